Context: an optimization exercise on an open-source flow, tuned for small area and a short achievable clock period. The choices shown serve that exercise and are no tape-out recipe.
Where RTL was checked, it was by simulation tests only, not by an equivalence proof against the original.
Runs are listed by start time; runs that overlapped did not see each other's results, and the first one shown may already differ from the original design.
Not every run is shown, and edits may drop behaviour that the tests do not exercise.
No functional check of the RTL was part of runs 2, 3 and 16.

--- flow/config.mk ---
export PLATFORM = sky130hd
export DESIGN_NAME = trash_compactor_part1
export DESIGN_NICKNAME = trash_compactor_part1
export VERILOG_FILES = /design/flow/design.v
export SDC_FILE = /design/flow/constraint.sdc
export NUM_CORES = 4
export LEC_CHECK = 0
export CAP_MARGIN = 20
export CORE_MARGIN = 2
export CORE_UTILIZATION = 40
export PLACE_DENSITY = 0.6
export SLEW_MARGIN = 20
--- flow/constraint.sdc ---
create_clock -name core_clock -period 10.0 [get_ports {clk}]
set_input_delay 2.0000 -clock core_clock [delete_from_list [all_inputs] [get_ports {clk}]]
set_output_delay 2.0000 -clock core_clock [all_outputs]
set_load 0.01 [all_outputs]
--- flow/design.v ---
module trash_compactor_part1 (
    input clk,
    input rst,
    input [31:0] data_in,  
    input op,
    input valid_in,
    output ready,
    output reg finished,
    output reg [63:0] result  
);
    localparam DATA_WIDTH = 16;
    localparam RESULT_WIDTH = 64;
    localparam NUM_ELEMENTS = 1000;
    localparam CHUNK1 = 1'b0;
    localparam CHUNK2 = 1'b1;
    reg word_cnt;
    reg [63:0] buffer;
    reg input_ready;
    reg buffer_op;
    reg stage1_valid;
    reg [DATA_WIDTH-1:0] stage1_line1;
    reg [DATA_WIDTH-1:0] stage1_line2;
    reg [DATA_WIDTH-1:0] stage1_line3;
    reg [DATA_WIDTH-1:0] stage1_line4;
    reg stage1_op;
    reg stage2_valid;
    reg [RESULT_WIDTH/2-1:0] stage2_result1;
    reg [RESULT_WIDTH/2-1:0] stage2_result2;
    reg stage2_op;
    reg stage3_valid;
    reg [RESULT_WIDTH-1:0] stage3_result;
    reg [DATA_WIDTH-1:0] stage3_low1;
    reg [DATA_WIDTH-1:0] stage3_low2;
    reg [DATA_WIDTH-1:0] stage3_high1;
    reg [DATA_WIDTH-1:0] stage3_high2;
    reg stage3_op;
    reg stage4_valid;
    reg [RESULT_WIDTH-1:0] stage4_result;
    reg [RESULT_WIDTH/2-1:0] stage4_hh;
    reg [RESULT_WIDTH/2-1:0] stage4_hl;
    reg [RESULT_WIDTH/2-1:0] stage4_lh;
    reg [RESULT_WIDTH/2-1:0] stage4_ll;
    reg stage4_op;
    reg stage5_valid;
    reg [RESULT_WIDTH-1:0] stage5_result;
    reg [RESULT_WIDTH-1:0] stage5_hh;
    reg [RESULT_WIDTH-1:0] stage5_hl;
    reg [RESULT_WIDTH-1:0] stage5_lh;
    reg [RESULT_WIDTH-1:0] stage5_ll;
    reg stage5_op;
    reg stage6_valid;
    reg [RESULT_WIDTH-1:0] stage6_result;
    reg [RESULT_WIDTH-1:0] sum_accumulator;
    reg [31:0] count_valid;
    assign ready = 1'b1;
    function [15:0] bcd_to_binary;
        input [15:0] bcd;
        reg [3:0] d3, d2, d1, d0;
        begin
            d3 = bcd[15:12];
            d2 = bcd[11:8];
            d1 = bcd[7:4];
            d0 = bcd[3:0];
            if(d2 == 0 && d1 == 0 && d0 == 0) begin
                bcd_to_binary = d3;
            end else if(d1 == 0 && d0 == 0) begin
                bcd_to_binary = d3 * 10 + d2;
            end else if(d0 == 0) begin
                bcd_to_binary = d3 * 100 + d2 * 10 + d1;
            end else begin
                bcd_to_binary = d3 * 1000 + d2 * 100 + d1 * 10 + d0;
            end
        end
    endfunction
    always @(posedge clk) begin
        if (rst) begin
            word_cnt <= CHUNK1;
            input_ready <= 0;
            buffer <= 64'b0;
            buffer_op <= 0;
        end else begin
            input_ready <= 0;
            if (valid_in) begin
                if (word_cnt == CHUNK1) begin
                    buffer[31:0] <= data_in;
                    buffer_op <= op;
                    word_cnt <= CHUNK2;
                end else begin
                    buffer[63:32] <= data_in;
                    word_cnt <= CHUNK1;
                    input_ready <= 1;
                end
            end
        end
    end
    always @(posedge clk) begin
        if (rst) begin
            stage1_valid <= 0;
        end else begin
            stage1_valid <= input_ready;
            if (input_ready) begin
                stage1_line1 <= bcd_to_binary(buffer[15:0]);
                stage1_line2 <= bcd_to_binary(buffer[31:16]);
                stage1_line3 <= bcd_to_binary(buffer[47:32]);
                stage1_line4 <= bcd_to_binary(buffer[63:48]);
                stage1_op <= buffer_op;
            end
        end
    end
    always @(posedge clk) begin
        if (rst) begin
            stage2_valid <= 0;
            stage2_result1 <= 0;
            stage2_result2 <= 0;
        end else begin
            stage2_valid <= stage1_valid;
            if (stage1_valid) begin
                if (stage1_op == 1'b0) begin
                    stage2_result1 <= stage1_line1 * stage1_line2;
                    stage2_result2 <= stage1_line3 * stage1_line4;
                end else begin
                    stage2_result1 <= stage1_line1 + stage1_line2;
                    stage2_result2 <= stage1_line3 + stage1_line4;
                end
                stage2_op <= stage1_op;
            end
        end
    end
    always @(posedge clk) begin
        if (rst) begin
            stage3_valid <= 0;
            stage3_result <= 0;
            stage3_low1 <= 0;
            stage3_low2 <= 0;
            stage3_high1 <= 0;
            stage3_high2 <= 0;
        end else begin
            stage3_valid <= stage2_valid;
            if (stage2_valid) begin
                if (stage2_op == 1'b0) begin
                    stage3_low1 <= stage2_result1[15:0];
                    stage3_high1 <= stage2_result1[31:16];
                    stage3_low2 <= stage2_result2[15:0];
                    stage3_high2 <= stage2_result2[31:16];
                end else begin
                    stage3_result <= stage2_result1 + stage2_result2;
                end
                stage3_op <= stage2_op;
            end
        end
    end
    always @(posedge clk) begin
        if (rst) begin
            stage4_valid <= 0;
            stage4_result <= 0;
            stage4_hh <= 0;
            stage4_hl <= 0;
            stage4_lh <= 0;
            stage4_ll <= 0;
        end else begin
            stage4_valid <= stage3_valid;
            if (stage3_valid) begin
                if (stage3_op == 1'b0) begin
                    stage4_ll <= stage3_low1 * stage3_low2;
                    stage4_hh <= stage3_high1 * stage3_high2;
                    stage4_hl <= stage3_high1 * stage3_low2;
                    stage4_lh <= stage3_low1 * stage3_high2;
                end else begin
                    stage4_result <= stage3_result;
                end
                stage4_op <= stage3_op;
            end
        end
    end
    always @(posedge clk) begin
        if (rst) begin
            stage5_valid <= 0;
            stage5_hh <= 0;
            stage5_hl <= 0;
            stage5_lh <= 0;
            stage5_ll <= 0;
            stage5_result <= 0;
        end else begin
            stage5_valid <= stage4_valid;
            if (stage4_valid) begin
                if (stage4_op == 1'b0) begin
                    stage5_hh <= stage4_hh << 32;
                    stage5_hl <= stage4_hl << 16;
                    stage5_lh <= stage4_lh << 16;
                    stage5_ll <= stage4_ll;
                end else begin
                    stage5_result <= stage4_result;
                end
                stage5_op <= stage4_op;
            end
        end
    end
    always @(posedge clk) begin
        if (rst) begin
            stage6_valid <= 0;
            stage6_result <= 0;
        end else begin
            stage6_valid <= stage5_valid;
            if (stage5_valid) begin
                if (stage5_op == 1'b0) begin
                    stage6_result <= stage5_hh + stage5_hl + stage5_lh + stage5_ll;
                end else begin
                    stage6_result <= stage5_result;
                end
            end
        end
    end
    always @(posedge clk) begin
        if (rst) begin
            sum_accumulator <= 0;
            count_valid <= 0;
            finished <= 0;
            result <= 0;
        end else if (stage6_valid) begin
            sum_accumulator <= sum_accumulator + stage6_result;
            count_valid <= count_valid + 1;
            if (count_valid == NUM_ELEMENTS - 1) begin
                finished <= 1;
                result <= sum_accumulator + stage6_result;
            end
        end
    end
endmodule
--- flow/run.sh ---
#!/bin/bash
# synth_recipe.tcl (not shown) runs the flow's synth.tcl, then flattens the netlist and writes it again
# the make line also repeats each setting of config.mk as NAME=value (left out here)
make -C /OpenROAD-flow-scripts/flow DESIGN_CONFIG=/design/flow/config.mk WORK_HOME=/design/flow/orfs CLKGATE_MAP_FILE= SYNTH_SCRIPT=/design/flow/synth_recipe.tcl finish
==> flow_metrics.tcl, run 1 <==
set metrics [dict create \
    design_area_um2 104900 \
    grt_first_pass_wirelength_mm 439.7 \
    clk_pin_slew_worst_paths_ps 70 \
    finalHoldViolations 0 \
    final_common_cell "nand2_1" \
    gp_congestion 0.9016 \
    grt_pass1_vias 78960 \
    cts_setup_buffers 0 \
    antenna_cells 0 \
    placed_area_um2 101500 \
    die_h_um 497.7 \
    slew_headroom_pct 29.58 \
    holdBufCountCts 0 \
    reg2reg_to "stage4_hh[30]$_SDFFE_PP0P_" \
    setup_viol 0 \
    n_fill_cell 23990 \
    rrSetupSlack_ps 2840 \
    worst_r2r_path_depth 22 \
    critical_path.cell_chain "buf_4, nand2_1, fa_1, fa_1, fa_1, fa_1, inv_1, fa_1, inv_1, fa_1, inv_1, ha_1, and4_1, a221oi_2, o21ai_1, a22oi_1, a21oi_1, o41ai_1, o31ai_1, xor2_1, nand2_1, a21oi_1" \
    viasPerCell 5.246 \
    antenna_left 0 \
    antenna_found_initial 2 \
    ys_warn_count 1 \
    nNetsFinal 13540 \
    grt.total_usage_pct 22.04 \
    cp.required_ps 10620 \
    critPathSlowestCell "dfxtp_1" \
    fmax_mhz 139.7 \
    cts_buffers 99 \
    min_path_type "flip-flop to flip-flop" \
    cp.arrival_ps 7770 \
    cts_num_sinks 846 \
    hpwlAfterDp_mm 211.1 \
    clk_latency_ps 770 \
    drv_slew 0 \
    slowest_delay_ps 830 \
    syn_area_per_cell_um2 8.586 \
    layout-area-overhead-vs-synth_pct 7.534 \
    crit_end "stage4_hh[30]$_SDFFE_PP0P_" \
    io_buffers 100 \
    clockBufferDepth 3 \
    cts_tree "done" \
    htree_levels 3 \
    cap_violations 0 \
    synth_flop_cell "dfxtp_1" \
    synth_nets 13770 \
    path_class "flip-flop to flip-flop" \
    outcome "timing/DRC/antenna clean" \
    rsz0062_at_grt "false" \
    critPathMaxFanout 19 \
    dieArea_um2 247700 \
    chipWidth_um 497.7 \
    fin_hold_ws_ps 440.1 \
    netlist_area_um2 97510 \
    ys_seq_area_share_pct 18.04 \
    core-area_um2 242800 \
    finalCritPeriodShare_pct 71.57 \
    cp_common_cell "fa_1" \
    async_flop_share_pct 0 \
    end_kind "flip-flop" \
    drt-pass1-iter-count 8 \
    worst_pin_slew_ps 1056 \
    vias 75640 \
    multiInputGateArea_um2 71940 \
    drc 0 \
    clock_skew_ps 35.78 \
    regToRegStartpoint "stage3_high2[3]$_SDFFE_PP0P_" \
    rows 181 \
    grt_max_degree 222 \
    wirelength_mm 272.4 \
    grt_overflow 0 \
    startpoint_type "flip-flop" \
    wl_per_cell_um 18.89 \
    start_util_pct 40.16 \
    synth-edff-count 65 \
    most-common-layout-cells "nand2_1 (1918), inv_1 (1621), fa_1 (1243), ha_1 (1130), a21oi_1 (890)" \
    syn_inst 11360 \
    min_period_ps 7157 \
    regArea_um2 17590 \
    crit_path_start "stage3_high2[3]$_SDFFE_PP0P_" \
    yosys_register_bits 846 \
    finalSetupTns_ps 0 \
    root_buffer "clkbuf_16" \
    ys_types 98 \
    drive_gt1_share_pct 3.174 \
    cts-resized-gates 0 \
    top_level_ports 102 \
    drt_iter0_markers 4427 \
]
worst max-delay path: cells and delay by family, from the launching register on:
family | cells | cell delay, ps
XOR/XNOR | 1 | 170
AO/OA/AOI/OAI | 7 | 1600
buffers and inverters | 4 | 580
adder cells (fa/ha/maj) | 7 | 3330
flip-flops | 1 | 830
AND/OR/NAND/NOR | 3 | 470
worst min path at each step:
stage / end / depth (start not counted) / start
floorplan: stage1_op$_DFFE_PP_ / 0 / buffer_op$_SDFFE_PP0P_
global placement: stage1_op$_DFFE_PP_ / 0 / buffer_op$_SDFFE_PP0P_
detailed placement: stage1_op$_DFFE_PP_ / 0 / buffer_op$_SDFFE_PP0P_
CTS: stage5_hl[23]$_SDFFE_PP0P_ / 2 / stage4_hl[7]$_SDFFE_PP0P_
global route: stage5_ll[10]$_SDFFE_PP0P_ / 2 / stage4_ll[10]$_SDFFE_PP0P_
finish: stage4_result[28]$_SDFFE_PP0P_ / 2 / stage3_result[28]$_SDFFE_PP0P_
per-layer routing:
metal / global-route usage, % / vias up / part of all wire [%]
met4: 6.162 / 0 / 2.9
met2: 37.13 / 1829 / 47
met5: 0 / - / 0
met1: 29.22 / 37500 / 45
li1: - / 35910 / -
met3: 3.413 / 403 / 5.5
synthesized netlist by cell type, types with 13 or more instances:
cell,instances,area share [%]
nand2_1,1918,7.4
inv_1,1621,6.2
fa_1,1243,26
ha_1,1130,15
a21oi_1,891,4.6
dfxtp_1,781,16
and2_1,710,4.6
clkbuf_1,494,1.9
nor2_1,418,1.6
xnor2_1,283,2.5
o21ai_0,245,1.3
a21o_1,195,1.5
xor2_1,166,1.5
mux2i_1,96,0.99
a211oi_1,82,0.63
o21bai_1,77,0.59
a22o_1,75,0.67
nor2b_1,73,0.47
nor3_1,73,0.37
edfxtp_1,65,2.0
nand3_1,64,0.33
nand2b_1,61,0.39
a31oi_1,53,0.34
nand4_1,51,0.33
o21a_1,44,0.34
buf_1,35,0.13
o211ai_1,34,0.26
o21ai_1,34,0.17
or3_1,31,0.20
and3_1,27,0.17
o22ai_1,21,0.13
nor4_1,20,0.13
o31ai_1,18,0.14
a22oi_1,15,0.12
or2_2,14,0.090
and4_1,13,0.12
cells by family after synthesis:
| kind of cell | after synthesis | share of synthesized area [%] |
|---|---|---|
| other | 1 | 0.003846 |
| AO/OA/AOI/OAI | 1911 | 12.04 |
| buffers and inverters | 2155 | 8.302 |
| flip-flops | 846 | 18.04 |
| multiplexers | 96 | 0.9855 |
| AND/OR/NAND/NOR | 3524 | 16.56 |
| adder cells (fa/ha/maj) | 2373 | 40.02 |
| XOR/XNOR | 450 | 4.050 |
final cells by class:
class                           instances  share of cell area (%)
Inverter                             1623                   5.810
Sequential cell                       846                   16.78
Timing Repair Buffer                  209                   1.774
Clock buffer                          132                   2.617
Tap cell                             3202                   3.821
Multi-Input combinational cell       8355                   68.61
Clock inverter                         50                  0.5847
state kept, by name (all words and copies together), names as in the netlist, 33 cells and up:
signal           flops
stage3_result       33
buffer              64
stage4_result       33
stage5_result       33
result              64
sum_accumulator     64
stage6_result       64
through the flow:
step                      worst slack, ps  util, %  std cells
after floorplan                      3714        -      11360
after global placement               2990    41.79      14230
after detailed placement             2884    41.80      14230
after CTS                            2850    43.18      14420
after global routing                 2409    43.19      14420
final                                2843    43.19      14420
Power of run 1 is not shown: the default activity estimate is doubtful for this run.
==> run 2: too many edits to list; what changed since run 1 <==
flow/design.v: 228 -> 1711 lines; modules unchanged: 0
  trash_compactor_part1: edited, 228 -> 1711 lines, shown in part
==> module trash_compactor_part1 as of run 2, first 63 of 1711 lines <==
module trash_compactor_part1 (
    input clk,
    input rst,
    input [31:0] data_in,
    input op,
    input valid_in,
    output ready,
    output reg finished,
    output reg [63:0] result
);
    localparam NUM_ELEMENTS = 1000;
    localparam FIN = 1016;
    assign ready = 1'b1;
    function [13:0] bcd2bin;
        input [15:0] x;
        reg [15:0] s;
        reg [6:0] hi, lo;
        begin
            if (x[11:0] == 12'd0)     s = {12'd0, x[15:12]};
            else if (x[7:0] == 8'd0)  s = {8'd0, x[15:8]};
            else if (x[3:0] == 4'd0)  s = {4'd0, x[15:4]};
            else                      s = x;
            hi = s[15:12] * 4'd10 + s[11:8];
            lo = s[7:4] * 4'd10 + s[3:0];
            bcd2bin = hi * 7'd100 + lo;
        end
    endfunction
    reg [31:0] d0;
    reg vin, opin, rst_q;
    always @(posedge clk) begin
        d0 <= data_in;
        opin <= op;
        vin <= valid_in & ~rst;
        rst_q <= rst;
    end
    reg wsel, opst;
    reg [9:0] cnt;
    wire stop = (cnt >= NUM_ELEMENTS);
    wire take = vin & ~stop;
    reg v1, f1, op1;
    reg [13:0] a1, b1;
    always @(posedge clk) begin
        a1 <= bcd2bin(d0[15:0]);
        b1 <= bcd2bin(d0[31:16]);
        v1 <= take & ~rst;
        f1 <= ~wsel;
        op1 <= wsel ? opst : opin;
        if (take & ~wsel) opst <= opin;
        if (rst_q) begin
            wsel <= 1'b0;
            cnt <= 10'd0;
        end else begin
            if (take) wsel <= ~wsel;
            if (stop ? (cnt != FIN) : (take & wsel)) cnt <= cnt + 10'd1;
        end
        finished <= ~rst & ~rst_q & (finished | (cnt == FIN));
    end
    wire [13:0] bm = op1 ? 14'd1 : b1;
    wire [13:0] em = op1 ? b1 : 14'd0;
    reg [26:0] r2_0;
    reg [26:0] r2_1;
    reg v2, f2, op2;
    always @(posedge clk) begin
==> run 2 against run 1 <==
Effect of this change: highest routed layer unchanged; sequential cell count shrank 490; design area is 65% lower; critical path type unchanged; critical endpoint is now r4_0[13]$_DFF_P_; largest cell class unchanged; count of clock-buffer cells in the layout shrank 72; cell count is 69% lower; die area is 65% lower; sequential share of layout area up 3.3 points; worst hold slack worse by 120 ps.
==> flow_metrics.tcl, run 2 <==
set metrics [dict create \
    grt_first_pass_wirelength_mm 126.9 \
    critPathSlowestCell "nor2_2" \
    dp.cells 4396 \
    core-area_um2 82240 \
    synth_common_cells "inv_1 (600), fa_1 (545), nor2b_1 (371)" \
    grt.total_usage_pct 18.98 \
    nNetsFinal 4156 \
    viasPerCell 4.827 \
    cts_num_sinks 356 \
    slowest_delay_ps 740 \
    outcome "timing/DRC/antenna clean" \
    synth.area.top_cells "fa_1 (33%), dfxtp_1 (20%), ha_1 (7.6%)" \
    die_h_um 292.4 \
    syn_inst 3327 \
    cp_common_cell "fa_1" \
    async_flop_share_pct 0 \
    rsz0062_at_grt "false" \
    grt_pass1_vias 23030 \
    io_buffers 100 \
    antenna_found_initial 4 \
    critPathMaxFanout 21 \
    finalHoldViolations 0 \
    root_buffer "clkbuf_16" \
    path_class "flip-flop to flip-flop" \
    holdBufCountCts 0 \
    largestRegisters "result: 64 flops, r4_0: 40 flops, r4_1: 40 flops" \
    top_level_ports 102 \
    drt-met1-wl_mm 34.43 \
    chipWidth_um 292.4 \
    cts_setup_buffers 0 \
    drv_slew 0 \
    crit_buf_inv 3 \
    cts_buffers 46 \
    netlist_area_um2 33270 \
    cp.required_ps 10480 \
    wl_met2_mm 37.59 \
    critical_path.cell_chain "nand2b_1, nor2_2, a22oi_2, buf_4, nor2b_1, fa_1, inv_1, fa_1, fa_1, fa_1, fa_1, inv_1, fa_1" \
    post-route-util_pct 44.80 \
    ys_types 76 \
    worst_pin_slew_ps 1043 \
    gp_congestion 0.8399 \
    drive_gt1_share_pct 5.951 \
    cp.arrival_ps 5680 \
    ys_seq_area_share_pct 22.26 \
    drt-pass1-iter-count 6 \
    ys_warn_count 1 \
    htree_levels 2 \
    layout-area-overhead-vs-synth_pct 10.74 \
    vias 21630 \
    finalSetupTns_ps 0 \
    cts_tree "done" \
    dieArea_um2 85490 \
    clockBufferDepth 3 \
    most-common-layout-cells "inv_1 (600), fa_1 (545), nor2b_1 (371), dfxtp_1 (326), and2_1 (270)" \
    clk_latency_ps 610 \
    stdcell_count 4481 \
    rows 105 \
    antenna_cells 0 \
    slew_headroom_pct 30.44 \
    hpwlAfterDp_mm 60.98 \
    regMostFlops "result" \
    startpoint_type "flip-flop" \
    yosys_register_bits 356 \
    end_kind "flip-flop" \
    wl_met3_mm 3.595 \
    min_period_ps 5206 \
    fmax_mhz 192.1 \
    antenna_left 0 \
    setup_viol 0 \
    largest_register_ffs 64 \
    drt_iter0_markers 922 \
    cp_top_family "adder cells" \
    cap_violations 0 \
    clock_skew_ps 34.83 \
    synth_nets 4109 \
    wirelength_mm 78.40 \
    finalCritPeriodShare_pct 52.06 \
    highest_layer "met4" \
    synth_top_area_cell "fa_1" \
    drc 0 \
    grt_overflow 0 \
    wl_per_cell_um 17.50 \
    min_path_type "flip-flop to flip-flop" \
    cts-resized-gates 0 \
    netlist.area_leader.share_pct 32.80 \
    synth-edff-count 28 \
    start_util_pct 40.45 \
    grt_max_degree 57 \
    syn_area_per_cell_um2 9.999 \
    synth_most_common_cell "inv_1" \
    final_common_cell "inv_1" \
    synth_flop_cell "dfxtp_1" \
    clk_pin_slew_worst_paths_ps 60 \
]
[run 2: cell count changes after synthesis, sizes merged, moves of 377 or more]
cell / previous run / this run
a21oi: 895 / 81
and2: 710 / 270
clkbuf: 494 / 117
dfxtp: 781 / 328
fa: 1243 / 545
ha: 1130 / 201
inv: 1621 / 600
nand2: 1918 / 94
[run 2: cell type report]
cell class | instances | area, µm²
Fill cell | 7908 | 45400
Timing Repair Buffer | 135 | 1264
Clock inverter | 25 | 229.0
Sequential cell | 356 | 7412
Multi-Input combinational cell | 2235 | 23040
Clock buffer | 60 | 1306
Tap cell | 1070 | 1339
Inverter | 600 | 2252
[run 2: metal layers]
layer  up-vias  global-route usage, %
li1      10280                      -
met1     10690                  24.49
met2       507                  32.59
met3       155                  2.701
met4         0                  6.679
met5         -                      0
[run 2: stage by stage]
stage / hold WS (ps) / setup slack, ps / cell area [µm²]
after CTS: 316.9 / 4768 / 36840
after global placement: 313.9 / 4938 / 35310
after detailed placement: 312.1 / 4766 / 35310
after global routing: 333.9 / 4424 / 36840
final: 324.2 / 4794 / 36840
after floorplan: 309.6 / 5234 / 33270
[run 2: cells by family after synthesis]
group           after synthesis  synth area share [%]
simple gates               1010                 17.42
flops                       356                 22.26
buf+inv                     736                 8.477
fa+ha+maj                   746                 40.36
xor+xnor                    128                 3.411
compound gates              291                 6.051
other cells                   1               0.01127
mux                          59                 2.005
[run 2: worst paths after layout]
kind | endpoint | slack [ps] | cells past startpoint | from
max reg2reg | r4_0[13]$_DFF_P_ | 4790 | 13 | f3$_DFF_P_
max | r4_0[13]$_DFF_P_ | 4790 | 13 | f3$_DFF_P_
min | yh[5]$_DFF_P_ | 320 | 0 | r3[19]$_DFF_P_
min reg2reg | yh[5]$_DFF_P_ | 320 | 0 | r3[19]$_DFF_P_
Power of run 2 is not shown: the default activity estimate is doubtful for this run.
==> run 3: too many edits to list; what changed since run 2 <==
flow/design.v: 1711 -> 1670 lines; modules unchanged: 0
  trash_compactor_part1: edited, 1711 -> 1670 lines, shown in part
==> module trash_compactor_part1, changes in run 3, first 59 of 1382 lines <==
@@ -12,13 +12,17 @@
     localparam FIN = 1016;
     assign ready = 1'b1;
-    function [13:0] bcd2bin;
+    function [15:0] bcd_shift;
         input [15:0] x;
-        reg [15:0] s;
+        begin
+            if (x[11:0] == 12'd0)     bcd_shift = {12'd0, x[15:12]};
+            else if (x[7:0] == 8'd0)  bcd_shift = {8'd0, x[15:8]};
+            else if (x[3:0] == 4'd0)  bcd_shift = {4'd0, x[15:4]};
+            else                      bcd_shift = x;
+        end
+    endfunction
+    function [13:0] bcd2bin;
+        input [15:0] s;
         reg [6:0] hi, lo;
         begin
-            if (x[11:0] == 12'd0)     s = {12'd0, x[15:12]};
-            else if (x[7:0] == 8'd0)  s = {8'd0, x[15:8]};
-            else if (x[3:0] == 4'd0)  s = {4'd0, x[15:4]};
-            else                      s = x;
             hi = s[15:12] * 4'd10 + s[11:8];
             lo = s[7:4] * 4'd10 + s[3:0];
@@ -29,5 +33,5 @@
     reg vin, opin, rst_q;
     always @(posedge clk) begin
-        d0 <= data_in;
+        d0 <= {bcd_shift(data_in[31:16]), bcd_shift(data_in[15:0])};
         opin <= op;
         vin <= valid_in & ~rst;
@@ -66,8 +70,9 @@
         op2 <= op1;
     end
+    wire [26:0] cpa = r2_0 + r2_1;
     reg [26:0] r3;
     reg v3, f3, op3;
     always @(posedge clk) begin
-        r3 <= r2_0 + r2_1;
+        r3 <= cpa;
         v3 <= v2 & ~rst;
         f3 <= f2;
@@ -75,18 +80,24 @@
     end
     reg [26:0] xh;
-    reg [12:0] yh;
+    reg [13:0] yp;
     reg hi, oph;
     wire lo = v3 & ~f3;
+    wire lo_next = v2 & ~f2;
     always @(posedge clk) begin
-        if (v3 & f3) xh <= r3;
-        yh <= r3[26:14];
+        if ((v3 & f3) | (lo & op3)) xh <= r3;
         hi <= lo & ~rst;
         oph <= op3;
+        if (rst)
+            yp <= 14'd0;
+        else if (lo_next)
==> run 3 against run 2 <==
Effect of this change: cell count shrank 1.7%; sequential share of layout area grew 0.40 points; critical path depth shrank 3; die area shrank 2.5%; synthesized cell count shrank 2.0%; first-iteration DRC count grew 1.4%; utilization grew 0.12 points; register-to-register slack gained 360 ps; non-clock buffer count shrank 7; design area shrank 1.9%; critical endpoint is now r2_0[13]$_DFF_P_; largest cell class unchanged; highest routed layer is now met5.
==> flow_metrics.tcl, run 3 <==
set metrics [dict create \
    outcome "timing/DRC/antenna clean" \
    clock_skew_ps 22.34 \
    dieArea_um2 83350 \
    cts_setup_buffers 0 \
    start_util_pct 40.32 \
    viasPerCell 4.824 \
    antenna_left 0 \
    min_period_ps 4842 \
    vias 21260 \
    regToRegStartpoint "op1$_DFF_P_" \
    syn_area_per_cell_um2 9.943 \
    grt_max_degree 73 \
    antenna_cells 0 \
    most-common-layout-cells "inv_1 (586), and2_1 (545), fa_1 (529), dfxtp_1 (326), ha_1 (192)" \
    async_flop_share_pct 0 \
    crit_path_start "op1$_DFF_P_" \
    largestRegisters "result: 64 flops, r4_0: 40 flops, r4_1: 39 flops" \
    final_common_cell "inv_1" \
    cp.required_ps 10480 \
    drt_iter0_markers 935 \
    die_h_um 288.7 \
    synth_common_cells "inv_1 (586), and2_1 (545), fa_1 (529)" \
    grt_overflow 0 \
    clk_pin_slew_worst_paths_ps 60 \
    cp.arrival_ps 5320 \
    finalSetupTns_ps 0 \
    end_kind "flip-flop" \
    cap_violations 0 \
    finalHoldViolations 0 \
    ys_seq_area_share_pct 22.84 \
    fmax_mhz 206.5 \
    synth_nets 4018 \
    setup_viol 0 \
    critPathMaxFanout 30 \
    cts_buffers 45 \
    drv_slew 0 \
    grt_first_pass_wirelength_mm 126.3 \
    worst_pin_slew_ps 1123 \
    cts-resized-gates 0 \
    cts_tree "done" \
    clockBufferDepth 3 \
    chipWidth_um 288.7 \
    clk_latency_ps 600 \
    grt_pass1_vias 22960 \
    startpoint_type "flip-flop" \
    htree_levels 2 \
    ys_warn_count 1 \
    yosys_register_bits 356 \
    holdBufCountCts 0 \
    ys_types 70 \
    largest_register_ffs 64 \
    slew_headroom_pct 25.01 \
    core-area_um2 80420 \
    drt-pass1-iter-count 5 \
    cts_num_sinks 356 \
    io_buffers 100 \
    root_buffer "clkbuf_16" \
    layout-area-overhead-vs-synth_pct 11.41 \
    synth.area.top_cells "fa_1 (33%), dfxtp_1 (20%), and2_1 (11%)" \
    drive_gt1_share_pct 5.497 \
    netlist.area_leader.share_pct 32.66 \
    synth_top_area_cell "fa_1" \
    top_level_ports 102 \
    wirelength_mm 77.83 \
    min_path_type "flip-flop to flip-flop" \
    finalCritPeriodShare_pct 48.42 \
    n_fill_cell 7832 \
    drc 0 \
    synth_most_common_cell "inv_1" \
    min-delay-start "d0[0]$_DFF_P_" \
    antenna_found_initial 3 \
    path_class "flip-flop to flip-flop" \
    rows 104 \
    synth_flop_cell "dfxtp_1" \
    rsz0062_at_grt "false" \
    regMostFlops "result" \
    hpwlAfterDp_mm 59.11 \
    syn_inst 3261 \
    wl_per_cell_um 17.66 \
    gp_congestion 0.8562 \
    grt.total_usage_pct 19.60 \
    netlist_area_um2 32420 \
    nNetsFinal 4067 \
    synth-edff-count 28 \
]
[run 3: cell count changes after synthesis, sizes merged, moves of 11 or more]
| cell | previous run | this run |
|---|---|---|
| nor2b | 371 | 77 |
| and2 | 270 | 545 |
| nand2 | 94 | 128 |
| and3 | 34 | 7 |
| xor2 | 63 | 45 |
| fa | 545 | 529 |
| a22o | 6 | 20 |
| inv | 600 | 586 |
| a22oi | 11 | 0 |
| nand2b | 27 | 16 |
[run 3: cell families (layout without fill, tap and decap cells)]
kind of cell / count (synthesis) / in the layout / synth area share [%]
AO/OA/AOI/OAI: 302 / 302 / 6.113
buffers and inverters: 712 / 798 / 8.370
flip-flops: 356 / 356 / 22.84
other: 1 / 1 / 0.01157
AND/OR/NAND/NOR: 988 / 988 / 17.19
XOR/XNOR: 117 / 117 / 3.203
adder cells (fa/ha/maj): 721 / 721 / 40.07
multiplexers: 64 / 64 / 2.196
[run 3: final cells by class]
type	count	area, µm²	area share (%)
Clock inverter	30	441.7	1.223
Multi-Input combinational cell	2193	22300	61.74
Inverter	586	2200	6.089
Clock buffer	54	1231	3.408
Tap cell	1060	1326	3.671
Sequential cell	356	7412	20.52
Timing Repair Buffer	128	1211	3.353
[run 3: critical path, cell delays in order, from the launching register on]
cell and delay [ps]:
dfxtp_1 570, nor2_1 850, nor2b_1 160, fa_1 580, inv_1 60, fa_1 520, fa_1 450, fa_1 500
fa_1 540, inv_1 50, fa_1 440
[run 3: per-stage QoR]
step                      worst slack [ps]  instances  hold slack (ps)  area, µm²  utilization (%)
after CTS                             5145       4407            326.3      36120            44.92
final                                 5158       4407            326.0      36120            44.92
after detailed placement              5146       4323            312.1      34450            42.84
after global routing                  4771       4407            332.3      36120            44.92
after global placement                5247       4323            313.4      34450            42.84
after floorplan                       5876       3261            309.6      32420                -
[run 3: final timing paths]
path	to	slack [ps]	depth (start not counted)
worst min register to register	a1[0]$_DFF_P_	330	0
worst max-delay path	r2_0[13]$_DFF_P_	5160	10
worst max register to register	r2_0[13]$_DFF_P_	5160	10
worst min-delay path	a1[0]$_DFF_P_	330	0
[run 3: layer usage]
| layer | track usage, % | routed length (µm) |
|---|---|---|
| met5 | 0 | 52 |
| met4 | 5.180 | 1906 |
| met3 | 2.654 | 3333 |
| met2 | 34.10 | 37980 |
| met1 | 25.66 | 34550 |
Power of run 3 is not shown: the default activity estimate is doubtful for this run.
--- run 4: outline of the changes from run 3 ---
flow/design.v: 1670 -> 1271 lines; modules unchanged: 0
  trash_compactor_part1: edited, 1670 -> 1271 lines, shown in part
==> module trash_compactor_part1, changes in run 4, first 23 of 2800 lines <==
@@ -21,11 +21,50 @@
         end
     endfunction
-    function [13:0] bcd2bin;
-        input [15:0] s;
-        reg [6:0] hi, lo;
+    function [13:0] mul1000;
+        input [3:0] d;
         begin
-            hi = s[15:12] * 4'd10 + s[11:8];
-            lo = s[7:4] * 4'd10 + s[3:0];
-            bcd2bin = hi * 7'd100 + lo;
+            mul1000[0] = 1'b0;
+            mul1000[1] = 1'b0;
+            mul1000[2] = 1'b0;
+            mul1000[3] = (d == 4'd1) | (d == 4'd3) | (d == 4'd5) | (d == 4'd7) | (d == 4'd9) | (d == 4'd11) | (d == 4'd13) | (d == 4'd15);
+            mul1000[4] = (d == 4'd2) | (d == 4'd3) | (d == 4'd6) | (d == 4'd7) | (d == 4'd10) | (d == 4'd11) | (d == 4'd14) | (d == 4'd15);
+            mul1000[5] = (d == 4'd1) | (d == 4'd3) | (d == 4'd4) | (d == 4'd6) | (d == 4'd9) | (d == 4'd11) | (d == 4'd12) | (d == 4'd14);
+            mul1000[6] = (d == 4'd1) | (d == 4'd2) | (d == 4'd6) | (d == 4'd7) | (d == 4'd8) | (d == 4'd11) | (d == 4'd12) | (d == 4'd13);
+            mul1000[7] = (d == 4'd1) | (d == 4'd2) | (d == 4'd3) | (d == 4'd4) | (d == 4'd5) | (d == 4'd11) | (d == 4'd12) | (d == 4'd13) | (d == 4'd14) | (d == 4'd15);
+            mul1000[8] = (d == 4'd1) | (d == 4'd2) | (d == 4'd3) | (d == 4'd4) | (d == 4'd5) | (d == 4'd6) | (d == 4'd7) | (d == 4'd8) | (d == 4'd9) | (d == 4'd10);
+            mul1000[9] = (d == 4'd1) | (d == 4'd2) | (d == 4'd3) | (d == 4'd4) | (d == 4'd5) | (d == 4'd6) | (d == 4'd7) | (d == 4'd8) | (d == 4'd9) | (d == 4'd10) | (d == 4'd11) | (d == 4'd12) | (d == 4'd13) | (d == 4'd14) | (d == 4'd15);
+            mul1000[10] = (d == 4'd2) | (d == 4'd4) | (d == 4'd6) | (d == 4'd8) | (d == 4'd10) | (d == 4'd12) | (d == 4'd14);
==> run 4 against run 3 <==
Effect of this change: cell count grew 0.91%; synthesized cell count up 5.6%; maximum frequency up 4.0%; area after synthesis down 1.6%; clock skew up 4.9 ps; worst hold slack got worse by 2.1 ps; non-clock buffer count increased by 14; highest routed layer is now met4.
==> flow_metrics.tcl, run 4 <==
set metrics [dict create \
    synth_xor_area_share_pct 8.596 \
    io_buffers 100 \
    slew_headroom_pct 24.74 \
    synth_mux_area_share_pct 2.935 \
    synth_most_common_cell "inv_1" \
    grt_overflow 0 \
    cts-resized-gates 0 \
    grt.total_usage_pct 20.40 \
    drt-pass1-iter-count 7 \
    min_period_ps 4656 \
    antenna_found_initial 2 \
    grt_pass1_vias 23420 \
    rsz0062_at_grt "false" \
    synth_flop_cell "dfxtp_1" \
    antenna_cells 0 \
    syn_inst 3445 \
    synth_common_cells "inv_1 (373), dfxtp_1 (349), fa_1 (340)" \
    drive_gt1_share_pct 7.036 \
    synth_top_area_cell "dfxtp_1" \
    grt_first_pass_wirelength_mm 133.0 \
    clock_skew_ps 27.28 \
    rows 103 \
    cts_num_sinks 377 \
    antenna_left 0 \
    chipWidth_um 286.4 \
    drt_iter0_markers 1896 \
    layout-area-overhead-vs-synth_pct 9.702 \
    largestRegisters "result: 64 flops, r4_0: 42 flops, r4_1: 41 flops" \
    cp.arrival_ps 5110 \
    most-common-layout-cells "inv_1 (373), dfxtp_1 (342), fa_1 (340), a22oi_1 (242), nor2_1 (229)" \
    synth.area.top_cells "dfxtp_1 (22%), fa_1 (21%), ha_1 (6.7%)" \
    finalHoldViolations 0 \
    cts_buffers 45 \
    clk_latency_ps 600 \
    n_fill_cell 7635 \
    outcome "timing/DRC/antenna clean" \
    drv_slew 0 \
    dieArea_um2 82000 \
    setup_viol 0 \
    die_h_um 286.4 \
    min_path_type "flip-flop to flip-flop" \
    cts_setup_buffers 0 \
    yosys_register_bits 377 \
    drc 0 \
    synth_compound_area_share_pct 16.76 \
    htree_levels 2 \
    worst_pin_slew_ps 1127 \
    core-area_um2 79000 \
    netlist_area_um2 31890 \
    top_level_ports 102 \
    fin_hold_ws_ps 323.9 \
    pre_cts_ws_ps 5372 \
    largest_register_ffs 64 \
    ys_seq_area_share_pct 24.54 \
    holdBufCountCts 0 \
    final_common_cell "inv_1" \
    synth_nets 3992 \
    clockBufferDepth 3 \
    fin_ws_ps 5344 \
    synth_fa_ha_area_share_pct 28.84 \
    syn_area_per_cell_um2 9.257 \
    fmax_mhz 214.8 \
    finalCritPeriodShare_pct 46.56 \
    ys_types 82 \
    viasPerCell 5.306 \
    path_class "flip-flop to flip-flop" \
    async_flop_share_pct 0 \
    wirelength_mm 83.79 \
    regMostFlops "result" \
    hpwlAfterDp_mm 62.62 \
    netlist.area_leader.share_pct 21.91 \
    synth-edff-count 28 \
    end_kind "flip-flop" \
    vias 23600 \
    critPathMaxFanout 26 \
    synth_top_family_by_area "adder cells" \
    start_util_pct 40.37 \
    synthSimpleGateAreaFrac_pct 10.53 \
    nNetsFinal 3908 \
    cp.required_ps 10450 \
    gp_congestion 0.9072 \
    ys_warn_count 1 \
    startpoint_type "flip-flop" \
    cap_violations 0 \
    grt_max_degree 77 \
    clk_pin_slew_worst_paths_ps 60 \
    root_buffer "clkbuf_16" \
    wl_per_cell_um 18.84 \
    finalSetupTns_ps 0 \
    cts_tree "done" \
]
-- run 4: area by class of cell --
cell class                      instances  area [µm²]  share of cell area (%)
Multi-Input combinational cell       2419       21580                   61.69
Inverter                              376        1411                   4.034
Sequential cell                       377        7841                   22.41
Timing Repair Buffer                  142        1316                   3.762
Clock inverter                         26       256.5                  0.7331
Tap cell                             1050        1314                   3.755
Clock buffer                           57        1264                   3.612
-- run 4: path summary, 6_finish.rpt --
kind,start,endpoint,slack [ps],depth (start not counted)
max,b1[1]$_DFF_P_,r2_0[13]$_DFF_P_,5340,9
min,f1$_DFF_P_,f2$_DFF_P_,320,0
max reg2reg,b1[1]$_DFF_P_,r2_0[13]$_DFF_P_,5340,9
min reg2reg,f1$_DFF_P_,f2$_DFF_P_,320,0
-- run 4: metal layers --
metal	vias to the layer above	global-route usage [%]	wire, µm	share of wire, %
met5	-	0	0	0
met4	0	9.202	4129	4.9
met3	181	2.687	4547	5.4
met2	766	33.81	39240	47
met1	11370	26.57	35870	43
li1	11280	-	-	-
-- run 4: per-stage QoR --
stage                     cell area [µm²]  std cells  utilization [%]
after floorplan                     31890       3445                -
after global placement              33460       4364            42.36
after detailed placement            33460       4364            42.36
after CTS                           34980       4447            44.28
after global routing                34990       4447            44.29
final                               34990       4447            44.29
-- run 4: kinds of logic (layout without fill, tap and decap cells) --
kind of cell             Yosys count  count (layout)
flip-flops                       377             377
other                              1               1
AO/OA/AOI/OAI                    811             811
XOR/XNOR                         313             313
multiplexers                      86              86
adder cells (fa/ha/maj)          536             536
AND/OR/NAND/NOR                  672             672
buffers and inverters            649             601
-- run 4: worst max-delay path, cell delays in order, from the launching register on --
cell,delay [ps]
dfxtp_1,790
clkinv_1,780
a21o_1,520
a22o_1,320
fa_1,530
inv_1,50
fa_1,500
fa_1,540
inv_1,50
fa_1,430
Power of run 4 is not shown: the default activity estimate is doubtful for this run.
==> run 5, diff against run 4 <==
==> flow/flow/run.sh (new file) <==
#!/bin/bash
# Layout: the standard flow with the standard synthesis; the later steps
# repair setup timing towards a slack of 5.8 ns (a shorter achieved period).
set -euo pipefail
bash standard.sh synth > synth.log 2>&1
bash standard.sh SETUP_SLACK_MARGIN=5.8 finish > layout.log 2>&1
==> flow/standard.sh (new file) <==
#!/bin/bash
# synth_recipe.tcl (not shown) runs the flow's synth.tcl, then flattens the netlist and writes it again
# the make line also repeats each setting of config.mk as NAME=value (left out here)
make -C /OpenROAD-flow-scripts/flow DESIGN_CONFIG=/design/flow/config.mk WORK_HOME=/design/flow/orfs CLKGATE_MAP_FILE= SYNTH_SCRIPT=/design/flow/synth_recipe.tcl "${@:-finish}"
removed: flow/run.sh
==> run 5 against run 4 <==
Effect of this change: design area is 0.19% higher; setup slack better by 610 ps; critical path depth is 3 higher; non-clock buffer count grew 1; count of clock-buffer cells in the layout did not move; clock skew is 2.6 ps higher; utilization rose by 0.082 points; synthesized cell count is the same; critical path type unchanged; largest cell class unchanged.
==> flow_metrics.tcl, run 5 <==
set metrics [dict create \
    die_h_um 286.4 \
    start_util_pct 40.37 \
    finalSetupTns_ps 0 \
    async_flop_share_pct 0 \
    grt_first_pass_wirelength_mm 133.0 \
    antenna_found_initial 2 \
    path_class "flip-flop to flip-flop" \
    io_buffers 100 \
    vias 23600 \
    clk_latency_ps 600 \
    netlist_area_um2 31890 \
    crit_path_start "b1[7]$_DFF_P_" \
    cp.required_ps 10470 \
    top_level_ports 102 \
    drv_slew 0 \
    worst_pin_slew_ps 1141 \
    drc 0 \
    viasPerCell 5.305 \
    nNetsFinal 3909 \
    wl_per_cell_um 18.86 \
    htree_levels 2 \
    synth_flop_cell "dfxtp_1" \
    cts_tree "done" \
    regArea_um2 7844 \
    clockBufferDepth 3 \
    drt_iter0_markers 1898 \
    drive_gt1_share_pct 7.416 \
    dieArea_um2 82000 \
    clk_pin_slew_worst_paths_ps 60 \
    synth_nets 3992 \
    antenna_left 0 \
    syn_area_per_cell_um2 9.257 \
    syn_inst 3445 \
    finalHoldViolations 0 \
    slew_headroom_pct 23.82 \
    regMostFlops "result" \
    ys_seq_area_share_pct 24.54 \
    end_kind "flip-flop" \
    ys_types 82 \
    cap_violations 0 \
    drt-pass1-iter-count 6 \
    chipWidth_um 286.4 \
    most-common-layout-cells "inv_1 (373), fa_1 (340), dfxtp_1 (340), a22oi_1 (242), nor2_1 (224)" \
    netlist.area_leader.share_pct 21.91 \
    largest_register_ffs 64 \
    grt.total_usage_pct 20.40 \
    ys_warn_count 1 \
    hpwlAfterDp_mm 62.62 \
    rsz0062_at_grt "true" \
    synth_top_area_cell "dfxtp_1" \
    critPathMaxFanout 25 \
    cp.arrival_ps 4520 \
    outcome "timing/DRC/antenna clean" \
    largestRegisters "result: 64 flops, r4_0: 42 flops, r4_1: 41 flops" \
    synth-edff-count 28 \
    min-delay-start "f1$_DFF_P_" \
    rows 103 \
    wirelength_mm 83.89 \
    cts_num_sinks 377 \
    grt_pass1_vias 23420 \
    yosys_register_bits 377 \
    n_fill_cell 7620 \
    fmax_mhz 247.0 \
    final_common_cell "inv_1" \
    grt_max_degree 77 \
    layout-area-overhead-vs-synth_pct 9.906 \
    grt_overflow 0 \
    startpoint_type "flip-flop" \
    min_path_type "flip-flop to flip-flop" \
    finalCritPeriodShare_pct 40.49 \
    core-area_um2 79000 \
    clock_skew_ps 29.85 \
    gp_congestion 0.9072 \
    cts_buffers 45 \
    synth_most_common_cell "inv_1" \
    antenna_cells 0 \
    synth.area.top_cells "dfxtp_1 (22%), fa_1 (21%), ha_1 (6.7%)" \
    multiInputGateArea_um2 21610 \
    regToRegStartpoint "b1[7]$_DFF_P_" \
    min_period_ps 4049 \
    root_buffer "clkbuf_16" \
    setup_viol 0 \
    synth_common_cells "inv_1 (373), dfxtp_1 (349), fa_1 (340)" \
]
## run 5: changes by cell type in the layout (fill, tap and decap cells not counted), moves of 2 or more
cell	before	now
dfxtp_1	342	340
nor2b_1	65	61
nor2_2	0	5
nor2_1	229	224
buf_4	42	40
nor2b_2	0	4
dfxtp_2	5	7
## run 5: worst max-delay path, cell delays in order, from the launching register on
cell	delay (ps)
dfxtp_1	320
buf_4	270
xor2_1	200
nor2b_2	520
a222oi_1	170
or2_2	320
fa_1	500
inv_1	50
fa_1	490
inv_1	50
fa_1	520
inv_1	50
fa_1	450
## run 5: per-stage QoR
stage | util, % | instances | hold slack (ps) | instance area, µm² | worst slack [ps]
floorplan | - | 3445 | 309.6 | 31890 | 6236
CTS | 44.30 | 4447 | 326.5 | 35000 | 5800
global route | 44.37 | 4448 | 335.4 | 35050 | 5744
finish | 44.37 | 4448 | 323.9 | 35050 | 5951
detailed placement | 42.36 | 4364 | 313.2 | 33460 | 5372
global placement | 42.36 | 4364 | 312.0 | 33460 | 5467
## run 5: what timing repair did
action | CTS | global route
buffers inserted | 0 | 1
setup endpoints to repair | 18 | 19
hold buffers | 0 | 0
gates resized for setup | 6 | 10
## run 5: final cells by class
class | count | area share, %
Clock inverter | 26 | 0.7318
Timing Repair Buffer | 143 | 3.866
Multi-Input combinational cell | 2419 | 61.64
Inverter | 376 | 4.030
Tap cell | 1050 | 3.748
Sequential cell | 377 | 22.38
Clock buffer | 57 | 3.605
## run 5: cells by family (layout without fill, tap and decap cells)
| logic type | after synthesis | count (layout) | share of synthesized area (%) |
|---|---|---|---|
| compound gates | 811 | 811 | 16.76 |
| simple gates | 672 | 672 | 10.53 |
| buf+inv | 649 | 602 | 7.780 |
| fa+ha+maj | 536 | 536 | 28.84 |
| flops | 377 | 377 | 24.54 |
| xor+xnor | 313 | 313 | 8.596 |
| mux | 86 | 86 | 2.935 |
| other cells | 1 | 1 | 0.01176 |
## run 5: final timing paths
check	endpoint	slack [ps]	depth (start not counted)
worst max-delay path	r2_0[15]$_DFF_P_	5950	12
worst min-delay path	f2$_DFF_P_	320	0
worst max register to register	r2_0[15]$_DFF_P_	5950	12
worst min register to register	f2$_DFF_P_	320	0
## run 5: layer usage
layer / wire (µm) / track usage [%] / vias to the layer above
met5: 0 / 0 / -
met4: 3948 / 9.202 / 0
met3: 4628 / 2.687 / 170
met2: 39500 / 33.81 / 743
met1: 35810 / 26.57 / 11400
li1: - / - / 11290
Power of run 5 is not shown: the default activity estimate is doubtful for this run.
==> run 6, diff against run 5 <==
==> flow/flow/run.sh (replaced) <==
#!/bin/bash
# Layout: the standard flow with the standard synthesis; the later steps
# repair setup timing towards a slack of 6.3 ns (a shorter achieved period).
set -euo pipefail
bash standard.sh synth > synth.log 2>&1
bash standard.sh SETUP_SLACK_MARGIN=6.3 finish > layout.log 2>&1
==> run 6 against run 5 <==
Effect of this change: non-clock buffer count is 48 higher; routed wire length up 4.6%; utilization is 1.2 points higher; synthesized cell count unchanged; sequential cell count unchanged; clock skew shrank 8.9 ps; critical path type unchanged; largest cell class unchanged.
==> flow_metrics.tcl, run 6 <==
set metrics [dict create \
    outcome "timing/DRC/antenna clean" \
    cp_common_cell "fa_1" \
    synth_common_cells "inv_1 (373), dfxtp_1 (349), fa_1 (340)" \
    clk_pin_slew_worst_paths_ps 60 \
    min_period_ps 3659 \
    path_class "flip-flop to flip-flop" \
    wl_per_cell_um 19.50 \
    cp.arrival_ps 4120 \
    rows 103 \
    syn_area_per_cell_um2 9.257 \
    cap_violations 0 \
    netlist.area_leader.share_pct 21.91 \
    synth-edff-count 28 \
    worst_r2r_path_depth 12 \
    top_level_ports 102 \
    vias 24170 \
    n_fill_cell 7538 \
    synth.area.top_cells "dfxtp_1 (22%), fa_1 (21%), ha_1 (6.7%)" \
    slowest_delay_ps 550 \
    whs_endpoint "f2$_DFF_P_" \
    layout-area-overhead-vs-synth_pct 12.83 \
    yosys_register_bits 377 \
    regMostFlops "result" \
    grt_pass1_vias 23680 \
    drv_slew 0 \
    antenna_left 0 \
    nNetsFinal 3960 \
    reg2reg_to "r2_0[15]$_DFF_P_" \
    grt_max_degree 63 \
    grt_first_pass_wirelength_mm 136.2 \
    io_buffers 100 \
    syn_inst 3445 \
    min_path_cells 0 \
    netlist_area_um2 31890 \
    rrSetupSlack_ps 6340 \
    final_common_cell "inv_1" \
    gp_congestion 0.9075 \
    ys_types 82 \
    synth_top_area_cell "dfxtp_1" \
    synth_most_common_cell "inv_1" \
    largest_register_ffs 64 \
    regToRegStartpoint "b1[5]$_DFF_P_" \
    rsz0062_at_grt "true" \
    clockBufferDepth 3 \
    drive_gt1_share_pct 9.890 \
    cp.required_ps 10460 \
    most-common-layout-cells "inv_1 (368), fa_1 (340), dfxtp_1 (325), a22oi_1 (242), nor2_1 (217)" \
    startpoint_type "flip-flop" \
    min_path_type "flip-flop to flip-flop" \
    crit_cells 12 \
    drc 0 \
    hpwlAfterDp_mm 62.37 \
    finalHoldViolations 0 \
    slew_headroom_pct 33.52 \
    critPathMaxFanout 19 \
    grt.total_usage_pct 21.05 \
    ys_warn_count 1 \
    synth_flop_cell "dfxtp_1" \
    synth_nets 3992 \
    ys_seq_area_share_pct 24.54 \
    die_h_um 286.4 \
    drt-pass1-iter-count 6 \
    antenna_found_initial 0 \
    end_kind "flip-flop" \
    viasPerCell 5.372 \
    cp_top_family "adder cells" \
    critPathSlowestCell "fa_1" \
    core-area_um2 79000 \
    root_buffer "clkbuf_16" \
    finalSetupTns_ps 0 \
    setup_viol 0 \
    holdBufCountCts 0 \
    cts_tree "done" \
    htree_levels 2 \
    async_flop_share_pct 0 \
    min-delay-start "f1$_DFF_P_" \
    chipWidth_um 286.4 \
    largestRegisters "result: 64 flops, r4_0: 42 flops, r4_1: 41 flops" \
    wirelength_mm 87.76 \
    critical_path.cell_chain "buf_12, or2_4, o21ai_0, o21ai_0, a21o_1, fa_1, inv_1, fa_1, inv_1, fa_1, inv_1, fa_1" \
    finalCritPeriodShare_pct 36.59 \
    drt_iter0_markers 1879 \
    clk_latency_ps 590 \
    grt_overflow 0 \
    clock_skew_ps 20.94 \
    dieArea_um2 82000 \
    worst_pin_slew_ps 993.5 \
    cts_buffers 46 \
    crit_buf_inv 4 \
    start_util_pct 40.37 \
    fmax_mhz 273.3 \
    cts_num_sinks 377 \
]
## run 6: cell counts after synthesis
No cell type changed its count.
## run 6: repair_timing
action / 4_1_cts / 5_1_grt
resized for setup: 62 / 67
gates cloned: 3 / 7
buffers inserted: 14 / 23
pin swaps: 1 / 9
setup endpoints to repair: 78 / 41
## run 6: final cells by class
class,instances,area (µm²),area share [%]
Timing Repair Buffer,191,2051,5.699
Clock inverter,21,239.0,0.6642
Antenna cell,2,5.005,0.01391
Multi-Input combinational cell,2421,21770,60.50
Inverter,376,1441,4.006
Sequential cell,377,7878,21.89
Clock buffer,62,1284,3.568
Tap cell,1050,1314,3.651
## run 6: how the worst max path moves through the flow
stage	startpoint	endpoint	slack [ps]
detailed placement	b1[1]$_DFF_P_	r2_0[13]$_DFF_P_	5380
global placement	b1[1]$_DFF_P_	r2_0[13]$_DFF_P_	5460
finish	b1[5]$_DFF_P_	r2_0[15]$_DFF_P_	6340
floorplan	b1[1]$_DFF_P_	r2_0[15]$_DFF_P_	6310
global route	d0[20]$_SDFF_PP0_	b1[13]$_DFF_P_	6220
CTS	b1[3]$_DFF_P_	r2_0[15]$_DFF_P_	6290
## run 6: cell families after synthesis
kind of cell               Yosys count  synth area share, %
buffers and inverters              649                7.780
and+or+nand+nor                    672                10.53
xor gates and xnor gates           313                8.596
muxes                               86                2.935
DFF                                377                24.54
AOI/OAI and AO/OA                  811                16.76
other                                1              0.01176
adders and majority gates          536                28.84
## run 6: metal layers
layer  up-vias  track usage (%)  share of wire (%)
li1      11400                -                  -
met1     11670            27.01                 42
met2       904            35.60                 48
met3       200            2.886                6.1
met4         0            8.809                4.5
met5         -                0                  0
## run 6: stage by stage
stage	instance area, µm²	hold slack (ps)	utilization (%)	worst slack, ps	std cells
final	35980	326.3	45.55	6341	4500
after global placement	33490	313.9	42.40	5465	4368
after CTS	35440	330.4	44.86	6288	4468
after detailed placement	33490	316.4	42.40	5377	4368
after global routing	35980	343.3	45.54	6222	4498
after floorplan	31900	309.6	-	6306	3445
Power of run 6 is not shown: the default activity estimate is doubtful for this run.
==> run 7, diff against run 6 <==
--- a/flow/design.v
+++ b/flow/design.v
@@ -203,4 +203,5 @@
     reg [26:0] r2_0;
     reg [26:0] r2_1;
+    reg [26:0] r2_2;
     reg v2, f2, op2;
     always @(posedge clk) begin
@@ -209,5 +210,5 @@
         op2 <= op1;
     end
-    wire [26:0] cpa = r2_0 + r2_1;
+    wire [26:0] cpa = r2_0 + r2_1 + r2_2;
     reg [26:0] r3;
     reg v3, f3, op3;
@@ -548,63 +549,11 @@
     wire m1s255 = bp_a1_6_14 ^ bp_a1_7_12;
     wire m1c256 = bp_a1_6_14 & bp_a1_7_12;
-    wire m1s257 = bp_a1_0_0 ^ e1ng[0];
-    wire m1c258 = bp_a1_0_0 & e1ng[0];
-    wire m1s259 = bp_a1_0_1 ^ em[1];
-    wire m1c260 = bp_a1_0_1 & em[1];
-    wire m1s261 = e1ng[1] ^ em[2] ^ m1s207;
-    wire m1c262 = (e1ng[1] & em[2]) | (e1ng[1] & m1s207) | (em[2] & m1s207);
-    wire m1s263 = em[3] ^ m1s209 ^ m1c208;
-    wire m1c264 = (em[3] & m1s209) | (em[3] & m1c208) | (m1s209 & m1c208);
-    wire m1s265 = m1s131 ^ m1s211 ^ m1c210;
-    wire m1c266 = (m1s131 & m1s211) | (m1s131 & m1c210) | (m1s211 & m1c210);
-    wire m1s267 = m1c132 ^ m1s213 ^ m1c212;
-    wire m1c268 = (m1c132 & m1s213) | (m1c132 & m1c212) | (m1s213 & m1c212);
-    wire m1s269 = m1c134 ^ m1s215 ^ m1c214;
-    wire m1c270 = (m1c134 & m1s215) | (m1c134 & m1c214) | (m1s215 & m1c214);
-    wire m1s271 = m1c138 ^ m1s217 ^ m1c216;
-    wire m1c272 = (m1c138 & m1s217) | (m1c138 & m1c216) | (m1s217 & m1c216);
-    wire m1s273 = m1c142 ^ m1s219 ^ m1c218;
-    wire m1c274 = (m1c142 & m1s219) | (m1c142 & m1c218) | (m1s219 & m1c218);
-    wire m1s275 = m1c146 ^ m1s221 ^ m1c220;
-    wire m1c276 = (m1c146 & m1s221) | (m1c146 & m1c220) | (m1s221 & m1c220);
-    wire m1s277 = m1c150 ^ m1s223 ^ m1c222;
-    wire m1c278 = (m1c150 & m1s223) | (m1c150 & m1c222) | (m1s223 & m1c222);
-    wire m1s279 = m1c154 ^ m1s225 ^ m1c224;
-    wire m1c280 = (m1c154 & m1s225) | (m1c154 & m1c224) | (m1s225 & m1c224);
-    wire m1s281 = m1c158 ^ m1s227 ^ m1c226;
-    wire m1c282 = (m1c158 & m1s227) | (m1c158 & m1c226) | (m1s227 & m1c226);
-    wire m1s283 = m1c162 ^ m1s229 ^ m1c228;
-    wire m1c284 = (m1c162 & m1s229) | (m1c162 & m1c228) | (m1s229 & m1c228);
-    wire m1s285 = m1c166 ^ m1s231 ^ m1c230;
-    wire m1c286 = (m1c166 & m1s231) | (m1c166 & m1c230) | (m1s231 & m1c230);
-    wire m1s287 = m1c170 ^ m1s233 ^ m1c232;
-    wire m1c288 = (m1c170 & m1s233) | (m1c170 & m1c232) | (m1s233 & m1c232);
-    wire m1s289 = m1c174 ^ m1s235 ^ m1c234;
-    wire m1c290 = (m1c174 & m1s235) | (m1c174 & m1c234) | (m1s235 & m1c234);
-    wire m1s291 = m1c178 ^ m1s237 ^ m1c236;
-    wire m1c292 = (m1c178 & m1s237) | (m1c178 & m1c236) | (m1s237 & m1c236);
-    wire m1s293 = m1c182 ^ m1s239 ^ m1c238;
-    wire m1c294 = (m1c182 & m1s239) | (m1c182 & m1c238) | (m1s239 & m1c238);
-    wire m1s295 = m1c186 ^ m1s241 ^ m1c240;
-    wire m1c296 = (m1c186 & m1s241) | (m1c186 & m1c240) | (m1s241 & m1c240);
-    wire m1s297 = m1c190 ^ m1s243 ^ m1c242;
-    wire m1c298 = (m1c190 & m1s243) | (m1c190 & m1c242) | (m1s243 & m1c242);
-    wire m1s299 = m1c194 ^ m1s245 ^ m1c244;
-    wire m1c300 = (m1c194 & m1s245) | (m1c194 & m1c244) | (m1s245 & m1c244);
-    wire m1s301 = m1c198 ^ m1s247 ^ m1c246;
-    wire m1c302 = (m1c198 & m1s247) | (m1c198 & m1c246) | (m1s247 & m1c246);
-    wire m1s303 = m1c202 ^ m1s249 ^ m1c248;
-    wire m1c304 = (m1c202 & m1s249) | (m1c202 & m1c248) | (m1s249 & m1c248);
-    wire m1s305 = m1c204 ^ m1s251 ^ m1c250;
-    wire m1c306 = (m1c204 & m1s251) | (m1c204 & m1c250) | (m1s251 & m1c250);
-    wire m1s307 = m1c206 ^ m1s253 ^ m1c252;
-    wire m1c308 = (m1c206 & m1s253) | (m1c206 & m1c252) | (m1s253 & m1c252);
-    wire m1s309 = 1'b1 ^ m1s255 ^ m1c254;
-    wire m1c310 = (1'b1 & m1s255) | (1'b1 & m1c254) | (m1s255 & m1c254);
-    wire [26:0] m1r0 = {m1s309, m1s307, m1s305, m1s303, m1s301, m1s299, m1s297, m1s295, m1s293, m1s291, m1s289, m1s287, m1s285, m1s283, m1s281, m1s279, m1s277, m1s275, m1s273, m1s271, m1s269, m1s267, m1s265, m1s263, m1s261, m1s259, em[0]};
-    wire [26:0] m1r1 = {m1c308, m1c306, m1c304, m1c302, m1c300, m1c298, m1c296, m1c294, m1c292, m1c290, m1c288, m1c286, m1c284, m1c282, m1c280, m1c278, m1c276, m1c274, m1c272, m1c270, m1c268, m1c266, m1c264, m1c262, m1c260, m1c258, m1s257};
+    wire [26:0] m1r0 = {1'b1, m1c206, m1c204, m1c202, m1c198, m1c194, m1c190, m1c186, m1c182, m1c178, m1c174, m1c170, m1c166, m1c162, m1c158, m1c154, m1c150, m1c146, m1c142, m1c138, m1c134, m1c132, m1s131, em[3], e1ng[1], bp_a1_0_1, bp_a1_0_0};
+    wire [26:0] m1r1 = {m1s255, m1s253, m1s251, m1s249, m1s247, m1s245, m1s243, m1s241, m1s239, m1s237, m1s235, m1s233, m1s231, m1s229, m1s227, m1s225, m1s223, m1s221, m1s219, m1s217, m1s215, m1s213, m1s211, m1s209, em[2], em[1], e1ng[0]};
+    wire [26:0] m1r2 = {m1c254, m1c252, m1c250, m1c248, m1c246, m1c244, m1c242, m1c240, m1c238, m1c236, m1c234, m1c232, m1c230, m1c228, m1c226, m1c224, m1c222, m1c220, m1c218, m1c216, m1c214, m1c212, m1c210, m1c208, m1s207, 1'b0, em[0]};
     always @(posedge clk) begin
         r2_0 <= m1r0;
         r2_1 <= m1r1;
+        r2_2 <= m1r2;
     end
     wire bp_xh_0_0 = ((e2s1[0] & xh[0])) ^ e2ng[0];
@@ -831,412 +780,412 @@
     wire bp_xh_7_25 = e2d7 & xh[25];
     wire bp_xh_7_26 = e2d7 & xh[26];
-    wire m2s311 = bp_xh_0_8 ^ bp_xh_1_6;
-    wire m2c312 = bp_xh_0_8 & bp_xh_1_6;
-    wire m2s313 = bp_xh_0_9 ^ bp_xh_1_7;
-    wire m2c314 = bp_xh_0_9 & bp_xh_1_7;
-    wire m2s315 = bp_xh_0_10 ^ bp_xh_1_8 ^ bp_xh_2_6;
-    wire m2c316 = (bp_xh_0_10 & bp_xh_1_8) | (bp_xh_0_10 & bp_xh_2_6) | (bp_xh_1_8 & bp_xh_2_6);
-    wire m2s317 = bp_xh_3_4 ^ bp_xh_4_2;
-    wire m2c318 = bp_xh_3_4 & bp_xh_4_2;
-    wire m2s319 = bp_xh_0_11 ^ bp_xh_1_9 ^ bp_xh_2_7;
-    wire m2c320 = (bp_xh_0_11 & bp_xh_1_9) | (bp_xh_0_11 & bp_xh_2_7) | (bp_xh_1_9 & bp_xh_2_7);
-    wire m2s321 = bp_xh_3_5 ^ bp_xh_4_3;
-    wire m2c322 = bp_xh_3_5 & bp_xh_4_3;
-    wire m2s323 = bp_xh_0_12 ^ bp_xh_1_10 ^ bp_xh_2_8;
-    wire m2c324 = (bp_xh_0_12 & bp_xh_1_10) | (bp_xh_0_12 & bp_xh_2_8) | (bp_xh_1_10 & bp_xh_2_8);
-    wire m2s325 = bp_xh_3_6 ^ bp_xh_4_4 ^ bp_xh_5_2;
-    wire m2c326 = (bp_xh_3_6 & bp_xh_4_4) | (bp_xh_3_6 & bp_xh_5_2) | (bp_xh_4_4 & bp_xh_5_2);
-    wire m2s327 = bp_xh_6_0 ^ e2ng[6];
-    wire m2c328 = bp_xh_6_0 & e2ng[6];
-    wire m2s329 = bp_xh_0_13 ^ bp_xh_1_11 ^ bp_xh_2_9;
-    wire m2c330 = (bp_xh_0_13 & bp_xh_1_11) | (bp_xh_0_13 & bp_xh_2_9) | (bp_xh_1_11 & bp_xh_2_9);
-    wire m2s331 = bp_xh_3_7 ^ bp_xh_4_5 ^ bp_xh_5_3;
-    wire m2c332 = (bp_xh_3_7 & bp_xh_4_5) | (bp_xh_3_7 & bp_xh_5_3) | (bp_xh_4_5 & bp_xh_5_3);
-    wire m2s333 = bp_xh_6_1 ^ zz[13];
-    wire m2c334 = bp_xh_6_1 & zz[13];
-    wire m2s335 = bp_xh_0_14 ^ bp_xh_1_12 ^ bp_xh_2_10;
-    wire m2c336 = (bp_xh_0_14 & bp_xh_1_12) | (bp_xh_0_14 & bp_xh_2_10) | (bp_xh_1_12 & bp_xh_2_10);
-    wire m2s337 = bp_xh_3_8 ^ bp_xh_4_6 ^ bp_xh_5_4;
-    wire m2c338 = (bp_xh_3_8 & bp_xh_4_6) | (bp_xh_3_8 & bp_xh_5_4) | (bp_xh_4_6 & bp_xh_5_4);
-    wire m2s339 = bp_xh_6_2 ^ bp_xh_7_0 ^ zz[14];
-    wire m2c340 = (bp_xh_6_2 & bp_xh_7_0) | (bp_xh_6_2 & zz[14]) | (bp_xh_7_0 & zz[14]);
-    wire m2s341 = bp_xh_0_15 ^ bp_xh_1_13 ^ bp_xh_2_11;
-    wire m2c342 = (bp_xh_0_15 & bp_xh_1_13) | (bp_xh_0_15 & bp_xh_2_11) | (bp_xh_1_13 & bp_xh_2_11);
-    wire m2s343 = bp_xh_3_9 ^ bp_xh_4_7 ^ bp_xh_5_5;
-    wire m2c344 = (bp_xh_3_9 & bp_xh_4_7) | (bp_xh_3_9 & bp_xh_5_5) | (bp_xh_4_7 & bp_xh_5_5);
-    wire m2s345 = bp_xh_6_3 ^ bp_xh_7_1;
-    wire m2c346 = bp_xh_6_3 & bp_xh_7_1;
-    wire m2s347 = bp_xh_0_16 ^ bp_xh_1_14 ^ bp_xh_2_12;
-    wire m2c348 = (bp_xh_0_16 & bp_xh_1_14) | (bp_xh_0_16 & bp_xh_2_12) | (bp_xh_1_14 & bp_xh_2_12);
-    wire m2s349 = bp_xh_3_10 ^ bp_xh_4_8 ^ bp_xh_5_6;
-    wire m2c350 = (bp_xh_3_10 & bp_xh_4_8) | (bp_xh_3_10 & bp_xh_5_6) | (bp_xh_4_8 & bp_xh_5_6);
-    wire m2s351 = bp_xh_6_4 ^ bp_xh_7_2;
-    wire m2c352 = bp_xh_6_4 & bp_xh_7_2;
-    wire m2s353 = bp_xh_0_17 ^ bp_xh_1_15 ^ bp_xh_2_13;
-    wire m2c354 = (bp_xh_0_17 & bp_xh_1_15) | (bp_xh_0_17 & bp_xh_2_13) | (bp_xh_1_15 & bp_xh_2_13);
-    wire m2s355 = bp_xh_3_11 ^ bp_xh_4_9 ^ bp_xh_5_7;
-    wire m2c356 = (bp_xh_3_11 & bp_xh_4_9) | (bp_xh_3_11 & bp_xh_5_7) | (bp_xh_4_9 & bp_xh_5_7);
-    wire m2s357 = bp_xh_6_5 ^ bp_xh_7_3;
-    wire m2c358 = bp_xh_6_5 & bp_xh_7_3;
-    wire m2s359 = bp_xh_0_18 ^ bp_xh_1_16 ^ bp_xh_2_14;
-    wire m2c360 = (bp_xh_0_18 & bp_xh_1_16) | (bp_xh_0_18 & bp_xh_2_14) | (bp_xh_1_16 & bp_xh_2_14);
-    wire m2s361 = bp_xh_3_12 ^ bp_xh_4_10 ^ bp_xh_5_8;
-    wire m2c362 = (bp_xh_3_12 & bp_xh_4_10) | (bp_xh_3_12 & bp_xh_5_8) | (bp_xh_4_10 & bp_xh_5_8);
-    wire m2s363 = bp_xh_6_6 ^ bp_xh_7_4;
-    wire m2c364 = bp_xh_6_6 & bp_xh_7_4;
-    wire m2s365 = bp_xh_0_19 ^ bp_xh_1_17 ^ bp_xh_2_15;
-    wire m2c366 = (bp_xh_0_19 & bp_xh_1_17) | (bp_xh_0_19 & bp_xh_2_15) | (bp_xh_1_17 & bp_xh_2_15);
-    wire m2s367 = bp_xh_3_13 ^ bp_xh_4_11 ^ bp_xh_5_9;
-    wire m2c368 = (bp_xh_3_13 & bp_xh_4_11) | (bp_xh_3_13 & bp_xh_5_9) | (bp_xh_4_11 & bp_xh_5_9);
-    wire m2s369 = bp_xh_6_7 ^ bp_xh_7_5;
-    wire m2c370 = bp_xh_6_7 & bp_xh_7_5;
-    wire m2s371 = bp_xh_0_20 ^ bp_xh_1_18 ^ bp_xh_2_16;
-    wire m2c372 = (bp_xh_0_20 & bp_xh_1_18) | (bp_xh_0_20 & bp_xh_2_16) | (bp_xh_1_18 & bp_xh_2_16);
-    wire m2s373 = bp_xh_3_14 ^ bp_xh_4_12 ^ bp_xh_5_10;
-    wire m2c374 = (bp_xh_3_14 & bp_xh_4_12) | (bp_xh_3_14 & bp_xh_5_10) | (bp_xh_4_12 & bp_xh_5_10);
-    wire m2s375 = bp_xh_6_8 ^ bp_xh_7_6;
-    wire m2c376 = bp_xh_6_8 & bp_xh_7_6;
-    wire m2s377 = bp_xh_0_21 ^ bp_xh_1_19 ^ bp_xh_2_17;
-    wire m2c378 = (bp_xh_0_21 & bp_xh_1_19) | (bp_xh_0_21 & bp_xh_2_17) | (bp_xh_1_19 & bp_xh_2_17);
-    wire m2s379 = bp_xh_3_15 ^ bp_xh_4_13 ^ bp_xh_5_11;
-    wire m2c380 = (bp_xh_3_15 & bp_xh_4_13) | (bp_xh_3_15 & bp_xh_5_11) | (bp_xh_4_13 & bp_xh_5_11);
-    wire m2s381 = bp_xh_6_9 ^ bp_xh_7_7;
-    wire m2c382 = bp_xh_6_9 & bp_xh_7_7;
-    wire m2s383 = bp_xh_0_22 ^ bp_xh_1_20 ^ bp_xh_2_18;
-    wire m2c384 = (bp_xh_0_22 & bp_xh_1_20) | (bp_xh_0_22 & bp_xh_2_18) | (bp_xh_1_20 & bp_xh_2_18);
-    wire m2s385 = bp_xh_3_16 ^ bp_xh_4_14 ^ bp_xh_5_12;
-    wire m2c386 = (bp_xh_3_16 & bp_xh_4_14) | (bp_xh_3_16 & bp_xh_5_12) | (bp_xh_4_14 & bp_xh_5_12);
-    wire m2s387 = bp_xh_6_10 ^ bp_xh_7_8;
-    wire m2c388 = bp_xh_6_10 & bp_xh_7_8;
-    wire m2s389 = bp_xh_0_23 ^ bp_xh_1_21 ^ bp_xh_2_19;
-    wire m2c390 = (bp_xh_0_23 & bp_xh_1_21) | (bp_xh_0_23 & bp_xh_2_19) | (bp_xh_1_21 & bp_xh_2_19);
-    wire m2s391 = bp_xh_3_17 ^ bp_xh_4_15 ^ bp_xh_5_13;
-    wire m2c392 = (bp_xh_3_17 & bp_xh_4_15) | (bp_xh_3_17 & bp_xh_5_13) | (bp_xh_4_15 & bp_xh_5_13);
-    wire m2s393 = bp_xh_6_11 ^ bp_xh_7_9;
-    wire m2c394 = bp_xh_6_11 & bp_xh_7_9;
-    wire m2s395 = bp_xh_0_24 ^ bp_xh_1_22 ^ bp_xh_2_20;
-    wire m2c396 = (bp_xh_0_24 & bp_xh_1_22) | (bp_xh_0_24 & bp_xh_2_20) | (bp_xh_1_22 & bp_xh_2_20);
-    wire m2s397 = bp_xh_3_18 ^ bp_xh_4_16 ^ bp_xh_5_14;
-    wire m2c398 = (bp_xh_3_18 & bp_xh_4_16) | (bp_xh_3_18 & bp_xh_5_14) | (bp_xh_4_16 & bp_xh_5_14);
-    wire m2s399 = bp_xh_6_12 ^ bp_xh_7_10;
-    wire m2c400 = bp_xh_6_12 & bp_xh_7_10;
-    wire m2s401 = bp_xh_0_25 ^ bp_xh_1_23 ^ bp_xh_2_21;
-    wire m2c402 = (bp_xh_0_25 & bp_xh_1_23) | (bp_xh_0_25 & bp_xh_2_21) | (bp_xh_1_23 & bp_xh_2_21);
-    wire m2s403 = bp_xh_3_19 ^ bp_xh_4_17 ^ bp_xh_5_15;
-    wire m2c404 = (bp_xh_3_19 & bp_xh_4_17) | (bp_xh_3_19 & bp_xh_5_15) | (bp_xh_4_17 & bp_xh_5_15);
-    wire m2s405 = bp_xh_6_13 ^ bp_xh_7_11;
-    wire m2c406 = bp_xh_6_13 & bp_xh_7_11;
-    wire m2s407 = bp_xh_0_26 ^ bp_xh_1_24 ^ bp_xh_2_22;
-    wire m2c408 = (bp_xh_0_26 & bp_xh_1_24) | (bp_xh_0_26 & bp_xh_2_22) | (bp_xh_1_24 & bp_xh_2_22);
-    wire m2s409 = bp_xh_3_20 ^ bp_xh_4_18 ^ bp_xh_5_16;
-    wire m2c410 = (bp_xh_3_20 & bp_xh_4_18) | (bp_xh_3_20 & bp_xh_5_16) | (bp_xh_4_18 & bp_xh_5_16);
-    wire m2s411 = bp_xh_6_14 ^ bp_xh_7_12;
-    wire m2c412 = bp_xh_6_14 & bp_xh_7_12;
-    wire m2s413 = bp_xh_0_27 ^ bp_xh_1_25 ^ bp_xh_2_23;
-    wire m2c414 = (bp_xh_0_27 & bp_xh_1_25) | (bp_xh_0_27 & bp_xh_2_23) | (bp_xh_1_25 & bp_xh_2_23);
-    wire m2s415 = bp_xh_3_21 ^ bp_xh_4_19 ^ bp_xh_5_17;
-    wire m2c416 = (bp_xh_3_21 & bp_xh_4_19) | (bp_xh_3_21 & bp_xh_5_17) | (bp_xh_4_19 & bp_xh_5_17);
-    wire m2s417 = bp_xh_6_15 ^ bp_xh_7_13;
-    wire m2c418 = bp_xh_6_15 & bp_xh_7_13;
-    wire m2s419 = e2nb[0] ^ bp_xh_1_26 ^ bp_xh_2_24;
-    wire m2c420 = (e2nb[0] & bp_xh_1_26) | (e2nb[0] & bp_xh_2_24) | (bp_xh_1_26 & bp_xh_2_24);
-    wire m2s421 = bp_xh_3_22 ^ bp_xh_4_20 ^ bp_xh_5_18;
-    wire m2c422 = (bp_xh_3_22 & bp_xh_4_20) | (bp_xh_3_22 & bp_xh_5_18) | (bp_xh_4_20 & bp_xh_5_18);
-    wire m2s423 = bp_xh_6_16 ^ bp_xh_7_14;
-    wire m2c424 = bp_xh_6_16 & bp_xh_7_14;
-    wire m2s425 = bp_xh_1_27 ^ bp_xh_2_25 ^ bp_xh_3_23;
-    wire m2c426 = (bp_xh_1_27 & bp_xh_2_25) | (bp_xh_1_27 & bp_xh_3_23) | (bp_xh_2_25 & bp_xh_3_23);
-    wire m2s427 = bp_xh_4_21 ^ bp_xh_5_19 ^ bp_xh_6_17;
-    wire m2c428 = (bp_xh_4_21 & bp_xh_5_19) | (bp_xh_4_21 & bp_xh_6_17) | (bp_xh_5_19 & bp_xh_6_17);
-    wire m2s429 = e2nb[1] ^ bp_xh_2_26 ^ bp_xh_3_24;
-    wire m2c430 = (e2nb[1] & bp_xh_2_26) | (e2nb[1] & bp_xh_3_24) | (bp_xh_2_26 & bp_xh_3_24);
-    wire m2s431 = bp_xh_4_22 ^ bp_xh_5_20;
-    wire m2c432 = bp_xh_4_22 & bp_xh_5_20;
-    wire m2s433 = bp_xh_2_27 ^ bp_xh_3_25 ^ bp_xh_4_23;
-    wire m2c434 = (bp_xh_2_27 & bp_xh_3_25) | (bp_xh_2_27 & bp_xh_4_23) | (bp_xh_3_25 & bp_xh_4_23);
-    wire m2s435 = e2nb[2] ^ bp_xh_3_26;
-    wire m2c436 = e2nb[2] & bp_xh_3_26;
-    wire m2s437 = bp_xh_0_4 ^ bp_xh_1_2;
-    wire m2c438 = bp_xh_0_4 & bp_xh_1_2;
-    wire m2s439 = bp_xh_0_5 ^ bp_xh_1_3;
-    wire m2c440 = bp_xh_0_5 & bp_xh_1_3;
-    wire m2s441 = bp_xh_0_6 ^ bp_xh_1_4 ^ bp_xh_2_2;
-    wire m2c442 = (bp_xh_0_6 & bp_xh_1_4) | (bp_xh_0_6 & bp_xh_2_2) | (bp_xh_1_4 & bp_xh_2_2);
-    wire m2s443 = bp_xh_3_0 ^ e2ng[3];
-    wire m2c444 = bp_xh_3_0 & e2ng[3];
-    wire m2s445 = bp_xh_0_7 ^ bp_xh_1_5 ^ bp_xh_2_3;
-    wire m2c446 = (bp_xh_0_7 & bp_xh_1_5) | (bp_xh_0_7 & bp_xh_2_3) | (bp_xh_1_5 & bp_xh_2_3);
-    wire m2s447 = bp_xh_3_1 ^ zz[7];
-    wire m2c448 = bp_xh_3_1 & zz[7];
-    wire m2s449 = bp_xh_2_4 ^ bp_xh_3_2 ^ bp_xh_4_0;
-    wire m2c450 = (bp_xh_2_4 & bp_xh_3_2) | (bp_xh_2_4 & bp_xh_4_0) | (bp_xh_3_2 & bp_xh_4_0);
-    wire m2s451 = e2ng[4] ^ zz[8] ^ m2s311;
-    wire m2c452 = (e2ng[4] & zz[8]) | (e2ng[4] & m2s311) | (zz[8] & m2s311);
-    wire m2s453 = bp_xh_2_5 ^ bp_xh_3_3 ^ bp_xh_4_1;
-    wire m2c454 = (bp_xh_2_5 & bp_xh_3_3) | (bp_xh_2_5 & bp_xh_4_1) | (bp_xh_3_3 & bp_xh_4_1);
-    wire m2s455 = zz[9] ^ m2s313 ^ m2c312;
-    wire m2c456 = (zz[9] & m2s313) | (zz[9] & m2c312) | (m2s313 & m2c312);
-    wire m2s457 = bp_xh_5_0 ^ e2ng[5] ^ zz[10];
-    wire m2c458 = (bp_xh_5_0 & e2ng[5]) | (bp_xh_5_0 & zz[10]) | (e2ng[5] & zz[10]);
-    wire m2s459 = m2s315 ^ m2s317 ^ m2c314;
-    wire m2c460 = (m2s315 & m2s317) | (m2s315 & m2c314) | (m2s317 & m2c314);
-    wire m2s461 = bp_xh_5_1 ^ zz[11] ^ m2s319;
-    wire m2c462 = (bp_xh_5_1 & zz[11]) | (bp_xh_5_1 & m2s319) | (zz[11] & m2s319);
-    wire m2s463 = m2s321 ^ m2c316 ^ m2c318;
-    wire m2c464 = (m2s321 & m2c316) | (m2s321 & m2c318) | (m2c316 & m2c318);
-    wire m2s465 = zz[12] ^ m2s323 ^ m2s325;
-    wire m2c466 = (zz[12] & m2s323) | (zz[12] & m2s325) | (m2s323 & m2s325);
-    wire m2s467 = m2s327 ^ m2c320 ^ m2c322;
-    wire m2c468 = (m2s327 & m2c320) | (m2s327 & m2c322) | (m2c320 & m2c322);
-    wire m2s469 = m2s329 ^ m2s331 ^ m2s333;
-    wire m2c470 = (m2s329 & m2s331) | (m2s329 & m2s333) | (m2s331 & m2s333);
-    wire m2s471 = m2c324 ^ m2c326 ^ m2c328;
-    wire m2c472 = (m2c324 & m2c326) | (m2c324 & m2c328) | (m2c326 & m2c328);
-    wire m2s473 = m2s335 ^ m2s337 ^ m2s339;
-    wire m2c474 = (m2s335 & m2s337) | (m2s335 & m2s339) | (m2s337 & m2s339);
-    wire m2s475 = m2c330 ^ m2c332 ^ m2c334;
-    wire m2c476 = (m2c330 & m2c332) | (m2c330 & m2c334) | (m2c332 & m2c334);
-    wire m2s477 = m2s341 ^ m2s343 ^ m2s345;
-    wire m2c478 = (m2s341 & m2s343) | (m2s341 & m2s345) | (m2s343 & m2s345);
-    wire m2s479 = m2c336 ^ m2c338 ^ m2c340;
-    wire m2c480 = (m2c336 & m2c338) | (m2c336 & m2c340) | (m2c338 & m2c340);
-    wire m2s481 = m2s347 ^ m2s349 ^ m2s351;
-    wire m2c482 = (m2s347 & m2s349) | (m2s347 & m2s351) | (m2s349 & m2s351);
-    wire m2s483 = m2c342 ^ m2c344 ^ m2c346;
-    wire m2c484 = (m2c342 & m2c344) | (m2c342 & m2c346) | (m2c344 & m2c346);
-    wire m2s485 = m2s353 ^ m2s355 ^ m2s357;
-    wire m2c486 = (m2s353 & m2s355) | (m2s353 & m2s357) | (m2s355 & m2s357);
-    wire m2s487 = m2c348 ^ m2c350 ^ m2c352;
-    wire m2c488 = (m2c348 & m2c350) | (m2c348 & m2c352) | (m2c350 & m2c352);
-    wire m2s489 = m2s359 ^ m2s361 ^ m2s363;
-    wire m2c490 = (m2s359 & m2s361) | (m2s359 & m2s363) | (m2s361 & m2s363);
-    wire m2s491 = m2c354 ^ m2c356 ^ m2c358;
-    wire m2c492 = (m2c354 & m2c356) | (m2c354 & m2c358) | (m2c356 & m2c358);
-    wire m2s493 = m2s365 ^ m2s367 ^ m2s369;
-    wire m2c494 = (m2s365 & m2s367) | (m2s365 & m2s369) | (m2s367 & m2s369);
-    wire m2s495 = m2c360 ^ m2c362 ^ m2c364;
-    wire m2c496 = (m2c360 & m2c362) | (m2c360 & m2c364) | (m2c362 & m2c364);
-    wire m2s497 = m2s371 ^ m2s373 ^ m2s375;
-    wire m2c498 = (m2s371 & m2s373) | (m2s371 & m2s375) | (m2s373 & m2s375);
-    wire m2s499 = m2c366 ^ m2c368 ^ m2c370;
-    wire m2c500 = (m2c366 & m2c368) | (m2c366 & m2c370) | (m2c368 & m2c370);
-    wire m2s501 = m2s377 ^ m2s379 ^ m2s381;
-    wire m2c502 = (m2s377 & m2s379) | (m2s377 & m2s381) | (m2s379 & m2s381);
-    wire m2s503 = m2c372 ^ m2c374 ^ m2c376;
-    wire m2c504 = (m2c372 & m2c374) | (m2c372 & m2c376) | (m2c374 & m2c376);
-    wire m2s505 = m2s383 ^ m2s385 ^ m2s387;
-    wire m2c506 = (m2s383 & m2s385) | (m2s383 & m2s387) | (m2s385 & m2s387);
-    wire m2s507 = m2c378 ^ m2c380 ^ m2c382;
-    wire m2c508 = (m2c378 & m2c380) | (m2c378 & m2c382) | (m2c380 & m2c382);
-    wire m2s509 = m2s389 ^ m2s391 ^ m2s393;
-    wire m2c510 = (m2s389 & m2s391) | (m2s389 & m2s393) | (m2s391 & m2s393);
-    wire m2s511 = m2c384 ^ m2c386 ^ m2c388;
-    wire m2c512 = (m2c384 & m2c386) | (m2c384 & m2c388) | (m2c386 & m2c388);
-    wire m2s513 = m2s395 ^ m2s397 ^ m2s399;
-    wire m2c514 = (m2s395 & m2s397) | (m2s395 & m2s399) | (m2s397 & m2s399);
-    wire m2s515 = m2c390 ^ m2c392 ^ m2c394;
-    wire m2c516 = (m2c390 & m2c392) | (m2c390 & m2c394) | (m2c392 & m2c394);
-    wire m2s517 = m2s401 ^ m2s403 ^ m2s405;
-    wire m2c518 = (m2s401 & m2s403) | (m2s401 & m2s405) | (m2s403 & m2s405);
-    wire m2s519 = m2c396 ^ m2c398 ^ m2c400;
-    wire m2c520 = (m2c396 & m2c398) | (m2c396 & m2c400) | (m2c398 & m2c400);
-    wire m2s521 = m2s407 ^ m2s409 ^ m2s411;
-    wire m2c522 = (m2s407 & m2s409) | (m2s407 & m2s411) | (m2s409 & m2s411);
-    wire m2s523 = m2c402 ^ m2c404 ^ m2c406;
-    wire m2c524 = (m2c402 & m2c404) | (m2c402 & m2c406) | (m2c404 & m2c406);
-    wire m2s525 = m2s413 ^ m2s415 ^ m2s417;
-    wire m2c526 = (m2s413 & m2s415) | (m2s413 & m2s417) | (m2s415 & m2s417);
-    wire m2s527 = m2c408 ^ m2c410 ^ m2c412;
-    wire m2c528 = (m2c408 & m2c410) | (m2c408 & m2c412) | (m2c410 & m2c412);
-    wire m2s529 = m2s419 ^ m2s421 ^ m2s423;
-    wire m2c530 = (m2s419 & m2s421) | (m2s419 & m2s423) | (m2s421 & m2s423);
-    wire m2s531 = m2c414 ^ m2c416 ^ m2c418;
-    wire m2c532 = (m2c414 & m2c416) | (m2c414 & m2c418) | (m2c416 & m2c418);
-    wire m2s533 = bp_xh_7_15 ^ m2s425 ^ m2s427;
-    wire m2c534 = (bp_xh_7_15 & m2s425) | (bp_xh_7_15 & m2s427) | (m2s425 & m2s427);
-    wire m2s535 = m2c420 ^ m2c422 ^ m2c424;
-    wire m2c536 = (m2c420 & m2c422) | (m2c420 & m2c424) | (m2c422 & m2c424);
-    wire m2s537 = bp_xh_6_18 ^ bp_xh_7_16 ^ m2s429;
-    wire m2c538 = (bp_xh_6_18 & bp_xh_7_16) | (bp_xh_6_18 & m2s429) | (bp_xh_7_16 & m2s429);
-    wire m2s539 = m2s431 ^ m2c426 ^ m2c428;
-    wire m2c540 = (m2s431 & m2c426) | (m2s431 & m2c428) | (m2c426 & m2c428);
-    wire m2s541 = bp_xh_5_21 ^ bp_xh_6_19 ^ bp_xh_7_17;
-    wire m2c542 = (bp_xh_5_21 & bp_xh_6_19) | (bp_xh_5_21 & bp_xh_7_17) | (bp_xh_6_19 & bp_xh_7_17);
-    wire m2s543 = m2s433 ^ m2c430 ^ m2c432;
-    wire m2c544 = (m2s433 & m2c430) | (m2s433 & m2c432) | (m2c430 & m2c432);
-    wire m2s545 = bp_xh_4_24 ^ bp_xh_5_22 ^ bp_xh_6_20;
-    wire m2c546 = (bp_xh_4_24 & bp_xh_5_22) | (bp_xh_4_24 & bp_xh_6_20) | (bp_xh_5_22 & bp_xh_6_20);
-    wire m2s547 = bp_xh_7_18 ^ m2s435 ^ m2c434;
-    wire m2c548 = (bp_xh_7_18 & m2s435) | (bp_xh_7_18 & m2c434) | (m2s435 & m2c434);
-    wire m2s549 = bp_xh_3_27 ^ bp_xh_4_25 ^ bp_xh_5_23;
-    wire m2c550 = (bp_xh_3_27 & bp_xh_4_25) | (bp_xh_3_27 & bp_xh_5_23) | (bp_xh_4_25 & bp_xh_5_23);
-    wire m2s551 = bp_xh_6_21 ^ bp_xh_7_19 ^ m2c436;
-    wire m2c552 = (bp_xh_6_21 & bp_xh_7_19) | (bp_xh_6_21 & m2c436) | (bp_xh_7_19 & m2c436);
-    wire m2s553 = e2nb[3] ^ bp_xh_4_26 ^ bp_xh_5_24;
-    wire m2c554 = (e2nb[3] & bp_xh_4_26) | (e2nb[3] & bp_xh_5_24) | (bp_xh_4_26 & bp_xh_5_24);
-    wire m2s555 = bp_xh_6_22 ^ bp_xh_7_20;
-    wire m2c556 = bp_xh_6_22 & bp_xh_7_20;
-    wire m2s557 = bp_xh_4_27 ^ bp_xh_5_25 ^ bp_xh_6_23;
-    wire m2c558 = (bp_xh_4_27 & bp_xh_5_25) | (bp_xh_4_27 & bp_xh_6_23) | (bp_xh_5_25 & bp_xh_6_23);
-    wire m2s559 = e2nb[4] ^ bp_xh_5_26;
-    wire m2c560 = e2nb[4] & bp_xh_5_26;
-    wire m2s561 = bp_xh_0_2 ^ bp_xh_1_0;
-    wire m2c562 = bp_xh_0_2 & bp_xh_1_0;
-    wire m2s563 = bp_xh_0_3 ^ bp_xh_1_1;
-    wire m2c564 = bp_xh_0_3 & bp_xh_1_1;
-    wire m2s565 = bp_xh_2_0 ^ e2ng[2] ^ zz[4];
-    wire m2c566 = (bp_xh_2_0 & e2ng[2]) | (bp_xh_2_0 & zz[4]) | (e2ng[2] & zz[4]);
-    wire m2s567 = bp_xh_2_1 ^ zz[5] ^ m2s439;
-    wire m2c568 = (bp_xh_2_1 & zz[5]) | (bp_xh_2_1 & m2s439) | (zz[5] & m2s439);
-    wire m2s569 = zz[6] ^ m2s441 ^ m2s443;
-    wire m2c570 = (zz[6] & m2s441) | (zz[6] & m2s443) | (m2s441 & m2s443);
-    wire m2s571 = m2s445 ^ m2s447 ^ m2c442;
-    wire m2c572 = (m2s445 & m2s447) | (m2s445 & m2c442) | (m2s447 & m2c442);
-    wire m2s573 = m2s449 ^ m2s451 ^ m2c446;
-    wire m2c574 = (m2s449 & m2s451) | (m2s449 & m2c446) | (m2s451 & m2c446);
-    wire m2s575 = m2s453 ^ m2s455 ^ m2c450;
-    wire m2c576 = (m2s453 & m2s455) | (m2s453 & m2c450) | (m2s455 & m2c450);
-    wire m2s577 = m2s457 ^ m2s459 ^ m2c454;
-    wire m2c578 = (m2s457 & m2s459) | (m2s457 & m2c454) | (m2s459 & m2c454);
-    wire m2s579 = m2s461 ^ m2s463 ^ m2c458;
-    wire m2c580 = (m2s461 & m2s463) | (m2s461 & m2c458) | (m2s463 & m2c458);
-    wire m2s581 = m2s465 ^ m2s467 ^ m2c462;
-    wire m2c582 = (m2s465 & m2s467) | (m2s465 & m2c462) | (m2s467 & m2c462);
-    wire m2s583 = m2s469 ^ m2s471 ^ m2c466;
-    wire m2c584 = (m2s469 & m2s471) | (m2s469 & m2c466) | (m2s471 & m2c466);
-    wire m2s585 = m2s473 ^ m2s475 ^ m2c470;
-    wire m2c586 = (m2s473 & m2s475) | (m2s473 & m2c470) | (m2s475 & m2c470);
-    wire m2s587 = m2s477 ^ m2s479 ^ m2c474;
-    wire m2c588 = (m2s477 & m2s479) | (m2s477 & m2c474) | (m2s479 & m2c474);
-    wire m2s589 = m2s481 ^ m2s483 ^ m2c478;
-    wire m2c590 = (m2s481 & m2s483) | (m2s481 & m2c478) | (m2s483 & m2c478);
-    wire m2s591 = m2s485 ^ m2s487 ^ m2c482;
-    wire m2c592 = (m2s485 & m2s487) | (m2s485 & m2c482) | (m2s487 & m2c482);
-    wire m2s593 = m2s489 ^ m2s491 ^ m2c486;
-    wire m2c594 = (m2s489 & m2s491) | (m2s489 & m2c486) | (m2s491 & m2c486);
-    wire m2s595 = m2s493 ^ m2s495 ^ m2c490;
-    wire m2c596 = (m2s493 & m2s495) | (m2s493 & m2c490) | (m2s495 & m2c490);
-    wire m2s597 = m2s497 ^ m2s499 ^ m2c494;
-    wire m2c598 = (m2s497 & m2s499) | (m2s497 & m2c494) | (m2s499 & m2c494);
-    wire m2s599 = m2s501 ^ m2s503 ^ m2c498;
-    wire m2c600 = (m2s501 & m2s503) | (m2s501 & m2c498) | (m2s503 & m2c498);
-    wire m2s601 = m2s505 ^ m2s507 ^ m2c502;
-    wire m2c602 = (m2s505 & m2s507) | (m2s505 & m2c502) | (m2s507 & m2c502);
-    wire m2s603 = m2s509 ^ m2s511 ^ m2c506;
-    wire m2c604 = (m2s509 & m2s511) | (m2s509 & m2c506) | (m2s511 & m2c506);
-    wire m2s605 = m2s513 ^ m2s515 ^ m2c510;
-    wire m2c606 = (m2s513 & m2s515) | (m2s513 & m2c510) | (m2s515 & m2c510);
-    wire m2s607 = m2s517 ^ m2s519 ^ m2c514;
-    wire m2c608 = (m2s517 & m2s519) | (m2s517 & m2c514) | (m2s519 & m2c514);
-    wire m2s609 = m2s521 ^ m2s523 ^ m2c518;
-    wire m2c610 = (m2s521 & m2s523) | (m2s521 & m2c518) | (m2s523 & m2c518);
-    wire m2s611 = m2s525 ^ m2s527 ^ m2c522;
-    wire m2c612 = (m2s525 & m2s527) | (m2s525 & m2c522) | (m2s527 & m2c522);
-    wire m2s613 = m2s529 ^ m2s531 ^ m2c526;
-    wire m2c614 = (m2s529 & m2s531) | (m2s529 & m2c526) | (m2s531 & m2c526);
-    wire m2s615 = m2s533 ^ m2s535 ^ m2c530;
-    wire m2c616 = (m2s533 & m2s535) | (m2s533 & m2c530) | (m2s535 & m2c530);
-    wire m2s617 = m2s537 ^ m2s539 ^ m2c534;
-    wire m2c618 = (m2s537 & m2s539) | (m2s537 & m2c534) | (m2s539 & m2c534);
-    wire m2s619 = m2s541 ^ m2s543 ^ m2c538;
-    wire m2c620 = (m2s541 & m2s543) | (m2s541 & m2c538) | (m2s543 & m2c538);
-    wire m2s621 = m2s545 ^ m2s547 ^ m2c542;
-    wire m2c622 = (m2s545 & m2s547) | (m2s545 & m2c542) | (m2s547 & m2c542);
-    wire m2s623 = m2s549 ^ m2s551 ^ m2c546;
-    wire m2c624 = (m2s549 & m2s551) | (m2s549 & m2c546) | (m2s551 & m2c546);
-    wire m2s625 = m2s553 ^ m2s555 ^ m2c550;
-    wire m2c626 = (m2s553 & m2s555) | (m2s553 & m2c550) | (m2s555 & m2c550);
-    wire m2s627 = bp_xh_7_21 ^ m2s557 ^ m2c554;
-    wire m2c628 = (bp_xh_7_21 & m2s557) | (bp_xh_7_21 & m2c554) | (m2s557 & m2c554);
-    wire m2s629 = bp_xh_6_24 ^ bp_xh_7_22 ^ m2s559;
-    wire m2c630 = (bp_xh_6_24 & bp_xh_7_22) | (bp_xh_6_24 & m2s559) | (bp_xh_7_22 & m2s559);
-    wire m2s631 = bp_xh_5_27 ^ bp_xh_6_25 ^ bp_xh_7_23;
-    wire m2c632 = (bp_xh_5_27 & bp_xh_6_25) | (bp_xh_5_27 & bp_xh_7_23) | (bp_xh_6_25 & bp_xh_7_23);
-    wire m2s633 = e2nb[5] ^ bp_xh_6_26;
-    wire m2c634 = e2nb[5] & bp_xh_6_26;
-    wire m2s635 = bp_xh_0_0 ^ e2ng[0];
-    wire m2c636 = bp_xh_0_0 & e2ng[0];
-    wire m2s637 = bp_xh_0_1 ^ zz[1];
-    wire m2c638 = bp_xh_0_1 & zz[1];
-    wire m2s639 = e2ng[1] ^ zz[2] ^ m2s561;
-    wire m2c640 = (e2ng[1] & zz[2]) | (e2ng[1] & m2s561) | (zz[2] & m2s561);
-    wire m2s641 = zz[3] ^ m2s563 ^ m2c562;
-    wire m2c642 = (zz[3] & m2s563) | (zz[3] & m2c562) | (m2s563 & m2c562);
-    wire m2s643 = m2s437 ^ m2s565 ^ m2c564;
-    wire m2c644 = (m2s437 & m2s565) | (m2s437 & m2c564) | (m2s565 & m2c564);
-    wire m2s645 = m2c438 ^ m2s567 ^ m2c566;
-    wire m2c646 = (m2c438 & m2s567) | (m2c438 & m2c566) | (m2s567 & m2c566);
-    wire m2s647 = m2c440 ^ m2s569 ^ m2c568;
-    wire m2c648 = (m2c440 & m2s569) | (m2c440 & m2c568) | (m2s569 & m2c568);
-    wire m2s649 = m2c444 ^ m2s571 ^ m2c570;
-    wire m2c650 = (m2c444 & m2s571) | (m2c444 & m2c570) | (m2s571 & m2c570);
-    wire m2s651 = m2c448 ^ m2s573 ^ m2c572;
-    wire m2c652 = (m2c448 & m2s573) | (m2c448 & m2c572) | (m2s573 & m2c572);
-    wire m2s653 = m2c452 ^ m2s575 ^ m2c574;
-    wire m2c654 = (m2c452 & m2s575) | (m2c452 & m2c574) | (m2s575 & m2c574);
-    wire m2s655 = m2c456 ^ m2s577 ^ m2c576;
-    wire m2c656 = (m2c456 & m2s577) | (m2c456 & m2c576) | (m2s577 & m2c576);
-    wire m2s657 = m2c460 ^ m2s579 ^ m2c578;
-    wire m2c658 = (m2c460 & m2s579) | (m2c460 & m2c578) | (m2s579 & m2c578);
-    wire m2s659 = m2c464 ^ m2s581 ^ m2c580;
-    wire m2c660 = (m2c464 & m2s581) | (m2c464 & m2c580) | (m2s581 & m2c580);
-    wire m2s661 = m2c468 ^ m2s583 ^ m2c582;
-    wire m2c662 = (m2c468 & m2s583) | (m2c468 & m2c582) | (m2s583 & m2c582);
-    wire m2s663 = m2c472 ^ m2s585 ^ m2c584;
-    wire m2c664 = (m2c472 & m2s585) | (m2c472 & m2c584) | (m2s585 & m2c584);
-    wire m2s665 = m2c476 ^ m2s587 ^ m2c586;
-    wire m2c666 = (m2c476 & m2s587) | (m2c476 & m2c586) | (m2s587 & m2c586);
-    wire m2s667 = m2c480 ^ m2s589 ^ m2c588;
-    wire m2c668 = (m2c480 & m2s589) | (m2c480 & m2c588) | (m2s589 & m2c588);
-    wire m2s669 = m2c484 ^ m2s591 ^ m2c590;
-    wire m2c670 = (m2c484 & m2s591) | (m2c484 & m2c590) | (m2s591 & m2c590);
-    wire m2s671 = m2c488 ^ m2s593 ^ m2c592;
-    wire m2c672 = (m2c488 & m2s593) | (m2c488 & m2c592) | (m2s593 & m2c592);
-    wire m2s673 = m2c492 ^ m2s595 ^ m2c594;
-    wire m2c674 = (m2c492 & m2s595) | (m2c492 & m2c594) | (m2s595 & m2c594);
-    wire m2s675 = m2c496 ^ m2s597 ^ m2c596;
-    wire m2c676 = (m2c496 & m2s597) | (m2c496 & m2c596) | (m2s597 & m2c596);
-    wire m2s677 = m2c500 ^ m2s599 ^ m2c598;
-    wire m2c678 = (m2c500 & m2s599) | (m2c500 & m2c598) | (m2s599 & m2c598);
-    wire m2s679 = m2c504 ^ m2s601 ^ m2c600;
-    wire m2c680 = (m2c504 & m2s601) | (m2c504 & m2c600) | (m2s601 & m2c600);
-    wire m2s681 = m2c508 ^ m2s603 ^ m2c602;
-    wire m2c682 = (m2c508 & m2s603) | (m2c508 & m2c602) | (m2s603 & m2c602);
-    wire m2s683 = m2c512 ^ m2s605 ^ m2c604;
-    wire m2c684 = (m2c512 & m2s605) | (m2c512 & m2c604) | (m2s605 & m2c604);
-    wire m2s685 = m2c516 ^ m2s607 ^ m2c606;
-    wire m2c686 = (m2c516 & m2s607) | (m2c516 & m2c606) | (m2s607 & m2c606);
-    wire m2s687 = m2c520 ^ m2s609 ^ m2c608;
-    wire m2c688 = (m2c520 & m2s609) | (m2c520 & m2c608) | (m2s609 & m2c608);
-    wire m2s689 = m2c524 ^ m2s611 ^ m2c610;
-    wire m2c690 = (m2c524 & m2s611) | (m2c524 & m2c610) | (m2s611 & m2c610);
-    wire m2s691 = m2c528 ^ m2s613 ^ m2c612;
-    wire m2c692 = (m2c528 & m2s613) | (m2c528 & m2c612) | (m2s613 & m2c612);
-    wire m2s693 = m2c532 ^ m2s615 ^ m2c614;
-    wire m2c694 = (m2c532 & m2s615) | (m2c532 & m2c614) | (m2s615 & m2c614);
-    wire m2s695 = m2c536 ^ m2s617 ^ m2c616;
-    wire m2c696 = (m2c536 & m2s617) | (m2c536 & m2c616) | (m2s617 & m2c616);
-    wire m2s697 = m2c540 ^ m2s619 ^ m2c618;
-    wire m2c698 = (m2c540 & m2s619) | (m2c540 & m2c618) | (m2s619 & m2c618);
-    wire m2s699 = m2c544 ^ m2s621 ^ m2c620;
-    wire m2c700 = (m2c544 & m2s621) | (m2c544 & m2c620) | (m2s621 & m2c620);
-    wire m2s701 = m2c548 ^ m2s623 ^ m2c622;
-    wire m2c702 = (m2c548 & m2s623) | (m2c548 & m2c622) | (m2s623 & m2c622);
-    wire m2s703 = m2c552 ^ m2s625 ^ m2c624;
-    wire m2c704 = (m2c552 & m2s625) | (m2c552 & m2c624) | (m2s625 & m2c624);
-    wire m2s705 = m2c556 ^ m2s627 ^ m2c626;
-    wire m2c706 = (m2c556 & m2s627) | (m2c556 & m2c626) | (m2s627 & m2c626);
-    wire m2s707 = m2c558 ^ m2s629 ^ m2c628;
-    wire m2c708 = (m2c558 & m2s629) | (m2c558 & m2c628) | (m2s629 & m2c628);
-    wire m2s709 = m2c560 ^ m2s631 ^ m2c630;
-    wire m2c710 = (m2c560 & m2s631) | (m2c560 & m2c630) | (m2s631 & m2c630);
-    wire m2s711 = bp_xh_7_24 ^ m2s633 ^ m2c632;
-    wire m2c712 = (bp_xh_7_24 & m2s633) | (bp_xh_7_24 & m2c632) | (m2s633 & m2c632);
-    wire m2s713 = bp_xh_6_27 ^ bp_xh_7_25 ^ m2c634;
-    wire m2c714 = (bp_xh_6_27 & bp_xh_7_25) | (bp_xh_6_27 & m2c634) | (bp_xh_7_25 & m2c634);
-    wire m2s715 = e2nb[6] ^ bp_xh_7_26;
-    wire m2c716 = e2nb[6] & bp_xh_7_26;
-    wire [41:0] m2r0 = {m2c716, m2s715, m2s713, m2s711, m2s709, m2s707, m2s705, m2s703, m2s701, m2s699, m2s697, m2s695, m2s693, m2s691, m2s689, m2s687, m2s685, m2s683, m2s681, m2s679, m2s677, m2s675, m2s673, m2s671, m2s669, m2s667, m2s665, m2s663, m2s661, m2s659, m2s657, m2s655, m2s653, m2s651, m2s649, m2s647, m2s645, m2s643, m2s641, m2s639, m2s637, zz[0]};
-    wire [41:0] m2r1 = {1'b0, m2c714, m2c712, m2c710, m2c708, m2c706, m2c704, m2c702, m2c700, m2c698, m2c696, m2c694, m2c692, m2c690, m2c688, m2c686, m2c684, m2c682, m2c680, m2c678, m2c676, m2c674, m2c672, m2c670, m2c668, m2c666, m2c664, m2c662, m2c660, m2c658, m2c656, m2c654, m2c652, m2c650, m2c648, m2c646, m2c644, m2c642, m2c640, m2c638, m2c636, m2s635};
+    wire m2s257 = bp_xh_0_8 ^ bp_xh_1_6;
+    wire m2c258 = bp_xh_0_8 & bp_xh_1_6;
+    wire m2s259 = bp_xh_0_9 ^ bp_xh_1_7;
+    wire m2c260 = bp_xh_0_9 & bp_xh_1_7;
+    wire m2s261 = bp_xh_0_10 ^ bp_xh_1_8 ^ bp_xh_2_6;
+    wire m2c262 = (bp_xh_0_10 & bp_xh_1_8) | (bp_xh_0_10 & bp_xh_2_6) | (bp_xh_1_8 & bp_xh_2_6);
+    wire m2s263 = bp_xh_3_4 ^ bp_xh_4_2;
+    wire m2c264 = bp_xh_3_4 & bp_xh_4_2;
+    wire m2s265 = bp_xh_0_11 ^ bp_xh_1_9 ^ bp_xh_2_7;
+    wire m2c266 = (bp_xh_0_11 & bp_xh_1_9) | (bp_xh_0_11 & bp_xh_2_7) | (bp_xh_1_9 & bp_xh_2_7);
+    wire m2s267 = bp_xh_3_5 ^ bp_xh_4_3;
+    wire m2c268 = bp_xh_3_5 & bp_xh_4_3;
+    wire m2s269 = bp_xh_0_12 ^ bp_xh_1_10 ^ bp_xh_2_8;
+    wire m2c270 = (bp_xh_0_12 & bp_xh_1_10) | (bp_xh_0_12 & bp_xh_2_8) | (bp_xh_1_10 & bp_xh_2_8);
+    wire m2s271 = bp_xh_3_6 ^ bp_xh_4_4 ^ bp_xh_5_2;
+    wire m2c272 = (bp_xh_3_6 & bp_xh_4_4) | (bp_xh_3_6 & bp_xh_5_2) | (bp_xh_4_4 & bp_xh_5_2);
+    wire m2s273 = bp_xh_6_0 ^ e2ng[6];
+    wire m2c274 = bp_xh_6_0 & e2ng[6];
+    wire m2s275 = bp_xh_0_13 ^ bp_xh_1_11 ^ bp_xh_2_9;
+    wire m2c276 = (bp_xh_0_13 & bp_xh_1_11) | (bp_xh_0_13 & bp_xh_2_9) | (bp_xh_1_11 & bp_xh_2_9);
+    wire m2s277 = bp_xh_3_7 ^ bp_xh_4_5 ^ bp_xh_5_3;
+    wire m2c278 = (bp_xh_3_7 & bp_xh_4_5) | (bp_xh_3_7 & bp_xh_5_3) | (bp_xh_4_5 & bp_xh_5_3);
+    wire m2s279 = bp_xh_6_1 ^ zz[13];
+    wire m2c280 = bp_xh_6_1 & zz[13];
+    wire m2s281 = bp_xh_0_14 ^ bp_xh_1_12 ^ bp_xh_2_10;
+    wire m2c282 = (bp_xh_0_14 & bp_xh_1_12) | (bp_xh_0_14 & bp_xh_2_10) | (bp_xh_1_12 & bp_xh_2_10);
+    wire m2s283 = bp_xh_3_8 ^ bp_xh_4_6 ^ bp_xh_5_4;
+    wire m2c284 = (bp_xh_3_8 & bp_xh_4_6) | (bp_xh_3_8 & bp_xh_5_4) | (bp_xh_4_6 & bp_xh_5_4);
+    wire m2s285 = bp_xh_6_2 ^ bp_xh_7_0 ^ zz[14];
+    wire m2c286 = (bp_xh_6_2 & bp_xh_7_0) | (bp_xh_6_2 & zz[14]) | (bp_xh_7_0 & zz[14]);
+    wire m2s287 = bp_xh_0_15 ^ bp_xh_1_13 ^ bp_xh_2_11;
+    wire m2c288 = (bp_xh_0_15 & bp_xh_1_13) | (bp_xh_0_15 & bp_xh_2_11) | (bp_xh_1_13 & bp_xh_2_11);
+    wire m2s289 = bp_xh_3_9 ^ bp_xh_4_7 ^ bp_xh_5_5;
+    wire m2c290 = (bp_xh_3_9 & bp_xh_4_7) | (bp_xh_3_9 & bp_xh_5_5) | (bp_xh_4_7 & bp_xh_5_5);
+    wire m2s291 = bp_xh_6_3 ^ bp_xh_7_1;
+    wire m2c292 = bp_xh_6_3 & bp_xh_7_1;
+    wire m2s293 = bp_xh_0_16 ^ bp_xh_1_14 ^ bp_xh_2_12;
+    wire m2c294 = (bp_xh_0_16 & bp_xh_1_14) | (bp_xh_0_16 & bp_xh_2_12) | (bp_xh_1_14 & bp_xh_2_12);
+    wire m2s295 = bp_xh_3_10 ^ bp_xh_4_8 ^ bp_xh_5_6;
+    wire m2c296 = (bp_xh_3_10 & bp_xh_4_8) | (bp_xh_3_10 & bp_xh_5_6) | (bp_xh_4_8 & bp_xh_5_6);
+    wire m2s297 = bp_xh_6_4 ^ bp_xh_7_2;
+    wire m2c298 = bp_xh_6_4 & bp_xh_7_2;
+    wire m2s299 = bp_xh_0_17 ^ bp_xh_1_15 ^ bp_xh_2_13;
+    wire m2c300 = (bp_xh_0_17 & bp_xh_1_15) | (bp_xh_0_17 & bp_xh_2_13) | (bp_xh_1_15 & bp_xh_2_13);
+    wire m2s301 = bp_xh_3_11 ^ bp_xh_4_9 ^ bp_xh_5_7;
+    wire m2c302 = (bp_xh_3_11 & bp_xh_4_9) | (bp_xh_3_11 & bp_xh_5_7) | (bp_xh_4_9 & bp_xh_5_7);
+    wire m2s303 = bp_xh_6_5 ^ bp_xh_7_3;
+    wire m2c304 = bp_xh_6_5 & bp_xh_7_3;
+    wire m2s305 = bp_xh_0_18 ^ bp_xh_1_16 ^ bp_xh_2_14;
+    wire m2c306 = (bp_xh_0_18 & bp_xh_1_16) | (bp_xh_0_18 & bp_xh_2_14) | (bp_xh_1_16 & bp_xh_2_14);
+    wire m2s307 = bp_xh_3_12 ^ bp_xh_4_10 ^ bp_xh_5_8;
+    wire m2c308 = (bp_xh_3_12 & bp_xh_4_10) | (bp_xh_3_12 & bp_xh_5_8) | (bp_xh_4_10 & bp_xh_5_8);
+    wire m2s309 = bp_xh_6_6 ^ bp_xh_7_4;
+    wire m2c310 = bp_xh_6_6 & bp_xh_7_4;
+    wire m2s311 = bp_xh_0_19 ^ bp_xh_1_17 ^ bp_xh_2_15;
+    wire m2c312 = (bp_xh_0_19 & bp_xh_1_17) | (bp_xh_0_19 & bp_xh_2_15) | (bp_xh_1_17 & bp_xh_2_15);
+    wire m2s313 = bp_xh_3_13 ^ bp_xh_4_11 ^ bp_xh_5_9;
+    wire m2c314 = (bp_xh_3_13 & bp_xh_4_11) | (bp_xh_3_13 & bp_xh_5_9) | (bp_xh_4_11 & bp_xh_5_9);
+    wire m2s315 = bp_xh_6_7 ^ bp_xh_7_5;
+    wire m2c316 = bp_xh_6_7 & bp_xh_7_5;
+    wire m2s317 = bp_xh_0_20 ^ bp_xh_1_18 ^ bp_xh_2_16;
+    wire m2c318 = (bp_xh_0_20 & bp_xh_1_18) | (bp_xh_0_20 & bp_xh_2_16) | (bp_xh_1_18 & bp_xh_2_16);
+    wire m2s319 = bp_xh_3_14 ^ bp_xh_4_12 ^ bp_xh_5_10;
+    wire m2c320 = (bp_xh_3_14 & bp_xh_4_12) | (bp_xh_3_14 & bp_xh_5_10) | (bp_xh_4_12 & bp_xh_5_10);
+    wire m2s321 = bp_xh_6_8 ^ bp_xh_7_6;
+    wire m2c322 = bp_xh_6_8 & bp_xh_7_6;
+    wire m2s323 = bp_xh_0_21 ^ bp_xh_1_19 ^ bp_xh_2_17;
+    wire m2c324 = (bp_xh_0_21 & bp_xh_1_19) | (bp_xh_0_21 & bp_xh_2_17) | (bp_xh_1_19 & bp_xh_2_17);
+    wire m2s325 = bp_xh_3_15 ^ bp_xh_4_13 ^ bp_xh_5_11;
+    wire m2c326 = (bp_xh_3_15 & bp_xh_4_13) | (bp_xh_3_15 & bp_xh_5_11) | (bp_xh_4_13 & bp_xh_5_11);
+    wire m2s327 = bp_xh_6_9 ^ bp_xh_7_7;
+    wire m2c328 = bp_xh_6_9 & bp_xh_7_7;
+    wire m2s329 = bp_xh_0_22 ^ bp_xh_1_20 ^ bp_xh_2_18;
+    wire m2c330 = (bp_xh_0_22 & bp_xh_1_20) | (bp_xh_0_22 & bp_xh_2_18) | (bp_xh_1_20 & bp_xh_2_18);
+    wire m2s331 = bp_xh_3_16 ^ bp_xh_4_14 ^ bp_xh_5_12;
+    wire m2c332 = (bp_xh_3_16 & bp_xh_4_14) | (bp_xh_3_16 & bp_xh_5_12) | (bp_xh_4_14 & bp_xh_5_12);
+    wire m2s333 = bp_xh_6_10 ^ bp_xh_7_8;
+    wire m2c334 = bp_xh_6_10 & bp_xh_7_8;
+    wire m2s335 = bp_xh_0_23 ^ bp_xh_1_21 ^ bp_xh_2_19;
+    wire m2c336 = (bp_xh_0_23 & bp_xh_1_21) | (bp_xh_0_23 & bp_xh_2_19) | (bp_xh_1_21 & bp_xh_2_19);
+    wire m2s337 = bp_xh_3_17 ^ bp_xh_4_15 ^ bp_xh_5_13;
+    wire m2c338 = (bp_xh_3_17 & bp_xh_4_15) | (bp_xh_3_17 & bp_xh_5_13) | (bp_xh_4_15 & bp_xh_5_13);
+    wire m2s339 = bp_xh_6_11 ^ bp_xh_7_9;
+    wire m2c340 = bp_xh_6_11 & bp_xh_7_9;
+    wire m2s341 = bp_xh_0_24 ^ bp_xh_1_22 ^ bp_xh_2_20;
+    wire m2c342 = (bp_xh_0_24 & bp_xh_1_22) | (bp_xh_0_24 & bp_xh_2_20) | (bp_xh_1_22 & bp_xh_2_20);
+    wire m2s343 = bp_xh_3_18 ^ bp_xh_4_16 ^ bp_xh_5_14;
+    wire m2c344 = (bp_xh_3_18 & bp_xh_4_16) | (bp_xh_3_18 & bp_xh_5_14) | (bp_xh_4_16 & bp_xh_5_14);
+    wire m2s345 = bp_xh_6_12 ^ bp_xh_7_10;
+    wire m2c346 = bp_xh_6_12 & bp_xh_7_10;
+    wire m2s347 = bp_xh_0_25 ^ bp_xh_1_23 ^ bp_xh_2_21;
+    wire m2c348 = (bp_xh_0_25 & bp_xh_1_23) | (bp_xh_0_25 & bp_xh_2_21) | (bp_xh_1_23 & bp_xh_2_21);
+    wire m2s349 = bp_xh_3_19 ^ bp_xh_4_17 ^ bp_xh_5_15;
+    wire m2c350 = (bp_xh_3_19 & bp_xh_4_17) | (bp_xh_3_19 & bp_xh_5_15) | (bp_xh_4_17 & bp_xh_5_15);
+    wire m2s351 = bp_xh_6_13 ^ bp_xh_7_11;
+    wire m2c352 = bp_xh_6_13 & bp_xh_7_11;
+    wire m2s353 = bp_xh_0_26 ^ bp_xh_1_24 ^ bp_xh_2_22;
+    wire m2c354 = (bp_xh_0_26 & bp_xh_1_24) | (bp_xh_0_26 & bp_xh_2_22) | (bp_xh_1_24 & bp_xh_2_22);
+    wire m2s355 = bp_xh_3_20 ^ bp_xh_4_18 ^ bp_xh_5_16;
+    wire m2c356 = (bp_xh_3_20 & bp_xh_4_18) | (bp_xh_3_20 & bp_xh_5_16) | (bp_xh_4_18 & bp_xh_5_16);
+    wire m2s357 = bp_xh_6_14 ^ bp_xh_7_12;
+    wire m2c358 = bp_xh_6_14 & bp_xh_7_12;
+    wire m2s359 = bp_xh_0_27 ^ bp_xh_1_25 ^ bp_xh_2_23;
+    wire m2c360 = (bp_xh_0_27 & bp_xh_1_25) | (bp_xh_0_27 & bp_xh_2_23) | (bp_xh_1_25 & bp_xh_2_23);
+    wire m2s361 = bp_xh_3_21 ^ bp_xh_4_19 ^ bp_xh_5_17;
+    wire m2c362 = (bp_xh_3_21 & bp_xh_4_19) | (bp_xh_3_21 & bp_xh_5_17) | (bp_xh_4_19 & bp_xh_5_17);
+    wire m2s363 = bp_xh_6_15 ^ bp_xh_7_13;
+    wire m2c364 = bp_xh_6_15 & bp_xh_7_13;
+    wire m2s365 = e2nb[0] ^ bp_xh_1_26 ^ bp_xh_2_24;
+    wire m2c366 = (e2nb[0] & bp_xh_1_26) | (e2nb[0] & bp_xh_2_24) | (bp_xh_1_26 & bp_xh_2_24);
+    wire m2s367 = bp_xh_3_22 ^ bp_xh_4_20 ^ bp_xh_5_18;
+    wire m2c368 = (bp_xh_3_22 & bp_xh_4_20) | (bp_xh_3_22 & bp_xh_5_18) | (bp_xh_4_20 & bp_xh_5_18);
+    wire m2s369 = bp_xh_6_16 ^ bp_xh_7_14;
+    wire m2c370 = bp_xh_6_16 & bp_xh_7_14;
+    wire m2s371 = bp_xh_1_27 ^ bp_xh_2_25 ^ bp_xh_3_23;
+    wire m2c372 = (bp_xh_1_27 & bp_xh_2_25) | (bp_xh_1_27 & bp_xh_3_23) | (bp_xh_2_25 & bp_xh_3_23);
+    wire m2s373 = bp_xh_4_21 ^ bp_xh_5_19 ^ bp_xh_6_17;
+    wire m2c374 = (bp_xh_4_21 & bp_xh_5_19) | (bp_xh_4_21 & bp_xh_6_17) | (bp_xh_5_19 & bp_xh_6_17);
+    wire m2s375 = e2nb[1] ^ bp_xh_2_26 ^ bp_xh_3_24;
+    wire m2c376 = (e2nb[1] & bp_xh_2_26) | (e2nb[1] & bp_xh_3_24) | (bp_xh_2_26 & bp_xh_3_24);
+    wire m2s377 = bp_xh_4_22 ^ bp_xh_5_20;
+    wire m2c378 = bp_xh_4_22 & bp_xh_5_20;
+    wire m2s379 = bp_xh_2_27 ^ bp_xh_3_25 ^ bp_xh_4_23;
+    wire m2c380 = (bp_xh_2_27 & bp_xh_3_25) | (bp_xh_2_27 & bp_xh_4_23) | (bp_xh_3_25 & bp_xh_4_23);
+    wire m2s381 = e2nb[2] ^ bp_xh_3_26;
+    wire m2c382 = e2nb[2] & bp_xh_3_26;
+    wire m2s383 = bp_xh_0_4 ^ bp_xh_1_2;
+    wire m2c384 = bp_xh_0_4 & bp_xh_1_2;
+    wire m2s385 = bp_xh_0_5 ^ bp_xh_1_3;
+    wire m2c386 = bp_xh_0_5 & bp_xh_1_3;
+    wire m2s387 = bp_xh_0_6 ^ bp_xh_1_4 ^ bp_xh_2_2;
+    wire m2c388 = (bp_xh_0_6 & bp_xh_1_4) | (bp_xh_0_6 & bp_xh_2_2) | (bp_xh_1_4 & bp_xh_2_2);
+    wire m2s389 = bp_xh_3_0 ^ e2ng[3];
+    wire m2c390 = bp_xh_3_0 & e2ng[3];
+    wire m2s391 = bp_xh_0_7 ^ bp_xh_1_5 ^ bp_xh_2_3;
+    wire m2c392 = (bp_xh_0_7 & bp_xh_1_5) | (bp_xh_0_7 & bp_xh_2_3) | (bp_xh_1_5 & bp_xh_2_3);
+    wire m2s393 = bp_xh_3_1 ^ zz[7];
+    wire m2c394 = bp_xh_3_1 & zz[7];
+    wire m2s395 = bp_xh_2_4 ^ bp_xh_3_2 ^ bp_xh_4_0;
+    wire m2c396 = (bp_xh_2_4 & bp_xh_3_2) | (bp_xh_2_4 & bp_xh_4_0) | (bp_xh_3_2 & bp_xh_4_0);
+    wire m2s397 = e2ng[4] ^ zz[8] ^ m2s257;
+    wire m2c398 = (e2ng[4] & zz[8]) | (e2ng[4] & m2s257) | (zz[8] & m2s257);
+    wire m2s399 = bp_xh_2_5 ^ bp_xh_3_3 ^ bp_xh_4_1;
+    wire m2c400 = (bp_xh_2_5 & bp_xh_3_3) | (bp_xh_2_5 & bp_xh_4_1) | (bp_xh_3_3 & bp_xh_4_1);
+    wire m2s401 = zz[9] ^ m2s259 ^ m2c258;
+    wire m2c402 = (zz[9] & m2s259) | (zz[9] & m2c258) | (m2s259 & m2c258);
+    wire m2s403 = bp_xh_5_0 ^ e2ng[5] ^ zz[10];
+    wire m2c404 = (bp_xh_5_0 & e2ng[5]) | (bp_xh_5_0 & zz[10]) | (e2ng[5] & zz[10]);
+    wire m2s405 = m2s261 ^ m2s263 ^ m2c260;
+    wire m2c406 = (m2s261 & m2s263) | (m2s261 & m2c260) | (m2s263 & m2c260);
+    wire m2s407 = bp_xh_5_1 ^ zz[11] ^ m2s265;
+    wire m2c408 = (bp_xh_5_1 & zz[11]) | (bp_xh_5_1 & m2s265) | (zz[11] & m2s265);
+    wire m2s409 = m2s267 ^ m2c262 ^ m2c264;
+    wire m2c410 = (m2s267 & m2c262) | (m2s267 & m2c264) | (m2c262 & m2c264);
+    wire m2s411 = zz[12] ^ m2s269 ^ m2s271;
+    wire m2c412 = (zz[12] & m2s269) | (zz[12] & m2s271) | (m2s269 & m2s271);
+    wire m2s413 = m2s273 ^ m2c266 ^ m2c268;
+    wire m2c414 = (m2s273 & m2c266) | (m2s273 & m2c268) | (m2c266 & m2c268);
+    wire m2s415 = m2s275 ^ m2s277 ^ m2s279;
+    wire m2c416 = (m2s275 & m2s277) | (m2s275 & m2s279) | (m2s277 & m2s279);
+    wire m2s417 = m2c270 ^ m2c272 ^ m2c274;
+    wire m2c418 = (m2c270 & m2c272) | (m2c270 & m2c274) | (m2c272 & m2c274);
+    wire m2s419 = m2s281 ^ m2s283 ^ m2s285;
+    wire m2c420 = (m2s281 & m2s283) | (m2s281 & m2s285) | (m2s283 & m2s285);
+    wire m2s421 = m2c276 ^ m2c278 ^ m2c280;
+    wire m2c422 = (m2c276 & m2c278) | (m2c276 & m2c280) | (m2c278 & m2c280);
+    wire m2s423 = m2s287 ^ m2s289 ^ m2s291;
+    wire m2c424 = (m2s287 & m2s289) | (m2s287 & m2s291) | (m2s289 & m2s291);
+    wire m2s425 = m2c282 ^ m2c284 ^ m2c286;
+    wire m2c426 = (m2c282 & m2c284) | (m2c282 & m2c286) | (m2c284 & m2c286);
+    wire m2s427 = m2s293 ^ m2s295 ^ m2s297;
+    wire m2c428 = (m2s293 & m2s295) | (m2s293 & m2s297) | (m2s295 & m2s297);
+    wire m2s429 = m2c288 ^ m2c290 ^ m2c292;
+    wire m2c430 = (m2c288 & m2c290) | (m2c288 & m2c292) | (m2c290 & m2c292);
+    wire m2s431 = m2s299 ^ m2s301 ^ m2s303;
+    wire m2c432 = (m2s299 & m2s301) | (m2s299 & m2s303) | (m2s301 & m2s303);
+    wire m2s433 = m2c294 ^ m2c296 ^ m2c298;
+    wire m2c434 = (m2c294 & m2c296) | (m2c294 & m2c298) | (m2c296 & m2c298);
+    wire m2s435 = m2s305 ^ m2s307 ^ m2s309;
+    wire m2c436 = (m2s305 & m2s307) | (m2s305 & m2s309) | (m2s307 & m2s309);
+    wire m2s437 = m2c300 ^ m2c302 ^ m2c304;
+    wire m2c438 = (m2c300 & m2c302) | (m2c300 & m2c304) | (m2c302 & m2c304);
+    wire m2s439 = m2s311 ^ m2s313 ^ m2s315;
+    wire m2c440 = (m2s311 & m2s313) | (m2s311 & m2s315) | (m2s313 & m2s315);
+    wire m2s441 = m2c306 ^ m2c308 ^ m2c310;
+    wire m2c442 = (m2c306 & m2c308) | (m2c306 & m2c310) | (m2c308 & m2c310);
+    wire m2s443 = m2s317 ^ m2s319 ^ m2s321;
+    wire m2c444 = (m2s317 & m2s319) | (m2s317 & m2s321) | (m2s319 & m2s321);
+    wire m2s445 = m2c312 ^ m2c314 ^ m2c316;
+    wire m2c446 = (m2c312 & m2c314) | (m2c312 & m2c316) | (m2c314 & m2c316);
+    wire m2s447 = m2s323 ^ m2s325 ^ m2s327;
+    wire m2c448 = (m2s323 & m2s325) | (m2s323 & m2s327) | (m2s325 & m2s327);
+    wire m2s449 = m2c318 ^ m2c320 ^ m2c322;
+    wire m2c450 = (m2c318 & m2c320) | (m2c318 & m2c322) | (m2c320 & m2c322);
+    wire m2s451 = m2s329 ^ m2s331 ^ m2s333;
+    wire m2c452 = (m2s329 & m2s331) | (m2s329 & m2s333) | (m2s331 & m2s333);
+    wire m2s453 = m2c324 ^ m2c326 ^ m2c328;
+    wire m2c454 = (m2c324 & m2c326) | (m2c324 & m2c328) | (m2c326 & m2c328);
+    wire m2s455 = m2s335 ^ m2s337 ^ m2s339;
+    wire m2c456 = (m2s335 & m2s337) | (m2s335 & m2s339) | (m2s337 & m2s339);
+    wire m2s457 = m2c330 ^ m2c332 ^ m2c334;
+    wire m2c458 = (m2c330 & m2c332) | (m2c330 & m2c334) | (m2c332 & m2c334);
+    wire m2s459 = m2s341 ^ m2s343 ^ m2s345;
+    wire m2c460 = (m2s341 & m2s343) | (m2s341 & m2s345) | (m2s343 & m2s345);
+    wire m2s461 = m2c336 ^ m2c338 ^ m2c340;
+    wire m2c462 = (m2c336 & m2c338) | (m2c336 & m2c340) | (m2c338 & m2c340);
+    wire m2s463 = m2s347 ^ m2s349 ^ m2s351;
+    wire m2c464 = (m2s347 & m2s349) | (m2s347 & m2s351) | (m2s349 & m2s351);
+    wire m2s465 = m2c342 ^ m2c344 ^ m2c346;
+    wire m2c466 = (m2c342 & m2c344) | (m2c342 & m2c346) | (m2c344 & m2c346);
+    wire m2s467 = m2s353 ^ m2s355 ^ m2s357;
+    wire m2c468 = (m2s353 & m2s355) | (m2s353 & m2s357) | (m2s355 & m2s357);
+    wire m2s469 = m2c348 ^ m2c350 ^ m2c352;
+    wire m2c470 = (m2c348 & m2c350) | (m2c348 & m2c352) | (m2c350 & m2c352);
+    wire m2s471 = m2s359 ^ m2s361 ^ m2s363;
+    wire m2c472 = (m2s359 & m2s361) | (m2s359 & m2s363) | (m2s361 & m2s363);
+    wire m2s473 = m2c354 ^ m2c356 ^ m2c358;
+    wire m2c474 = (m2c354 & m2c356) | (m2c354 & m2c358) | (m2c356 & m2c358);
+    wire m2s475 = m2s365 ^ m2s367 ^ m2s369;
+    wire m2c476 = (m2s365 & m2s367) | (m2s365 & m2s369) | (m2s367 & m2s369);
+    wire m2s477 = m2c360 ^ m2c362 ^ m2c364;
+    wire m2c478 = (m2c360 & m2c362) | (m2c360 & m2c364) | (m2c362 & m2c364);
+    wire m2s479 = bp_xh_7_15 ^ m2s371 ^ m2s373;
+    wire m2c480 = (bp_xh_7_15 & m2s371) | (bp_xh_7_15 & m2s373) | (m2s371 & m2s373);
+    wire m2s481 = m2c366 ^ m2c368 ^ m2c370;
+    wire m2c482 = (m2c366 & m2c368) | (m2c366 & m2c370) | (m2c368 & m2c370);
+    wire m2s483 = bp_xh_6_18 ^ bp_xh_7_16 ^ m2s375;
+    wire m2c484 = (bp_xh_6_18 & bp_xh_7_16) | (bp_xh_6_18 & m2s375) | (bp_xh_7_16 & m2s375);
+    wire m2s485 = m2s377 ^ m2c372 ^ m2c374;
+    wire m2c486 = (m2s377 & m2c372) | (m2s377 & m2c374) | (m2c372 & m2c374);
+    wire m2s487 = bp_xh_5_21 ^ bp_xh_6_19 ^ bp_xh_7_17;
+    wire m2c488 = (bp_xh_5_21 & bp_xh_6_19) | (bp_xh_5_21 & bp_xh_7_17) | (bp_xh_6_19 & bp_xh_7_17);
+    wire m2s489 = m2s379 ^ m2c376 ^ m2c378;
+    wire m2c490 = (m2s379 & m2c376) | (m2s379 & m2c378) | (m2c376 & m2c378);
+    wire m2s491 = bp_xh_4_24 ^ bp_xh_5_22 ^ bp_xh_6_20;
+    wire m2c492 = (bp_xh_4_24 & bp_xh_5_22) | (bp_xh_4_24 & bp_xh_6_20) | (bp_xh_5_22 & bp_xh_6_20);
+    wire m2s493 = bp_xh_7_18 ^ m2s381 ^ m2c380;
+    wire m2c494 = (bp_xh_7_18 & m2s381) | (bp_xh_7_18 & m2c380) | (m2s381 & m2c380);
+    wire m2s495 = bp_xh_3_27 ^ bp_xh_4_25 ^ bp_xh_5_23;
+    wire m2c496 = (bp_xh_3_27 & bp_xh_4_25) | (bp_xh_3_27 & bp_xh_5_23) | (bp_xh_4_25 & bp_xh_5_23);
+    wire m2s497 = bp_xh_6_21 ^ bp_xh_7_19 ^ m2c382;
+    wire m2c498 = (bp_xh_6_21 & bp_xh_7_19) | (bp_xh_6_21 & m2c382) | (bp_xh_7_19 & m2c382);
+    wire m2s499 = e2nb[3] ^ bp_xh_4_26 ^ bp_xh_5_24;
+    wire m2c500 = (e2nb[3] & bp_xh_4_26) | (e2nb[3] & bp_xh_5_24) | (bp_xh_4_26 & bp_xh_5_24);
+    wire m2s501 = bp_xh_6_22 ^ bp_xh_7_20;
+    wire m2c502 = bp_xh_6_22 & bp_xh_7_20;
+    wire m2s503 = bp_xh_4_27 ^ bp_xh_5_25 ^ bp_xh_6_23;
+    wire m2c504 = (bp_xh_4_27 & bp_xh_5_25) | (bp_xh_4_27 & bp_xh_6_23) | (bp_xh_5_25 & bp_xh_6_23);
+    wire m2s505 = e2nb[4] ^ bp_xh_5_26;
+    wire m2c506 = e2nb[4] & bp_xh_5_26;
+    wire m2s507 = bp_xh_0_2 ^ bp_xh_1_0;
+    wire m2c508 = bp_xh_0_2 & bp_xh_1_0;
+    wire m2s509 = bp_xh_0_3 ^ bp_xh_1_1;
+    wire m2c510 = bp_xh_0_3 & bp_xh_1_1;
+    wire m2s511 = bp_xh_2_0 ^ e2ng[2] ^ zz[4];
+    wire m2c512 = (bp_xh_2_0 & e2ng[2]) | (bp_xh_2_0 & zz[4]) | (e2ng[2] & zz[4]);
+    wire m2s513 = bp_xh_2_1 ^ zz[5] ^ m2s385;
+    wire m2c514 = (bp_xh_2_1 & zz[5]) | (bp_xh_2_1 & m2s385) | (zz[5] & m2s385);
+    wire m2s515 = zz[6] ^ m2s387 ^ m2s389;
+    wire m2c516 = (zz[6] & m2s387) | (zz[6] & m2s389) | (m2s387 & m2s389);
+    wire m2s517 = m2s391 ^ m2s393 ^ m2c388;
+    wire m2c518 = (m2s391 & m2s393) | (m2s391 & m2c388) | (m2s393 & m2c388);
+    wire m2s519 = m2s395 ^ m2s397 ^ m2c392;
+    wire m2c520 = (m2s395 & m2s397) | (m2s395 & m2c392) | (m2s397 & m2c392);
+    wire m2s521 = m2s399 ^ m2s401 ^ m2c396;
+    wire m2c522 = (m2s399 & m2s401) | (m2s399 & m2c396) | (m2s401 & m2c396);
+    wire m2s523 = m2s403 ^ m2s405 ^ m2c400;
+    wire m2c524 = (m2s403 & m2s405) | (m2s403 & m2c400) | (m2s405 & m2c400);
+    wire m2s525 = m2s407 ^ m2s409 ^ m2c404;
+    wire m2c526 = (m2s407 & m2s409) | (m2s407 & m2c404) | (m2s409 & m2c404);
+    wire m2s527 = m2s411 ^ m2s413 ^ m2c408;
+    wire m2c528 = (m2s411 & m2s413) | (m2s411 & m2c408) | (m2s413 & m2c408);
+    wire m2s529 = m2s415 ^ m2s417 ^ m2c412;
+    wire m2c530 = (m2s415 & m2s417) | (m2s415 & m2c412) | (m2s417 & m2c412);
+    wire m2s531 = m2s419 ^ m2s421 ^ m2c416;
+    wire m2c532 = (m2s419 & m2s421) | (m2s419 & m2c416) | (m2s421 & m2c416);
+    wire m2s533 = m2s423 ^ m2s425 ^ m2c420;
+    wire m2c534 = (m2s423 & m2s425) | (m2s423 & m2c420) | (m2s425 & m2c420);
+    wire m2s535 = m2s427 ^ m2s429 ^ m2c424;
+    wire m2c536 = (m2s427 & m2s429) | (m2s427 & m2c424) | (m2s429 & m2c424);
+    wire m2s537 = m2s431 ^ m2s433 ^ m2c428;
+    wire m2c538 = (m2s431 & m2s433) | (m2s431 & m2c428) | (m2s433 & m2c428);
+    wire m2s539 = m2s435 ^ m2s437 ^ m2c432;
+    wire m2c540 = (m2s435 & m2s437) | (m2s435 & m2c432) | (m2s437 & m2c432);
+    wire m2s541 = m2s439 ^ m2s441 ^ m2c436;
+    wire m2c542 = (m2s439 & m2s441) | (m2s439 & m2c436) | (m2s441 & m2c436);
+    wire m2s543 = m2s443 ^ m2s445 ^ m2c440;
+    wire m2c544 = (m2s443 & m2s445) | (m2s443 & m2c440) | (m2s445 & m2c440);
+    wire m2s545 = m2s447 ^ m2s449 ^ m2c444;
+    wire m2c546 = (m2s447 & m2s449) | (m2s447 & m2c444) | (m2s449 & m2c444);
+    wire m2s547 = m2s451 ^ m2s453 ^ m2c448;
+    wire m2c548 = (m2s451 & m2s453) | (m2s451 & m2c448) | (m2s453 & m2c448);
+    wire m2s549 = m2s455 ^ m2s457 ^ m2c452;
+    wire m2c550 = (m2s455 & m2s457) | (m2s455 & m2c452) | (m2s457 & m2c452);
+    wire m2s551 = m2s459 ^ m2s461 ^ m2c456;
+    wire m2c552 = (m2s459 & m2s461) | (m2s459 & m2c456) | (m2s461 & m2c456);
+    wire m2s553 = m2s463 ^ m2s465 ^ m2c460;
+    wire m2c554 = (m2s463 & m2s465) | (m2s463 & m2c460) | (m2s465 & m2c460);
+    wire m2s555 = m2s467 ^ m2s469 ^ m2c464;
+    wire m2c556 = (m2s467 & m2s469) | (m2s467 & m2c464) | (m2s469 & m2c464);
+    wire m2s557 = m2s471 ^ m2s473 ^ m2c468;
+    wire m2c558 = (m2s471 & m2s473) | (m2s471 & m2c468) | (m2s473 & m2c468);
+    wire m2s559 = m2s475 ^ m2s477 ^ m2c472;
+    wire m2c560 = (m2s475 & m2s477) | (m2s475 & m2c472) | (m2s477 & m2c472);
+    wire m2s561 = m2s479 ^ m2s481 ^ m2c476;
+    wire m2c562 = (m2s479 & m2s481) | (m2s479 & m2c476) | (m2s481 & m2c476);
+    wire m2s563 = m2s483 ^ m2s485 ^ m2c480;
+    wire m2c564 = (m2s483 & m2s485) | (m2s483 & m2c480) | (m2s485 & m2c480);
+    wire m2s565 = m2s487 ^ m2s489 ^ m2c484;
+    wire m2c566 = (m2s487 & m2s489) | (m2s487 & m2c484) | (m2s489 & m2c484);
+    wire m2s567 = m2s491 ^ m2s493 ^ m2c488;
+    wire m2c568 = (m2s491 & m2s493) | (m2s491 & m2c488) | (m2s493 & m2c488);
+    wire m2s569 = m2s495 ^ m2s497 ^ m2c492;
+    wire m2c570 = (m2s495 & m2s497) | (m2s495 & m2c492) | (m2s497 & m2c492);
+    wire m2s571 = m2s499 ^ m2s501 ^ m2c496;
+    wire m2c572 = (m2s499 & m2s501) | (m2s499 & m2c496) | (m2s501 & m2c496);
+    wire m2s573 = bp_xh_7_21 ^ m2s503 ^ m2c500;
+    wire m2c574 = (bp_xh_7_21 & m2s503) | (bp_xh_7_21 & m2c500) | (m2s503 & m2c500);
+    wire m2s575 = bp_xh_6_24 ^ bp_xh_7_22 ^ m2s505;
+    wire m2c576 = (bp_xh_6_24 & bp_xh_7_22) | (bp_xh_6_24 & m2s505) | (bp_xh_7_22 & m2s505);
+    wire m2s577 = bp_xh_5_27 ^ bp_xh_6_25 ^ bp_xh_7_23;
+    wire m2c578 = (bp_xh_5_27 & bp_xh_6_25) | (bp_xh_5_27 & bp_xh_7_23) | (bp_xh_6_25 & bp_xh_7_23);
+    wire m2s579 = e2nb[5] ^ bp_xh_6_26;
+    wire m2c580 = e2nb[5] & bp_xh_6_26;
+    wire m2s581 = bp_xh_0_0 ^ e2ng[0];
+    wire m2c582 = bp_xh_0_0 & e2ng[0];
+    wire m2s583 = bp_xh_0_1 ^ zz[1];
+    wire m2c584 = bp_xh_0_1 & zz[1];
+    wire m2s585 = e2ng[1] ^ zz[2] ^ m2s507;
+    wire m2c586 = (e2ng[1] & zz[2]) | (e2ng[1] & m2s507) | (zz[2] & m2s507);
+    wire m2s587 = zz[3] ^ m2s509 ^ m2c508;
+    wire m2c588 = (zz[3] & m2s509) | (zz[3] & m2c508) | (m2s509 & m2c508);
+    wire m2s589 = m2s383 ^ m2s511 ^ m2c510;
+    wire m2c590 = (m2s383 & m2s511) | (m2s383 & m2c510) | (m2s511 & m2c510);
+    wire m2s591 = m2c384 ^ m2s513 ^ m2c512;
+    wire m2c592 = (m2c384 & m2s513) | (m2c384 & m2c512) | (m2s513 & m2c512);
+    wire m2s593 = m2c386 ^ m2s515 ^ m2c514;
+    wire m2c594 = (m2c386 & m2s515) | (m2c386 & m2c514) | (m2s515 & m2c514);
+    wire m2s595 = m2c390 ^ m2s517 ^ m2c516;
+    wire m2c596 = (m2c390 & m2s517) | (m2c390 & m2c516) | (m2s517 & m2c516);
+    wire m2s597 = m2c394 ^ m2s519 ^ m2c518;
+    wire m2c598 = (m2c394 & m2s519) | (m2c394 & m2c518) | (m2s519 & m2c518);
+    wire m2s599 = m2c398 ^ m2s521 ^ m2c520;
+    wire m2c600 = (m2c398 & m2s521) | (m2c398 & m2c520) | (m2s521 & m2c520);
+    wire m2s601 = m2c402 ^ m2s523 ^ m2c522;
+    wire m2c602 = (m2c402 & m2s523) | (m2c402 & m2c522) | (m2s523 & m2c522);
+    wire m2s603 = m2c406 ^ m2s525 ^ m2c524;
+    wire m2c604 = (m2c406 & m2s525) | (m2c406 & m2c524) | (m2s525 & m2c524);
+    wire m2s605 = m2c410 ^ m2s527 ^ m2c526;
+    wire m2c606 = (m2c410 & m2s527) | (m2c410 & m2c526) | (m2s527 & m2c526);
+    wire m2s607 = m2c414 ^ m2s529 ^ m2c528;
+    wire m2c608 = (m2c414 & m2s529) | (m2c414 & m2c528) | (m2s529 & m2c528);
+    wire m2s609 = m2c418 ^ m2s531 ^ m2c530;
+    wire m2c610 = (m2c418 & m2s531) | (m2c418 & m2c530) | (m2s531 & m2c530);
+    wire m2s611 = m2c422 ^ m2s533 ^ m2c532;
+    wire m2c612 = (m2c422 & m2s533) | (m2c422 & m2c532) | (m2s533 & m2c532);
+    wire m2s613 = m2c426 ^ m2s535 ^ m2c534;
+    wire m2c614 = (m2c426 & m2s535) | (m2c426 & m2c534) | (m2s535 & m2c534);
+    wire m2s615 = m2c430 ^ m2s537 ^ m2c536;
+    wire m2c616 = (m2c430 & m2s537) | (m2c430 & m2c536) | (m2s537 & m2c536);
+    wire m2s617 = m2c434 ^ m2s539 ^ m2c538;
+    wire m2c618 = (m2c434 & m2s539) | (m2c434 & m2c538) | (m2s539 & m2c538);
+    wire m2s619 = m2c438 ^ m2s541 ^ m2c540;
+    wire m2c620 = (m2c438 & m2s541) | (m2c438 & m2c540) | (m2s541 & m2c540);
+    wire m2s621 = m2c442 ^ m2s543 ^ m2c542;
+    wire m2c622 = (m2c442 & m2s543) | (m2c442 & m2c542) | (m2s543 & m2c542);
+    wire m2s623 = m2c446 ^ m2s545 ^ m2c544;
+    wire m2c624 = (m2c446 & m2s545) | (m2c446 & m2c544) | (m2s545 & m2c544);
+    wire m2s625 = m2c450 ^ m2s547 ^ m2c546;
+    wire m2c626 = (m2c450 & m2s547) | (m2c450 & m2c546) | (m2s547 & m2c546);
+    wire m2s627 = m2c454 ^ m2s549 ^ m2c548;
+    wire m2c628 = (m2c454 & m2s549) | (m2c454 & m2c548) | (m2s549 & m2c548);
+    wire m2s629 = m2c458 ^ m2s551 ^ m2c550;
+    wire m2c630 = (m2c458 & m2s551) | (m2c458 & m2c550) | (m2s551 & m2c550);
+    wire m2s631 = m2c462 ^ m2s553 ^ m2c552;
+    wire m2c632 = (m2c462 & m2s553) | (m2c462 & m2c552) | (m2s553 & m2c552);
+    wire m2s633 = m2c466 ^ m2s555 ^ m2c554;
+    wire m2c634 = (m2c466 & m2s555) | (m2c466 & m2c554) | (m2s555 & m2c554);
+    wire m2s635 = m2c470 ^ m2s557 ^ m2c556;
+    wire m2c636 = (m2c470 & m2s557) | (m2c470 & m2c556) | (m2s557 & m2c556);
+    wire m2s637 = m2c474 ^ m2s559 ^ m2c558;
+    wire m2c638 = (m2c474 & m2s559) | (m2c474 & m2c558) | (m2s559 & m2c558);
+    wire m2s639 = m2c478 ^ m2s561 ^ m2c560;
+    wire m2c640 = (m2c478 & m2s561) | (m2c478 & m2c560) | (m2s561 & m2c560);
+    wire m2s641 = m2c482 ^ m2s563 ^ m2c562;
+    wire m2c642 = (m2c482 & m2s563) | (m2c482 & m2c562) | (m2s563 & m2c562);
+    wire m2s643 = m2c486 ^ m2s565 ^ m2c564;
+    wire m2c644 = (m2c486 & m2s565) | (m2c486 & m2c564) | (m2s565 & m2c564);
+    wire m2s645 = m2c490 ^ m2s567 ^ m2c566;
+    wire m2c646 = (m2c490 & m2s567) | (m2c490 & m2c566) | (m2s567 & m2c566);
+    wire m2s647 = m2c494 ^ m2s569 ^ m2c568;
+    wire m2c648 = (m2c494 & m2s569) | (m2c494 & m2c568) | (m2s569 & m2c568);
+    wire m2s649 = m2c498 ^ m2s571 ^ m2c570;
+    wire m2c650 = (m2c498 & m2s571) | (m2c498 & m2c570) | (m2s571 & m2c570);
+    wire m2s651 = m2c502 ^ m2s573 ^ m2c572;
+    wire m2c652 = (m2c502 & m2s573) | (m2c502 & m2c572) | (m2s573 & m2c572);
+    wire m2s653 = m2c504 ^ m2s575 ^ m2c574;
+    wire m2c654 = (m2c504 & m2s575) | (m2c504 & m2c574) | (m2s575 & m2c574);
+    wire m2s655 = m2c506 ^ m2s577 ^ m2c576;
+    wire m2c656 = (m2c506 & m2s577) | (m2c506 & m2c576) | (m2s577 & m2c576);
+    wire m2s657 = bp_xh_7_24 ^ m2s579 ^ m2c578;
+    wire m2c658 = (bp_xh_7_24 & m2s579) | (bp_xh_7_24 & m2c578) | (m2s579 & m2c578);
+    wire m2s659 = bp_xh_6_27 ^ bp_xh_7_25 ^ m2c580;
+    wire m2c660 = (bp_xh_6_27 & bp_xh_7_25) | (bp_xh_6_27 & m2c580) | (bp_xh_7_25 & m2c580);
+    wire m2s661 = e2nb[6] ^ bp_xh_7_26;
+    wire m2c662 = e2nb[6] & bp_xh_7_26;
+    wire [41:0] m2r0 = {m2c662, m2s661, m2s659, m2s657, m2s655, m2s653, m2s651, m2s649, m2s647, m2s645, m2s643, m2s641, m2s639, m2s637, m2s635, m2s633, m2s631, m2s629, m2s627, m2s625, m2s623, m2s621, m2s619, m2s617, m2s615, m2s613, m2s611, m2s609, m2s607, m2s605, m2s603, m2s601, m2s599, m2s597, m2s595, m2s593, m2s591, m2s589, m2s587, m2s585, m2s583, zz[0]};
+    wire [41:0] m2r1 = {1'b0, m2c660, m2c658, m2c656, m2c654, m2c652, m2c650, m2c648, m2c646, m2c644, m2c642, m2c640, m2c638, m2c636, m2c634, m2c632, m2c630, m2c628, m2c626, m2c624, m2c622, m2c620, m2c618, m2c616, m2c614, m2c612, m2c610, m2c608, m2c606, m2c604, m2c602, m2c600, m2c598, m2c596, m2c594, m2c592, m2c590, m2c588, m2c586, m2c584, m2c582, m2s581};
     reg [41:0] r4_0, r4_1;
     always @(posedge clk) begin
==> flow/flow/run.sh (replaced) <==
#!/bin/bash
# Layout: the standard flow with the standard synthesis; the later steps
# repair setup timing towards a slack of 6.7 ns (a shorter achieved period).
set -euo pipefail
bash standard.sh synth > synth.log 2>&1
bash standard.sh SETUP_SLACK_MARGIN=6.7 finish > layout.log 2>&1
==> run 7 against run 6 <==
Effect of this change: first-iteration DRC count rose by 21%; non-clock buffer count up 85; sequential cell count increased by 25; design area is 5.4% higher.
==> flow_metrics.tcl, run 7 <==
set metrics [dict create \
    outcome "timing/DRC/antenna clean" \
    cp_top_family "flip-flops" \
    clock_skew_ps 21.88 \
    slowest_delay_ps 370 \
    final_common_cell "inv_1" \
    core-area_um2 80680 \
    clk_latency_ps 590 \
    top_level_ports 102 \
    critPathSlowestCell "dfxtp_1" \
    syn_area_per_cell_um2 9.309 \
    crit_buf_inv 1 \
    min_period_ps 3247 \
    synth-edff-count 28 \
    pre_cts_ws_ps 5861 \
    regMostFlops "result" \
    most-common-layout-cells "inv_1 (339), dfxtp_1 (323), fa_1 (322), nor2_1 (215), a21oi_1 (191)" \
    finalHoldViolations 0 \
    grt_overflow 0 \
    wirelength_mm 89.34 \
    cts_tree "done" \
    n_fill_cell 7698 \
    synth_flop_cell "dfxtp_1" \
    fmax_mhz 308.0 \
    ys_warn_count 1 \
    min_path_type "flip-flop to flip-flop" \
    netlist_area_um2 32670 \
    wl_per_cell_um 19.18 \
    crit_path_start "result[17]$_SDFF_PP0_" \
    htree_levels 2 \
    cp.required_ps 8000 \
    grt_max_degree 84 \
    grt.total_usage_pct 20.98 \
    cp.arrival_ps 1250 \
    slew_headroom_pct 37.85 \
    critical_path.cell_chain "dlygate4sd2_1" \
    antenna_found_initial 0 \
    critPathMaxFanout 2 \
    drt-pass1-iter-count 6 \
    rsz0062_at_grt "true" \
    async_flop_share_pct 0 \
    grt_first_pass_wirelength_mm 139.1 \
    antenna_left 0 \
    root_buffer "clkbuf_16" \
    clockBufferDepth 3 \
    finalCritPeriodShare_pct 32.47 \
    die_h_um 289.8 \
    largestRegisters "result: 64 flops, r4_0: 42 flops, r4_1: 41 flops" \
    antenna_cells 0 \
    drt_iter0_markers 2267 \
    cts_num_sinks 402 \
    synth_nets 4056 \
    synth.area.top_cells "dfxtp_1 (23%), fa_1 (21%), ha_1 (6.5%)" \
    synth_most_common_cell "dfxtp_1" \
    cts_buffers 47 \
    drc 0 \
    syn_inst 3509 \
    dieArea_um2 83960 \
    grt_pass1_vias 24990 \
    gp_congestion 0.8967 \
    chipWidth_um 289.8 \
    vias 25210 \
    ys_types 82 \
    setup_viol 0 \
    min-delay-start "f1$_DFF_P_" \
    nNetsFinal 4107 \
    viasPerCell 5.410 \
    regArea_um2 8417 \
    end_kind "output port" \
    finalSetupTns_ps 0 \
    drv_slew 0 \
    yosys_register_bits 402 \
    ys_seq_area_share_pct 25.50 \
    post-route-util_pct 47.03 \
    netlist.area_leader.share_pct 22.92 \
    layout-area-overhead-vs-synth_pct 16.15 \
    hpwlAfterDp_mm 63.05 \
    worst_pin_slew_ps 928.8 \
    largest_register_ffs 64 \
    start_util_pct 40.49 \
    rows 104 \
    startpoint_type "flip-flop" \
    synth_common_cells "dfxtp_1 (374), inv_1 (353), fa_1 (342)" \
    multiInputGateArea_um2 22330 \
    clk_pin_slew_worst_paths_ps 60 \
    path_class "flip-flop to output port" \
    regToRegStartpoint "e2s2[4]$_SDFF_PP0_" \
    io_buffers 100 \
    synth_top_area_cell "dfxtp_1" \
    cap_violations 0 \
    fin_ws_ps 6753 \
    drive_gt1_share_pct 15.28 \
]
[run 7: worst paths after layout]
check	endpoint	slack, ps	cells past startpoint
worst max register to register	r4_0[31]$_DFF_P_	6760	9
worst max-delay path	result[17]	6750	1
worst min-delay path	f2$_DFF_P_	330	0
worst min register to register	f2$_DFF_P_	330	0
[run 7: metal layers]
metal | GRT usage (%) | part of all wire, % | vias up | wire, µm
met5 | 0 | 0 | - | 0
met4 | 8.833 | 4.3 | 0 | 3862
met3 | 3.148 | 6.4 | 218 | 5689
met2 | 36.35 | 49 | 976 | 43550
met1 | 26.01 | 41 | 12110 | 36240
li1 | - | - | 11900 | -
[run 7: area by class of cell]
type / count / share of cell area, %
Multi-Input combinational cell: 2475 / 58.86
Sequential cell: 402 / 22.18
Timing Repair Buffer: 276 / 7.572
Clock buffer: 64 / 3.647
Inverter: 357 / 3.637
Tap cell: 1060 / 3.496
Clock inverter: 24 / 0.5870
Timing Repair inverter: 1 / 0.01979
[run 7: kinds of logic after synthesis]
logic type	count (synthesis)	synth area share, %
XOR/XNOR	305	8.178
multiplexers	84	2.831
other	1	0.01148
buffers and inverters	632	7.450
flip-flops	402	25.50
adder cells (fa/ha/maj)	536	28.20
AO/OA/AOI/OAI	805	16.50
AND/OR/NAND/NOR	744	11.34
[run 7: timing repair]
| action | CTS | global route |
|---|---|---|
| buffers inserted | 70 | 48 |
| gates resized for setup | 168 | 201 |
| pin swaps | 12 | 62 |
| setup endpoints to repair | 189 | 129 |
| hold endpoints to repair | 0 | 0 |
| cloned | 2 | 5 |
| hold buffers | 0 | 0 |
[run 7: stage by stage]
stage / std cells / hold slack [ps] / instance area (µm²)
6_report: 4659 / 325.8 / 37940
2_1_floorplan: 3509 / 309.6 / 32730
3_5_place_dp: 4446 / 313.6 / 34340
4_1_cts: 4606 / 328.1 / 36890
3_3_place_gp: 4445 / 312.9 / 34320
5_1_grt: 4659 / 341.3 / 37940
Power of run 7 is not shown: the default activity estimate is doubtful for this run.
==> run 8, diff against run 7 <==
==> flow/flow/run.sh (replaced) <==
#!/bin/bash
# Layout: the standard flow with the standard synthesis; the later steps
# repair setup timing towards a slack of 7.0 ns (a shorter achieved period),
# and the port buffers start as buf_2 (resized later where timing needs it).
set -euo pipefail
bash standard.sh synth > synth.log 2>&1
bash standard.sh SETUP_SLACK_MARGIN=7.0 "BUFFER_PORTS_ARGS=-buffer_cell sky130_fd_sc_hd__buf_2" finish > layout.log 2>&1
--- a/flow/config.mk
+++ b/flow/config.mk
@@ -8,5 +8,7 @@
 export CAP_MARGIN = 20
 export CORE_MARGIN = 2
-export CORE_UTILIZATION = 40
-export PLACE_DENSITY = 0.6
+export CORE_UTILIZATION = 55
+export CTS_CLUSTER_DIAMETER = 100
+export CTS_CLUSTER_SIZE = 24
+export PLACE_DENSITY = 0.7
 export SLEW_MARGIN = 20
==> run 8 against run 7 <==
Effect of this change: highest routed layer is now met5; worst hold slack got worse by 14 ps; via count up 14%; sequential cell count unchanged; utilization grew 23 points; count of clock-buffer cells in the layout down 32.
==> flow_metrics.tcl, run 8 <==
set metrics [dict create \
    outcome "timing/DRC/antenna clean" \
    top_level_ports 102 \
    finalSetupTns_ps 0 \
    grt_first_pass_wirelength_mm 160.8 \
    wirelength_mm 110.8 \
    drt-pass1-iter-count 12 \
    die_h_um 247.7 \
    rows 89 \
    critPathSlowestCell "fa_1" \
    ys_types 82 \
    drive_gt1_share_pct 31.80 \
    synth_common_cells "dfxtp_1 (374), inv_1 (353), fa_1 (342)" \
    syn_area_per_cell_um2 9.309 \
    holdBufCountCts 0 \
    startpoint_type "flip-flop" \
    largestRegisters "result: 64 flops, r4_0: 42 flops, r4_1: 41 flops" \
    start_util_pct 55.45 \
    root_buffer "clkbuf_16" \
    n_fill_cell 4126 \
    ys_seq_area_share_pct 25.50 \
    multiInputGateArea_um2 23820 \
    cts_num_sinks 402 \
    syn_inst 3509 \
    antenna_left 0 \
    end_kind "flip-flop" \
    cp.required_ps 10450 \
    largest_register_ffs 64 \
    cp.arrival_ps 3790 \
    min_period_ps 3345 \
    core-area_um2 58910 \
    stdcell_count 4564 \
    wl_met2_mm 51.91 \
    grt_overflow 0 \
    htree_levels 1 \
    antenna_found_initial 2 \
    finalHoldViolations 0 \
    critical_path.cell_chain "buf_6, buf_16, mux2_4, fa_1, inv_2, fa_2, inv_2, fa_2, a21o_1, a21oi_2, o21ai_2, a21oi_2, o21bai_1, a21oi_1, nor2_1" \
    worst_pin_slew_ps 876.4 \
    dieArea_um2 61360 \
    regToRegStartpoint "ph4$_DFF_P_" \
    hpwlAfterDp_mm 66.93 \
    synth-edff-count 28 \
    finalCritPeriodShare_pct 33.45 \
    async_flop_share_pct 0 \
    cts_tree "done" \
    gp_congestion 0.9730 \
    slew_headroom_pct 41.36 \
    drc 0 \
    chipWidth_um 247.7 \
    nNetsFinal 4316 \
    synth_flop_cell "dfxtp_1" \
    ys_warn_count 1 \
    dp.cells 4154 \
    slowest_delay_ps 490 \
    synth_most_common_cell "dfxtp_1" \
    regArea_um2 8573 \
    post-route-util_pct 70.00 \
    final_common_cell "inv_1" \
    crit_buf_inv 4 \
    cp_top_family "adder cells" \
    setup_viol 0 \
    synth.area.top_cells "dfxtp_1 (23%), fa_1 (21%), ha_1 (6.5%)" \
    min_path_type "flip-flop to flip-flop" \
    vias 28610 \
    min-delay-start "hi$_DFF_P_" \
    yosys_register_bits 402 \
    clk_latency_ps 610 \
    most-common-layout-cells "inv_1 (300), fa_1 (277), dfxtp_1 (268), buf_4 (256), nor2_1 (208)" \
    crit_path_start "ph4$_DFF_P_" \
    critPathMaxFanout 6 \
    io_buffers 100 \
    cap_violations 0 \
    netlist.area_leader.share_pct 22.92 \
    clockBufferDepth 3 \
    grt_pass1_vias 28340 \
    layout-area-overhead-vs-synth_pct 26.23 \
    synth_top_area_cell "dfxtp_1" \
    fmax_mhz 298.9 \
    wl_per_cell_um 24.27 \
    rsz0062_at_grt "true" \
    netlist_area_um2 32670 \
    clock_skew_ps 38.90 \
    grt.total_usage_pct 34.00 \
    wl_met3_mm 10.48 \
    highest_layer "met5" \
    synth_nets 4056 \
    path_class "flip-flop to flip-flop" \
    drv_slew 0 \
    clk_pin_slew_worst_paths_ps 100 \
    drt_iter0_markers 3342 \
    viasPerCell 6.269 \
    regMostFlops "result" \
    cts_buffers 24 \
    drt-met1-wl_mm 38.87 \
    grt_max_degree 97 \
]
## run 8: cell counts after synthesis
No cell type changed its count.
## run 8: final timing paths
| kind | to | slack [ps] | cells past startpoint |
|---|---|---|---|
| max | creg[4]$_SDFF_PP0_ | 6650 | 15 |
| min | ph4$_DFF_P_ | 310 | 0 |
| max reg2reg | creg[4]$_SDFF_PP0_ | 6650 | 15 |
| min reg2reg | ph4$_DFF_P_ | 310 | 0 |
## run 8: worst register-to-register path, stage by stage (launching register included)
cell and delay, ps:
dfxtp_4 420, buf_6 130, buf_16 120, mux2_4 310, fa_1 490, inv_2 80
fa_2 240, inv_2 50, fa_2 340, a21o_1 200, a21oi_2 210, o21ai_2 90
a21oi_2 200, o21bai_1 90, a21oi_1 130, nor2_1 90
## run 8: layout make-up
type / count / area share (%)
Tap cell: 773 / 2.346
Sequential cell: 402 / 20.79
Clock inverter: 11 / 0.4673
Timing Repair Buffer: 505 / 13.55
Multi-Input combinational cell: 2477 / 57.76
Inverter: 357 / 3.411
Antenna cell: 5 / 0.03034
Clock buffer: 32 / 1.614
Timing Repair inverter: 2 / 0.03641
## run 8: cell families (layout without fill, tap and decap cells)
group / count (synthesis) / in the layout / share of synthesized area (%)
AND/OR/NAND/NOR: 744 / 746 / 11.34
adder cells (fa/ha/maj): 536 / 536 / 28.20
XOR/XNOR: 305 / 305 / 8.178
other: 1 / 6 / 0.01148
multiplexers: 84 / 84 / 2.831
flip-flops: 402 / 402 / 25.50
buffers and inverters: 632 / 907 / 7.450
AO/OA/AOI/OAI: 805 / 805 / 16.50
## run 8: through the flow
stage | worst slack [ps] | area, µm² | hold slack [ps]
2_1_floorplan | 6737 | 33660 | 309.5
3_3_place_gp | 6122 | 33750 | 314.4
3_5_place_dp | 6026 | 33750 | 313.2
4_1_cts | 6778 | 39470 | 334.6
5_1_grt | 6557 | 41220 | 337.0
6_report | 6655 | 41230 | 311.9
## run 8: per-layer routing
metal  vias to the layer above  track usage, %
met5                         -               0
met1                     13820           39.96
met2                      1868           57.22
li1                      12330               -
met3                       590           5.785
met4                         2           22.63
## run 8: timing repair
action	in CTS	in global routing
gates cloned	28	4
setup endpoints to repair	237	209
gates resized for setup	563	285
pin swaps	163	204
setup buffers	250	80
Power of run 8 is not shown: the default activity estimate is doubtful for this run.
==> run 9, diff against run 8 <==
--- a/flow/config.mk
+++ b/flow/config.mk
@@ -8,7 +8,7 @@
 export CAP_MARGIN = 20
 export CORE_MARGIN = 2
-export CORE_UTILIZATION = 55
+export CORE_UTILIZATION = 40
 export CTS_CLUSTER_DIAMETER = 100
 export CTS_CLUSTER_SIZE = 24
-export PLACE_DENSITY = 0.7
+export PLACE_DENSITY = 0.6
 export SLEW_MARGIN = 20
==> run 9 against run 8 <==
Effect of this change: still clean; register-to-register slack improved by 90 ps; global-route usage fell by 12 points; maximum frequency rose by 2.8%; routed wire length fell by 9.3%; utilization fell by 19 points; synthesized cell count did not move; first-iteration DRC count fell by 18%; non-clock buffer count fell by 22; critical path type unchanged.
==> flow_metrics.tcl, run 9 <==
set metrics [dict create \
    cts_buffers 24 \
    n_fill_cell 7073 \
    grt_first_pass_wirelength_mm 147.8 \
    outcome "timing/DRC/antenna clean" \
    syn_area_per_cell_um2 9.309 \
    end_kind "flip-flop" \
    wirelength_mm 100.4 \
    ys_types 82 \
    grt_pass1_vias 25740 \
    clock_skew_ps 30.92 \
    synth_common_cells "dfxtp_1 (374), inv_1 (353), fa_1 (342)" \
    final_common_cell "inv_1" \
    drive_gt1_share_pct 31.14 \
    pre_cts_ws_ps 6045 \
    fmax_mhz 307.2 \
    cts_num_sinks 402 \
    netlist.area_leader.share_pct 22.92 \
    largestRegisters "result: 64 flops, r4_0: 42 flops, r4_1: 41 flops" \
    critPathSlowestCell "fa_2" \
    finalHoldViolations 0 \
    drv_slew 0 \
    gp_congestion 0.8891 \
    grt_max_degree 77 \
    io_buffers 100 \
    yosys_register_bits 402 \
    finalCritPeriodShare_pct 32.56 \
    clk_latency_ps 600 \
    slew_headroom_pct 26.20 \
    cap_violations 0 \
    drt_iter0_markers 2736 \
    cp_common_cell "fa_2" \
    wl_per_cell_um 20.85 \
    regToRegStartpoint "a1[13]$_DFF_P_" \
    drt-pass1-iter-count 8 \
    synth-edff-count 28 \
    synth_nets 4056 \
    min-delay-start "d0[0]$_DFF_P_" \
    synth_top_area_cell "dfxtp_1" \
    grt_overflow 0 \
    chipWidth_um 289.8 \
    slowest_delay_ps 550 \
    fin_ws_ps 6744 \
    start_util_pct 40.49 \
    startpoint_type "flip-flop" \
    syn_inst 3509 \
    cp.required_ps 10530 \
    hpwlAfterDp_mm 64.01 \
    cp_top_family "adder cells" \
    clk_pin_slew_worst_paths_ps 100 \
    viasPerCell 5.515 \
    largest_register_ffs 64 \
    worst_pin_slew_ps 1103 \
    setup_viol 0 \
    nNetsFinal 4291 \
    post-route-util_pct 50.96 \
    ys_seq_area_share_pct 25.50 \
    regMostFlops "result" \
    min_path_type "flip-flop to flip-flop" \
    critical_path.cell_chain "buf_6, clkinvlp_4, o21ai_0, o21ai_0, a221oi_2, or2_2, fa_2, fa_2, inv_2, fa_2" \
    crit_path_start "a1[13]$_DFF_P_" \
    clockBufferDepth 3 \
    drc 0 \
    synth_most_common_cell "dfxtp_1" \
    cts_tree "done" \
    cp.arrival_ps 3790 \
    min_period_ps 3256 \
    vias 26570 \
    critPathMaxFanout 20 \
    synth.area.top_cells "dfxtp_1 (23%), fa_1 (21%), ha_1 (6.5%)" \
    rows 104 \
    layout-area-overhead-vs-synth_pct 25.86 \
    most-common-layout-cells "inv_1 (282), dfxtp_1 (266), fa_1 (265), buf_4 (231), nor2_1 (205)" \
    antenna_left 0 \
    grt.total_usage_pct 22.50 \
    root_buffer "clkbuf_16" \
    crit_buf_inv 3 \
    antenna_found_initial 2 \
    finalSetupTns_ps 0 \
    htree_levels 1 \
    ys_warn_count 1 \
    rsz0062_at_grt "true" \
    synth_flop_cell "dfxtp_1" \
    dieArea_um2 83960 \
    path_class "flip-flop to flip-flop" \
    top_level_ports 102 \
    die_h_um 289.8 \
    core-area_um2 80680 \
    antenna_cells 0 \
    netlist_area_um2 32670 \
    async_flop_share_pct 0 \
]
run 9: path summary, 6_finish.rpt:
path	slack (ps)	depth (start not counted)	end
worst min register to register	320	0	a1[0]$_DFF_P_
worst max register to register	6740	10	r2_1[17]$_DFF_P_
worst max-delay path	6740	10	r2_1[17]$_DFF_P_
worst min-delay path	320	0	a1[0]$_DFF_P_
run 9: logic make-up (layout without fill, tap and decap cells):
| kind of cell | count (synthesis) | after routing | share of synthesized area, % |
|---|---|---|---|
| mux | 84 | 84 | 2.831 |
| compound gates | 805 | 805 | 16.50 |
| other cells | 1 | 1 | 0.01148 |
| fa+ha+maj | 536 | 536 | 28.20 |
| xor+xnor | 305 | 305 | 8.178 |
| flops | 402 | 402 | 25.50 |
| simple gates | 744 | 745 | 11.34 |
| buf+inv | 632 | 879 | 7.450 |
run 9: layer usage:
layer  part of all wire, %  up-vias  track usage, %  routed length (µm)
met3                   6.4      332           2.841                6405
met2                    48     1115           38.93               48660
li1                      -    12250               -                   -
met1                    39    12870           28.02               39450
met5                     0        -               0                   0
met4                   5.9        0           10.08                5900
run 9: through the flow:
| stage | instance area [µm²] | hold slack [ps] | std cells |
|---|---|---|---|
| 3_3_place_gp | 34120 | 312.1 | 4443 |
| 2_1_floorplan | 33660 | 309.5 | 3509 |
| 6_report | 41110 | 324.7 | 4817 |
| 5_1_grt | 41110 | 327.6 | 4817 |
| 4_1_cts | 39070 | 324.2 | 4722 |
| 3_5_place_dp | 34120 | 313.8 | 4443 |
run 9: final cells by class:
class | count | area [µm²] | share of cell area (%)
Multi-Input combinational cell | 2476 | 23620 | 57.46
Timing Repair Buffer | 483 | 5399 | 13.13
Sequential cell | 402 | 8563 | 20.83
Tap cell | 1060 | 1326 | 3.226
Clock buffer | 30 | 644.4 | 1.567
Inverter | 357 | 1406 | 3.421
Clock inverter | 9 | 148.9 | 0.3622
run 9: timing repair:
item,CTS,global route
hold buffers,0,0
pin swaps,164,200
resized for setup,497,319
endpoints found under the hold margin,0,0
cloned,20,16
endpoints found under the setup margin,232,204
setup buffers,220,79
Power of run 9 is not shown: the default activity estimate is doubtful for this run.
==> run 10, diff against run 9 <==
==> flow/flow/run.sh (replaced) <==
#!/bin/bash
# Layout: the standard flow with the standard synthesis; the later steps
# repair setup timing towards a slack of 6.5 ns (a shorter achieved period),
# and the port buffers start as buf_2 (resized later where timing needs it).
set -euo pipefail
bash standard.sh synth > synth.log 2>&1
bash standard.sh SETUP_SLACK_MARGIN=6.5 "BUFFER_PORTS_ARGS=-buffer_cell sky130_fd_sc_hd__buf_2" finish > layout.log 2>&1
==> run 10 against run 9 <==
Effect of this change: critical endpoint is now r4_0[14]$_DFF_P_; via count down 7.5%; utilization decreased by 7.0 points; count of clock-buffer cells in the layout stayed put; highest routed layer unchanged; still clean on timing, DRC and antenna; register-to-register slack worse by 150 ps; first-iteration DRC count shrank 24%; sequential cell count stayed put.
==> flow_metrics.tcl, run 10 <==
set metrics [dict create \
    hpwlAfterDp_mm 63.35 \
    largestRegisters "result: 64 flops, r4_0: 42 flops, r4_1: 41 flops" \
    rsz0062_at_grt "true" \
    crit_cells 7 \
    worst_r2r_path_depth 7 \
    critPathMaxFanout 15 \
    grt.total_usage_pct 20.40 \
    antenna_cells 0 \
    drt_iter0_markers 2070 \
    synth_nets 4056 \
    synth_flop_cell "dfxtp_1" \
    crit_buf_inv 1 \
    regToRegStartpoint "xh[5]$_DFFE_PP_" \
    syn_inst 3509 \
    min_period_ps 3405 \
    viasPerCell 5.405 \
    wirelength_mm 87.06 \
    grt_overflow 0 \
    antenna_found_initial 0 \
    async_flop_share_pct 0 \
    netlist_area_um2 32670 \
    outcome "timing/DRC/antenna clean" \
    cap_violations 0 \
    rows 104 \
    min_path_type "flip-flop to flip-flop" \
    n_fill_cell 7870 \
    synth.area.top_cells "dfxtp_1 (23%), fa_1 (21%), ha_1 (6.5%)" \
    grt_max_degree 69 \
    startpoint_type "flip-flop" \
    path_class "flip-flop to flip-flop" \
    layout-area-overhead-vs-synth_pct 8.622 \
    top_level_ports 102 \
    syn_area_per_cell_um2 9.309 \
    ys_seq_area_share_pct 25.50 \
    setup_viol 0 \
    drive_gt1_share_pct 12.33 \
    start_util_pct 40.49 \
    gp_congestion 0.8772 \
    antenna_left 0 \
    slew_headroom_pct 34.00 \
    crit_path_start "xh[5]$_DFFE_PP_" \
    crit_end "r4_0[14]$_DFF_P_" \
    regMostFlops "result" \
    synth-edff-count 28 \
    critPathSlowestCell "edfxtp_1" \
    grt_first_pass_wirelength_mm 135.4 \
    clk_pin_slew_worst_paths_ps 90 \
    design_area_um2 35480 \
    cp.arrival_ps 3870 \
    fmax_mhz 293.7 \
    placed_area_um2 33790 \
    io_buffers 100 \
    clk_latency_ps 600 \
    drv_slew 0 \
    drt-pass1-iter-count 11 \
    reg2reg_to "r4_0[14]$_DFF_P_" \
    finalCritPeriodShare_pct 34.05 \
    end_kind "flip-flop" \
    grt_pass1_vias 23970 \
    post-route-util_pct 43.98 \
    cp_top_family "adder cells" \
    ys_warn_count 1 \
    worst_pin_slew_ps 986.3 \
    finalSetupTns_ps 0 \
    clock_skew_ps 38.41 \
    vias 24580 \
    cts_tree "done" \
    htree_levels 1 \
    nNetsFinal 4021 \
    cp.required_ps 10470 \
    chipWidth_um 289.8 \
    synth_common_cells "dfxtp_1 (374), inv_1 (353), fa_1 (342)" \
    cts_num_sinks 402 \
    clockBufferDepth 3 \
    ys_types 82 \
    finalHoldViolations 0 \
    drc 0 \
    cts_buffers 24 \
    yosys_register_bits 402 \
    largest_register_ffs 64 \
    slowest_delay_ps 810 \
    wl_per_cell_um 19.15 \
    die_h_um 289.8 \
    root_buffer "clkbuf_16" \
    cp_common_cell "fa_1" \
    netlist.area_leader.share_pct 22.92 \
    fin_hold_ws_ps 331.9 \
    most-common-layout-cells "inv_1 (351), dfxtp_1 (351), fa_1 (340), nor2_1 (222), a21oi_1 (199)" \
    rrSetupSlack_ps 6600 \
    dieArea_um2 83960 \
    core-area_um2 80680 \
    synth_most_common_cell "dfxtp_1" \
    synth_top_area_cell "dfxtp_1" \
    critical_path.cell_chain "a22oi_1, xor2_1, fa_1, fa_1, fa_1, inv_1, fa_1" \
]
-- run 10: area by class of cell --
type,instances,area [µm²],area share [%]
sequential,402,8372,23.59
tap,1060,1326,3.738
multi-input combinational,2476,22040,62.11
clock inverter,9,145.1,0.4091
inverter,357,1349,3.801
clock buffer,30,675.6,1.904
timing repair buffer,213,1578,4.447
-- run 10: metal layers --
metal	wire (µm)	global-route usage (%)	vias up
met4	3685	8.218	0
li1	-	-	11700
met5	0	0	-
met2	42330	35.30	876
met1	36490	26.18	11830
met3	4556	1.962	177
-- run 10: worst min-delay path by stage --
stage / slack (ps) / cells after the start / start / endpoint
6_report: 330 / 0 / f1$_DFF_P_ / f2$_DFF_P_
3_5_place_dp: 320 / 0 / d0[0]$_DFF_P_ / a1[0]$_DFF_P_
3_3_place_gp: 320 / 0 / f1$_DFF_P_ / f2$_DFF_P_
2_1_floorplan: 310 / 0 / d0[0]$_DFF_P_ / a1[0]$_DFF_P_
5_1_grt: 330 / 0 / f1$_DFF_P_ / f2$_DFF_P_
4_1_cts: 340 / 0 / f1$_DFF_P_ / f2$_DFF_P_
-- run 10: per-stage QoR --
step / instances / setup slack [ps]
2_1_floorplan: 3509 / 6478
3_3_place_gp: 4445 / 5914
3_5_place_dp: 4445 / 5825
4_1_cts: 4492 / 6504
5_1_grt: 4547 / 6477
6_report: 4547 / 6595
-- run 10: kinds of logic (layout without fill, tap and decap cells) --
logic type,Yosys count,count (layout),share of synthesized area (%)
flops,402,402,25.50
mux,84,84,2.831
fa+ha+maj,536,536,28.20
simple gates,744,745,11.34
compound gates,805,805,16.50
buf+inv,632,609,7.450
other cells,1,1,0.01148
xor+xnor,305,305,8.178
-- run 10: what timing repair did --
item | 4_1_cts | 5_1_grt
hold buffers | 0 | 0
buffers inserted | 7 | 53
resized for setup | 27 | 47
hold endpoints to repair | 0 | 0
cloned | 1 | 2
endpoints found under the setup margin | 92 | 58
pin swaps | 0 | 7
Power of run 10 is not shown: the default activity estimate is doubtful for this run.
==> run 11, diff against run 10 <==
==> flow/flow/run.sh (replaced) <==
#!/bin/bash
# Layout: the standard flow with the standard synthesis; the later steps
# repair setup timing towards a slack of 6.7 ns (a shorter achieved period),
# and the port buffers start as buf_2 (resized later where timing needs it).
set -euo pipefail
bash standard.sh synth > synth.log 2>&1
bash standard.sh SETUP_SLACK_MARGIN=6.7 "BUFFER_PORTS_ARGS=-buffer_cell sky130_fd_sc_hd__buf_2" finish > layout.log 2>&1
==> run 11 against run 10 <==
Effect of this change: global-route usage grew 0.35 points; design area grew 3.2%; via count grew 1.8%; synthesized cell count is the same; sequential cell count is the same; maximum frequency grew 4.8%; critical path type unchanged; critical endpoint is now r4_0[31]$_DFF_P_.
==> flow_metrics.tcl, run 11 <==
set metrics [dict create \
    reg2reg_to "r4_0[31]$_DFF_P_" \
    rrSetupSlack_ps 6750 \
    drt_iter0_markers 2198 \
    cp.arrival_ps 3710 \
    synth_mux_area_share_pct 2.831 \
    syn_inst 3509 \
    critPathSlowestCell "edfxtp_1" \
    outcome "timing/DRC/antenna clean" \
    final_common_cell "dfxtp_1" \
    synth_top_family_by_area "adder cells" \
    finalCritPeriodShare_pct 32.50 \
    yosys_register_bits 402 \
    netlist.area_leader.share_pct 22.92 \
    synth_nets 4056 \
    drive_gt1_share_pct 15.96 \
    netlist_area_um2 32670 \
    regMostFlops "result" \
    hpwlAfterDp_mm 63.52 \
    rows 104 \
    wl_met3_mm 5.170 \
    synth_compound_area_share_pct 16.50 \
    drt-pass1-iter-count 14 \
    grt_overflow 0 \
    end_kind "flip-flop" \
    ys_types 82 \
    whs_endpoint "f2$_DFF_P_" \
    fin_ws_ps 6750 \
    wirelength_mm 89.81 \
    min_period_ps 3250 \
    most-common-layout-cells "dfxtp_1 (343), inv_1 (338), fa_1 (322), nor2_1 (217), a21oi_1 (192)" \
    grt_pass1_vias 24160 \
    drv_slew 0 \
    core-area_um2 80680 \
    viasPerCell 5.438 \
    clk_latency_ps 590 \
    htree_levels 1 \
    nNetsFinal 4074 \
    cap_violations 0 \
    min-delay-start "f1$_DFF_P_" \
    wl_per_cell_um 19.53 \
    synth_flop_cell "dfxtp_1" \
    startpoint_type "flip-flop" \
    grt_first_pass_wirelength_mm 137.6 \
    ys_seq_area_share_pct 25.50 \
    synth_xor_area_share_pct 8.178 \
    min_path_cells 0 \
    synth-edff-count 28 \
    io_buffers 100 \
    pre_cts_ws_ps 5869 \
    largest_register_ffs 64 \
    dieArea_um2 83960 \
    drt-met1-wl_mm 37.04 \
    cp.required_ps 10460 \
    worst_pin_slew_ps 990.2 \
    async_flop_share_pct 0 \
    gp_congestion 0.8862 \
    crit_buf_inv 2 \
    setup_viol 0 \
    drc 0 \
    top_level_ports 102 \
    cts_buffers 23 \
    die_h_um 289.8 \
    clock_skew_ps 20.48 \
    slew_headroom_pct 33.75 \
    critical_path.cell_chain "a22oi_1, xnor2_1, fa_1, fa_1, inv_1, fa_1, inv_1, fa_1" \
    rsz0062_at_grt "true" \
    cts_tree "done" \
    fmax_mhz 307.7 \
    grt_max_degree 89 \
    antenna_cells 0 \
    synth.area.top_cells "dfxtp_1 (23%), fa_1 (21%), ha_1 (6.5%)" \
    regToRegStartpoint "xh[24]$_DFFE_PP_" \
    crit_path_start "xh[24]$_DFFE_PP_" \
    start_util_pct 40.49 \
    ys_warn_count 1 \
    synthSimpleGateAreaFrac_pct 11.34 \
    synth_top_area_cell "dfxtp_1" \
    min_path_type "flip-flop to flip-flop" \
    layout-area-overhead-vs-synth_pct 12.07 \
    slowest_delay_ps 550 \
    synth_fa_ha_area_share_pct 28.20 \
    finalSetupTns_ps 0 \
    clockBufferDepth 3 \
    critPathMaxFanout 7 \
    worst_r2r_path_depth 8 \
    antenna_left 0 \
    vias 25010 \
    grt.total_usage_pct 20.75 \
    chipWidth_um 289.8 \
    path_class "flip-flop to flip-flop" \
    root_buffer "clkbuf_16" \
    cts_num_sinks 402 \
    cp_common_cell "fa_1" \
    synth_common_cells "dfxtp_1 (374), inv_1 (353), fa_1 (342)" \
    cp_top_family "adder cells" \
    clk_pin_slew_worst_paths_ps 100 \
    synth_most_common_cell "dfxtp_1" \
    syn_area_per_cell_um2 9.309 \
    largestRegisters "result: 64 flops, r4_0: 42 flops, r4_1: 41 flops" \
    finalHoldViolations 0 \
    wl_met2_mm 43.44 \
    antenna_found_initial 0 \
    highest_layer "met4" \
]
-- run 11: cell counts after synthesis --
No cell type changed its count.
-- run 11: cell families after synthesis --
| kind of cell | after synthesis |
|---|---|
| compound gates | 805 |
| mux | 84 |
| flops | 402 |
| other cells | 1 |
| fa+ha+maj | 536 |
| buf+inv | 632 |
| xor+xnor | 305 |
| simple gates | 744 |
-- run 11: worst max-delay path by stage --
stage          slack (ps)  cells after the start                 end
2_1_floorplan        6650                     10    r4_0[12]$_DFF_P_
3_3_place_gp         5910                     14  creg[4]$_SDFF_PP0_
3_5_place_dp         5870                     14  creg[4]$_SDFF_PP0_
4_1_cts              6630                     14  creg[4]$_SDFF_PP0_
5_1_grt              6630                     14  creg[4]$_SDFF_PP0_
6_report             6750                      8    r4_0[31]$_DFF_P_
-- run 11: repair_timing --
item	in CTS	in global routing
endpoints found under the setup margin	124	82
hold buffers	0	0
setup buffers	81	26
gates cloned	2	10
resized for setup	97	175
pin swaps	9	47
-- run 11: area by class of cell --
| cell class | instances | area (µm²) |
|---|---|---|
| Clock buffer | 29 | 608.1 |
| Timing Repair Buffer | 268 | 2455 |
| Sequential cell | 402 | 8412 |
| Tap cell | 1060 | 1326 |
| Multi-Input combinational cell | 2475 | 22320 |
| Clock inverter | 8 | 107.6 |
| Inverter | 357 | 1384 |
| Fill cell | 7681 | 44070 |
-- run 11: per-stage QoR --
step | util [%] | instance area (µm²) | hold WS [ps] | instances
floorplan | - | 32730 | 309.6 | 3509
finish | 45.38 | 36610 | 334.5 | 4599
global route | 45.38 | 36610 | 349.5 | 4599
detailed placement | 41.90 | 33810 | 313.6 | 4443
CTS | 44.14 | 35610 | 337.4 | 4563
global placement | 41.90 | 33810 | 311.9 | 4443
-- run 11: metal layers --
layer  track usage (%)  up-vias
met5                 0        -
met4             7.872        0
met3             2.339      175
met2             36.04      951
met1             26.48    12080
li1                  -    11800
Power of run 11 is not shown: the default activity estimate is doubtful for this run.
==> run 12, diff against run 11 <==
==> flow/flow/run.sh (replaced) <==
#!/bin/bash
# Layout: the standard flow with the standard synthesis; the later steps
# repair setup timing towards a slack of 6.7 ns (a shorter achieved period),
# the port buffers start as buf_2 (resized later where timing needs it), and
# the clock tree is built without dummy balancing loads.
set -euo pipefail
bash standard.sh synth > synth.log 2>&1
bash standard.sh SETUP_SLACK_MARGIN=6.7 "BUFFER_PORTS_ARGS=-buffer_cell sky130_fd_sc_hd__buf_2" \
  "CTS_ARGS=-sink_clustering_enable -repair_clock_nets -sink_clustering_size 24 -sink_clustering_max_diameter 100 -dont_use_dummy_load" \
  finish > layout.log 2>&1
--- a/flow/config.mk
+++ b/flow/config.mk
@@ -9,6 +9,4 @@
 export CORE_MARGIN = 2
 export CORE_UTILIZATION = 40
-export CTS_CLUSTER_DIAMETER = 100
-export CTS_CLUSTER_SIZE = 24
 export PLACE_DENSITY = 0.6
 export SLEW_MARGIN = 20
==> run 12 against run 11 <==
Effect of this change: die area unchanged; utilization about the same; area after synthesis unchanged; non-clock buffer count up 3; cell count down 0.24%; still clean; count of clock-buffer cells in the layout down 6; sequential cell count unchanged; routed wire length up 0.53%; design area about the same; highest routed layer unchanged; first-iteration DRC count up 7.3%; global-route usage down 0.055 points.
==> flow_metrics.tcl, run 12 <==
set metrics [dict create \
    outcome "timing/DRC/antenna clean" \
    syn_inst 3509 \
    slew_headroom_pct 34.55 \
    ys_types 82 \
    path_class "flip-flop to flip-flop" \
    async_flop_share_pct 0 \
    drc 0 \
    synth.area.top_cells "dfxtp_1 (23%), fa_1 (21%), ha_1 (6.5%)" \
    drt-pass1-iter-count 12 \
    setup_viol 0 \
    synth_most_common_cell "dfxtp_1" \
    fmax_mhz 305.6 \
    regMostFlops "result" \
    die_h_um 289.8 \
    cts_tree "done" \
    placed_area_um2 33810 \
    cts_num_sinks 402 \
    clk_latency_ps 570 \
    drt_iter0_markers 2359 \
    ys_warn_count 1 \
    end_kind "flip-flop" \
    synth_common_cells "dfxtp_1 (374), inv_1 (353), fa_1 (342)" \
    largestRegisters "result: 64 flops, r4_0: 42 flops, r4_1: 41 flops" \
    most-common-layout-cells "dfxtp_1 (343), inv_1 (336), fa_1 (315), nor2_1 (217), a21oi_1 (189)" \
    layout-area-overhead-vs-synth_pct 12.11 \
    rsz0062_at_grt "true" \
    netlist_area_um2 32670 \
    clockBufferDepth 3 \
    clock_skew_ps 44.54 \
    nNetsFinal 4077 \
    yosys_register_bits 402 \
    finalHoldViolations 0 \
    antenna_left 0 \
    antenna_cells 0 \
    hpwlAfterDp_mm 63.52 \
    io_buffers 100 \
    regArea_um2 8412 \
    cts_buffers 23 \
    htree_levels 1 \
    min-delay-start "f1$_DFF_P_" \
    regToRegStartpoint "a1[12]$_DFF_P_" \
    grt_overflow 0 \
    holdBufCountCts 0 \
    design_area_um2 36620 \
    grt.total_usage_pct 20.70 \
    ys_seq_area_share_pct 25.50 \
    root_buffer "clkbuf_16" \
    min_period_ps 3272 \
    startpoint_type "flip-flop" \
    drive_gt1_share_pct 16.33 \
    syn_area_per_cell_um2 9.309 \
    grt_max_degree 89 \
    critPathMaxFanout 13 \
    synth_top_area_cell "dfxtp_1" \
    core-area_um2 80680 \
    multiInputGateArea_um2 22380 \
    finalCritPeriodShare_pct 32.72 \
    synth-edff-count 28 \
    synth_flop_cell "dfxtp_1" \
    wl_per_cell_um 19.68 \
    grt_first_pass_wirelength_mm 137.2 \
    post-route-util_pct 45.39 \
    cap_violations 0 \
    final_common_cell "dfxtp_1" \
    cp.arrival_ps 3790 \
    worst_pin_slew_ps 978.1 \
    netlist.area_leader.share_pct 22.92 \
    crit_path_start "a1[12]$_DFF_P_" \
    vias 24970 \
    antenna_found_initial 0 \
    cp.required_ps 10510 \
    chipWidth_um 289.8 \
    n_fill_cell 7675 \
    drv_slew 0 \
    finalSetupTns_ps 0 \
    dieArea_um2 83960 \
    wirelength_mm 90.28 \
    rows 104 \
    clk_pin_slew_worst_paths_ps 80 \
    viasPerCell 5.443 \
    largest_register_ffs 64 \
    start_util_pct 40.49 \
    top_level_ports 102 \
    grt_pass1_vias 24100 \
    synth_nets 4056 \
    gp_congestion 0.8862 \
    min_path_type "flip-flop to flip-flop" \
]
run 12: cell count changes in the layout (fill, tap and decap cells not counted), moves of 4 or more:
cell	previous run	this run
buf_4	103	98
buf_6	16	22
inv_2	7	11
clkbuf_1	5	0
fa_1	322	315
o21ai_1	22	26
fa_2	20	27
o21ai_0	124	119
clkinvlp_4	12	8
run 12: per-stage QoR:
stage          hold slack, ps  setup slack [ps]  instances
5_1_grt                 346.9              6614       4588
4_1_cts                 336.5              6644       4551
6_report                331.4              6728       4588
2_1_floorplan           309.6              6652       3509
3_5_place_dp            313.6              5869       4443
3_3_place_gp            311.9              5915       4443
run 12: worst paths after layout:
check | endpoint | slack [ps] | cells after the start
setup / recovery | r2_1[14]$_DFF_P_ | 6730 | 10
hold / removal | f2$_DFF_P_ | 330 | 0
setup reg to reg | r2_1[14]$_DFF_P_ | 6730 | 10
hold reg to reg | f2$_DFF_P_ | 330 | 0
run 12: repair_timing:
item                       in CTS  in global routing
buffers inserted               82                 26
setup endpoints to repair     123                 86
gates resized for setup        92                202
pin swaps                       8                 64
cloned                          3                 11
run 12: area by class of cell:
cell class | count | area share (%)
clock buffers | 23 | 1.572
repair buffers | 271 | 6.967
flip-flops and latches | 402 | 22.97
multi-input cells | 2475 | 61.11
inverters | 357 | 3.758
well taps | 1060 | 3.622
run 12: logic make-up after synthesis:
logic type	share of synthesized area (%)
mux	2.831
buf+inv	7.450
other cells	0.01148
xor+xnor	8.178
flops	25.50
simple gates	11.34
compound gates	16.50
fa+ha+maj	28.20
run 12: worst max-delay path, stage by stage (launching register included):
cell and delay [ps]:
dfxtp_4 430, buf_12 170, clkinvlp_4 210, o21ai_0 200, o221ai_1 130, a222oi_1 400
or2_4 200, fa_1 410, inv_1 90, fa_1 420, fa_1 540
run 12: metal layers:
metal | part of all wire (%) | GRT usage (%) | up-vias
li1 | - | - | 11790
met1 | 41 | 26.50 | 12060
met2 | 48 | 35.89 | 935
met3 | 6.1 | 2.402 | 196
met4 | 4.6 | 7.615 | 0
met5 | 0 | 0 | -
Power of run 12 is not shown: the default activity estimate is doubtful for this run.
==> run 13, diff against run 12 <==
--- a/flow/config.mk
+++ b/flow/config.mk
@@ -8,5 +8,5 @@
 export CAP_MARGIN = 20
 export CORE_MARGIN = 2
-export CORE_UTILIZATION = 40
+export CORE_UTILIZATION = 50
 export PLACE_DENSITY = 0.6
 export SLEW_MARGIN = 20
==> run 13 against run 12 <==
Effect of this change: die area fell by 20%; global-route usage rose by 7.6 points; cell count fell by 3.5%; routed wire length rose by 9.7%; setup slack got worse by 41 ps; synthesized cell count did not move; sequential share of layout area fell by 0.14 points; critical path type unchanged; still clean on timing, DRC and antenna; register-to-register slack got worse by 40 ps.
==> flow_metrics.tcl, run 13 <==
set metrics [dict create \
    outcome "timing/DRC/antenna clean" \
    cts_buffers 23 \
    clk_pin_slew_worst_paths_ps 90 \
    vias 26300 \
    ys_warn_count 1 \
    synth_top_area_cell "dfxtp_1" \
    drc 0 \
    synth_nets 4056 \
    syn_inst 3509 \
    min_period_ps 3313 \
    synth_common_cells "dfxtp_1 (374), inv_1 (353), fa_1 (342)" \
    dp.cells 4236 \
    die_h_um 259.6 \
    grt.total_usage_pct 28.26 \
    ys_types 82 \
    yosys_register_bits 402 \
    htree_levels 1 \
    wirelength_mm 99.03 \
    synth_flop_cell "dfxtp_1" \
    cap_violations 0 \
    grt_overflow 0 \
    antenna_left 0 \
    synth_compound_area_share_pct 16.50 \
    drv_slew 0 \
    worst_pin_slew_ps 864.9 \
    most-common-layout-cells "dfxtp_1 (347), inv_1 (337), fa_1 (316), nor2_1 (215), a21oi_1 (189)" \
    async_flop_share_pct 0 \
    netlist.area_leader.share_pct 22.92 \
    cp.arrival_ps 3740 \
    ys_seq_area_share_pct 25.50 \
    drive_gt1_share_pct 18.09 \
    path_class "flip-flop to flip-flop" \
    slew_headroom_pct 42.13 \
    synth.area.top_cells "dfxtp_1 (23%), fa_1 (21%), ha_1 (6.5%)" \
    cp.required_ps 10430 \
    synth-edff-count 28 \
    final_common_cell "dfxtp_1" \
    root_buffer "clkbuf_16" \
    gp_congestion 0.9134 \
    hpwlAfterDp_mm 68.21 \
    layout-area-overhead-vs-synth_pct 12.77 \
    grt_first_pass_wirelength_mm 148.6 \
    rows 93 \
    largestRegisters "result: 64 flops, r4_0: 42 flops, r4_1: 41 flops" \
    synth_most_common_cell "dfxtp_1" \
    largest_register_ffs 64 \
    fmax_mhz 301.8 \
    syn_area_per_cell_um2 9.309 \
    synth_fa_ha_area_share_pct 28.20 \
    cts_tree "done" \
    finalHoldViolations 0 \
    dieArea_um2 67390 \
    netlist_area_um2 32670 \
    holdBufCountCts 0 \
    synthSimpleGateAreaFrac_pct 11.34 \
    synth_xor_area_share_pct 8.178 \
    finalCritPeriodShare_pct 33.13 \
    drt_iter0_markers 2595 \
    nNetsFinal 4121 \
    finalSetupTns_ps 0 \
    chipWidth_um 259.6 \
    synth_mux_area_share_pct 2.831 \
    start_util_pct 50.67 \
    end_kind "flip-flop" \
    critPathMaxFanout 4 \
    stdcell_count 4429 \
    synth_top_family_by_area "adder cells" \
    viasPerCell 5.938 \
    wl_per_cell_um 22.36 \
    design_area_um2 36840 \
    antenna_found_initial 3 \
    clockBufferDepth 3 \
    drt-pass1-iter-count 8 \
    clock_skew_ps 66.40 \
    io_buffers 100 \
    post-route-util_pct 57.14 \
    regMostFlops "result" \
    startpoint_type "flip-flop" \
    top_level_ports 102 \
    clk_latency_ps 590 \
    grt_max_degree 82 \
    rsz0062_at_grt "true" \
    setup_viol 0 \
    min_path_type "flip-flop to flip-flop" \
    cts_num_sinks 402 \
    placed_area_um2 33540 \
    grt_pass1_vias 26180 \
    core-area_um2 64460 \
]
## run 13: worst paths after layout
path | start | cells past startpoint | slack, ps | end
worst min register to register | d0[0]$_DFF_P_ | 0 | 310 | a1[0]$_DFF_P_
worst max register to register | xh[24]$_DFFE_PP_ | 9 | 6690 | r4_0[30]$_DFF_P_
worst max-delay path | xh[24]$_DFFE_PP_ | 9 | 6690 | r4_0[30]$_DFF_P_
worst min-delay path | d0[0]$_DFF_P_ | 0 | 310 | a1[0]$_DFF_P_
## run 13: logic make-up (layout without fill, tap and decap cells)
kind of cell | after synthesis | in the layout
flops | 402 | 402
fa+ha+maj | 536 | 536
other cells | 1 | 3
simple gates | 744 | 744
compound gates | 805 | 805
xor+xnor | 305 | 305
buf+inv | 632 | 695
mux | 84 | 84
## run 13: worst max-delay path, cell delays in order (launching register included)
cell,delay [ps]
edfxtp_1,500
buf_4,200
a22oi_1,170
xnor2_1,170
fa_1,470
fa_1,550
inv_1,60
fa_1,490
inv_1,60
fa_1,520
## run 13: layer usage
metal  share of wire (%)  up-vias  track usage [%]
li1                    -    11870                -
met1                  39    12950            35.60
met2                  48     1193            47.72
met3                 6.3      289            2.817
met4                 6.2        0            15.61
met5                   0        -                0
## run 13: final cells by class
| type | count | area, µm² |
|---|---|---|
| fill | 5675 | 27630 |
| timing repair buffer | 311 | 2805 |
| timing repair inverter | 4 | 25.02 |
| inverter | 357 | 1379 |
| antenna | 2 | 5.005 |
| sequential | 402 | 8412 |
| multi-input combinational | 2475 | 22570 |
| clock buffer | 23 | 575.6 |
| tap | 855 | 1070 |
## run 13: metrics by stage
step / setup slack, ps / hold slack (ps)
after detailed placement: 5919 / 312.8
after global placement: 5946 / 316.7
after floorplan: 6652 / 309.6
final: 6687 / 312.8
after global routing: 6545 / 314.1
after CTS: 6677 / 306.2
## run 13: timing repair
action	in CTS	in global routing
gates cloned	5	10
setup buffers	109	44
setup endpoints to repair	132	93
gates resized for setup	107	215
pin swaps	12	93
Power of run 13 is not shown: the default activity estimate is doubtful for this run.
==> run 14, diff against run 13 <==
==> flow/flow/run.sh (replaced) <==
#!/bin/bash
# Layout: the standard flow with the standard synthesis; the later steps
# repair setup timing towards a slack of 6.8 ns (a shorter achieved period),
# the port buffers start as buf_2 (resized later where timing needs it), and
# the clock tree is built without dummy balancing loads.
set -euo pipefail
bash standard.sh synth > synth.log 2>&1
bash standard.sh SETUP_SLACK_MARGIN=6.8 "BUFFER_PORTS_ARGS=-buffer_cell sky130_fd_sc_hd__buf_2" \
  "CTS_ARGS=-sink_clustering_enable -repair_clock_nets -sink_clustering_size 24 -sink_clustering_max_diameter 100 -dont_use_dummy_load" \
  finish > layout.log 2>&1
--- a/flow/config.mk
+++ b/flow/config.mk
@@ -8,5 +8,5 @@
 export CAP_MARGIN = 20
 export CORE_MARGIN = 2
-export CORE_UTILIZATION = 50
+export CORE_UTILIZATION = 40
 export PLACE_DENSITY = 0.6
 export SLEW_MARGIN = 20
==> run 14 against run 13 <==
Effect of this change: largest cell class unchanged; maximum frequency grew 1.6%; register-to-register slack gained 50 ps; synthesized cell count is the same.
==> flow_metrics.tcl, run 14 <==
set metrics [dict create \
    outcome "timing/DRC/antenna clean" \
    grt_max_degree 94 \
    clk_latency_ps 580 \
    htree_levels 1 \
    largest_register_ffs 64 \
    core-area_um2 80680 \
    start_util_pct 40.49 \
    dieArea_um2 83960 \
    async_flop_share_pct 0 \
    clockBufferDepth 3 \
    synth_common_cells "dfxtp_1 (374), inv_1 (353), fa_1 (342)" \
    grt.total_usage_pct 20.97 \
    clk_pin_slew_worst_paths_ps 90 \
    layout-area-overhead-vs-synth_pct 15.55 \
    yosys_register_bits 402 \
    grt_first_pass_wirelength_mm 139.4 \
    ys_types 82 \
    drt_iter0_markers 2165 \
    rows 104 \
    synth-edff-count 28 \
    post-route-util_pct 46.78 \
    slew_headroom_pct 32.27 \
    final_common_cell "inv_1" \
    viasPerCell 5.470 \
    cts_buffers 24 \
    finalCritPeriodShare_pct 32.62 \
    critical_path.cell_chain "buf_12, a22oi_1, xnor2_1, fa_1, inv_1, fa_1, inv_1, fa_1, inv_1, fa_1" \
    crit_buf_inv 4 \
    synth_most_common_cell "dfxtp_1" \
    cp_common_cell "fa_1" \
    drv_slew 0 \
    die_h_um 289.8 \
    path_class "flip-flop to flip-flop" \
    antenna_left 0 \
    ys_seq_area_share_pct 25.50 \
    wirelength_mm 92.28 \
    drive_gt1_share_pct 20.63 \
    drc 0 \
    top_level_ports 102 \
    gp_congestion 0.8880 \
    clock_skew_ps 34.32 \
    antenna_cells 0 \
    largestRegisters "result: 64 flops, r4_0: 42 flops, r4_1: 41 flops" \
    finalSetupTns_ps 0 \
    netlist.area_leader.share_pct 22.92 \
    synth_flop_cell "dfxtp_1" \
    min_path_type "flip-flop to flip-flop" \
    min_period_ps 3262 \
    worst_pin_slew_ps 1012 \
    io_buffers 100 \
    end_kind "flip-flop" \
    ys_warn_count 1 \
    synth_nets 4056 \
    chipWidth_um 289.8 \
    cts_tree "done" \
    fmax_mhz 306.5 \
    fin_hold_ws_ps 317.2 \
    grt_pass1_vias 24580 \
    cp.arrival_ps 3720 \
    critPathMaxFanout 6 \
    synth.area.top_cells "dfxtp_1 (23%), fa_1 (21%), ha_1 (6.5%)" \
    cts_num_sinks 402 \
    vias 25390 \
    cap_violations 0 \
    nNetsFinal 4131 \
    syn_area_per_cell_um2 9.309 \
    critPathSlowestCell "fa_1" \
    design_area_um2 37740 \
    slowest_delay_ps 530 \
    root_buffer "clkbuf_16" \
    wl_per_cell_um 19.88 \
    holdBufCountCts 0 \
    setup_viol 0 \
    placed_area_um2 33850 \
    synth_top_area_cell "dfxtp_1" \
    hpwlAfterDp_mm 62.74 \
    syn_inst 3509 \
    startpoint_type "flip-flop" \
    grt_overflow 0 \
    cp.required_ps 10460 \
    rsz0062_at_grt "true" \
    antenna_found_initial 0 \
    drt-pass1-iter-count 9 \
    finalHoldViolations 0 \
    cp_top_family "adder cells" \
    regMostFlops "result" \
    netlist_area_um2 32670 \
    most-common-layout-cells "inv_1 (325), dfxtp_1 (323), fa_1 (302), nor2_1 (212), a21oi_1 (189)" \
]
run 14: cell counts after synthesis:
No cell type changed its count.
run 14: through the flow:
step	std cells	setup WS [ps]
final	4642	6738
after global routing	4642	6642
after CTS	4567	6731
after detailed placement	4445	5928
after global placement	4444	5954
after floorplan	3509	6737
run 14: worst paths after layout:
kind	from	to	slack, ps	cells past startpoint
worst max-delay path	xh[8]$_DFFE_PP_	r4_0[11]$_DFF_P_	6740	10
worst min-delay path	f1$_DFF_P_	f2$_DFF_P_	320	0
worst max register to register	xh[8]$_DFFE_PP_	r4_0[11]$_DFF_P_	6740	10
worst min register to register	f1$_DFF_P_	f2$_DFF_P_	320	0
run 14: worst register-to-register path: cells and delay by family (launching register included):
kind                       cells  cell delay, ps
AOI/OAI and AO/OA              1             210
DFF                            1             490
buffers and inverters          4             350
adders and majority gates      4            1960
xor gates and xnor gates       1             120
run 14: cell families after synthesis:
kind of cell | share of synthesized area (%)
other | 0.01148
xor gates and xnor gates | 8.178
adders and majority gates | 28.20
muxes | 2.831
buffers and inverters | 7.450
AOI/OAI and AO/OA | 16.50
DFF | 25.50
and+or+nand+nor | 11.34
run 14: metal layers:
| layer | up-vias | global-route usage [%] | wire (µm) |
|---|---|---|---|
| met5 | - | 0 | 0 |
| met4 | 0 | 8.949 | 4565 |
| met3 | 233 | 2.488 | 5198 |
| met2 | 952 | 36.32 | 44860 |
| met1 | 12310 | 26.36 | 37650 |
| li1 | 11900 | - | - |
run 14: area by class of cell:
class,count,area (µm²)
fill,7539,42930
multi-input combinational,2475,22760
sequential,402,8462
timing repair buffer,323,3193
inverter,357,1396
tap,1060,1326
clock buffer,24,600.6
timing repair inverter,1,5.005
run 14: what timing repair did:
item                       CTS  global route
resized for setup          166           287
setup endpoints to repair  135           116
setup buffers               92            61
pin swaps                   39           121
cloned                       6            14
Power of run 14 is not shown: the default activity estimate is doubtful for this run.
==> run 15, diff against run 14 <==
==> flow/flow/run.sh (replaced) <==
#!/bin/bash
# Layout: the standard flow with the standard synthesis; the later steps
# repair setup timing towards a slack of 6.6 ns (a shorter achieved period),
# the port buffers start as buf_2 (resized later where timing needs it), and
# the clock tree is built without dummy balancing loads.
set -euo pipefail
bash standard.sh synth > synth.log 2>&1
bash standard.sh SETUP_SLACK_MARGIN=6.6 "BUFFER_PORTS_ARGS=-buffer_cell sky130_fd_sc_hd__buf_2" \
  "CTS_ARGS=-sink_clustering_enable -repair_clock_nets -sink_clustering_size 24 -sink_clustering_max_diameter 100 -dont_use_dummy_load" \
  finish > layout.log 2>&1
==> run 15 against run 14 <==
Effect of this change: still clean on timing, DRC and antenna; via count down 3.5%; count of clock-buffer cells in the layout unchanged; cell count down 1.8%; sequential cell count unchanged.
==> flow_metrics.tcl, run 15 <==
set metrics [dict create \
    largest_register_ffs 64 \
    clockBufferDepth 3 \
    largestRegisters "result: 64 flops, r4_0: 42 flops, r4_1: 41 flops" \
    regMostFlops "result" \
    cap_violations 0 \
    cts_tree "done" \
    async_flop_share_pct 0 \
    core-area_um2 80680 \
    cp.arrival_ps 3780 \
    finalSetupTns_ps 0 \
    synth_most_common_cell "dfxtp_1" \
    syn_inst 3509 \
    dieArea_um2 83960 \
    synth.area.top_cells "dfxtp_1 (23%), fa_1 (21%), ha_1 (6.5%)" \
    drive_gt1_share_pct 13.12 \
    grt_pass1_vias 24100 \
    hpwlAfterDp_mm 62.95 \
    antenna_cells 0 \
    clk_pin_slew_worst_paths_ps 100 \
    vias 24510 \
    syn_area_per_cell_um2 9.309 \
    end_kind "flip-flop" \
    drt_iter0_markers 2295 \
    synth_common_cells "dfxtp_1 (374), inv_1 (353), fa_1 (342)" \
    nNetsFinal 4047 \
    grt_first_pass_wirelength_mm 135.2 \
    holdBufCountCts 0 \
    worst_pin_slew_ps 992.5 \
    htree_levels 1 \
    regArea_um2 8377 \
    wirelength_mm 86.48 \
    gp_congestion 0.8799 \
    outcome "timing/DRC/antenna clean" \
    slew_headroom_pct 33.59 \
    wl_per_cell_um 18.97 \
    min_period_ps 3324 \
    grt_overflow 0 \
    grt.total_usage_pct 20.35 \
    root_buffer "clkbuf_16" \
    design_area_um2 35560 \
    die_h_um 289.8 \
    yosys_register_bits 402 \
    final_common_cell "dfxtp_1" \
    rsz0062_at_grt "true" \
    synth-edff-count 28 \
    netlist.area_leader.share_pct 22.92 \
    setup_viol 0 \
    drt-pass1-iter-count 9 \
    min_path_type "flip-flop to flip-flop" \
    rrSetupSlack_ps 6680 \
    startpoint_type "flip-flop" \
    clk_latency_ps 580 \
    synth_top_area_cell "dfxtp_1" \
    grt_max_degree 99 \
    top_level_ports 102 \
    multiInputGateArea_um2 22070 \
    placed_area_um2 33770 \
    post-route-util_pct 44.08 \
    ys_types 82 \
    finalCritPeriodShare_pct 33.24 \
    antenna_left 0 \
    cts_num_sinks 402 \
    chipWidth_um 289.8 \
    most-common-layout-cells "dfxtp_1 (351), inv_1 (348), fa_1 (338), nor2_1 (221)" \
    synth_nets 4056 \
    cp.required_ps 10460 \
    ys_seq_area_share_pct 25.50 \
    ys_warn_count 1 \
    layout-area-overhead-vs-synth_pct 8.875 \
    drv_slew 0 \
    viasPerCell 5.378 \
    finalHoldViolations 0 \
    start_util_pct 40.49 \
    netlist_area_um2 32670 \
    antenna_found_initial 0 \
    drc 0 \
    fmax_mhz 300.9 \
    clock_skew_ps 49.79 \
    critPathMaxFanout 27 \
    rows 104 \
    n_fill_cell 7816 \
    io_buffers 100 \
    synth_flop_cell "dfxtp_1" \
    cts_buffers 24 \
    path_class "flip-flop to flip-flop" \
]
[run 15: cell counts after synthesis]
No cell type changed its count.
[run 15: worst max-delay path: stages (launching register included)]
cell and delay [ps]:
dfxtp_1 310, buf_4 360, a22oi_1 180, xor2_1 180, fa_1 570, inv_1 60, fa_1 540, inv_1 50
fa_1 470, inv_1 50, fa_1 430
[run 15: logic make-up after synthesis]
| family | after synthesis | synth area share, % |
|---|---|---|
| xor gates and xnor gates | 305 | 8.178 |
| muxes | 84 | 2.831 |
| other | 1 | 0.01148 |
| and+or+nand+nor | 744 | 11.34 |
| adders and majority gates | 536 | 28.20 |
| DFF | 402 | 25.50 |
| buffers and inverters | 632 | 7.450 |
| AOI/OAI and AO/OA | 805 | 16.50 |
[run 15: area by class of cell]
cell class	count	share of cell area, %
timing repair buffer	238	5.073
tap	1060	3.729
multi-input combinational	2475	62.07
sequential	402	23.55
inverter	357	3.845
clock buffer	24	1.689
timing repair inverter	2	0.04222
[run 15: worst paths after layout]
kind,startpoint,endpoint,cells after the start
setup reg to reg,e2s1[5]$_SDFF_PP0_,r4_0[12]$_DFF_P_,10
hold / removal,f1$_DFF_P_,f2$_DFF_P_,0
setup / recovery,e2s1[5]$_SDFF_PP0_,r4_0[12]$_DFF_P_,10
hold reg to reg,f1$_DFF_P_,f2$_DFF_P_,0
[run 15: through the flow]
stage	hold WS [ps]	cells	setup WS [ps]
2_1_floorplan	309.6	3509	6558
3_3_place_gp	315.4	4442	5893
3_5_place_dp	327.5	4442	5838
4_1_cts	349.6	4514	6570
5_1_grt	352.7	4558	6532
6_report	343.5	4558	6676
[run 15: timing repair]
item / in CTS / in global routing
pin swaps: 3 / 15
hold endpoints to repair: 0 / 0
gates cloned: 3 / 1
gates resized for setup: 41 / 72
buffers inserted: 45 / 43
endpoints found under the setup margin: 109 / 82
[run 15: metal layers]
metal | vias up | wire length (µm) | share of wire, % | GRT usage (%)
met5 | - | 0 | 0 | 0
met4 | 0 | 3025 | 3.5 | 6.718
met3 | 153 | 4805 | 5.6 | 2.111
met2 | 831 | 42440 | 49 | 35.75
met1 | 11800 | 36200 | 42 | 26.14
li1 | 11730 | - | - | -
Power of run 15 is not shown: the default activity estimate is doubtful for this run.
==> run 16: too many edits to list; what changed since run 15 <==
flow/design.v: 1220 -> 1363 lines; modules unchanged: 0
  trash_compactor_part1: edited, 1220 -> 1363 lines, shown in part
==> module trash_compactor_part1 as of run 16, first 34 of 1363 lines <==
module trash_compactor_part1 (
    input clk,
    input rst,
    input [31:0] data_in,
    input op,
    input valid_in,
    output ready,
    output reg finished,
    output reg [63:0] result
);
    localparam NUM_ELEMENTS = 1000;
    localparam FIN = 1016;
    assign ready = 1'b1;
    function [15:0] bcd_shift;
        input [15:0] x;
        begin
            if (x[11:0] == 12'd0)     bcd_shift = {12'd0, x[15:12]};
            else if (x[7:0] == 8'd0)  bcd_shift = {8'd0, x[15:8]};
            else if (x[3:0] == 4'd0)  bcd_shift = {4'd0, x[15:4]};
            else                      bcd_shift = x;
        end
    endfunction
    function [13:0] mul1000;
        input [3:0] d;
        begin
            mul1000[0] = 1'b0;
            mul1000[1] = 1'b0;
            mul1000[2] = 1'b0;
            mul1000[3] = (d == 4'd1) | (d == 4'd3) | (d == 4'd5) | (d == 4'd7) | (d == 4'd9) | (d == 4'd11) | (d == 4'd13) | (d == 4'd15);
            mul1000[4] = (d == 4'd2) | (d == 4'd3) | (d == 4'd6) | (d == 4'd7) | (d == 4'd10) | (d == 4'd11) | (d == 4'd14) | (d == 4'd15);
            mul1000[5] = (d == 4'd1) | (d == 4'd3) | (d == 4'd4) | (d == 4'd6) | (d == 4'd9) | (d == 4'd11) | (d == 4'd12) | (d == 4'd14);
            mul1000[6] = (d == 4'd1) | (d == 4'd2) | (d == 4'd6) | (d == 4'd7) | (d == 4'd8) | (d == 4'd11) | (d == 4'd12) | (d == 4'd13);
            mul1000[7] = (d == 4'd1) | (d == 4'd2) | (d == 4'd3) | (d == 4'd4) | (d == 4'd5) | (d == 4'd11) | (d == 4'd12) | (d == 4'd13) | (d == 4'd14) | (d == 4'd15);
            mul1000[8] = (d == 4'd1) | (d == 4'd2) | (d == 4'd3) | (d == 4'd4) | (d == 4'd5) | (d == 4'd6) | (d == 4'd7) | (d == 4'd8) | (d == 4'd9) | (d == 4'd10);
==> run 16 against run 15 <==
Effect of this change: die area fell by 3.6%; via count decreased by 13%; non-clock buffer count is 12 lower; register-to-register slack got worse by 80 ps; maximum frequency fell by 2.3%; sequential share of layout area rose by 1.7 points; routed wire length down 11%; largest cell class unchanged.
==> flow_metrics.tcl, run 16 <==
set metrics [dict create \
    rsz0062_at_grt "true" \
    start_util_pct 40.49 \
    vias 21210 \
    grt_pass1_vias 22190 \
    ys_types 75 \
    chipWidth_um 284.5 \
    antenna_left 0 \
    min-delay-start "f1$_DFF_P_" \
    synth_top_family_by_area "adder cells" \
    synth_xor_area_share_pct 8.155 \
    cts_tree "done" \
    wirelength_mm 77.31 \
    cp_top_family "adder cells" \
    startpoint_type "flip-flop" \
    post-route-util_pct 44.82 \
    slowest_delay_ps 550 \
    holdBufCountCts 0 \
    min_path_cells 0 \
    critical_path.cell_chain "fa_1, fa_2, ha_4, fa_2, a211oi_2, o21ai_2, a211oi_2, o21a_1, o31ai_2, buf_4, or3_1, a21oi_2" \
    fmax_mhz 293.8 \
    cp.arrival_ps 3920 \
    nNetsFinal 3773 \
    hpwlAfterDp_mm 56.72 \
    end_kind "flip-flop" \
    worst_pin_slew_ps 1043 \
    top_level_ports 102 \
    die_h_um 284.5 \
    min_period_ps 3403 \
    syn_area_per_cell_um2 10.16 \
    n_fill_cell 7353 \
    fin_ws_ps 6597 \
    synth.area.top_cells "fa_1 (26%), dfxtp_1 (25%), ha_1 (6.5%)" \
    yosys_register_bits 423 \
    cts_buffers 24 \
    synth_compound_area_share_pct 10.13 \
    gp_congestion 0.8721 \
    cp.required_ps 10510 \
    dieArea_um2 80930 \
    synth_fa_ha_area_share_pct 32.63 \
    finalSetupTns_ps 0 \
    drc 0 \
    synth_mux_area_share_pct 2.398 \
    finalHoldViolations 0 \
    grt_overflow 0 \
    layout-area-overhead-vs-synth_pct 10.69 \
    netlist.area_leader.share_pct 26.08 \
    critPathSlowestCell "fa_1" \
    min_path_type "flip-flop to flip-flop" \
    grt.busiest_layer "met2" \
    largest_register_ffs 64 \
    synth_common_cells "fa_1 (410), dfxtp_1 (395), inv_1 (366)" \
    setup_viol 0 \
    root_buffer "clkbuf_16" \
    pre_cts_ws_ps 5911 \
    netlist_area_um2 31470 \
    viasPerCell 5.048 \
    synth-edff-count 28 \
    grt.total_usage_pct 19.09 \
    async_flop_share_pct 0 \
    ys_warn_count 1 \
    grt_max_degree 69 \
    synth_top_area_cell "fa_1" \
    slew_headroom_pct 30.29 \
    clockBufferDepth 3 \
    largestRegisters "result: 64 flops, r4_0: 42 flops, r4_1: 41 flops" \
    syn_inst 3097 \
    finalCritPeriodShare_pct 34.03 \
    rrSetupSlack_ps 6600 \
    whs_endpoint "f2$_DFF_P_" \
    drt_iter0_markers 1192 \
    synth_nets 3706 \
    worst_r2r_path_depth 12 \
    antenna_cells 0 \
    synth_flop_cell "dfxtp_1" \
    final_common_cell "fa_1" \
    reg2reg_to "e2s2[5]$_SDFF_PP0_" \
    rows 102 \
    critPathMaxFanout 4 \
    io_buffers 100 \
    drt-pass1-iter-count 6 \
    core-area_um2 77720 \
    clk_pin_slew_worst_paths_ps 90 \
    grt_first_pass_wirelength_mm 123.3 \
    regToRegStartpoint "r2_2[2]$_DFF_P_" \
    fin_hold_ws_ps 281.0 \
    drv_slew 0 \
    use_met3_pct 2.592 \
    ys_seq_area_share_pct 27.80 \
    path_class "flip-flop to flip-flop" \
    cap_violations 0 \
    most-common-layout-cells "fa_1 (405), dfxtp_1 (370), inv_1 (366), and2_1 (239), a22oi_1 (187)" \
    synth_most_common_cell "fa_1" \
    antenna_found_initial 0 \
    met2_usage_pct 32.99 \
    drive_gt1_share_pct 13.12 \
    grt_use_met1_pct 24.69 \
    crit_buf_inv 1 \
    synthSimpleGateAreaFrac_pct 12.15 \
    wl_per_cell_um 18.40 \
    outcome "timing/DRC/antenna clean" \
    clock_skew_ps 58.21 \
    clk_latency_ps 590 \
    cts_num_sinks 423 \
    htree_levels 1 \
    regMostFlops "result" \
]
run 16: changes by cell type after synthesis, moves of 64 or more:
cell	previous run	this run
o21ai_0	138	58
clkbuf_1	216	152
and2_1	98	239
fa_1	342	410
a21oi_1	211	92
nor2_1	225	135
run 16: area by class of cell:
class / instances / area (µm²) / share of cell area, %
well taps: 1040 / 1301 / 3.736
clock buffers: 24 / 600.6 / 1.724
flip-flops and latches: 423 / 8795 / 25.25
repair buffers: 226 / 1758 / 5.047
multi-input cells: 2122 / 21000 / 60.29
inverters: 367 / 1378 / 3.955
run 16: per-layer routing:
layer  share of wire [%]  routed length (µm)  vias to the layer above
met5                   0                   0                        -
met4                 3.3                2550                        0
met3                 4.9                3768                      136
met2                  49               37970                      552
met1                  43               33020                    10460
li1                    -                   -                    10060
run 16: timing repair:
item	CTS	global route
gates cloned	1	1
endpoints found under the setup margin	113	76
pin swaps	14	25
buffers inserted	75	19
gates resized for setup	43	82
run 16: how the worst max path moves through the flow:
stage                       startpoint            endpoint  slack (ps)  cells past startpoint
floorplan           e2ng[0]$_SDFF_PP0_    r4_0[12]$_DFF_P_        6560                      9
global placement           ph4$_DFF_P_  creg[4]$_SDFF_PP0_        5980                     14
detailed placement         ph4$_DFF_P_  creg[4]$_SDFF_PP0_        5910                     14
CTS                    r2_2[2]$_DFF_P_  e2s2[5]$_SDFF_PP0_        6540                     12
global route           r2_2[2]$_DFF_P_  e2s2[5]$_SDFF_PP0_        6420                     13
finish                 r2_2[2]$_DFF_P_  e2s2[5]$_SDFF_PP0_        6600                     12
run 16: per-stage QoR:
step,instance area [µm²],instances
after detailed placement,32770,4082
after global routing,34830,4202
after floorplan,31490,3097
after CTS,34240,4182
after global placement,32770,4082
final,34830,4202
run 16: kinds of logic after synthesis:
family	count (synthesis)
XOR/XNOR	293
AND/OR/NAND/NOR	718
flip-flops	423
multiplexers	68
buffers and inverters	552
AO/OA/AOI/OAI	467
adder cells (fa/ha/maj)	575
other	1
Power of run 16 is not shown: the default activity estimate is doubtful for this run.
==> run 17, diff against run 16 <==
--- a/flow/design.v
+++ b/flow/design.v
@@ -204,5 +204,4 @@
     reg [26:0] r2_1;
     reg [26:0] r2_2;
-    reg [26:0] r2_3;
     reg v2, f2, op2;
     always @(posedge clk) begin
@@ -211,5 +210,5 @@
         op2 <= op1;
     end
-    wire [26:0] cpa = r2_0 + r2_1 + r2_2 + r2_3;
+    wire [26:0] cpa = r2_0 + r2_1 + r2_2;
     reg [26:0] r3;
     reg v3, f3, op3;
@@ -690,13 +689,57 @@
     wire m1s317 = pp_a1_13_10 ^ pp_a1_12_11 ^ pp_a1_11_12;
     wire m1c318 = (pp_a1_13_10 & pp_a1_12_11) | (pp_a1_13_10 & pp_a1_11_12) | (pp_a1_12_11 & pp_a1_11_12);
-    wire [26:0] m1r0 = {pp_a1_13_13, pp_a1_13_12, pp_a1_13_11, pp_a1_10_13, m1s313, m1s309, m1s305, m1s301, m1s297, m1s293, m1s289, m1s285, m1s281, m1s277, m1s273, m1s269, m1s265, m1s261, m1s257, m1s253, m1s249, m1s245, em[4], pp_a1_1_2, pp_a1_2_0, pp_a1_1_0, pp_a1_0_0};
-    wire [26:0] m1r1 = {1'b0, pp_a1_12_13, pp_a1_12_12, m1s317, m1s315, m1s311, m1s307, m1s303, m1s299, m1s295, m1s291, m1s287, m1s283, m1s279, m1s275, m1s271, m1s267, m1s263, m1s259, m1s255, m1s251, m1s247, m1s241, pp_a1_0_3, pp_a1_1_1, pp_a1_0_1, em[0]};
-    wire [26:0] m1r2 = {1'b0, 1'b0, pp_a1_11_13, m1c314, m1c310, m1c306, m1c302, m1c298, m1c294, m1c290, m1c286, m1c282, m1c278, m1c274, m1c270, m1c266, m1c262, m1c258, m1c254, m1c250, m1c246, m1c242, m1s243, em[3], pp_a1_0_2, em[1], 1'b0};
-    wire [26:0] m1r3 = {1'b0, 1'b0, m1c318, m1c316, m1c312, m1c308, m1c304, m1c300, m1c296, m1c292, m1c288, m1c284, m1c280, m1c276, m1c272, m1c268, m1c264, m1c260, m1c256, m1c252, m1c248, m1c244, m1c240, m1s239, em[2], 1'b0, 1'b0};
+    wire m1s319 = pp_a1_2_0 ^ pp_a1_1_1;
+    wire m1c320 = pp_a1_2_0 & pp_a1_1_1;
+    wire m1s321 = pp_a1_1_2 ^ pp_a1_0_3 ^ em[3];
+    wire m1c322 = (pp_a1_1_2 & pp_a1_0_3) | (pp_a1_1_2 & em[3]) | (pp_a1_0_3 & em[3]);
+    wire m1s323 = em[4] ^ m1s241 ^ m1s243;
+    wire m1c324 = (em[4] & m1s241) | (em[4] & m1s243) | (m1s241 & m1s243);
+    wire m1s325 = m1s245 ^ m1s247 ^ m1c242;
+    wire m1c326 = (m1s245 & m1s247) | (m1s245 & m1c242) | (m1s247 & m1c242);
+    wire m1s327 = m1s249 ^ m1s251 ^ m1c246;
+    wire m1c328 = (m1s249 & m1s251) | (m1s249 & m1c246) | (m1s251 & m1c246);
+    wire m1s329 = m1s253 ^ m1s255 ^ m1c250;
+    wire m1c330 = (m1s253 & m1s255) | (m1s253 & m1c250) | (m1s255 & m1c250);
+    wire m1s331 = m1s257 ^ m1s259 ^ m1c254;
+    wire m1c332 = (m1s257 & m1s259) | (m1s257 & m1c254) | (m1s259 & m1c254);
+    wire m1s333 = m1s261 ^ m1s263 ^ m1c258;
+    wire m1c334 = (m1s261 & m1s263) | (m1s261 & m1c258) | (m1s263 & m1c258);
+    wire m1s335 = m1s265 ^ m1s267 ^ m1c262;
+    wire m1c336 = (m1s265 & m1s267) | (m1s265 & m1c262) | (m1s267 & m1c262);
+    wire m1s337 = m1s269 ^ m1s271 ^ m1c266;
+    wire m1c338 = (m1s269 & m1s271) | (m1s269 & m1c266) | (m1s271 & m1c266);
+    wire m1s339 = m1s273 ^ m1s275 ^ m1c270;
+    wire m1c340 = (m1s273 & m1s275) | (m1s273 & m1c270) | (m1s275 & m1c270);
+    wire m1s341 = m1s277 ^ m1s279 ^ m1c274;
+    wire m1c342 = (m1s277 & m1s279) | (m1s277 & m1c274) | (m1s279 & m1c274);
+    wire m1s343 = m1s281 ^ m1s283 ^ m1c278;
+    wire m1c344 = (m1s281 & m1s283) | (m1s281 & m1c278) | (m1s283 & m1c278);
+    wire m1s345 = m1s285 ^ m1s287 ^ m1c282;
+    wire m1c346 = (m1s285 & m1s287) | (m1s285 & m1c282) | (m1s287 & m1c282);
+    wire m1s347 = m1s289 ^ m1s291 ^ m1c286;
+    wire m1c348 = (m1s289 & m1s291) | (m1s289 & m1c286) | (m1s291 & m1c286);
+    wire m1s349 = m1s293 ^ m1s295 ^ m1c290;
+    wire m1c350 = (m1s293 & m1s295) | (m1s293 & m1c290) | (m1s295 & m1c290);
+    wire m1s351 = m1s297 ^ m1s299 ^ m1c294;
+    wire m1c352 = (m1s297 & m1s299) | (m1s297 & m1c294) | (m1s299 & m1c294);
+    wire m1s353 = m1s301 ^ m1s303 ^ m1c298;
+    wire m1c354 = (m1s301 & m1s303) | (m1s301 & m1c298) | (m1s303 & m1c298);
+    wire m1s355 = m1s305 ^ m1s307 ^ m1c302;
+    wire m1c356 = (m1s305 & m1s307) | (m1s305 & m1c302) | (m1s307 & m1c302);
+    wire m1s357 = m1s309 ^ m1s311 ^ m1c306;
+    wire m1c358 = (m1s309 & m1s311) | (m1s309 & m1c306) | (m1s311 & m1c306);
+    wire m1s359 = m1s313 ^ m1s315 ^ m1c310;
+    wire m1c360 = (m1s313 & m1s315) | (m1s313 & m1c310) | (m1s315 & m1c310);
+    wire m1s361 = pp_a1_10_13 ^ m1s317 ^ m1c314;
+    wire m1c362 = (pp_a1_10_13 & m1s317) | (pp_a1_10_13 & m1c314) | (m1s317 & m1c314);
+    wire m1s363 = pp_a1_13_11 ^ pp_a1_12_12 ^ pp_a1_11_13;
+    wire m1c364 = (pp_a1_13_11 & pp_a1_12_12) | (pp_a1_13_11 & pp_a1_11_13) | (pp_a1_12_12 & pp_a1_11_13);
+    wire [26:0] m1r0 = {pp_a1_13_13, pp_a1_13_12, m1c318, m1c316, m1c312, m1c308, m1c304, m1c300, m1c296, m1c292, m1c288, m1c284, m1c280, m1c276, m1c272, m1c268, m1c264, m1c260, m1c256, m1c252, m1c248, m1c244, m1c240, m1s239, pp_a1_0_2, pp_a1_1_0, pp_a1_0_0};
+    wire [26:0] m1r1 = {1'b0, pp_a1_12_13, m1s363, m1s361, m1s359, m1s357, m1s355, m1s353, m1s351, m1s349, m1s347, m1s345, m1s343, m1s341, m1s339, m1s337, m1s335, m1s333, m1s331, m1s329, m1s327, m1s325, m1s323, m1s321, em[2], pp_a1_0_1, em[0]};
+    wire [26:0] m1r2 = {1'b0, m1c364, m1c362, m1c360, m1c358, m1c356, m1c354, m1c352, m1c350, m1c348, m1c346, m1c344, m1c342, m1c340, m1c338, m1c336, m1c334, m1c332, m1c330, m1c328, m1c326, m1c324, m1c322, m1c320, m1s319, em[1], 1'b0};
     always @(posedge clk) begin
         r2_0 <= m1r0;
         r2_1 <= m1r1;
         r2_2 <= m1r2;
-        r2_3 <= m1r3;
     end
     wire bp_xh_0_0 = ((e2s1[0] & xh[0])) ^ e2ng[0];
@@ -923,412 +966,412 @@
     wire bp_xh_7_25 = e2d7 & xh[25];
     wire bp_xh_7_26 = e2d7 & xh[26];
-    wire m2s319 = bp_xh_0_8 ^ bp_xh_1_6;
-    wire m2c320 = bp_xh_0_8 & bp_xh_1_6;
-    wire m2s321 = bp_xh_0_9 ^ bp_xh_1_7;
-    wire m2c322 = bp_xh_0_9 & bp_xh_1_7;
-    wire m2s323 = bp_xh_0_10 ^ bp_xh_1_8 ^ bp_xh_2_6;
-    wire m2c324 = (bp_xh_0_10 & bp_xh_1_8) | (bp_xh_0_10 & bp_xh_2_6) | (bp_xh_1_8 & bp_xh_2_6);
-    wire m2s325 = bp_xh_3_4 ^ bp_xh_4_2;
-    wire m2c326 = bp_xh_3_4 & bp_xh_4_2;
-    wire m2s327 = bp_xh_0_11 ^ bp_xh_1_9 ^ bp_xh_2_7;
-    wire m2c328 = (bp_xh_0_11 & bp_xh_1_9) | (bp_xh_0_11 & bp_xh_2_7) | (bp_xh_1_9 & bp_xh_2_7);
-    wire m2s329 = bp_xh_3_5 ^ bp_xh_4_3;
-    wire m2c330 = bp_xh_3_5 & bp_xh_4_3;
-    wire m2s331 = bp_xh_0_12 ^ bp_xh_1_10 ^ bp_xh_2_8;
-    wire m2c332 = (bp_xh_0_12 & bp_xh_1_10) | (bp_xh_0_12 & bp_xh_2_8) | (bp_xh_1_10 & bp_xh_2_8);
-    wire m2s333 = bp_xh_3_6 ^ bp_xh_4_4 ^ bp_xh_5_2;
-    wire m2c334 = (bp_xh_3_6 & bp_xh_4_4) | (bp_xh_3_6 & bp_xh_5_2) | (bp_xh_4_4 & bp_xh_5_2);
-    wire m2s335 = bp_xh_6_0 ^ e2ng[6];
-    wire m2c336 = bp_xh_6_0 & e2ng[6];
-    wire m2s337 = bp_xh_0_13 ^ bp_xh_1_11 ^ bp_xh_2_9;
-    wire m2c338 = (bp_xh_0_13 & bp_xh_1_11) | (bp_xh_0_13 & bp_xh_2_9) | (bp_xh_1_11 & bp_xh_2_9);
-    wire m2s339 = bp_xh_3_7 ^ bp_xh_4_5 ^ bp_xh_5_3;
-    wire m2c340 = (bp_xh_3_7 & bp_xh_4_5) | (bp_xh_3_7 & bp_xh_5_3) | (bp_xh_4_5 & bp_xh_5_3);
-    wire m2s341 = bp_xh_6_1 ^ zz[13];
-    wire m2c342 = bp_xh_6_1 & zz[13];
-    wire m2s343 = bp_xh_0_14 ^ bp_xh_1_12 ^ bp_xh_2_10;
-    wire m2c344 = (bp_xh_0_14 & bp_xh_1_12) | (bp_xh_0_14 & bp_xh_2_10) | (bp_xh_1_12 & bp_xh_2_10);
-    wire m2s345 = bp_xh_3_8 ^ bp_xh_4_6 ^ bp_xh_5_4;
-    wire m2c346 = (bp_xh_3_8 & bp_xh_4_6) | (bp_xh_3_8 & bp_xh_5_4) | (bp_xh_4_6 & bp_xh_5_4);
-    wire m2s347 = bp_xh_6_2 ^ bp_xh_7_0 ^ zz[14];
-    wire m2c348 = (bp_xh_6_2 & bp_xh_7_0) | (bp_xh_6_2 & zz[14]) | (bp_xh_7_0 & zz[14]);
-    wire m2s349 = bp_xh_0_15 ^ bp_xh_1_13 ^ bp_xh_2_11;
-    wire m2c350 = (bp_xh_0_15 & bp_xh_1_13) | (bp_xh_0_15 & bp_xh_2_11) | (bp_xh_1_13 & bp_xh_2_11);
-    wire m2s351 = bp_xh_3_9 ^ bp_xh_4_7 ^ bp_xh_5_5;
-    wire m2c352 = (bp_xh_3_9 & bp_xh_4_7) | (bp_xh_3_9 & bp_xh_5_5) | (bp_xh_4_7 & bp_xh_5_5);
-    wire m2s353 = bp_xh_6_3 ^ bp_xh_7_1;
-    wire m2c354 = bp_xh_6_3 & bp_xh_7_1;
-    wire m2s355 = bp_xh_0_16 ^ bp_xh_1_14 ^ bp_xh_2_12;
-    wire m2c356 = (bp_xh_0_16 & bp_xh_1_14) | (bp_xh_0_16 & bp_xh_2_12) | (bp_xh_1_14 & bp_xh_2_12);
-    wire m2s357 = bp_xh_3_10 ^ bp_xh_4_8 ^ bp_xh_5_6;
-    wire m2c358 = (bp_xh_3_10 & bp_xh_4_8) | (bp_xh_3_10 & bp_xh_5_6) | (bp_xh_4_8 & bp_xh_5_6);
-    wire m2s359 = bp_xh_6_4 ^ bp_xh_7_2;
-    wire m2c360 = bp_xh_6_4 & bp_xh_7_2;
-    wire m2s361 = bp_xh_0_17 ^ bp_xh_1_15 ^ bp_xh_2_13;
-    wire m2c362 = (bp_xh_0_17 & bp_xh_1_15) | (bp_xh_0_17 & bp_xh_2_13) | (bp_xh_1_15 & bp_xh_2_13);
-    wire m2s363 = bp_xh_3_11 ^ bp_xh_4_9 ^ bp_xh_5_7;
-    wire m2c364 = (bp_xh_3_11 & bp_xh_4_9) | (bp_xh_3_11 & bp_xh_5_7) | (bp_xh_4_9 & bp_xh_5_7);
-    wire m2s365 = bp_xh_6_5 ^ bp_xh_7_3;
-    wire m2c366 = bp_xh_6_5 & bp_xh_7_3;
-    wire m2s367 = bp_xh_0_18 ^ bp_xh_1_16 ^ bp_xh_2_14;
-    wire m2c368 = (bp_xh_0_18 & bp_xh_1_16) | (bp_xh_0_18 & bp_xh_2_14) | (bp_xh_1_16 & bp_xh_2_14);
-    wire m2s369 = bp_xh_3_12 ^ bp_xh_4_10 ^ bp_xh_5_8;
-    wire m2c370 = (bp_xh_3_12 & bp_xh_4_10) | (bp_xh_3_12 & bp_xh_5_8) | (bp_xh_4_10 & bp_xh_5_8);
-    wire m2s371 = bp_xh_6_6 ^ bp_xh_7_4;
-    wire m2c372 = bp_xh_6_6 & bp_xh_7_4;
-    wire m2s373 = bp_xh_0_19 ^ bp_xh_1_17 ^ bp_xh_2_15;
-    wire m2c374 = (bp_xh_0_19 & bp_xh_1_17) | (bp_xh_0_19 & bp_xh_2_15) | (bp_xh_1_17 & bp_xh_2_15);
-    wire m2s375 = bp_xh_3_13 ^ bp_xh_4_11 ^ bp_xh_5_9;
-    wire m2c376 = (bp_xh_3_13 & bp_xh_4_11) | (bp_xh_3_13 & bp_xh_5_9) | (bp_xh_4_11 & bp_xh_5_9);
-    wire m2s377 = bp_xh_6_7 ^ bp_xh_7_5;
-    wire m2c378 = bp_xh_6_7 & bp_xh_7_5;
-    wire m2s379 = bp_xh_0_20 ^ bp_xh_1_18 ^ bp_xh_2_16;
-    wire m2c380 = (bp_xh_0_20 & bp_xh_1_18) | (bp_xh_0_20 & bp_xh_2_16) | (bp_xh_1_18 & bp_xh_2_16);
-    wire m2s381 = bp_xh_3_14 ^ bp_xh_4_12 ^ bp_xh_5_10;
-    wire m2c382 = (bp_xh_3_14 & bp_xh_4_12) | (bp_xh_3_14 & bp_xh_5_10) | (bp_xh_4_12 & bp_xh_5_10);
-    wire m2s383 = bp_xh_6_8 ^ bp_xh_7_6;
-    wire m2c384 = bp_xh_6_8 & bp_xh_7_6;
-    wire m2s385 = bp_xh_0_21 ^ bp_xh_1_19 ^ bp_xh_2_17;
-    wire m2c386 = (bp_xh_0_21 & bp_xh_1_19) | (bp_xh_0_21 & bp_xh_2_17) | (bp_xh_1_19 & bp_xh_2_17);
-    wire m2s387 = bp_xh_3_15 ^ bp_xh_4_13 ^ bp_xh_5_11;
-    wire m2c388 = (bp_xh_3_15 & bp_xh_4_13) | (bp_xh_3_15 & bp_xh_5_11) | (bp_xh_4_13 & bp_xh_5_11);
-    wire m2s389 = bp_xh_6_9 ^ bp_xh_7_7;
-    wire m2c390 = bp_xh_6_9 & bp_xh_7_7;
-    wire m2s391 = bp_xh_0_22 ^ bp_xh_1_20 ^ bp_xh_2_18;
-    wire m2c392 = (bp_xh_0_22 & bp_xh_1_20) | (bp_xh_0_22 & bp_xh_2_18) | (bp_xh_1_20 & bp_xh_2_18);
-    wire m2s393 = bp_xh_3_16 ^ bp_xh_4_14 ^ bp_xh_5_12;
-    wire m2c394 = (bp_xh_3_16 & bp_xh_4_14) | (bp_xh_3_16 & bp_xh_5_12) | (bp_xh_4_14 & bp_xh_5_12);
-    wire m2s395 = bp_xh_6_10 ^ bp_xh_7_8;
-    wire m2c396 = bp_xh_6_10 & bp_xh_7_8;
-    wire m2s397 = bp_xh_0_23 ^ bp_xh_1_21 ^ bp_xh_2_19;
-    wire m2c398 = (bp_xh_0_23 & bp_xh_1_21) | (bp_xh_0_23 & bp_xh_2_19) | (bp_xh_1_21 & bp_xh_2_19);
-    wire m2s399 = bp_xh_3_17 ^ bp_xh_4_15 ^ bp_xh_5_13;
-    wire m2c400 = (bp_xh_3_17 & bp_xh_4_15) | (bp_xh_3_17 & bp_xh_5_13) | (bp_xh_4_15 & bp_xh_5_13);
-    wire m2s401 = bp_xh_6_11 ^ bp_xh_7_9;
-    wire m2c402 = bp_xh_6_11 & bp_xh_7_9;
-    wire m2s403 = bp_xh_0_24 ^ bp_xh_1_22 ^ bp_xh_2_20;
-    wire m2c404 = (bp_xh_0_24 & bp_xh_1_22) | (bp_xh_0_24 & bp_xh_2_20) | (bp_xh_1_22 & bp_xh_2_20);
-    wire m2s405 = bp_xh_3_18 ^ bp_xh_4_16 ^ bp_xh_5_14;
-    wire m2c406 = (bp_xh_3_18 & bp_xh_4_16) | (bp_xh_3_18 & bp_xh_5_14) | (bp_xh_4_16 & bp_xh_5_14);
-    wire m2s407 = bp_xh_6_12 ^ bp_xh_7_10;
-    wire m2c408 = bp_xh_6_12 & bp_xh_7_10;
-    wire m2s409 = bp_xh_0_25 ^ bp_xh_1_23 ^ bp_xh_2_21;
-    wire m2c410 = (bp_xh_0_25 & bp_xh_1_23) | (bp_xh_0_25 & bp_xh_2_21) | (bp_xh_1_23 & bp_xh_2_21);
-    wire m2s411 = bp_xh_3_19 ^ bp_xh_4_17 ^ bp_xh_5_15;
-    wire m2c412 = (bp_xh_3_19 & bp_xh_4_17) | (bp_xh_3_19 & bp_xh_5_15) | (bp_xh_4_17 & bp_xh_5_15);
-    wire m2s413 = bp_xh_6_13 ^ bp_xh_7_11;
-    wire m2c414 = bp_xh_6_13 & bp_xh_7_11;
-    wire m2s415 = bp_xh_0_26 ^ bp_xh_1_24 ^ bp_xh_2_22;
-    wire m2c416 = (bp_xh_0_26 & bp_xh_1_24) | (bp_xh_0_26 & bp_xh_2_22) | (bp_xh_1_24 & bp_xh_2_22);
-    wire m2s417 = bp_xh_3_20 ^ bp_xh_4_18 ^ bp_xh_5_16;
-    wire m2c418 = (bp_xh_3_20 & bp_xh_4_18) | (bp_xh_3_20 & bp_xh_5_16) | (bp_xh_4_18 & bp_xh_5_16);
-    wire m2s419 = bp_xh_6_14 ^ bp_xh_7_12;
-    wire m2c420 = bp_xh_6_14 & bp_xh_7_12;
-    wire m2s421 = bp_xh_0_27 ^ bp_xh_1_25 ^ bp_xh_2_23;
-    wire m2c422 = (bp_xh_0_27 & bp_xh_1_25) | (bp_xh_0_27 & bp_xh_2_23) | (bp_xh_1_25 & bp_xh_2_23);
-    wire m2s423 = bp_xh_3_21 ^ bp_xh_4_19 ^ bp_xh_5_17;
-    wire m2c424 = (bp_xh_3_21 & bp_xh_4_19) | (bp_xh_3_21 & bp_xh_5_17) | (bp_xh_4_19 & bp_xh_5_17);
-    wire m2s425 = bp_xh_6_15 ^ bp_xh_7_13;
-    wire m2c426 = bp_xh_6_15 & bp_xh_7_13;
-    wire m2s427 = e2nb[0] ^ bp_xh_1_26 ^ bp_xh_2_24;
-    wire m2c428 = (e2nb[0] & bp_xh_1_26) | (e2nb[0] & bp_xh_2_24) | (bp_xh_1_26 & bp_xh_2_24);
-    wire m2s429 = bp_xh_3_22 ^ bp_xh_4_20 ^ bp_xh_5_18;
-    wire m2c430 = (bp_xh_3_22 & bp_xh_4_20) | (bp_xh_3_22 & bp_xh_5_18) | (bp_xh_4_20 & bp_xh_5_18);
-    wire m2s431 = bp_xh_6_16 ^ bp_xh_7_14;
-    wire m2c432 = bp_xh_6_16 & bp_xh_7_14;
-    wire m2s433 = bp_xh_1_27 ^ bp_xh_2_25 ^ bp_xh_3_23;
-    wire m2c434 = (bp_xh_1_27 & bp_xh_2_25) | (bp_xh_1_27 & bp_xh_3_23) | (bp_xh_2_25 & bp_xh_3_23);
-    wire m2s435 = bp_xh_4_21 ^ bp_xh_5_19 ^ bp_xh_6_17;
-    wire m2c436 = (bp_xh_4_21 & bp_xh_5_19) | (bp_xh_4_21 & bp_xh_6_17) | (bp_xh_5_19 & bp_xh_6_17);
-    wire m2s437 = e2nb[1] ^ bp_xh_2_26 ^ bp_xh_3_24;
-    wire m2c438 = (e2nb[1] & bp_xh_2_26) | (e2nb[1] & bp_xh_3_24) | (bp_xh_2_26 & bp_xh_3_24);
-    wire m2s439 = bp_xh_4_22 ^ bp_xh_5_20;
-    wire m2c440 = bp_xh_4_22 & bp_xh_5_20;
-    wire m2s441 = bp_xh_2_27 ^ bp_xh_3_25 ^ bp_xh_4_23;
-    wire m2c442 = (bp_xh_2_27 & bp_xh_3_25) | (bp_xh_2_27 & bp_xh_4_23) | (bp_xh_3_25 & bp_xh_4_23);
-    wire m2s443 = e2nb[2] ^ bp_xh_3_26;
-    wire m2c444 = e2nb[2] & bp_xh_3_26;
-    wire m2s445 = bp_xh_0_4 ^ bp_xh_1_2;
-    wire m2c446 = bp_xh_0_4 & bp_xh_1_2;
-    wire m2s447 = bp_xh_0_5 ^ bp_xh_1_3;
-    wire m2c448 = bp_xh_0_5 & bp_xh_1_3;
-    wire m2s449 = bp_xh_0_6 ^ bp_xh_1_4 ^ bp_xh_2_2;
-    wire m2c450 = (bp_xh_0_6 & bp_xh_1_4) | (bp_xh_0_6 & bp_xh_2_2) | (bp_xh_1_4 & bp_xh_2_2);
-    wire m2s451 = bp_xh_3_0 ^ e2ng[3];
-    wire m2c452 = bp_xh_3_0 & e2ng[3];
-    wire m2s453 = bp_xh_0_7 ^ bp_xh_1_5 ^ bp_xh_2_3;
-    wire m2c454 = (bp_xh_0_7 & bp_xh_1_5) | (bp_xh_0_7 & bp_xh_2_3) | (bp_xh_1_5 & bp_xh_2_3);
-    wire m2s455 = bp_xh_3_1 ^ zz[7];
-    wire m2c456 = bp_xh_3_1 & zz[7];
-    wire m2s457 = bp_xh_2_4 ^ bp_xh_3_2 ^ bp_xh_4_0;
-    wire m2c458 = (bp_xh_2_4 & bp_xh_3_2) | (bp_xh_2_4 & bp_xh_4_0) | (bp_xh_3_2 & bp_xh_4_0);
-    wire m2s459 = e2ng[4] ^ zz[8] ^ m2s319;
-    wire m2c460 = (e2ng[4] & zz[8]) | (e2ng[4] & m2s319) | (zz[8] & m2s319);
-    wire m2s461 = bp_xh_2_5 ^ bp_xh_3_3 ^ bp_xh_4_1;
-    wire m2c462 = (bp_xh_2_5 & bp_xh_3_3) | (bp_xh_2_5 & bp_xh_4_1) | (bp_xh_3_3 & bp_xh_4_1);
-    wire m2s463 = zz[9] ^ m2s321 ^ m2c320;
-    wire m2c464 = (zz[9] & m2s321) | (zz[9] & m2c320) | (m2s321 & m2c320);
-    wire m2s465 = bp_xh_5_0 ^ e2ng[5] ^ zz[10];
-    wire m2c466 = (bp_xh_5_0 & e2ng[5]) | (bp_xh_5_0 & zz[10]) | (e2ng[5] & zz[10]);
-    wire m2s467 = m2s323 ^ m2s325 ^ m2c322;
-    wire m2c468 = (m2s323 & m2s325) | (m2s323 & m2c322) | (m2s325 & m2c322);
-    wire m2s469 = bp_xh_5_1 ^ zz[11] ^ m2s327;
-    wire m2c470 = (bp_xh_5_1 & zz[11]) | (bp_xh_5_1 & m2s327) | (zz[11] & m2s327);
-    wire m2s471 = m2s329 ^ m2c324 ^ m2c326;
-    wire m2c472 = (m2s329 & m2c324) | (m2s329 & m2c326) | (m2c324 & m2c326);
-    wire m2s473 = zz[12] ^ m2s331 ^ m2s333;
-    wire m2c474 = (zz[12] & m2s331) | (zz[12] & m2s333) | (m2s331 & m2s333);
-    wire m2s475 = m2s335 ^ m2c328 ^ m2c330;
-    wire m2c476 = (m2s335 & m2c328) | (m2s335 & m2c330) | (m2c328 & m2c330);
-    wire m2s477 = m2s337 ^ m2s339 ^ m2s341;
-    wire m2c478 = (m2s337 & m2s339) | (m2s337 & m2s341) | (m2s339 & m2s341);
-    wire m2s479 = m2c332 ^ m2c334 ^ m2c336;
-    wire m2c480 = (m2c332 & m2c334) | (m2c332 & m2c336) | (m2c334 & m2c336);
-    wire m2s481 = m2s343 ^ m2s345 ^ m2s347;
-    wire m2c482 = (m2s343 & m2s345) | (m2s343 & m2s347) | (m2s345 & m2s347);
-    wire m2s483 = m2c338 ^ m2c340 ^ m2c342;
-    wire m2c484 = (m2c338 & m2c340) | (m2c338 & m2c342) | (m2c340 & m2c342);
-    wire m2s485 = m2s349 ^ m2s351 ^ m2s353;
-    wire m2c486 = (m2s349 & m2s351) | (m2s349 & m2s353) | (m2s351 & m2s353);
-    wire m2s487 = m2c344 ^ m2c346 ^ m2c348;
-    wire m2c488 = (m2c344 & m2c346) | (m2c344 & m2c348) | (m2c346 & m2c348);
-    wire m2s489 = m2s355 ^ m2s357 ^ m2s359;
-    wire m2c490 = (m2s355 & m2s357) | (m2s355 & m2s359) | (m2s357 & m2s359);
-    wire m2s491 = m2c350 ^ m2c352 ^ m2c354;
-    wire m2c492 = (m2c350 & m2c352) | (m2c350 & m2c354) | (m2c352 & m2c354);
-    wire m2s493 = m2s361 ^ m2s363 ^ m2s365;
-    wire m2c494 = (m2s361 & m2s363) | (m2s361 & m2s365) | (m2s363 & m2s365);
-    wire m2s495 = m2c356 ^ m2c358 ^ m2c360;
-    wire m2c496 = (m2c356 & m2c358) | (m2c356 & m2c360) | (m2c358 & m2c360);
-    wire m2s497 = m2s367 ^ m2s369 ^ m2s371;
-    wire m2c498 = (m2s367 & m2s369) | (m2s367 & m2s371) | (m2s369 & m2s371);
-    wire m2s499 = m2c362 ^ m2c364 ^ m2c366;
-    wire m2c500 = (m2c362 & m2c364) | (m2c362 & m2c366) | (m2c364 & m2c366);
-    wire m2s501 = m2s373 ^ m2s375 ^ m2s377;
-    wire m2c502 = (m2s373 & m2s375) | (m2s373 & m2s377) | (m2s375 & m2s377);
-    wire m2s503 = m2c368 ^ m2c370 ^ m2c372;
-    wire m2c504 = (m2c368 & m2c370) | (m2c368 & m2c372) | (m2c370 & m2c372);
-    wire m2s505 = m2s379 ^ m2s381 ^ m2s383;
-    wire m2c506 = (m2s379 & m2s381) | (m2s379 & m2s383) | (m2s381 & m2s383);
-    wire m2s507 = m2c374 ^ m2c376 ^ m2c378;
-    wire m2c508 = (m2c374 & m2c376) | (m2c374 & m2c378) | (m2c376 & m2c378);
-    wire m2s509 = m2s385 ^ m2s387 ^ m2s389;
-    wire m2c510 = (m2s385 & m2s387) | (m2s385 & m2s389) | (m2s387 & m2s389);
-    wire m2s511 = m2c380 ^ m2c382 ^ m2c384;
-    wire m2c512 = (m2c380 & m2c382) | (m2c380 & m2c384) | (m2c382 & m2c384);
-    wire m2s513 = m2s391 ^ m2s393 ^ m2s395;
-    wire m2c514 = (m2s391 & m2s393) | (m2s391 & m2s395) | (m2s393 & m2s395);
-    wire m2s515 = m2c386 ^ m2c388 ^ m2c390;
-    wire m2c516 = (m2c386 & m2c388) | (m2c386 & m2c390) | (m2c388 & m2c390);
-    wire m2s517 = m2s397 ^ m2s399 ^ m2s401;
-    wire m2c518 = (m2s397 & m2s399) | (m2s397 & m2s401) | (m2s399 & m2s401);
-    wire m2s519 = m2c392 ^ m2c394 ^ m2c396;
-    wire m2c520 = (m2c392 & m2c394) | (m2c392 & m2c396) | (m2c394 & m2c396);
-    wire m2s521 = m2s403 ^ m2s405 ^ m2s407;
-    wire m2c522 = (m2s403 & m2s405) | (m2s403 & m2s407) | (m2s405 & m2s407);
-    wire m2s523 = m2c398 ^ m2c400 ^ m2c402;
-    wire m2c524 = (m2c398 & m2c400) | (m2c398 & m2c402) | (m2c400 & m2c402);
-    wire m2s525 = m2s409 ^ m2s411 ^ m2s413;
-    wire m2c526 = (m2s409 & m2s411) | (m2s409 & m2s413) | (m2s411 & m2s413);
-    wire m2s527 = m2c404 ^ m2c406 ^ m2c408;
-    wire m2c528 = (m2c404 & m2c406) | (m2c404 & m2c408) | (m2c406 & m2c408);
-    wire m2s529 = m2s415 ^ m2s417 ^ m2s419;
-    wire m2c530 = (m2s415 & m2s417) | (m2s415 & m2s419) | (m2s417 & m2s419);
-    wire m2s531 = m2c410 ^ m2c412 ^ m2c414;
-    wire m2c532 = (m2c410 & m2c412) | (m2c410 & m2c414) | (m2c412 & m2c414);
-    wire m2s533 = m2s421 ^ m2s423 ^ m2s425;
-    wire m2c534 = (m2s421 & m2s423) | (m2s421 & m2s425) | (m2s423 & m2s425);
-    wire m2s535 = m2c416 ^ m2c418 ^ m2c420;
-    wire m2c536 = (m2c416 & m2c418) | (m2c416 & m2c420) | (m2c418 & m2c420);
-    wire m2s537 = m2s427 ^ m2s429 ^ m2s431;
-    wire m2c538 = (m2s427 & m2s429) | (m2s427 & m2s431) | (m2s429 & m2s431);
-    wire m2s539 = m2c422 ^ m2c424 ^ m2c426;
-    wire m2c540 = (m2c422 & m2c424) | (m2c422 & m2c426) | (m2c424 & m2c426);
-    wire m2s541 = bp_xh_7_15 ^ m2s433 ^ m2s435;
-    wire m2c542 = (bp_xh_7_15 & m2s433) | (bp_xh_7_15 & m2s435) | (m2s433 & m2s435);
-    wire m2s543 = m2c428 ^ m2c430 ^ m2c432;
-    wire m2c544 = (m2c428 & m2c430) | (m2c428 & m2c432) | (m2c430 & m2c432);
-    wire m2s545 = bp_xh_6_18 ^ bp_xh_7_16 ^ m2s437;
-    wire m2c546 = (bp_xh_6_18 & bp_xh_7_16) | (bp_xh_6_18 & m2s437) | (bp_xh_7_16 & m2s437);
-    wire m2s547 = m2s439 ^ m2c434 ^ m2c436;
-    wire m2c548 = (m2s439 & m2c434) | (m2s439 & m2c436) | (m2c434 & m2c436);
-    wire m2s549 = bp_xh_5_21 ^ bp_xh_6_19 ^ bp_xh_7_17;
-    wire m2c550 = (bp_xh_5_21 & bp_xh_6_19) | (bp_xh_5_21 & bp_xh_7_17) | (bp_xh_6_19 & bp_xh_7_17);
-    wire m2s551 = m2s441 ^ m2c438 ^ m2c440;
-    wire m2c552 = (m2s441 & m2c438) | (m2s441 & m2c440) | (m2c438 & m2c440);
-    wire m2s553 = bp_xh_4_24 ^ bp_xh_5_22 ^ bp_xh_6_20;
-    wire m2c554 = (bp_xh_4_24 & bp_xh_5_22) | (bp_xh_4_24 & bp_xh_6_20) | (bp_xh_5_22 & bp_xh_6_20);
-    wire m2s555 = bp_xh_7_18 ^ m2s443 ^ m2c442;
-    wire m2c556 = (bp_xh_7_18 & m2s443) | (bp_xh_7_18 & m2c442) | (m2s443 & m2c442);
-    wire m2s557 = bp_xh_3_27 ^ bp_xh_4_25 ^ bp_xh_5_23;
-    wire m2c558 = (bp_xh_3_27 & bp_xh_4_25) | (bp_xh_3_27 & bp_xh_5_23) | (bp_xh_4_25 & bp_xh_5_23);
-    wire m2s559 = bp_xh_6_21 ^ bp_xh_7_19 ^ m2c444;
-    wire m2c560 = (bp_xh_6_21 & bp_xh_7_19) | (bp_xh_6_21 & m2c444) | (bp_xh_7_19 & m2c444);
-    wire m2s561 = e2nb[3] ^ bp_xh_4_26 ^ bp_xh_5_24;
-    wire m2c562 = (e2nb[3] & bp_xh_4_26) | (e2nb[3] & bp_xh_5_24) | (bp_xh_4_26 & bp_xh_5_24);
-    wire m2s563 = bp_xh_6_22 ^ bp_xh_7_20;
-    wire m2c564 = bp_xh_6_22 & bp_xh_7_20;
-    wire m2s565 = bp_xh_4_27 ^ bp_xh_5_25 ^ bp_xh_6_23;
-    wire m2c566 = (bp_xh_4_27 & bp_xh_5_25) | (bp_xh_4_27 & bp_xh_6_23) | (bp_xh_5_25 & bp_xh_6_23);
-    wire m2s567 = e2nb[4] ^ bp_xh_5_26;
-    wire m2c568 = e2nb[4] & bp_xh_5_26;
-    wire m2s569 = bp_xh_0_2 ^ bp_xh_1_0;
-    wire m2c570 = bp_xh_0_2 & bp_xh_1_0;
-    wire m2s571 = bp_xh_0_3 ^ bp_xh_1_1;
-    wire m2c572 = bp_xh_0_3 & bp_xh_1_1;
-    wire m2s573 = bp_xh_2_0 ^ e2ng[2] ^ zz[4];
-    wire m2c574 = (bp_xh_2_0 & e2ng[2]) | (bp_xh_2_0 & zz[4]) | (e2ng[2] & zz[4]);
-    wire m2s575 = bp_xh_2_1 ^ zz[5] ^ m2s447;
-    wire m2c576 = (bp_xh_2_1 & zz[5]) | (bp_xh_2_1 & m2s447) | (zz[5] & m2s447);
-    wire m2s577 = zz[6] ^ m2s449 ^ m2s451;
-    wire m2c578 = (zz[6] & m2s449) | (zz[6] & m2s451) | (m2s449 & m2s451);
-    wire m2s579 = m2s453 ^ m2s455 ^ m2c450;
-    wire m2c580 = (m2s453 & m2s455) | (m2s453 & m2c450) | (m2s455 & m2c450);
-    wire m2s581 = m2s457 ^ m2s459 ^ m2c454;
-    wire m2c582 = (m2s457 & m2s459) | (m2s457 & m2c454) | (m2s459 & m2c454);
-    wire m2s583 = m2s461 ^ m2s463 ^ m2c458;
-    wire m2c584 = (m2s461 & m2s463) | (m2s461 & m2c458) | (m2s463 & m2c458);
-    wire m2s585 = m2s465 ^ m2s467 ^ m2c462;
-    wire m2c586 = (m2s465 & m2s467) | (m2s465 & m2c462) | (m2s467 & m2c462);
-    wire m2s587 = m2s469 ^ m2s471 ^ m2c466;
-    wire m2c588 = (m2s469 & m2s471) | (m2s469 & m2c466) | (m2s471 & m2c466);
-    wire m2s589 = m2s473 ^ m2s475 ^ m2c470;
-    wire m2c590 = (m2s473 & m2s475) | (m2s473 & m2c470) | (m2s475 & m2c470);
-    wire m2s591 = m2s477 ^ m2s479 ^ m2c474;
-    wire m2c592 = (m2s477 & m2s479) | (m2s477 & m2c474) | (m2s479 & m2c474);
-    wire m2s593 = m2s481 ^ m2s483 ^ m2c478;
-    wire m2c594 = (m2s481 & m2s483) | (m2s481 & m2c478) | (m2s483 & m2c478);
-    wire m2s595 = m2s485 ^ m2s487 ^ m2c482;
-    wire m2c596 = (m2s485 & m2s487) | (m2s485 & m2c482) | (m2s487 & m2c482);
-    wire m2s597 = m2s489 ^ m2s491 ^ m2c486;
-    wire m2c598 = (m2s489 & m2s491) | (m2s489 & m2c486) | (m2s491 & m2c486);
-    wire m2s599 = m2s493 ^ m2s495 ^ m2c490;
-    wire m2c600 = (m2s493 & m2s495) | (m2s493 & m2c490) | (m2s495 & m2c490);
-    wire m2s601 = m2s497 ^ m2s499 ^ m2c494;
-    wire m2c602 = (m2s497 & m2s499) | (m2s497 & m2c494) | (m2s499 & m2c494);
-    wire m2s603 = m2s501 ^ m2s503 ^ m2c498;
-    wire m2c604 = (m2s501 & m2s503) | (m2s501 & m2c498) | (m2s503 & m2c498);
-    wire m2s605 = m2s505 ^ m2s507 ^ m2c502;
-    wire m2c606 = (m2s505 & m2s507) | (m2s505 & m2c502) | (m2s507 & m2c502);
-    wire m2s607 = m2s509 ^ m2s511 ^ m2c506;
-    wire m2c608 = (m2s509 & m2s511) | (m2s509 & m2c506) | (m2s511 & m2c506);
-    wire m2s609 = m2s513 ^ m2s515 ^ m2c510;
-    wire m2c610 = (m2s513 & m2s515) | (m2s513 & m2c510) | (m2s515 & m2c510);
-    wire m2s611 = m2s517 ^ m2s519 ^ m2c514;
-    wire m2c612 = (m2s517 & m2s519) | (m2s517 & m2c514) | (m2s519 & m2c514);
-    wire m2s613 = m2s521 ^ m2s523 ^ m2c518;
-    wire m2c614 = (m2s521 & m2s523) | (m2s521 & m2c518) | (m2s523 & m2c518);
-    wire m2s615 = m2s525 ^ m2s527 ^ m2c522;
-    wire m2c616 = (m2s525 & m2s527) | (m2s525 & m2c522) | (m2s527 & m2c522);
-    wire m2s617 = m2s529 ^ m2s531 ^ m2c526;
-    wire m2c618 = (m2s529 & m2s531) | (m2s529 & m2c526) | (m2s531 & m2c526);
-    wire m2s619 = m2s533 ^ m2s535 ^ m2c530;
-    wire m2c620 = (m2s533 & m2s535) | (m2s533 & m2c530) | (m2s535 & m2c530);
-    wire m2s621 = m2s537 ^ m2s539 ^ m2c534;
-    wire m2c622 = (m2s537 & m2s539) | (m2s537 & m2c534) | (m2s539 & m2c534);
-    wire m2s623 = m2s541 ^ m2s543 ^ m2c538;
-    wire m2c624 = (m2s541 & m2s543) | (m2s541 & m2c538) | (m2s543 & m2c538);
-    wire m2s625 = m2s545 ^ m2s547 ^ m2c542;
-    wire m2c626 = (m2s545 & m2s547) | (m2s545 & m2c542) | (m2s547 & m2c542);
-    wire m2s627 = m2s549 ^ m2s551 ^ m2c546;
-    wire m2c628 = (m2s549 & m2s551) | (m2s549 & m2c546) | (m2s551 & m2c546);
-    wire m2s629 = m2s553 ^ m2s555 ^ m2c550;
-    wire m2c630 = (m2s553 & m2s555) | (m2s553 & m2c550) | (m2s555 & m2c550);
-    wire m2s631 = m2s557 ^ m2s559 ^ m2c554;
-    wire m2c632 = (m2s557 & m2s559) | (m2s557 & m2c554) | (m2s559 & m2c554);
-    wire m2s633 = m2s561 ^ m2s563 ^ m2c558;
-    wire m2c634 = (m2s561 & m2s563) | (m2s561 & m2c558) | (m2s563 & m2c558);
-    wire m2s635 = bp_xh_7_21 ^ m2s565 ^ m2c562;
-    wire m2c636 = (bp_xh_7_21 & m2s565) | (bp_xh_7_21 & m2c562) | (m2s565 & m2c562);
-    wire m2s637 = bp_xh_6_24 ^ bp_xh_7_22 ^ m2s567;
-    wire m2c638 = (bp_xh_6_24 & bp_xh_7_22) | (bp_xh_6_24 & m2s567) | (bp_xh_7_22 & m2s567);
-    wire m2s639 = bp_xh_5_27 ^ bp_xh_6_25 ^ bp_xh_7_23;
-    wire m2c640 = (bp_xh_5_27 & bp_xh_6_25) | (bp_xh_5_27 & bp_xh_7_23) | (bp_xh_6_25 & bp_xh_7_23);
-    wire m2s641 = e2nb[5] ^ bp_xh_6_26;
-    wire m2c642 = e2nb[5] & bp_xh_6_26;
-    wire m2s643 = bp_xh_0_0 ^ e2ng[0];
-    wire m2c644 = bp_xh_0_0 & e2ng[0];
-    wire m2s645 = bp_xh_0_1 ^ zz[1];
-    wire m2c646 = bp_xh_0_1 & zz[1];
-    wire m2s647 = e2ng[1] ^ zz[2] ^ m2s569;
-    wire m2c648 = (e2ng[1] & zz[2]) | (e2ng[1] & m2s569) | (zz[2] & m2s569);
-    wire m2s649 = zz[3] ^ m2s571 ^ m2c570;
-    wire m2c650 = (zz[3] & m2s571) | (zz[3] & m2c570) | (m2s571 & m2c570);
-    wire m2s651 = m2s445 ^ m2s573 ^ m2c572;
-    wire m2c652 = (m2s445 & m2s573) | (m2s445 & m2c572) | (m2s573 & m2c572);
-    wire m2s653 = m2c446 ^ m2s575 ^ m2c574;
-    wire m2c654 = (m2c446 & m2s575) | (m2c446 & m2c574) | (m2s575 & m2c574);
-    wire m2s655 = m2c448 ^ m2s577 ^ m2c576;
-    wire m2c656 = (m2c448 & m2s577) | (m2c448 & m2c576) | (m2s577 & m2c576);
-    wire m2s657 = m2c452 ^ m2s579 ^ m2c578;
-    wire m2c658 = (m2c452 & m2s579) | (m2c452 & m2c578) | (m2s579 & m2c578);
-    wire m2s659 = m2c456 ^ m2s581 ^ m2c580;
-    wire m2c660 = (m2c456 & m2s581) | (m2c456 & m2c580) | (m2s581 & m2c580);
-    wire m2s661 = m2c460 ^ m2s583 ^ m2c582;
-    wire m2c662 = (m2c460 & m2s583) | (m2c460 & m2c582) | (m2s583 & m2c582);
-    wire m2s663 = m2c464 ^ m2s585 ^ m2c584;
-    wire m2c664 = (m2c464 & m2s585) | (m2c464 & m2c584) | (m2s585 & m2c584);
-    wire m2s665 = m2c468 ^ m2s587 ^ m2c586;
-    wire m2c666 = (m2c468 & m2s587) | (m2c468 & m2c586) | (m2s587 & m2c586);
-    wire m2s667 = m2c472 ^ m2s589 ^ m2c588;
-    wire m2c668 = (m2c472 & m2s589) | (m2c472 & m2c588) | (m2s589 & m2c588);
-    wire m2s669 = m2c476 ^ m2s591 ^ m2c590;
-    wire m2c670 = (m2c476 & m2s591) | (m2c476 & m2c590) | (m2s591 & m2c590);
-    wire m2s671 = m2c480 ^ m2s593 ^ m2c592;
-    wire m2c672 = (m2c480 & m2s593) | (m2c480 & m2c592) | (m2s593 & m2c592);
-    wire m2s673 = m2c484 ^ m2s595 ^ m2c594;
-    wire m2c674 = (m2c484 & m2s595) | (m2c484 & m2c594) | (m2s595 & m2c594);
-    wire m2s675 = m2c488 ^ m2s597 ^ m2c596;
-    wire m2c676 = (m2c488 & m2s597) | (m2c488 & m2c596) | (m2s597 & m2c596);
-    wire m2s677 = m2c492 ^ m2s599 ^ m2c598;
-    wire m2c678 = (m2c492 & m2s599) | (m2c492 & m2c598) | (m2s599 & m2c598);
-    wire m2s679 = m2c496 ^ m2s601 ^ m2c600;
-    wire m2c680 = (m2c496 & m2s601) | (m2c496 & m2c600) | (m2s601 & m2c600);
-    wire m2s681 = m2c500 ^ m2s603 ^ m2c602;
-    wire m2c682 = (m2c500 & m2s603) | (m2c500 & m2c602) | (m2s603 & m2c602);
-    wire m2s683 = m2c504 ^ m2s605 ^ m2c604;
-    wire m2c684 = (m2c504 & m2s605) | (m2c504 & m2c604) | (m2s605 & m2c604);
-    wire m2s685 = m2c508 ^ m2s607 ^ m2c606;
-    wire m2c686 = (m2c508 & m2s607) | (m2c508 & m2c606) | (m2s607 & m2c606);
-    wire m2s687 = m2c512 ^ m2s609 ^ m2c608;
-    wire m2c688 = (m2c512 & m2s609) | (m2c512 & m2c608) | (m2s609 & m2c608);
-    wire m2s689 = m2c516 ^ m2s611 ^ m2c610;
-    wire m2c690 = (m2c516 & m2s611) | (m2c516 & m2c610) | (m2s611 & m2c610);
-    wire m2s691 = m2c520 ^ m2s613 ^ m2c612;
-    wire m2c692 = (m2c520 & m2s613) | (m2c520 & m2c612) | (m2s613 & m2c612);
-    wire m2s693 = m2c524 ^ m2s615 ^ m2c614;
-    wire m2c694 = (m2c524 & m2s615) | (m2c524 & m2c614) | (m2s615 & m2c614);
-    wire m2s695 = m2c528 ^ m2s617 ^ m2c616;
-    wire m2c696 = (m2c528 & m2s617) | (m2c528 & m2c616) | (m2s617 & m2c616);
-    wire m2s697 = m2c532 ^ m2s619 ^ m2c618;
-    wire m2c698 = (m2c532 & m2s619) | (m2c532 & m2c618) | (m2s619 & m2c618);
-    wire m2s699 = m2c536 ^ m2s621 ^ m2c620;
-    wire m2c700 = (m2c536 & m2s621) | (m2c536 & m2c620) | (m2s621 & m2c620);
-    wire m2s701 = m2c540 ^ m2s623 ^ m2c622;
-    wire m2c702 = (m2c540 & m2s623) | (m2c540 & m2c622) | (m2s623 & m2c622);
-    wire m2s703 = m2c544 ^ m2s625 ^ m2c624;
-    wire m2c704 = (m2c544 & m2s625) | (m2c544 & m2c624) | (m2s625 & m2c624);
-    wire m2s705 = m2c548 ^ m2s627 ^ m2c626;
-    wire m2c706 = (m2c548 & m2s627) | (m2c548 & m2c626) | (m2s627 & m2c626);
-    wire m2s707 = m2c552 ^ m2s629 ^ m2c628;
-    wire m2c708 = (m2c552 & m2s629) | (m2c552 & m2c628) | (m2s629 & m2c628);
-    wire m2s709 = m2c556 ^ m2s631 ^ m2c630;
-    wire m2c710 = (m2c556 & m2s631) | (m2c556 & m2c630) | (m2s631 & m2c630);
-    wire m2s711 = m2c560 ^ m2s633 ^ m2c632;
-    wire m2c712 = (m2c560 & m2s633) | (m2c560 & m2c632) | (m2s633 & m2c632);
-    wire m2s713 = m2c564 ^ m2s635 ^ m2c634;
-    wire m2c714 = (m2c564 & m2s635) | (m2c564 & m2c634) | (m2s635 & m2c634);
-    wire m2s715 = m2c566 ^ m2s637 ^ m2c636;
-    wire m2c716 = (m2c566 & m2s637) | (m2c566 & m2c636) | (m2s637 & m2c636);
-    wire m2s717 = m2c568 ^ m2s639 ^ m2c638;
-    wire m2c718 = (m2c568 & m2s639) | (m2c568 & m2c638) | (m2s639 & m2c638);
-    wire m2s719 = bp_xh_7_24 ^ m2s641 ^ m2c640;
-    wire m2c720 = (bp_xh_7_24 & m2s641) | (bp_xh_7_24 & m2c640) | (m2s641 & m2c640);
-    wire m2s721 = bp_xh_6_27 ^ bp_xh_7_25 ^ m2c642;
-    wire m2c722 = (bp_xh_6_27 & bp_xh_7_25) | (bp_xh_6_27 & m2c642) | (bp_xh_7_25 & m2c642);
-    wire m2s723 = e2nb[6] ^ bp_xh_7_26;
-    wire m2c724 = e2nb[6] & bp_xh_7_26;
-    wire [41:0] m2r0 = {m2c724, m2s723, m2s721, m2s719, m2s717, m2s715, m2s713, m2s711, m2s709, m2s707, m2s705, m2s703, m2s701, m2s699, m2s697, m2s695, m2s693, m2s691, m2s689, m2s687, m2s685, m2s683, m2s681, m2s679, m2s677, m2s675, m2s673, m2s671, m2s669, m2s667, m2s665, m2s663, m2s661, m2s659, m2s657, m2s655, m2s653, m2s651, m2s649, m2s647, m2s645, zz[0]};
-    wire [41:0] m2r1 = {1'b0, m2c722, m2c720, m2c718, m2c716, m2c714, m2c712, m2c710, m2c708, m2c706, m2c704, m2c702, m2c700, m2c698, m2c696, m2c694, m2c692, m2c690, m2c688, m2c686, m2c684, m2c682, m2c680, m2c678, m2c676, m2c674, m2c672, m2c670, m2c668, m2c666, m2c664, m2c662, m2c660, m2c658, m2c656, m2c654, m2c652, m2c650, m2c648, m2c646, m2c644, m2s643};
+    wire m2s365 = bp_xh_0_8 ^ bp_xh_1_6;
+    wire m2c366 = bp_xh_0_8 & bp_xh_1_6;
+    wire m2s367 = bp_xh_0_9 ^ bp_xh_1_7;
+    wire m2c368 = bp_xh_0_9 & bp_xh_1_7;
+    wire m2s369 = bp_xh_0_10 ^ bp_xh_1_8 ^ bp_xh_2_6;
+    wire m2c370 = (bp_xh_0_10 & bp_xh_1_8) | (bp_xh_0_10 & bp_xh_2_6) | (bp_xh_1_8 & bp_xh_2_6);
+    wire m2s371 = bp_xh_3_4 ^ bp_xh_4_2;
+    wire m2c372 = bp_xh_3_4 & bp_xh_4_2;
+    wire m2s373 = bp_xh_0_11 ^ bp_xh_1_9 ^ bp_xh_2_7;
+    wire m2c374 = (bp_xh_0_11 & bp_xh_1_9) | (bp_xh_0_11 & bp_xh_2_7) | (bp_xh_1_9 & bp_xh_2_7);
+    wire m2s375 = bp_xh_3_5 ^ bp_xh_4_3;
+    wire m2c376 = bp_xh_3_5 & bp_xh_4_3;
+    wire m2s377 = bp_xh_0_12 ^ bp_xh_1_10 ^ bp_xh_2_8;
+    wire m2c378 = (bp_xh_0_12 & bp_xh_1_10) | (bp_xh_0_12 & bp_xh_2_8) | (bp_xh_1_10 & bp_xh_2_8);
+    wire m2s379 = bp_xh_3_6 ^ bp_xh_4_4 ^ bp_xh_5_2;
+    wire m2c380 = (bp_xh_3_6 & bp_xh_4_4) | (bp_xh_3_6 & bp_xh_5_2) | (bp_xh_4_4 & bp_xh_5_2);
+    wire m2s381 = bp_xh_6_0 ^ e2ng[6];
+    wire m2c382 = bp_xh_6_0 & e2ng[6];
+    wire m2s383 = bp_xh_0_13 ^ bp_xh_1_11 ^ bp_xh_2_9;
+    wire m2c384 = (bp_xh_0_13 & bp_xh_1_11) | (bp_xh_0_13 & bp_xh_2_9) | (bp_xh_1_11 & bp_xh_2_9);
+    wire m2s385 = bp_xh_3_7 ^ bp_xh_4_5 ^ bp_xh_5_3;
+    wire m2c386 = (bp_xh_3_7 & bp_xh_4_5) | (bp_xh_3_7 & bp_xh_5_3) | (bp_xh_4_5 & bp_xh_5_3);
+    wire m2s387 = bp_xh_6_1 ^ zz[13];
+    wire m2c388 = bp_xh_6_1 & zz[13];
+    wire m2s389 = bp_xh_0_14 ^ bp_xh_1_12 ^ bp_xh_2_10;
+    wire m2c390 = (bp_xh_0_14 & bp_xh_1_12) | (bp_xh_0_14 & bp_xh_2_10) | (bp_xh_1_12 & bp_xh_2_10);
+    wire m2s391 = bp_xh_3_8 ^ bp_xh_4_6 ^ bp_xh_5_4;
+    wire m2c392 = (bp_xh_3_8 & bp_xh_4_6) | (bp_xh_3_8 & bp_xh_5_4) | (bp_xh_4_6 & bp_xh_5_4);
+    wire m2s393 = bp_xh_6_2 ^ bp_xh_7_0 ^ zz[14];
+    wire m2c394 = (bp_xh_6_2 & bp_xh_7_0) | (bp_xh_6_2 & zz[14]) | (bp_xh_7_0 & zz[14]);
+    wire m2s395 = bp_xh_0_15 ^ bp_xh_1_13 ^ bp_xh_2_11;
+    wire m2c396 = (bp_xh_0_15 & bp_xh_1_13) | (bp_xh_0_15 & bp_xh_2_11) | (bp_xh_1_13 & bp_xh_2_11);
+    wire m2s397 = bp_xh_3_9 ^ bp_xh_4_7 ^ bp_xh_5_5;
+    wire m2c398 = (bp_xh_3_9 & bp_xh_4_7) | (bp_xh_3_9 & bp_xh_5_5) | (bp_xh_4_7 & bp_xh_5_5);
+    wire m2s399 = bp_xh_6_3 ^ bp_xh_7_1;
+    wire m2c400 = bp_xh_6_3 & bp_xh_7_1;
+    wire m2s401 = bp_xh_0_16 ^ bp_xh_1_14 ^ bp_xh_2_12;
+    wire m2c402 = (bp_xh_0_16 & bp_xh_1_14) | (bp_xh_0_16 & bp_xh_2_12) | (bp_xh_1_14 & bp_xh_2_12);
+    wire m2s403 = bp_xh_3_10 ^ bp_xh_4_8 ^ bp_xh_5_6;
+    wire m2c404 = (bp_xh_3_10 & bp_xh_4_8) | (bp_xh_3_10 & bp_xh_5_6) | (bp_xh_4_8 & bp_xh_5_6);
+    wire m2s405 = bp_xh_6_4 ^ bp_xh_7_2;
+    wire m2c406 = bp_xh_6_4 & bp_xh_7_2;
+    wire m2s407 = bp_xh_0_17 ^ bp_xh_1_15 ^ bp_xh_2_13;
+    wire m2c408 = (bp_xh_0_17 & bp_xh_1_15) | (bp_xh_0_17 & bp_xh_2_13) | (bp_xh_1_15 & bp_xh_2_13);
+    wire m2s409 = bp_xh_3_11 ^ bp_xh_4_9 ^ bp_xh_5_7;
+    wire m2c410 = (bp_xh_3_11 & bp_xh_4_9) | (bp_xh_3_11 & bp_xh_5_7) | (bp_xh_4_9 & bp_xh_5_7);
+    wire m2s411 = bp_xh_6_5 ^ bp_xh_7_3;
+    wire m2c412 = bp_xh_6_5 & bp_xh_7_3;
+    wire m2s413 = bp_xh_0_18 ^ bp_xh_1_16 ^ bp_xh_2_14;
+    wire m2c414 = (bp_xh_0_18 & bp_xh_1_16) | (bp_xh_0_18 & bp_xh_2_14) | (bp_xh_1_16 & bp_xh_2_14);
+    wire m2s415 = bp_xh_3_12 ^ bp_xh_4_10 ^ bp_xh_5_8;
+    wire m2c416 = (bp_xh_3_12 & bp_xh_4_10) | (bp_xh_3_12 & bp_xh_5_8) | (bp_xh_4_10 & bp_xh_5_8);
+    wire m2s417 = bp_xh_6_6 ^ bp_xh_7_4;
+    wire m2c418 = bp_xh_6_6 & bp_xh_7_4;
+    wire m2s419 = bp_xh_0_19 ^ bp_xh_1_17 ^ bp_xh_2_15;
+    wire m2c420 = (bp_xh_0_19 & bp_xh_1_17) | (bp_xh_0_19 & bp_xh_2_15) | (bp_xh_1_17 & bp_xh_2_15);
+    wire m2s421 = bp_xh_3_13 ^ bp_xh_4_11 ^ bp_xh_5_9;
+    wire m2c422 = (bp_xh_3_13 & bp_xh_4_11) | (bp_xh_3_13 & bp_xh_5_9) | (bp_xh_4_11 & bp_xh_5_9);
+    wire m2s423 = bp_xh_6_7 ^ bp_xh_7_5;
+    wire m2c424 = bp_xh_6_7 & bp_xh_7_5;
+    wire m2s425 = bp_xh_0_20 ^ bp_xh_1_18 ^ bp_xh_2_16;
+    wire m2c426 = (bp_xh_0_20 & bp_xh_1_18) | (bp_xh_0_20 & bp_xh_2_16) | (bp_xh_1_18 & bp_xh_2_16);
+    wire m2s427 = bp_xh_3_14 ^ bp_xh_4_12 ^ bp_xh_5_10;
+    wire m2c428 = (bp_xh_3_14 & bp_xh_4_12) | (bp_xh_3_14 & bp_xh_5_10) | (bp_xh_4_12 & bp_xh_5_10);
+    wire m2s429 = bp_xh_6_8 ^ bp_xh_7_6;
+    wire m2c430 = bp_xh_6_8 & bp_xh_7_6;
+    wire m2s431 = bp_xh_0_21 ^ bp_xh_1_19 ^ bp_xh_2_17;
+    wire m2c432 = (bp_xh_0_21 & bp_xh_1_19) | (bp_xh_0_21 & bp_xh_2_17) | (bp_xh_1_19 & bp_xh_2_17);
+    wire m2s433 = bp_xh_3_15 ^ bp_xh_4_13 ^ bp_xh_5_11;
+    wire m2c434 = (bp_xh_3_15 & bp_xh_4_13) | (bp_xh_3_15 & bp_xh_5_11) | (bp_xh_4_13 & bp_xh_5_11);
+    wire m2s435 = bp_xh_6_9 ^ bp_xh_7_7;
+    wire m2c436 = bp_xh_6_9 & bp_xh_7_7;
+    wire m2s437 = bp_xh_0_22 ^ bp_xh_1_20 ^ bp_xh_2_18;
+    wire m2c438 = (bp_xh_0_22 & bp_xh_1_20) | (bp_xh_0_22 & bp_xh_2_18) | (bp_xh_1_20 & bp_xh_2_18);
+    wire m2s439 = bp_xh_3_16 ^ bp_xh_4_14 ^ bp_xh_5_12;
+    wire m2c440 = (bp_xh_3_16 & bp_xh_4_14) | (bp_xh_3_16 & bp_xh_5_12) | (bp_xh_4_14 & bp_xh_5_12);
+    wire m2s441 = bp_xh_6_10 ^ bp_xh_7_8;
+    wire m2c442 = bp_xh_6_10 & bp_xh_7_8;
+    wire m2s443 = bp_xh_0_23 ^ bp_xh_1_21 ^ bp_xh_2_19;
+    wire m2c444 = (bp_xh_0_23 & bp_xh_1_21) | (bp_xh_0_23 & bp_xh_2_19) | (bp_xh_1_21 & bp_xh_2_19);
+    wire m2s445 = bp_xh_3_17 ^ bp_xh_4_15 ^ bp_xh_5_13;
+    wire m2c446 = (bp_xh_3_17 & bp_xh_4_15) | (bp_xh_3_17 & bp_xh_5_13) | (bp_xh_4_15 & bp_xh_5_13);
+    wire m2s447 = bp_xh_6_11 ^ bp_xh_7_9;
+    wire m2c448 = bp_xh_6_11 & bp_xh_7_9;
+    wire m2s449 = bp_xh_0_24 ^ bp_xh_1_22 ^ bp_xh_2_20;
+    wire m2c450 = (bp_xh_0_24 & bp_xh_1_22) | (bp_xh_0_24 & bp_xh_2_20) | (bp_xh_1_22 & bp_xh_2_20);
+    wire m2s451 = bp_xh_3_18 ^ bp_xh_4_16 ^ bp_xh_5_14;
+    wire m2c452 = (bp_xh_3_18 & bp_xh_4_16) | (bp_xh_3_18 & bp_xh_5_14) | (bp_xh_4_16 & bp_xh_5_14);
+    wire m2s453 = bp_xh_6_12 ^ bp_xh_7_10;
+    wire m2c454 = bp_xh_6_12 & bp_xh_7_10;
+    wire m2s455 = bp_xh_0_25 ^ bp_xh_1_23 ^ bp_xh_2_21;
+    wire m2c456 = (bp_xh_0_25 & bp_xh_1_23) | (bp_xh_0_25 & bp_xh_2_21) | (bp_xh_1_23 & bp_xh_2_21);
+    wire m2s457 = bp_xh_3_19 ^ bp_xh_4_17 ^ bp_xh_5_15;
+    wire m2c458 = (bp_xh_3_19 & bp_xh_4_17) | (bp_xh_3_19 & bp_xh_5_15) | (bp_xh_4_17 & bp_xh_5_15);
+    wire m2s459 = bp_xh_6_13 ^ bp_xh_7_11;
+    wire m2c460 = bp_xh_6_13 & bp_xh_7_11;
+    wire m2s461 = bp_xh_0_26 ^ bp_xh_1_24 ^ bp_xh_2_22;
+    wire m2c462 = (bp_xh_0_26 & bp_xh_1_24) | (bp_xh_0_26 & bp_xh_2_22) | (bp_xh_1_24 & bp_xh_2_22);
+    wire m2s463 = bp_xh_3_20 ^ bp_xh_4_18 ^ bp_xh_5_16;
+    wire m2c464 = (bp_xh_3_20 & bp_xh_4_18) | (bp_xh_3_20 & bp_xh_5_16) | (bp_xh_4_18 & bp_xh_5_16);
+    wire m2s465 = bp_xh_6_14 ^ bp_xh_7_12;
+    wire m2c466 = bp_xh_6_14 & bp_xh_7_12;
+    wire m2s467 = bp_xh_0_27 ^ bp_xh_1_25 ^ bp_xh_2_23;
+    wire m2c468 = (bp_xh_0_27 & bp_xh_1_25) | (bp_xh_0_27 & bp_xh_2_23) | (bp_xh_1_25 & bp_xh_2_23);
+    wire m2s469 = bp_xh_3_21 ^ bp_xh_4_19 ^ bp_xh_5_17;
+    wire m2c470 = (bp_xh_3_21 & bp_xh_4_19) | (bp_xh_3_21 & bp_xh_5_17) | (bp_xh_4_19 & bp_xh_5_17);
+    wire m2s471 = bp_xh_6_15 ^ bp_xh_7_13;
+    wire m2c472 = bp_xh_6_15 & bp_xh_7_13;
+    wire m2s473 = e2nb[0] ^ bp_xh_1_26 ^ bp_xh_2_24;
+    wire m2c474 = (e2nb[0] & bp_xh_1_26) | (e2nb[0] & bp_xh_2_24) | (bp_xh_1_26 & bp_xh_2_24);
+    wire m2s475 = bp_xh_3_22 ^ bp_xh_4_20 ^ bp_xh_5_18;
+    wire m2c476 = (bp_xh_3_22 & bp_xh_4_20) | (bp_xh_3_22 & bp_xh_5_18) | (bp_xh_4_20 & bp_xh_5_18);
+    wire m2s477 = bp_xh_6_16 ^ bp_xh_7_14;
+    wire m2c478 = bp_xh_6_16 & bp_xh_7_14;
+    wire m2s479 = bp_xh_1_27 ^ bp_xh_2_25 ^ bp_xh_3_23;
+    wire m2c480 = (bp_xh_1_27 & bp_xh_2_25) | (bp_xh_1_27 & bp_xh_3_23) | (bp_xh_2_25 & bp_xh_3_23);
+    wire m2s481 = bp_xh_4_21 ^ bp_xh_5_19 ^ bp_xh_6_17;
+    wire m2c482 = (bp_xh_4_21 & bp_xh_5_19) | (bp_xh_4_21 & bp_xh_6_17) | (bp_xh_5_19 & bp_xh_6_17);
+    wire m2s483 = e2nb[1] ^ bp_xh_2_26 ^ bp_xh_3_24;
+    wire m2c484 = (e2nb[1] & bp_xh_2_26) | (e2nb[1] & bp_xh_3_24) | (bp_xh_2_26 & bp_xh_3_24);
+    wire m2s485 = bp_xh_4_22 ^ bp_xh_5_20;
+    wire m2c486 = bp_xh_4_22 & bp_xh_5_20;
+    wire m2s487 = bp_xh_2_27 ^ bp_xh_3_25 ^ bp_xh_4_23;
+    wire m2c488 = (bp_xh_2_27 & bp_xh_3_25) | (bp_xh_2_27 & bp_xh_4_23) | (bp_xh_3_25 & bp_xh_4_23);
+    wire m2s489 = e2nb[2] ^ bp_xh_3_26;
+    wire m2c490 = e2nb[2] & bp_xh_3_26;
+    wire m2s491 = bp_xh_0_4 ^ bp_xh_1_2;
+    wire m2c492 = bp_xh_0_4 & bp_xh_1_2;
+    wire m2s493 = bp_xh_0_5 ^ bp_xh_1_3;
+    wire m2c494 = bp_xh_0_5 & bp_xh_1_3;
+    wire m2s495 = bp_xh_0_6 ^ bp_xh_1_4 ^ bp_xh_2_2;
+    wire m2c496 = (bp_xh_0_6 & bp_xh_1_4) | (bp_xh_0_6 & bp_xh_2_2) | (bp_xh_1_4 & bp_xh_2_2);
+    wire m2s497 = bp_xh_3_0 ^ e2ng[3];
+    wire m2c498 = bp_xh_3_0 & e2ng[3];
+    wire m2s499 = bp_xh_0_7 ^ bp_xh_1_5 ^ bp_xh_2_3;
+    wire m2c500 = (bp_xh_0_7 & bp_xh_1_5) | (bp_xh_0_7 & bp_xh_2_3) | (bp_xh_1_5 & bp_xh_2_3);
+    wire m2s501 = bp_xh_3_1 ^ zz[7];
+    wire m2c502 = bp_xh_3_1 & zz[7];
+    wire m2s503 = bp_xh_2_4 ^ bp_xh_3_2 ^ bp_xh_4_0;
+    wire m2c504 = (bp_xh_2_4 & bp_xh_3_2) | (bp_xh_2_4 & bp_xh_4_0) | (bp_xh_3_2 & bp_xh_4_0);
+    wire m2s505 = e2ng[4] ^ zz[8] ^ m2s365;
+    wire m2c506 = (e2ng[4] & zz[8]) | (e2ng[4] & m2s365) | (zz[8] & m2s365);
+    wire m2s507 = bp_xh_2_5 ^ bp_xh_3_3 ^ bp_xh_4_1;
+    wire m2c508 = (bp_xh_2_5 & bp_xh_3_3) | (bp_xh_2_5 & bp_xh_4_1) | (bp_xh_3_3 & bp_xh_4_1);
+    wire m2s509 = zz[9] ^ m2s367 ^ m2c366;
+    wire m2c510 = (zz[9] & m2s367) | (zz[9] & m2c366) | (m2s367 & m2c366);
+    wire m2s511 = bp_xh_5_0 ^ e2ng[5] ^ zz[10];
+    wire m2c512 = (bp_xh_5_0 & e2ng[5]) | (bp_xh_5_0 & zz[10]) | (e2ng[5] & zz[10]);
+    wire m2s513 = m2s369 ^ m2s371 ^ m2c368;
+    wire m2c514 = (m2s369 & m2s371) | (m2s369 & m2c368) | (m2s371 & m2c368);
+    wire m2s515 = bp_xh_5_1 ^ zz[11] ^ m2s373;
+    wire m2c516 = (bp_xh_5_1 & zz[11]) | (bp_xh_5_1 & m2s373) | (zz[11] & m2s373);
+    wire m2s517 = m2s375 ^ m2c370 ^ m2c372;
+    wire m2c518 = (m2s375 & m2c370) | (m2s375 & m2c372) | (m2c370 & m2c372);
+    wire m2s519 = zz[12] ^ m2s377 ^ m2s379;
+    wire m2c520 = (zz[12] & m2s377) | (zz[12] & m2s379) | (m2s377 & m2s379);
+    wire m2s521 = m2s381 ^ m2c374 ^ m2c376;
+    wire m2c522 = (m2s381 & m2c374) | (m2s381 & m2c376) | (m2c374 & m2c376);
+    wire m2s523 = m2s383 ^ m2s385 ^ m2s387;
+    wire m2c524 = (m2s383 & m2s385) | (m2s383 & m2s387) | (m2s385 & m2s387);
+    wire m2s525 = m2c378 ^ m2c380 ^ m2c382;
+    wire m2c526 = (m2c378 & m2c380) | (m2c378 & m2c382) | (m2c380 & m2c382);
+    wire m2s527 = m2s389 ^ m2s391 ^ m2s393;
+    wire m2c528 = (m2s389 & m2s391) | (m2s389 & m2s393) | (m2s391 & m2s393);
+    wire m2s529 = m2c384 ^ m2c386 ^ m2c388;
+    wire m2c530 = (m2c384 & m2c386) | (m2c384 & m2c388) | (m2c386 & m2c388);
+    wire m2s531 = m2s395 ^ m2s397 ^ m2s399;
+    wire m2c532 = (m2s395 & m2s397) | (m2s395 & m2s399) | (m2s397 & m2s399);
+    wire m2s533 = m2c390 ^ m2c392 ^ m2c394;
+    wire m2c534 = (m2c390 & m2c392) | (m2c390 & m2c394) | (m2c392 & m2c394);
+    wire m2s535 = m2s401 ^ m2s403 ^ m2s405;
+    wire m2c536 = (m2s401 & m2s403) | (m2s401 & m2s405) | (m2s403 & m2s405);
+    wire m2s537 = m2c396 ^ m2c398 ^ m2c400;
+    wire m2c538 = (m2c396 & m2c398) | (m2c396 & m2c400) | (m2c398 & m2c400);
+    wire m2s539 = m2s407 ^ m2s409 ^ m2s411;
+    wire m2c540 = (m2s407 & m2s409) | (m2s407 & m2s411) | (m2s409 & m2s411);
+    wire m2s541 = m2c402 ^ m2c404 ^ m2c406;
+    wire m2c542 = (m2c402 & m2c404) | (m2c402 & m2c406) | (m2c404 & m2c406);
+    wire m2s543 = m2s413 ^ m2s415 ^ m2s417;
+    wire m2c544 = (m2s413 & m2s415) | (m2s413 & m2s417) | (m2s415 & m2s417);
+    wire m2s545 = m2c408 ^ m2c410 ^ m2c412;
+    wire m2c546 = (m2c408 & m2c410) | (m2c408 & m2c412) | (m2c410 & m2c412);
+    wire m2s547 = m2s419 ^ m2s421 ^ m2s423;
+    wire m2c548 = (m2s419 & m2s421) | (m2s419 & m2s423) | (m2s421 & m2s423);
+    wire m2s549 = m2c414 ^ m2c416 ^ m2c418;
+    wire m2c550 = (m2c414 & m2c416) | (m2c414 & m2c418) | (m2c416 & m2c418);
+    wire m2s551 = m2s425 ^ m2s427 ^ m2s429;
+    wire m2c552 = (m2s425 & m2s427) | (m2s425 & m2s429) | (m2s427 & m2s429);
+    wire m2s553 = m2c420 ^ m2c422 ^ m2c424;
+    wire m2c554 = (m2c420 & m2c422) | (m2c420 & m2c424) | (m2c422 & m2c424);
+    wire m2s555 = m2s431 ^ m2s433 ^ m2s435;
+    wire m2c556 = (m2s431 & m2s433) | (m2s431 & m2s435) | (m2s433 & m2s435);
+    wire m2s557 = m2c426 ^ m2c428 ^ m2c430;
+    wire m2c558 = (m2c426 & m2c428) | (m2c426 & m2c430) | (m2c428 & m2c430);
+    wire m2s559 = m2s437 ^ m2s439 ^ m2s441;
+    wire m2c560 = (m2s437 & m2s439) | (m2s437 & m2s441) | (m2s439 & m2s441);
+    wire m2s561 = m2c432 ^ m2c434 ^ m2c436;
+    wire m2c562 = (m2c432 & m2c434) | (m2c432 & m2c436) | (m2c434 & m2c436);
+    wire m2s563 = m2s443 ^ m2s445 ^ m2s447;
+    wire m2c564 = (m2s443 & m2s445) | (m2s443 & m2s447) | (m2s445 & m2s447);
+    wire m2s565 = m2c438 ^ m2c440 ^ m2c442;
+    wire m2c566 = (m2c438 & m2c440) | (m2c438 & m2c442) | (m2c440 & m2c442);
+    wire m2s567 = m2s449 ^ m2s451 ^ m2s453;
+    wire m2c568 = (m2s449 & m2s451) | (m2s449 & m2s453) | (m2s451 & m2s453);
+    wire m2s569 = m2c444 ^ m2c446 ^ m2c448;
+    wire m2c570 = (m2c444 & m2c446) | (m2c444 & m2c448) | (m2c446 & m2c448);
+    wire m2s571 = m2s455 ^ m2s457 ^ m2s459;
+    wire m2c572 = (m2s455 & m2s457) | (m2s455 & m2s459) | (m2s457 & m2s459);
+    wire m2s573 = m2c450 ^ m2c452 ^ m2c454;
+    wire m2c574 = (m2c450 & m2c452) | (m2c450 & m2c454) | (m2c452 & m2c454);
+    wire m2s575 = m2s461 ^ m2s463 ^ m2s465;
+    wire m2c576 = (m2s461 & m2s463) | (m2s461 & m2s465) | (m2s463 & m2s465);
+    wire m2s577 = m2c456 ^ m2c458 ^ m2c460;
+    wire m2c578 = (m2c456 & m2c458) | (m2c456 & m2c460) | (m2c458 & m2c460);
+    wire m2s579 = m2s467 ^ m2s469 ^ m2s471;
+    wire m2c580 = (m2s467 & m2s469) | (m2s467 & m2s471) | (m2s469 & m2s471);
+    wire m2s581 = m2c462 ^ m2c464 ^ m2c466;
+    wire m2c582 = (m2c462 & m2c464) | (m2c462 & m2c466) | (m2c464 & m2c466);
+    wire m2s583 = m2s473 ^ m2s475 ^ m2s477;
+    wire m2c584 = (m2s473 & m2s475) | (m2s473 & m2s477) | (m2s475 & m2s477);
+    wire m2s585 = m2c468 ^ m2c470 ^ m2c472;
+    wire m2c586 = (m2c468 & m2c470) | (m2c468 & m2c472) | (m2c470 & m2c472);
+    wire m2s587 = bp_xh_7_15 ^ m2s479 ^ m2s481;
+    wire m2c588 = (bp_xh_7_15 & m2s479) | (bp_xh_7_15 & m2s481) | (m2s479 & m2s481);
+    wire m2s589 = m2c474 ^ m2c476 ^ m2c478;
+    wire m2c590 = (m2c474 & m2c476) | (m2c474 & m2c478) | (m2c476 & m2c478);
+    wire m2s591 = bp_xh_6_18 ^ bp_xh_7_16 ^ m2s483;
+    wire m2c592 = (bp_xh_6_18 & bp_xh_7_16) | (bp_xh_6_18 & m2s483) | (bp_xh_7_16 & m2s483);
+    wire m2s593 = m2s485 ^ m2c480 ^ m2c482;
+    wire m2c594 = (m2s485 & m2c480) | (m2s485 & m2c482) | (m2c480 & m2c482);
+    wire m2s595 = bp_xh_5_21 ^ bp_xh_6_19 ^ bp_xh_7_17;
+    wire m2c596 = (bp_xh_5_21 & bp_xh_6_19) | (bp_xh_5_21 & bp_xh_7_17) | (bp_xh_6_19 & bp_xh_7_17);
+    wire m2s597 = m2s487 ^ m2c484 ^ m2c486;
+    wire m2c598 = (m2s487 & m2c484) | (m2s487 & m2c486) | (m2c484 & m2c486);
+    wire m2s599 = bp_xh_4_24 ^ bp_xh_5_22 ^ bp_xh_6_20;
+    wire m2c600 = (bp_xh_4_24 & bp_xh_5_22) | (bp_xh_4_24 & bp_xh_6_20) | (bp_xh_5_22 & bp_xh_6_20);
+    wire m2s601 = bp_xh_7_18 ^ m2s489 ^ m2c488;
+    wire m2c602 = (bp_xh_7_18 & m2s489) | (bp_xh_7_18 & m2c488) | (m2s489 & m2c488);
+    wire m2s603 = bp_xh_3_27 ^ bp_xh_4_25 ^ bp_xh_5_23;
+    wire m2c604 = (bp_xh_3_27 & bp_xh_4_25) | (bp_xh_3_27 & bp_xh_5_23) | (bp_xh_4_25 & bp_xh_5_23);
+    wire m2s605 = bp_xh_6_21 ^ bp_xh_7_19 ^ m2c490;
+    wire m2c606 = (bp_xh_6_21 & bp_xh_7_19) | (bp_xh_6_21 & m2c490) | (bp_xh_7_19 & m2c490);
+    wire m2s607 = e2nb[3] ^ bp_xh_4_26 ^ bp_xh_5_24;
+    wire m2c608 = (e2nb[3] & bp_xh_4_26) | (e2nb[3] & bp_xh_5_24) | (bp_xh_4_26 & bp_xh_5_24);
+    wire m2s609 = bp_xh_6_22 ^ bp_xh_7_20;
+    wire m2c610 = bp_xh_6_22 & bp_xh_7_20;
+    wire m2s611 = bp_xh_4_27 ^ bp_xh_5_25 ^ bp_xh_6_23;
+    wire m2c612 = (bp_xh_4_27 & bp_xh_5_25) | (bp_xh_4_27 & bp_xh_6_23) | (bp_xh_5_25 & bp_xh_6_23);
+    wire m2s613 = e2nb[4] ^ bp_xh_5_26;
+    wire m2c614 = e2nb[4] & bp_xh_5_26;
+    wire m2s615 = bp_xh_0_2 ^ bp_xh_1_0;
+    wire m2c616 = bp_xh_0_2 & bp_xh_1_0;
+    wire m2s617 = bp_xh_0_3 ^ bp_xh_1_1;
+    wire m2c618 = bp_xh_0_3 & bp_xh_1_1;
+    wire m2s619 = bp_xh_2_0 ^ e2ng[2] ^ zz[4];
+    wire m2c620 = (bp_xh_2_0 & e2ng[2]) | (bp_xh_2_0 & zz[4]) | (e2ng[2] & zz[4]);
+    wire m2s621 = bp_xh_2_1 ^ zz[5] ^ m2s493;
+    wire m2c622 = (bp_xh_2_1 & zz[5]) | (bp_xh_2_1 & m2s493) | (zz[5] & m2s493);
+    wire m2s623 = zz[6] ^ m2s495 ^ m2s497;
+    wire m2c624 = (zz[6] & m2s495) | (zz[6] & m2s497) | (m2s495 & m2s497);
+    wire m2s625 = m2s499 ^ m2s501 ^ m2c496;
+    wire m2c626 = (m2s499 & m2s501) | (m2s499 & m2c496) | (m2s501 & m2c496);
+    wire m2s627 = m2s503 ^ m2s505 ^ m2c500;
+    wire m2c628 = (m2s503 & m2s505) | (m2s503 & m2c500) | (m2s505 & m2c500);
+    wire m2s629 = m2s507 ^ m2s509 ^ m2c504;
+    wire m2c630 = (m2s507 & m2s509) | (m2s507 & m2c504) | (m2s509 & m2c504);
+    wire m2s631 = m2s511 ^ m2s513 ^ m2c508;
+    wire m2c632 = (m2s511 & m2s513) | (m2s511 & m2c508) | (m2s513 & m2c508);
+    wire m2s633 = m2s515 ^ m2s517 ^ m2c512;
+    wire m2c634 = (m2s515 & m2s517) | (m2s515 & m2c512) | (m2s517 & m2c512);
+    wire m2s635 = m2s519 ^ m2s521 ^ m2c516;
+    wire m2c636 = (m2s519 & m2s521) | (m2s519 & m2c516) | (m2s521 & m2c516);
+    wire m2s637 = m2s523 ^ m2s525 ^ m2c520;
+    wire m2c638 = (m2s523 & m2s525) | (m2s523 & m2c520) | (m2s525 & m2c520);
+    wire m2s639 = m2s527 ^ m2s529 ^ m2c524;
+    wire m2c640 = (m2s527 & m2s529) | (m2s527 & m2c524) | (m2s529 & m2c524);
+    wire m2s641 = m2s531 ^ m2s533 ^ m2c528;
+    wire m2c642 = (m2s531 & m2s533) | (m2s531 & m2c528) | (m2s533 & m2c528);
+    wire m2s643 = m2s535 ^ m2s537 ^ m2c532;
+    wire m2c644 = (m2s535 & m2s537) | (m2s535 & m2c532) | (m2s537 & m2c532);
+    wire m2s645 = m2s539 ^ m2s541 ^ m2c536;
+    wire m2c646 = (m2s539 & m2s541) | (m2s539 & m2c536) | (m2s541 & m2c536);
+    wire m2s647 = m2s543 ^ m2s545 ^ m2c540;
+    wire m2c648 = (m2s543 & m2s545) | (m2s543 & m2c540) | (m2s545 & m2c540);
+    wire m2s649 = m2s547 ^ m2s549 ^ m2c544;
+    wire m2c650 = (m2s547 & m2s549) | (m2s547 & m2c544) | (m2s549 & m2c544);
+    wire m2s651 = m2s551 ^ m2s553 ^ m2c548;
+    wire m2c652 = (m2s551 & m2s553) | (m2s551 & m2c548) | (m2s553 & m2c548);
+    wire m2s653 = m2s555 ^ m2s557 ^ m2c552;
+    wire m2c654 = (m2s555 & m2s557) | (m2s555 & m2c552) | (m2s557 & m2c552);
+    wire m2s655 = m2s559 ^ m2s561 ^ m2c556;
+    wire m2c656 = (m2s559 & m2s561) | (m2s559 & m2c556) | (m2s561 & m2c556);
+    wire m2s657 = m2s563 ^ m2s565 ^ m2c560;
+    wire m2c658 = (m2s563 & m2s565) | (m2s563 & m2c560) | (m2s565 & m2c560);
+    wire m2s659 = m2s567 ^ m2s569 ^ m2c564;
+    wire m2c660 = (m2s567 & m2s569) | (m2s567 & m2c564) | (m2s569 & m2c564);
+    wire m2s661 = m2s571 ^ m2s573 ^ m2c568;
+    wire m2c662 = (m2s571 & m2s573) | (m2s571 & m2c568) | (m2s573 & m2c568);
+    wire m2s663 = m2s575 ^ m2s577 ^ m2c572;
+    wire m2c664 = (m2s575 & m2s577) | (m2s575 & m2c572) | (m2s577 & m2c572);
+    wire m2s665 = m2s579 ^ m2s581 ^ m2c576;
+    wire m2c666 = (m2s579 & m2s581) | (m2s579 & m2c576) | (m2s581 & m2c576);
+    wire m2s667 = m2s583 ^ m2s585 ^ m2c580;
+    wire m2c668 = (m2s583 & m2s585) | (m2s583 & m2c580) | (m2s585 & m2c580);
+    wire m2s669 = m2s587 ^ m2s589 ^ m2c584;
+    wire m2c670 = (m2s587 & m2s589) | (m2s587 & m2c584) | (m2s589 & m2c584);
+    wire m2s671 = m2s591 ^ m2s593 ^ m2c588;
+    wire m2c672 = (m2s591 & m2s593) | (m2s591 & m2c588) | (m2s593 & m2c588);
+    wire m2s673 = m2s595 ^ m2s597 ^ m2c592;
+    wire m2c674 = (m2s595 & m2s597) | (m2s595 & m2c592) | (m2s597 & m2c592);
+    wire m2s675 = m2s599 ^ m2s601 ^ m2c596;
+    wire m2c676 = (m2s599 & m2s601) | (m2s599 & m2c596) | (m2s601 & m2c596);
+    wire m2s677 = m2s603 ^ m2s605 ^ m2c600;
+    wire m2c678 = (m2s603 & m2s605) | (m2s603 & m2c600) | (m2s605 & m2c600);
+    wire m2s679 = m2s607 ^ m2s609 ^ m2c604;
+    wire m2c680 = (m2s607 & m2s609) | (m2s607 & m2c604) | (m2s609 & m2c604);
+    wire m2s681 = bp_xh_7_21 ^ m2s611 ^ m2c608;
+    wire m2c682 = (bp_xh_7_21 & m2s611) | (bp_xh_7_21 & m2c608) | (m2s611 & m2c608);
+    wire m2s683 = bp_xh_6_24 ^ bp_xh_7_22 ^ m2s613;
+    wire m2c684 = (bp_xh_6_24 & bp_xh_7_22) | (bp_xh_6_24 & m2s613) | (bp_xh_7_22 & m2s613);
+    wire m2s685 = bp_xh_5_27 ^ bp_xh_6_25 ^ bp_xh_7_23;
+    wire m2c686 = (bp_xh_5_27 & bp_xh_6_25) | (bp_xh_5_27 & bp_xh_7_23) | (bp_xh_6_25 & bp_xh_7_23);
+    wire m2s687 = e2nb[5] ^ bp_xh_6_26;
+    wire m2c688 = e2nb[5] & bp_xh_6_26;
+    wire m2s689 = bp_xh_0_0 ^ e2ng[0];
+    wire m2c690 = bp_xh_0_0 & e2ng[0];
+    wire m2s691 = bp_xh_0_1 ^ zz[1];
+    wire m2c692 = bp_xh_0_1 & zz[1];
+    wire m2s693 = e2ng[1] ^ zz[2] ^ m2s615;
+    wire m2c694 = (e2ng[1] & zz[2]) | (e2ng[1] & m2s615) | (zz[2] & m2s615);
+    wire m2s695 = zz[3] ^ m2s617 ^ m2c616;
+    wire m2c696 = (zz[3] & m2s617) | (zz[3] & m2c616) | (m2s617 & m2c616);
+    wire m2s697 = m2s491 ^ m2s619 ^ m2c618;
+    wire m2c698 = (m2s491 & m2s619) | (m2s491 & m2c618) | (m2s619 & m2c618);
+    wire m2s699 = m2c492 ^ m2s621 ^ m2c620;
+    wire m2c700 = (m2c492 & m2s621) | (m2c492 & m2c620) | (m2s621 & m2c620);
+    wire m2s701 = m2c494 ^ m2s623 ^ m2c622;
+    wire m2c702 = (m2c494 & m2s623) | (m2c494 & m2c622) | (m2s623 & m2c622);
+    wire m2s703 = m2c498 ^ m2s625 ^ m2c624;
+    wire m2c704 = (m2c498 & m2s625) | (m2c498 & m2c624) | (m2s625 & m2c624);
+    wire m2s705 = m2c502 ^ m2s627 ^ m2c626;
+    wire m2c706 = (m2c502 & m2s627) | (m2c502 & m2c626) | (m2s627 & m2c626);
+    wire m2s707 = m2c506 ^ m2s629 ^ m2c628;
+    wire m2c708 = (m2c506 & m2s629) | (m2c506 & m2c628) | (m2s629 & m2c628);
+    wire m2s709 = m2c510 ^ m2s631 ^ m2c630;
+    wire m2c710 = (m2c510 & m2s631) | (m2c510 & m2c630) | (m2s631 & m2c630);
+    wire m2s711 = m2c514 ^ m2s633 ^ m2c632;
+    wire m2c712 = (m2c514 & m2s633) | (m2c514 & m2c632) | (m2s633 & m2c632);
+    wire m2s713 = m2c518 ^ m2s635 ^ m2c634;
+    wire m2c714 = (m2c518 & m2s635) | (m2c518 & m2c634) | (m2s635 & m2c634);
+    wire m2s715 = m2c522 ^ m2s637 ^ m2c636;
+    wire m2c716 = (m2c522 & m2s637) | (m2c522 & m2c636) | (m2s637 & m2c636);
+    wire m2s717 = m2c526 ^ m2s639 ^ m2c638;
+    wire m2c718 = (m2c526 & m2s639) | (m2c526 & m2c638) | (m2s639 & m2c638);
+    wire m2s719 = m2c530 ^ m2s641 ^ m2c640;
+    wire m2c720 = (m2c530 & m2s641) | (m2c530 & m2c640) | (m2s641 & m2c640);
+    wire m2s721 = m2c534 ^ m2s643 ^ m2c642;
+    wire m2c722 = (m2c534 & m2s643) | (m2c534 & m2c642) | (m2s643 & m2c642);
+    wire m2s723 = m2c538 ^ m2s645 ^ m2c644;
+    wire m2c724 = (m2c538 & m2s645) | (m2c538 & m2c644) | (m2s645 & m2c644);
+    wire m2s725 = m2c542 ^ m2s647 ^ m2c646;
+    wire m2c726 = (m2c542 & m2s647) | (m2c542 & m2c646) | (m2s647 & m2c646);
+    wire m2s727 = m2c546 ^ m2s649 ^ m2c648;
+    wire m2c728 = (m2c546 & m2s649) | (m2c546 & m2c648) | (m2s649 & m2c648);
+    wire m2s729 = m2c550 ^ m2s651 ^ m2c650;
+    wire m2c730 = (m2c550 & m2s651) | (m2c550 & m2c650) | (m2s651 & m2c650);
+    wire m2s731 = m2c554 ^ m2s653 ^ m2c652;
+    wire m2c732 = (m2c554 & m2s653) | (m2c554 & m2c652) | (m2s653 & m2c652);
+    wire m2s733 = m2c558 ^ m2s655 ^ m2c654;
+    wire m2c734 = (m2c558 & m2s655) | (m2c558 & m2c654) | (m2s655 & m2c654);
+    wire m2s735 = m2c562 ^ m2s657 ^ m2c656;
+    wire m2c736 = (m2c562 & m2s657) | (m2c562 & m2c656) | (m2s657 & m2c656);
+    wire m2s737 = m2c566 ^ m2s659 ^ m2c658;
+    wire m2c738 = (m2c566 & m2s659) | (m2c566 & m2c658) | (m2s659 & m2c658);
+    wire m2s739 = m2c570 ^ m2s661 ^ m2c660;
+    wire m2c740 = (m2c570 & m2s661) | (m2c570 & m2c660) | (m2s661 & m2c660);
+    wire m2s741 = m2c574 ^ m2s663 ^ m2c662;
+    wire m2c742 = (m2c574 & m2s663) | (m2c574 & m2c662) | (m2s663 & m2c662);
+    wire m2s743 = m2c578 ^ m2s665 ^ m2c664;
+    wire m2c744 = (m2c578 & m2s665) | (m2c578 & m2c664) | (m2s665 & m2c664);
+    wire m2s745 = m2c582 ^ m2s667 ^ m2c666;
+    wire m2c746 = (m2c582 & m2s667) | (m2c582 & m2c666) | (m2s667 & m2c666);
+    wire m2s747 = m2c586 ^ m2s669 ^ m2c668;
+    wire m2c748 = (m2c586 & m2s669) | (m2c586 & m2c668) | (m2s669 & m2c668);
+    wire m2s749 = m2c590 ^ m2s671 ^ m2c670;
+    wire m2c750 = (m2c590 & m2s671) | (m2c590 & m2c670) | (m2s671 & m2c670);
+    wire m2s751 = m2c594 ^ m2s673 ^ m2c672;
+    wire m2c752 = (m2c594 & m2s673) | (m2c594 & m2c672) | (m2s673 & m2c672);
+    wire m2s753 = m2c598 ^ m2s675 ^ m2c674;
+    wire m2c754 = (m2c598 & m2s675) | (m2c598 & m2c674) | (m2s675 & m2c674);
+    wire m2s755 = m2c602 ^ m2s677 ^ m2c676;
+    wire m2c756 = (m2c602 & m2s677) | (m2c602 & m2c676) | (m2s677 & m2c676);
+    wire m2s757 = m2c606 ^ m2s679 ^ m2c678;
+    wire m2c758 = (m2c606 & m2s679) | (m2c606 & m2c678) | (m2s679 & m2c678);
+    wire m2s759 = m2c610 ^ m2s681 ^ m2c680;
+    wire m2c760 = (m2c610 & m2s681) | (m2c610 & m2c680) | (m2s681 & m2c680);
+    wire m2s761 = m2c612 ^ m2s683 ^ m2c682;
+    wire m2c762 = (m2c612 & m2s683) | (m2c612 & m2c682) | (m2s683 & m2c682);
+    wire m2s763 = m2c614 ^ m2s685 ^ m2c684;
+    wire m2c764 = (m2c614 & m2s685) | (m2c614 & m2c684) | (m2s685 & m2c684);
+    wire m2s765 = bp_xh_7_24 ^ m2s687 ^ m2c686;
+    wire m2c766 = (bp_xh_7_24 & m2s687) | (bp_xh_7_24 & m2c686) | (m2s687 & m2c686);
+    wire m2s767 = bp_xh_6_27 ^ bp_xh_7_25 ^ m2c688;
+    wire m2c768 = (bp_xh_6_27 & bp_xh_7_25) | (bp_xh_6_27 & m2c688) | (bp_xh_7_25 & m2c688);
+    wire m2s769 = e2nb[6] ^ bp_xh_7_26;
+    wire m2c770 = e2nb[6] & bp_xh_7_26;
+    wire [41:0] m2r0 = {m2c770, m2s769, m2s767, m2s765, m2s763, m2s761, m2s759, m2s757, m2s755, m2s753, m2s751, m2s749, m2s747, m2s745, m2s743, m2s741, m2s739, m2s737, m2s735, m2s733, m2s731, m2s729, m2s727, m2s725, m2s723, m2s721, m2s719, m2s717, m2s715, m2s713, m2s711, m2s709, m2s707, m2s705, m2s703, m2s701, m2s699, m2s697, m2s695, m2s693, m2s691, zz[0]};
+    wire [41:0] m2r1 = {1'b0, m2c768, m2c766, m2c764, m2c762, m2c760, m2c758, m2c756, m2c754, m2c752, m2c750, m2c748, m2c746, m2c744, m2c742, m2c740, m2c738, m2c736, m2c734, m2c732, m2c730, m2c728, m2c726, m2c724, m2c722, m2c720, m2c718, m2c716, m2c714, m2c712, m2c710, m2c708, m2c706, m2c704, m2c702, m2c700, m2c698, m2c696, m2c694, m2c692, m2c690, m2s689};
     reg [41:0] r4_0, r4_1;
     always @(posedge clk) begin
==> flow/flow/run.sh (replaced) <==
#!/bin/bash
# Layout: the standard flow with the standard synthesis; the later steps
# repair setup timing towards a slack of 6.5 ns (a shorter achieved period),
# the port buffers start as buf_2 (resized later where timing needs it), and
# the clock tree is built without dummy balancing loads.
set -euo pipefail
bash standard.sh synth > synth.log 2>&1
bash standard.sh SETUP_SLACK_MARGIN=6.5 "BUFFER_PORTS_ARGS=-buffer_cell sky130_fd_sc_hd__buf_2" \
  "CTS_ARGS=-sink_clustering_enable -repair_clock_nets -sink_clustering_size 24 -sink_clustering_max_diameter 100 -dont_use_dummy_load" \
  finish > layout.log 2>&1
==> run 17 against run 16 <==
Effect of this change: highest routed layer unchanged; critical endpoint is now r2_1[14]$_DFF_P_; count of clock-buffer cells in the layout down 1; critical path type unchanged; global-route usage shrank 0.21 points; sequential share of layout area shrank 0.58 points; still clean on timing, DRC and antenna; clock skew grew 33 ps; area after synthesis shrank 2.0%; register-to-register slack got worse by 99 ps; die area fell by 2.0%; setup slack worse by 99 ps; critical path depth fell by 2; non-clock buffer count increased by 4; synthesized cell count shrank 1.2%; largest cell class unchanged; via count fell by 2.8%.
==> flow_metrics.tcl, run 17 <==
set metrics [dict create \
    drt_iter0_markers 1234 \
    clockBufferDepth 3 \
    ys_types 69 \
    wl_per_cell_um 17.94 \
    cap_violations 0 \
    async_flop_share_pct 0 \
    multiInputGateArea_um2 20530 \
    synth.area.top_cells "fa_1 (27%), dfxtp_1 (24%), ha_1 (6.6%)" \
    synth_most_common_cell "fa_1" \
    syn_inst 3059 \
    regToRegStartpoint "op1$_DFF_P_" \
    startpoint_type "flip-flop" \
    largestRegisters "result: 64 flops, r4_0: 42 flops, r4_1: 41 flops" \
    ys_seq_area_share_pct 26.94 \
    regArea_um2 8367 \
    grt_max_degree 84 \
    root_buffer "clkbuf_16" \
    critPathMaxFanout 8 \
    fmax_mhz 285.5 \
    synth_compound_area_share_pct 10.13 \
    viasPerCell 4.960 \
    synth_flop_cell "dfxtp_1" \
    synth_mux_area_share_pct 2.435 \
    io_buffers 100 \
    wirelength_mm 74.59 \
    cts_num_sinks 401 \
    min_path_cells 0 \
    ys_warn_count 1 \
    cp.arrival_ps 4030 \
    synth-edff-count 28 \
    htree_levels 1 \
    min-delay-start "f1$_DFF_P_" \
    pre_cts_ws_ps 5919 \
    n_fill_cell 7335 \
    wl_met3_mm 3.278 \
    cts_tree "done" \
    antenna_found_initial 0 \
    synth_nets 3667 \
    drc 0 \
    drv_slew 0 \
    die_h_um 281.7 \
    wl_met2_mm 37.15 \
    highest_layer "met4" \
    vias 20620 \
    end_kind "flip-flop" \
    finalSetupTns_ps 0 \
    whs_endpoint "f2$_DFF_P_" \
    worst_r2r_path_depth 10 \
    grt_pass1_vias 21020 \
    synth_xor_area_share_pct 8.748 \
    synth_top_family_by_area "adder cells" \
    outcome "timing/DRC/antenna clean" \
    clk_latency_ps 590 \
    most-common-layout-cells "fa_1 (408), inv_1 (381), dfxtp_1 (350), and2_1 (194), a22oi_1 (191)" \
    grt.total_usage_pct 18.88 \
    rsz0062_at_grt "true" \
    slew_headroom_pct 39.25 \
    drive_gt1_share_pct 12.54 \
    holdBufCountCts 0 \
    clock_skew_ps 90.98 \
    antenna_left 0 \
    synth_common_cells "fa_1 (410), inv_1 (384), dfxtp_1 (373)" \
    regMostFlops "result" \
    syn_area_per_cell_um2 10.08 \
    top_level_ports 102 \
    dieArea_um2 79330 \
    synth_top_area_cell "fa_1" \
    netlist.area_leader.share_pct 26.62 \
    grt_first_pass_wirelength_mm 117.7 \
    hpwlAfterDp_mm 55.35 \
    chipWidth_um 281.7 \
    synthSimpleGateAreaFrac_pct 11.41 \
    gp_congestion 0.8434 \
    finalCritPeriodShare_pct 35.02 \
    finalHoldViolations 0 \
    synth_fa_ha_area_share_pct 33.26 \
    final_common_cell "fa_1" \
    start_util_pct 40.53 \
    reg2reg_to "r2_1[14]$_DFF_P_" \
    drt-pass1-iter-count 5 \
    grt_overflow 0 \
    yosys_register_bits 401 \
    netlist_area_um2 30840 \
    cts_buffers 23 \
    post-route-util_pct 44.59 \
    cp.required_ps 10530 \
    min_period_ps 3502 \
    fin_ws_ps 6498 \
    clk_pin_slew_worst_paths_ps 90 \
    worst_pin_slew_ps 911.2 \
    path_class "flip-flop to flip-flop" \
    nNetsFinal 3736 \
    setup_viol 0 \
    rrSetupSlack_ps 6500 \
    min_path_type "flip-flop to flip-flop" \
    core-area_um2 76080 \
    largest_register_ffs 64 \
    drt-met1-wl_mm 32.12 \
    rows 101 \
    layout-area-overhead-vs-synth_pct 10.01 \
]
## run 17: timing repair
item | 4_1_cts | 5_1_grt
buffers inserted | 41 | 57
pin swaps | 6 | 20
gates resized for setup | 30 | 54
endpoints found under the setup margin | 90 | 45
endpoints found under the hold margin | 0 | 0
gates cloned | 1 | 1
## run 17: layout make-up
| class | count | share of cell area, % |
|---|---|---|
| tap | 1030 | 3.799 |
| clock buffer | 23 | 1.697 |
| inverter | 385 | 4.260 |
| multi-input combinational | 2087 | 60.52 |
| sequential | 401 | 24.66 |
| timing repair buffer | 230 | 5.049 |
| antenna | 1 | 0.007377 |
## run 17: worst max path at each step
| stage | start | endpoint | slack (ps) | cells past startpoint |
|---|---|---|---|---|
| 2_1_floorplan | op1$_DFF_P_ | r2_1[14]$_DFF_P_ | 6470 | 12 |
| 3_3_place_gp | ph4$_DFF_P_ | creg[5]$_SDFF_PP0_ | 5930 | 15 |
| 3_5_place_dp | ph4$_DFF_P_ | creg[4]$_SDFF_PP0_ | 5920 | 15 |
| 4_1_cts | a1[13]$_DFF_P_ | r2_1[14]$_DFF_P_ | 6420 | 9 |
| 5_1_grt | d0[4]$_SDFF_PP0_ | a1[13]$_DFF_P_ | 6380 | 13 |
| 6_report | op1$_DFF_P_ | r2_1[14]$_DFF_P_ | 6500 | 10 |
## run 17: worst max-delay path, cell delays in order, from the launching register on
cell and delay, ps:
dfxtp_4 410, nor2b_4 210, nand2_2 90, fa_1 530, inv_1 50, fa_1 500
inv_1 60, fa_2 520, inv_1 50, fa_1 480, fa_2 570
## run 17: per-layer routing
| metal | GRT usage [%] | up-vias |
|---|---|---|
| met5 | 0 | - |
| met4 | 5.169 | 0 |
| met3 | 2.146 | 89 |
| met2 | 33.45 | 462 |
| met1 | 24.35 | 10210 |
| li1 | - | 9856 |
## run 17: cells by family (layout without fill, tap and decap cells)
logic type | Yosys count | in the layout
and+or+nand+nor | 683 | 683
other | 1 | 2
AOI/OAI and AO/OA | 453 | 453
xor gates and xnor gates | 308 | 308
muxes | 68 | 68
buffers and inverters | 571 | 638
DFF | 401 | 401
adders and majority gates | 574 | 574
## run 17: per-stage QoR
step | hold slack (ps) | cell area, µm² | std cells
global route | 345.1 | 33920 | 4156
floorplan | 309.6 | 30930 | 3059
global placement | 313.2 | 32170 | 4033
CTS | 334.8 | 33230 | 4098
finish | 333.1 | 33920 | 4157
detailed placement | 312.1 | 32170 | 4033
Power of run 17 is not shown: the default activity estimate is doubtful for this run.
==> run 18, diff against run 17 <==
==> flow/flow/run.sh (replaced) <==
#!/bin/bash
# Layout: the standard flow with the standard synthesis; the later steps
# repair setup timing towards a slack of 6.75 ns (a shorter achieved period),
# the port buffers start as buf_2 (resized later where timing needs it), and
# the clock tree is built without dummy balancing loads.
set -euo pipefail
bash standard.sh synth > synth.log 2>&1
bash standard.sh SETUP_SLACK_MARGIN=6.75 "BUFFER_PORTS_ARGS=-buffer_cell sky130_fd_sc_hd__buf_2" \
  "CTS_ARGS=-sink_clustering_enable -repair_clock_nets -sink_clustering_size 24 -sink_clustering_max_diameter 100 -dont_use_dummy_load" \
  finish > layout.log 2>&1
==> run 18 against run 17 <==
Effect of this change: still clean; area after synthesis unchanged; die area unchanged; design area rose by 4.7%; register-to-register slack improved by 60 ps; global-route usage increased by 0.60 points; setup slack improved by 58 ps; synthesized cell count unchanged; sequential cell count unchanged; routed wire length increased by 5.6%.
==> flow_metrics.tcl, run 18 <==
set metrics [dict create \
    grt.total_usage_pct 19.48 \
    yosys_register_bits 401 \
    min_period_ps 3444 \
    drive_gt1_share_pct 20.03 \
    fin_hold_ws_ps 313.2 \
    clk_latency_ps 590 \
    drv_slew 0 \
    drt-pass1-iter-count 5 \
    antenna_left 0 \
    grt_first_pass_wirelength_mm 121.2 \
    syn_area_per_cell_um2 10.08 \
    clockBufferDepth 3 \
    wirelength_mm 78.76 \
    synth_top_area_cell "fa_1" \
    antenna_found_initial 0 \
    worst_pin_slew_ps 788.4 \
    largestRegisters "result: 64 flops, r4_0: 42 flops, r4_1: 41 flops" \
    regToRegStartpoint "op1$_DFF_P_" \
    gp_congestion 0.8656 \
    io_buffers 100 \
    finalCritPeriodShare_pct 34.44 \
    path_class "flip-flop to flip-flop" \
    most-common-layout-cells "fa_1 (371), inv_1 (362), dfxtp_1 (341), and2_1 (180), xnor2_1 (174)" \
    synth_most_common_cell "fa_1" \
    rrSetupSlack_ps 6560 \
    grt_pass1_vias 21670 \
    start_util_pct 40.53 \
    core-area_um2 76080 \
    min_path_cells 0 \
    final_common_cell "fa_1" \
    min-delay-start "f1$_DFF_P_" \
    cts_tree "done" \
    synth_flop_cell "dfxtp_1" \
    wl_per_cell_um 18.68 \
    outcome "timing/DRC/antenna clean" \
    whs_endpoint "f2$_DFF_P_" \
    root_buffer "clkbuf_16" \
    syn_inst 3059 \
    ys_types 69 \
    slew_headroom_pct 47.44 \
    synth.area.top_cells "fa_1 (27%), dfxtp_1 (24%), ha_1 (6.6%)" \
    drt_iter0_markers 1153 \
    top_level_ports 102 \
    clock_skew_ps 52.79 \
    reg2reg_to "r2_1[13]$_DFF_P_" \
    regArea_um2 8393 \
    rsz0062_at_grt "true" \
    cp.required_ps 10470 \
    cts_num_sinks 401 \
    multiInputGateArea_um2 21250 \
    layout-area-overhead-vs-synth_pct 15.21 \
    synth_nets 3667 \
    holdBufCountCts 0 \
    worst_r2r_path_depth 9 \
    htree_levels 1 \
    cap_violations 0 \
    startpoint_type "flip-flop" \
    nNetsFinal 3796 \
    critPathMaxFanout 8 \
    cp.arrival_ps 3910 \
    finalSetupTns_ps 0 \
    fmax_mhz 290.3 \
    regMostFlops "result" \
    largest_register_ffs 64 \
    grt_overflow 0 \
    drc 0 \
    post-route-util_pct 46.70 \
    dieArea_um2 79330 \
    viasPerCell 5.042 \
    ys_warn_count 1 \
    netlist_area_um2 30840 \
    finalHoldViolations 0 \
    grt_max_degree 72 \
    async_flop_share_pct 0 \
    ys_seq_area_share_pct 26.94 \
    chipWidth_um 281.7 \
    n_fill_cell 7155 \
    clk_pin_slew_worst_paths_ps 90 \
    vias 21260 \
    setup_viol 0 \
    cts_buffers 24 \
    end_kind "flip-flop" \
    hpwlAfterDp_mm 55.83 \
    synth_common_cells "fa_1 (410), inv_1 (384), dfxtp_1 (373)" \
    synth-edff-count 28 \
    die_h_um 281.7 \
    netlist.area_leader.share_pct 26.62 \
    rows 101 \
    min_path_type "flip-flop to flip-flop" \
]
## run 18: cell counts after synthesis
Identical to the previous run, type by type.
## run 18: kinds of logic (layout without fill, tap and decap cells)
| kind of cell | after synthesis | after routing | share of synthesized area [%] |
|---|---|---|---|
| compound gates | 453 | 453 | 10.13 |
| buf+inv | 571 | 698 | 7.072 |
| flops | 401 | 401 | 26.94 |
| fa+ha+maj | 574 | 574 | 33.26 |
| simple gates | 683 | 683 | 11.41 |
| xor+xnor | 308 | 308 | 8.748 |
| other cells | 1 | 2 | 0.01216 |
| mux | 68 | 68 | 2.435 |
## run 18: worst max path at each step
stage | startpoint | endpoint | slack [ps] | cells past startpoint
finish | op1$_DFF_P_ | r2_1[13]$_DFF_P_ | 6560 | 9
CTS | a1[13]$_DFF_P_ | r2_1[13]$_DFF_P_ | 6490 | 8
floorplan | op1$_DFF_P_ | r2_1[14]$_DFF_P_ | 6580 | 12
global route | d0[4]$_SDFF_PP0_ | a1[13]$_DFF_P_ | 6430 | 13
global placement | ph4$_DFF_P_ | creg[5]$_SDFF_PP0_ | 6000 | 15
detailed placement | ph4$_DFF_P_ | creg[3]$_SDFF_PP0_ | 5950 | 14
## run 18: per-stage QoR
step	setup WS, ps	cell area [µm²]	cells
after floorplan	6581	31050	3059
after global routing	6433	35520	4216
after global placement	5995	32230	4032
final	6556	35530	4217
after CTS	6488	34220	4164
after detailed placement	5954	32230	4032
## run 18: area by class of cell
type                       count  share of cell area (%)
tap                         1030                   3.628
timing repair buffer         289                   7.174
multi-input combinational   2087                   59.81
inverter                     385                   4.068
antenna                        1                0.007044
clock buffer                  24                   1.690
sequential                   401                   23.62
## run 18: layer usage
metal | part of all wire [%] | GRT usage, % | wire length (µm)
met3 | 5.5 | 2.453 | 4354
met5 | 0 | 0 | 0
met4 | 4.2 | 7.610 | 3272
met1 | 41 | 24.63 | 32440
met2 | 49 | 33.86 | 38700
## run 18: timing repair
action | CTS | global route
endpoints found under the setup margin | 114 | 87
gates resized for setup | 128 | 208
pin swaps | 40 | 145
buffers inserted | 105 | 44
cloned | 3 | 7
## run 18: worst max-delay path, cell delays in order, from the launching register on
cell and delay [ps]:
dfxtp_4 410, nor2b_4 250, and2_4 190, fa_1 430, fa_1 490, inv_1 50, fa_1 490, inv_1 50
fa_1 550, fa_2 420
Power of run 18 is not shown: the default activity estimate is doubtful for this run.
==> run 19, diff against run 18 <==
==> flow/flow/run.sh (replaced) <==
#!/bin/bash
# Layout: the standard flow with the standard synthesis; the later steps
# repair setup timing towards a slack of 6.6 ns (a shorter achieved period),
# the port buffers start as buf_2 (resized later where timing needs it), and
# the clock tree is built without dummy balancing loads.
set -euo pipefail
bash standard.sh synth > synth.log 2>&1
bash standard.sh SETUP_SLACK_MARGIN=6.6 "BUFFER_PORTS_ARGS=-buffer_cell sky130_fd_sc_hd__buf_2" \
  "CTS_ARGS=-sink_clustering_enable -repair_clock_nets -sink_clustering_size 24 -sink_clustering_max_diameter 100 -dont_use_dummy_load" \
  finish > layout.log 2>&1
==> run 19 against run 18 <==
Effect of this change: still clean; maximum frequency rose by 0.48%; cell count fell by 1.3%; setup slack improved by 17 ps; sequential share of layout area rose by 0.91 points; design area fell by 4.0%; register-to-register slack improved by 20 ps; utilization fell by 1.9 points; global-route usage barely moved; area after synthesis did not move; count of clock-buffer cells in the layout rose by 1; via count fell by 2.8%; non-clock buffer count fell by 56; largest cell class unchanged.
==> flow_metrics.tcl, run 19 <==
set metrics [dict create \
    cp.arrival_ps 3860 \
    dp.cells 4034 \
    ys_seq_area_share_pct 26.94 \
    antenna_left 0 \
    io_buffers 100 \
    multiInputGateArea_um2 20620 \
    layout-area-overhead-vs-synth_pct 10.61 \
    chipWidth_um 281.7 \
    grt_first_pass_wirelength_mm 121.0 \
    top_level_ports 102 \
    cts_num_sinks 401 \
    htree_levels 1 \
    regToRegStartpoint "op1$_DFF_P_" \
    synth.area.top_cells "fa_1 (27%), dfxtp_1 (24%), ha_1 (6.6%)" \
    worst_pin_slew_ps 1008 \
    outcome "timing/DRC/antenna clean" \
    die_h_um 281.7 \
    drv_slew 0 \
    syn_inst 3059 \
    drt-pass1-iter-count 8 \
    drt_iter0_markers 1071 \
    netlist_area_um2 30840 \
    viasPerCell 4.967 \
    root_buffer "clkbuf_16" \
    syn_area_per_cell_um2 10.08 \
    min-delay-start "hi$_DFF_P_" \
    clock_skew_ps 49.24 \
    rsz0062_at_grt "true" \
    startpoint_type "flip-flop" \
    ys_warn_count 1 \
    finalCritPeriodShare_pct 34.28 \
    gp_congestion 0.8784 \
    ys_types 69 \
    cts_buffers 25 \
    stdcell_count 4161 \
    finalSetupTns_ps 0 \
    holdBufCountCts 0 \
    synth_nets 3667 \
    netlist.area_leader.share_pct 26.62 \
    min_period_ps 3428 \
    synth_most_common_cell "fa_1" \
    vias 20670 \
    end_kind "flip-flop" \
    setup_viol 0 \
    whs_endpoint "ph4$_DFF_P_" \
    regArea_um2 8367 \
    grt_max_degree 77 \
    drive_gt1_share_pct 13.25 \
    grt.total_usage_pct 19.44 \
    worst_r2r_path_depth 10 \
    wl_per_cell_um 18.25 \
    regMostFlops "result" \
    clockBufferDepth 3 \
    slew_headroom_pct 32.53 \
    rrSetupSlack_ps 6570 \
    finalHoldViolations 0 \
    grt_pass1_vias 21590 \
    min_path_cells 0 \
    cap_violations 0 \
    n_fill_cell 7344 \
    most-common-layout-cells "fa_1 (405), inv_1 (379), dfxtp_1 (352), and2_1 (193), a22oi_1 (189)" \
    synth_flop_cell "dfxtp_1" \
    hpwlAfterDp_mm 55.68 \
    largestRegisters "result: 64 flops, r4_0: 42 flops, r4_1: 41 flops" \
    clk_pin_slew_worst_paths_ps 100 \
    synth-edff-count 28 \
    async_flop_share_pct 0 \
    cp.required_ps 10430 \
    antenna_found_initial 0 \
    start_util_pct 40.53 \
    fmax_mhz 291.7 \
    largest_register_ffs 64 \
    yosys_register_bits 401 \
    wirelength_mm 75.93 \
    synth_common_cells "fa_1 (410), inv_1 (384), dfxtp_1 (373)" \
    path_class "flip-flop to flip-flop" \
    grt_overflow 0 \
    final_common_cell "fa_1" \
    core-area_um2 76080 \
    reg2reg_to "r2_1[14]$_DFF_P_" \
    clk_latency_ps 590 \
    dieArea_um2 79330 \
    rows 101 \
    min_path_type "flip-flop to flip-flop" \
    drc 0 \
    cts_tree "done" \
    synth_top_area_cell "fa_1" \
    critPathMaxFanout 6 \
    antenna_cells 0 \
    nNetsFinal 3741 \
]
[run 19: critical path: stages (launching register included)]
cell and delay, ps:
dfxtp_4 390, nor2b_4 180, nand2_1 100, fa_1 560
inv_2 40, fa_1 490, inv_2 40, fa_2 530
inv_2 40, fa_1 520, fa_2 420
[run 19: per-layer routing]
layer | vias to the layer above | part of all wire, % | track usage [%]
li1 | 9889 | - | -
met1 | 10190 | 43 | 25.01
met2 | 483 | 49 | 33.96
met3 | 103 | 4.1 | 2.337
met4 | 0 | 3.2 | 6.288
met5 | - | 0 | 0
[run 19: worst max-delay path by stage]
stage,slack [ps],startpoint,end
floorplan,6470,op1$_DFF_P_,r2_1[14]$_DFF_P_
global placement,5990,ph4$_DFF_P_,creg[5]$_SDFF_PP0_
detailed placement,5920,ph4$_DFF_P_,creg[4]$_SDFF_PP0_
CTS,6530,d0[4]$_SDFF_PP0_,a1[13]$_DFF_P_
global route,6440,op1$_DFF_P_,r2_1[14]$_DFF_P_
finish,6570,op1$_DFF_P_,r2_1[14]$_DFF_P_
[run 19: cell type report]
class	count	area share [%]
flip-flops and latches	401	24.53
clock buffers	25	1.834
multi-input cells	2087	60.46
inverters	385	4.237
repair buffers	233	5.154
well taps	1030	3.779
[run 19: stage by stage]
step	worst slack [ps]	hold WS, ps	utilization, %	instance area, µm²
2_1_floorplan	6472	309.6	-	30970
3_3_place_gp	5985	314.2	42.33	32200
4_1_cts	6527	320.2	44.16	33590
6_report	6572	324.5	44.83	34110
3_5_place_dp	5917	316.8	42.33	32200
5_1_grt	6442	320.9	44.83	34110
[run 19: kinds of logic (layout without fill, tap and decap cells)]
logic type / count (synthesis) / after routing / share of synthesized area [%]
xor gates and xnor gates: 308 / 308 / 8.748
other: 1 / 1 / 0.01216
adders and majority gates: 574 / 574 / 33.26
buffers and inverters: 571 / 643 / 7.072
and+or+nand+nor: 683 / 683 / 11.41
muxes: 68 / 68 / 2.435
AOI/OAI and AO/OA: 453 / 453 / 10.13
DFF: 401 / 401 / 26.94
[run 19: what timing repair did]
action / CTS / global route
cloned: 1 / 1
setup endpoints to repair: 88 / 72
gates resized for setup: 44 / 53
setup buffers: 72 / 28
pin swaps: 17 / 36
Power of run 19 is not shown: the default activity estimate is doubtful for this run.

separate check: timing with driven ports:
No port has a modelled driver above. Below, the same layouts with a new extraction and two added sets of constraints. Step 1 sets driving cells, clkbuf_16 on the clock port and buf_2 on the other inputs (assumed; they add their load-dependent delay and slew). Step 2 moves the port delays by t, midway between the first and last clock arrival at a register: inputs arrive t later, outputs are due t later. That takes back most of the time a late clock gives input paths. Three values: ideal ports, drivers, drivers and shift; two values: the first two.
| run | t (ns) | slack for setup (ns) | worst setup path after step 2 | worst data-port slew with drivers (ns) |
|---|---|---|---|---|
| run 1 | 0.849 | 2.843 / 2.843 / 2.843 | register to register | 0.09 |
| run 2 | 0.657 | 4.794 / 4.794 / 4.794 | register to register | 0.04 |
| run 3 | 0.655 | 5.158 / 5.158 / 5.158 | register to register | 0.04 |
| run 4 | 0.653 | 5.344 / 5.344 / 5.344 | register to register | 0.04 |
| run 5 | 0.651 | 5.951 / 5.951 / 5.722 | input to register | 0.04 |
| run 6 | 0.647 | 6.341 / 6.341 / 5.833 | input to register | 0.04 |
| run 7 | 0.639 | 6.753 / 6.689 / 6.217 | input to register | 0.04 |
| run 8 | 0.650 | 6.655 / 6.655 / 6.512 | input to register | 0.04 |
| run 9 | 0.649 | 6.744 / 6.744 / 6.636 | input to register | 0.03 |
| run 10 | 0.645 | 6.595 / 6.595 / 6.142 | input to register | 0.04 |
| run 11 | 0.647 | 6.750 / 6.750 / 6.285 | input to register | 0.04 |
| run 12 | 0.615 | 6.728 / 6.728 / 6.300 | input to register | 0.04 |
| run 13 | 0.615 | 6.687 / 6.687 / 6.293 | input to register | 0.03 |
| run 14 | 0.631 | 6.738 / 6.738 / 6.323 | input to register | 0.04 |
| run 15 | 0.617 | 6.676 / 6.676 / 6.154 | input to register | 0.04 |
| run 16 | 0.619 | 6.597 / 6.597 / 6.183 | input to register | 0.04 |
| run 17 | 0.611 | 6.498 / 6.498 / 6.183 | input to register | 0.03 |
| run 18 | 0.623 | 6.556 / 6.556 / 6.316 | input to register | 0.04 |
| run 19 | 0.633 | 6.572 / 6.572 / 6.192 | input to register | 0.03 |
After both steps setup and hold are still met in every run listed. The setup slack of run 7, which loses most, moves by -0.064 ns with the drivers and by -0.536 ns with both steps.
